What follows belongs to an exercise in optimizing a design on an open flow for small area and a short achievable clock period; a production flow would make more cautious choices. RTL that was checked went through simulation tests only; none was proved equivalent to the original. Order is by start time. A run may have started before the one above it ended, and the first run may already hold edits. The series may have gaps, and a smaller design here may also do less where the tests do not look. No functional check of the RTL was part of runs 11, 12, 24 and 29 to 31. No driver is modelled on the clock port, so clocking that relies on it looks cheaper here than on a real chip. Power and IR drop assume default switching activity.

[flow/run.sh]
#!/bin/bash
# synth_recipe.tcl (not shown) runs the flow's synth.tcl, then flattens the netlist and writes it again
# the make line also repeats each setting of config.mk as NAME=value (left out here)
make -C /OpenROAD-flow-scripts/flow DESIGN_CONFIG=/design/flow/config.mk WORK_HOME=/design/flow/orfs CLKGATE_MAP_FILE= SYNTH_SCRIPT=/design/flow/synth_recipe.tcl finish
[flow/config.mk]
export PLATFORM = sky130hd
export DESIGN_NAME = interrupt_controller
export DESIGN_NICKNAME = interrupt_controller
export VERILOG_FILES = /design/flow/design.v
export SDC_FILE = /design/flow/constraint.sdc
export NUM_CORES = 8
export LEC_CHECK = 0
export CAP_MARGIN = 20
export CORE_MARGIN = 2
export CORE_UTILIZATION = 40
export SLEW_MARGIN = 20
[flow/constraint.sdc]
create_clock -name core_clock -period 30.0 [get_ports {pclk_i}]
set_input_delay 6.0000 -clock core_clock [delete_from_list [all_inputs] [get_ports {pclk_i}]]
set_output_delay 6.0000 -clock core_clock [all_outputs]
set_load 0.01 [all_outputs]
[flow/design.v]
module interrupt_controller(
	pclk_i,
	prst_i,
	penable_i,
	pready_o,
	pwrite_i,
	paddr_i,
	pwdata_i,
	prdata_o,
	interrupt_active_i,
	interrupt_valid_o,
	interrupt_to_be_serviced_o,
	interrupt_serviced_i);
	parameter NUM_INTR=16;
	parameter WIDTH=$clog2(NUM_INTR);
	parameter S_NO_INTERRUPT = 3'b001;
	parameter S_ACTIVE_INTERRUPT = 3'b010;
	parameter S_SERVICED_DONE = 3'b100;
	input pclk_i,prst_i,penable_i,pwrite_i;
	input [WIDTH-1:0]paddr_i,pwdata_i;
	output reg pready_o;
	output reg [WIDTH-1:0] prdata_o;
	input [NUM_INTR-1:0]interrupt_active_i;
	input interrupt_serviced_i;
	output reg interrupt_valid_o;
	output reg [WIDTH-1:0] interrupt_to_be_serviced_o;
	reg [WIDTH-1:0] priority_reg[NUM_INTR-1:0];
	reg [2:0]state;
	integer i;
	reg flag;
	reg [WIDTH-1:0] highest_priority_value;
	reg [WIDTH-1:0] highest_priority_peri;
	always@(posedge pclk_i)begin
		if(prst_i==1)begin
			pready_o<=0;
			prdata_o<=0;
			for(i=0;i<NUM_INTR;i=i+1) priority_reg[i]<=0;
				end
		else begin
			if(penable_i)begin
				pready_o<=1;
				if(pwrite_i)begin
					priority_reg[paddr_i]<=pwdata_i;
				end
				else begin
					prdata_o<=priority_reg[paddr_i];
				end
			end
			else begin
				pready_o<=0;
			end
		end
	end
	always@(posedge pclk_i)begin
		if(prst_i==1)begin
			state<=S_NO_INTERRUPT;
			interrupt_valid_o<=0;
			flag=0;
			highest_priority_value=0;
	 		highest_priority_peri=0;
			interrupt_to_be_serviced_o<=0;
		end
		else begin
			case(state)
				S_NO_INTERRUPT:begin
					if(interrupt_active_i!=0) begin
						state<=S_ACTIVE_INTERRUPT;
						flag=1;
					end
					else state<=S_NO_INTERRUPT;
				end
				S_ACTIVE_INTERRUPT:begin
						flag=1;
						highest_priority_value=0;
						highest_priority_peri=0;
						for (i=0;i<NUM_INTR;i=i+1) begin
							if (interrupt_active_i[i] ==1 ) begin
								if (flag) begin
									highest_priority_value=priority_reg[i];
									highest_priority_peri=i;
									flag=0;
								end
								else begin
									if (highest_priority_value<priority_reg[i]) begin
										highest_priority_value=priority_reg[i];
										highest_priority_peri=i;
									end
						    	end
							end
						end
						interrupt_valid_o<=1;
						interrupt_to_be_serviced_o<=highest_priority_peri;
						state<=S_SERVICED_DONE;
						end
				S_SERVICED_DONE:begin
					if (interrupt_serviced_i)begin
						interrupt_valid_o<=0;
						interrupt_to_be_serviced_o<=0;
						highest_priority_value=0;
						highest_priority_peri=0;
						if (interrupt_active_i != 0) begin
							state<=S_ACTIVE_INTERRUPT;
							flag=1;
						end
						else begin
							state<= S_NO_INTERRUPT;
						end
					end
                end
				endcase
		end
end
endmodule
==> run_results.csv, run 1 <==
group,metric,value,unit
outcome,run_status,"complete, no violations",
clock_tree,cts_tree,"done",
power,internal_power,282,uW
power,seqPwrFrac,28.6,%
timing,hold_violations,0,
detailed_routing,dr.pass1.iters,5,
placement,gp_congestion,0.947,
timing,fmax,0.0352,GHz
critical_path,end_kind,"flip-flop",
timing,finalMaxSlewViolations,0,
die,die_x,135,um
power,p_sw,170,uW
clock_tree,htreeDepth,3,
cells_and_area,layout.cells.non_filler,1023,
critical_path,cp_top_family,"compound AO/OA/AOI/OAI gates",
global_route,antenna_found_initial,1,
cells_and_area,areaGrowthSynthToFinish,16.8,%
critical_path,critical_path.max_stage_delay,0.57,ns
power,power_density,56.1,nW/um^2
clock_tree,numCtsBuffers,9,
global_route,grt_use_met2,32.5,%
critical_path,critPathMostFrequentCell,"ha_1",
timing,relSlewSlack,51.5,%
timing,fin_skew,0.00538,ns
detailed_routing,wirelength,18300,um
yosys,synthCells,750,
yosys,synth_edf_count,64,
detailed_routing,vias_per_cell,5.59,
detailed_routing,drc,0,
clock_tree,clock_sinks,77,
placement,dp_cells,995,
clock_tree,cts_root_buffer,"clkbuf_16",
critical_path,worstPathArrival,28.59,ns
run,max_cap_viol_count,0,
clock_tree,clk_pin_slew,0.06,ns
global_route,met1_usage,29.1,%
yosys,synth-seq-cells,77,
cells_and_area,nets,881,
die,ios,39,
yosys,netlist.area_leader.share,27.8,%
yosys,yosys_warnings,1,
timing,timing.final.crit_share,94.6,%
yosys,yosys.area.top_type,"edfxtp_1",
die,fp.dieH,135,um
global_route,grt_max_degree,30,
critical_path,crit_path_top_delay_cell,"clkdlybuf4s50_1",
timing,layout_setup_ws,1.61,ns
yosys,syn-cell-area,6900,um^2
cells_and_area,final_util,47.3,%
die,initial_utilization,40.5,%
global_route,grt_pass1_wl,29500,um
power,p_comb_share,48.0,%
detailed_routing,vias,5723,
critical_path,crit_fanout,10,
clock_tree,clockBufferDepth,2,
cells_and_area,layout-drive-gt1-share,16.0,%
yosys,ys_seq_area_share,31.6,%
hold_path,hold_path_class,"flip-flop to flip-flop",
critical_path,startpoint_type,"input port",
global_route,top_usage_layer,"met2",
detailed_routing,detail-route-antenna-nets,0,
detailed_routing,drtIter0Drc,463,
power,leakage,0.00329,uW
placement,pre_cts_slack,0.219,ns
critical_path,setup.worst_path.class,"input port to flip-flop",
critical_path,crit_buf_inv,9,
power,finalPower,452,uW
power,swShare,37.5,%
timing,min_period,28.39,ns
detailed_routing,wl_per_cell,17.8,um
critical_path,cp_data_required_time,30.20,ns
clock_tree,cts_hold_buf,0,
die,die-area,18300,um^2
global_route,gr-usage-met3,3.29,%
yosys,synth_ff_type,"edfxtp_1",
placement,dpl.hpwl,14200,um
timing,finalSetupViolations,0,
die,placement_rows,48,
yosys,synth_area_per_cell,9.21,um^2
global_route,grt_pass1_vias,5625,
cells_and_area,fillers,1626,
yosys,synth_cell_types,77,
cells_and_area,largest_register_ff_count,64,
clock_tree,worstSkewPairLatency,0.33,ns
global_route,grt_usage,20.5,%
global_route,gr-total-overflow,0,
power,worst_ir_drop_vdd,0.0000378,V
power,power_frac_clock,23.4,%
cells_and_area,n_antenna_cell,0,
yosys,async_flop_share,0,%
timing,worstMarginPinSlew,0.720,ns
die,fp.coreArea,17100,um^2
yosys,synth.area.top_cells,"edfxtp_1, ha_1, and2_1",
yosys,syn_nets,837,
placement,port_buffers,38,
==> area by class of cell <==
cell class	count	area, um^2	share of cell area, %
multi-input cells	568	4490	55.7
flip-flops and latches	77	2180	27.1
repair buffers	57	523	6.48
inverters	81	304	3.77
well taps	225	282	3.49
clock buffers	10	229	2.84
clock inverters	5	57.6	0.714
==> cells in the mapped netlist, drive strengths merged, types with 19 or more instances <==
cell,count
inv,81
and2,80
edfxtp,64
ha,58
nor2,57
nand2,46
o21ai,40
a21oi,32
nand3,21
mux4,20
clkbuf,19
or2,19
==> power groups by stage <==
stage	registers (uW)	clock network, uW	logic [uW]
final	129	106	217
after floorplan	128	0	149
after CTS	129	107	199
after global placement	131	0	195
after global routing	130	112	241
after detailed placement	131	0	197
==> cell usage in the layout, fill, tap and decap left out, types with 16 or more instances in the layout <==
master and n:
nand2_1 46, buf_4 19, or2_2 19, inv_1 80
edfxtp_1 64, nor2_1 57, nand3_1 21, and2_1 79
ha_1 58, mux4_2 20, o21ai_0 21, o211ai_1 16
clkdlybuf4s50_1 38, a21oi_1 26
==> stage by stage <==
step	hold WS [ns]	setup TNS, ns	cell area [um^2]
finish	0.503	0	8070
floorplan	0.514	0	6900
CTS	0.517	0	7800
detailed placement	0.491	0	7510
global placement	0.490	0	7510
global route	0.550	-0.0886	8070
==> kinds of logic (layout without fill, tap and decap cells) <==
group                      Yosys count  in the layout  share of synthesized area [%]
AOI/OAI and AO/OA                  181            181                           19.9
adders and majority gates           58             58                           10.5
buffers and inverters              105            153                           5.87
DFF                                 77             77                           31.6
muxes                               38             38                           9.35
and+or+nand+nor                    291            291                           22.8
==> worst reg2reg max path, delay by kind of cell, from the launching register on <==
| family | cells | cell delay (ns) |
|---|---|---|
| AO/OA/AOI/OAI | 66 | 12.41 |
| flip-flops | 1 | 0.45 |
| adder cells (fa/ha/maj) | 15 | 3.87 |
| multiplexers | 4 | 1.33 |
| AND/OR/NAND/NOR | 22 | 3.47 |
| buffers and inverters | 9 | 0.88 |
==> per-layer routing <==
metal | routed length, um | up-vias
met2 | 8360 | 143
li1 | - | 2815
met3 | 836 | 26
met4 | 319 | 2
met5 | 10 | -
met1 | 8730 | 2737
==> repair_timing <==
item,in CTS,in global routing
buffers inserted,0,13
hold endpoints to repair,0,0
gates resized for setup,0,31
endpoints found under the setup margin,0,4
==> path summary, 6_finish.rpt <==
kind         cells after the start                        startpoint                                         end  slack [ns]
max reg2reg                    116  priority_reg[1][3]$_SDFFCE_PN0P_  interrupt_to_be_serviced_o[1]$_SDFFE_PP0P_        7.46
min reg2reg                      2          prdata_o[2]$_SDFFE_PP0P_                    prdata_o[2]$_SDFFE_PP0P_        0.50
min                              2          prdata_o[2]$_SDFFE_PP0P_                    prdata_o[2]$_SDFFE_PP0P_        0.50
max                            117             interrupt_active_i[0]  interrupt_to_be_serviced_o[1]$_SDFFE_PP0P_        1.61
==> run 2, diff against run 1 <==
==> flow/design.v (replaced) <==
module interrupt_controller(
	pclk_i,
	prst_i,
	penable_i,
	pready_o,
	pwrite_i,
	paddr_i,
	pwdata_i,
	prdata_o,
	interrupt_active_i,
	interrupt_valid_o,
	interrupt_to_be_serviced_o,
	interrupt_serviced_i);
	input pclk_i,prst_i,penable_i,pwrite_i;
	input [3:0] paddr_i,pwdata_i;
	output reg pready_o;
	output reg [3:0] prdata_o;
	input [15:0] interrupt_active_i;
	input interrupt_serviced_i;
	output reg interrupt_valid_o;
	output reg [3:0] interrupt_to_be_serviced_o;
	reg arb;
	integer i;
	genvar g;
	reg [15:0] pb3, pb2, pb1, pb0;
	wire [3:0] wdata = pwdata_i & {4{~prst_i}};
	wire wr = penable_i & pwrite_i;
	wire [15:0] sel;
	generate
		for (g = 0; g < 16; g = g + 1) begin : regs
			assign sel[g] = paddr_i == g;
			always @(posedge pclk_i)
				if (prst_i | (wr & sel[g])) begin
					pb3[g] <= wdata[3];
					pb2[g] <= wdata[2];
					pb1[g] <= wdata[1];
					pb0[g] <= wdata[0];
				end
		end
	endgenerate
	wire [3:0] rdata = {|(sel & pb3), |(sel & pb2), |(sel & pb1), |(sel & pb0)};
	always @(posedge pclk_i) begin
		pready_o <= penable_i & ~prst_i;
		if (prst_i | (penable_i & ~pwrite_i))
			prdata_o <= rdata & {4{~prst_i}};
	end
	wire [15:0] c3 = interrupt_active_i;
	wire h3 = |(c3 & pb3);
	wire h2 = h3 ? |(c3 & pb3 & pb2) : |(c3 & pb2);
	wire [15:0] c1 = c3 & (pb3 | {16{~h3}}) & (pb2 | {16{~h2}});
	wire h1 = |(c1 & pb1);
	wire h0 = h1 ? |(c1 & pb1 & pb0) : |(c1 & pb0);
	wire [15:0] cw = c1 & (pb1 | {16{~h1}}) & (pb0 | {16{~h0}});
	wire [3:0] winner;
	wire lo8 = |cw[7:0];
	wire [7:0] e8 = lo8 ? cw[7:0] : cw[15:8];
	wire lo4 = |e8[3:0];
	wire [3:0] e4 = lo4 ? e8[3:0] : e8[7:4];
	wire lo2 = |e4[1:0];
	wire [1:0] e2 = lo2 ? e4[1:0] : e4[3:2];
	assign winner = {~lo8 & (|cw[15:8]), ~lo4, ~lo2, ~e2[0]} & {4{|cw}};
	always @(posedge pclk_i) begin
		if (prst_i) begin
			arb <= 1'b0;
			interrupt_valid_o <= 1'b0;
			interrupt_to_be_serviced_o <= 4'd0;
		end else begin
			arb <= (|interrupt_active_i) &
			       ((~arb & ~interrupt_valid_o) | (interrupt_valid_o & interrupt_serviced_i));
			interrupt_valid_o <= arb | (interrupt_valid_o & ~interrupt_serviced_i);
			if (arb) interrupt_to_be_serviced_o <= winner;
			else if (interrupt_serviced_i) interrupt_to_be_serviced_o <= 4'd0;
		end
	end
endmodule
--- a/flow/config.mk
+++ b/flow/config.mk
@@ -5,6 +5,7 @@
 export SDC_FILE = /design/flow/constraint.sdc
 export NUM_CORES = 8
 export LEC_CHECK = 0
+export ABC_AREA = 1
 export CAP_MARGIN = 20
 export CORE_MARGIN = 2
 export CORE_UTILIZATION = 40
==> run_results.csv, run 2 <==
group,metric,value,unit
cells_and_area,nets,698,
global_route,grt_max_degree,18,
power,power_frac_clock,35.6,%
timing,rsz0062_at_grt,"false",
yosys,netlist.area_leader.share,43.6,%
detailed_routing,vias_per_cell,5.39,
clock_tree,clockBufferDepth,2,
die,fp.coreArea,11400,um^2
cells_and_area,regArea,2180,um^2
cells_and_area,final_area,5500,um^2
yosys,ys_seq_area_share,46.6,%
cells_and_area,areaGrowthSynthToFinish,17.5,%
yosys,synth_cell_types,34,
detailed_routing,vias,4407,
clock_tree,worstSkewPairLatency,0.35,ns
detailed_routing,detail-route-antenna-nets,0,
hold_path,hold_path_class,"flip-flop to flip-flop",
die,placement_rows,39,
power,internal_power,215,uW
timing,relSlewSlack,42.3,%
clock_tree,cts_root_buffer,"clkbuf_16",
detailed_routing,dr.pass1.iters,4,
yosys,synthTopCellsByCount,"nand2_1, inv_1, nor2_1",
critical_path,end_kind,"flip-flop",
die,ios,39,
critical_path,critical_path.max_stage_delay,0.47,ns
timing,min_period,9.95,ns
power,worst_ir_drop_vdd,0.0000419,V
placement,pre_cts_slack,19.73,ns
critical_path,crit_path_top_delay_cell,"clkdlybuf4s50_1",
timing,fmax,0.101,GHz
timing,fin_skew,0.00713,ns
power,p_sw,92.9,uW
yosys,synthCells,625,
cells_and_area,layout-drive-gt1-share,6.82,%
clock_tree,post_cts_buffers,0,
critical_path,setup.worst_path.class,"input port to flip-flop",
detailed_routing,drtIter0Drc,332,
power,p_comb_share,21.3,%
cells_and_area,final_common_cell,"nand2_1",
run,max_cap_viol_count,0,
global_route,gr-total-overflow,0,
detailed_routing,wirelength,16000,um
die,initial_utilization,41.0,%
yosys,yosys.area.top_type,"edfxtp_1",
yosys,synth.area.top_cells,"edfxtp_1, nand2_1, inv_1",
global_route,grt_usage,26.4,%
yosys,synth-seq-cells,75,
clock_tree,clock_sinks,75,
global_route,grt_pass1_vias,4249,
critical_path,critPathMostFrequentCell,"nand2_1",
global_route,grt_pass1_wl,24400,um
placement,place_area,5200,um^2
timing,worstMarginPinSlew,0.864,ns
timing,tns,0,ns
die,die-area,12600,um^2
yosys,synth_area_per_cell,7.50,um^2
clock_tree,post_cts_resized,0,
cells_and_area,multi_input_area,2050,um^2
placement,gp_congestion,1.00,
yosys,syn-cell-area,4690,um^2
clock_tree,numCtsBuffers,9,
yosys,synth.most_common_cell,"nand2_1",
power,swShare,30.2,%
placement,dpl.hpwl,12400,um
clock_tree,clk_pin_slew,0.06,ns
critical_path,cp_data_required_time,30.21,ns
power,leakage,0.00244,uW
yosys,syn_nets,654,
die,die_x,112,um
timing,timing.final.crit_share,33.2,%
outcome,run_status,"complete, no violations",
timing,layout_setup_ws,20.05,ns
global_route,antenna_found_initial,0,
timing,hold_violations,0,
yosys,synth_ff_type,"edfxtp_1",
power,seqPwrFrac,43.1,%
yosys,synth_edf_count,68,
critical_path,crit_buf_inv,2,
critical_path,startpoint_type,"input port",
cells_and_area,n_antenna_cell,0,
detailed_routing,wl_per_cell,19.6,um
critical_path,crit_fanout,16,
die,fp.dieH,112,um
cells_and_area,layout_common_cells,"nand2_1, inv_1, nor2_1, edfxtp_1, nand3_1",
detailed_routing,drc,0,
critical_path,worstPathArrival,10.16,ns
critical_path,cp_top_family,"simple AND/OR/NAND/NOR gates",
placement,port_buffers,38,
clock_tree,htreeDepth,3,
yosys,yosys_warnings,1,
cells_and_area,fillers,1156,
yosys,async_flop_share,0,%
timing,finalMaxSlewViolations,0,
clock_tree,cts_tree,"done",
timing,finalSetupViolations,0,
clock_tree,cts_hold_buf,0,
power,power_density,55.9,nW/um^2
run 2: cells by family after synthesis:
group	Yosys count	synth area share, %
AOI/OAI and AO/OA	89	11.1
buffers and inverters	112	9.77
DFF	75	46.6
and+or+nand+nor	349	32.6
run 2: final cells by class:
cell class / instances / area share (%)
inverter: 104 / 7.14
sequential: 75 / 39.6
timing repair buffer: 41 / 7.32
clock inverter: 2 / 0.637
multi-input combinational: 438 / 37.2
tap: 143 / 3.25
clock buffer: 14 / 4.80
run 2: path summary, 6_finish.rpt:
kind	start	endpoint	slack, ns	depth (start not counted)
min	interrupt_to_be_serviced_o[1]$_SDFFE_PP0P_	interrupt_to_be_serviced_o[1]$_SDFFE_PP0P_	0.47	2
max	interrupt_active_i[0]	interrupt_to_be_serviced_o[0]$_SDFFE_PP0P_	20.05	29
max reg2reg	pb3[2]$_DFFE_PP_	interrupt_to_be_serviced_o[0]$_SDFFE_PP0P_	25.75	28
min reg2reg	interrupt_to_be_serviced_o[1]$_SDFFE_PP0P_	interrupt_to_be_serviced_o[1]$_SDFFE_PP0P_	0.47	2
run 2: worst min-delay path: cells and delay by family, from the launching register on:
kind	cells	cell delay (ns)
AND/OR/NAND/NOR	1	0.06
flip-flops	1	0.30
AO/OA/AOI/OAI	1	0.05
run 2: power groups by stage:
stage | clock (uW) | sequential (uW) | combinational [uW]
finish | 110 | 133 | 65.6
global route | 115 | 133 | 73.1
CTS | 111 | 132 | 65.1
detailed placement | 0 | 134 | 64.9
global placement | 0 | 135 | 65.0
floorplan | 0 | 132 | 43.8
run 2: per-stage QoR:
stage	total power (uW)	util (%)	hold WS, ns	cells
finish	308	48.2	0.468	817
global route	322	48.2	0.498	817
CTS	308	48.2	0.471	817
detailed placement	199	45.6	0.463	801
global placement	200	45.6	0.454	801
floorplan	176	-	0.487	625
run 2: layer usage:
| metal | routed length [um] | vias up | global-route usage, % |
|---|---|---|---|
| li1 | - | 2169 | - |
| met1 | 7180 | 2007 | 36.1 |
| met2 | 7090 | 197 | 41.1 |
| met3 | 1090 | 34 | 4.70 |
| met4 | 659 | 0 | 12.2 |
| met5 | 0 | - | 0 |
==> run 3, diff against run 2 <==
--- a/flow/design.v
+++ b/flow/design.v
@@ -51,14 +51,18 @@
 	wire h1 = |(c1 & pb1);
 	wire h0 = h1 ? |(c1 & pb1 & pb0) : |(c1 & pb0);
 	wire [15:0] cw = c1 & (pb1 | {16{~h1}}) & (pb0 | {16{~h0}});
-	wire [3:0] winner;
-	wire lo8 = |cw[7:0];
-	wire [7:0] e8 = lo8 ? cw[7:0] : cw[15:8];
-	wire lo4 = |e8[3:0];
-	wire [3:0] e4 = lo4 ? e8[3:0] : e8[7:4];
-	wire lo2 = |e4[1:0];
-	wire [1:0] e2 = lo2 ? e4[1:0] : e4[3:2];
-	assign winner = {~lo8 & (|cw[15:8]), ~lo4, ~lo2, ~e2[0]} & {4{|cw}};
+	wire [3:0] nz, lo_odd, lo_hi;
+	generate
+		for (g = 0; g < 4; g = g + 1) begin : quad
+			wire [3:0] q = cw[4*g+3:4*g];
+			assign nz[g] = |q;
+			assign lo_hi[g] = ~q[0] & ~q[1];
+			assign lo_odd[g] = ~q[0] & (q[1] | ~q[2]);
+		end
+	endgenerate
+	wire [3:0] fq = {nz[3] & ~nz[2] & ~nz[1] & ~nz[0], nz[2] & ~nz[1] & ~nz[0],
+	                 nz[1] & ~nz[0], nz[0]};
+	wire [3:0] winner = {fq[3] | fq[2], fq[3] | fq[1], |(fq & lo_hi), |(fq & lo_odd)};
 	always @(posedge pclk_i) begin
 		if (prst_i) begin
 			arb <= 1'b0;
==> flow/flow/run.sh (new file) <==
#!/bin/bash
# Own layout flow: the standard flow, with smaller port buffers and
# timing repair aimed below the clock period.
set -euo pipefail
bash standard.sh \
  "BUFFER_PORTS_ARGS=-buffer_cell sky130_fd_sc_hd__buf_2" \
  "SETUP_SLACK_MARGIN=21" \
  finish > standard_flow.log 2>&1
==> flow/standard.sh (new file) <==
#!/bin/bash
# synth_recipe.tcl (not shown) runs the flow's synth.tcl, then flattens the netlist and writes it again
# the make line also repeats each setting of config.mk as NAME=value (left out here)
make -C /OpenROAD-flow-scripts/flow DESIGN_CONFIG=/design/flow/config.mk WORK_HOME=/design/flow/orfs CLKGATE_MAP_FILE= SYNTH_SCRIPT=/design/flow/synth_recipe.tcl "${@:-finish}"
removed: flow/run.sh
==> run_results.csv, run 3 <==
group,metric,value,unit
global_route,grt_pass1_vias,4134,
yosys,ys_seq_area_share,46.4,%
yosys,syn-cell-area,4700,um^2
detailed_routing,dr.pass1.iters,5,
cells_and_area,nets,721,
critical_path,end_kind,"flip-flop",
cells_and_area,areaGrowthSynthToFinish,15.6,%
timing,relSlewSlack,32.9,%
yosys,yosys_warnings,1,
detailed_routing,detail-route-antenna-nets,0,
yosys,yosys.area.top_type,"edfxtp_1",
placement,dpl.hpwl,12300,um
detailed_routing,vias_per_cell,5.47,
yosys,synth_top_family_by_area,"simple AND/OR/NAND/NOR gates",
clock_tree,cts_root_buffer,"clkbuf_16",
global_route,grt_usage,24.9,%
yosys,synth-xor-area-share,0,%
die,ios,39,
placement,place_area,5010,um^2
yosys,synth_compound_area_share,9.93,%
detailed_routing,wirelength,15300,um
global_route,gr-total-overflow,0,
timing,timing.final.crit_share,28.7,%
yosys,synth_ff_type,"edfxtp_1",
detailed_routing,drtIter0Drc,481,
yosys,synth_cell_types,32,
clock_tree,clk_pin_slew,0.06,ns
die,placement_rows,39,
hold_path,hold_path_class,"flip-flop to flip-flop",
yosys,synth.area.mux_share,0,%
clock_tree,worstSkewPairLatency,0.35,ns
power,power_density,57.6,nW/um^2
global_route,antenna_found_initial,0,
yosys,synth-seq-cells,75,
yosys,synth_area_per_cell,7.35,um^2
global_route,grt_max_degree,18,
yosys,synth_edf_count,68,
clock_tree,clock_sinks,75,
timing,min_period,8.62,ns
yosys,netlist.area_leader.share,43.5,%
timing,rsz0062_at_grt,"false",
die,fp.dieH,112,um
detailed_routing,wl_per_cell,18.2,um
yosys,synthTopCellsByCount,"nand2_1, inv_1, nor2_1",
cells_and_area,layout_common_cells,"nand2_1, inv_1, nor2_1, edfxtp_1, nand3_1",
placement,port_buffers,38,
power,worst_ir_drop_vdd,0.0000363,V
die,die-area,12600,um^2
die,fp.coreArea,11400,um^2
clock_tree,cts_tree,"done",
global_route,grt_pass1_wl,23300,um
critical_path,cp_data_required_time,30.29,ns
timing,finalMaxSlewViolations,0,
detailed_routing,drc,0,
cells_and_area,layout-drive-gt1-share,13.1,%
cells_and_area,fillers,1192,
timing,worstMarginPinSlew,1.00,ns
critical_path,setup.worst_path.class,"input port to flip-flop",
yosys,synthCells,639,
detailed_routing,vias,4594,
clock_tree,numCtsBuffers,9,
timing,hold_violations,0,
cells_and_area,final_common_cell,"nand2_1",
critical_path,worstPathArrival,8.91,ns
critical_path,startpoint_type,"input port",
yosys,synth.most_common_cell,"nand2_1",
yosys,async_flop_share,0,%
timing,fmax,0.116,GHz
die,initial_utilization,41.2,%
clock_tree,clockBufferDepth,2,
power,finalPower,313,uW
yosys,synth_fa_ha_area_share,0,%
timing,finalSetupViolations,0,
placement,gp_congestion,0.936,
yosys,synth-simple-area-share,34.2,%
cells_and_area,n_antenna_cell,0,
timing,tns,0,ns
power,leakage,0.00247,uW
yosys,syn_nets,668,
run,max_cap_viol_count,0,
die,die_x,112,um
cells_and_area,final_area,5430,um^2
outcome,run_status,"complete, no violations",
timing,fin_skew,0.00455,ns
clock_tree,htreeDepth,3,
clock_tree,cts_hold_buf,0,
critical_path,crit_fanout,7,
yosys,synth.area.top_cells,"edfxtp_1, nand2_1, inv_1",
-- run 3: metrics by stage --
step | hold WS (ns) | util [%] | cells | setup slack [ns]
2_1_floorplan | 0.481 | - | 639 | 21.73
3_3_place_gp | 0.451 | 43.9 | 813 | 20.67
3_5_place_dp | 0.454 | 43.9 | 813 | 20.70
4_1_cts | 0.464 | 46.5 | 829 | 21.04
5_1_grt | 0.485 | 47.6 | 840 | 21.05
6_report | 0.461 | 47.6 | 840 | 21.38
-- run 3: kinds of logic (layout without fill, tap and decap cells) --
group | after synthesis | count (layout)
buf+inv | 110 | 168
simple gates | 376 | 376
flops | 75 | 75
compound gates | 78 | 78
-- run 3: final timing paths --
| path | from | cells past startpoint | to | slack, ns |
|---|---|---|---|---|
| max | interrupt_active_i[14] | 26 | interrupt_to_be_serviced_o[0]$_SDFFE_PP0P_ | 21.38 |
| min | interrupt_to_be_serviced_o[3]$_SDFFE_PP0P_ | 2 | interrupt_to_be_serviced_o[3]$_SDFFE_PP0P_ | 0.46 |
| max reg2reg | pb3[14]$_DFFE_PP_ | 25 | interrupt_to_be_serviced_o[0]$_SDFFE_PP0P_ | 26.69 |
| min reg2reg | interrupt_to_be_serviced_o[3]$_SDFFE_PP0P_ | 2 | interrupt_to_be_serviced_o[3]$_SDFFE_PP0P_ | 0.46 |
-- run 3: area by class of cell --
class / instances / area [um^2] / share of cell area, %
Sequential cell: 75 / 2180 / 40.2
Clock inverter: 7 / 68.8 / 1.27
Clock buffer: 9 / 225 / 4.15
Timing Repair Buffer: 49 / 285 / 5.25
Tap cell: 143 / 179 / 3.29
Inverter: 103 / 387 / 7.12
Multi-Input combinational cell: 454 / 2100 / 38.7
-- run 3: critical path: stages --
cell      delay (ns)
buf_2           0.12
nand2_1         0.07
nand2_1         0.06
nor2_1          0.11
nand2_1         0.13
nor2_4          0.22
buf_4           0.14
inv_1           0.04
a21oi_1         0.33
nand3_1         0.15
nand2_1         0.12
nor2_1          0.05
nand2_1         0.10
nor2_4          0.06
buf_4           0.15
inv_1           0.18
a21oi_1         0.11
nand2_1         0.10
nand2_1         0.06
clkinv_1        0.05
nand2_2         0.07
nor2_2          0.15
nand3_1         0.09
nand3_1         0.08
nand2_1         0.06
a21oi_2         0.11
-- run 3: what timing repair did --
| action | 4_1_cts | 5_1_grt |
|---|---|---|
| buffers inserted | 0 | 11 |
| gates resized for setup | 0 | 7 |
| endpoints found under the setup margin | 0 | 4 |
-- run 3: metal layers --
metal,track usage [%],vias up,wire [um]
met4,9.84,0,430
met5,0,-,0
met3,3.40,27,1210
met2,37.6,214,6750
met1,36.3,2136,6930
li1,-,2217,-
-- run 3: power by group --
group	switching [uW]	internal, uW	total, uW
Clock	46.4	64.0	110
Combinational	46.1	24.3	70.4
Sequential	7.65	125	132
==> run 4, diff against run 3 <==
==> flow/flow/run.sh (replaced) <==
#!/bin/bash
# Own layout flow: the standard flow (standard.sh) with
#  - the standard synthesis, except that ABC maps with flow/abc.script
#    (registers are mapped before ABC runs, so they are unchanged),
#  - smaller port buffers,
#  - timing repair aimed at a setup slack margin below the clock period.
# Each step's full output is in standard_flow.log and ORFS's logs/.
set -euo pipefail
source flow/params.sh
export MY_ABC_SCRIPT=$PWD/flow/abc.script
args=("BUFFER_PORTS_ARGS=-buffer_cell $PORT_BUF" "SETUP_SLACK_MARGIN=$MARGIN")
if [[ "${OWN_ABC:-1}" == 1 ]]; then args+=("SYNTH_SCRIPT=$PWD/flow/synth.tcl"); fi
bash standard.sh "${args[@]}" finish > standard_flow.log 2>&1
==> flow/flow/abc.script (new file) <==
&get -n
 &st
 &dch
 &nf -R 1000
 &put
 topo
 upsize -c
 dnsize -c
==> flow/flow/params.sh (new file) <==
PORT_BUF=sky130_fd_sc_hd__buf_1
MARGIN=21
==> flow/flow/synth.tcl (new file) <==
# synth_recipe.tcl (the standard synthesis), with ABC's script replaced by
# flow/abc.script when MY_ABC_SCRIPT names it.
proc synth {args} { yosys synth -nofsm -noshare {*}$args }
proc abc {args} {
  set i [lsearch -exact $args -script]
  if { $i >= 0 && [info exists ::env(MY_ABC_SCRIPT)] } {
    lset args [expr {$i + 1}] $::env(MY_ABC_SCRIPT)
  }
  puts "abc wrapper: $args"
  yosys abc {*}$args
}
source $::env(SCRIPTS_DIR)/synth.tcl
# left out here: clear keep_hierarchy, flatten, clean up, hide names made inside functions, write 1_2_yosys.v
--- a/flow/config.mk
+++ b/flow/config.mk
@@ -9,4 +9,5 @@
 export CAP_MARGIN = 20
 export CORE_MARGIN = 2
 export CORE_UTILIZATION = 40
+export CTS_BUF_LIST = sky130_fd_sc_hd__clkbuf_8
 export SLEW_MARGIN = 20
==> run_results.csv, run 4 <==
group,metric,value,unit
outcome,run_status,"complete, no violations",
cells_and_area,final_common_cell,"edfxtp_1",
clock_tree,cts_hold_buf,0,
critical_path,r2r_start,"pb3[3]$_DFFE_PP_",
yosys,synthCells,322,
die,placement_rows,36,
cells_and_area,areaGrowthSynthToFinish,24.3,%
critical_path,crit_fanout,8,
yosys,synth_area_per_cell,12.7,um^2
cells_and_area,layout_common_cells,"edfxtp_1, a22oi_1, buf_1, buf_4, nor2_1",
die,fp.dieH,105,um
timing,relSlewSlack,31.3,%
timing,hold_violations,0,
yosys,synth-seq-cells,75,
detailed_routing,vias,3627,
detailed_routing,drc,0,
detailed_routing,detail-route-antenna-nets,0,
critical_path,r2r_slack,25.72,ns
yosys,synth_edf_count,68,
global_route,grt_max_degree,33,
global_route,grt_pass1_wl,19500,um
run,max_cap_viol_count,0,
hold_path,hold_start,"interrupt_to_be_serviced_o[1]$_SDFFE_PP0P_",
clock_tree,worstSkewPairLatency,0.37,ns
power,leakage,0.00186,uW
yosys,synth_ff_type,"edfxtp_1",
timing,finalSetupViolations,0,
critical_path,setup.worst_path.class,"input port to flip-flop",
hold_path,whs_path_depth,2,
timing,rsz0062_at_grt,"true",
cells_and_area,n_antenna_cell,0,
placement,port_buffers,38,
critical_path,r2r_end,"interrupt_to_be_serviced_o[0]$_SDFFE_PP0P_",
cells_and_area,layout-drive-gt1-share,27.3,%
yosys,ys_seq_area_share,53.4,%
clock_tree,cts_tree,"done",
detailed_routing,vias_per_cell,6.77,
yosys,netlist.area_leader.share,49.9,%
placement,gp_congestion,0.958,
detailed_routing,wirelength,13100,um
timing,fin_skew,0.0116,ns
critical_path,end_kind,"flip-flop",
power,power_density,52.7,nW/um^2
global_route,gr-total-overflow,0,
cells_and_area,nets,427,
detailed_routing,drtIter0Drc,599,
hold_path,worstHoldEndpoint,"interrupt_to_be_serviced_o[1]$_SDFFE_PP0P_",
placement,dpl.hpwl,9330,um
yosys,yosys.area.top_type,"edfxtp_1",
clock_tree,htreeDepth,3,
global_route,antenna_found_initial,0,
yosys,synth_cell_types,51,
critical_path,worstPathArrival,9.77,ns
yosys,synthTopCellsByCount,"edfxtp_1, a22oi_1, nor2_1",
power,worst_ir_drop_vdd,0.0000239,V
critical_path,cp_data_required_time,30.31,ns
global_route,grt_usage,23.6,%
clock_tree,clock_sinks,75,
timing,min_period,9.47,ns
timing,finalMaxSlewViolations,0,
yosys,yosys_warnings,1,
die,ios,39,
yosys,synth.most_common_cell,"edfxtp_1",
detailed_routing,wl_per_cell,24.4,um
timing,fmax,0.106,GHz
global_route,grt_pass1_vias,3406,
clock_tree,cts_root_buffer,"clkbuf_8",
clock_tree,numCtsBuffers,9,
yosys,syn-cell-area,4090,um^2
timing,tns,0,ns
timing,worstMarginPinSlew,1.03,ns
yosys,async_flop_share,0,%
yosys,syn_nets,351,
clock_tree,clk_pin_slew,0.08,ns
die,die-area,11000,um^2
timing,timing.final.crit_share,31.6,%
die,fp.coreArea,9860,um^2
die,die_x,105,um
power,finalPower,268,uW
critical_path,startpoint_type,"input port",
die,initial_utilization,41.5,%
yosys,synth.area.top_cells,"edfxtp_1, a22oi_1, o221a_2",
critical_path,reg2reg_depth,21,
hold_path,hold_path_class,"flip-flop to flip-flop",
clock_tree,clockBufferDepth,2,
detailed_routing,dr.pass1.iters,5,
run 4: cell count changes after synthesis, sizes merged, moves of 11 or more:
cell,previous run,this run
nand2,195,16
inv,101,0
nor2,97,23
nand3,58,5
a22oi,0,34
o21ai,30,5
o221a,0,22
a21o,0,17
o22ai,18,1
a21oi,16,5
run 4: cell type report:
type / instances / area (um^2)
clock inverter: 7 / 35.0
sequential: 75 / 2180
multi-input combinational: 243 / 2090
inverter: 4 / 15.0
tap: 133 / 166
clock buffer: 9 / 124
timing repair buffer: 65 / 465
fill: 879 / 4780
run 4: report_power, final:
part | internal (uW) | total [uW] | switching, uW
registers | 125 | 137 | 12.1
clock network | 28.8 | 66.4 | 37.6
logic | 29.5 | 64.8 | 35.4
total | 183 | 268 | 85.1
run 4: cells by family after synthesis:
logic type	Yosys count	share of synthesized area [%]
compound gates	142	30.5
buf+inv	4	0.367
flops	75	53.4
simple gates	101	15.8
run 4: per-stage QoR:
step	hold slack [ns]	worst slack [ns]	instances	area, um^2	util, %
floorplan	0.470	20.44	322	4090	-
global placement	0.439	19.72	496	4420	44.8
detailed placement	0.446	19.65	496	4420	44.8
CTS	0.461	20.56	525	4800	48.6
global route	0.494	20.36	536	5080	51.5
finish	0.455	20.53	536	5080	51.5
run 4: routing by layer:
| layer | global-route usage [%] | up-vias | routed length (um) |
|---|---|---|---|
| met5 | 0 | - | 0 |
| met1 | 32.4 | 1748 | 5360 |
| met4 | 15.0 | 0 | 745 |
| met3 | 3.62 | 54 | 1130 |
| met2 | 34.9 | 252 | 5860 |
| li1 | - | 1573 | - |
run 4: how the worst max path moves through the flow:
stage	slack [ns]	cells after the start	endpoint	startpoint
final	20.53	22	interrupt_to_be_serviced_o[0]$_SDFFE_PP0P_	interrupt_active_i[4]
after global routing	20.36	22	interrupt_to_be_serviced_o[2]$_SDFFE_PP0P_	interrupt_active_i[10]
after CTS	20.56	21	interrupt_to_be_serviced_o[1]$_SDFFE_PP0P_	interrupt_active_i[3]
after detailed placement	19.65	19	interrupt_to_be_serviced_o[1]$_SDFFE_PP0P_	interrupt_active_i[8]
after global placement	19.72	19	interrupt_to_be_serviced_o[0]$_SDFFE_PP0P_	interrupt_active_i[8]
after floorplan	20.44	18	interrupt_to_be_serviced_o[0]$_SDFFE_PP0P_	interrupt_active_i[8]
run 4: critical path: stages:
cell and delay, ns:
buf_8 0.10, a222oi_1 0.38, nand3_2 0.23, nor2_8 0.15, a211oi_4 0.08, buf_6 0.15
o221a_4 0.23, and2_4 0.18, a2111oi_4 0.44, nand3_4 0.14, nor2_8 0.12, a211oi_4 0.08
buf_4 0.17, o221ai_1 0.21, nand2_1 0.16, nor2_4 0.17, buf_4 0.12, o21ai_2 0.06
o32a_1 0.33, o21ai_1 0.08, o21ai_1 0.07, a21oi_1 0.12
run 4: repair_timing:
action                                  in CTS  in global routing
pin swaps                                   21                 26
gates resized for setup                     30                 39
setup buffers                               13                 11
hold endpoints to repair                     0                  0
endpoints found under the setup margin       4                  4
==> run 5, diff against run 4 <==
==> flow/flow/params.sh (replaced) <==
PORT_BUF=sky130_fd_sc_hd__buf_1
MARGIN=20.5
--- a/flow/config.mk
+++ b/flow/config.mk
@@ -9,5 +9,5 @@
 export CAP_MARGIN = 20
 export CORE_MARGIN = 2
 export CORE_UTILIZATION = 40
-export CTS_BUF_LIST = sky130_fd_sc_hd__clkbuf_8
+export CTS_BUF_LIST = sky130_fd_sc_hd__clkbuf_4 sky130_fd_sc_hd__clkbuf_8
 export SLEW_MARGIN = 20
==> run_results.csv, run 5 <==
group,metric,value,unit
outcome,run_status,"complete, no violations",
power,p_sw,82.7,uW
die,fp.coreArea,9860,um^2
power,finalPower,280,uW
die,ios,39,
detailed_routing,vias_per_cell,6.79,
die,fp.dieH,105,um
timing,tns,0,ns
clock_tree,cts_root_buffer,"clkbuf_8",
power,p_comb_share,23.8,%
yosys,synth_edf_count,68,
global_route,grt_pass1_vias,3427,
power,swShare,29.5,%
global_route,antenna_found_initial,0,
global_route,grt_usage,23.2,%
timing,timing.final.crit_share,31.8,%
detailed_routing,top_layer_used,"met4",
yosys,yosys.area.top_type,"edfxtp_1",
power,leakage,0.00187,uW
cells_and_area,nets,421,
critical_path,end_kind,"flip-flop",
detailed_routing,met2_length,5700,um
critical_path,cp_data_required_time,30.28,ns
clock_tree,clock_sinks,75,
yosys,netlist.area_leader.share,49.9,%
timing,finalSetupViolations,0,
yosys,synth_cell_types,51,
clock_tree,numCtsBuffers,9,
yosys,syn-cell-area,4090,um^2
die,initial_utilization,41.5,%
cells_and_area,layout-drive-gt1-share,26.4,%
timing,fmax,0.105,GHz
power,power_density,54.9,nW/um^2
die,die-area,11000,um^2
run,max_cap_viol_count,0,
timing,relSlewSlack,31.9,%
cells_and_area,areaGrowthSynthToFinish,24.7,%
detailed_routing,drc,0,
critical_path,cp_top_family,"compound AO/OA/AOI/OAI gates",
timing,min_period,9.53,ns
hold_path,hold_path_class,"flip-flop to flip-flop",
detailed_routing,dr.pass1.iters,5,
detailed_routing,wl_met3,1190,um
critical_path,crit_path_top_delay_cell,"a222oi_1",
power,internal_power,197,uW
yosys,ys_seq_area_share,53.4,%
clock_tree,cts_tree,"done",
cells_and_area,n_antenna_cell,0,
placement,dp_cells,496,
critical_path,critical_path.max_stage_delay,0.41,ns
yosys,synth.area.top_cells,"edfxtp_1, a22oi_1, o221a_2",
placement,dpl.hpwl,9330,um
placement,gp_congestion,0.974,
yosys,synth.most_common_cell,"edfxtp_1",
critical_path,path_cells,"buf_4 -> a222oi_1 -> nand3_2 -> nor2_8 -> a211oi_4 -> buf_6 -> o221a_4 -> and2_4 -> a2111oi_4 -> nand3_4 -> nor2_8 -> a211oi_4 -> buf_12 -> o221a_4 -> or2_4 -> nor2_4 -> nand2_1 -> or2_4 -> o32ai_4 -> o21ai_1 -> a21oi_1",
power,seqPwrFrac,49.0,%
critical_path,worstPathArrival,9.81,ns
critical_path,crit_fanout,6,
global_route,grt_pass1_wl,19300,um
critical_path,setup.worst_path.class,"input port to flip-flop",
yosys,syn_nets,351,
timing,worstMarginPinSlew,1.02,ns
clock_tree,worstSkewPairLatency,0.35,ns
power,power_frac_clock,27.2,%
clock_tree,clk_pin_slew,0.07,ns
yosys,synthTopCellsByCount,"edfxtp_1, a22oi_1, nor2_1",
clock_tree,cts_hold_buf,0,
cells_and_area,final_common_cell,"edfxtp_1",
detailed_routing,vias,3600,
timing,hold_violations,0,
detailed_routing,wirelength,12700,um
placement,port_buffers,38,
clock_tree,htreeDepth,3,
detailed_routing,detail-route-antenna-nets,0,
yosys,async_flop_share,0,%
critical_path,startpoint_type,"input port",
detailed_routing,wl_met1,5150,um
yosys,synth_area_per_cell,12.7,um^2
yosys,yosys_warnings,1,
cells_and_area,layout_common_cells,"edfxtp_1, a22oi_1, buf_1, nor2_1",
yosys,synth-seq-cells,75,
timing,hold_slack,0.453,ns
power,worst_ir_drop_vdd,0.0000248,V
timing,fin_skew,0.00452,ns
die,die_x,105,um
die,placement_rows,36,
timing,rsz0062_at_grt,"true",
timing,finalMaxSlewViolations,0,
cells_and_area,layout.cells.non_filler,530,
clock_tree,clockBufferDepth,2,
detailed_routing,wl_per_cell,23.9,um
global_route,gr-total-overflow,0,
critical_path,crit_buf_inv,3,
global_route,grt_max_degree,33,
yosys,synth_ff_type,"edfxtp_1",
detailed_routing,drtIter0Drc,523,
yosys,synthCells,322,
==> run 5: cell count changes in the layout (fill, tap and decap cells not counted), moves of 2 or more <==
cell	change
buf_8	-3
and2_2	-2
clkbuf_2	+2
clkinv_2	-3
o221a_4	+4
o221a_2	-4
clkbuf_4	+4
buf_4	-7
and2_4	+2
==> run 5: cells by family (layout without fill, tap and decap cells) <==
group	count (synthesis)	in the layout	synth area share, %
and+or+nand+nor	101	101	15.8
AOI/OAI and AO/OA	142	142	30.5
DFF	75	75	53.4
buffers and inverters	4	79	0.367
==> run 5: final cells by class <==
| cell class | instances | area, um^2 |
|---|---|---|
| Clock buffer | 13 | 154 |
| Clock inverter | 3 | 38.8 |
| Fill cell | 871 | 4770 |
| Inverter | 4 | 15.0 |
| Multi-Input combinational cell | 243 | 2130 |
| Sequential cell | 75 | 2180 |
| Tap cell | 133 | 166 |
| Timing Repair Buffer | 59 | 410 |
==> run 5: worst paths after layout <==
path	start	to	slack, ns	cells past startpoint
setup / recovery	interrupt_active_i[12]	interrupt_to_be_serviced_o[1]$_SDFFE_PP0P_	20.47	21
hold / removal	interrupt_to_be_serviced_o[1]$_SDFFE_PP0P_	interrupt_to_be_serviced_o[1]$_SDFFE_PP0P_	0.45	2
setup reg to reg	pb3[4]$_DFFE_PP_	interrupt_to_be_serviced_o[1]$_SDFFE_PP0P_	25.73	20
hold reg to reg	interrupt_to_be_serviced_o[1]$_SDFFE_PP0P_	interrupt_to_be_serviced_o[1]$_SDFFE_PP0P_	0.45	2
==> run 5: layer usage <==
| metal | track usage, % | vias up |
|---|---|---|
| met5 | 0 | - |
| li1 | - | 1572 |
| met1 | 30.0 | 1730 |
| met3 | 6.86 | 47 |
| met2 | 34.3 | 251 |
| met4 | 13.4 | 0 |
==> run 5: through the flow <==
| step | util [%] | worst slack (ns) | area, um^2 |
|---|---|---|---|
| 6_report | 51.7 | 20.47 | 5100 |
| 5_1_grt | 51.7 | 20.36 | 5100 |
| 3_3_place_gp | 44.8 | 19.71 | 4420 |
| 2_1_floorplan | - | 20.44 | 4090 |
| 3_5_place_dp | 44.8 | 19.68 | 4420 |
| 4_1_cts | 50.4 | 20.48 | 4970 |
==> run 5: what timing repair did <==
item | 4_1_cts | 5_1_grt
setup buffers | 13 | 3
gates resized for setup | 42 | 26
pin swaps | 29 | 22
setup endpoints to repair | 4 | 4
gates cloned | 2 | 0
==> run 5: worst min-delay path, stage by stage, from the launching register on <==
cell and delay (ns):
dfxtp_1 0.31, nand2_1 0.05, a21oi_1 0.05
==> run 5: power by group through the flow <==
stage / Clock [uW] / Sequential (uW) / Combinational [uW]
4_1_cts: 77.9 / 136 / 62.5
6_report: 76.2 / 137 / 66.7
5_1_grt: 82.1 / 138 / 71.3
2_1_floorplan: 0 / 133 / 33.9
3_5_place_dp: 0 / 137 / 48.1
3_3_place_gp: 0 / 137 / 48.1
==> run 6, diff against run 5 <==
==> flow/flow/params.sh (replaced) <==
PORT_BUF=sky130_fd_sc_hd__buf_1
MARGIN=21
OWN_ABC=0
--- a/flow/config.mk
+++ b/flow/config.mk
@@ -9,5 +9,5 @@
 export CAP_MARGIN = 20
 export CORE_MARGIN = 2
 export CORE_UTILIZATION = 40
-export CTS_BUF_LIST = sky130_fd_sc_hd__clkbuf_4 sky130_fd_sc_hd__clkbuf_8
+export CTS_BUF_LIST = sky130_fd_sc_hd__clkbuf_8
 export SLEW_MARGIN = 20
==> run_results.csv, run 6 <==
group,metric,value,unit
critical_path,end_kind,"flip-flop",
yosys,synth-seq-cells,75,
timing,rsz0062_at_grt,"false",
die,fp.coreArea,11400,um^2
critical_path,worstPathArrival,8.97,ns
detailed_routing,drc,0,
cells_and_area,nets,720,
cells_and_area,final_area,5240,um^2
critical_path,critPathMostFrequentCell,"nand2_1",
timing,tns,0,ns
die,ios,39,
clock_tree,numCtsBuffers,9,
placement,port_buffers,38,
die,die_x,112,um
detailed_routing,dr.pass1.iters,7,
cells_and_area,layout_common_cells,"nand2_1, inv_1, nor2_1, edfxtp_1, nand3_1",
global_route,grt_pass1_vias,4214,
power,leakage,0.00231,uW
clock_tree,clock_sinks,75,
timing,hold_violations,0,
critical_path,cp_data_required_time,30.31,ns
global_route,grt_pass1_wl,23400,um
critical_path,critical_path.max_stage_delay,0.20,ns
detailed_routing,wirelength,15500,um
yosys,synth_edf_count,68,
clock_tree,cts_tree,"done",
outcome,run_status,"complete, no violations",
yosys,async_flop_share,0,%
power,swShare,33.5,%
critical_path,crit_path_top_delay_cell,"nor2_4",
die,initial_utilization,41.2,%
hold_path,hold_path_class,"flip-flop to flip-flop",
clock_tree,cts_root_buffer,"clkbuf_8",
detailed_routing,detail-route-antenna-nets,0,
clock_tree,worstSkewPairLatency,0.37,ns
power,power_density,52.6,nW/um^2
yosys,netlist.area_leader.share,43.5,%
yosys,yosys.area.top_type,"edfxtp_1",
power,power_frac_clock,27.8,%
yosys,synth_ff_type,"edfxtp_1",
clock_tree,clockBufferDepth,2,
power,p_comb_share,24.3,%
timing,finalSetupViolations,0,
detailed_routing,vias_per_cell,5.40,
timing,fmax,0.115,GHz
global_route,gr-total-overflow,0,
global_route,grt_max_degree,18,
cells_and_area,final_common_cell,"nand2_1",
placement,pre_cts_slack,20.63,ns
power,seqPwrFrac,48.0,%
power,worst_ir_drop_vdd,0.0000360,V
cells_and_area,areaGrowthSynthToFinish,11.6,%
timing,worstMarginPinSlew,0.896,ns
die,die-area,12600,um^2
cells_and_area,layout-drive-gt1-share,6.61,%
placement,gp_congestion,0.981,
yosys,syn_nets,668,
timing,finalMaxSlewViolations,0,
critical_path,setup.worst_path.class,"input port to flip-flop",
clock_tree,cts_hold_buf,0,
placement,place_area,4970,um^2
critical_path,r2r_slack,26.63,ns
yosys,ys_seq_area_share,46.4,%
yosys,syn-cell-area,4700,um^2
cells_and_area,n_antenna_cell,0,
yosys,synthCells,639,
global_route,grt_usage,25.0,%
die,placement_rows,39,
critical_path,startpoint_type,"input port",
critical_path,crit_fanout,16,
cells_and_area,fillers,1210,
clock_tree,htreeDepth,3,
yosys,synth_cell_types,32,
timing,min_period,8.66,ns
detailed_routing,drtIter0Drc,615,
run,max_cap_viol_count,0,
placement,dpl.hpwl,12400,um
detailed_routing,vias,4533,
critical_path,crit_buf_inv,3,
timing,layout_setup_ws,21.34,ns
yosys,synth.area.top_cells,"edfxtp_1, nand2_1, inv_1",
timing,timing.final.crit_share,28.9,%
timing,relSlewSlack,39.7,%
die,fp.dieH,112,um
critical_path,cp_top_family,"simple AND/OR/NAND/NOR gates",
timing,fin_skew,0.0125,ns
detailed_routing,wl_per_cell,18.5,um
yosys,synth_area_per_cell,7.35,um^2
yosys,yosys_warnings,1,
power,p_sw,92.4,uW
yosys,synth.most_common_cell,"nand2_1",
power,internal_power,183,uW
cells_and_area,final_util,45.9,%
clock_tree,clk_pin_slew,0.08,ns
global_route,antenna_found_initial,0,
yosys,synthTopCellsByCount,"nand2_1, inv_1, nor2_1",
==> run 6: changes by cell type in the layout (fill, tap and decap cells not counted), sizes merged, moves of 22 or more <==
| cell | before | now |
|---|---|---|
| o221a | 22 | 0 |
| inv | 0 | 103 |
| nand2 | 16 | 195 |
| nand3 | 5 | 58 |
| nor2 | 23 | 97 |
| a22oi | 34 | 0 |
| o21ai | 5 | 30 |
==> run 6: power groups by stage <==
stage	Combinational, uW	Clock (uW)	Sequential (uW)
finish	66.9	76.5	132
global route	74.6	81.1	133
CTS	61.2	77.8	132
detailed placement	61.1	0	134
global placement	61.0	0	134
floorplan	45.1	0	132
==> run 6: worst register-to-register path, delay by kind of cell, from the launching register on <==
kind	cells	cell delay (ns)
DFF	1	0.46
AOI/OAI and AO/OA	1	0.12
and+or+nand+nor	23	2.52
buffers and inverters	2	0.19
==> run 6: final timing paths <==
check	cells past startpoint	endpoint	start
setup / recovery	27	interrupt_to_be_serviced_o[0]$_SDFFE_PP0P_	interrupt_active_i[14]
hold / removal	2	interrupt_to_be_serviced_o[2]$_SDFFE_PP0P_	interrupt_to_be_serviced_o[2]$_SDFFE_PP0P_
setup reg to reg	26	interrupt_to_be_serviced_o[0]$_SDFFE_PP0P_	pb3[10]$_DFFE_PP_
hold reg to reg	2	interrupt_to_be_serviced_o[2]$_SDFFE_PP0P_	interrupt_to_be_serviced_o[2]$_SDFFE_PP0P_
==> run 6: cells by family after synthesis <==
group,synth area share [%]
and+or+nand+nor,34.2
AOI/OAI and AO/OA,9.93
DFF,46.4
buffers and inverters,9.42
==> run 6: cell type report <==
class | instances | area [um^2] | share of cell area, %
timing repair buffer | 48 | 218 | 4.15
inverter | 103 | 387 | 7.37
tap | 143 | 179 | 3.41
multi-input combinational | 454 | 2090 | 39.9
sequential | 75 | 2180 | 41.6
clock buffer | 9 | 124 | 2.36
clock inverter | 7 | 61.3 | 1.17
==> run 6: what timing repair did <==
| item | 4_1_cts | 5_1_grt |
|---|---|---|
| setup buffers | 0 | 9 |
| gates resized for setup | 0 | 1 |
| endpoints found under the setup margin | 0 | 4 |
| endpoints found under the hold margin | 0 | 0 |
==> run 6: metrics by stage <==
stage,total power (uW),hold WS (ns),cells
floorplan,177,0.481,639
global placement,195,0.453,814
detailed placement,195,0.460,814
CTS,271,0.472,830
global route,289,0.506,839
finish,276,0.467,839
==> run 6: routing by layer <==
| metal | vias up | routed length [um] | part of all wire, % | track usage, % |
|---|---|---|---|---|
| met5 | - | 0 | 0 | 0 |
| met4 | 0 | 411 | 2.7 | 8.13 |
| met3 | 29 | 1310 | 8.5 | 4.91 |
| met2 | 236 | 6940 | 45 | 38.9 |
| met1 | 2055 | 6820 | 44 | 35.3 |
| li1 | 2213 | - | - | - |
==> run 7, diff against run 6 <==
==> flow/flow/params.sh (replaced) <==
PORT_BUF=sky130_fd_sc_hd__buf_1
MARGIN=20
--- a/flow/config.mk
+++ b/flow/config.mk
@@ -10,4 +10,6 @@
 export CORE_MARGIN = 2
 export CORE_UTILIZATION = 40
 export CTS_BUF_LIST = sky130_fd_sc_hd__clkbuf_8
+export CTS_CLUSTER_DIAMETER = 150
+export CTS_CLUSTER_SIZE = 25
 export SLEW_MARGIN = 20
==> run_results.csv, run 7 <==
group,metric,value,unit
yosys,async_flop_share,0,%
timing,fin_skew,0.00409,ns
power,power_density,53.9,nW/um^2
critical_path,crit_path_top_delay_cell,"a2111oi_4",
cells_and_area,areaGrowthSynthToFinish,13.7,%
power,p_comb_share,21.2,%
critical_path,r2r_start,"pb3[10]$_DFFE_PP_",
clock_tree,clk_pin_slew,0.07,ns
power,p_sw,76.1,uW
clock_tree,numCtsBuffers,9,
timing,rsz0062_at_grt,"false",
yosys,netlist.area_leader.share,49.9,%
power,seqPwrFrac,53.9,%
yosys,ys_seq_area_share,53.4,%
critical_path,r2r_end,"interrupt_to_be_serviced_o[0]$_SDFFE_PP0P_",
detailed_routing,drc,0,
yosys,synth.most_common_cell,"edfxtp_1",
global_route,antenna_found_initial,0,
cells_and_area,fillers,896,
critical_path,crit_fanout,8,
global_route,gr-total-overflow,0,
critical_path,cp_data_required_time,30.28,ns
die,fp.dieH,105,um
yosys,synth_compound_area_share,30.5,%
yosys,syn_nets,351,
placement,gp_congestion,0.941,
timing,min_period,9.77,ns
timing,hold_violations,0,
clock_tree,cts_tree,"done",
detailed_routing,vias,3552,
timing,timing.final.crit_share,32.6,%
yosys,synth.area.top_cells,"edfxtp_1, a22oi_1, o221a_2",
clock_tree,worstSkewPairLatency,0.35,ns
die,placement_rows,36,
hold_path,hold_path_class,"flip-flop to flip-flop",
detailed_routing,dr.pass1.iters,5,
power,leakage,0.00162,uW
global_route,grt_pass1_vias,3352,
yosys,synth_fa_ha_area_share,0,%
yosys,synth_area_per_cell,12.7,um^2
die,die_x,105,um
placement,dp_cells,496,
yosys,syn-cell-area,4090,um^2
critical_path,reg2reg_depth,22,
critical_path,critical_path.max_stage_delay,0.36,ns
critical_path,setup.worst_path.class,"input port to flip-flop",
critical_path,startpoint,"interrupt_active_i[10]",
yosys,synth_top_family_by_area,"compound AO/OA/AOI/OAI gates",
critical_path,path_cells,"buf_1 -> a22o_1 -> a221oi_2 -> nand3_2 -> nor2_8 -> a211oi_4 -> buf_4 -> o221a_1 -> and2_4 -> a2111oi_4 -> nand3_4 -> nor2_8 -> a211oi_4 -> buf_4 -> buf_4 -> o221ai_1 -> nand2_1 -> nor2_4 -> nand2_1 -> or2_4 -> nor3_1 -> o21ai_1 -> a21oi_1",
critical_path,critPathMostFrequentCell,"buf_4",
clock_tree,clock_sinks,75,
critical_path,worstPathArrival,10.06,ns
timing,finalMaxSlewViolations,0,
cells_and_area,layout-drive-gt1-share,18.6,%
clock_tree,htreeDepth,3,
critical_path,end_kind,"flip-flop",
power,worst_ir_drop_vdd,0.0000273,V
yosys,yosys_warnings,1,
yosys,synth_ff_type,"edfxtp_1",
clock_tree,clockBufferDepth,2,
timing,tns,0,ns
yosys,yosys.area.top_type,"edfxtp_1",
power,swShare,30.3,%
die,fp.coreArea,9860,um^2
yosys,synth.area.mux_share,0,%
yosys,synth_edf_count,68,
detailed_routing,wirelength,12200,um
outcome,run_status,"complete, no violations",
timing,worstMarginPinSlew,0.983,ns
yosys,synth-xor-area-share,0,%
detailed_routing,wl_per_cell,23.6,um
yosys,synth-seq-cells,75,
cells_and_area,layout_common_cells,"edfxtp_1, buf_1, a22oi_1, nor2_1, o221a_2",
placement,port_buffers,38,
yosys,synth_cell_types,51,
detailed_routing,detail-route-antenna-nets,0,
run,max_cap_viol_count,0,
critical_path,startpoint_type,"input port",
die,ios,39,
detailed_routing,drtIter0Drc,449,
global_route,grt_max_degree,33,
global_route,grt_pass1_wl,18600,um
placement,dpl.hpwl,9220,um
cells_and_area,nets,413,
timing,fmax,0.102,GHz
cells_and_area,final_common_cell,"edfxtp_1",
critical_path,endpoint,"interrupt_to_be_serviced_o[0]$_SDFFE_PP0P_",
power,power_frac_clock,24.9,%
cells_and_area,layout.cells.non_filler,520,
cells_and_area,n_antenna_cell,0,
die,die-area,11000,um^2
power,internal_power,175,uW
timing,relSlewSlack,34.4,%
yosys,synth-simple-area-share,15.8,%
detailed_routing,vias_per_cell,6.83,
critical_path,r2r_slack,25.56,ns
die,initial_utilization,41.5,%
yosys,synthTopCellsByCount,"edfxtp_1, a22oi_1, nor2_1",
yosys,synthCells,322,
global_route,grt_usage,22.2,%
clock_tree,cts_root_buffer,"clkbuf_8",
timing,finalSetupViolations,0,
[run 7: cell count changes after synthesis, sizes merged, moves of 11 or more]
cell   before  now
a21o        0   17
a21oi      16    5
inv       101    0
a22oi       0   34
nor2       97   23
o221a       0   22
nand3      58    5
o21ai      30    5
o22ai      18    1
nand2     195   16
[run 7: how the worst min path moves through the flow]
stage / from / endpoint / slack [ns] / cells past startpoint
floorplan: interrupt_to_be_serviced_o[0]$_SDFFE_PP0P_ / interrupt_to_be_serviced_o[0]$_SDFFE_PP0P_ / 0.47 / 2
global placement: interrupt_to_be_serviced_o[0]$_SDFFE_PP0P_ / interrupt_to_be_serviced_o[0]$_SDFFE_PP0P_ / 0.45 / 2
detailed placement: interrupt_to_be_serviced_o[1]$_SDFFE_PP0P_ / interrupt_to_be_serviced_o[1]$_SDFFE_PP0P_ / 0.46 / 2
CTS: interrupt_to_be_serviced_o[1]$_SDFFE_PP0P_ / interrupt_to_be_serviced_o[1]$_SDFFE_PP0P_ / 0.46 / 2
global route: interrupt_to_be_serviced_o[1]$_SDFFE_PP0P_ / interrupt_to_be_serviced_o[1]$_SDFFE_PP0P_ / 0.50 / 2
finish: interrupt_to_be_serviced_o[1]$_SDFFE_PP0P_ / interrupt_to_be_serviced_o[1]$_SDFFE_PP0P_ / 0.46 / 2
[run 7: critical path: cells and delay by family]
| family | cells | cell delay (ns) |
|---|---|---|
| AO/OA/AOI/OAI | 9 | 1.78 |
| buffers and inverters | 4 | 0.60 |
| AND/OR/NAND/NOR | 10 | 1.68 |
[run 7: logic make-up (layout without fill, tap and decap cells)]
family	Yosys count	after routing
AOI/OAI and AO/OA	142	142
buffers and inverters	4	69
DFF	75	75
and+or+nand+nor	101	101
[run 7: routing by layer]
metal,wire length (um),up-vias,GRT usage (%)
met5,0,-,0
met4,496,0,11.0
met3,1150,42,4.55
met2,5340,239,33.1
met1,5260,1730,30.6
li1,-,1541,-
[run 7: cell type report]
| type | instances | area, um^2 | share of cell area (%) |
|---|---|---|---|
| clock buffers | 9 | 124 | 2.66 |
| clock inverters | 5 | 25.0 | 0.538 |
| multi-input cells | 243 | 1900 | 40.8 |
| inverters | 4 | 15.0 | 0.323 |
| well taps | 133 | 166 | 3.58 |
| repair buffers | 51 | 240 | 5.17 |
| flip-flops and latches | 75 | 2180 | 46.9 |
[run 7: power by group through the flow]
stage / sequential (uW) / combinational (uW) / clock [uW]
after floorplan: 133 / 33.8 / 0
after global placement: 137 / 47.8 / 0
after detailed placement: 137 / 48.3 / 0
after CTS: 134 / 48.8 / 63.7
after global routing: 136 / 57.4 / 67.0
final: 135 / 53.2 / 62.3
[run 7: timing repair]
action                                  CTS  global route
pin swaps                                 1             4
endpoints found under the setup margin    2             4
hold buffers                              0             0
gates resized for setup                   0             0
setup buffers                             2             8
[run 7: metrics by stage]
step / total power, uW / area (um^2) / setup WS [ns] / hold slack, ns / utilization [%]
after floorplan: 167 / 4090 / 20.40 / 0.470 / -
after global placement: 185 / 4420 / 19.74 / 0.450 / 44.8
after detailed placement: 185 / 4420 / 19.59 / 0.456 / 44.8
after CTS: 247 / 4580 / 20.01 / 0.464 / 46.5
after global routing: 260 / 4650 / 19.99 / 0.497 / 47.1
final: 251 / 4650 / 20.23 / 0.459 / 47.1
==> run 8, diff against run 7 <==
--- a/flow/config.mk
+++ b/flow/config.mk
@@ -9,7 +9,7 @@
 export CAP_MARGIN = 20
 export CORE_MARGIN = 2
 export CORE_UTILIZATION = 40
-export CTS_BUF_LIST = sky130_fd_sc_hd__clkbuf_8
+export CTS_BUF_LIST = sky130_fd_sc_hd__clkbuf_16
 export CTS_CLUSTER_DIAMETER = 150
-export CTS_CLUSTER_SIZE = 25
+export CTS_CLUSTER_SIZE = 40
 export SLEW_MARGIN = 20
==> run_results.csv, run 8 <==
group,metric,value,unit
clock_tree,htreeDepth,3,
timing,fmax,0.102,GHz
critical_path,r2r_end,"interrupt_to_be_serviced_o[0]$_SDFFE_PP0P_",
detailed_routing,dr.pass1.iters,5,
die,die-area,11000,um^2
critical_path,r2r_start,"pb3[4]$_DFFE_PP_",
hold_path,hold_path_class,"flip-flop to flip-flop",
timing,rsz0062_at_grt,"false",
critical_path,end_kind,"flip-flop",
timing,finalSetupViolations,0,
clock_tree,cts_hold_buf,0,
detailed_routing,wirelength,12300,um
power,worst_ir_drop_vdd,0.0000455,V
yosys,synthTopCellsByCount,"edfxtp_1, a22oi_1, nor2_1",
die,placement_rows,36,
hold_path,hold_start,"interrupt_to_be_serviced_o[1]$_SDFFE_PP0P_",
critical_path,crit_fanout,8,
yosys,synth_area_per_cell,12.7,um^2
timing,relSlewSlack,30.7,%
placement,dpl.hpwl,9220,um
global_route,gr-total-overflow,0,
yosys,synth.most_common_cell,"edfxtp_1",
cells_and_area,areaGrowthSynthToFinish,16.2,%
detailed_routing,wl_per_cell,23.7,um
run,max_cap_viol_count,0,
timing,timing.final.crit_share,32.6,%
clock_tree,clk_pin_slew,0.05,ns
clock_tree,clock_sinks,75,
detailed_routing,drc,0,
global_route,grt_usage,22.5,%
clock_tree,clockBufferDepth,2,
hold_path,whs_path_depth,2,
global_route,grt_max_degree,33,
cells_and_area,nets,413,
critical_path,cp_data_required_time,30.26,ns
yosys,netlist.area_leader.share,49.9,%
cells_and_area,layout_common_cells,"edfxtp_1, buf_1, a22oi_1, nor2_1, o221a_2",
die,ios,39,
placement,port_buffers,38,
clock_tree,cts_root_buffer,"clkbuf_16",
clock_tree,worstSkewPairLatency,0.33,ns
critical_path,setup.worst_path.class,"input port to flip-flop",
global_route,grt_pass1_vias,3378,
cells_and_area,layout.cells.non_filler,520,
detailed_routing,vias_per_cell,6.88,
yosys,syn-cell-area,4090,um^2
yosys,ys_seq_area_share,53.4,%
clock_tree,numCtsBuffers,9,
placement,gp_congestion,0.941,
yosys,synthCells,322,
placement,dp_cells,496,
die,fp.dieH,105,um
clock_tree,cts_tree,"done",
yosys,synth-seq-cells,75,
global_route,grt_pass1_wl,18700,um
timing,min_period,9.79,ns
global_route,antenna_found_initial,0,
yosys,synth_cell_types,51,
critical_path,startpoint,"interrupt_active_i[4]",
timing,layout_setup_ws,20.21,ns
yosys,synth_edf_count,68,
yosys,yosys_warnings,1,
timing,tns,0,ns
timing,finalMaxSlewViolations,0,
cells_and_area,fillers,884,
power,leakage,0.00167,uW
critical_path,startpoint_type,"input port",
yosys,synth_ff_type,"edfxtp_1",
outcome,run_status,"complete, no violations",
die,fp.coreArea,9860,um^2
timing,worstMarginPinSlew,1.03,ns
critical_path,worstPathArrival,10.06,ns
critical_path,endpoint,"interrupt_to_be_serviced_o[0]$_SDFFE_PP0P_",
timing,hold_violations,0,
detailed_routing,detail-route-antenna-nets,0,
timing,fin_skew,0.00322,ns
die,initial_utilization,41.5,%
critical_path,reg2reg_depth,20,
yosys,syn_nets,351,
cells_and_area,n_antenna_cell,0,
yosys,synth.area.top_cells,"edfxtp_1, a22oi_1, o221a_2",
placement,pre_cts_slack,19.59,ns
die,die_x,105,um
detailed_routing,vias,3576,
cells_and_area,final_common_cell,"edfxtp_1",
detailed_routing,drtIter0Drc,446,
power,power_density,59.1,nW/um^2
cells_and_area,layout-drive-gt1-share,18.6,%
yosys,yosys.area.top_type,"edfxtp_1",
critical_path,r2r_slack,25.57,ns
yosys,async_flop_share,0,%
[run 8: cell families after synthesis]
family                 count (synthesis)  share of synthesized area (%)
AND/OR/NAND/NOR                      101                           15.8
buffers and inverters                  4                          0.367
flip-flops                            75                           53.4
AO/OA/AOI/OAI                        142                           30.5
[run 8: layer usage]
layer | share of wire, % | GRT usage, % | vias to the layer above
li1 | - | - | 1541
met1 | 42 | 30.4 | 1746
met2 | 44 | 33.4 | 249
met3 | 9.6 | 5.49 | 40
met4 | 4.3 | 11.2 | 0
met5 | 0 | 0 | -
[run 8: how the worst min path moves through the flow]
stage	end	slack, ns
finish	interrupt_to_be_serviced_o[1]$_SDFFE_PP0P_	0.46
detailed placement	interrupt_to_be_serviced_o[1]$_SDFFE_PP0P_	0.46
global placement	interrupt_to_be_serviced_o[0]$_SDFFE_PP0P_	0.45
global route	interrupt_to_be_serviced_o[1]$_SDFFE_PP0P_	0.49
CTS	interrupt_to_be_serviced_o[1]$_SDFFE_PP0P_	0.46
floorplan	interrupt_to_be_serviced_o[0]$_SDFFE_PP0P_	0.47
[run 8: worst max-delay path, stage by stage]
cell,delay [ns]
buf_1,0.14
a222oi_1,0.44
nand3_2,0.20
nor2_8,0.18
a211oi_4,0.08
buf_4,0.17
o221a_1,0.31
and2_4,0.20
a2111oi_4,0.37
nand3_4,0.16
nor2_8,0.16
a211oi_4,0.08
buf_4,0.16
o221a_1,0.24
or2_4,0.27
nor2_2,0.14
nand2_1,0.07
or2_4,0.24
nor3_1,0.20
o21ai_1,0.10
a21oi_1,0.14
[run 8: timing repair]
item / 4_1_cts / 5_1_grt
setup endpoints to repair: 2 / 4
pin swaps: 2 / 4
resized for setup: 0 / 0
buffers inserted: 2 / 8
[run 8: layout make-up]
class                   instances  area (um^2)  area share (%)
inverters                       4         15.0           0.316
flip-flops and latches         75         2180            45.9
repair buffers                 51          240            5.06
well taps                     133          166            3.50
multi-input cells             243         1900            39.9
clock inverters                 5         25.0           0.527
clock buffers                   9          225            4.74
[run 8: through the flow]
stage | util (%) | hold slack, ns | instance area [um^2] | power [uW]
finish | 48.2 | 0.457 | 4750 | 281
global route | 48.2 | 0.494 | 4750 | 291
CTS | 47.5 | 0.462 | 4690 | 277
detailed placement | 44.8 | 0.456 | 4420 | 185
global placement | 44.8 | 0.450 | 4420 | 185
floorplan | - | 0.470 | 4090 | 167
[run 8: power breakdown]
part / total [uW] / internal (uW) / leakage, uW / switching, uW
logic: 53.1 / 22.0 / 0.000819 / 31.1
clock network: 92.2 / 54.0 / 0.000130 / 38.2
registers: 135 / 125 / 0.000719 / 10.7
total: 281 / 201 / 0.00167 / 80.0
==> run 9, diff against run 8 <==
--- a/flow/config.mk
+++ b/flow/config.mk
@@ -8,8 +8,7 @@
 export ABC_AREA = 1
 export CAP_MARGIN = 20
 export CORE_MARGIN = 2
-export CORE_UTILIZATION = 40
-export CTS_BUF_LIST = sky130_fd_sc_hd__clkbuf_16
-export CTS_CLUSTER_DIAMETER = 150
-export CTS_CLUSTER_SIZE = 40
+export CORE_UTILIZATION = 60
+export CTS_BUF_LIST = sky130_fd_sc_hd__clkbuf_8
+export PLACE_DENSITY = 0.75
 export SLEW_MARGIN = 20
==> run_results.csv, run 9 <==
group,metric,value,unit
outcome,run_status,"complete, no violations",
yosys,synth.most_common_cell,"edfxtp_1",
die,ios,39,
yosys,ys_seq_area_share,53.4,%
detailed_routing,vias_per_cell,7.82,
die,die_x,86.6,um
die,placement_rows,30,
cells_and_area,n_antenna_cell,0,
yosys,synth_cell_types,51,
timing,finalMaxSlewViolations,0,
power,power_density,60.4,nW/um^2
hold_path,hold_start,"interrupt_to_be_serviced_o[1]$_SDFFE_PP0P_",
placement,place_area,4350,um^2
cells_and_area,areaGrowthSynthToFinish,13.7,%
global_route,grt_pass1_vias,3206,
detailed_routing,wl_per_cell,26.2,um
timing,tns,0,ns
critical_path,r2r_slack,25.53,ns
clock_tree,cts_root_buffer,"clkbuf_8",
critical_path,crit_fanout,18,
detailed_routing,dr.pass1.iters,5,
detailed_routing,drtIter0Drc,570,
timing,fmax,0.102,GHz
cells_and_area,final_util,69.6,%
yosys,yosys.area.top_type,"edfxtp_1",
timing,timing.final.crit_share,32.7,%
timing,hold_slack,0.454,ns
timing,rsz0062_at_grt,"false",
timing,relSlewSlack,27.7,%
die,fp.coreArea,6680,um^2
detailed_routing,drc,0,
placement,dpl.hpwl,8760,um
die,initial_utilization,61.2,%
yosys,synth-seq-cells,75,
clock_tree,clk_pin_slew,0.08,ns
clock_tree,htreeDepth,3,
timing,finalSetupViolations,0,
global_route,gr-total-overflow,0,
run,max_cap_viol_count,0,
hold_path,worstHoldEndpoint,"interrupt_to_be_serviced_o[1]$_SDFFE_PP0P_",
critical_path,r2r_start,"pb3[10]$_DFFE_PP_",
timing,worstMarginPinSlew,1.08,ns
die,die-area,7490,um^2
placement,port_buffers,38,
critical_path,reg2reg_depth,19,
global_route,gr-usage-met3,9.33,%
detailed_routing,vias,3620,
hold_path,hold_path_class,"flip-flop to flip-flop",
cells_and_area,fillers,487,
global_route,top_usage_layer,"met2",
timing,hold_violations,0,
global_route,met1_usage,46.9,%
cells_and_area,layout-drive-gt1-share,18.3,%
global_route,grt_pass1_wl,18200,um
timing,min_period,9.80,ns
global_route,grt_usage,33.1,%
critical_path,setup.worst_path.class,"input port to flip-flop",
clock_tree,cts_tree,"done",
cells_and_area,nets,407,
cells_and_area,layout_common_cells,"edfxtp_1, buf_1, a22oi_1, nor2_1, o221a_2",
global_route,antenna_found_initial,0,
placement,gp_congestion,1.06,
yosys,synthCells,322,
clock_tree,numCtsBuffers,9,
cells_and_area,final_area,4650,um^2
yosys,synth_edf_count,68,
hold_path,whs_path_depth,2,
yosys,async_flop_share,0,%
clock_tree,clock_sinks,75,
power,worst_ir_drop_vdd,0.0000359,V
cells_and_area,final_common_cell,"edfxtp_1",
critical_path,end_kind,"flip-flop",
yosys,yosys_warnings,1,
timing,fin_skew,0.0108,ns
yosys,netlist.area_leader.share,49.9,%
critical_path,worstPathArrival,10.10,ns
yosys,synth.area.top_cells,"edfxtp_1, a22oi_1, o221a_2",
yosys,syn_nets,351,
global_route,grt_max_degree,33,
yosys,synth_area_per_cell,12.7,um^2
detailed_routing,wirelength,12100,um
detailed_routing,detail-route-antenna-nets,0,
critical_path,startpoint_type,"input port",
clock_tree,clockBufferDepth,2,
power,leakage,0.00163,uW
critical_path,cp_data_required_time,30.30,ns
clock_tree,worstSkewPairLatency,0.37,ns
yosys,synth_ff_type,"edfxtp_1",
critical_path,r2r_end,"interrupt_to_be_serviced_o[1]$_SDFFE_PP0P_",
yosys,syn-cell-area,4090,um^2
yosys,synthTopCellsByCount,"edfxtp_1, a22oi_1, nor2_1",
global_route,grt_use_met2,47.6,%
die,fp.dieH,86.6,um
-- run 9: report_power, final --
part | switching [uW] | internal [uW]
clock network | 38.8 | 55.2
logic | 31.7 | 19.9
registers | 10.8 | 124
-- run 9: cell type report --
cell class	count	area [um^2]	share of cell area (%)
clock inverter	7	116	2.50
sequential	75	2180	46.9
clock buffer	9	124	2.66
tap	80	100	2.15
inverter	4	15.0	0.323
multi-input combinational	245	1930	41.5
timing repair buffer	43	180	3.88
-- run 9: layer usage --
layer	vias to the layer above	share of wire (%)
met1	1716	39
met4	0	3.8
li1	1543	-
met3	53	13
met5	-	0
met2	308	44
-- run 9: logic make-up after synthesis --
family	count (synthesis)	share of synthesized area, %
buf+inv	4	0.367
compound gates	142	30.5
simple gates	101	15.8
flops	75	53.4
-- run 9: critical path, cell delays in order --
cell       delay, ns
buf_1           0.13
a22o_1          0.26
a221oi_2        0.26
nand3_2         0.19
nor2_8          0.26
a211oi_4        0.14
o221a_1         0.30
and2_4          0.19
a2111oi_4       0.37
nand3_4         0.14
nor2_8          0.26
a211oi_2        0.20
o221a_2         0.30
or2_4           0.25
nor2_2          0.12
nand2_1         0.06
or2_4           0.24
o32ai_2         0.20
o21ai_1         0.08
a21oi_1         0.14
-- run 9: timing repair --
action,4_1_cts,5_1_grt
gates resized for setup,0,1
hold buffers,0,0
setup buffers,0,3
setup endpoints to repair,0,4
-- run 9: through the flow --
| stage | std cells | power [uW] | worst slack (ns) |
|---|---|---|---|
| 2_1_floorplan | 322 | 167 | 20.40 |
| 3_3_place_gp | 442 | 184 | 19.78 |
| 3_5_place_dp | 442 | 184 | 19.76 |
| 4_1_cts | 458 | 277 | 20.12 |
| 5_1_grt | 463 | 290 | 20.02 |
| 6_report | 463 | 281 | 20.20 |
-- run 9: worst max path at each step --
stage | cells after the start | end | start | slack [ns]
3_3_place_gp | 19 | interrupt_to_be_serviced_o[0]$_SDFFE_PP0P_ | interrupt_active_i[10] | 19.78
6_report | 20 | interrupt_to_be_serviced_o[1]$_SDFFE_PP0P_ | interrupt_active_i[10] | 20.20
3_5_place_dp | 19 | interrupt_to_be_serviced_o[0]$_SDFFE_PP0P_ | interrupt_active_i[8] | 19.76
2_1_floorplan | 18 | interrupt_to_be_serviced_o[1]$_SDFFE_PP0P_ | interrupt_active_i[3] | 20.40
5_1_grt | 19 | interrupt_to_be_serviced_o[1]$_SDFFE_PP0P_ | interrupt_active_i[12] | 20.02
4_1_cts | 19 | interrupt_to_be_serviced_o[0]$_SDFFE_PP0P_ | interrupt_active_i[8] | 20.12
==> run 10, diff against run 9 <==
--- a/flow/config.mk
+++ b/flow/config.mk
@@ -8,7 +8,7 @@
 export ABC_AREA = 1
 export CAP_MARGIN = 20
 export CORE_MARGIN = 2
-export CORE_UTILIZATION = 60
+export CORE_UTILIZATION = 70
 export CTS_BUF_LIST = sky130_fd_sc_hd__clkbuf_8
-export PLACE_DENSITY = 0.75
+export PLACE_DENSITY = 0.85
 export SLEW_MARGIN = 20
==> run_results.csv, run 10 <==
group,metric,value,unit
yosys,synth_area_per_cell,12.7,um^2
yosys,synthCells,322,
detailed_routing,drc,0,
cells_and_area,nets,406,
clock_tree,clk_pin_slew,0.07,ns
cells_and_area,areaGrowthSynthToFinish,13.8,%
global_route,grt_pass1_vias,3510,
die,fp.coreArea,5570,um^2
critical_path,startpoint_type,"input port",
yosys,synth_edf_count,68,
timing,fmax,0.103,GHz
timing,min_period,9.70,ns
cells_and_area,regArea,2180,um^2
global_route,grt_max_degree,33,
die,die-area,6470,um^2
yosys,yosys.area.top_type,"edfxtp_1",
critical_path,r2r_end,"interrupt_to_be_serviced_o[0]$_SDFFE_PP0P_",
yosys,synth-seq-cells,75,
critical_path,reg2reg_depth,20,
yosys,synth_ff_type,"edfxtp_1",
power,leakage,0.00164,uW
cells_and_area,n_antenna_cell,0,
hold_path,hold_start,"interrupt_to_be_serviced_o[1]$_SDFFE_PP0P_",
clock_tree,cts_hold_buf,0,
clock_tree,post_cts_resized,0,
power,worst_ir_drop_vdd,0.0000549,V
timing,relSlewSlack,34.5,%
yosys,synth_cell_types,51,
hold_path,whs_path_depth,2,
placement,gp_congestion,0.985,
yosys,async_flop_share,0,%
cells_and_area,layout_common_cells,"edfxtp_1, buf_1, a22oi_1, nor2_1, o221a_2",
clock_tree,numCtsBuffers,9,
cells_and_area,fillers,330,
yosys,synth.most_common_cell,"edfxtp_1",
timing,finalSetupViolations,0,
global_route,gr-total-overflow,0,
timing,rsz0062_at_grt,"false",
yosys,ys_seq_area_share,53.4,%
yosys,synth.area.top_cells,"edfxtp_1, a22oi_1, o221a_2",
detailed_routing,dr.pass1.iters,7,
detailed_routing,detail-route-antenna-nets,0,
outcome,run_status,"complete, no violations",
power,power_density,62.1,nW/um^2
critical_path,crit_fanout,16,
yosys,netlist.area_leader.share,49.9,%
critical_path,setup.worst_path.class,"input port to flip-flop",
global_route,antenna_found_initial,0,
clock_tree,post_cts_buffers,0,
critical_path,end_kind,"flip-flop",
timing,hold_slack,0.452,ns
die,ios,39,
hold_path,hold_path_class,"flip-flop to flip-flop",
detailed_routing,wirelength,12400,um
hold_path,worstHoldEndpoint,"interrupt_to_be_serviced_o[1]$_SDFFE_PP0P_",
timing,timing.final.crit_share,32.3,%
clock_tree,worstSkewPairLatency,0.35,ns
detailed_routing,drtIter0Drc,711,
yosys,syn-cell-area,4090,um^2
die,initial_utilization,73.4,%
timing,hold_violations,0,
placement,port_buffers,38,
yosys,synthTopCellsByCount,"edfxtp_1, a22oi_1, nor2_1",
yosys,yosys_warnings,1,
clock_tree,clock_sinks,75,
die,die_x,80.4,um
clock_tree,cts_root_buffer,"clkbuf_8",
critical_path,worstPathArrival,9.98,ns
clock_tree,cts_tree,"done",
timing,tns,0,ns
timing,finalMaxSlewViolations,0,
yosys,syn_nets,351,
detailed_routing,wl_per_cell,27.4,um
placement,dpl.hpwl,8990,um
cells_and_area,layout-drive-gt1-share,17.3,%
cells_and_area,final_common_cell,"edfxtp_1",
detailed_routing,vias,3732,
run,max_cap_viol_count,0,
critical_path,r2r_start,"pb2[8]$_DFFE_PP_",
cells_and_area,multi_input_area,1900,um^2
critical_path,cp_data_required_time,30.28,ns
global_route,grt_pass1_wl,19000,um
die,placement_rows,27,
clock_tree,htreeDepth,3,
detailed_routing,vias_per_cell,8.22,
global_route,grt_usage,41.0,%
clock_tree,clockBufferDepth,2,
die,fp.dieH,80.4,um
timing,fin_skew,0.00468,ns
critical_path,r2r_slack,25.64,ns
timing,worstMarginPinSlew,0.983,ns
## run 10: stage by stage
step / setup slack (ns) / cell area [um^2] / utilization (%) / power [uW] / std cells
floorplan: 20.40 / 4090 / - / 167 / 322
global placement: 19.85 / 4330 / 77.7 / 183 / 433
detailed placement: 19.65 / 4330 / 77.7 / 185 / 433
CTS: 20.00 / 4590 / 82.3 / 283 / 449
global route: 20.11 / 4650 / 83.5 / 297 / 454
finish: 20.30 / 4650 / 83.5 / 289 / 454
## run 10: where the power goes
group	switching [uW]	internal [uW]
Combinational	32.4	21.5
Sequential	11.1	125
Clock	36.5	62.8
Total	80.0	209
## run 10: layer usage
metal	track usage [%]	vias to the layer above	wire length, um
met5	0	-	0
met4	23.7	0	670
met3	11.1	88	1790
met2	60.2	373	5470
met1	54.9	1736	4500
li1	-	1535	-
## run 10: critical path, cell delays in order
cell      delay (ns)
buf_1           0.17
a22o_1          0.27
a221oi_1        0.21
nand4_1         0.14
a2111o_1        0.35
a211oi_4        0.28
buf_12          0.18
o221a_2         0.28
a22oi_1         0.11
and4_1          0.21
nand4_1         0.14
a211oi_4        0.09
buf_12          0.15
o221ai_1        0.27
nand2_1         0.18
nor2_4          0.18
nand2_1         0.09
or2_4           0.25
nor3_1          0.17
o21ai_1         0.10
a21oi_1         0.15
## run 10: logic make-up (layout without fill, tap and decap cells)
kind of cell | after synthesis | count (layout) | share of synthesized area [%]
AO/OA/AOI/OAI | 142 | 142 | 30.5
buffers and inverters | 4 | 64 | 0.367
flip-flops | 75 | 75 | 53.4
AND/OR/NAND/NOR | 101 | 101 | 15.8
## run 10: worst max path at each step
stage,endpoint,slack [ns],depth (start not counted),startpoint
floorplan,interrupt_to_be_serviced_o[1]$_SDFFE_PP0P_,20.40,18,interrupt_active_i[3]
global placement,interrupt_to_be_serviced_o[0]$_SDFFE_PP0P_,19.85,19,interrupt_active_i[8]
detailed placement,interrupt_to_be_serviced_o[0]$_SDFFE_PP0P_,19.65,19,interrupt_active_i[8]
CTS,interrupt_to_be_serviced_o[0]$_SDFFE_PP0P_,20.00,19,interrupt_active_i[8]
global route,interrupt_to_be_serviced_o[2]$_SDFFE_PP0P_,20.11,20,interrupt_active_i[8]
finish,interrupt_to_be_serviced_o[0]$_SDFFE_PP0P_,20.30,21,interrupt_active_i[8]
## run 10: cell type report
type                    count  area share (%)
clock buffers               9            2.66
repair buffers             44            4.57
inverters                   4           0.323
clock inverters             7            2.82
well taps                  72            1.94
flip-flops and latches     75            46.9
multi-input cells         243            40.8
==> run 11, diff against run 10 <==
--- a/flow/design.v
+++ b/flow/design.v
@@ -44,13 +44,11 @@
 		if (prst_i | (penable_i & ~pwrite_i))
 			prdata_o <= rdata & {4{~prst_i}};
 	end
-	wire [15:0] c3 = interrupt_active_i;
-	wire h3 = |(c3 & pb3);
-	wire h2 = h3 ? |(c3 & pb3 & pb2) : |(c3 & pb2);
-	wire [15:0] c1 = c3 & (pb3 | {16{~h3}}) & (pb2 | {16{~h2}});
-	wire h1 = |(c1 & pb1);
-	wire h0 = h1 ? |(c1 & pb1 & pb0) : |(c1 & pb0);
-	wire [15:0] cw = c1 & (pb1 | {16{~h1}}) & (pb0 | {16{~h0}});
+	wire [15:0] cw;
+	ic_arb_core u_core(
+		.req(interrupt_active_i),
+		.pb3(pb3), .pb2(pb2), .pb1(pb1), .pb0(pb0),
+		.cw(cw));
 	wire [3:0] nz, lo_odd, lo_hi;
 	generate
 		for (g = 0; g < 4; g = g + 1) begin : quad
@@ -77,3 +75,14 @@
 		end
 	end
 endmodule
+module ic_arb_core(req, pb3, pb2, pb1, pb0, cw);
+	input [15:0] req;
+	input [15:0] pb3, pb2, pb1, pb0;
+	output [15:0] cw;
+	wire h3 = |(req & pb3);
+	wire h2 = h3 ? |(req & pb3 & pb2) : |(req & pb2);
+	wire [15:0] c1 = req & (pb3 | {16{~h3}}) & (pb2 | {16{~h2}});
+	wire h1 = |(c1 & pb1);
+	wire h0 = h1 ? |(c1 & pb1 & pb0) : |(c1 & pb0);
+	assign cw = c1 & (pb1 | {16{~h1}}) & (pb0 | {16{~h0}});
+endmodule
==> flow/flow/run.sh (replaced) <==
#!/bin/bash
# Own layout flow: the standard flow (standard.sh) with
#  - the standard synthesis, except that ABC maps with flow/abc.script
#    (registers are mapped before ABC runs, so they are unchanged) and,
#    when flow/arb_core.v exists, the combinational module ic_arb_core is
#    read from that gate netlist (made by gen/gen_core.py) instead of
#    being synthesised from rtl/ic.v,
#  - smaller port buffers,
#  - timing repair aimed at a setup slack margin below the clock period.
# make's full output is in standard_flow.log; ORFS's step logs are in orfs/logs/.
set -euo pipefail
source flow/params.sh
export MY_ABC_SCRIPT=$PWD/flow/abc.script
args=("BUFFER_PORTS_ARGS=-buffer_cell $PORT_BUF" "SETUP_SLACK_MARGIN=$MARGIN")
if [[ "${OWN_ABC:-1}" == 1 ]]; then args+=("SYNTH_SCRIPT=$PWD/flow/synth.tcl"); fi
if [[ -f flow/arb_core.v ]]; then
  export ARB_CORE_NETLIST=$PWD/flow/arb_core.v
  args+=("SYNTH_CANONICALIZE_TCL=$PWD/flow/subst.tcl")
fi
if [[ -n "${CTS_ARGS:-}" ]]; then args+=("CTS_ARGS=$CTS_ARGS"); fi
bash standard.sh "${args[@]}" finish > standard_flow.log 2>&1
==> flow/flow/abc.script (replaced) <==
&get -n
&st
&dch
&nf -R 1000
&put
==> flow/flow/arb_core.v (new file) <==
// generated by gen/gen_core.py: the arbiter's two elimination stages
module ic_arb_core(req, pb3, pb2, pb1, pb0, cw);
  input [15:0] req, pb3, pb2, pb1, pb0;
  output [15:0] cw;
  wire [15:0] c1;
  wire s1h_x0;
  wire s1h_x1;
  wire s1h_x2;
  wire s1h_x3;
  wire s1h_x4;
  wire s1h_x5;
  wire s1h_x6;
  wire s1h_x7;
  wire s1h_y0;
  wire s1h_y1;
  wire s1h_n;
  wire s1a_z0;
  wire s1a_z1;
  wire s1a_z2;
  wire s1a_z3;
  wire s1a_z4;
  wire s1a_z5;
  wire s1a_z6;
  wire s1a_z7;
  wire s1a_z8;
  wire s1a_z9;
  wire s1a_z10;
  wire s1a_z11;
  wire s1a_z12;
  wire s1a_z13;
  wire s1a_z14;
  wire s1a_z15;
  wire s1a_w0;
  wire s1a_w1;
  wire s1a_w2;
  wire s1a_w3;
  wire s1a_n;
  wire s1b_x0;
  wire s1b_x1;
  wire s1b_x2;
  wire s1b_x3;
  wire s1b_x4;
  wire s1b_x5;
  wire s1b_x6;
  wire s1b_x7;
  wire s1b_y0;
  wire s1b_y1;
  wire s1b_n;
  wire s1_nlo;
  wire s2h_x0;
  wire s2h_x1;
  wire s2h_x2;
  wire s2h_x3;
  wire s2h_x4;
  wire s2h_x5;
  wire s2h_x6;
  wire s2h_x7;
  wire s2h_y0;
  wire s2h_y1;
  wire s2h_n;
  wire s2a_z0;
  wire s2a_z1;
  wire s2a_z2;
  wire s2a_z3;
  wire s2a_z4;
  wire s2a_z5;
  wire s2a_z6;
  wire s2a_z7;
  wire s2a_z8;
  wire s2a_z9;
  wire s2a_z10;
  wire s2a_z11;
  wire s2a_z12;
  wire s2a_z13;
  wire s2a_z14;
  wire s2a_z15;
  wire s2a_w0;
  wire s2a_w1;
  wire s2a_w2;
  wire s2a_w3;
  wire s2a_n;
  wire s2b_x0;
  wire s2b_x1;
  wire s2b_x2;
  wire s2b_x3;
  wire s2b_x4;
  wire s2b_x5;
  wire s2b_x6;
  wire s2b_x7;
  wire s2b_y0;
  wire s2b_y1;
  wire s2b_n;
  wire s2_nlo;
  sky130_fd_sc_hd__a22oi_1 g1 (.A1(req[0]), .A2(pb3[0]), .B1(req[1]), .B2(pb3[1]), .Y(s1h_x0));
  sky130_fd_sc_hd__a22oi_1 g2 (.A1(req[2]), .A2(pb3[2]), .B1(req[3]), .B2(pb3[3]), .Y(s1h_x1));
  sky130_fd_sc_hd__a22oi_1 g3 (.A1(req[4]), .A2(pb3[4]), .B1(req[5]), .B2(pb3[5]), .Y(s1h_x2));
  sky130_fd_sc_hd__a22oi_1 g4 (.A1(req[6]), .A2(pb3[6]), .B1(req[7]), .B2(pb3[7]), .Y(s1h_x3));
  sky130_fd_sc_hd__a22oi_1 g5 (.A1(req[8]), .A2(pb3[8]), .B1(req[9]), .B2(pb3[9]), .Y(s1h_x4));
  sky130_fd_sc_hd__a22oi_1 g6 (.A1(req[10]), .A2(pb3[10]), .B1(req[11]), .B2(pb3[11]), .Y(s1h_x5));
  sky130_fd_sc_hd__a22oi_1 g7 (.A1(req[12]), .A2(pb3[12]), .B1(req[13]), .B2(pb3[13]), .Y(s1h_x6));
  sky130_fd_sc_hd__a22oi_1 g8 (.A1(req[14]), .A2(pb3[14]), .B1(req[15]), .B2(pb3[15]), .Y(s1h_x7));
  sky130_fd_sc_hd__nand4_1 g9 (.A(s1h_x0), .B(s1h_x1), .C(s1h_x2), .D(s1h_x3), .Y(s1h_y0));
  sky130_fd_sc_hd__nand4_1 g10 (.A(s1h_x4), .B(s1h_x5), .C(s1h_x6), .D(s1h_x7), .Y(s1h_y1));
  sky130_fd_sc_hd__nor2_1 g11 (.A(s1h_y0), .B(s1h_y1), .Y(s1h_n));
  sky130_fd_sc_hd__nand3_1 g12 (.A(req[0]), .B(pb3[0]), .C(pb2[0]), .Y(s1a_z0));
  sky130_fd_sc_hd__nand3_1 g13 (.A(req[1]), .B(pb3[1]), .C(pb2[1]), .Y(s1a_z1));
  sky130_fd_sc_hd__nand3_1 g14 (.A(req[2]), .B(pb3[2]), .C(pb2[2]), .Y(s1a_z2));
  sky130_fd_sc_hd__nand3_1 g15 (.A(req[3]), .B(pb3[3]), .C(pb2[3]), .Y(s1a_z3));
  sky130_fd_sc_hd__nand3_1 g16 (.A(req[4]), .B(pb3[4]), .C(pb2[4]), .Y(s1a_z4));
  sky130_fd_sc_hd__nand3_1 g17 (.A(req[5]), .B(pb3[5]), .C(pb2[5]), .Y(s1a_z5));
  sky130_fd_sc_hd__nand3_1 g18 (.A(req[6]), .B(pb3[6]), .C(pb2[6]), .Y(s1a_z6));
  sky130_fd_sc_hd__nand3_1 g19 (.A(req[7]), .B(pb3[7]), .C(pb2[7]), .Y(s1a_z7));
  sky130_fd_sc_hd__nand3_1 g20 (.A(req[8]), .B(pb3[8]), .C(pb2[8]), .Y(s1a_z8));
  sky130_fd_sc_hd__nand3_1 g21 (.A(req[9]), .B(pb3[9]), .C(pb2[9]), .Y(s1a_z9));
  sky130_fd_sc_hd__nand3_1 g22 (.A(req[10]), .B(pb3[10]), .C(pb2[10]), .Y(s1a_z10));
  sky130_fd_sc_hd__nand3_1 g23 (.A(req[11]), .B(pb3[11]), .C(pb2[11]), .Y(s1a_z11));
  sky130_fd_sc_hd__nand3_1 g24 (.A(req[12]), .B(pb3[12]), .C(pb2[12]), .Y(s1a_z12));
  sky130_fd_sc_hd__nand3_1 g25 (.A(req[13]), .B(pb3[13]), .C(pb2[13]), .Y(s1a_z13));
  sky130_fd_sc_hd__nand3_1 g26 (.A(req[14]), .B(pb3[14]), .C(pb2[14]), .Y(s1a_z14));
  sky130_fd_sc_hd__nand3_1 g27 (.A(req[15]), .B(pb3[15]), .C(pb2[15]), .Y(s1a_z15));
  sky130_fd_sc_hd__nand4_1 g28 (.A(s1a_z0), .B(s1a_z1), .C(s1a_z2), .D(s1a_z3), .Y(s1a_w0));
  sky130_fd_sc_hd__nand4_1 g29 (.A(s1a_z4), .B(s1a_z5), .C(s1a_z6), .D(s1a_z7), .Y(s1a_w1));
  sky130_fd_sc_hd__nand4_1 g30 (.A(s1a_z8), .B(s1a_z9), .C(s1a_z10), .D(s1a_z11), .Y(s1a_w2));
  sky130_fd_sc_hd__nand4_1 g31 (.A(s1a_z12), .B(s1a_z13), .C(s1a_z14), .D(s1a_z15), .Y(s1a_w3));
  sky130_fd_sc_hd__nor4_1 g32 (.A(s1a_w0), .B(s1a_w1), .C(s1a_w2), .D(s1a_w3), .Y(s1a_n));
  sky130_fd_sc_hd__a22oi_1 g33 (.A1(req[0]), .A2(pb2[0]), .B1(req[1]), .B2(pb2[1]), .Y(s1b_x0));
  sky130_fd_sc_hd__a22oi_1 g34 (.A1(req[2]), .A2(pb2[2]), .B1(req[3]), .B2(pb2[3]), .Y(s1b_x1));
  sky130_fd_sc_hd__a22oi_1 g35 (.A1(req[4]), .A2(pb2[4]), .B1(req[5]), .B2(pb2[5]), .Y(s1b_x2));
  sky130_fd_sc_hd__a22oi_1 g36 (.A1(req[6]), .A2(pb2[6]), .B1(req[7]), .B2(pb2[7]), .Y(s1b_x3));
  sky130_fd_sc_hd__a22oi_1 g37 (.A1(req[8]), .A2(pb2[8]), .B1(req[9]), .B2(pb2[9]), .Y(s1b_x4));
  sky130_fd_sc_hd__a22oi_1 g38 (.A1(req[10]), .A2(pb2[10]), .B1(req[11]), .B2(pb2[11]), .Y(s1b_x5));
  sky130_fd_sc_hd__a22oi_1 g39 (.A1(req[12]), .A2(pb2[12]), .B1(req[13]), .B2(pb2[13]), .Y(s1b_x6));
  sky130_fd_sc_hd__a22oi_1 g40 (.A1(req[14]), .A2(pb2[14]), .B1(req[15]), .B2(pb2[15]), .Y(s1b_x7));
  sky130_fd_sc_hd__nand4_1 g41 (.A(s1b_x0), .B(s1b_x1), .C(s1b_x2), .D(s1b_x3), .Y(s1b_y0));
  sky130_fd_sc_hd__nand4_1 g42 (.A(s1b_x4), .B(s1b_x5), .C(s1b_x6), .D(s1b_x7), .Y(s1b_y1));
  sky130_fd_sc_hd__nor2_1 g43 (.A(s1b_y0), .B(s1b_y1), .Y(s1b_n));
  sky130_fd_sc_hd__mux2_1 g44 (.A0(s1a_n), .A1(s1b_n), .S(s1h_n), .X(s1_nlo));
  sky130_fd_sc_hd__o221a_1 g45 (.A1(pb3[0]), .A2(s1h_n), .B1(pb2[0]), .B2(s1_nlo), .C1(req[0]), .X(c1[0]));
  sky130_fd_sc_hd__o221a_1 g46 (.A1(pb3[1]), .A2(s1h_n), .B1(pb2[1]), .B2(s1_nlo), .C1(req[1]), .X(c1[1]));
  sky130_fd_sc_hd__o221a_1 g47 (.A1(pb3[2]), .A2(s1h_n), .B1(pb2[2]), .B2(s1_nlo), .C1(req[2]), .X(c1[2]));
  sky130_fd_sc_hd__o221a_1 g48 (.A1(pb3[3]), .A2(s1h_n), .B1(pb2[3]), .B2(s1_nlo), .C1(req[3]), .X(c1[3]));
  sky130_fd_sc_hd__o221a_1 g49 (.A1(pb3[4]), .A2(s1h_n), .B1(pb2[4]), .B2(s1_nlo), .C1(req[4]), .X(c1[4]));
  sky130_fd_sc_hd__o221a_1 g50 (.A1(pb3[5]), .A2(s1h_n), .B1(pb2[5]), .B2(s1_nlo), .C1(req[5]), .X(c1[5]));
  sky130_fd_sc_hd__o221a_1 g51 (.A1(pb3[6]), .A2(s1h_n), .B1(pb2[6]), .B2(s1_nlo), .C1(req[6]), .X(c1[6]));
  sky130_fd_sc_hd__o221a_1 g52 (.A1(pb3[7]), .A2(s1h_n), .B1(pb2[7]), .B2(s1_nlo), .C1(req[7]), .X(c1[7]));
  sky130_fd_sc_hd__o221a_1 g53 (.A1(pb3[8]), .A2(s1h_n), .B1(pb2[8]), .B2(s1_nlo), .C1(req[8]), .X(c1[8]));
  sky130_fd_sc_hd__o221a_1 g54 (.A1(pb3[9]), .A2(s1h_n), .B1(pb2[9]), .B2(s1_nlo), .C1(req[9]), .X(c1[9]));
  sky130_fd_sc_hd__o221a_1 g55 (.A1(pb3[10]), .A2(s1h_n), .B1(pb2[10]), .B2(s1_nlo), .C1(req[10]), .X(c1[10]));
  sky130_fd_sc_hd__o221a_1 g56 (.A1(pb3[11]), .A2(s1h_n), .B1(pb2[11]), .B2(s1_nlo), .C1(req[11]), .X(c1[11]));
  sky130_fd_sc_hd__o221a_1 g57 (.A1(pb3[12]), .A2(s1h_n), .B1(pb2[12]), .B2(s1_nlo), .C1(req[12]), .X(c1[12]));
  sky130_fd_sc_hd__o221a_1 g58 (.A1(pb3[13]), .A2(s1h_n), .B1(pb2[13]), .B2(s1_nlo), .C1(req[13]), .X(c1[13]));
  sky130_fd_sc_hd__o221a_1 g59 (.A1(pb3[14]), .A2(s1h_n), .B1(pb2[14]), .B2(s1_nlo), .C1(req[14]), .X(c1[14]));
  sky130_fd_sc_hd__o221a_1 g60 (.A1(pb3[15]), .A2(s1h_n), .B1(pb2[15]), .B2(s1_nlo), .C1(req[15]), .X(c1[15]));
  sky130_fd_sc_hd__a22oi_1 g61 (.A1(c1[0]), .A2(pb1[0]), .B1(c1[1]), .B2(pb1[1]), .Y(s2h_x0));
  sky130_fd_sc_hd__a22oi_1 g62 (.A1(c1[2]), .A2(pb1[2]), .B1(c1[3]), .B2(pb1[3]), .Y(s2h_x1));
  sky130_fd_sc_hd__a22oi_1 g63 (.A1(c1[4]), .A2(pb1[4]), .B1(c1[5]), .B2(pb1[5]), .Y(s2h_x2));
  sky130_fd_sc_hd__a22oi_1 g64 (.A1(c1[6]), .A2(pb1[6]), .B1(c1[7]), .B2(pb1[7]), .Y(s2h_x3));
  sky130_fd_sc_hd__a22oi_1 g65 (.A1(c1[8]), .A2(pb1[8]), .B1(c1[9]), .B2(pb1[9]), .Y(s2h_x4));
  sky130_fd_sc_hd__a22oi_1 g66 (.A1(c1[10]), .A2(pb1[10]), .B1(c1[11]), .B2(pb1[11]), .Y(s2h_x5));
  sky130_fd_sc_hd__a22oi_1 g67 (.A1(c1[12]), .A2(pb1[12]), .B1(c1[13]), .B2(pb1[13]), .Y(s2h_x6));
  sky130_fd_sc_hd__a22oi_1 g68 (.A1(c1[14]), .A2(pb1[14]), .B1(c1[15]), .B2(pb1[15]), .Y(s2h_x7));
  sky130_fd_sc_hd__nand4_1 g69 (.A(s2h_x0), .B(s2h_x1), .C(s2h_x2), .D(s2h_x3), .Y(s2h_y0));
  sky130_fd_sc_hd__nand4_1 g70 (.A(s2h_x4), .B(s2h_x5), .C(s2h_x6), .D(s2h_x7), .Y(s2h_y1));
  sky130_fd_sc_hd__nor2_1 g71 (.A(s2h_y0), .B(s2h_y1), .Y(s2h_n));
  sky130_fd_sc_hd__nand3_1 g72 (.A(c1[0]), .B(pb1[0]), .C(pb0[0]), .Y(s2a_z0));
  sky130_fd_sc_hd__nand3_1 g73 (.A(c1[1]), .B(pb1[1]), .C(pb0[1]), .Y(s2a_z1));
  sky130_fd_sc_hd__nand3_1 g74 (.A(c1[2]), .B(pb1[2]), .C(pb0[2]), .Y(s2a_z2));
  sky130_fd_sc_hd__nand3_1 g75 (.A(c1[3]), .B(pb1[3]), .C(pb0[3]), .Y(s2a_z3));
  sky130_fd_sc_hd__nand3_1 g76 (.A(c1[4]), .B(pb1[4]), .C(pb0[4]), .Y(s2a_z4));
  sky130_fd_sc_hd__nand3_1 g77 (.A(c1[5]), .B(pb1[5]), .C(pb0[5]), .Y(s2a_z5));
  sky130_fd_sc_hd__nand3_1 g78 (.A(c1[6]), .B(pb1[6]), .C(pb0[6]), .Y(s2a_z6));
  sky130_fd_sc_hd__nand3_1 g79 (.A(c1[7]), .B(pb1[7]), .C(pb0[7]), .Y(s2a_z7));
  sky130_fd_sc_hd__nand3_1 g80 (.A(c1[8]), .B(pb1[8]), .C(pb0[8]), .Y(s2a_z8));
  sky130_fd_sc_hd__nand3_1 g81 (.A(c1[9]), .B(pb1[9]), .C(pb0[9]), .Y(s2a_z9));
  sky130_fd_sc_hd__nand3_1 g82 (.A(c1[10]), .B(pb1[10]), .C(pb0[10]), .Y(s2a_z10));
  sky130_fd_sc_hd__nand3_1 g83 (.A(c1[11]), .B(pb1[11]), .C(pb0[11]), .Y(s2a_z11));
  sky130_fd_sc_hd__nand3_1 g84 (.A(c1[12]), .B(pb1[12]), .C(pb0[12]), .Y(s2a_z12));
  sky130_fd_sc_hd__nand3_1 g85 (.A(c1[13]), .B(pb1[13]), .C(pb0[13]), .Y(s2a_z13));
  sky130_fd_sc_hd__nand3_1 g86 (.A(c1[14]), .B(pb1[14]), .C(pb0[14]), .Y(s2a_z14));
  sky130_fd_sc_hd__nand3_1 g87 (.A(c1[15]), .B(pb1[15]), .C(pb0[15]), .Y(s2a_z15));
  sky130_fd_sc_hd__nand4_1 g88 (.A(s2a_z0), .B(s2a_z1), .C(s2a_z2), .D(s2a_z3), .Y(s2a_w0));
  sky130_fd_sc_hd__nand4_1 g89 (.A(s2a_z4), .B(s2a_z5), .C(s2a_z6), .D(s2a_z7), .Y(s2a_w1));
  sky130_fd_sc_hd__nand4_1 g90 (.A(s2a_z8), .B(s2a_z9), .C(s2a_z10), .D(s2a_z11), .Y(s2a_w2));
  sky130_fd_sc_hd__nand4_1 g91 (.A(s2a_z12), .B(s2a_z13), .C(s2a_z14), .D(s2a_z15), .Y(s2a_w3));
  sky130_fd_sc_hd__nor4_1 g92 (.A(s2a_w0), .B(s2a_w1), .C(s2a_w2), .D(s2a_w3), .Y(s2a_n));
  sky130_fd_sc_hd__a22oi_1 g93 (.A1(c1[0]), .A2(pb0[0]), .B1(c1[1]), .B2(pb0[1]), .Y(s2b_x0));
  sky130_fd_sc_hd__a22oi_1 g94 (.A1(c1[2]), .A2(pb0[2]), .B1(c1[3]), .B2(pb0[3]), .Y(s2b_x1));
  sky130_fd_sc_hd__a22oi_1 g95 (.A1(c1[4]), .A2(pb0[4]), .B1(c1[5]), .B2(pb0[5]), .Y(s2b_x2));
  sky130_fd_sc_hd__a22oi_1 g96 (.A1(c1[6]), .A2(pb0[6]), .B1(c1[7]), .B2(pb0[7]), .Y(s2b_x3));
  sky130_fd_sc_hd__a22oi_1 g97 (.A1(c1[8]), .A2(pb0[8]), .B1(c1[9]), .B2(pb0[9]), .Y(s2b_x4));
  sky130_fd_sc_hd__a22oi_1 g98 (.A1(c1[10]), .A2(pb0[10]), .B1(c1[11]), .B2(pb0[11]), .Y(s2b_x5));
  sky130_fd_sc_hd__a22oi_1 g99 (.A1(c1[12]), .A2(pb0[12]), .B1(c1[13]), .B2(pb0[13]), .Y(s2b_x6));
  sky130_fd_sc_hd__a22oi_1 g100 (.A1(c1[14]), .A2(pb0[14]), .B1(c1[15]), .B2(pb0[15]), .Y(s2b_x7));
  sky130_fd_sc_hd__nand4_1 g101 (.A(s2b_x0), .B(s2b_x1), .C(s2b_x2), .D(s2b_x3), .Y(s2b_y0));
  sky130_fd_sc_hd__nand4_1 g102 (.A(s2b_x4), .B(s2b_x5), .C(s2b_x6), .D(s2b_x7), .Y(s2b_y1));
  sky130_fd_sc_hd__nor2_1 g103 (.A(s2b_y0), .B(s2b_y1), .Y(s2b_n));
  sky130_fd_sc_hd__mux2_1 g104 (.A0(s2a_n), .A1(s2b_n), .S(s2h_n), .X(s2_nlo));
  sky130_fd_sc_hd__o221a_1 g105 (.A1(pb1[0]), .A2(s2h_n), .B1(pb0[0]), .B2(s2_nlo), .C1(c1[0]), .X(cw[0]));
  sky130_fd_sc_hd__o221a_1 g106 (.A1(pb1[1]), .A2(s2h_n), .B1(pb0[1]), .B2(s2_nlo), .C1(c1[1]), .X(cw[1]));
  sky130_fd_sc_hd__o221a_1 g107 (.A1(pb1[2]), .A2(s2h_n), .B1(pb0[2]), .B2(s2_nlo), .C1(c1[2]), .X(cw[2]));
  sky130_fd_sc_hd__o221a_1 g108 (.A1(pb1[3]), .A2(s2h_n), .B1(pb0[3]), .B2(s2_nlo), .C1(c1[3]), .X(cw[3]));
  sky130_fd_sc_hd__o221a_1 g109 (.A1(pb1[4]), .A2(s2h_n), .B1(pb0[4]), .B2(s2_nlo), .C1(c1[4]), .X(cw[4]));
  sky130_fd_sc_hd__o221a_1 g110 (.A1(pb1[5]), .A2(s2h_n), .B1(pb0[5]), .B2(s2_nlo), .C1(c1[5]), .X(cw[5]));
  sky130_fd_sc_hd__o221a_1 g111 (.A1(pb1[6]), .A2(s2h_n), .B1(pb0[6]), .B2(s2_nlo), .C1(c1[6]), .X(cw[6]));
  sky130_fd_sc_hd__o221a_1 g112 (.A1(pb1[7]), .A2(s2h_n), .B1(pb0[7]), .B2(s2_nlo), .C1(c1[7]), .X(cw[7]));
  sky130_fd_sc_hd__o221a_1 g113 (.A1(pb1[8]), .A2(s2h_n), .B1(pb0[8]), .B2(s2_nlo), .C1(c1[8]), .X(cw[8]));
  sky130_fd_sc_hd__o221a_1 g114 (.A1(pb1[9]), .A2(s2h_n), .B1(pb0[9]), .B2(s2_nlo), .C1(c1[9]), .X(cw[9]));
  sky130_fd_sc_hd__o221a_1 g115 (.A1(pb1[10]), .A2(s2h_n), .B1(pb0[10]), .B2(s2_nlo), .C1(c1[10]), .X(cw[10]));
  sky130_fd_sc_hd__o221a_1 g116 (.A1(pb1[11]), .A2(s2h_n), .B1(pb0[11]), .B2(s2_nlo), .C1(c1[11]), .X(cw[11]));
  sky130_fd_sc_hd__o221a_1 g117 (.A1(pb1[12]), .A2(s2h_n), .B1(pb0[12]), .B2(s2_nlo), .C1(c1[12]), .X(cw[12]));
  sky130_fd_sc_hd__o221a_1 g118 (.A1(pb1[13]), .A2(s2h_n), .B1(pb0[13]), .B2(s2_nlo), .C1(c1[13]), .X(cw[13]));
  sky130_fd_sc_hd__o221a_1 g119 (.A1(pb1[14]), .A2(s2h_n), .B1(pb0[14]), .B2(s2_nlo), .C1(c1[14]), .X(cw[14]));
  sky130_fd_sc_hd__o221a_1 g120 (.A1(pb1[15]), .A2(s2h_n), .B1(pb0[15]), .B2(s2_nlo), .C1(c1[15]), .X(cw[15]));
endmodule
==> flow/flow/params.sh (replaced) <==
PORT_BUF=sky130_fd_sc_hd__buf_1
MARGIN=21.5
==> flow/flow/subst.tcl (new file) <==
# Replace the behavioural ic_arb_core by its gate netlist (gen/gen_core.py).
delete ic_arb_core
read_verilog $::env(ARB_CORE_NETLIST)
hierarchy -check -top $::env(DESIGN_NAME)
--- a/flow/config.mk
+++ b/flow/config.mk
@@ -8,7 +8,6 @@
 export ABC_AREA = 1
 export CAP_MARGIN = 20
 export CORE_MARGIN = 2
-export CORE_UTILIZATION = 70
+export CORE_UTILIZATION = 40
 export CTS_BUF_LIST = sky130_fd_sc_hd__clkbuf_8
-export PLACE_DENSITY = 0.85
 export SLEW_MARGIN = 20
==> run_results.csv, run 11 <==
group,metric,value,unit
detailed_routing,dr.pass1.iters,5,
timing,finalSetupViolations,0,
yosys,yosys_warnings,1,
critical_path,endpoint,"interrupt_to_be_serviced_o[0]$_SDFFE_PP0P_",
timing,relSlewSlack,27.0,%
timing,rsz0062_at_grt,"true",
clock_tree,clock_sinks,75,
die,placement_rows,36,
cells_and_area,nets,435,
critical_path,r2r_slack,25.79,ns
clock_tree,worstSkewPairLatency,0.35,ns
die,fp.dieH,103,um
yosys,yosys.area.top_type,"edfxtp_1",
detailed_routing,wl_per_cell,22.8,um
clock_tree,htreeDepth,3,
placement,dpl.hpwl,8380,um
cells_and_area,n_antenna_cell,0,
cells_and_area,layout-drive-gt1-share,24.3,%
timing,finalMaxSlewViolations,0,
timing,tns,0,ns
critical_path,path_cells,"buf_8 -> a22oi_2 -> nand4_1 -> nor2_4 -> mux2_4 -> o221a_4 -> a22oi_2 -> nand4_1 -> nor2_4 -> mux2_2 -> o221a_1 -> or4_4 -> a22oi_2 -> o311ai_2 -> a22oi_1 -> nor2_1",
timing,fin_skew,0.00741,ns
critical_path,critical_path.max_stage_delay,0.50,ns
power,leakage,0.00180,uW
clock_tree,cts_tree,"done",
critical_path,setup.worst_path.class,"input port to flip-flop",
power,worst_ir_drop_vdd,0.0000316,V
clock_tree,clk_pin_slew,0.08,ns
timing,worstMarginPinSlew,1.09,ns
die,ios,39,
cells_and_area,final_common_cell,"edfxtp_1",
global_route,grt_usage,23.7,%
critical_path,crit_fanout,8,
critical_path,startpoint_type,"input port",
die,die-area,10700,um^2
critical_path,critPathMostFrequentCell,"a22oi_2",
critical_path,cp_data_required_time,30.24,ns
clock_tree,numCtsBuffers,9,
detailed_routing,wirelength,12400,um
die,fp.coreArea,9680,um^2
detailed_routing,drc,0,
critical_path,worstPathArrival,9.68,ns
critical_path,end_kind,"flip-flop",
cells_and_area,fillers,852,
yosys,synth_ff_type,"edfxtp_1",
timing,hold_violations,0,
global_route,gr-total-overflow,0,
detailed_routing,detail-route-antenna-nets,0,
clock_tree,cts_root_buffer,"clkbuf_8",
yosys,synth_area_per_cell,11.7,um^2
critical_path,crit_path_top_delay_cell,"or4_4",
timing,min_period,9.44,ns
outcome,run_status,"complete, no violations",
detailed_routing,vias,3652,
global_route,grt_max_degree,33,
placement,port_buffers,38,
critical_path,reg2reg_depth,15,
yosys,syn-cell-area,3940,um^2
run,max_cap_viol_count,0,
yosys,syn_nets,366,
die,initial_utilization,40.7,%
power,finalPower,295,uW
detailed_routing,vias_per_cell,6.71,
critical_path,r2r_end,"interrupt_to_be_serviced_o[0]$_SDFFE_PP0P_",
clock_tree,cts_hold_buf,0,
yosys,synth.most_common_cell,"edfxtp_1",
critical_path,startpoint,"interrupt_active_i[12]",
global_route,grt_pass1_vias,3325,
cells_and_area,layout_common_cells,"edfxtp_1, a22oi_1, nand3_1, nor2_1, buf_1",
cells_and_area,areaGrowthSynthToFinish,28.7,%
placement,gp_congestion,0.955,
yosys,ys_seq_area_share,55.4,%
global_route,antenna_found_initial,0,
global_route,grt_pass1_wl,18500,um
yosys,synth.area.top_cells,"edfxtp_1, a22oi_1, o221a_1",
yosys,synth-seq-cells,75,
hold_path,hold_path_class,"flip-flop to flip-flop",
yosys,synth_cell_types,25,
critical_path,r2r_start,"pb3[10]$_DFFE_PP_",
power,power_density,58.1,nW/um^2
yosys,netlist.area_leader.share,51.8,%
yosys,synth_edf_count,68,
timing,timing.final.crit_share,31.5,%
yosys,synthCells,337,
yosys,async_flop_share,0,%
die,die_x,103,um
timing,fmax,0.106,GHz
yosys,synthTopCellsByCount,"edfxtp_1, a22oi_1, nand3_1, nor2_1, o221a_1",
clock_tree,clockBufferDepth,2,
detailed_routing,drtIter0Drc,386,
[run 11: worst min-delay path by stage]
stage | cells past startpoint | slack, ns | start | to
after floorplan | 2 | 0.47 | interrupt_to_be_serviced_o[2]$_SDFFE_PP0P_ | interrupt_to_be_serviced_o[2]$_SDFFE_PP0P_
after CTS | 2 | 0.46 | interrupt_to_be_serviced_o[3]$_SDFFE_PP0P_ | interrupt_to_be_serviced_o[3]$_SDFFE_PP0P_
after detailed placement | 2 | 0.45 | interrupt_to_be_serviced_o[2]$_SDFFE_PP0P_ | interrupt_to_be_serviced_o[2]$_SDFFE_PP0P_
after global placement | 2 | 0.44 | interrupt_to_be_serviced_o[2]$_SDFFE_PP0P_ | interrupt_to_be_serviced_o[2]$_SDFFE_PP0P_
after global routing | 2 | 0.47 | interrupt_to_be_serviced_o[3]$_SDFFE_PP0P_ | interrupt_to_be_serviced_o[3]$_SDFFE_PP0P_
final | 2 | 0.46 | interrupt_to_be_serviced_o[3]$_SDFFE_PP0P_ | interrupt_to_be_serviced_o[3]$_SDFFE_PP0P_
[run 11: area by class of cell]
class / instances / area, um^2 / share of cell area, %
clock buffers: 9 / 124 / 2.44
clock inverters: 7 / 116 / 2.29
inverters: 5 / 18.8 / 0.370
multi-input cells: 259 / 2130 / 42.1
flip-flops and latches: 75 / 2180 / 43.0
well taps: 133 / 166 / 3.28
repair buffers: 56 / 332 / 6.54
[run 11: cells by family (layout without fill, tap and decap cells)]
group | after synthesis | count (layout) | share of synthesized area, %
mux | 2 | 4 | 0.572
compound gates | 128 | 128 | 27.0
flops | 75 | 75 | 55.4
simple gates | 127 | 127 | 16.5
buf+inv | 5 | 77 | 0.476
[run 11: routing by layer]
layer  part of all wire (%)  vias to the layer above  GRT usage, %  routed length [um]
met2                     45                      228          35.4                5560
met3                    8.6                       48          4.77                1070
met5                      0                        -             0                   0
li1                       -                     1612             -                   -
met1                     42                     1764          32.3                5230
met4                    4.6                        0          13.3                 569
[run 11: critical path, delay by kind of cell]
kind	cells	cell delay [ns]
and+or+nand+nor	6	1.38
muxes	2	0.78
AOI/OAI and AO/OA	7	1.41
buffers and inverters	1	0.10
[run 11: where the power goes]
part / switching, uW / leakage (uW) / internal, uW / total, uW
clock network: 40.1 / 0.000125 / 55.3 / 95.3
logic: 34.7 / 0.000960 / 27.9 / 62.6
registers: 12.2 / 0.000719 / 124 / 137
[run 11: stage by stage]
step                utilization (%)  hold slack, ns  worst slack, ns  instance area, um^2  instances
global route                   52.4           0.474            20.44                 5070        544
floorplan                         -           0.470            20.35                 4000        337
finish                         52.4           0.457            20.56                 5070        544
global placement               44.7           0.440            19.59                 4330        511
detailed placement             44.7           0.451            19.53                 4330        511
CTS                            51.1           0.462            20.68                 4950        540
[run 11: repair_timing]
item | CTS | global route
pin swaps | 15 | 13
resized for setup | 51 | 17
gates cloned | 2 | 0
setup endpoints to repair | 4 | 4
buffers inserted | 11 | 4
==> run 12, diff against run 11 <==
==> flow/flow/params.sh (replaced) <==
PORT_BUF=sky130_fd_sc_hd__buf_1
MARGIN=21
==> run_results.csv, run 12 <==
group,metric,value,unit
timing,relSlewSlack,27.0,%
cells_and_area,layout_common_cells,"edfxtp_1, a22oi_1, nand3_1, nor2_1, buf_1",
cells_and_area,layout-drive-gt1-share,24.3,%
yosys,synthTopCellsByCount,"edfxtp_1, a22oi_1, nand3_1, nor2_1, o221a_1",
critical_path,cp_num_cells,16,
hold_path,hold_path_class,"flip-flop to flip-flop",
die,die-area,10700,um^2
timing,finalMaxSlewViolations,0,
die,ios,39,
critical_path,worstPathArrival,9.68,ns
detailed_routing,dr.pass1.iters,5,
critical_path,crit_buf_inv,1,
critical_path,startpoint,"interrupt_active_i[12]",
placement,dpl.hpwl,8380,um
cells_and_area,n_antenna_cell,0,
yosys,synth.area.top_cells,"edfxtp_1, a22oi_1, o221a_1",
clock_tree,numCtsBuffers,9,
critical_path,startpoint_type,"input port",
die,placement_rows,36,
cells_and_area,final_common_cell,"edfxtp_1",
yosys,ys_seq_area_share,55.4,%
yosys,synth-seq-cells,75,
timing,min_period,9.44,ns
clock_tree,cts_root_buffer,"clkbuf_8",
die,initial_utilization,40.7,%
timing,fin_skew,0.00741,ns
critical_path,critical_path.max_stage_delay,0.50,ns
detailed_routing,vias_per_cell,6.71,
global_route,antenna_found_initial,0,
critical_path,end_kind,"flip-flop",
critical_path,setup.worst_path.class,"input port to flip-flop",
cells_and_area,nets,435,
yosys,synth_area_per_cell,11.7,um^2
power,power_density,58.1,nW/um^2
timing,finalSetupViolations,0,
critical_path,r2r_slack,25.79,ns
critical_path,r2r_end,"interrupt_to_be_serviced_o[0]$_SDFFE_PP0P_",
detailed_routing,drc,0,
power,leakage,0.00180,uW
timing,timing.final.crit_share,31.5,%
detailed_routing,vias,3652,
placement,gp_congestion,0.955,
clock_tree,cts_hold_buf,0,
timing,rsz0062_at_grt,"true",
detailed_routing,drtIter0Drc,386,
global_route,grt_pass1_vias,3325,
cells_and_area,areaGrowthSynthToFinish,28.7,%
yosys,yosys_warnings,1,
global_route,grt_pass1_wl,18500,um
yosys,synth_edf_count,68,
yosys,netlist.area_leader.share,51.8,%
timing,fmax,0.106,GHz
clock_tree,clock_sinks,75,
timing,worstMarginPinSlew,1.09,ns
timing,hold_violations,0,
global_route,grt_usage,23.7,%
clock_tree,clockBufferDepth,2,
yosys,synth_cell_types,25,
global_route,gr-total-overflow,0,
yosys,syn-cell-area,3940,um^2
detailed_routing,wl_per_cell,22.8,um
yosys,synth.most_common_cell,"edfxtp_1",
critical_path,cp_data_required_time,30.24,ns
critical_path,crit_fanout,8,
detailed_routing,detail-route-antenna-nets,0,
power,worst_ir_drop_vdd,0.0000316,V
die,die_x,103,um
critical_path,r2r_start,"pb3[10]$_DFFE_PP_",
clock_tree,worstSkewPairLatency,0.35,ns
critical_path,cp_top_family,"compound AO/OA/AOI/OAI gates",
critical_path,reg2reg_depth,15,
die,fp.dieH,103,um
cells_and_area,final_util,52.4,%
yosys,yosys.area.top_type,"edfxtp_1",
outcome,run_status,"complete, no violations",
die,fp.coreArea,9680,um^2
yosys,synthCells,337,
global_route,grt_max_degree,33,
clock_tree,cts_tree,"done",
detailed_routing,wirelength,12400,um
critical_path,crit_path_top_delay_cell,"or4_4",
timing,tns,0,ns
critical_path,endpoint,"interrupt_to_be_serviced_o[0]$_SDFFE_PP0P_",
clock_tree,clk_pin_slew,0.08,ns
yosys,synth_ff_type,"edfxtp_1",
critical_path,critPathMostFrequentCell,"a22oi_2",
yosys,async_flop_share,0,%
clock_tree,htreeDepth,3,
critical_path,path_cells,"buf_8 -> a22oi_2 -> nand4_1 -> nor2_4 -> mux2_4 -> o221a_4 -> a22oi_2 -> nand4_1 -> nor2_4 -> mux2_2 -> o221a_1 -> or4_4 -> a22oi_2 -> o311ai_2 -> a22oi_1 -> nor2_1",
run,max_cap_viol_count,0,
yosys,syn_nets,366,
placement,port_buffers,38,
## run 12: cell counts in the layout (fill, tap and decap cells not counted)
No cell type changed its count.
## run 12: timing repair
| action | 4_1_cts | 5_1_grt |
|---|---|---|
| setup buffers | 11 | 4 |
| gates cloned | 2 | 0 |
| resized for setup | 51 | 17 |
| endpoints found under the setup margin | 4 | 4 |
| pin swaps | 15 | 13 |
## run 12: final cells by class
class                      instances  area, um^2
inverter                           5        18.8
clock inverter                     7         116
sequential                        75        2180
multi-input combinational        259        2130
fill                             852        4610
timing repair buffer              56         332
clock buffer                       9         124
tap                              133         166
## run 12: kinds of logic (layout without fill, tap and decap cells)
kind of cell	after synthesis	count (layout)	share of synthesized area, %
AOI/OAI and AO/OA	128	128	27.0
DFF	75	75	55.4
muxes	2	4	0.572
buffers and inverters	5	77	0.476
and+or+nand+nor	127	127	16.5
## run 12: layer usage
layer / global-route usage (%) / routed length, um
met1: 32.3 / 5230
met4: 13.3 / 569
met3: 4.77 / 1070
met5: 0 / 0
met2: 35.4 / 5560
## run 12: stage by stage
step	setup slack [ns]	cell area, um^2	std cells	hold WS [ns]	total power (uW)
floorplan	20.35	4000	337	0.470	163
global placement	19.59	4330	511	0.440	180
detailed placement	19.53	4330	511	0.451	180
CTS	20.68	4950	540	0.462	290
global route	20.44	5070	544	0.474	305
finish	20.56	5070	544	0.457	295
## run 12: worst reg2reg max path, stage by stage, from the launching register on
cell and delay, ns:
edfxtp_1 0.51, a22oi_2 0.22, nand4_1 0.18, nor2_4 0.20
mux2_4 0.39, o221a_4 0.29, a22oi_2 0.17, nand4_1 0.22
nor2_4 0.21, mux2_2 0.39, o221a_1 0.28, or4_4 0.51
a22oi_2 0.18, o311ai_2 0.13, a22oi_1 0.17, nor2_1 0.05
## run 12: report_power, final
part | leakage, uW | internal, uW | total, uW | switching, uW
clock network | 0.000125 | 55.3 | 95.3 | 40.1
logic | 0.000960 | 27.9 | 62.6 | 34.7
registers | 0.000719 | 124 | 137 | 12.2
## run 12: worst min path at each step
stage | start | endpoint | slack, ns | cells past startpoint
2_1_floorplan | interrupt_to_be_serviced_o[2]$_SDFFE_PP0P_ | interrupt_to_be_serviced_o[2]$_SDFFE_PP0P_ | 0.47 | 2
3_3_place_gp | interrupt_to_be_serviced_o[2]$_SDFFE_PP0P_ | interrupt_to_be_serviced_o[2]$_SDFFE_PP0P_ | 0.44 | 2
3_5_place_dp | interrupt_to_be_serviced_o[2]$_SDFFE_PP0P_ | interrupt_to_be_serviced_o[2]$_SDFFE_PP0P_ | 0.45 | 2
4_1_cts | interrupt_to_be_serviced_o[3]$_SDFFE_PP0P_ | interrupt_to_be_serviced_o[3]$_SDFFE_PP0P_ | 0.46 | 2
5_1_grt | interrupt_to_be_serviced_o[3]$_SDFFE_PP0P_ | interrupt_to_be_serviced_o[3]$_SDFFE_PP0P_ | 0.47 | 2
6_report | interrupt_to_be_serviced_o[3]$_SDFFE_PP0P_ | interrupt_to_be_serviced_o[3]$_SDFFE_PP0P_ | 0.46 | 2
==> run 13, diff against run 12 <==
==> flow/design.v (replaced) <==
module interrupt_controller(
	pclk_i,
	prst_i,
	penable_i,
	pready_o,
	pwrite_i,
	paddr_i,
	pwdata_i,
	prdata_o,
	interrupt_active_i,
	interrupt_valid_o,
	interrupt_to_be_serviced_o,
	interrupt_serviced_i);
	input pclk_i,prst_i,penable_i,pwrite_i;
	input [3:0] paddr_i,pwdata_i;
	output reg pready_o;
	output reg [3:0] prdata_o;
	input [15:0] interrupt_active_i;
	input interrupt_serviced_i;
	output reg interrupt_valid_o;
	output reg [3:0] interrupt_to_be_serviced_o;
	reg arb;
	integer i;
	genvar g;
	reg [15:0] pb3, pb2, npb1, npb0;
	wire [3:0] wdata = pwdata_i & {4{~prst_i}};
	wire wr = penable_i & pwrite_i;
	wire [15:0] sel;
	generate
		for (g = 0; g < 16; g = g + 1) begin : regs
			assign sel[g] = paddr_i == g;
			always @(posedge pclk_i)
				if (prst_i | (wr & sel[g])) begin
					pb3[g] <= wdata[3];
					pb2[g] <= wdata[2];
					npb1[g] <= ~wdata[1];
					npb0[g] <= ~wdata[0];
				end
		end
	endgenerate
	wire [3:0] rdata = {|(sel & pb3), |(sel & pb2), |(sel & ~npb1), |(sel & ~npb0)};
	always @(posedge pclk_i) begin
		pready_o <= penable_i & ~prst_i;
		if (prst_i | (penable_i & ~pwrite_i))
			prdata_o <= rdata & {4{~prst_i}};
	end
	wire [3:0] winner;
	ic_arb_core u_core(
		.req(interrupt_active_i),
		.pb3(pb3), .pb2(pb2), .npb1(npb1), .npb0(npb0),
		.win(winner));
	always @(posedge pclk_i) begin
		if (prst_i) begin
			arb <= 1'b0;
			interrupt_valid_o <= 1'b0;
			interrupt_to_be_serviced_o <= 4'd0;
		end else begin
			arb <= (|interrupt_active_i) &
			       ((~arb & ~interrupt_valid_o) | (interrupt_valid_o & interrupt_serviced_i));
			interrupt_valid_o <= arb | (interrupt_valid_o & ~interrupt_serviced_i);
			if (arb) interrupt_to_be_serviced_o <= winner;
			else if (interrupt_serviced_i) interrupt_to_be_serviced_o <= 4'd0;
		end
	end
endmodule
module ic_arb_core(req, pb3, pb2, npb1, npb0, win);
	input [15:0] req;
	input [15:0] pb3, pb2, npb1, npb0;
	output [3:0] win;
	genvar g;
	wire [15:0] pb1 = ~npb1;
	wire [15:0] pb0 = ~npb0;
	wire h3 = |(req & pb3);
	wire h2 = h3 ? |(req & pb3 & pb2) : |(req & pb2);
	wire [15:0] c1 = req & (pb3 | {16{~h3}}) & (pb2 | {16{~h2}});
	wire h1 = |(c1 & pb1);
	wire h0 = h1 ? |(c1 & pb1 & pb0) : |(c1 & pb0);
	wire [15:0] cw = c1 & (pb1 | {16{~h1}}) & (pb0 | {16{~h0}});
	wire [3:0] nz, lo_odd, lo_hi;
	generate
		for (g = 0; g < 4; g = g + 1) begin : quad
			wire [3:0] q = cw[4*g+3:4*g];
			assign nz[g] = |q;
			assign lo_hi[g] = ~q[0] & ~q[1];
			assign lo_odd[g] = ~q[0] & (q[1] | ~q[2]);
		end
	endgenerate
	wire [3:0] fq = {nz[3] & ~nz[2] & ~nz[1] & ~nz[0], nz[2] & ~nz[1] & ~nz[0],
	                 nz[1] & ~nz[0], nz[0]};
	assign win = {fq[3] | fq[2], fq[3] | fq[1], |(fq & lo_hi), |(fq & lo_odd)};
endmodule
==> flow/flow/arb_core.v (replaced) <==
// generated by gen/gen_core3.py: the arbiter
module ic_arb_core(req, pb3, pb2, npb1, npb0, win);
  input [15:0] req, pb3, pb2, npb1, npb0;
  output [3:0] win;
  wire [15:0] nc1, cw;
  wire s1h_x0;
  wire s1h_x1;
  wire s1h_x2;
  wire s1h_x3;
  wire s1h_x4;
  wire s1h_x5;
  wire s1h_x6;
  wire s1h_x7;
  wire s1h_y0;
  wire s1h_y1;
  wire nh3;
  wire s1a_z0;
  wire s1a_z1;
  wire s1a_z2;
  wire s1a_z3;
  wire s1a_z4;
  wire s1a_z5;
  wire s1a_z6;
  wire s1a_z7;
  wire s1a_z8;
  wire s1a_z9;
  wire s1a_z10;
  wire s1a_z11;
  wire s1a_z12;
  wire s1a_z13;
  wire s1a_z14;
  wire s1a_z15;
  wire s1a_w0;
  wire s1a_w1;
  wire s1a_w2;
  wire s1a_w3;
  wire nt2a;
  wire s1b_x0;
  wire s1b_x1;
  wire s1b_x2;
  wire s1b_x3;
  wire s1b_x4;
  wire s1b_x5;
  wire s1b_x6;
  wire s1b_x7;
  wire s1b_y0;
  wire s1b_y1;
  wire nt2b;
  wire nh2;
  wire s2h_x0;
  wire s2h_x1;
  wire s2h_x2;
  wire s2h_x3;
  wire s2h_x4;
  wire s2h_x5;
  wire s2h_x6;
  wire s2h_x7;
  wire s2h_y0;
  wire s2h_y1;
  wire h1;
  wire s2a_z0;
  wire s2a_z1;
  wire s2a_z2;
  wire s2a_z3;
  wire s2a_z4;
  wire s2a_z5;
  wire s2a_z6;
  wire s2a_z7;
  wire s2a_z8;
  wire s2a_z9;
  wire s2a_z10;
  wire s2a_z11;
  wire s2a_z12;
  wire s2a_z13;
  wire s2a_z14;
  wire s2a_z15;
  wire s2a_w0;
  wire s2a_w1;
  wire s2a_w2;
  wire s2a_w3;
  wire t0a;
  wire s2b_x0;
  wire s2b_x1;
  wire s2b_x2;
  wire s2b_x3;
  wire s2b_x4;
  wire s2b_x5;
  wire s2b_x6;
  wire s2b_x7;
  wire s2b_y0;
  wire s2b_y1;
  wire t0b;
  wire h0;
  wire pn0;
  wire pn1;
  wire pn2;
  wire pn3;
  wire pn4;
  wire pn5;
  wire pn6;
  wire pn7;
  wire nz0;
  wire nz1;
  wire nz2;
  wire nz3;
  wire z01;
  wire f1;
  wire f2;
  wire f3;
  wire e23;
  wire u0;
  wire u1;
  wire od0;
  wire od1;
  wire od2;
  wire od3;
  wire v0;
  wire v1;
  sky130_fd_sc_hd__a22oi_1 g1 (.A1(req[0]), .A2(pb3[0]), .B1(req[1]), .B2(pb3[1]), .Y(s1h_x0));
  sky130_fd_sc_hd__a22oi_1 g2 (.A1(req[2]), .A2(pb3[2]), .B1(req[3]), .B2(pb3[3]), .Y(s1h_x1));
  sky130_fd_sc_hd__a22oi_1 g3 (.A1(req[4]), .A2(pb3[4]), .B1(req[5]), .B2(pb3[5]), .Y(s1h_x2));
  sky130_fd_sc_hd__a22oi_1 g4 (.A1(req[6]), .A2(pb3[6]), .B1(req[7]), .B2(pb3[7]), .Y(s1h_x3));
  sky130_fd_sc_hd__a22oi_1 g5 (.A1(req[8]), .A2(pb3[8]), .B1(req[9]), .B2(pb3[9]), .Y(s1h_x4));
  sky130_fd_sc_hd__a22oi_1 g6 (.A1(req[10]), .A2(pb3[10]), .B1(req[11]), .B2(pb3[11]), .Y(s1h_x5));
  sky130_fd_sc_hd__a22oi_1 g7 (.A1(req[12]), .A2(pb3[12]), .B1(req[13]), .B2(pb3[13]), .Y(s1h_x6));
  sky130_fd_sc_hd__a22oi_1 g8 (.A1(req[14]), .A2(pb3[14]), .B1(req[15]), .B2(pb3[15]), .Y(s1h_x7));
  sky130_fd_sc_hd__nand4_1 g9 (.A(s1h_x0), .B(s1h_x1), .C(s1h_x2), .D(s1h_x3), .Y(s1h_y0));
  sky130_fd_sc_hd__nand4_1 g10 (.A(s1h_x4), .B(s1h_x5), .C(s1h_x6), .D(s1h_x7), .Y(s1h_y1));
  sky130_fd_sc_hd__nor2_4 g11 (.A(s1h_y0), .B(s1h_y1), .Y(nh3));
  sky130_fd_sc_hd__nand3_1 g12 (.A(req[0]), .B(pb3[0]), .C(pb2[0]), .Y(s1a_z0));
  sky130_fd_sc_hd__nand3_1 g13 (.A(req[1]), .B(pb3[1]), .C(pb2[1]), .Y(s1a_z1));
  sky130_fd_sc_hd__nand3_1 g14 (.A(req[2]), .B(pb3[2]), .C(pb2[2]), .Y(s1a_z2));
  sky130_fd_sc_hd__nand3_1 g15 (.A(req[3]), .B(pb3[3]), .C(pb2[3]), .Y(s1a_z3));
  sky130_fd_sc_hd__nand3_1 g16 (.A(req[4]), .B(pb3[4]), .C(pb2[4]), .Y(s1a_z4));
  sky130_fd_sc_hd__nand3_1 g17 (.A(req[5]), .B(pb3[5]), .C(pb2[5]), .Y(s1a_z5));
  sky130_fd_sc_hd__nand3_1 g18 (.A(req[6]), .B(pb3[6]), .C(pb2[6]), .Y(s1a_z6));
  sky130_fd_sc_hd__nand3_1 g19 (.A(req[7]), .B(pb3[7]), .C(pb2[7]), .Y(s1a_z7));
  sky130_fd_sc_hd__nand3_1 g20 (.A(req[8]), .B(pb3[8]), .C(pb2[8]), .Y(s1a_z8));
  sky130_fd_sc_hd__nand3_1 g21 (.A(req[9]), .B(pb3[9]), .C(pb2[9]), .Y(s1a_z9));
  sky130_fd_sc_hd__nand3_1 g22 (.A(req[10]), .B(pb3[10]), .C(pb2[10]), .Y(s1a_z10));
  sky130_fd_sc_hd__nand3_1 g23 (.A(req[11]), .B(pb3[11]), .C(pb2[11]), .Y(s1a_z11));
  sky130_fd_sc_hd__nand3_1 g24 (.A(req[12]), .B(pb3[12]), .C(pb2[12]), .Y(s1a_z12));
  sky130_fd_sc_hd__nand3_1 g25 (.A(req[13]), .B(pb3[13]), .C(pb2[13]), .Y(s1a_z13));
  sky130_fd_sc_hd__nand3_1 g26 (.A(req[14]), .B(pb3[14]), .C(pb2[14]), .Y(s1a_z14));
  sky130_fd_sc_hd__nand3_1 g27 (.A(req[15]), .B(pb3[15]), .C(pb2[15]), .Y(s1a_z15));
  sky130_fd_sc_hd__nand4_1 g28 (.A(s1a_z0), .B(s1a_z1), .C(s1a_z2), .D(s1a_z3), .Y(s1a_w0));
  sky130_fd_sc_hd__nand4_1 g29 (.A(s1a_z4), .B(s1a_z5), .C(s1a_z6), .D(s1a_z7), .Y(s1a_w1));
  sky130_fd_sc_hd__nand4_1 g30 (.A(s1a_z8), .B(s1a_z9), .C(s1a_z10), .D(s1a_z11), .Y(s1a_w2));
  sky130_fd_sc_hd__nand4_1 g31 (.A(s1a_z12), .B(s1a_z13), .C(s1a_z14), .D(s1a_z15), .Y(s1a_w3));
  sky130_fd_sc_hd__nor4_1 g32 (.A(s1a_w0), .B(s1a_w1), .C(s1a_w2), .D(s1a_w3), .Y(nt2a));
  sky130_fd_sc_hd__a22oi_1 g33 (.A1(req[0]), .A2(pb2[0]), .B1(req[1]), .B2(pb2[1]), .Y(s1b_x0));
  sky130_fd_sc_hd__a22oi_1 g34 (.A1(req[2]), .A2(pb2[2]), .B1(req[3]), .B2(pb2[3]), .Y(s1b_x1));
  sky130_fd_sc_hd__a22oi_1 g35 (.A1(req[4]), .A2(pb2[4]), .B1(req[5]), .B2(pb2[5]), .Y(s1b_x2));
  sky130_fd_sc_hd__a22oi_1 g36 (.A1(req[6]), .A2(pb2[6]), .B1(req[7]), .B2(pb2[7]), .Y(s1b_x3));
  sky130_fd_sc_hd__a22oi_1 g37 (.A1(req[8]), .A2(pb2[8]), .B1(req[9]), .B2(pb2[9]), .Y(s1b_x4));
  sky130_fd_sc_hd__a22oi_1 g38 (.A1(req[10]), .A2(pb2[10]), .B1(req[11]), .B2(pb2[11]), .Y(s1b_x5));
  sky130_fd_sc_hd__a22oi_1 g39 (.A1(req[12]), .A2(pb2[12]), .B1(req[13]), .B2(pb2[13]), .Y(s1b_x6));
  sky130_fd_sc_hd__a22oi_1 g40 (.A1(req[14]), .A2(pb2[14]), .B1(req[15]), .B2(pb2[15]), .Y(s1b_x7));
  sky130_fd_sc_hd__nand4_1 g41 (.A(s1b_x0), .B(s1b_x1), .C(s1b_x2), .D(s1b_x3), .Y(s1b_y0));
  sky130_fd_sc_hd__nand4_1 g42 (.A(s1b_x4), .B(s1b_x5), .C(s1b_x6), .D(s1b_x7), .Y(s1b_y1));
  sky130_fd_sc_hd__nor2_1 g43 (.A(s1b_y0), .B(s1b_y1), .Y(nt2b));
  sky130_fd_sc_hd__mux2_4 g44 (.A0(nt2a), .A1(nt2b), .S(nh3), .X(nh2));
  sky130_fd_sc_hd__o221ai_1 g45 (.A1(pb3[0]), .A2(nh3), .B1(pb2[0]), .B2(nh2), .C1(req[0]), .Y(nc1[0]));
  sky130_fd_sc_hd__o221ai_1 g46 (.A1(pb3[1]), .A2(nh3), .B1(pb2[1]), .B2(nh2), .C1(req[1]), .Y(nc1[1]));
  sky130_fd_sc_hd__o221ai_1 g47 (.A1(pb3[2]), .A2(nh3), .B1(pb2[2]), .B2(nh2), .C1(req[2]), .Y(nc1[2]));
  sky130_fd_sc_hd__o221ai_1 g48 (.A1(pb3[3]), .A2(nh3), .B1(pb2[3]), .B2(nh2), .C1(req[3]), .Y(nc1[3]));
  sky130_fd_sc_hd__o221ai_1 g49 (.A1(pb3[4]), .A2(nh3), .B1(pb2[4]), .B2(nh2), .C1(req[4]), .Y(nc1[4]));
  sky130_fd_sc_hd__o221ai_1 g50 (.A1(pb3[5]), .A2(nh3), .B1(pb2[5]), .B2(nh2), .C1(req[5]), .Y(nc1[5]));
  sky130_fd_sc_hd__o221ai_1 g51 (.A1(pb3[6]), .A2(nh3), .B1(pb2[6]), .B2(nh2), .C1(req[6]), .Y(nc1[6]));
  sky130_fd_sc_hd__o221ai_1 g52 (.A1(pb3[7]), .A2(nh3), .B1(pb2[7]), .B2(nh2), .C1(req[7]), .Y(nc1[7]));
  sky130_fd_sc_hd__o221ai_1 g53 (.A1(pb3[8]), .A2(nh3), .B1(pb2[8]), .B2(nh2), .C1(req[8]), .Y(nc1[8]));
  sky130_fd_sc_hd__o221ai_1 g54 (.A1(pb3[9]), .A2(nh3), .B1(pb2[9]), .B2(nh2), .C1(req[9]), .Y(nc1[9]));
  sky130_fd_sc_hd__o221ai_1 g55 (.A1(pb3[10]), .A2(nh3), .B1(pb2[10]), .B2(nh2), .C1(req[10]), .Y(nc1[10]));
  sky130_fd_sc_hd__o221ai_1 g56 (.A1(pb3[11]), .A2(nh3), .B1(pb2[11]), .B2(nh2), .C1(req[11]), .Y(nc1[11]));
  sky130_fd_sc_hd__o221ai_1 g57 (.A1(pb3[12]), .A2(nh3), .B1(pb2[12]), .B2(nh2), .C1(req[12]), .Y(nc1[12]));
  sky130_fd_sc_hd__o221ai_1 g58 (.A1(pb3[13]), .A2(nh3), .B1(pb2[13]), .B2(nh2), .C1(req[13]), .Y(nc1[13]));
  sky130_fd_sc_hd__o221ai_1 g59 (.A1(pb3[14]), .A2(nh3), .B1(pb2[14]), .B2(nh2), .C1(req[14]), .Y(nc1[14]));
  sky130_fd_sc_hd__o221ai_1 g60 (.A1(pb3[15]), .A2(nh3), .B1(pb2[15]), .B2(nh2), .C1(req[15]), .Y(nc1[15]));
  sky130_fd_sc_hd__o22ai_1 g61 (.A1(nc1[0]), .A2(npb1[0]), .B1(nc1[1]), .B2(npb1[1]), .Y(s2h_x0));
  sky130_fd_sc_hd__o22ai_1 g62 (.A1(nc1[2]), .A2(npb1[2]), .B1(nc1[3]), .B2(npb1[3]), .Y(s2h_x1));
  sky130_fd_sc_hd__o22ai_1 g63 (.A1(nc1[4]), .A2(npb1[4]), .B1(nc1[5]), .B2(npb1[5]), .Y(s2h_x2));
  sky130_fd_sc_hd__o22ai_1 g64 (.A1(nc1[6]), .A2(npb1[6]), .B1(nc1[7]), .B2(npb1[7]), .Y(s2h_x3));
  sky130_fd_sc_hd__o22ai_1 g65 (.A1(nc1[8]), .A2(npb1[8]), .B1(nc1[9]), .B2(npb1[9]), .Y(s2h_x4));
  sky130_fd_sc_hd__o22ai_1 g66 (.A1(nc1[10]), .A2(npb1[10]), .B1(nc1[11]), .B2(npb1[11]), .Y(s2h_x5));
  sky130_fd_sc_hd__o22ai_1 g67 (.A1(nc1[12]), .A2(npb1[12]), .B1(nc1[13]), .B2(npb1[13]), .Y(s2h_x6));
  sky130_fd_sc_hd__o22ai_1 g68 (.A1(nc1[14]), .A2(npb1[14]), .B1(nc1[15]), .B2(npb1[15]), .Y(s2h_x7));
  sky130_fd_sc_hd__nor4_1 g69 (.A(s2h_x0), .B(s2h_x1), .C(s2h_x2), .D(s2h_x3), .Y(s2h_y0));
  sky130_fd_sc_hd__nor4_1 g70 (.A(s2h_x4), .B(s2h_x5), .C(s2h_x6), .D(s2h_x7), .Y(s2h_y1));
  sky130_fd_sc_hd__nand2_4 g71 (.A(s2h_y0), .B(s2h_y1), .Y(h1));
  sky130_fd_sc_hd__nor3_1 g72 (.A(nc1[0]), .B(npb1[0]), .C(npb0[0]), .Y(s2a_z0));
  sky130_fd_sc_hd__nor3_1 g73 (.A(nc1[1]), .B(npb1[1]), .C(npb0[1]), .Y(s2a_z1));
  sky130_fd_sc_hd__nor3_1 g74 (.A(nc1[2]), .B(npb1[2]), .C(npb0[2]), .Y(s2a_z2));
  sky130_fd_sc_hd__nor3_1 g75 (.A(nc1[3]), .B(npb1[3]), .C(npb0[3]), .Y(s2a_z3));
  sky130_fd_sc_hd__nor3_1 g76 (.A(nc1[4]), .B(npb1[4]), .C(npb0[4]), .Y(s2a_z4));
  sky130_fd_sc_hd__nor3_1 g77 (.A(nc1[5]), .B(npb1[5]), .C(npb0[5]), .Y(s2a_z5));
  sky130_fd_sc_hd__nor3_1 g78 (.A(nc1[6]), .B(npb1[6]), .C(npb0[6]), .Y(s2a_z6));
  sky130_fd_sc_hd__nor3_1 g79 (.A(nc1[7]), .B(npb1[7]), .C(npb0[7]), .Y(s2a_z7));
  sky130_fd_sc_hd__nor3_1 g80 (.A(nc1[8]), .B(npb1[8]), .C(npb0[8]), .Y(s2a_z8));
  sky130_fd_sc_hd__nor3_1 g81 (.A(nc1[9]), .B(npb1[9]), .C(npb0[9]), .Y(s2a_z9));
  sky130_fd_sc_hd__nor3_1 g82 (.A(nc1[10]), .B(npb1[10]), .C(npb0[10]), .Y(s2a_z10));
  sky130_fd_sc_hd__nor3_1 g83 (.A(nc1[11]), .B(npb1[11]), .C(npb0[11]), .Y(s2a_z11));
  sky130_fd_sc_hd__nor3_1 g84 (.A(nc1[12]), .B(npb1[12]), .C(npb0[12]), .Y(s2a_z12));
  sky130_fd_sc_hd__nor3_1 g85 (.A(nc1[13]), .B(npb1[13]), .C(npb0[13]), .Y(s2a_z13));
  sky130_fd_sc_hd__nor3_1 g86 (.A(nc1[14]), .B(npb1[14]), .C(npb0[14]), .Y(s2a_z14));
  sky130_fd_sc_hd__nor3_1 g87 (.A(nc1[15]), .B(npb1[15]), .C(npb0[15]), .Y(s2a_z15));
  sky130_fd_sc_hd__nor4_1 g88 (.A(s2a_z0), .B(s2a_z1), .C(s2a_z2), .D(s2a_z3), .Y(s2a_w0));
  sky130_fd_sc_hd__nor4_1 g89 (.A(s2a_z4), .B(s2a_z5), .C(s2a_z6), .D(s2a_z7), .Y(s2a_w1));
  sky130_fd_sc_hd__nor4_1 g90 (.A(s2a_z8), .B(s2a_z9), .C(s2a_z10), .D(s2a_z11), .Y(s2a_w2));
  sky130_fd_sc_hd__nor4_1 g91 (.A(s2a_z12), .B(s2a_z13), .C(s2a_z14), .D(s2a_z15), .Y(s2a_w3));
  sky130_fd_sc_hd__nand4_1 g92 (.A(s2a_w0), .B(s2a_w1), .C(s2a_w2), .D(s2a_w3), .Y(t0a));
  sky130_fd_sc_hd__o22ai_1 g93 (.A1(nc1[0]), .A2(npb0[0]), .B1(nc1[1]), .B2(npb0[1]), .Y(s2b_x0));
  sky130_fd_sc_hd__o22ai_1 g94 (.A1(nc1[2]), .A2(npb0[2]), .B1(nc1[3]), .B2(npb0[3]), .Y(s2b_x1));
  sky130_fd_sc_hd__o22ai_1 g95 (.A1(nc1[4]), .A2(npb0[4]), .B1(nc1[5]), .B2(npb0[5]), .Y(s2b_x2));
  sky130_fd_sc_hd__o22ai_1 g96 (.A1(nc1[6]), .A2(npb0[6]), .B1(nc1[7]), .B2(npb0[7]), .Y(s2b_x3));
  sky130_fd_sc_hd__o22ai_1 g97 (.A1(nc1[8]), .A2(npb0[8]), .B1(nc1[9]), .B2(npb0[9]), .Y(s2b_x4));
  sky130_fd_sc_hd__o22ai_1 g98 (.A1(nc1[10]), .A2(npb0[10]), .B1(nc1[11]), .B2(npb0[11]), .Y(s2b_x5));
  sky130_fd_sc_hd__o22ai_1 g99 (.A1(nc1[12]), .A2(npb0[12]), .B1(nc1[13]), .B2(npb0[13]), .Y(s2b_x6));
  sky130_fd_sc_hd__o22ai_1 g100 (.A1(nc1[14]), .A2(npb0[14]), .B1(nc1[15]), .B2(npb0[15]), .Y(s2b_x7));
  sky130_fd_sc_hd__nor4_1 g101 (.A(s2b_x0), .B(s2b_x1), .C(s2b_x2), .D(s2b_x3), .Y(s2b_y0));
  sky130_fd_sc_hd__nor4_1 g102 (.A(s2b_x4), .B(s2b_x5), .C(s2b_x6), .D(s2b_x7), .Y(s2b_y1));
  sky130_fd_sc_hd__nand2_1 g103 (.A(s2b_y0), .B(s2b_y1), .Y(t0b));
  sky130_fd_sc_hd__mux2_4 g104 (.A0(t0b), .A1(t0a), .S(h1), .X(h0));
  sky130_fd_sc_hd__a221oi_1 g105 (.A1(npb1[0]), .A2(h1), .B1(npb0[0]), .B2(h0), .C1(nc1[0]), .Y(cw[0]));
  sky130_fd_sc_hd__a221oi_1 g106 (.A1(npb1[1]), .A2(h1), .B1(npb0[1]), .B2(h0), .C1(nc1[1]), .Y(cw[1]));
  sky130_fd_sc_hd__a221oi_1 g107 (.A1(npb1[2]), .A2(h1), .B1(npb0[2]), .B2(h0), .C1(nc1[2]), .Y(cw[2]));
  sky130_fd_sc_hd__a221oi_1 g108 (.A1(npb1[3]), .A2(h1), .B1(npb0[3]), .B2(h0), .C1(nc1[3]), .Y(cw[3]));
  sky130_fd_sc_hd__a221oi_1 g109 (.A1(npb1[4]), .A2(h1), .B1(npb0[4]), .B2(h0), .C1(nc1[4]), .Y(cw[4]));
  sky130_fd_sc_hd__a221oi_1 g110 (.A1(npb1[5]), .A2(h1), .B1(npb0[5]), .B2(h0), .C1(nc1[5]), .Y(cw[5]));
  sky130_fd_sc_hd__a221oi_1 g111 (.A1(npb1[6]), .A2(h1), .B1(npb0[6]), .B2(h0), .C1(nc1[6]), .Y(cw[6]));
  sky130_fd_sc_hd__a221oi_1 g112 (.A1(npb1[7]), .A2(h1), .B1(npb0[7]), .B2(h0), .C1(nc1[7]), .Y(cw[7]));
  sky130_fd_sc_hd__a221oi_1 g113 (.A1(npb1[8]), .A2(h1), .B1(npb0[8]), .B2(h0), .C1(nc1[8]), .Y(cw[8]));
  sky130_fd_sc_hd__a221oi_1 g114 (.A1(npb1[9]), .A2(h1), .B1(npb0[9]), .B2(h0), .C1(nc1[9]), .Y(cw[9]));
  sky130_fd_sc_hd__a221oi_1 g115 (.A1(npb1[10]), .A2(h1), .B1(npb0[10]), .B2(h0), .C1(nc1[10]), .Y(cw[10]));
  sky130_fd_sc_hd__a221oi_1 g116 (.A1(npb1[11]), .A2(h1), .B1(npb0[11]), .B2(h0), .C1(nc1[11]), .Y(cw[11]));
  sky130_fd_sc_hd__a221oi_1 g117 (.A1(npb1[12]), .A2(h1), .B1(npb0[12]), .B2(h0), .C1(nc1[12]), .Y(cw[12]));
  sky130_fd_sc_hd__a221oi_1 g118 (.A1(npb1[13]), .A2(h1), .B1(npb0[13]), .B2(h0), .C1(nc1[13]), .Y(cw[13]));
  sky130_fd_sc_hd__a221oi_1 g119 (.A1(npb1[14]), .A2(h1), .B1(npb0[14]), .B2(h0), .C1(nc1[14]), .Y(cw[14]));
  sky130_fd_sc_hd__a221oi_1 g120 (.A1(npb1[15]), .A2(h1), .B1(npb0[15]), .B2(h0), .C1(nc1[15]), .Y(cw[15]));
  sky130_fd_sc_hd__nor2_1 g121 (.A(cw[0]), .B(cw[1]), .Y(pn0));
  sky130_fd_sc_hd__nor2_1 g122 (.A(cw[2]), .B(cw[3]), .Y(pn1));
  sky130_fd_sc_hd__nor2_1 g123 (.A(cw[4]), .B(cw[5]), .Y(pn2));
  sky130_fd_sc_hd__nor2_1 g124 (.A(cw[6]), .B(cw[7]), .Y(pn3));
  sky130_fd_sc_hd__nor2_1 g125 (.A(cw[8]), .B(cw[9]), .Y(pn4));
  sky130_fd_sc_hd__nor2_1 g126 (.A(cw[10]), .B(cw[11]), .Y(pn5));
  sky130_fd_sc_hd__nor2_1 g127 (.A(cw[12]), .B(cw[13]), .Y(pn6));
  sky130_fd_sc_hd__nor2_1 g128 (.A(cw[14]), .B(cw[15]), .Y(pn7));
  sky130_fd_sc_hd__nand2_1 g129 (.A(pn0), .B(pn1), .Y(nz0));
  sky130_fd_sc_hd__nand2_1 g130 (.A(pn2), .B(pn3), .Y(nz1));
  sky130_fd_sc_hd__nand2_1 g131 (.A(pn4), .B(pn5), .Y(nz2));
  sky130_fd_sc_hd__nand2_1 g132 (.A(pn6), .B(pn7), .Y(nz3));
  sky130_fd_sc_hd__nor2_1 g133 (.A(nz0), .B(nz1), .Y(z01));
  sky130_fd_sc_hd__nor2b_1 g134 (.A(nz0), .B_N(nz1), .Y(f1));
  sky130_fd_sc_hd__and2_1 g135 (.A(z01), .B(nz2), .X(f2));
  sky130_fd_sc_hd__and3b_1 g136 (.A_N(nz2), .B(z01), .C(nz3), .X(f3));
  sky130_fd_sc_hd__o21a_1 g137 (.A1(nz2), .A2(nz3), .B1(z01), .X(win[3]));
  sky130_fd_sc_hd__and2b_1 g138 (.A_N(nz2), .B(nz3), .X(e23));
  sky130_fd_sc_hd__o21ba_1 g139 (.A1(nz1), .A2(e23), .B1_N(nz0), .X(win[2]));
  sky130_fd_sc_hd__a22oi_1 g140 (.A1(nz0), .A2(pn0), .B1(f1), .B2(pn2), .Y(u0));
  sky130_fd_sc_hd__a22oi_1 g141 (.A1(f2), .A2(pn4), .B1(f3), .B2(pn6), .Y(u1));
  sky130_fd_sc_hd__nand2_1 g142 (.A(u0), .B(u1), .Y(win[1]));
  sky130_fd_sc_hd__mux2i_1 g143 (.A0(cw[0]), .A1(cw[2]), .S(pn0), .Y(od0));
  sky130_fd_sc_hd__mux2i_1 g144 (.A0(cw[4]), .A1(cw[6]), .S(pn2), .Y(od1));
  sky130_fd_sc_hd__mux2i_1 g145 (.A0(cw[8]), .A1(cw[10]), .S(pn4), .Y(od2));
  sky130_fd_sc_hd__mux2i_1 g146 (.A0(cw[12]), .A1(cw[14]), .S(pn6), .Y(od3));
  sky130_fd_sc_hd__a22oi_1 g147 (.A1(nz0), .A2(od0), .B1(f1), .B2(od1), .Y(v0));
  sky130_fd_sc_hd__a22oi_1 g148 (.A1(f2), .A2(od2), .B1(f3), .B2(od3), .Y(v1));
  sky130_fd_sc_hd__nand2_1 g149 (.A(v0), .B(v1), .Y(win[0]));
endmodule
==> flow/flow/params.sh (replaced) <==
PORT_BUF=sky130_fd_sc_hd__buf_1
MARGIN=0
==> run_results.csv, run 13 <==
group,metric,value,unit
placement,dpl.hpwl,8490,um
critical_path,crit_buf_inv,1,
die,placement_rows,36,
clock_tree,worstSkewPairLatency,0.36,ns
critical_path,setup.worst_path.class,"input port to flip-flop",
critical_path,startpoint_type,"input port",
timing,finalMaxSlewViolations,0,
power,worst_ir_drop_vdd,0.0000276,V
clock_tree,cts_hold_buf,0,
global_route,antenna_found_initial,0,
detailed_routing,detail-route-antenna-nets,0,
clock_tree,cts_root_buffer,"clkbuf_8",
detailed_routing,drtIter0Drc,496,
clock_tree,post_cts_buffers,0,
yosys,ys_seq_area_share,55.1,%
clock_tree,htreeDepth,3,
timing,timing.final.crit_share,35.4,%
detailed_routing,wl_per_cell,21.5,um
yosys,synth_area_per_cell,11.2,um^2
power,p_comb_share,17.6,%
critical_path,cp_data_required_time,30.24,ns
power,power_density,58.7,nW/um^2
critical_path,crit_path_top_delay_cell,"nor4_1",
critical_path,end_kind,"flip-flop",
yosys,synth_ff_type,"edfxtp_1",
yosys,synth_cell_types,31,
power,power_frac_clock,31.4,%
yosys,synth.area.top_cells,"edfxtp_1, a22oi_1, o22ai_1",
timing,tns,0,ns
outcome,run_status,"complete, no violations",
yosys,syn-cell-area,3960,um^2
global_route,grt_usage,21.8,%
clock_tree,post_cts_resized,0,
power,p_sw,76.9,uW
yosys,yosys.area.top_type,"edfxtp_1",
die,initial_utilization,40.9,%
global_route,grt_max_degree,33,
power,leakage,0.00146,uW
power,seqPwrFrac,51.0,%
global_route,grt_pass1_vias,3286,
cells_and_area,multi_input_area,1780,um^2
yosys,syn_nets,382,
timing,worstMarginPinSlew,1.09,ns
die,die-area,10700,um^2
detailed_routing,dr.pass1.iters,6,
run,max_cap_viol_count,0,
global_route,gr-total-overflow,0,
clock_tree,cts_tree,"done",
cells_and_area,layout_common_cells,"edfxtp_1, buf_1, a22oi_1, o22ai_1, nor2_1",
placement,gp_congestion,0.939,
die,ios,39,
timing,relSlewSlack,27.0,%
die,fp.coreArea,9680,um^2
yosys,synth-seq-cells,75,
timing,hold_violations,0,
detailed_routing,drc,0,
cells_and_area,fillers,894,
detailed_routing,vias_per_cell,6.76,
detailed_routing,vias,3656,
timing,rsz0062_at_grt,"false",
yosys,synth_edf_count,68,
yosys,synthTopCellsByCount,"edfxtp_1, a22oi_1, o22ai_1",
placement,port_buffers,38,
critical_path,path_cells,"buf_1 -> a22oi_1 -> nand4_1 -> nor2_4 -> mux2_4 -> o221ai_1 -> o22ai_1 -> nor4_1 -> nand2_4 -> mux2_4 -> a221oi_1 -> nor2_1 -> nand2_1 -> nor2_1 -> and2_1 -> a22oi_1 -> nand2_1 -> a22oi_1 -> nor2_1",
clock_tree,clockBufferDepth,2,
yosys,async_flop_share,0,%
yosys,yosys_warnings,1,
global_route,grt_pass1_wl,18200,um
critical_path,worstPathArrival,10.88,ns
cells_and_area,nets,432,
power,swShare,29.2,%
die,die_x,104,um
clock_tree,clock_sinks,75,
die,fp.dieH,104,um
critical_path,cp_top_family,"simple AND/OR/NAND/NOR gates",
critical_path,critical_path.max_stage_delay,0.66,ns
yosys,synthCells,353,
timing,fin_skew,0.0112,ns
timing,finalSetupViolations,0,
cells_and_area,n_antenna_cell,0,
cells_and_area,final_common_cell,"edfxtp_1",
clock_tree,numCtsBuffers,9,
yosys,netlist.area_leader.share,51.5,%
hold_path,hold_path_class,"flip-flop to flip-flop",
cells_and_area,final_util,46.4,%
yosys,synth.most_common_cell,"edfxtp_1",
timing,min_period,10.63,ns
critical_path,crit_fanout,17,
power,finalPower,264,uW
cells_and_area,layout-drive-gt1-share,4.66,%
cells_and_area,areaGrowthSynthToFinish,13.3,%
timing,fmax,0.0941,GHz
cells_and_area,regArea,2180,um^2
power,internal_power,187,uW
clock_tree,clk_pin_slew,0.08,ns
detailed_routing,wirelength,11700,um
run 13: cell count changes after synthesis, moves of 13 or more:
cell | before | now
a221oi_1 | 0 | 20
a22oi_1 | 67 | 32
nor3_1 | 9 | 22
o221ai_1 | 0 | 16
o22ai_1 | 0 | 32
o221a_1 | 32 | 0
nand4_1 | 24 | 10
run 13: path summary, 6_finish.rpt:
| kind | from | endpoint | slack, ns | depth (start not counted) |
|---|---|---|---|---|
| max reg2reg | pb3[0]$_DFFE_PP_ | interrupt_to_be_serviced_o[0]$_SDFFE_PP0P_ | 24.65 | 18 |
| min | interrupt_valid_o$_SDFF_PP0_ | arb$_SDFF_PP0_ | 0.50 | 2 |
| min reg2reg | interrupt_valid_o$_SDFF_PP0_ | arb$_SDFF_PP0_ | 0.50 | 2 |
| max | interrupt_active_i[0] | interrupt_to_be_serviced_o[0]$_SDFFE_PP0P_ | 19.37 | 19 |
run 13: area by class of cell:
class	instances	area share, %
flip-flops and latches	75	48.6
multi-input cells	276	39.6
well taps	133	3.70
repair buffers	39	3.34
clock buffers	9	2.76
clock inverters	7	1.84
inverters	2	0.167
run 13: worst register-to-register path, delay by kind of cell, from the launching register on:
kind	cells	cell delay, ns
DFF	1	0.46
and+or+nand+nor	10	2.33
muxes	2	0.89
AOI/OAI and AO/OA	6	1.55
run 13: routing by layer:
metal / track usage, % / wire length, um
met1: 31.1 / 5040
met2: 32.6 / 5170
met3: 4.66 / 1150
met4: 8.59 / 292
met5: 0 / 0
run 13: power groups by stage:
stage	clock network (uW)	logic (uW)	registers [uW]
6_report	82.7	46.4	134
5_1_grt	88.9	50.3	136
4_1_cts	84.5	45.2	134
3_5_place_dp	0	45.1	136
3_3_place_gp	0	44.6	137
2_1_floorplan	0	30.2	134
run 13: through the flow:
| step | hold WS [ns] | area [um^2] | std cells | worst slack, ns |
|---|---|---|---|---|
| global route | 0.536 | 4490 | 541 | 19.18 |
| detailed placement | 0.487 | 4280 | 525 | 19.22 |
| CTS | 0.501 | 4490 | 541 | 19.60 |
| floorplan | 0.498 | 3960 | 353 | 20.25 |
| global placement | 0.470 | 4280 | 525 | 19.22 |
| finish | 0.496 | 4490 | 541 | 19.37 |
run 13: logic make-up (layout without fill, tap and decap cells):
group / after synthesis / after routing / synth area share (%)
and+or+nand+nor: 142 / 142 / 18.6
muxes: 6 / 6 / 1.77
buffers and inverters: 2 / 57 / 0.189
DFF: 75 / 75 / 55.1
AOI/OAI and AO/OA: 128 / 128 / 24.4
==> run 14, diff against run 13 <==
==> flow/flow/params.sh (replaced) <==
PORT_BUF=sky130_fd_sc_hd__buf_1
MARGIN=20.3
==> run_results.csv, run 14 <==
group,metric,value,unit
placement,place_area,4300,um^2
cells_and_area,areaGrowthSynthToFinish,30.8,%
timing,worstMarginPinSlew,0.948,ns
global_route,grt_max_degree,33,
global_route,grt_usage,23.9,%
clock_tree,cts_root_buffer,"clkbuf_8",
power,power_density,57.0,nW/um^2
detailed_routing,drtIter0Drc,449,
timing,tns,0,ns
timing,timing.final.crit_share,32.1,%
critical_path,worstPathArrival,9.86,ns
clock_tree,clockBufferDepth,2,
yosys,async_flop_share,0,%
outcome,run_status,"complete, no violations",
detailed_routing,drc,0,
global_route,grt_pass1_vias,3506,
yosys,yosys.area.top_type,"edfxtp_1",
cells_and_area,layout-drive-gt1-share,21.7,%
yosys,synthTopCellsByCount,"edfxtp_1, a22oi_1, o22ai_1",
hold_path,worstHoldEndpoint,"arb$_SDFF_PP0_",
yosys,syn-cell-area,3960,um^2
cells_and_area,final_area,5180,um^2
yosys,synth_fa_ha_area_share,0,%
die,die-area,10700,um^2
global_route,antenna_found_initial,0,
detailed_routing,dr.pass1.iters,5,
timing,min_period,9.62,ns
cells_and_area,n_antenna_cell,0,
critical_path,r2r_end,"interrupt_to_be_serviced_o[0]$_SDFFE_PP0P_",
critical_path,reg2reg_depth,18,
timing,relSlewSlack,36.8,%
cells_and_area,nets,447,
placement,port_buffers,38,
clock_tree,cts_tree,"done",
hold_path,hold_path_class,"flip-flop to flip-flop",
placement,dp_cells,525,
yosys,synth-xor-area-share,0,%
critical_path,startpoint_type,"input port",
timing,hold_slack,0.500,ns
power,worst_ir_drop_vdd,0.0000278,V
cells_and_area,layout.cells.non_filler,556,
detailed_routing,vias,3802,
timing,finalSetupViolations,0,
hold_path,hold_start,"interrupt_valid_o$_SDFF_PP0_",
die,placement_rows,36,
critical_path,cp_data_required_time,30.23,ns
yosys,synth_area_per_cell,11.2,um^2
critical_path,crit_fanout,8,
detailed_routing,vias_per_cell,6.84,
timing,finalMaxSlewViolations,0,
yosys,synth.area.mux_share,1.77,%
timing,hold_violations,0,
clock_tree,htreeDepth,3,
power,leakage,0.00169,uW
die,die_x,104,um
cells_and_area,layout_common_cells,"edfxtp_1, buf_1, a22oi_1, o22ai_1, nor2_1",
yosys,ys_seq_area_share,55.1,%
yosys,synth_edf_count,68,
timing,fmax,0.104,GHz
placement,dpl.hpwl,9150,um
detailed_routing,detail-route-antenna-nets,0,
timing,fin_skew,0.00675,ns
yosys,synth.most_common_cell,"edfxtp_1",
die,initial_utilization,40.9,%
yosys,yosys_warnings,1,
cells_and_area,final_common_cell,"edfxtp_1",
yosys,synth_cell_types,31,
run,max_cap_viol_count,0,
detailed_routing,wl_per_cell,23.7,um
yosys,synth-seq-cells,75,
global_route,gr-total-overflow,0,
clock_tree,worstSkewPairLatency,0.36,ns
die,fp.dieH,104,um
yosys,syn_nets,382,
yosys,synth_compound_area_share,24.4,%
yosys,synth-simple-area-share,18.6,%
clock_tree,numCtsBuffers,9,
critical_path,setup.worst_path.class,"input port to flip-flop",
critical_path,r2r_slack,25.66,ns
detailed_routing,wirelength,13200,um
die,ios,39,
yosys,synth.area.top_cells,"edfxtp_1, a22oi_1, o22ai_1",
die,fp.coreArea,9680,um^2
yosys,synthCells,353,
critical_path,r2r_start,"pb3[0]$_DFFE_PP_",
yosys,synth_ff_type,"edfxtp_1",
global_route,grt_pass1_wl,19600,um
hold_path,whs_path_depth,2,
placement,gp_congestion,0.926,
yosys,netlist.area_leader.share,51.5,%
clock_tree,clock_sinks,75,
clock_tree,clk_pin_slew,0.07,ns
critical_path,end_kind,"flip-flop",
timing,rsz0062_at_grt,"true",
yosys,synth_top_family_by_area,"compound AO/OA/AOI/OAI gates",
## run 14: changes by cell type in the layout (fill, tap and decap cells not counted), moves of 5 or more
| cell | before | now |
|---|---|---|
| buf_4 | 1 | 14 |
| o221ai_1 | 16 | 0 |
| nor4_1 | 18 | 12 |
| clkbuf_2 | 0 | 6 |
| buf_1 | 38 | 32 |
| a221oi_1 | 20 | 8 |
| nor4_2 | 0 | 5 |
| o221ai_4 | 0 | 13 |
| a221oi_4 | 0 | 8 |
## run 14: cell type report
cell class	count	area (um^2)
Fill cell	849	4500
Tap cell	133	166
Clock buffer	9	124
Multi-Input combinational cell	278	2330
Timing Repair Buffer	52	255
Sequential cell	75	2180
Clock inverter	7	116
Inverter	2	7.51
## run 14: metrics by stage
stage	total power, uW	worst slack, ns	utilization, %
after floorplan	164	20.34	-
after global placement	182	19.41	44.3
after detailed placement	183	19.30	44.4
after CTS	278	20.33	48.6
after global routing	308	20.25	53.5
final	296	20.38	53.5
## run 14: critical path, stage by stage
cell      delay [ns]
clkbuf_2        0.16
a22oi_2         0.22
nand4_1         0.24
nor2_4          0.23
mux2_4          0.42
buf_4           0.17
o221ai_4        0.26
o22ai_2         0.15
nor4_4          0.26
nand2_4         0.11
mux2_4          0.41
buf_4           0.18
a221oi_1        0.32
nor2_2          0.10
mux2i_1         0.14
a22oi_1         0.17
nand2_1         0.09
a22oi_2         0.19
nor2_1          0.06
## run 14: how the worst max path moves through the flow
| stage | start | to | slack [ns] |
|---|---|---|---|
| 6_report | interrupt_active_i[4] | interrupt_to_be_serviced_o[0]$_SDFFE_PP0P_ | 20.38 |
| 5_1_grt | interrupt_active_i[4] | interrupt_to_be_serviced_o[0]$_SDFFE_PP0P_ | 20.25 |
| 4_1_cts | interrupt_active_i[4] | interrupt_to_be_serviced_o[0]$_SDFFE_PP0P_ | 20.33 |
| 3_5_place_dp | interrupt_active_i[4] | interrupt_to_be_serviced_o[0]$_SDFFE_PP0P_ | 19.30 |
| 3_3_place_gp | interrupt_active_i[4] | interrupt_to_be_serviced_o[0]$_SDFFE_PP0P_ | 19.41 |
| 2_1_floorplan | interrupt_active_i[6] | interrupt_to_be_serviced_o[0]$_SDFFE_PP0P_ | 20.34 |
## run 14: logic make-up (layout without fill, tap and decap cells)
family | count (synthesis) | after routing
AND/OR/NAND/NOR | 142 | 142
AO/OA/AOI/OAI | 128 | 128
flip-flops | 75 | 75
multiplexers | 6 | 8
buffers and inverters | 2 | 70
## run 14: report_power, final
part | total [uW] | internal (uW) | leakage [uW] | switching [uW]
Combinational | 65.1 | 24.9 | 0.000838 | 40.2
Sequential | 139 | 125 | 0.000727 | 14.1
Clock | 91.9 | 55.0 | 0.000121 | 36.9
## run 14: what timing repair did
action / 4_1_cts / 5_1_grt
gates resized for setup: 22 / 55
gates cloned: 1 / 1
pin swaps: 4 / 21
hold buffers: 0 / 0
buffers inserted: 2 / 11
setup endpoints to repair: 4 / 3
## run 14: layer usage
layer | part of all wire (%) | wire (um) | track usage [%] | up-vias
met1 | 42 | 5570 | 33.2 | 1853
li1 | - | - | - | 1666
met5 | 0 | 0 | 0 | -
met4 | 4.6 | 600 | 9.85 | 0
met3 | 8.3 | 1090 | 5.16 | 45
met2 | 45 | 5910 | 36.4 | 238
==> run 15, diff against run 14 <==
==> flow/design.v (replaced) <==
module interrupt_controller(
	pclk_i,
	prst_i,
	penable_i,
	pready_o,
	pwrite_i,
	paddr_i,
	pwdata_i,
	prdata_o,
	interrupt_active_i,
	interrupt_valid_o,
	interrupt_to_be_serviced_o,
	interrupt_serviced_i);
	input pclk_i,prst_i,penable_i,pwrite_i;
	input [3:0] paddr_i,pwdata_i;
	output reg pready_o;
	output reg [3:0] prdata_o;
	input [15:0] interrupt_active_i;
	input interrupt_serviced_i;
	output reg interrupt_valid_o;
	output reg [3:0] interrupt_to_be_serviced_o;
	reg arb;
	integer i;
	genvar g;
	reg [15:0] pb3, pb2, pb1, pb0;
	wire [3:0] wdata = pwdata_i & {4{~prst_i}};
	wire wr = penable_i & pwrite_i;
	wire [15:0] sel;
	generate
		for (g = 0; g < 16; g = g + 1) begin : regs
			assign sel[g] = paddr_i == g;
			always @(posedge pclk_i)
				if (prst_i | (wr & sel[g])) begin
					pb3[g] <= wdata[3];
					pb2[g] <= wdata[2];
					pb1[g] <= wdata[1];
					pb0[g] <= wdata[0];
				end
		end
	endgenerate
	wire [3:0] rdata = {|(sel & pb3), |(sel & pb2), |(sel & pb1), |(sel & pb0)};
	always @(posedge pclk_i) begin
		pready_o <= penable_i & ~prst_i;
		if (prst_i | (penable_i & ~pwrite_i))
			prdata_o <= rdata & {4{~prst_i}};
	end
	wire [15:0] c3 = interrupt_active_i;
	wire h3 = |(c3 & pb3);
	wire h2 = h3 ? |(c3 & pb3 & pb2) : |(c3 & pb2);
	wire [15:0] c1 = c3 & (pb3 | {16{~h3}}) & (pb2 | {16{~h2}});
	wire h1 = |(c1 & pb1);
	wire h0 = h1 ? |(c1 & pb1 & pb0) : |(c1 & pb0);
	wire [15:0] cw = c1 & (pb1 | {16{~h1}}) & (pb0 | {16{~h0}});
	wire [3:0] nz, lo_odd, lo_hi;
	generate
		for (g = 0; g < 4; g = g + 1) begin : quad
			wire [3:0] q = cw[4*g+3:4*g];
			assign nz[g] = |q;
			assign lo_hi[g] = ~q[0] & ~q[1];
			assign lo_odd[g] = ~q[0] & (q[1] | ~q[2]);
		end
	endgenerate
	wire [3:0] fq = {nz[3] & ~nz[2] & ~nz[1] & ~nz[0], nz[2] & ~nz[1] & ~nz[0],
	                 nz[1] & ~nz[0], nz[0]};
	wire [3:0] winner = {fq[3] | fq[2], fq[3] | fq[1], |(fq & lo_hi), |(fq & lo_odd)};
	always @(posedge pclk_i) begin
		if (prst_i) begin
			arb <= 1'b0;
			interrupt_valid_o <= 1'b0;
			interrupt_to_be_serviced_o <= 4'd0;
		end else begin
			arb <= (|interrupt_active_i) &
			       ((~arb & ~interrupt_valid_o) | (interrupt_valid_o & interrupt_serviced_i));
			interrupt_valid_o <= arb | (interrupt_valid_o & ~interrupt_serviced_i);
			if (arb) interrupt_to_be_serviced_o <= winner;
			else if (interrupt_serviced_i) interrupt_to_be_serviced_o <= 4'd0;
		end
	end
endmodule
==> flow/flow/run.sh (replaced) <==
#!/bin/bash
# Own layout flow: the standard flow (standard.sh) with
#  - the standard synthesis, except that ABC maps with flow/abc.script
#    (registers are mapped before ABC runs, so they are unchanged),
#  - smaller port buffers,
#  - timing repair aimed at a setup slack margin below the clock period.
# Each step's full output is in standard_flow.log and ORFS's logs/.
set -euo pipefail
source flow/params.sh
export MY_ABC_SCRIPT=$PWD/flow/abc.script
args=("BUFFER_PORTS_ARGS=-buffer_cell $PORT_BUF" "SETUP_SLACK_MARGIN=$MARGIN")
if [[ "${OWN_ABC:-1}" == 1 ]]; then args+=("SYNTH_SCRIPT=$PWD/flow/synth.tcl"); fi
bash standard.sh "${args[@]}" finish > standard_flow.log 2>&1
==> flow/flow/abc.script (replaced) <==
&get -n
 &st
 &dch
 &nf -R 1000
 &put
 topo
 upsize -c
 dnsize -c
==> flow/flow/params.sh (replaced) <==
PORT_BUF=sky130_fd_sc_hd__buf_1
MARGIN=20
removed: flow/flow/arb_core.v
removed: flow/flow/subst.tcl
==> run_results.csv, run 15 <==
group,metric,value,unit
outcome,run_status,"complete, no violations",
hold_path,hold_start,"interrupt_to_be_serviced_o[1]$_SDFFE_PP0P_",
yosys,yosys_warnings,1,
power,leakage,0.00162,uW
detailed_routing,vias,3552,
timing,rsz0062_at_grt,"false",
cells_and_area,layout-drive-gt1-share,18.6,%
detailed_routing,met2_length,5340,um
critical_path,worstPathArrival,10.06,ns
die,initial_utilization,41.5,%
detailed_routing,vias_per_cell,6.83,
power,seqPwrFrac,53.9,%
placement,place_area,4420,um^2
timing,fmax,0.102,GHz
yosys,synth_cell_types,51,
timing,hold_slack,0.459,ns
yosys,synth_area_per_cell,12.7,um^2
timing,tns,0,ns
die,fp.coreArea,9860,um^2
yosys,synthTopCellsByCount,"edfxtp_1, a22oi_1, nor2_1",
die,die-area,11000,um^2
timing,relSlewSlack,34.4,%
cells_and_area,regArea,2180,um^2
yosys,yosys.area.top_type,"edfxtp_1",
clock_tree,clk_pin_slew,0.07,ns
yosys,synth_top_family_by_area,"compound AO/OA/AOI/OAI gates",
hold_path,hold_path_class,"flip-flop to flip-flop",
yosys,syn_nets,351,
yosys,synth_compound_area_share,30.5,%
power,worst_ir_drop_vdd,0.0000273,V
yosys,synth.most_common_cell,"edfxtp_1",
die,die_x,105,um
yosys,async_flop_share,0,%
cells_and_area,final_common_cell,"edfxtp_1",
yosys,synth_fa_ha_area_share,0,%
critical_path,end_kind,"flip-flop",
placement,gp_congestion,0.941,
timing,fin_skew,0.00409,ns
cells_and_area,nets,413,
clock_tree,cts_root_buffer,"clkbuf_8",
detailed_routing,wl_per_cell,23.6,um
cells_and_area,fillers,896,
timing,min_period,9.77,ns
power,swShare,30.3,%
placement,dpl.hpwl,9220,um
cells_and_area,layout.cells.non_filler,520,
yosys,synth-xor-area-share,0,%
global_route,gr-total-overflow,0,
clock_tree,post_cts_resized,0,
critical_path,crit_fanout,8,
timing,hold_violations,0,
die,ios,39,
power,p_sw,76.1,uW
detailed_routing,drtIter0Drc,449,
timing,finalMaxSlewViolations,0,
cells_and_area,layout_common_cells,"edfxtp_1, buf_1, a22oi_1, nor2_1, o221a_2",
detailed_routing,wirelength,12200,um
critical_path,setup.worst_path.class,"input port to flip-flop",
global_route,grt_pass1_wl,18600,um
power,p_comb_share,21.2,%
global_route,antenna_found_initial,0,
global_route,grt_max_degree,33,
critical_path,cp_data_required_time,30.28,ns
placement,dp_cells,496,
detailed_routing,top_layer_used,"met4",
die,fp.dieH,105,um
yosys,synthCells,322,
critical_path,r2r_start,"pb3[10]$_DFFE_PP_",
power,power_frac_clock,24.9,%
timing,timing.final.crit_share,32.6,%
global_route,grt_usage,22.2,%
yosys,synth.area.mux_share,0,%
detailed_routing,dr.pass1.iters,5,
detailed_routing,drc,0,
cells_and_area,final_area,4650,um^2
clock_tree,htreeDepth,3,
timing,worstMarginPinSlew,0.983,ns
yosys,syn-cell-area,4090,um^2
yosys,synth_ff_type,"edfxtp_1",
critical_path,startpoint_type,"input port",
run,max_cap_viol_count,0,
power,power_density,53.9,nW/um^2
clock_tree,clockBufferDepth,2,
detailed_routing,wl_met1,5260,um
yosys,synth.area.top_cells,"edfxtp_1, a22oi_1, o221a_2",
clock_tree,worstSkewPairLatency,0.35,ns
cells_and_area,areaGrowthSynthToFinish,13.7,%
power,internal_power,175,uW
yosys,synth_edf_count,68,
detailed_routing,wl_met3,1150,um
timing,finalSetupViolations,0,
clock_tree,cts_hold_buf,0,
global_route,grt_pass1_vias,3352,
critical_path,startpoint,"interrupt_active_i[10]",
die,placement_rows,36,
power,finalPower,251,uW
detailed_routing,detail-route-antenna-nets,0,
yosys,synth-seq-cells,75,
yosys,ys_seq_area_share,53.4,%
cells_and_area,multi_input_area,1900,um^2
clock_tree,numCtsBuffers,9,
placement,port_buffers,38,
yosys,netlist.area_leader.share,49.9,%
clock_tree,clock_sinks,75,
cells_and_area,n_antenna_cell,0,
yosys,synth-simple-area-share,15.8,%
clock_tree,cts_tree,"done",
## run 15: path summary, 6_finish.rpt
| path | cells after the start | to | slack (ns) |
|---|---|---|---|
| setup / recovery | 23 | interrupt_to_be_serviced_o[0]$_SDFFE_PP0P_ | 20.23 |
| setup reg to reg | 22 | interrupt_to_be_serviced_o[0]$_SDFFE_PP0P_ | 25.56 |
| hold reg to reg | 2 | interrupt_to_be_serviced_o[1]$_SDFFE_PP0P_ | 0.46 |
| hold / removal | 2 | interrupt_to_be_serviced_o[1]$_SDFFE_PP0P_ | 0.46 |
## run 15: area by class of cell
class / count / share of cell area [%]
Clock buffer: 9 / 2.66
Multi-Input combinational cell: 243 / 40.8
Sequential cell: 75 / 46.9
Clock inverter: 5 / 0.538
Tap cell: 133 / 3.58
Inverter: 4 / 0.323
Timing Repair Buffer: 51 / 5.17
## run 15: worst max-delay path, stage by stage
cell and delay [ns]:
buf_1 0.13, a22o_1 0.26, a221oi_2 0.24, nand3_2 0.17, nor2_8 0.18, a211oi_4 0.08
buf_4 0.17, o221a_1 0.30, and2_4 0.20, a2111oi_4 0.36, nand3_4 0.16, nor2_8 0.16
a211oi_4 0.08, buf_4 0.16, buf_4 0.14, o221ai_1 0.22, nand2_1 0.15, nor2_4 0.15
nand2_1 0.07, or2_4 0.24, nor3_1 0.20, o21ai_1 0.10, a21oi_1 0.14
## run 15: cells by family (layout without fill, tap and decap cells)
| logic type | Yosys count | count (layout) |
|---|---|---|
| flops | 75 | 75 |
| simple gates | 101 | 101 |
| buf+inv | 4 | 69 |
| compound gates | 142 | 142 |
## run 15: metal layers
layer	vias to the layer above	track usage, %
met5	-	0
met4	0	11.0
met3	42	4.55
met2	239	33.1
met1	1730	30.6
li1	1541	-
## run 15: timing repair
| action | in CTS | in global routing |
|---|---|---|
| hold endpoints to repair | 0 | 0 |
| endpoints found under the setup margin | 2 | 4 |
| pin swaps | 1 | 4 |
| buffers inserted | 2 | 8 |
| cloned | 0 | 0 |
## run 15: power groups by stage
stage                     Sequential, uW  Clock (uW)  Combinational [uW]
final                                135        62.3                53.2
after global routing                 136        67.0                57.4
after CTS                            134        63.7                48.8
after detailed placement             137           0                48.3
after global placement               137           0                47.8
after floorplan                      133           0                33.8
## run 15: per-stage QoR
| stage | setup WS [ns] | util, % |
|---|---|---|
| global placement | 19.74 | 44.8 |
| floorplan | 20.40 | - |
| global route | 19.99 | 47.1 |
| finish | 20.23 | 47.1 |
| detailed placement | 19.59 | 44.8 |
| CTS | 20.01 | 46.5 |
==> run 16, diff against run 15 <==
==> flow/design.v: back to that of run 13 <==
==> flow/flow/run.sh (replaced) <==
#!/bin/bash
# Own layout flow: the standard flow (standard.sh) with
#  - the standard synthesis, except that ABC maps with flow/abc.script
#    (registers are mapped before ABC runs, so they are unchanged) and,
#    when flow/arb_core.v exists, the combinational module ic_arb_core is
#    read from that gate netlist (made by gen/gen_core.py) instead of
#    being synthesised from rtl/ic.v,
#  - smaller port buffers,
#  - timing repair aimed at a setup slack margin below the clock period.
# make's full output is in standard_flow.log; ORFS's step logs are in orfs/logs/.
set -euo pipefail
source flow/params.sh
export MY_ABC_SCRIPT=$PWD/flow/abc.script
args=("BUFFER_PORTS_ARGS=-buffer_cell $PORT_BUF" "SETUP_SLACK_MARGIN=$MARGIN")
if [[ "${OWN_ABC:-1}" == 1 ]]; then args+=("SYNTH_SCRIPT=$PWD/flow/synth.tcl"); fi
if [[ -f flow/arb_core.v ]]; then
  export ARB_CORE_NETLIST=$PWD/flow/arb_core.v
  args+=("SYNTH_CANONICALIZE_TCL=$PWD/flow/subst.tcl")
fi
if [[ -n "${CTS_ARGS:-}" ]]; then args+=("CTS_ARGS=$CTS_ARGS"); fi
bash standard.sh "${args[@]}" finish > standard_flow.log 2>&1
==> flow/flow/abc.script (replaced) <==
&get -n
&st
&dch
&nf -R 1000
&put
==> flow/flow/arb_core.v (new file) <==
// generated by gen/gen_core4.py g10=2 g11=8 g117=4 g134=2 g136=2 g138=2 g140=2 g142=2 g144=2 g45=4 g74=4 g9=2
module ic_arb_core(req, pb3, pb2, npb1, npb0, win);
  input [15:0] req, pb3, pb2, npb1, npb0;
  output [3:0] win;
  wire [15:0] nc1, cw;
  wire x3_0;
  wire x3_1;
  wire x3_2;
  wire x3_3;
  wire x3_4;
  wire x3_5;
  wire x3_6;
  wire x3_7;
  wire y3_0;
  wire y3_1;
  wire nh3;
  wire x2b_0;
  wire x2b_1;
  wire x2b_2;
  wire x2b_3;
  wire x2b_4;
  wire x2b_5;
  wire x2b_6;
  wire x2b_7;
  wire y2b_0;
  wire y2b_1;
  wire z2a_0;
  wire z2a_1;
  wire z2a_2;
  wire z2a_3;
  wire z2a_4;
  wire z2a_5;
  wire z2a_6;
  wire z2a_7;
  wire z2a_8;
  wire z2a_9;
  wire z2a_10;
  wire z2a_11;
  wire z2a_12;
  wire z2a_13;
  wire z2a_14;
  wire z2a_15;
  wire q2a_0;
  wire q2a_1;
  wire q2a_2;
  wire q2a_3;
  wire s2a_0;
  wire s2a_1;
  wire t2a;
  wire nh2;
  wire t1_x0;
  wire t1_x1;
  wire t1_x2;
  wire t1_x3;
  wire t1_x4;
  wire t1_x5;
  wire t1_x6;
  wire t1_x7;
  wire t1_r0;
  wire t1_r1;
  wire t1_r2;
  wire t1_r3;
  wire h1;
  wire t0b_x0;
  wire t0b_x1;
  wire t0b_x2;
  wire t0b_x3;
  wire t0b_x4;
  wire t0b_x5;
  wire t0b_x6;
  wire t0b_x7;
  wire t0b_r0;
  wire t0b_r1;
  wire t0b_r2;
  wire t0b_r3;
  wire y0b_0;
  wire y0b_1;
  wire nt0b;
  wire z0a_0;
  wire z0a_1;
  wire z0a_2;
  wire z0a_3;
  wire z0a_4;
  wire z0a_5;
  wire z0a_6;
  wire z0a_7;
  wire z0a_8;
  wire z0a_9;
  wire z0a_10;
  wire z0a_11;
  wire z0a_12;
  wire z0a_13;
  wire z0a_14;
  wire z0a_15;
  wire r0a_0;
  wire r0a_1;
  wire r0a_2;
  wire r0a_3;
  wire r0a_4;
  wire r0a_5;
  wire r0a_6;
  wire r0a_7;
  wire y0a_0;
  wire y0a_1;
  wire nt0a;
  wire h0;
  wire pn0;
  wire pn1;
  wire pn2;
  wire pn3;
  wire pn4;
  wire pn5;
  wire pn6;
  wire pn7;
  wire nz0;
  wire nz1;
  wire nz2;
  wire nz3;
  wire z01;
  wire f1;
  wire f2;
  wire f3;
  wire e23;
  wire u0;
  wire u1;
  wire od0;
  wire od1;
  wire od2;
  wire od3;
  wire v0;
  wire v1;
  sky130_fd_sc_hd__a22oi_1 g1 (.A1(req[0]), .A2(pb3[0]), .B1(req[1]), .B2(pb3[1]), .Y(x3_0));
  sky130_fd_sc_hd__a22oi_1 g2 (.A1(req[2]), .A2(pb3[2]), .B1(req[3]), .B2(pb3[3]), .Y(x3_1));
  sky130_fd_sc_hd__a22oi_1 g3 (.A1(req[4]), .A2(pb3[4]), .B1(req[5]), .B2(pb3[5]), .Y(x3_2));
  sky130_fd_sc_hd__a22oi_1 g4 (.A1(req[6]), .A2(pb3[6]), .B1(req[7]), .B2(pb3[7]), .Y(x3_3));
  sky130_fd_sc_hd__a22oi_1 g5 (.A1(req[8]), .A2(pb3[8]), .B1(req[9]), .B2(pb3[9]), .Y(x3_4));
  sky130_fd_sc_hd__a22oi_1 g6 (.A1(req[10]), .A2(pb3[10]), .B1(req[11]), .B2(pb3[11]), .Y(x3_5));
  sky130_fd_sc_hd__a22oi_1 g7 (.A1(req[12]), .A2(pb3[12]), .B1(req[13]), .B2(pb3[13]), .Y(x3_6));
  sky130_fd_sc_hd__a22oi_1 g8 (.A1(req[14]), .A2(pb3[14]), .B1(req[15]), .B2(pb3[15]), .Y(x3_7));
  sky130_fd_sc_hd__nand4_2 g9 (.A(x3_0), .B(x3_1), .C(x3_2), .D(x3_3), .Y(y3_0));
  sky130_fd_sc_hd__nand4_2 g10 (.A(x3_4), .B(x3_5), .C(x3_6), .D(x3_7), .Y(y3_1));
  sky130_fd_sc_hd__nor2_8 g11 (.A(y3_0), .B(y3_1), .Y(nh3));
  sky130_fd_sc_hd__a22oi_1 g12 (.A1(req[0]), .A2(pb2[0]), .B1(req[1]), .B2(pb2[1]), .Y(x2b_0));
  sky130_fd_sc_hd__a22oi_1 g13 (.A1(req[2]), .A2(pb2[2]), .B1(req[3]), .B2(pb2[3]), .Y(x2b_1));
  sky130_fd_sc_hd__a22oi_1 g14 (.A1(req[4]), .A2(pb2[4]), .B1(req[5]), .B2(pb2[5]), .Y(x2b_2));
  sky130_fd_sc_hd__a22oi_1 g15 (.A1(req[6]), .A2(pb2[6]), .B1(req[7]), .B2(pb2[7]), .Y(x2b_3));
  sky130_fd_sc_hd__a22oi_1 g16 (.A1(req[8]), .A2(pb2[8]), .B1(req[9]), .B2(pb2[9]), .Y(x2b_4));
  sky130_fd_sc_hd__a22oi_1 g17 (.A1(req[10]), .A2(pb2[10]), .B1(req[11]), .B2(pb2[11]), .Y(x2b_5));
  sky130_fd_sc_hd__a22oi_1 g18 (.A1(req[12]), .A2(pb2[12]), .B1(req[13]), .B2(pb2[13]), .Y(x2b_6));
  sky130_fd_sc_hd__a22oi_1 g19 (.A1(req[14]), .A2(pb2[14]), .B1(req[15]), .B2(pb2[15]), .Y(x2b_7));
  sky130_fd_sc_hd__nand4_1 g20 (.A(x2b_0), .B(x2b_1), .C(x2b_2), .D(x2b_3), .Y(y2b_0));
  sky130_fd_sc_hd__nand4_1 g21 (.A(x2b_4), .B(x2b_5), .C(x2b_6), .D(x2b_7), .Y(y2b_1));
  sky130_fd_sc_hd__nand3_1 g22 (.A(req[0]), .B(pb3[0]), .C(pb2[0]), .Y(z2a_0));
  sky130_fd_sc_hd__nand3_1 g23 (.A(req[1]), .B(pb3[1]), .C(pb2[1]), .Y(z2a_1));
  sky130_fd_sc_hd__nand3_1 g24 (.A(req[2]), .B(pb3[2]), .C(pb2[2]), .Y(z2a_2));
  sky130_fd_sc_hd__nand3_1 g25 (.A(req[3]), .B(pb3[3]), .C(pb2[3]), .Y(z2a_3));
  sky130_fd_sc_hd__nand3_1 g26 (.A(req[4]), .B(pb3[4]), .C(pb2[4]), .Y(z2a_4));
  sky130_fd_sc_hd__nand3_1 g27 (.A(req[5]), .B(pb3[5]), .C(pb2[5]), .Y(z2a_5));
  sky130_fd_sc_hd__nand3_1 g28 (.A(req[6]), .B(pb3[6]), .C(pb2[6]), .Y(z2a_6));
  sky130_fd_sc_hd__nand3_1 g29 (.A(req[7]), .B(pb3[7]), .C(pb2[7]), .Y(z2a_7));
  sky130_fd_sc_hd__nand3_1 g30 (.A(req[8]), .B(pb3[8]), .C(pb2[8]), .Y(z2a_8));
  sky130_fd_sc_hd__nand3_1 g31 (.A(req[9]), .B(pb3[9]), .C(pb2[9]), .Y(z2a_9));
  sky130_fd_sc_hd__nand3_1 g32 (.A(req[10]), .B(pb3[10]), .C(pb2[10]), .Y(z2a_10));
  sky130_fd_sc_hd__nand3_1 g33 (.A(req[11]), .B(pb3[11]), .C(pb2[11]), .Y(z2a_11));
  sky130_fd_sc_hd__nand3_1 g34 (.A(req[12]), .B(pb3[12]), .C(pb2[12]), .Y(z2a_12));
  sky130_fd_sc_hd__nand3_1 g35 (.A(req[13]), .B(pb3[13]), .C(pb2[13]), .Y(z2a_13));
  sky130_fd_sc_hd__nand3_1 g36 (.A(req[14]), .B(pb3[14]), .C(pb2[14]), .Y(z2a_14));
  sky130_fd_sc_hd__nand3_1 g37 (.A(req[15]), .B(pb3[15]), .C(pb2[15]), .Y(z2a_15));
  sky130_fd_sc_hd__nand4_1 g38 (.A(z2a_0), .B(z2a_1), .C(z2a_2), .D(z2a_3), .Y(q2a_0));
  sky130_fd_sc_hd__nand4_1 g39 (.A(z2a_4), .B(z2a_5), .C(z2a_6), .D(z2a_7), .Y(q2a_1));
  sky130_fd_sc_hd__nand4_1 g40 (.A(z2a_8), .B(z2a_9), .C(z2a_10), .D(z2a_11), .Y(q2a_2));
  sky130_fd_sc_hd__nand4_1 g41 (.A(z2a_12), .B(z2a_13), .C(z2a_14), .D(z2a_15), .Y(q2a_3));
  sky130_fd_sc_hd__nor2_1 g42 (.A(q2a_0), .B(q2a_1), .Y(s2a_0));
  sky130_fd_sc_hd__nor2_1 g43 (.A(q2a_2), .B(q2a_3), .Y(s2a_1));
  sky130_fd_sc_hd__nand2_1 g44 (.A(s2a_0), .B(s2a_1), .Y(t2a));
  sky130_fd_sc_hd__a221oi_4 g45 (.A1(nh3), .A2(y2b_0), .B1(nh3), .B2(y2b_1), .C1(t2a), .Y(nh2));
  sky130_fd_sc_hd__o221ai_1 g46 (.A1(pb3[0]), .A2(nh3), .B1(pb2[0]), .B2(nh2), .C1(req[0]), .Y(nc1[0]));
  sky130_fd_sc_hd__o221ai_1 g47 (.A1(pb3[1]), .A2(nh3), .B1(pb2[1]), .B2(nh2), .C1(req[1]), .Y(nc1[1]));
  sky130_fd_sc_hd__o221ai_1 g48 (.A1(pb3[2]), .A2(nh3), .B1(pb2[2]), .B2(nh2), .C1(req[2]), .Y(nc1[2]));
  sky130_fd_sc_hd__o221ai_1 g49 (.A1(pb3[3]), .A2(nh3), .B1(pb2[3]), .B2(nh2), .C1(req[3]), .Y(nc1[3]));
  sky130_fd_sc_hd__o221ai_1 g50 (.A1(pb3[4]), .A2(nh3), .B1(pb2[4]), .B2(nh2), .C1(req[4]), .Y(nc1[4]));
  sky130_fd_sc_hd__o221ai_1 g51 (.A1(pb3[5]), .A2(nh3), .B1(pb2[5]), .B2(nh2), .C1(req[5]), .Y(nc1[5]));
  sky130_fd_sc_hd__o221ai_1 g52 (.A1(pb3[6]), .A2(nh3), .B1(pb2[6]), .B2(nh2), .C1(req[6]), .Y(nc1[6]));
  sky130_fd_sc_hd__o221ai_1 g53 (.A1(pb3[7]), .A2(nh3), .B1(pb2[7]), .B2(nh2), .C1(req[7]), .Y(nc1[7]));
  sky130_fd_sc_hd__o221ai_1 g54 (.A1(pb3[8]), .A2(nh3), .B1(pb2[8]), .B2(nh2), .C1(req[8]), .Y(nc1[8]));
  sky130_fd_sc_hd__o221ai_1 g55 (.A1(pb3[9]), .A2(nh3), .B1(pb2[9]), .B2(nh2), .C1(req[9]), .Y(nc1[9]));
  sky130_fd_sc_hd__o221ai_1 g56 (.A1(pb3[10]), .A2(nh3), .B1(pb2[10]), .B2(nh2), .C1(req[10]), .Y(nc1[10]));
  sky130_fd_sc_hd__o221ai_1 g57 (.A1(pb3[11]), .A2(nh3), .B1(pb2[11]), .B2(nh2), .C1(req[11]), .Y(nc1[11]));
  sky130_fd_sc_hd__o221ai_1 g58 (.A1(pb3[12]), .A2(nh3), .B1(pb2[12]), .B2(nh2), .C1(req[12]), .Y(nc1[12]));
  sky130_fd_sc_hd__o221ai_1 g59 (.A1(pb3[13]), .A2(nh3), .B1(pb2[13]), .B2(nh2), .C1(req[13]), .Y(nc1[13]));
  sky130_fd_sc_hd__o221ai_1 g60 (.A1(pb3[14]), .A2(nh3), .B1(pb2[14]), .B2(nh2), .C1(req[14]), .Y(nc1[14]));
  sky130_fd_sc_hd__o221ai_1 g61 (.A1(pb3[15]), .A2(nh3), .B1(pb2[15]), .B2(nh2), .C1(req[15]), .Y(nc1[15]));
  sky130_fd_sc_hd__o22ai_1 g62 (.A1(nc1[0]), .A2(npb1[0]), .B1(nc1[1]), .B2(npb1[1]), .Y(t1_x0));
  sky130_fd_sc_hd__o22ai_1 g63 (.A1(nc1[2]), .A2(npb1[2]), .B1(nc1[3]), .B2(npb1[3]), .Y(t1_x1));
  sky130_fd_sc_hd__o22ai_1 g64 (.A1(nc1[4]), .A2(npb1[4]), .B1(nc1[5]), .B2(npb1[5]), .Y(t1_x2));
  sky130_fd_sc_hd__o22ai_1 g65 (.A1(nc1[6]), .A2(npb1[6]), .B1(nc1[7]), .B2(npb1[7]), .Y(t1_x3));
  sky130_fd_sc_hd__o22ai_1 g66 (.A1(nc1[8]), .A2(npb1[8]), .B1(nc1[9]), .B2(npb1[9]), .Y(t1_x4));
  sky130_fd_sc_hd__o22ai_1 g67 (.A1(nc1[10]), .A2(npb1[10]), .B1(nc1[11]), .B2(npb1[11]), .Y(t1_x5));
  sky130_fd_sc_hd__o22ai_1 g68 (.A1(nc1[12]), .A2(npb1[12]), .B1(nc1[13]), .B2(npb1[13]), .Y(t1_x6));
  sky130_fd_sc_hd__o22ai_1 g69 (.A1(nc1[14]), .A2(npb1[14]), .B1(nc1[15]), .B2(npb1[15]), .Y(t1_x7));
  sky130_fd_sc_hd__nor2_1 g70 (.A(t1_x0), .B(t1_x1), .Y(t1_r0));
  sky130_fd_sc_hd__nor2_1 g71 (.A(t1_x2), .B(t1_x3), .Y(t1_r1));
  sky130_fd_sc_hd__nor2_1 g72 (.A(t1_x4), .B(t1_x5), .Y(t1_r2));
  sky130_fd_sc_hd__nor2_1 g73 (.A(t1_x6), .B(t1_x7), .Y(t1_r3));
  sky130_fd_sc_hd__nand4_4 g74 (.A(t1_r0), .B(t1_r1), .C(t1_r2), .D(t1_r3), .Y(h1));
  sky130_fd_sc_hd__o22ai_1 g75 (.A1(nc1[0]), .A2(npb0[0]), .B1(nc1[1]), .B2(npb0[1]), .Y(t0b_x0));
  sky130_fd_sc_hd__o22ai_1 g76 (.A1(nc1[2]), .A2(npb0[2]), .B1(nc1[3]), .B2(npb0[3]), .Y(t0b_x1));
  sky130_fd_sc_hd__o22ai_1 g77 (.A1(nc1[4]), .A2(npb0[4]), .B1(nc1[5]), .B2(npb0[5]), .Y(t0b_x2));
  sky130_fd_sc_hd__o22ai_1 g78 (.A1(nc1[6]), .A2(npb0[6]), .B1(nc1[7]), .B2(npb0[7]), .Y(t0b_x3));
  sky130_fd_sc_hd__o22ai_1 g79 (.A1(nc1[8]), .A2(npb0[8]), .B1(nc1[9]), .B2(npb0[9]), .Y(t0b_x4));
  sky130_fd_sc_hd__o22ai_1 g80 (.A1(nc1[10]), .A2(npb0[10]), .B1(nc1[11]), .B2(npb0[11]), .Y(t0b_x5));
  sky130_fd_sc_hd__o22ai_1 g81 (.A1(nc1[12]), .A2(npb0[12]), .B1(nc1[13]), .B2(npb0[13]), .Y(t0b_x6));
  sky130_fd_sc_hd__o22ai_1 g82 (.A1(nc1[14]), .A2(npb0[14]), .B1(nc1[15]), .B2(npb0[15]), .Y(t0b_x7));
  sky130_fd_sc_hd__nor2_1 g83 (.A(t0b_x0), .B(t0b_x1), .Y(t0b_r0));
  sky130_fd_sc_hd__nor2_1 g84 (.A(t0b_x2), .B(t0b_x3), .Y(t0b_r1));
  sky130_fd_sc_hd__nor2_1 g85 (.A(t0b_x4), .B(t0b_x5), .Y(t0b_r2));
  sky130_fd_sc_hd__nor2_1 g86 (.A(t0b_x6), .B(t0b_x7), .Y(t0b_r3));
  sky130_fd_sc_hd__nand2_1 g87 (.A(t0b_r0), .B(t0b_r1), .Y(y0b_0));
  sky130_fd_sc_hd__nand2_1 g88 (.A(t0b_r2), .B(t0b_r3), .Y(y0b_1));
  sky130_fd_sc_hd__nor2_1 g89 (.A(y0b_0), .B(y0b_1), .Y(nt0b));
  sky130_fd_sc_hd__nor3_1 g90 (.A(nc1[0]), .B(npb1[0]), .C(npb0[0]), .Y(z0a_0));
  sky130_fd_sc_hd__nor3_1 g91 (.A(nc1[1]), .B(npb1[1]), .C(npb0[1]), .Y(z0a_1));
  sky130_fd_sc_hd__nor3_1 g92 (.A(nc1[2]), .B(npb1[2]), .C(npb0[2]), .Y(z0a_2));
  sky130_fd_sc_hd__nor3_1 g93 (.A(nc1[3]), .B(npb1[3]), .C(npb0[3]), .Y(z0a_3));
  sky130_fd_sc_hd__nor3_1 g94 (.A(nc1[4]), .B(npb1[4]), .C(npb0[4]), .Y(z0a_4));
  sky130_fd_sc_hd__nor3_1 g95 (.A(nc1[5]), .B(npb1[5]), .C(npb0[5]), .Y(z0a_5));
  sky130_fd_sc_hd__nor3_1 g96 (.A(nc1[6]), .B(npb1[6]), .C(npb0[6]), .Y(z0a_6));
  sky130_fd_sc_hd__nor3_1 g97 (.A(nc1[7]), .B(npb1[7]), .C(npb0[7]), .Y(z0a_7));
  sky130_fd_sc_hd__nor3_1 g98 (.A(nc1[8]), .B(npb1[8]), .C(npb0[8]), .Y(z0a_8));
  sky130_fd_sc_hd__nor3_1 g99 (.A(nc1[9]), .B(npb1[9]), .C(npb0[9]), .Y(z0a_9));
  sky130_fd_sc_hd__nor3_1 g100 (.A(nc1[10]), .B(npb1[10]), .C(npb0[10]), .Y(z0a_10));
  sky130_fd_sc_hd__nor3_1 g101 (.A(nc1[11]), .B(npb1[11]), .C(npb0[11]), .Y(z0a_11));
  sky130_fd_sc_hd__nor3_1 g102 (.A(nc1[12]), .B(npb1[12]), .C(npb0[12]), .Y(z0a_12));
  sky130_fd_sc_hd__nor3_1 g103 (.A(nc1[13]), .B(npb1[13]), .C(npb0[13]), .Y(z0a_13));
  sky130_fd_sc_hd__nor3_1 g104 (.A(nc1[14]), .B(npb1[14]), .C(npb0[14]), .Y(z0a_14));
  sky130_fd_sc_hd__nor3_1 g105 (.A(nc1[15]), .B(npb1[15]), .C(npb0[15]), .Y(z0a_15));
  sky130_fd_sc_hd__nor2_1 g106 (.A(z0a_0), .B(z0a_1), .Y(r0a_0));
  sky130_fd_sc_hd__nor2_1 g107 (.A(z0a_2), .B(z0a_3), .Y(r0a_1));
  sky130_fd_sc_hd__nor2_1 g108 (.A(z0a_4), .B(z0a_5), .Y(r0a_2));
  sky130_fd_sc_hd__nor2_1 g109 (.A(z0a_6), .B(z0a_7), .Y(r0a_3));
  sky130_fd_sc_hd__nor2_1 g110 (.A(z0a_8), .B(z0a_9), .Y(r0a_4));
  sky130_fd_sc_hd__nor2_1 g111 (.A(z0a_10), .B(z0a_11), .Y(r0a_5));
  sky130_fd_sc_hd__nor2_1 g112 (.A(z0a_12), .B(z0a_13), .Y(r0a_6));
  sky130_fd_sc_hd__nor2_1 g113 (.A(z0a_14), .B(z0a_15), .Y(r0a_7));
  sky130_fd_sc_hd__nand4_1 g114 (.A(r0a_0), .B(r0a_1), .C(r0a_2), .D(r0a_3), .Y(y0a_0));
  sky130_fd_sc_hd__nand4_1 g115 (.A(r0a_4), .B(r0a_5), .C(r0a_6), .D(r0a_7), .Y(y0a_1));
  sky130_fd_sc_hd__nor2_1 g116 (.A(y0a_0), .B(y0a_1), .Y(nt0a));
  sky130_fd_sc_hd__a21oi_4 g117 (.A1(nt0a), .A2(h1), .B1(nt0b), .Y(h0));
  sky130_fd_sc_hd__a221oi_1 g118 (.A1(npb1[0]), .A2(h1), .B1(npb0[0]), .B2(h0), .C1(nc1[0]), .Y(cw[0]));
  sky130_fd_sc_hd__a221oi_1 g119 (.A1(npb1[1]), .A2(h1), .B1(npb0[1]), .B2(h0), .C1(nc1[1]), .Y(cw[1]));
  sky130_fd_sc_hd__a221oi_1 g120 (.A1(npb1[2]), .A2(h1), .B1(npb0[2]), .B2(h0), .C1(nc1[2]), .Y(cw[2]));
  sky130_fd_sc_hd__a221oi_1 g121 (.A1(npb1[3]), .A2(h1), .B1(npb0[3]), .B2(h0), .C1(nc1[3]), .Y(cw[3]));
  sky130_fd_sc_hd__a221oi_1 g122 (.A1(npb1[4]), .A2(h1), .B1(npb0[4]), .B2(h0), .C1(nc1[4]), .Y(cw[4]));
  sky130_fd_sc_hd__a221oi_1 g123 (.A1(npb1[5]), .A2(h1), .B1(npb0[5]), .B2(h0), .C1(nc1[5]), .Y(cw[5]));
  sky130_fd_sc_hd__a221oi_1 g124 (.A1(npb1[6]), .A2(h1), .B1(npb0[6]), .B2(h0), .C1(nc1[6]), .Y(cw[6]));
  sky130_fd_sc_hd__a221oi_1 g125 (.A1(npb1[7]), .A2(h1), .B1(npb0[7]), .B2(h0), .C1(nc1[7]), .Y(cw[7]));
  sky130_fd_sc_hd__a221oi_1 g126 (.A1(npb1[8]), .A2(h1), .B1(npb0[8]), .B2(h0), .C1(nc1[8]), .Y(cw[8]));
  sky130_fd_sc_hd__a221oi_1 g127 (.A1(npb1[9]), .A2(h1), .B1(npb0[9]), .B2(h0), .C1(nc1[9]), .Y(cw[9]));
  sky130_fd_sc_hd__a221oi_1 g128 (.A1(npb1[10]), .A2(h1), .B1(npb0[10]), .B2(h0), .C1(nc1[10]), .Y(cw[10]));
  sky130_fd_sc_hd__a221oi_1 g129 (.A1(npb1[11]), .A2(h1), .B1(npb0[11]), .B2(h0), .C1(nc1[11]), .Y(cw[11]));
  sky130_fd_sc_hd__a221oi_1 g130 (.A1(npb1[12]), .A2(h1), .B1(npb0[12]), .B2(h0), .C1(nc1[12]), .Y(cw[12]));
  sky130_fd_sc_hd__a221oi_1 g131 (.A1(npb1[13]), .A2(h1), .B1(npb0[13]), .B2(h0), .C1(nc1[13]), .Y(cw[13]));
  sky130_fd_sc_hd__a221oi_1 g132 (.A1(npb1[14]), .A2(h1), .B1(npb0[14]), .B2(h0), .C1(nc1[14]), .Y(cw[14]));
  sky130_fd_sc_hd__a221oi_1 g133 (.A1(npb1[15]), .A2(h1), .B1(npb0[15]), .B2(h0), .C1(nc1[15]), .Y(cw[15]));
  sky130_fd_sc_hd__nor2_2 g134 (.A(cw[0]), .B(cw[1]), .Y(pn0));
  sky130_fd_sc_hd__nor2_1 g135 (.A(cw[2]), .B(cw[3]), .Y(pn1));
  sky130_fd_sc_hd__nor2_2 g136 (.A(cw[4]), .B(cw[5]), .Y(pn2));
  sky130_fd_sc_hd__nor2_1 g137 (.A(cw[6]), .B(cw[7]), .Y(pn3));
  sky130_fd_sc_hd__nor2_2 g138 (.A(cw[8]), .B(cw[9]), .Y(pn4));
  sky130_fd_sc_hd__nor2_1 g139 (.A(cw[10]), .B(cw[11]), .Y(pn5));
  sky130_fd_sc_hd__nor2_2 g140 (.A(cw[12]), .B(cw[13]), .Y(pn6));
  sky130_fd_sc_hd__nor2_1 g141 (.A(cw[14]), .B(cw[15]), .Y(pn7));
  sky130_fd_sc_hd__nand2_2 g142 (.A(pn0), .B(pn1), .Y(nz0));
  sky130_fd_sc_hd__nand2_1 g143 (.A(pn2), .B(pn3), .Y(nz1));
  sky130_fd_sc_hd__nand2_2 g144 (.A(pn4), .B(pn5), .Y(nz2));
  sky130_fd_sc_hd__nand2_1 g145 (.A(pn6), .B(pn7), .Y(nz3));
  sky130_fd_sc_hd__nor2_1 g146 (.A(nz0), .B(nz1), .Y(z01));
  sky130_fd_sc_hd__nor2b_1 g147 (.A(nz0), .B_N(nz1), .Y(f1));
  sky130_fd_sc_hd__and2_1 g148 (.A(z01), .B(nz2), .X(f2));
  sky130_fd_sc_hd__and3b_1 g149 (.A_N(nz2), .B(z01), .C(nz3), .X(f3));
  sky130_fd_sc_hd__o21a_1 g150 (.A1(nz2), .A2(nz3), .B1(z01), .X(win[3]));
  sky130_fd_sc_hd__and2b_1 g151 (.A_N(nz2), .B(nz3), .X(e23));
  sky130_fd_sc_hd__o21ba_1 g152 (.A1(nz1), .A2(e23), .B1_N(nz0), .X(win[2]));
  sky130_fd_sc_hd__a22oi_1 g153 (.A1(nz0), .A2(pn0), .B1(f1), .B2(pn2), .Y(u0));
  sky130_fd_sc_hd__a22oi_1 g154 (.A1(f2), .A2(pn4), .B1(f3), .B2(pn6), .Y(u1));
  sky130_fd_sc_hd__nand2_1 g155 (.A(u0), .B(u1), .Y(win[1]));
  sky130_fd_sc_hd__mux2i_1 g156 (.A0(cw[0]), .A1(cw[2]), .S(pn0), .Y(od0));
  sky130_fd_sc_hd__mux2i_1 g157 (.A0(cw[4]), .A1(cw[6]), .S(pn2), .Y(od1));
  sky130_fd_sc_hd__mux2i_1 g158 (.A0(cw[8]), .A1(cw[10]), .S(pn4), .Y(od2));
  sky130_fd_sc_hd__mux2i_1 g159 (.A0(cw[12]), .A1(cw[14]), .S(pn6), .Y(od3));
  sky130_fd_sc_hd__a22oi_1 g160 (.A1(nz0), .A2(od0), .B1(f1), .B2(od1), .Y(v0));
  sky130_fd_sc_hd__a22oi_1 g161 (.A1(f2), .A2(od2), .B1(f3), .B2(od3), .Y(v1));
  sky130_fd_sc_hd__nand2_1 g162 (.A(v0), .B(v1), .Y(win[0]));
endmodule
==> flow/flow/subst.tcl (new file) <==
# Replace the behavioural ic_arb_core by its gate netlist (gen/gen_core.py).
delete ic_arb_core
read_verilog $::env(ARB_CORE_NETLIST)
hierarchy -check -top $::env(DESIGN_NAME)
==> run_results.csv, run 16 <==
group,metric,value,unit
outcome,run_status,"complete, no violations",
yosys,syn-cell-area,4050,um^2
critical_path,cp_top_family,"compound AO/OA/AOI/OAI gates",
critical_path,path_cells,"buf_1 -> a22oi_1 -> nand4_2 -> nor2_8 -> a221oi_4 -> o221ai_1 -> nor3_1 -> nor2_1 -> nand4_1 -> nor2_1 -> a21oi_2 -> a221oi_1 -> nor2_1 -> nand2_1 -> nor2_1 -> and3b_1 -> a22oi_1 -> nand2_1 -> a22oi_1 -> nor2_1",
die,die-area,10900,um^2
yosys,yosys_warnings,1,
detailed_routing,detail-route-antenna-nets,0,
critical_path,cp_data_required_time,30.23,ns
clock_tree,clock_sinks,75,
critical_path,end_kind,"flip-flop",
timing,fin_skew,0.00854,ns
yosys,netlist.area_leader.share,50.4,%
placement,gp_congestion,0.914,
yosys,synth_cell_types,35,
power,leakage,0.00152,uW
power,power_density,57.0,nW/um^2
run,max_cap_viol_count,0,
power,finalPower,261,uW
yosys,synthTopCellsByCount,"edfxtp_1, nor2_1, a22oi_1, o22ai_1",
die,die_x,105,um
detailed_routing,dr.pass1.iters,8,
cells_and_area,layout-drive-gt1-share,7.58,%
yosys,syn_nets,395,
clock_tree,clockBufferDepth,2,
critical_path,critPathMostFrequentCell,"nor2_1",
cells_and_area,n_antenna_cell,0,
clock_tree,numCtsBuffers,9,
clock_tree,cts_tree,"done",
timing,fmax,0.103,GHz
placement,dpl.hpwl,8840,um
clock_tree,clk_pin_slew,0.08,ns
detailed_routing,drc,0,
cells_and_area,fillers,956,
timing,rsz0062_at_grt,"false",
global_route,antenna_found_initial,0,
die,fp.dieH,105,um
cells_and_area,areaGrowthSynthToFinish,13.1,%
power,worst_ir_drop_vdd,0.0000242,V
detailed_routing,wl_per_cell,21.8,um
die,fp.coreArea,9820,um^2
yosys,synth_edf_count,68,
yosys,synth.area.top_cells,"edfxtp_1, a22oi_1, o22ai_1",
timing,timing.final.crit_share,32.4,%
global_route,grt_pass1_wl,18600,um
die,placement_rows,36,
critical_path,worstPathArrival,9.96,ns
yosys,synthCells,366,
detailed_routing,vias_per_cell,6.70,
clock_tree,post_cts_buffers,0,
timing,worstMarginPinSlew,0.955,ns
timing,min_period,9.72,ns
timing,hold_violations,0,
critical_path,crit_path_top_delay_cell,"o221ai_1",
yosys,ys_seq_area_share,53.9,%
clock_tree,cts_root_buffer,"clkbuf_8",
yosys,synth-seq-cells,75,
clock_tree,htreeDepth,3,
yosys,synth_area_per_cell,11.1,um^2
die,initial_utilization,41.3,%
die,ios,39,
critical_path,critical_path.max_stage_delay,0.45,ns
global_route,grt_pass1_vias,3291,
cells_and_area,nets,446,
timing,finalSetupViolations,0,
timing,relSlewSlack,36.3,%
global_route,gr-total-overflow,0,
global_route,grt_usage,22.1,%
critical_path,startpoint_type,"input port",
global_route,grt_max_degree,33,
cells_and_area,final_common_cell,"edfxtp_1",
hold_path,hold_path_class,"flip-flop to flip-flop",
critical_path,crit_fanout,18,
timing,tns,0,ns
cells_and_area,layout_common_cells,"edfxtp_1, nor2_1, buf_1, a22oi_1, o22ai_1",
critical_path,setup.worst_path.class,"input port to flip-flop",
yosys,synth_ff_type,"edfxtp_1",
detailed_routing,vias,3719,
placement,port_buffers,38,
clock_tree,worstSkewPairLatency,0.35,ns
yosys,synth.most_common_cell,"edfxtp_1",
detailed_routing,wirelength,12100,um
detailed_routing,drtIter0Drc,616,
timing,finalMaxSlewViolations,0,
critical_path,crit_buf_inv,1,
yosys,async_flop_share,0,%
yosys,yosys.area.top_type,"edfxtp_1",
[run 16: cell types whose count changed after synthesis, sizes merged, moves of 5 or more]
cell,previous run,this run
o221ai,10,16
nor2,23,49
o21ai,5,0
and2,8,2
a31oi,11,2
o221a,22,0
o22ai,1,32
nor3,8,22
nand3,5,22
a22o,10,4
and3,9,0
a221oi,10,21
[run 16: timing repair]
item	CTS	global route
hold buffers	0	0
gates resized for setup	0	1
setup endpoints to repair	0	1
endpoints found under the hold margin	0	0
[run 16: final timing paths]
kind	startpoint	endpoint	slack (ns)	cells after the start
worst max-delay path	interrupt_active_i[2]	interrupt_to_be_serviced_o[1]$_SDFFE_PP0P_	20.28	20
worst min-delay path	interrupt_to_be_serviced_o[1]$_SDFFE_PP0P_	interrupt_to_be_serviced_o[1]$_SDFFE_PP0P_	0.50	2
worst max register to register	pb3[0]$_DFFE_PP_	interrupt_to_be_serviced_o[1]$_SDFFE_PP0P_	25.58	19
worst min register to register	interrupt_to_be_serviced_o[1]$_SDFFE_PP0P_	interrupt_to_be_serviced_o[1]$_SDFFE_PP0P_	0.50	2
[run 16: kinds of logic after synthesis]
kind of cell	after synthesis	share of synthesized area [%]
mux	4	0.988
simple gates	155	20.0
flops	75	53.9
compound gates	130	24.9
buf+inv	2	0.185
[run 16: through the flow]
stage	setup WS [ns]	hold WS (ns)	area (um^2)	instances	utilization (%)
floorplan	20.88	0.498	4050	366	-
global placement	20.05	0.484	4370	538	44.5
detailed placement	19.99	0.487	4370	538	44.5
CTS	20.35	0.509	4560	554	46.5
global route	20.02	0.547	4580	555	46.6
finish	20.28	0.503	4580	555	46.6
[run 16: area by class of cell]
| cell class | count | area [um^2] | area share [%] |
|---|---|---|---|
| clock buffers | 9 | 124 | 2.70 |
| well taps | 133 | 166 | 3.63 |
| repair buffers | 39 | 150 | 3.28 |
| inverters | 2 | 7.51 | 0.164 |
| clock inverters | 7 | 68.8 | 1.50 |
| multi-input cells | 290 | 1880 | 41.1 |
| flip-flops and latches | 75 | 2180 | 47.6 |
[run 16: tightest hold or removal path, delay by kind of cell (launching register included)]
family / cells / cell delay, ns
AOI/OAI and AO/OA: 1 / 0.06
and+or+nand+nor: 1 / 0.08
DFF: 1 / 0.33
[run 16: routing by layer]
layer,up-vias,GRT usage [%],part of all wire [%]
met3,31,4.24,9.8
li1,1660,-,-
met5,-,0,0
met1,1764,32.2,44
met4,0,7.33,2.1
met2,264,33.2,44
[run 16: report_power, final]
| group | leakage (uW) | switching (uW) | internal [uW] | total [uW] |
|---|---|---|---|---|
| Combinational | 0.000690 | 32.0 | 17.2 | 49.2 |
| Sequential | 0.000727 | 10.7 | 124 | 135 |
| Clock | 0.000101 | 38.5 | 38.2 | 76.7 |
==> run 17, diff against run 16 <==
==> flow/flow/params.sh (replaced) <==
PORT_BUF=sky130_fd_sc_hd__buf_1
MARGIN=0
==> run_results.csv, run 17 <==
group,metric,value,unit
global_route,grt_pass1_vias,3291,
hold_path,hold_path_class,"flip-flop to flip-flop",
yosys,synth_ff_type,"edfxtp_1",
timing,tns,0,ns
yosys,syn-cell-area,4050,um^2
cells_and_area,layout-drive-gt1-share,7.13,%
clock_tree,numCtsBuffers,9,
critical_path,worstPathArrival,10.07,ns
yosys,syn_nets,395,
cells_and_area,areaGrowthSynthToFinish,12.7,%
global_route,gr-total-overflow,0,
yosys,synth_cell_types,35,
power,worst_ir_drop_vdd,0.0000239,V
critical_path,r2r_start,"pb3[0]$_DFFE_PP_",
cells_and_area,multi_input_area,1870,um^2
global_route,grt_pass1_wl,18600,um
timing,finalMaxSlewViolations,0,
clock_tree,post_cts_resized,0,
clock_tree,clockBufferDepth,2,
critical_path,r2r_end,"interrupt_to_be_serviced_o[1]$_SDFFE_PP0P_",
yosys,synth.area.top_cells,"edfxtp_1, a22oi_1, o22ai_1",
cells_and_area,regArea,2180,um^2
clock_tree,worstSkewPairLatency,0.35,ns
timing,hold_violations,0,
yosys,yosys.area.top_type,"edfxtp_1",
yosys,synthCells,366,
placement,place_area,4370,um^2
detailed_routing,drtIter0Drc,582,
timing,relSlewSlack,35.1,%
run,max_cap_viol_count,0,
die,initial_utilization,41.3,%
yosys,synth-seq-cells,75,
yosys,synth.most_common_cell,"edfxtp_1",
timing,timing.final.crit_share,32.6,%
critical_path,setup.worst_path.class,"input port to flip-flop",
detailed_routing,top_layer_used,"met4",
clock_tree,post_cts_buffers,0,
clock_tree,cts_tree,"done",
yosys,synthTopCellsByCount,"edfxtp_1, nor2_1, a22oi_1, o22ai_1",
placement,port_buffers,38,
detailed_routing,drc,0,
critical_path,reg2reg_depth,18,
placement,gp_congestion,0.914,
detailed_routing,vias,3679,
clock_tree,htreeDepth,3,
timing,min_period,9.78,ns
global_route,grt_max_degree,33,
critical_path,end_kind,"flip-flop",
yosys,synth_area_per_cell,11.1,um^2
yosys,synth_edf_count,68,
die,die_x,105,um
detailed_routing,wl_per_cell,21.8,um
critical_path,startpoint_type,"input port",
timing,rsz0062_at_grt,"false",
detailed_routing,dr.pass1.iters,5,
die,ios,39,
die,placement_rows,36,
critical_path,crit_fanout,18,
power,power_density,56.9,nW/um^2
yosys,ys_seq_area_share,53.9,%
die,fp.coreArea,9820,um^2
global_route,antenna_found_initial,0,
die,die-area,10900,um^2
timing,fin_skew,0.0101,ns
cells_and_area,final_area,4570,um^2
placement,dpl.hpwl,8840,um
cells_and_area,layout_common_cells,"edfxtp_1, nor2_1, buf_1, a22oi_1, o22ai_1",
critical_path,r2r_slack,25.53,ns
global_route,grt_usage,22.1,%
clock_tree,cts_hold_buf,0,
timing,fmax,0.102,GHz
yosys,async_flop_share,0,%
critical_path,endpoint,"interrupt_to_be_serviced_o[1]$_SDFFE_PP0P_",
detailed_routing,detail-route-antenna-nets,0,
cells_and_area,n_antenna_cell,0,
critical_path,cp_data_required_time,30.29,ns
detailed_routing,vias_per_cell,6.64,
detailed_routing,wirelength,12100,um
cells_and_area,nets,445,
critical_path,startpoint,"interrupt_active_i[2]",
timing,worstMarginPinSlew,0.972,ns
detailed_routing,wl_met3,1200,um
cells_and_area,fillers,955,
clock_tree,clk_pin_slew,0.08,ns
outcome,run_status,"complete, no violations",
power,leakage,0.00152,uW
timing,finalSetupViolations,0,
yosys,yosys_warnings,1,
die,fp.dieH,105,um
clock_tree,cts_root_buffer,"clkbuf_8",
cells_and_area,final_common_cell,"edfxtp_1",
detailed_routing,met2_length,5270,um
clock_tree,clock_sinks,75,
detailed_routing,wl_met1,5360,um
yosys,netlist.area_leader.share,50.4,%
## run 17: cell count changes in the layout (fill, tap and decap cells not counted)
cell      change
o221ai_1      +1
a21oi_2       -1
o221ai_2      -1
## run 17: critical path, cell delays in order
cell and delay [ns]:
buf_1 0.13, a22oi_1 0.25, nand4_2 0.23, nor2_8 0.34, a221oi_4 0.22, o221ai_1 0.46
o22ai_1 0.17, nor2_1 0.20, nand4_4 0.28, a21oi_4 0.46, a221oi_1 0.20, nor2_2 0.23
nand2_2 0.11, nor2_1 0.21, and3b_1 0.22, a22oi_1 0.08, nand2_1 0.09, a22oi_1 0.08
nor2_1 0.09
## run 17: cell families (layout without fill, tap and decap cells)
| kind of cell | Yosys count | after routing | share of synthesized area (%) |
|---|---|---|---|
| compound gates | 130 | 130 | 24.9 |
| buf+inv | 2 | 57 | 0.185 |
| flops | 75 | 75 | 53.9 |
| mux | 4 | 4 | 0.988 |
| simple gates | 155 | 155 | 20.0 |
## run 17: where the power goes
part	leakage (uW)	switching [uW]	internal (uW)
logic	0.000688	31.3	16.9
clock network	0.000101	38.3	38.2
registers	0.000727	10.6	124
## run 17: area by class of cell
cell class	instances	area share, %
tap	133	3.64
multi-input combinational	289	40.9
timing repair buffer	39	3.29
clock buffer	9	2.71
clock inverter	7	1.51
sequential	75	47.8
inverter	2	0.164
## run 17: per-stage QoR
stage                     cells  util, %  total power, uW  hold WS [ns]  worst slack (ns)
after detailed placement    538     44.5              184         0.487             19.99
after global placement      538     44.5              184         0.484             20.05
final                       554     46.5              260         0.502             20.22
after global routing        554     46.5              270         0.547             19.96
after CTS                   554     46.5              260         0.509             20.35
after floorplan             366        -              166         0.498             20.88
## run 17: routing by layer
layer,global-route usage [%],up-vias
li1,-,1651
met1,32.2,1747
met2,33.2,254
met3,4.24,27
met4,7.33,0
met5,0,-
## run 17: worst min path at each step
stage | start | end | slack [ns] | cells past startpoint
after floorplan | interrupt_valid_o$_SDFF_PP0_ | arb$_SDFF_PP0_ | 0.50 | 2
after global placement | interrupt_to_be_serviced_o[3]$_SDFFE_PP0P_ | interrupt_to_be_serviced_o[3]$_SDFFE_PP0P_ | 0.48 | 2
after detailed placement | interrupt_to_be_serviced_o[1]$_SDFFE_PP0P_ | interrupt_to_be_serviced_o[1]$_SDFFE_PP0P_ | 0.49 | 2
after CTS | interrupt_to_be_serviced_o[1]$_SDFFE_PP0P_ | interrupt_to_be_serviced_o[1]$_SDFFE_PP0P_ | 0.51 | 2
after global routing | interrupt_to_be_serviced_o[0]$_SDFFE_PP0P_ | interrupt_to_be_serviced_o[0]$_SDFFE_PP0P_ | 0.55 | 2
final | interrupt_to_be_serviced_o[1]$_SDFFE_PP0P_ | interrupt_to_be_serviced_o[1]$_SDFFE_PP0P_ | 0.50 | 2
==> run 18, diff against run 17 <==
--- a/flow/flow/arb_core.v
+++ b/flow/flow/arb_core.v
@@ -1,4 +1,4 @@
-// generated by gen/gen_core4.py g10=2 g11=8 g117=4 g134=2 g136=2 g138=2 g140=2 g142=2 g144=2 g45=4 g74=4 g9=2
+// generated by gen/gen_core4.py g11=8 g117=4 g138=2 g140=2 g144=2 g146=2 g45=4 g74=4 g9=2
 module ic_arb_core(req, pb3, pb2, npb1, npb0, win);
   input [15:0] req, pb3, pb2, npb1, npb0;
   output [3:0] win;
@@ -138,7 +138,7 @@
   sky130_fd_sc_hd__a22oi_1 g7 (.A1(req[12]), .A2(pb3[12]), .B1(req[13]), .B2(pb3[13]), .Y(x3_6));
   sky130_fd_sc_hd__a22oi_1 g8 (.A1(req[14]), .A2(pb3[14]), .B1(req[15]), .B2(pb3[15]), .Y(x3_7));
   sky130_fd_sc_hd__nand4_2 g9 (.A(x3_0), .B(x3_1), .C(x3_2), .D(x3_3), .Y(y3_0));
-  sky130_fd_sc_hd__nand4_2 g10 (.A(x3_4), .B(x3_5), .C(x3_6), .D(x3_7), .Y(y3_1));
+  sky130_fd_sc_hd__nand4_1 g10 (.A(x3_4), .B(x3_5), .C(x3_6), .D(x3_7), .Y(y3_1));
   sky130_fd_sc_hd__nor2_8 g11 (.A(y3_0), .B(y3_1), .Y(nh3));
   sky130_fd_sc_hd__a22oi_1 g12 (.A1(req[0]), .A2(pb2[0]), .B1(req[1]), .B2(pb2[1]), .Y(x2b_0));
   sky130_fd_sc_hd__a22oi_1 g13 (.A1(req[2]), .A2(pb2[2]), .B1(req[3]), .B2(pb2[3]), .Y(x2b_1));
@@ -262,19 +262,19 @@
   sky130_fd_sc_hd__a221oi_1 g131 (.A1(npb1[13]), .A2(h1), .B1(npb0[13]), .B2(h0), .C1(nc1[13]), .Y(cw[13]));
   sky130_fd_sc_hd__a221oi_1 g132 (.A1(npb1[14]), .A2(h1), .B1(npb0[14]), .B2(h0), .C1(nc1[14]), .Y(cw[14]));
   sky130_fd_sc_hd__a221oi_1 g133 (.A1(npb1[15]), .A2(h1), .B1(npb0[15]), .B2(h0), .C1(nc1[15]), .Y(cw[15]));
-  sky130_fd_sc_hd__nor2_2 g134 (.A(cw[0]), .B(cw[1]), .Y(pn0));
+  sky130_fd_sc_hd__nor2_1 g134 (.A(cw[0]), .B(cw[1]), .Y(pn0));
   sky130_fd_sc_hd__nor2_1 g135 (.A(cw[2]), .B(cw[3]), .Y(pn1));
-  sky130_fd_sc_hd__nor2_2 g136 (.A(cw[4]), .B(cw[5]), .Y(pn2));
+  sky130_fd_sc_hd__nor2_1 g136 (.A(cw[4]), .B(cw[5]), .Y(pn2));
   sky130_fd_sc_hd__nor2_1 g137 (.A(cw[6]), .B(cw[7]), .Y(pn3));
   sky130_fd_sc_hd__nor2_2 g138 (.A(cw[8]), .B(cw[9]), .Y(pn4));
   sky130_fd_sc_hd__nor2_1 g139 (.A(cw[10]), .B(cw[11]), .Y(pn5));
   sky130_fd_sc_hd__nor2_2 g140 (.A(cw[12]), .B(cw[13]), .Y(pn6));
   sky130_fd_sc_hd__nor2_1 g141 (.A(cw[14]), .B(cw[15]), .Y(pn7));
-  sky130_fd_sc_hd__nand2_2 g142 (.A(pn0), .B(pn1), .Y(nz0));
+  sky130_fd_sc_hd__nand2_1 g142 (.A(pn0), .B(pn1), .Y(nz0));
   sky130_fd_sc_hd__nand2_1 g143 (.A(pn2), .B(pn3), .Y(nz1));
   sky130_fd_sc_hd__nand2_2 g144 (.A(pn4), .B(pn5), .Y(nz2));
   sky130_fd_sc_hd__nand2_1 g145 (.A(pn6), .B(pn7), .Y(nz3));
-  sky130_fd_sc_hd__nor2_1 g146 (.A(nz0), .B(nz1), .Y(z01));
+  sky130_fd_sc_hd__nor2_2 g146 (.A(nz0), .B(nz1), .Y(z01));
   sky130_fd_sc_hd__nor2b_1 g147 (.A(nz0), .B_N(nz1), .Y(f1));
   sky130_fd_sc_hd__and2_1 g148 (.A(z01), .B(nz2), .X(f2));
   sky130_fd_sc_hd__and3b_1 g149 (.A_N(nz2), .B(z01), .C(nz3), .X(f3));
==> flow/flow/params.sh (replaced) <==
PORT_BUF=sky130_fd_sc_hd__buf_1
MARGIN=20.5
CTS_ARGS="-sink_clustering_enable -repair_clock_nets -buf_list sky130_fd_sc_hd__clkbuf_8 -dont_use_dummy_load"
==> run_results.csv, run 18 <==
group,metric,value,unit
detailed_routing,dr.pass1.iters,5,
yosys,synth_cell_types,35,
timing,fmax,0.107,GHz
die,ios,39,
yosys,netlist.area_leader.share,50.5,%
global_route,gr-total-overflow,0,
die,die_x,105,um
yosys,synth-seq-cells,75,
global_route,grt_max_degree,33,
clock_tree,numCtsBuffers,9,
critical_path,r2r_end,"interrupt_to_be_serviced_o[0]$_SDFFE_PP0P_",
clock_tree,cts_tree,"done",
yosys,yosys_warnings,1,
detailed_routing,wirelength,12700,um
yosys,synth_area_per_cell,11.0,um^2
die,placement_rows,36,
die,initial_utilization,41.3,%
clock_tree,cts_hold_buf,0,
die,fp.dieH,105,um
placement,gp_congestion,0.948,
yosys,synthCells,366,
power,finalPower,257,uW
critical_path,reg2reg_depth,19,
timing,finalMaxSlewViolations,0,
yosys,synth_ff_type,"edfxtp_1",
cells_and_area,nets,458,
critical_path,worstPathArrival,9.60,ns
timing,finalSetupViolations,0,
yosys,synth.most_common_cell,"edfxtp_1",
power,power_density,53.7,nW/um^2
cells_and_area,areaGrowthSynthToFinish,18.3,%
yosys,yosys.area.top_type,"edfxtp_1",
hold_path,hold_path_class,"flip-flop to flip-flop",
timing,min_period,9.37,ns
placement,port_buffers,38,
detailed_routing,vias,3767,
cells_and_area,layout_common_cells,"edfxtp_1, nor2_1, buf_1, o22ai_1, a22oi_1",
hold_path,hold_start,"interrupt_to_be_serviced_o[0]$_SDFFE_PP0P_",
cells_and_area,final_common_cell,"edfxtp_1",
detailed_routing,drc,0,
critical_path,cp_data_required_time,30.22,ns
hold_path,worstHoldEndpoint,"interrupt_to_be_serviced_o[0]$_SDFFE_PP0P_",
timing,tns,0,ns
cells_and_area,multi_input_area,2060,um^2
global_route,grt_pass1_vias,3423,
die,die-area,10900,um^2
yosys,synth.area.top_cells,"edfxtp_1, a22oi_1, o22ai_1",
global_route,grt_usage,22.6,%
detailed_routing,drtIter0Drc,450,
clock_tree,clk_pin_slew,0.06,ns
cells_and_area,fillers,889,
run,max_cap_viol_count,0,
yosys,ys_seq_area_share,54.0,%
critical_path,setup.worst_path.class,"input port to flip-flop",
placement,dpl.hpwl,8760,um
yosys,synth_edf_count,68,
critical_path,r2r_start,"pb3[10]$_DFFE_PP_",
global_route,grt_pass1_wl,18900,um
power,leakage,0.00157,uW
clock_tree,htreeDepth,3,
critical_path,startpoint_type,"input port",
cells_and_area,regArea,2180,um^2
cells_and_area,n_antenna_cell,0,
timing,rsz0062_at_grt,"false",
clock_tree,cts_root_buffer,"clkbuf_8",
timing,hold_violations,0,
yosys,syn-cell-area,4040,um^2
clock_tree,worstSkewPairLatency,0.36,ns
cells_and_area,layout-drive-gt1-share,14.5,%
clock_tree,clockBufferDepth,2,
hold_path,whs_path_depth,2,
detailed_routing,detail-route-antenna-nets,0,
clock_tree,clock_sinks,75,
detailed_routing,vias_per_cell,6.73,
timing,fin_skew,0.0177,ns
power,worst_ir_drop_vdd,0.0000236,V
critical_path,r2r_slack,25.91,ns
timing,worstMarginPinSlew,0.994,ns
yosys,async_flop_share,0,%
critical_path,crit_fanout,8,
yosys,synthTopCellsByCount,"edfxtp_1, nor2_1, a22oi_1, o22ai_1",
detailed_routing,wl_per_cell,22.6,um
timing,timing.final.crit_share,31.2,%
critical_path,end_kind,"flip-flop",
yosys,syn_nets,395,
outcome,run_status,"complete, no violations",
timing,relSlewSlack,33.7,%
global_route,antenna_found_initial,0,
die,fp.coreArea,9770,um^2
-- run 18: cell count changes after synthesis --
cell and change:
nand2_2 -1, nand4_1 +1, nor2_1 +1, nand2_1 +1
nand4_2 -1, nor2_2 -1
-- run 18: where the power goes --
part / internal [uW] / switching [uW] / total, uW
combinational: 23.0 / 37.0 / 60.0
clock: 26.8 / 33.6 / 60.4
sequential: 125 / 11.5 / 136
-- run 18: stage by stage --
step	instances	hold WS [ns]	utilization [%]	setup slack (ns)	area [um^2]
2_1_floorplan	366	0.498	-	20.88	4040
3_3_place_gp	538	0.491	44.6	19.90	4360
3_5_place_dp	538	0.488	44.6	19.91	4360
4_1_cts	555	0.506	46.7	20.52	4560
5_1_grt	560	0.546	48.9	20.47	4780
6_report	560	0.504	48.9	20.63	4780
-- run 18: worst max path at each step --
stage	start	end	slack [ns]	cells after the start
floorplan	interrupt_active_i[14]	interrupt_to_be_serviced_o[1]$_SDFFE_PP0P_	20.88	18
global placement	interrupt_active_i[12]	interrupt_to_be_serviced_o[1]$_SDFFE_PP0P_	19.90	18
detailed placement	interrupt_active_i[12]	interrupt_to_be_serviced_o[1]$_SDFFE_PP0P_	19.91	18
CTS	interrupt_active_i[12]	interrupt_to_be_serviced_o[1]$_SDFFE_PP0P_	20.52	20
global route	interrupt_active_i[12]	interrupt_to_be_serviced_o[1]$_SDFFE_PP0P_	20.47	20
finish	interrupt_active_i[10]	interrupt_to_be_serviced_o[0]$_SDFFE_PP0P_	20.63	20
-- run 18: area by class of cell --
type	count	share of cell area (%)
inverters	2	0.157
multi-input cells	290	43.1
well taps	133	3.48
flip-flops and latches	75	45.7
clock buffers	9	2.59
repair buffers	51	5.03
-- run 18: logic make-up after synthesis --
group	share of synthesized area [%]
mux	0.991
compound gates	25.0
flops	54.0
simple gates	19.8
buf+inv	0.186
-- run 18: timing repair --
| item | in CTS | in global routing |
|---|---|---|
| pin swaps | 3 | 8 |
| resized for setup | 3 | 29 |
| setup buffers | 7 | 5 |
| gates cloned | 1 | 0 |
| setup endpoints to repair | 4 | 4 |
-- run 18: critical path: stages --
cell      delay (ns)
buf_1           0.16
a22oi_1         0.22
nand4_1         0.27
nor2_8          0.21
a221oi_4        0.08
buf_4           0.19
buf_4           0.15
o221ai_4        0.20
o22ai_1         0.15
nor2_2          0.20
nand4_4         0.19
a21oi_4         0.34
a221oi_1        0.14
nor2_1          0.25
nand2_1         0.15
nor2b_1         0.17
a22oi_1         0.19
nand2_1         0.10
a22oi_1         0.19
nor2_1          0.05
-- run 18: per-layer routing --
layer	global-route usage [%]	routed length (um)	up-vias
met5	0	0	-
met4	8.40	395	0
met3	5.20	1290	41
met2	33.8	5610	281
met1	31.9	5370	1762
li1	-	-	1683
==> run 19, diff against run 18 <==
==> flow/flow/params.sh (replaced) <==
PORT_BUF=sky130_fd_sc_hd__buf_1
MARGIN=0
CTS_ARGS="-sink_clustering_enable -repair_clock_nets -buf_list sky130_fd_sc_hd__clkbuf_8 -dont_use_dummy_load"
==> run_results.csv, run 19 <==
group,metric,value,unit
global_route,antenna_found_initial,0,
yosys,synth.most_common_cell,"edfxtp_1",
placement,dpl.hpwl,8760,um
die,die_x,105,um
cells_and_area,nets,445,
outcome,run_status,"complete, no violations",
timing,min_period,9.88,ns
detailed_routing,drtIter0Drc,379,
hold_path,whs_path_depth,2,
timing,hold_slack,0.504,ns
timing,finalMaxSlewViolations,0,
yosys,syn-cell-area,4040,um^2
yosys,netlist.area_leader.share,50.5,%
global_route,grt_max_degree,33,
clock_tree,numCtsBuffers,9,
power,leakage,0.00148,uW
critical_path,r2r_end,"interrupt_to_be_serviced_o[0]$_SDFFE_PP0P_",
die,placement_rows,36,
clock_tree,cts_hold_buf,0,
global_route,gr-total-overflow,0,
placement,port_buffers,38,
run,max_cap_viol_count,0,
die,ios,39,
hold_path,worstHoldEndpoint,"interrupt_to_be_serviced_o[0]$_SDFFE_PP0P_",
critical_path,worstPathArrival,10.10,ns
yosys,synth_area_per_cell,11.0,um^2
power,power_density,54.2,nW/um^2
yosys,synth_cell_types,35,
timing,fmax,0.101,GHz
yosys,syn_nets,395,
die,initial_utilization,41.3,%
power,finalPower,243,uW
yosys,yosys_warnings,1,
critical_path,r2r_slack,25.45,ns
timing,rsz0062_at_grt,"false",
yosys,ys_seq_area_share,54.0,%
yosys,async_flop_share,0,%
timing,timing.final.crit_share,32.9,%
critical_path,reg2reg_depth,17,
clock_tree,htreeDepth,3,
global_route,grt_pass1_wl,18600,um
die,fp.dieH,105,um
timing,worstMarginPinSlew,0.988,ns
detailed_routing,detail-route-antenna-nets,0,
die,die-area,10900,um^2
cells_and_area,layout-drive-gt1-share,5.07,%
cells_and_area,final_common_cell,"edfxtp_1",
detailed_routing,wirelength,12000,um
clock_tree,cts_root_buffer,"clkbuf_8",
critical_path,startpoint_type,"input port",
clock_tree,clock_sinks,75,
clock_tree,post_cts_resized,0,
global_route,grt_usage,22.3,%
clock_tree,clk_pin_slew,0.06,ns
yosys,synth-seq-cells,75,
placement,gp_congestion,0.948,
timing,hold_violations,0,
timing,tns,0,ns
detailed_routing,vias,3631,
clock_tree,worstSkewPairLatency,0.36,ns
hold_path,hold_path_class,"flip-flop to flip-flop",
critical_path,cp_data_required_time,30.22,ns
global_route,grt_pass1_vias,3340,
yosys,synthTopCellsByCount,"edfxtp_1, nor2_1, a22oi_1, o22ai_1",
timing,finalSetupViolations,0,
clock_tree,clockBufferDepth,2,
detailed_routing,wl_per_cell,22.0,um
timing,relSlewSlack,34.1,%
critical_path,crit_fanout,18,
cells_and_area,fillers,920,
cells_and_area,areaGrowthSynthToFinish,11.0,%
power,worst_ir_drop_vdd,0.0000235,V
detailed_routing,vias_per_cell,6.64,
detailed_routing,drc,0,
detailed_routing,dr.pass1.iters,7,
clock_tree,cts_tree,"done",
cells_and_area,n_antenna_cell,0,
cells_and_area,layout_common_cells,"edfxtp_1, nor2_1, buf_1, a22oi_1, o22ai_1",
hold_path,hold_start,"interrupt_to_be_serviced_o[0]$_SDFFE_PP0P_",
clock_tree,post_cts_buffers,0,
yosys,synth.area.top_cells,"edfxtp_1, a22oi_1, o22ai_1",
yosys,synthCells,366,
critical_path,setup.worst_path.class,"input port to flip-flop",
die,fp.coreArea,9770,um^2
yosys,yosys.area.top_type,"edfxtp_1",
placement,pre_cts_slack,19.91,ns
timing,layout_setup_ws,20.12,ns
timing,fin_skew,0.0216,ns
cells_and_area,regArea,2180,um^2
yosys,synth_ff_type,"edfxtp_1",
cells_and_area,multi_input_area,1860,um^2
critical_path,end_kind,"flip-flop",
yosys,synth_edf_count,68,
critical_path,r2r_start,"pb3[10]$_DFFE_PP_",
run 19: cell counts after synthesis:
Identical to the previous run, type by type.
run 19: how the worst max path moves through the flow:
stage	from	slack (ns)	to
floorplan	interrupt_active_i[14]	20.88	interrupt_to_be_serviced_o[1]$_SDFFE_PP0P_
global placement	interrupt_active_i[12]	19.90	interrupt_to_be_serviced_o[1]$_SDFFE_PP0P_
detailed placement	interrupt_active_i[12]	19.91	interrupt_to_be_serviced_o[1]$_SDFFE_PP0P_
CTS	interrupt_active_i[12]	20.25	interrupt_to_be_serviced_o[1]$_SDFFE_PP0P_
global route	interrupt_active_i[12]	19.79	interrupt_to_be_serviced_o[1]$_SDFFE_PP0P_
finish	interrupt_active_i[12]	20.12	interrupt_to_be_serviced_o[0]$_SDFFE_PP0P_
run 19: where the power goes:
part	internal, uW	switching, uW	leakage (uW)	total, uW
clock network	26.8	33.2	0.0000647	60.0
registers	125	10.0	0.000727	135
logic	16.8	31.6	0.000683	48.4
run 19: kinds of logic (layout without fill, tap and decap cells):
kind of cell	after synthesis	in the layout	share of synthesized area (%)
and+or+nand+nor	155	155	19.8
AOI/OAI and AO/OA	130	130	25.0
DFF	75	75	54.0
muxes	4	4	0.991
buffers and inverters	2	50	0.186
run 19: area by class of cell:
class | instances | share of cell area (%)
Inverter | 2 | 0.167
Multi-Input combinational cell | 289 | 41.4
Sequential cell | 75 | 48.6
Tap cell | 133 | 3.71
Clock buffer | 9 | 2.76
Timing Repair Buffer | 39 | 3.35
run 19: stage by stage:
stage,util (%),cells,instance area [um^2]
2_1_floorplan,-,366,4040
3_3_place_gp,44.6,538,4360
3_5_place_dp,44.6,538,4360
4_1_cts,45.8,547,4480
5_1_grt,45.9,547,4490
6_report,45.9,547,4490
run 19: worst max-delay path, stage by stage:
cell and delay, ns:
buf_1 0.14, a22oi_1 0.22, nand4_1 0.27, nor2_8 0.34
a221oi_4 0.22, o221ai_1 0.43, o22ai_1 0.16, nor2_1 0.27
nand4_4 0.29, a21oi_4 0.47, a221oi_1 0.17, nor2_1 0.25
nand2_1 0.15, nor2b_1 0.17, a22oi_1 0.20, nand2_1 0.09
a22oi_1 0.19, nor2_1 0.05
run 19: routing by layer:
metal / wire length (um) / up-vias / track usage (%)
met4: 309 / 0 / 7.43
li1: - / 1646 / -
met2: 5250 / 252 / 33.4
met5: 0 / - / 0
met3: 1260 / 29 / 5.33
met1: 5200 / 1704 / 31.6
==> run 20, diff against run 19 <==
--- a/flow/config.mk
+++ b/flow/config.mk
@@ -8,6 +8,7 @@
 export ABC_AREA = 1
 export CAP_MARGIN = 20
 export CORE_MARGIN = 2
-export CORE_UTILIZATION = 40
+export CORE_UTILIZATION = 65
 export CTS_BUF_LIST = sky130_fd_sc_hd__clkbuf_8
+export PLACE_DENSITY = 0.8
 export SLEW_MARGIN = 20
==> run_results.csv, run 20 <==
group,metric,value,unit
clock_tree,cts_tree,"done",
die,die-area,6860,um^2
cells_and_area,final_util,74.1,%
yosys,async_flop_share,0,%
detailed_routing,wirelength,11500,um
critical_path,critical_path.max_stage_delay,0.50,ns
critical_path,crit_path_top_delay_cell,"a21oi_4",
cells_and_area,regArea,2180,um^2
clock_tree,numCtsBuffers,9,
die,fp.dieH,82.8,um
yosys,synth_edf_count,68,
power,leakage,0.00148,uW
clock_tree,clk_pin_slew,0.06,ns
clock_tree,worstSkewPairLatency,0.34,ns
critical_path,end_kind,"flip-flop",
yosys,synth_ff_type,"edfxtp_1",
detailed_routing,drtIter0Drc,762,
timing,finalMaxSlewViolations,0,
die,ios,39,
power,worst_ir_drop_vdd,0.0000384,V
yosys,yosys_warnings,1,
timing,rsz0062_at_grt,"false",
outcome,run_status,"complete, no violations",
clock_tree,post_cts_buffers,0,
global_route,grt_pass1_wl,18100,um
global_route,antenna_found_initial,0,
yosys,synthCells,366,
power,power_density,54.7,nW/um^2
clock_tree,htreeDepth,3,
timing,hold_violations,0,
yosys,netlist.area_leader.share,50.5,%
timing,relSlewSlack,34.9,%
yosys,yosys.area.top_type,"edfxtp_1",
cells_and_area,multi_input_area,1860,um^2
placement,port_buffers,38,
global_route,grt_usage,34.0,%
die,placement_rows,28,
critical_path,reg2reg_depth,17,
global_route,gr-total-overflow,0,
timing,min_period,10.12,ns
clock_tree,cts_root_buffer,"clkbuf_8",
global_route,grt_max_degree,33,
power,finalPower,242,uW
cells_and_area,areaGrowthSynthToFinish,9.23,%
critical_path,crit_fanout,18,
yosys,synth-seq-cells,75,
timing,tns,0,ns
detailed_routing,dr.pass1.iters,10,
clock_tree,post_cts_resized,0,
clock_tree,clockBufferDepth,2,
placement,place_area,4280,um^2
yosys,synth_cell_types,35,
cells_and_area,layout_common_cells,"edfxtp_1, nor2_1, buf_1, a22oi_1, o22ai_1",
cells_and_area,fillers,440,
detailed_routing,wl_per_cell,23.6,um
timing,timing.final.crit_share,33.7,%
run,max_cap_viol_count,0,
detailed_routing,vias_per_cell,7.71,
yosys,syn-cell-area,4040,um^2
critical_path,setup.worst_path.class,"input port to flip-flop",
global_route,grt_pass1_vias,3422,
clock_tree,cts_hold_buf,0,
die,initial_utilization,67.8,%
die,fp.coreArea,5960,um^2
detailed_routing,drc,0,
placement,gp_congestion,0.934,
detailed_routing,detail-route-antenna-nets,0,
placement,dpl.hpwl,8160,um
critical_path,worstPathArrival,10.33,ns
die,die_x,82.8,um
cells_and_area,final_area,4410,um^2
yosys,syn_nets,395,
cells_and_area,n_antenna_cell,0,
timing,worstMarginPinSlew,0.977,ns
critical_path,startpoint_type,"input port",
yosys,ys_seq_area_share,54.0,%
detailed_routing,vias,3772,
yosys,synth_area_per_cell,11.0,um^2
yosys,synthTopCellsByCount,"edfxtp_1, nor2_1, a22oi_1, o22ai_1",
timing,fin_skew,0.0163,ns
critical_path,path_cells,"buf_1 -> a22oi_1 -> nand4_1 -> nor2_8 -> a221oi_4 -> o221ai_1 -> o22ai_1 -> nor2_1 -> nand4_4 -> a21oi_4 -> a221oi_1 -> nor2_1 -> nand2_1 -> nor2b_1 -> a22oi_1 -> nand2_1 -> a22oi_1 -> nor2_1",
cells_and_area,nets,445,
yosys,synth.most_common_cell,"edfxtp_1",
critical_path,cp_data_required_time,30.21,ns
cells_and_area,final_common_cell,"edfxtp_1",
hold_path,hold_path_class,"flip-flop to flip-flop",
timing,fmax,0.0988,GHz
clock_tree,clock_sinks,75,
cells_and_area,layout-drive-gt1-share,5.07,%
timing,finalSetupViolations,0,
yosys,synth.area.top_cells,"edfxtp_1, a22oi_1, o22ai_1",
hold_path,whs_path_depth,2,
run 20: cell counts in the layout (fill, tap and decap cells not counted):
Identical to the previous run, type by type.
run 20: path summary, 6_finish.rpt:
kind                                                    from                                          to  slack [ns]
worst min register to register  interrupt_valid_o$_SDFF_PP0_                              arb$_SDFF_PP0_        0.47
worst max register to register              pb3[8]$_DFFE_PP_  interrupt_to_be_serviced_o[1]$_SDFFE_PP0P_       25.19
worst min-delay path            interrupt_valid_o$_SDFF_PP0_                              arb$_SDFF_PP0_        0.47
worst max-delay path                   interrupt_active_i[8]  interrupt_to_be_serviced_o[1]$_SDFFE_PP0P_       19.88
run 20: layer usage:
layer	share of wire (%)	routed length [um]	up-vias	track usage, %
met5	0	0	-	0
met4	4.7	537	0	16.4
met3	13	1520	64	7.55
met2	44	5100	363	50.1
met1	38	4370	1695	48.2
li1	-	-	1650	-
run 20: cell type report:
type                            instances  share of cell area (%)
Sequential cell                        75                    49.4
Multi-Input combinational cell        289                    42.0
Timing Repair Buffer                   39                    3.40
Clock buffer                            9                    2.81
Tap cell                               75                    2.13
Inverter                                2                   0.170
run 20: power breakdown:
group	total (uW)	internal, uW	switching, uW
combinational	48.8	16.8	32.1
sequential	134	125	9.92
clock	58.3	26.8	31.5
run 20: logic make-up after synthesis:
group	Yosys count	share of synthesized area [%]
and+or+nand+nor	155	19.8
AOI/OAI and AO/OA	130	25.0
DFF	75	54.0
muxes	4	0.991
buffers and inverters	2	0.186
run 20: through the flow:
stage	setup slack, ns	hold slack, ns	instances
6_report	19.88	0.474	489
5_1_grt	19.65	0.490	489
4_1_cts	20.10	0.476	489
3_5_place_dp	19.83	0.478	480
3_3_place_gp	19.89	0.474	480
2_1_floorplan	20.88	0.498	366
run 20: worst max-delay path, delay by kind of cell:
| family | cells | cell delay (ns) |
|---|---|---|
| compound gates | 8 | 2.18 |
| simple gates | 9 | 2.03 |
| buf+inv | 1 | 0.13 |
==> run 21, diff against run 20 <==
==> flow/flow/params.sh (replaced) <==
PORT_BUF=sky130_fd_sc_hd__buf_1
MARGIN=0
CTS_ARGS="-sink_clustering_enable -repair_clock_nets -buf_list sky130_fd_sc_hd__clkbuf_4 -dont_use_dummy_load"
--- a/flow/config.mk
+++ b/flow/config.mk
@@ -9,6 +9,6 @@
 export CAP_MARGIN = 20
 export CORE_MARGIN = 2
 export CORE_UTILIZATION = 65
-export CTS_BUF_LIST = sky130_fd_sc_hd__clkbuf_8
+export CTS_BUF_LIST = sky130_fd_sc_hd__clkbuf_4
 export PLACE_DENSITY = 0.8
 export SLEW_MARGIN = 20
==> run_results.csv, run 21 <==
group,metric,value,unit
die,ios,39,
critical_path,cp_data_required_time,30.28,ns
detailed_routing,vias,3698,
die,placement_rows,28,
hold_path,hold_path_class,"flip-flop to flip-flop",
placement,gp_congestion,0.934,
timing,fin_skew,0.0260,ns
clock_tree,post_cts_resized,0,
yosys,syn_nets,395,
yosys,yosys_warnings,1,
die,die-area,6860,um^2
die,die_x,82.8,um
timing,min_period,9.98,ns
power,leakage,0.00145,uW
placement,dpl.hpwl,8160,um
detailed_routing,drc,0,
timing,finalSetupViolations,0,
power,worst_ir_drop_vdd,0.0000349,V
critical_path,setup.worst_path.class,"input port to flip-flop",
yosys,synth_edf_count,68,
detailed_routing,detail-route-antenna-nets,0,
run,max_cap_viol_count,0,
global_route,antenna_found_initial,1,
timing,fmax,0.100,GHz
critical_path,worstPathArrival,10.27,ns
clock_tree,clockBufferDepth,2,
detailed_routing,wl_per_cell,23.2,um
detailed_routing,wirelength,11300,um
timing,finalMaxSlewViolations,0,
global_route,grt_max_degree,33,
global_route,grt_pass1_vias,3322,
yosys,synth_ff_type,"edfxtp_1",
clock_tree,cts_tree,"done",
timing,hold_violations,0,
die,initial_utilization,67.8,%
clock_tree,numCtsBuffers,9,
clock_tree,clk_pin_slew,0.09,ns
global_route,grt_usage,33.4,%
die,fp.coreArea,5960,um^2
detailed_routing,vias_per_cell,7.56,
timing,rsz0062_at_grt,"false",
timing,tns,0,ns
clock_tree,cts_hold_buf,0,
timing,timing.final.crit_share,33.3,%
yosys,ys_seq_area_share,54.0,%
cells_and_area,layout-drive-gt1-share,5.07,%
global_route,gr-total-overflow,0,
clock_tree,post_cts_buffers,0,
clock_tree,cts_root_buffer,"clkbuf_4",
yosys,syn-cell-area,4040,um^2
yosys,synth_area_per_cell,11.0,um^2
detailed_routing,dr.pass1.iters,8,
cells_and_area,nets,445,
detailed_routing,drtIter0Drc,633,
cells_and_area,layout_common_cells,"edfxtp_1, nor2_1, buf_1, a22oi_1, o22ai_1",
yosys,synth_cell_types,35,
critical_path,critical_path.max_stage_delay,0.48,ns
cells_and_area,areaGrowthSynthToFinish,7.84,%
timing,worstMarginPinSlew,0.967,ns
critical_path,end_kind,"flip-flop",
clock_tree,htreeDepth,3,
timing,relSlewSlack,35.5,%
die,fp.dieH,82.8,um
power,power_density,52.1,nW/um^2
yosys,synth.most_common_cell,"edfxtp_1",
clock_tree,clock_sinks,75,
critical_path,crit_fanout,18,
outcome,run_status,"complete, no violations",
yosys,synthTopCellsByCount,"edfxtp_1, nor2_1, a22oi_1, o22ai_1",
global_route,grt_pass1_wl,17800,um
critical_path,cp_top_family,"compound AO/OA/AOI/OAI gates",
critical_path,crit_path_top_delay_cell,"o221ai_1",
yosys,synth.area.top_cells,"edfxtp_1, a22oi_1, o22ai_1",
cells_and_area,final_common_cell,"edfxtp_1",
timing,hold_slack,0.478,ns
yosys,yosys.area.top_type,"edfxtp_1",
placement,port_buffers,38,
yosys,async_flop_share,0,%
clock_tree,worstSkewPairLatency,0.42,ns
yosys,synth-seq-cells,75,
yosys,synthCells,366,
critical_path,crit_buf_inv,1,
critical_path,path_cells,"buf_1 -> a22oi_1 -> nand4_1 -> nor2_8 -> a221oi_4 -> o221ai_1 -> o22ai_1 -> nor2_1 -> nand4_4 -> a21oi_4 -> a221oi_1 -> nor2_1 -> nand2_1 -> nor2b_1 -> a22oi_1 -> nand2_1 -> a22oi_1 -> nor2_1",
yosys,netlist.area_leader.share,50.5,%
critical_path,startpoint_type,"input port",
cells_and_area,n_antenna_cell,0,
run 21: cell counts after synthesis:
No cell type changed its count.
run 21: final cells by class:
type	count	area, um^2
timing repair buffer	39	150
multi-input combinational	289	1860
inverter	2	7.51
fill	447	1600
sequential	75	2180
clock buffer	9	67.6
tap	75	93.8
run 21: report_power, final:
part           total [uW]  internal [uW]  switching [uW]
combinational        48.5           16.8            31.7
sequential            134            124            9.82
clock                44.2           13.9            30.3
total                 227            155            71.8
run 21: cells by family (layout without fill, tap and decap cells):
group	after synthesis	in the layout	share of synthesized area (%)
DFF	75	75	54.0
muxes	4	4	0.991
buffers and inverters	2	50	0.186
AOI/OAI and AO/OA	130	130	25.0
and+or+nand+nor	155	155	19.8
run 21: per-stage QoR:
stage / setup slack [ns] / std cells / area (um^2) / util (%) / total power (uW)
final: 20.02 / 489 / 4360 / 73.2 / 227
after global routing: 19.77 / 489 / 4360 / 73.2 / 236
after CTS: 20.24 / 489 / 4350 / 73.1 / 225
after detailed placement: 19.83 / 480 / 4280 / 71.9 / 183
after global placement: 19.89 / 480 / 4280 / 71.9 / 182
after floorplan: 20.88 / 366 / 4040 / - / 166
run 21: worst register-to-register path: stages (launching register included):
cell and delay (ns):
edfxtp_1 0.47, a22oi_1 0.27, nand4_1 0.28, nor2_8 0.35, a221oi_4 0.23, o221ai_1 0.48, o22ai_1 0.18, nor2_1 0.29
nand4_4 0.30, a21oi_4 0.48, a221oi_1 0.16, nor2_1 0.25, nand2_1 0.17, nor2b_1 0.18, a22oi_1 0.23, nand2_1 0.08
a22oi_1 0.18, nor2_1 0.05
run 21: final timing paths:
path / startpoint / endpoint / depth (start not counted) / slack (ns)
worst max-delay path: interrupt_active_i[8] / interrupt_to_be_serviced_o[0]$_SDFFE_PP0P_ / 18 / 20.02
worst min-delay path: interrupt_valid_o$_SDFF_PP0_ / arb$_SDFF_PP0_ / 2 / 0.48
worst max register to register: pb3[8]$_DFFE_PP_ / interrupt_to_be_serviced_o[0]$_SDFFE_PP0P_ / 17 / 25.24
worst min register to register: interrupt_valid_o$_SDFF_PP0_ / arb$_SDFF_PP0_ / 2 / 0.48
run 21: routing by layer:
layer  wire length [um]  part of all wire [%]  track usage [%]  up-vias
met5                 12                  0.11                0        -
met4                368                   3.2             12.4        2
met3               1450                    13             9.24       44
met2               5000                    44             48.5      308
met1               4500                    40             48.4     1688
li1                   -                     -                -     1656
==> run 22, diff against run 21 <==
--- a/flow/flow/run.sh
+++ b/flow/flow/run.sh
@@ -18,4 +18,5 @@
   args+=("SYNTH_CANONICALIZE_TCL=$PWD/flow/subst.tcl")
 fi
 if [[ -n "${CTS_ARGS:-}" ]]; then args+=("CTS_ARGS=$CTS_ARGS"); fi
-bash standard.sh "${args[@]}" finish > standard_flow.log 2>&1
+if [[ -n "${EXTRA:-}" ]]; then for kv in $EXTRA; do args+=("$kv"); done; fi
+bash standard.sh "${args[@]}" "${FLOW_TARGET:-finish}" > standard_flow.log 2>&1
==> flow/flow/params.sh (replaced) <==
PORT_BUF=sky130_fd_sc_hd__buf_1
MARGIN=20.5
CTS_ARGS="-sink_clustering_enable -repair_clock_nets -buf_list sky130_fd_sc_hd__clkbuf_4 -dont_use_dummy_load"
==> run_results.csv, run 22 <==
group,metric,value,unit
outcome,run_status,"complete, no violations",
yosys,synthCells,366,
clock_tree,cts_root_buffer,"clkbuf_4",
detailed_routing,drc,0,
power,leakage,0.00156,uW
hold_path,hold_start,"interrupt_valid_o$_SDFF_PP0_",
die,placement_rows,28,
placement,dpl.hpwl,8160,um
detailed_routing,drtIter0Drc,727,
clock_tree,clockBufferDepth,2,
yosys,syn_nets,395,
cells_and_area,layout-drive-gt1-share,14.0,%
detailed_routing,wl_per_cell,24.0,um
yosys,async_flop_share,0,%
global_route,antenna_found_initial,0,
die,fp.coreArea,5960,um^2
global_route,grt_usage,33.6,%
cells_and_area,layout_common_cells,"edfxtp_1, nor2_1, buf_1, a22oi_1, o22ai_1",
critical_path,end_kind,"flip-flop",
detailed_routing,vias_per_cell,7.70,
die,initial_utilization,67.8,%
die,die_x,82.8,um
yosys,synth.area.top_cells,"edfxtp_1, a22oi_1, o22ai_1",
critical_path,startpoint_type,"input port",
die,die-area,6860,um^2
critical_path,path_cells,"buf_1 -> a22oi_1 -> nand4_1 -> nor2_8 -> a221oi_4 -> buf_4 -> o221ai_2 -> nor3_1 -> nor2_1 -> nand4_1 -> nor2_2 -> a21oi_4 -> buf_4 -> buf_4 -> a221oi_1 -> nor2_1 -> nand2_2 -> nor2_2 -> and3b_1 -> a22oi_1 -> nand2_1 -> a22oi_1 -> nor2_1",
global_route,grt_pass1_vias,3381,
critical_path,r2r_start,"pb3[8]$_DFFE_PP_",
yosys,synth-seq-cells,75,
timing,finalMaxSlewViolations,0,
placement,port_buffers,38,
timing,relSlewSlack,34.5,%
detailed_routing,detail-route-antenna-nets,0,
critical_path,cp_data_required_time,30.29,ns
yosys,synth_area_per_cell,11.0,um^2
detailed_routing,dr.pass1.iters,6,
yosys,synthTopCellsByCount,"edfxtp_1, nor2_1, a22oi_1, o22ai_1",
critical_path,r2r_end,"interrupt_to_be_serviced_o[1]$_SDFFE_PP0P_",
timing,hold_violations,0,
timing,finalSetupViolations,0,
global_route,grt_pass1_wl,17900,um
timing,fin_skew,0.0269,ns
critical_path,worstPathArrival,9.72,ns
critical_path,endpoint,"interrupt_to_be_serviced_o[1]$_SDFFE_PP0P_",
cells_and_area,nets,459,
clock_tree,cts_tree,"done",
timing,timing.final.crit_share,31.4,%
clock_tree,htreeDepth,3,
power,swShare,32.7,%
yosys,yosys.area.top_type,"edfxtp_1",
yosys,synth_edf_count,68,
global_route,gr-total-overflow,0,
run,max_cap_viol_count,0,
power,power_density,51.3,nW/um^2
timing,fmax,0.106,GHz
critical_path,crit_fanout,8,
timing,min_period,9.42,ns
clock_tree,clk_pin_slew,0.09,ns
critical_path,critical_path.max_stage_delay,0.30,ns
detailed_routing,wirelength,12100,um
yosys,yosys_warnings,1,
hold_path,hold_path_class,"flip-flop to flip-flop",
placement,gp_congestion,0.934,
yosys,synth_ff_type,"edfxtp_1",
critical_path,startpoint,"interrupt_active_i[8]",
power,internal_power,162,uW
die,fp.dieH,82.8,um
yosys,synth_cell_types,35,
clock_tree,clock_sinks,75,
power,seqPwrFrac,56.4,%
cells_and_area,n_antenna_cell,0,
cells_and_area,areaGrowthSynthToFinish,16.4,%
power,worst_ir_drop_vdd,0.0000400,V
timing,tns,0,ns
clock_tree,worstSkewPairLatency,0.44,ns
yosys,netlist.area_leader.share,50.5,%
yosys,syn-cell-area,4040,um^2
yosys,synth.most_common_cell,"edfxtp_1",
timing,rsz0062_at_grt,"false",
critical_path,crit_path_top_delay_cell,"nand4_1",
critical_path,setup.worst_path.class,"input port to flip-flop",
power,power_frac_clock,18.7,%
power,p_sw,78.9,uW
die,ios,39,
timing,worstMarginPinSlew,0.981,ns
detailed_routing,vias,3875,
yosys,ys_seq_area_share,54.0,%
clock_tree,cts_hold_buf,0,
power,p_comb_share,24.9,%
cells_and_area,final_common_cell,"edfxtp_1",
timing,hold_slack,0.478,ns
clock_tree,numCtsBuffers,9,
critical_path,r2r_slack,25.78,ns
global_route,grt_max_degree,33,
critical_path,reg2reg_depth,22,
## run 22: how the worst min path moves through the flow
stage / endpoint / slack (ns) / cells after the start
2_1_floorplan: arb$_SDFF_PP0_ / 0.50 / 2
4_1_cts: arb$_SDFF_PP0_ / 0.48 / 2
6_report: arb$_SDFF_PP0_ / 0.48 / 2
3_3_place_gp: arb$_SDFF_PP0_ / 0.47 / 2
3_5_place_dp: arb$_SDFF_PP0_ / 0.48 / 2
5_1_grt: arb$_SDFF_PP0_ / 0.49 / 2
## run 22: power by group through the flow
stage / clock, uW / combinational [uW] / sequential, uW
4_1_cts: 44.4 / 50.3 / 134
6_report: 45.0 / 60.0 / 136
3_3_place_gp: 0 / 45.9 / 136
3_5_place_dp: 0 / 46.7 / 136
5_1_grt: 48.2 / 64.2 / 137
2_1_floorplan: 0 / 32.1 / 134
## run 22: critical path: cells and delay by family
family	cells	cell delay, ns
buffers and inverters	4	0.64
and+or+nand+nor	12	1.71
AOI/OAI and AO/OA	7	1.35
## run 22: what timing repair did
item,CTS,global route
setup endpoints to repair,3,4
gates resized for setup,0,34
pin swaps,3,3
buffers inserted,8,6
## run 22: per-layer routing
metal	part of all wire [%]	GRT usage [%]	up-vias
li1	-	-	1680
met1	38	48.2	1777
met2	45	47.9	350
met3	13	9.84	68
met4	4.9	14.6	0
met5	0	0	-
## run 22: cells by family after synthesis
kind of cell	synth area share, %
simple gates	19.8
mux	0.991
compound gates	25.0
flops	54.0
buf+inv	0.186
## run 22: final cells by class
type | count | area [um^2]
Tap cell | 75 | 93.8
Multi-Input combinational cell | 289 | 2090
Fill cell | 396 | 1250
Timing Repair Buffer | 53 | 255
Clock buffer | 9 | 67.6
Inverter | 2 | 7.51
Sequential cell | 75 | 2180
## run 22: metrics by stage
stage / setup WS (ns) / utilization [%] / instances / instance area (um^2) / total power [uW]
2_1_floorplan: 20.88 / - / 366 / 4040 / 166
3_3_place_gp: 19.89 / 71.9 / 480 / 4280 / 182
3_5_place_dp: 19.83 / 71.9 / 480 / 4280 / 183
4_1_cts: 20.54 / 74.1 / 497 / 4410 / 228
5_1_grt: 20.39 / 78.9 / 503 / 4700 / 249
6_report: 20.58 / 78.9 / 503 / 4700 / 241
==> run 23, diff against run 22 <==
==> flow/flow/params.sh (replaced) <==
PORT_BUF=sky130_fd_sc_hd__buf_1
MARGIN=20.5
CTS_ARGS="-sink_clustering_enable -repair_clock_nets -buf_list sky130_fd_sc_hd__clkbuf_4 -dont_use_dummy_load"
EXTRA="SKIP_INCREMENTAL_REPAIR=1"
==> run_results.csv, run 23 <==
group,metric,value,unit
critical_path,crit_path_top_delay_cell,"o221ai_1",
cells_and_area,n_antenna_cell,0,
critical_path,crit_buf_inv,4,
placement,dpl.hpwl,8160,um
clock_tree,cts_root_buffer,"clkbuf_4",
yosys,synthCells,366,
timing,hold_violations,0,
critical_path,worstPathArrival,9.95,ns
die,die_x,82.8,um
timing,finalSetupViolations,0,
die,die-area,6860,um^2
clock_tree,clock_sinks,75,
power,internal_power,158,uW
cells_and_area,layout_common_cells,"edfxtp_1, nor2_1, buf_1, a22oi_1, o22ai_1",
power,seqPwrFrac,58.2,%
critical_path,setup.worst_path.class,"input port to flip-flop",
yosys,synth.area.top_cells,"edfxtp_1, a22oi_1, o22ai_1",
detailed_routing,drtIter0Drc,681,
critical_path,startpoint_type,"input port",
cells_and_area,nets,453,
clock_tree,cts_hold_buf,0,
clock_tree,clockBufferDepth,2,
clock_tree,cts_tree,"done",
power,swShare,31.5,%
global_route,grt_pass1_vias,3381,
yosys,syn-cell-area,4040,um^2
critical_path,cp_top_family,"simple AND/OR/NAND/NOR gates",
power,leakage,0.00149,uW
outcome,run_status,"complete, no violations",
yosys,syn_nets,395,
detailed_routing,detail-route-antenna-nets,0,
yosys,async_flop_share,0,%
critical_path,cp_data_required_time,30.29,ns
die,fp.dieH,82.8,um
timing,relSlewSlack,22.4,%
clock_tree,numCtsBuffers,9,
detailed_routing,vias,3793,
clock_tree,worstSkewPairLatency,0.43,ns
detailed_routing,drc,0,
die,placement_rows,28,
timing,timing.final.crit_share,32.2,%
global_route,grt_usage,33.6,%
yosys,yosys_warnings,1,
placement,gp_congestion,0.934,
power,p_sw,72.7,uW
die,fp.coreArea,5960,um^2
placement,place_area,4280,um^2
critical_path,cp_num_cells,23,
global_route,grt_max_degree,33,
timing,fmax,0.104,GHz
yosys,synth-seq-cells,75,
global_route,antenna_found_initial,0,
cells_and_area,layout.cells.non_filler,497,
critical_path,path_cells,"buf_1 -> a22oi_1 -> nand4_1 -> nor2_8 -> a221oi_4 -> buf_4 -> o221ai_1 -> nor3_1 -> nor2_1 -> nand4_1 -> nor2_1 -> a21oi_4 -> buf_4 -> buf_4 -> a221oi_1 -> nor2_1 -> nand2_1 -> nor2_2 -> and3b_1 -> a22oi_1 -> nand2_1 -> a22oi_1 -> nor2_1",
power,power_frac_clock,19.2,%
yosys,synth_cell_types,35,
die,initial_utilization,67.8,%
yosys,synth_ff_type,"edfxtp_1",
critical_path,critPathMostFrequentCell,"nor2_1",
clock_tree,post_cts_resized,0,
yosys,netlist.area_leader.share,50.5,%
yosys,synth_edf_count,68,
cells_and_area,areaGrowthSynthToFinish,9.20,%
placement,dp_cells,480,
cells_and_area,final_util,74.1,%
power,worst_ir_drop_vdd,0.0000375,V
hold_path,whs_path_depth,2,
yosys,ys_seq_area_share,54.0,%
detailed_routing,wirelength,11400,um
hold_path,hold_path_class,"flip-flop to flip-flop",
timing,fin_skew,0.0269,ns
timing,worstMarginPinSlew,1.16,ns
clock_tree,htreeDepth,3,
yosys,yosys.area.top_type,"edfxtp_1",
detailed_routing,dr.pass1.iters,7,
global_route,gr-total-overflow,0,
timing,min_period,9.66,ns
cells_and_area,fillers,446,
critical_path,reg2reg_depth,22,
clock_tree,post_cts_buffers,8,
placement,port_buffers,38,
critical_path,critical_path.max_stage_delay,0.45,ns
hold_path,hold_start,"interrupt_valid_o$_SDFF_PP0_",
clock_tree,clk_pin_slew,0.09,ns
detailed_routing,wl_per_cell,23.0,um
critical_path,r2r_start,"pb3[8]$_DFFE_PP_",
critical_path,crit_fanout,8,
timing,hold_slack,0.473,ns
detailed_routing,vias_per_cell,7.63,
power,power_density,52.3,nW/um^2
cells_and_area,final_area,4410,um^2
critical_path,end_kind,"flip-flop",
yosys,synthTopCellsByCount,"edfxtp_1, nor2_1, a22oi_1, o22ai_1",
timing,tns,0,ns
yosys,synth_area_per_cell,11.0,um^2
cells_and_area,layout-drive-gt1-share,6.40,%
run,max_cap_viol_count,0,
power,p_comb_share,22.7,%
global_route,grt_pass1_wl,17900,um
die,ios,39,
yosys,synth.most_common_cell,"edfxtp_1",
cells_and_area,final_common_cell,"edfxtp_1",
timing,finalMaxSlewViolations,0,
critical_path,startpoint,"interrupt_active_i[8]",
## run 23: layer usage
layer  routed length [um]  global-route usage, %  up-vias
met5                    0                      0        -
met4                  506                   14.6        0
met3                 1580                   9.84       62
met2                 4920                   47.9      346
met1                 4440                   48.2     1718
li1                     -                      -     1667
## run 23: final timing paths
| check | slack, ns | to |
|---|---|---|
| worst max-delay path | 20.34 | interrupt_to_be_serviced_o[1]$_SDFFE_PP0P_ |
| worst min-delay path | 0.47 | arb$_SDFF_PP0_ |
| worst max register to register | 25.56 | interrupt_to_be_serviced_o[1]$_SDFFE_PP0P_ |
| worst min register to register | 0.47 | arb$_SDFF_PP0_ |
## run 23: area by class of cell
class | instances | area (um^2) | share of cell area (%)
sequential | 75 | 2180 | 49.5
clock buffer | 9 | 67.6 | 1.53
tap | 75 | 93.8 | 2.13
timing repair buffer | 47 | 210 | 4.76
inverter | 2 | 7.51 | 0.170
multi-input combinational | 289 | 1850 | 41.9
## run 23: power groups by stage
stage,Clock [uW],Sequential (uW),Combinational [uW]
6_report,44.3,134,52.3
3_3_place_gp,0,136,45.9
4_1_cts,44.4,134,50.3
2_1_floorplan,0,134,32.1
3_5_place_dp,0,136,46.7
5_1_grt,48.1,135,56.3
## run 23: per-stage QoR
stage	worst slack [ns]	power, uW
6_report	20.34	231
5_1_grt	20.11	240
4_1_cts	20.54	228
3_5_place_dp	19.83	183
3_3_place_gp	19.89	182
2_1_floorplan	20.88	166
## run 23: logic make-up after synthesis
group | count (synthesis) | share of synthesized area (%)
simple gates | 155 | 19.8
compound gates | 130 | 25.0
flops | 75 | 54.0
mux | 4 | 0.991
buf+inv | 2 | 0.186
## run 23: worst reg2reg max path, delay by kind of cell (launching register included)
kind                   cells  cell delay [ns]
DFF                        1             0.47
buffers and inverters      3             0.47
AOI/OAI and AO/OA          7             1.56
and+or+nand+nor           12             1.84
==> run 24, diff against run 23 <==
--- a/flow/design.v
+++ b/flow/design.v
@@ -44,11 +44,11 @@
 		if (prst_i | (penable_i & ~pwrite_i))
 			prdata_o <= rdata & {4{~prst_i}};
 	end
-	wire [3:0] winner;
+	wire [3:0] nwinner;
 	ic_arb_core u_core(
 		.req(interrupt_active_i),
 		.pb3(pb3), .pb2(pb2), .npb1(npb1), .npb0(npb0),
-		.win(winner));
+		.nwin(nwinner));
 	always @(posedge pclk_i) begin
 		if (prst_i) begin
 			arb <= 1'b0;
@@ -58,15 +58,15 @@
 			arb <= (|interrupt_active_i) &
 			       ((~arb & ~interrupt_valid_o) | (interrupt_valid_o & interrupt_serviced_i));
 			interrupt_valid_o <= arb | (interrupt_valid_o & ~interrupt_serviced_i);
-			if (arb) interrupt_to_be_serviced_o <= winner;
+			if (arb) interrupt_to_be_serviced_o <= ~nwinner;
 			else if (interrupt_serviced_i) interrupt_to_be_serviced_o <= 4'd0;
 		end
 	end
 endmodule
-module ic_arb_core(req, pb3, pb2, npb1, npb0, win);
+module ic_arb_core(req, pb3, pb2, npb1, npb0, nwin);
 	input [15:0] req;
 	input [15:0] pb3, pb2, npb1, npb0;
-	output [3:0] win;
+	output [3:0] nwin;
 	genvar g;
 	wire [15:0] pb1 = ~npb1;
 	wire [15:0] pb0 = ~npb0;
@@ -87,5 +87,5 @@
 	endgenerate
 	wire [3:0] fq = {nz[3] & ~nz[2] & ~nz[1] & ~nz[0], nz[2] & ~nz[1] & ~nz[0],
 	                 nz[1] & ~nz[0], nz[0]};
-	assign win = {fq[3] | fq[2], fq[3] | fq[1], |(fq & lo_hi), |(fq & lo_odd)};
+	assign nwin = ~{fq[3] | fq[2], fq[3] | fq[1], |(fq & lo_hi), |(fq & lo_odd)};
 endmodule
--- a/flow/flow/run.sh
+++ b/flow/flow/run.sh
@@ -6,11 +6,14 @@
 #    read from that gate netlist (made by gen/gen_core.py) instead of
 #    being synthesised from rtl/ic.v,
 #  - smaller port buffers,
-#  - timing repair aimed at a setup slack margin below the clock period.
+#  - timing repair aimed at a setup slack margin below the clock period,
+#  - clock buffers upsized after CTS where the register clock pins would
+#    see too slow a slew (flow/clkfix.tcl).
 # make's full output is in standard_flow.log; ORFS's step logs are in orfs/logs/.
 set -euo pipefail
 source flow/params.sh
 export MY_ABC_SCRIPT=$PWD/flow/abc.script
+export CLK_SLEW_LIMIT=${CLK_SLEW_LIMIT:-0.1}
 args=("BUFFER_PORTS_ARGS=-buffer_cell $PORT_BUF" "SETUP_SLACK_MARGIN=$MARGIN")
 if [[ "${OWN_ABC:-1}" == 1 ]]; then args+=("SYNTH_SCRIPT=$PWD/flow/synth.tcl"); fi
 if [[ -f flow/arb_core.v ]]; then
@@ -18,5 +21,6 @@
   args+=("SYNTH_CANONICALIZE_TCL=$PWD/flow/subst.tcl")
 fi
 if [[ -n "${CTS_ARGS:-}" ]]; then args+=("CTS_ARGS=$CTS_ARGS"); fi
+if [[ -f flow/clkfix.tcl ]]; then args+=("POST_CTS_TCL=$PWD/flow/clkfix.tcl"); fi
 if [[ -n "${EXTRA:-}" ]]; then for kv in $EXTRA; do args+=("$kv"); done; fi
 bash standard.sh "${args[@]}" "${FLOW_TARGET:-finish}" > standard_flow.log 2>&1
--- a/flow/flow/arb_core.v
+++ b/flow/flow/arb_core.v
@@ -1,7 +1,7 @@
-// generated by gen/gen_core4.py g11=8 g117=4 g138=2 g140=2 g144=2 g146=2 g45=4 g74=4 g9=2
-module ic_arb_core(req, pb3, pb2, npb1, npb0, win);
+// generated by gen/gen_core8.py y3_0=2 nh3=8 nh2=4 h1=4 h0=4
+module ic_arb_core(req, pb3, pb2, npb1, npb0, nwin);
   input [15:0] req, pb3, pb2, npb1, npb0;
-  output [3:0] win;
+  output [3:0] nwin;
   wire [15:0] nc1, cw;
   wire x3_0;
   wire x3_1;
@@ -116,19 +116,22 @@
   wire nz1;
   wire nz2;
   wire nz3;
-  wire z01;
-  wire f1;
-  wire f2;
-  wire f3;
-  wire e23;
-  wire u0;
-  wire u1;
-  wire od0;
-  wire od1;
-  wire od2;
-  wire od3;
-  wire v0;
-  wire v1;
+  wire nnz0;
+  wire nnz1;
+  wire nnz2;
+  wire nnz3;
+  wire lo8;
+  wire nlo8;
+  wire hi8;
+  wire e3only;
+  wire la;
+  wire ha;
+  wire O0;
+  wire O1;
+  wire O2;
+  wire O3;
+  wire lq;
+  wire hq;
   sky130_fd_sc_hd__a22oi_1 g1 (.A1(req[0]), .A2(pb3[0]), .B1(req[1]), .B2(pb3[1]), .Y(x3_0));
   sky130_fd_sc_hd__a22oi_1 g2 (.A1(req[2]), .A2(pb3[2]), .B1(req[3]), .B2(pb3[3]), .Y(x3_1));
   sky130_fd_sc_hd__a22oi_1 g3 (.A1(req[4]), .A2(pb3[4]), .B1(req[5]), .B2(pb3[5]), .Y(x3_2));
@@ -266,29 +269,30 @@
   sky130_fd_sc_hd__nor2_1 g135 (.A(cw[2]), .B(cw[3]), .Y(pn1));
   sky130_fd_sc_hd__nor2_1 g136 (.A(cw[4]), .B(cw[5]), .Y(pn2));
   sky130_fd_sc_hd__nor2_1 g137 (.A(cw[6]), .B(cw[7]), .Y(pn3));
-  sky130_fd_sc_hd__nor2_2 g138 (.A(cw[8]), .B(cw[9]), .Y(pn4));
+  sky130_fd_sc_hd__nor2_1 g138 (.A(cw[8]), .B(cw[9]), .Y(pn4));
   sky130_fd_sc_hd__nor2_1 g139 (.A(cw[10]), .B(cw[11]), .Y(pn5));
-  sky130_fd_sc_hd__nor2_2 g140 (.A(cw[12]), .B(cw[13]), .Y(pn6));
+  sky130_fd_sc_hd__nor2_1 g140 (.A(cw[12]), .B(cw[13]), .Y(pn6));
   sky130_fd_sc_hd__nor2_1 g141 (.A(cw[14]), .B(cw[15]), .Y(pn7));
   sky130_fd_sc_hd__nand2_1 g142 (.A(pn0), .B(pn1), .Y(nz0));
   sky130_fd_sc_hd__nand2_1 g143 (.A(pn2), .B(pn3), .Y(nz1));
-  sky130_fd_sc_hd__nand2_2 g144 (.A(pn4), .B(pn5), .Y(nz2));
+  sky130_fd_sc_hd__nand2_1 g144 (.A(pn4), .B(pn5), .Y(nz2));
   sky130_fd_sc_hd__nand2_1 g145 (.A(pn6), .B(pn7), .Y(nz3));
-  sky130_fd_sc_hd__nor2_2 g146 (.A(nz0), .B(nz1), .Y(z01));
-  sky130_fd_sc_hd__nor2b_1 g147 (.A(nz0), .B_N(nz1), .Y(f1));
-  sky130_fd_sc_hd__and2_1 g148 (.A(z01), .B(nz2), .X(f2));
-  sky130_fd_sc_hd__and3b_1 g149 (.A_N(nz2), .B(z01), .C(nz3), .X(f3));
-  sky130_fd_sc_hd__o21a_1 g150 (.A1(nz2), .A2(nz3), .B1(z01), .X(win[3]));
-  sky130_fd_sc_hd__and2b_1 g151 (.A_N(nz2), .B(nz3), .X(e23));
-  sky130_fd_sc_hd__o21ba_1 g152 (.A1(nz1), .A2(e23), .B1_N(nz0), .X(win[2]));
-  sky130_fd_sc_hd__a22oi_1 g153 (.A1(nz0), .A2(pn0), .B1(f1), .B2(pn2), .Y(u0));
-  sky130_fd_sc_hd__a22oi_1 g154 (.A1(f2), .A2(pn4), .B1(f3), .B2(pn6), .Y(u1));
-  sky130_fd_sc_hd__nand2_1 g155 (.A(u0), .B(u1), .Y(win[1]));
-  sky130_fd_sc_hd__mux2i_1 g156 (.A0(cw[0]), .A1(cw[2]), .S(pn0), .Y(od0));
-  sky130_fd_sc_hd__mux2i_1 g157 (.A0(cw[4]), .A1(cw[6]), .S(pn2), .Y(od1));
-  sky130_fd_sc_hd__mux2i_1 g158 (.A0(cw[8]), .A1(cw[10]), .S(pn4), .Y(od2));
-  sky130_fd_sc_hd__mux2i_1 g159 (.A0(cw[12]), .A1(cw[14]), .S(pn6), .Y(od3));
-  sky130_fd_sc_hd__a22oi_1 g160 (.A1(nz0), .A2(od0), .B1(f1), .B2(od1), .Y(v0));
-  sky130_fd_sc_hd__a22oi_1 g161 (.A1(f2), .A2(od2), .B1(f3), .B2(od3), .Y(v1));
-  sky130_fd_sc_hd__nand2_1 g162 (.A(v0), .B(v1), .Y(win[0]));
+  sky130_fd_sc_hd__and2_1 g146 (.A(pn0), .B(pn1), .X(nnz0));
+  sky130_fd_sc_hd__and2_1 g147 (.A(pn4), .B(pn5), .X(nnz2));
+  sky130_fd_sc_hd__nand4_1 g148 (.A(pn0), .B(pn1), .C(pn2), .D(pn3), .Y(lo8));
+  sky130_fd_sc_hd__and4_1 g149 (.A(pn0), .B(pn1), .C(pn2), .D(pn3), .X(nlo8));
+  sky130_fd_sc_hd__nand4_1 g150 (.A(pn4), .B(pn5), .C(pn6), .D(pn7), .Y(hi8));
+  sky130_fd_sc_hd__nand2b_1 g151 (.A_N(lo8), .B(hi8), .Y(nwin[3]));
+  sky130_fd_sc_hd__and3_1 g152 (.A(pn4), .B(pn5), .C(nz3), .X(e3only));
+  sky130_fd_sc_hd__o21ai_1 g153 (.A1(lo8), .A2(e3only), .B1(nnz0), .Y(nwin[2]));
+  sky130_fd_sc_hd__a32o_1 g154 (.A1(nnz0), .A2(nz1), .A3(pn2), .B1(nz0), .B2(pn0), .X(la));
+  sky130_fd_sc_hd__a32o_1 g155 (.A1(nnz2), .A2(nz3), .A3(pn6), .B1(nz2), .B2(pn4), .X(ha));
+  sky130_fd_sc_hd__a21oi_1 g156 (.A1(nlo8), .A2(ha), .B1(la), .Y(nwin[1]));
+  sky130_fd_sc_hd__a21oi_1 g157 (.A1(pn0), .A2(cw[2]), .B1(cw[0]), .Y(O0));
+  sky130_fd_sc_hd__a21oi_1 g158 (.A1(pn2), .A2(cw[6]), .B1(cw[4]), .Y(O1));
+  sky130_fd_sc_hd__a21oi_1 g159 (.A1(pn4), .A2(cw[10]), .B1(cw[8]), .Y(O2));
+  sky130_fd_sc_hd__a21oi_1 g160 (.A1(pn6), .A2(cw[14]), .B1(cw[12]), .Y(O3));
+  sky130_fd_sc_hd__a32o_1 g161 (.A1(O1), .A2(nz1), .A3(nnz0), .B1(O0), .B2(nz0), .X(lq));
+  sky130_fd_sc_hd__a32o_1 g162 (.A1(O3), .A2(nz3), .A3(nnz2), .B1(O2), .B2(nz2), .X(hq));
+  sky130_fd_sc_hd__a21oi_1 g163 (.A1(nlo8), .A2(hq), .B1(lq), .Y(nwin[0]));
 endmodule
==> flow/flow/clkfix.tcl (new file) <==
set_propagated_clock [all_clocks]
estimate_parasitics -placement
set limit [expr {[info exists ::env(CLK_SLEW_LIMIT)] ? $::env(CLK_SLEW_LIMIT) : 0.1}]
set changed 1
while {$changed} {
  set changed 0
  foreach inst [get_cells *] {
    set r [get_property $inst ref_name]
    if {![regexp {^sky130_fd_sc_hd__clkbuf_([0-9]+)$} $r -> sz]} continue
    set worst 0.0
    foreach pin [get_pins -of_objects $inst -filter "direction==output"] {
      foreach load [get_pins -of_objects [get_nets -of_objects $pin] -filter "direction==input"] {
        if {[get_name $load] ne "CLK" && ![string match "*/CLK" [get_full_name $load]]} continue
        set s [get_property $load slew_max]
        if {$s > $worst} { set worst $s }
      }
    }
    if {$worst > $limit && $sz < 16} {
      set nsz [expr {$sz * 2}]
      puts "clkfix: [get_name $inst] $r -> clkbuf_$nsz (sink slew $worst)"
      replace_cell $inst [get_lib_cells */sky130_fd_sc_hd__clkbuf_$nsz]
      estimate_parasitics -placement
      set changed 1
    }
  }
}
detailed_placement
check_placement -verbose
==> flow/flow/params.sh (replaced) <==
PORT_BUF=sky130_fd_sc_hd__buf_1
MARGIN=20.5
CTS_ARGS="-sink_clustering_enable -repair_clock_nets -buf_list sky130_fd_sc_hd__clkbuf_4 -dont_use_dummy_load"
EXTRA="SKIP_INCREMENTAL_REPAIR=1"
CLK_SLEW_LIMIT=0.1
==> run_results.csv, run 24 <==
group,metric,value,unit
global_route,gr-total-overflow,0,
clock_tree,clock_sinks,75,
critical_path,cp_top_family,"compound AO/OA/AOI/OAI gates",
die,die_x,82.8,um
yosys,synth.area.top_cells,"edfxtp_1, o22ai_1, a22oi_1",
detailed_routing,vias,3839,
timing,relSlewSlack,30.2,%
yosys,yosys_warnings,1,
critical_path,end_kind,"flip-flop",
timing,min_period,9.61,ns
placement,dp_cells,485,
clock_tree,cts_tree,"done",
outcome,run_status,"complete, no violations",
timing,tns,0,ns
cells_and_area,n_antenna_cell,0,
clock_tree,clk_pin_slew,0.07,ns
yosys,synth_area_per_cell,10.9,um^2
die,placement_rows,28,
placement,place_area,4280,um^2
timing,timing.final.crit_share,32.0,%
global_route,grt_max_degree,33,
yosys,synth.most_common_cell,"edfxtp_1",
global_route,antenna_found_initial,0,
detailed_routing,drtIter0Drc,603,
yosys,synth_compound_area_share,25.4,%
global_route,grt_usage,33.2,%
yosys,synth_cell_types,31,
detailed_routing,detail-route-antenna-nets,0,
cells_and_area,layout_common_cells,"edfxtp_1, nor2_1, buf_1, o22ai_1, a22oi_1",
timing,hold_violations,0,
power,power_density,53.3,nW/um^2
detailed_routing,wl_per_cell,22.7,um
placement,gp_congestion,0.965,
detailed_routing,dr.pass1.iters,8,
critical_path,cp_data_required_time,30.27,ns
cells_and_area,areaGrowthSynthToFinish,9.29,%
yosys,synth_ff_type,"edfxtp_1",
timing,finalMaxSlewViolations,0,
die,die-area,6860,um^2
cells_and_area,final_area,4410,um^2
critical_path,startpoint_type,"input port",
critical_path,worstPathArrival,9.88,ns
global_route,grt_pass1_wl,17800,um
yosys,syn-cell-area,4040,um^2
yosys,synth_edf_count,68,
critical_path,crit_fanout,17,
critical_path,setup.worst_path.class,"input port to flip-flop",
global_route,grt_pass1_vias,3563,
yosys,yosys.area.top_type,"edfxtp_1",
die,fp.coreArea,5960,um^2
yosys,synthTopCellsByCount,"edfxtp_1, nor2_1, o22ai_1",
critical_path,critPathMostFrequentCell,"nor2_1",
placement,port_buffers,38,
detailed_routing,vias_per_cell,7.68,
cells_and_area,final_common_cell,"edfxtp_1",
yosys,synthCells,371,
yosys,syn_nets,400,
yosys,ys_seq_area_share,54.0,%
die,fp.dieH,82.8,um
yosys,netlist.area_leader.share,50.6,%
clock_tree,worstSkewPairLatency,0.41,ns
detailed_routing,wirelength,11400,um
critical_path,path_cells,"buf_1 -> a22oi_1 -> nand4_1 -> nor2_8 -> a221oi_4 -> buf_4 -> o221ai_1 -> o22ai_1 -> nor2_1 -> nand4_4 -> a21oi_4 -> buf_4 -> a221oi_1 -> nor2_1 -> nand2_1 -> a32o_1 -> a21oi_1 -> nor2b_1 -> a21oi_1 -> nor2_1",
power,leakage,0.00145,uW
run,max_cap_viol_count,0,
hold_path,hold_path_class,"flip-flop to flip-flop",
cells_and_area,layout-drive-gt1-share,4.94,%
timing,fin_skew,0.0267,ns
critical_path,crit_path_top_delay_cell,"o221ai_1",
timing,finalSetupViolations,0,
placement,dpl.hpwl,8210,um
cells_and_area,nets,456,
critical_path,crit_buf_inv,3,
yosys,synth_top_family_by_area,"compound AO/OA/AOI/OAI gates",
yosys,synth.area.mux_share,0,%
yosys,synth-seq-cells,75,
critical_path,critical_path.max_stage_delay,0.39,ns
yosys,synth-simple-area-share,20.4,%
timing,hold_slack,0.490,ns
power,finalPower,235,uW
power,worst_ir_drop_vdd,0.0000348,V
timing,fmax,0.104,GHz
yosys,synth_fa_ha_area_share,0,%
die,ios,39,
timing,worstMarginPinSlew,1.04,ns
cells_and_area,layout.cells.non_filler,500,
detailed_routing,drc,0,
yosys,async_flop_share,0,%
yosys,synth-xor-area-share,0,%
die,initial_utilization,67.8,%
-- run 24: changes by cell type after synthesis, moves of 2 or more --
cell	change
a21oi_1	+10
nor2b_1	+3
mux2i_1	-4
nor2_2	-3
a32o_1	+4
a22oi_1	-8
nor2_1	+2
nand4_1	+2
-- run 24: worst min-delay path, stage by stage (launching register included) --
cell	delay (ns)
dfxtp_1	0.33
a21oi_1	0.06
nor2_1	0.07
-- run 24: cell families after synthesis --
logic type             count (synthesis)
buffers and inverters                  2
DFF                                   75
AOI/OAI and AO/OA                    135
and+or+nand+nor                      159
-- run 24: stage by stage --
| stage | worst slack, ns | util [%] |
|---|---|---|
| after global routing | 20.12 | 74.1 |
| after detailed placement | 19.90 | 71.9 |
| final | 20.39 | 74.1 |
| after global placement | 19.95 | 71.9 |
| after floorplan | 20.89 | - |
-- run 24: layout make-up --
class                           count  area, um^2
Clock buffer                        9        86.3
Fill cell                         436        1540
Timing Repair Buffer               45         195
Inverter                            2        7.51
Sequential cell                    75        2180
Tap cell                           75        93.8
Multi-Input combinational cell    294        1850
-- run 24: layer usage --
layer	GRT usage [%]	routed length, um	share of wire [%]
met1	47.1	4360	38
met2	50.9	5170	46
met3	6.06	1430	13
met4	13.6	397	3.5
met5	0	0	0
-- run 24: final timing paths --
check | startpoint | to | slack (ns) | depth (start not counted)
setup / recovery | interrupt_active_i[8] | interrupt_to_be_serviced_o[1]$_SDFFE_PP0P_ | 20.39 | 20
hold / removal | interrupt_to_be_serviced_o[3]$_SDFFE_PP0P_ | interrupt_to_be_serviced_o[3]$_SDFFE_PP0P_ | 0.49 | 2
setup reg to reg | pb3[8]$_DFFE_PP_ | interrupt_to_be_serviced_o[1]$_SDFFE_PP0P_ | 25.66 | 19
hold reg to reg | interrupt_to_be_serviced_o[3]$_SDFFE_PP0P_ | interrupt_to_be_serviced_o[3]$_SDFFE_PP0P_ | 0.49 | 2
-- run 24: report_power, final --
group / internal (uW) / switching (uW)
combinational: 18.9 / 33.1
clock: 18.2 / 31.0
sequential: 124 / 9.55
total: 162 / 73.7
==> run 25, diff against run 24 <==
--- a/flow/design.v
+++ b/flow/design.v
@@ -20,7 +20,6 @@
 	output reg interrupt_valid_o;
 	output reg [3:0] interrupt_to_be_serviced_o;
 	reg arb;
-	integer i;
 	genvar g;
 	reg [15:0] pb3, pb2, npb1, npb0;
 	wire [3:0] wdata = pwdata_i & {4{~prst_i}};
--- a/flow/flow/run.sh
+++ b/flow/flow/run.sh
@@ -3,10 +3,12 @@
 #  - the standard synthesis, except that ABC maps with flow/abc.script
 #    (registers are mapped before ABC runs, so they are unchanged) and,
 #    when flow/arb_core.v exists, the combinational module ic_arb_core is
-#    read from that gate netlist (made by gen/gen_core.py) instead of
+#    read from that gate netlist (made by gen/gen_core8.py) instead of
 #    being synthesised from rtl/ic.v,
-#  - smaller port buffers,
-#  - timing repair aimed at a setup slack margin below the clock period,
+#  - smaller port buffers (PORT_BUF),
+#  - timing repair aimed at a setup slack margin below the clock period
+#    (MARGIN), and the other settings in flow/params.sh (CTS arguments,
+#    EXTRA make variables),
 #  - clock buffers upsized after CTS where the register clock pins would
 #    see too slow a slew (flow/clkfix.tcl).
 # make's full output is in standard_flow.log; ORFS's step logs are in orfs/logs/.
==> flow/flow/subst.tcl (replaced) <==
# Replace the behavioural ic_arb_core by its gate netlist (gen/gen_core8.py).
delete ic_arb_core
read_verilog $::env(ARB_CORE_NETLIST)
hierarchy -check -top $::env(DESIGN_NAME)
==> run_results.csv, run 25 <==
group,metric,value,unit
yosys,synth-seq-cells,75,
run,max_cap_viol_count,0,
detailed_routing,wl_per_cell,22.7,um
hold_path,whs_path_depth,2,
critical_path,reg2reg_depth,19,
timing,min_period,9.61,ns
timing,fmax,0.104,GHz
placement,dpl.hpwl,8210,um
detailed_routing,detail-route-antenna-nets,0,
detailed_routing,wirelength,11400,um
cells_and_area,areaGrowthSynthToFinish,9.29,%
cells_and_area,layout_common_cells,"edfxtp_1, nor2_1, buf_1, o22ai_1, a22oi_1",
cells_and_area,fillers,436,
critical_path,worstPathArrival,9.88,ns
timing,timing.final.crit_share,32.0,%
detailed_routing,met2_length,5170,um
global_route,grt_max_degree,33,
critical_path,setup.worst_path.class,"input port to flip-flop",
power,power_density,53.3,nW/um^2
power,worst_ir_drop_vdd,0.0000348,V
critical_path,cp_data_required_time,30.27,ns
yosys,synthTopCellsByCount,"edfxtp_1, nor2_1, o22ai_1",
critical_path,crit_fanout,17,
timing,tns,0,ns
detailed_routing,drc,0,
yosys,synth_cell_types,31,
clock_tree,worstSkewPairLatency,0.41,ns
timing,fin_skew,0.0267,ns
cells_and_area,layout-drive-gt1-share,4.94,%
die,die-area,6860,um^2
timing,worstMarginPinSlew,1.04,ns
detailed_routing,wl_met3,1430,um
yosys,synth_ff_type,"edfxtp_1",
global_route,gr-total-overflow,0,
cells_and_area,final_area,4410,um^2
global_route,grt_pass1_vias,3563,
yosys,synth_area_per_cell,10.9,um^2
detailed_routing,dr.pass1.iters,8,
outcome,run_status,"complete, no violations",
detailed_routing,wl_met1,4360,um
yosys,syn-cell-area,4040,um^2
hold_path,hold_path_class,"flip-flop to flip-flop",
detailed_routing,vias_per_cell,7.68,
yosys,netlist.area_leader.share,50.6,%
yosys,ys_seq_area_share,54.0,%
yosys,synth.area.top_cells,"edfxtp_1, o22ai_1, a22oi_1",
critical_path,startpoint_type,"input port",
die,placement_rows,28,
critical_path,end_kind,"flip-flop",
yosys,yosys.area.top_type,"edfxtp_1",
global_route,grt_usage,33.2,%
die,initial_utilization,67.8,%
power,leakage,0.00145,uW
global_route,antenna_found_initial,0,
clock_tree,clk_pin_slew,0.07,ns
yosys,syn_nets,400,
die,fp.coreArea,5960,um^2
yosys,synth.most_common_cell,"edfxtp_1",
yosys,yosys_warnings,1,
timing,relSlewSlack,30.2,%
cells_and_area,final_common_cell,"edfxtp_1",
cells_and_area,n_antenna_cell,0,
placement,gp_congestion,0.965,
yosys,synthCells,371,
timing,finalMaxSlewViolations,0,
yosys,synth_edf_count,68,
clock_tree,cts_tree,"done",
die,die_x,82.8,um
placement,port_buffers,38,
detailed_routing,top_layer_used,"met4",
detailed_routing,vias,3839,
timing,hold_violations,0,
timing,finalSetupViolations,0,
detailed_routing,drtIter0Drc,603,
global_route,grt_pass1_wl,17800,um
cells_and_area,nets,456,
die,ios,39,
yosys,async_flop_share,0,%
clock_tree,clock_sinks,75,
die,fp.dieH,82.8,um
placement,place_area,4280,um^2
-- run 25: cell counts after synthesis --
Identical to the previous run, type by type.
-- run 25: worst max-delay path, stage by stage --
cell	delay, ns
buf_1	0.14
a22oi_1	0.20
nand4_1	0.28
nor2_8	0.24
a221oi_4	0.09
buf_4	0.18
o221ai_1	0.39
o22ai_1	0.19
nor2_1	0.29
nand4_4	0.31
a21oi_4	0.22
buf_4	0.17
a221oi_1	0.12
nor2_1	0.31
nand2_1	0.13
a32o_1	0.27
a21oi_1	0.13
nor2b_1	0.06
a21oi_1	0.12
nor2_1	0.05
-- run 25: final timing paths --
kind	from	to	slack, ns
max	interrupt_active_i[8]	interrupt_to_be_serviced_o[1]$_SDFFE_PP0P_	20.39
min	interrupt_to_be_serviced_o[3]$_SDFFE_PP0P_	interrupt_to_be_serviced_o[3]$_SDFFE_PP0P_	0.49
max reg2reg	pb3[8]$_DFFE_PP_	interrupt_to_be_serviced_o[1]$_SDFFE_PP0P_	25.66
min reg2reg	interrupt_to_be_serviced_o[3]$_SDFFE_PP0P_	interrupt_to_be_serviced_o[3]$_SDFFE_PP0P_	0.49
-- run 25: metal layers --
| layer | vias to the layer above | GRT usage [%] |
|---|---|---|
| li1 | 1681 | - |
| met1 | 1777 | 47.1 |
| met2 | 336 | 50.9 |
| met3 | 45 | 6.06 |
| met4 | 0 | 13.6 |
| met5 | - | 0 |
-- run 25: cell families (layout without fill, tap and decap cells) --
| family | Yosys count | in the layout | synth area share (%) |
|---|---|---|---|
| and+or+nand+nor | 159 | 159 | 20.4 |
| buffers and inverters | 2 | 56 | 0.186 |
| AOI/OAI and AO/OA | 135 | 135 | 25.4 |
| DFF | 75 | 75 | 54.0 |
-- run 25: area by class of cell --
cell class / instances / area [um^2] / area share (%)
Sequential cell: 75 / 2180 / 49.4
Tap cell: 75 / 93.8 / 2.13
Multi-Input combinational cell: 294 / 1850 / 41.9
Inverter: 2 / 7.51 / 0.170
Timing Repair Buffer: 45 / 195 / 4.42
Clock buffer: 9 / 86.3 / 1.96
-- run 25: per-stage QoR --
step           std cells  worst slack [ns]  utilization [%]  hold WS [ns]  total power (uW)
6_report             500             20.39             74.1         0.490               235
5_1_grt              500             20.12             74.1         0.521               245
3_5_place_dp         485             19.90             71.9         0.478               184
3_3_place_gp         485             19.95             71.9         0.467               182
2_1_floorplan        371             20.89                -         0.498               166
-- run 25: power by group --
group          total [uW]  internal (uW)  leakage (uW)  switching (uW)
registers             134            124      0.000727            9.55
logic                52.0           18.9      0.000678            33.1
clock network        49.2           18.2     0.0000492            31.0
==> run 26, diff against run 25 <==
--- a/flow/design.v
+++ b/flow/design.v
@@ -22,26 +22,29 @@
 	reg arb;
 	genvar g;
 	reg [15:0] pb3, pb2, npb1, npb0;
-	wire [3:0] wdata = pwdata_i & {4{~prst_i}};
-	wire wr = penable_i & pwrite_i;
-	wire [15:0] sel;
+	wire [15:0] we;
+	wire [3:0] wd, rd_d;
+	wire rd_en, rdy_d;
+	ic_port u_port(
+		.rst(prst_i), .pen(penable_i), .pw(pwrite_i),
+		.pa(paddr_i), .pd(pwdata_i),
+		.pb3(pb3), .pb2(pb2), .npb1(npb1), .npb0(npb0),
+		.we(we), .wd(wd), .rd_en(rd_en), .rd_d(rd_d), .rdy_d(rdy_d));
 	generate
 		for (g = 0; g < 16; g = g + 1) begin : regs
-			assign sel[g] = paddr_i == g;
 			always @(posedge pclk_i)
-				if (prst_i | (wr & sel[g])) begin
-					pb3[g] <= wdata[3];
-					pb2[g] <= wdata[2];
-					npb1[g] <= ~wdata[1];
-					npb0[g] <= ~wdata[0];
+				if (we[g]) begin
+					pb3[g] <= wd[3];
+					pb2[g] <= wd[2];
+					npb1[g] <= wd[1];
+					npb0[g] <= wd[0];
 				end
 		end
 	endgenerate
-	wire [3:0] rdata = {|(sel & pb3), |(sel & pb2), |(sel & ~npb1), |(sel & ~npb0)};
 	always @(posedge pclk_i) begin
-		pready_o <= penable_i & ~prst_i;
-		if (prst_i | (penable_i & ~pwrite_i))
-			prdata_o <= rdata & {4{~prst_i}};
+		pready_o <= rdy_d;
+		if (rd_en)
+			prdata_o <= rd_d;
 	end
 	wire [3:0] nwinner;
 	ic_arb_core u_core(
@@ -88,3 +91,26 @@
 	                 nz[1] & ~nz[0], nz[0]};
 	assign nwin = ~{fq[3] | fq[2], fq[3] | fq[1], |(fq & lo_hi), |(fq & lo_odd)};
 endmodule
+module ic_port(rst, pen, pw, pa, pd, pb3, pb2, npb1, npb0, we, wd, rd_en, rd_d, rdy_d);
+	input rst, pen, pw;
+	input [3:0] pa, pd;
+	input [15:0] pb3, pb2, npb1, npb0;
+	output [15:0] we;
+	output [3:0] wd;
+	output rd_en;
+	output [3:0] rd_d;
+	output rdy_d;
+	genvar g;
+	wire [15:0] sel;
+	generate
+		for (g = 0; g < 16; g = g + 1) begin : dec
+			assign sel[g] = pa == g;
+		end
+	endgenerate
+	wire [3:0] wdata = pd & {4{~rst}};
+	assign we = {16{rst}} | ({16{pen & pw}} & sel);
+	assign wd = {wdata[3], wdata[2], ~wdata[1], ~wdata[0]};
+	assign rd_en = rst | (pen & ~pw);
+	assign rd_d = {|(sel & pb3), |(sel & pb2), |(sel & ~npb1), |(sel & ~npb0)} & {4{~rst}};
+	assign rdy_d = pen & ~rst;
+endmodule
--- a/flow/flow/run.sh
+++ b/flow/flow/run.sh
@@ -1,10 +1,10 @@
 #!/bin/bash
 # Own layout flow: the standard flow (standard.sh) with
 #  - the standard synthesis, except that ABC maps with flow/abc.script
-#    (registers are mapped before ABC runs, so they are unchanged) and,
-#    when flow/arb_core.v exists, the combinational module ic_arb_core is
-#    read from that gate netlist (made by gen/gen_core8.py) instead of
-#    being synthesised from rtl/ic.v,
+#    (registers are mapped before ABC runs, so they are unchanged); also
+#    the combinational modules ic_arb_core and ic_port are read from the
+#    gate netlists flow/arb_core.v and flow/port.v (made by gen/gen_core8.py
+#    and gen/gen_port.py) instead of being synthesised from rtl/ic.v,
 #  - smaller port buffers (PORT_BUF),
 #  - timing repair aimed at a setup slack margin below the clock period
 #    (MARGIN), and the other settings in flow/params.sh (CTS arguments,
@@ -18,8 +18,11 @@
 export CLK_SLEW_LIMIT=${CLK_SLEW_LIMIT:-0.1}
 args=("BUFFER_PORTS_ARGS=-buffer_cell $PORT_BUF" "SETUP_SLACK_MARGIN=$MARGIN")
 if [[ "${OWN_ABC:-1}" == 1 ]]; then args+=("SYNTH_SCRIPT=$PWD/flow/synth.tcl"); fi
-if [[ -f flow/arb_core.v ]]; then
-  export ARB_CORE_NETLIST=$PWD/flow/arb_core.v
+subst=""
+if [[ -f flow/arb_core.v ]]; then subst="$subst ic_arb_core=$PWD/flow/arb_core.v"; fi
+if [[ -f flow/port.v ]]; then subst="$subst ic_port=$PWD/flow/port.v"; fi
+if [[ -n "$subst" ]]; then
+  export SUBST_NETLISTS="$subst"
   args+=("SYNTH_CANONICALIZE_TCL=$PWD/flow/subst.tcl")
 fi
 if [[ -n "${CTS_ARGS:-}" ]]; then args+=("CTS_ARGS=$CTS_ARGS"); fi
==> flow/flow/port.v (new file) <==
// generated by gen/gen_port.py 
module ic_port(rst, pen, pw, pa, pd, pb3, pb2, npb1, npb0, we, wd, rd_en, rd_d, rdy_d);
  input rst, pen, pw;
  input [3:0] pa, pd;
  input [15:0] pb3, pb2, npb1, npb0;
  output [15:0] we;
  output [3:0] wd, rd_d;
  output rd_en, rdy_d;
  wire na0;
  wire na1;
  wire na2;
  wire na3;
  wire nrst;
  wire npw;
  wire lo0;
  wire lo1;
  wire lo2;
  wire lo3;
  wire nlo0;
  wire nlo1;
  wire nlo2;
  wire nlo3;
  wire hi0;
  wire hi1;
  wire hi2;
  wire hi3;
  wire nhi0;
  wire nhi1;
  wire nhi2;
  wire nhi3;
  wire wa0;
  wire wa1;
  wire wa2;
  wire wa3;
  wire wb0;
  wire wb1;
  wire wb2;
  wire wb3;
  wire r3_x0_0;
  wire r3_x0_1;
  wire r3_g0;
  wire r3_x1_0;
  wire r3_x1_1;
  wire r3_g1;
  wire r3_x2_0;
  wire r3_x2_1;
  wire r3_g2;
  wire r3_x3_0;
  wire r3_x3_1;
  wire r3_g3;
  wire r3_y0;
  wire r3_y1;
  wire r2_x0_0;
  wire r2_x0_1;
  wire r2_g0;
  wire r2_x1_0;
  wire r2_x1_1;
  wire r2_g1;
  wire r2_x2_0;
  wire r2_x2_1;
  wire r2_g2;
  wire r2_x3_0;
  wire r2_x3_1;
  wire r2_g3;
  wire r2_y0;
  wire r2_y1;
  wire r1_x0_0;
  wire r1_x0_1;
  wire r1_ng0;
  wire r1_x1_0;
  wire r1_x1_1;
  wire r1_ng1;
  wire r1_x2_0;
  wire r1_x2_1;
  wire r1_ng2;
  wire r1_x3_0;
  wire r1_x3_1;
  wire r1_ng3;
  wire r1_z0;
  wire r1_z1;
  wire r0_x0_0;
  wire r0_x0_1;
  wire r0_ng0;
  wire r0_x1_0;
  wire r0_x1_1;
  wire r0_ng1;
  wire r0_x2_0;
  wire r0_x2_1;
  wire r0_ng2;
  wire r0_x3_0;
  wire r0_x3_1;
  wire r0_ng3;
  wire r0_z0;
  wire r0_z1;
  sky130_fd_sc_hd__inv_1 p1 (.A(pa[0]), .Y(na0));
  sky130_fd_sc_hd__inv_1 p2 (.A(pa[1]), .Y(na1));
  sky130_fd_sc_hd__inv_1 p3 (.A(pa[2]), .Y(na2));
  sky130_fd_sc_hd__inv_1 p4 (.A(pa[3]), .Y(na3));
  sky130_fd_sc_hd__inv_1 p5 (.A(rst), .Y(nrst));
  sky130_fd_sc_hd__inv_1 p6 (.A(pw), .Y(npw));
  sky130_fd_sc_hd__nor2_1 p7 (.A(pa[0]), .B(pa[1]), .Y(lo0));
  sky130_fd_sc_hd__nor2_1 p8 (.A(na0), .B(pa[1]), .Y(lo1));
  sky130_fd_sc_hd__nor2_1 p9 (.A(pa[0]), .B(na1), .Y(lo2));
  sky130_fd_sc_hd__nor2_1 p10 (.A(na0), .B(na1), .Y(lo3));
  sky130_fd_sc_hd__nand2_1 p11 (.A(na0), .B(na1), .Y(nlo0));
  sky130_fd_sc_hd__nand2_1 p12 (.A(pa[0]), .B(na1), .Y(nlo1));
  sky130_fd_sc_hd__nand2_1 p13 (.A(na0), .B(pa[1]), .Y(nlo2));
  sky130_fd_sc_hd__nand2_1 p14 (.A(pa[0]), .B(pa[1]), .Y(nlo3));
  sky130_fd_sc_hd__nor2_1 p15 (.A(pa[2]), .B(pa[3]), .Y(hi0));
  sky130_fd_sc_hd__nor2_1 p16 (.A(na2), .B(pa[3]), .Y(hi1));
  sky130_fd_sc_hd__nor2_1 p17 (.A(pa[2]), .B(na3), .Y(hi2));
  sky130_fd_sc_hd__nor2_1 p18 (.A(na2), .B(na3), .Y(hi3));
  sky130_fd_sc_hd__nand2_1 p19 (.A(na2), .B(na3), .Y(nhi0));
  sky130_fd_sc_hd__nand2_1 p20 (.A(pa[2]), .B(na3), .Y(nhi1));
  sky130_fd_sc_hd__nand2_1 p21 (.A(na2), .B(pa[3]), .Y(nhi2));
  sky130_fd_sc_hd__nand2_1 p22 (.A(pa[2]), .B(pa[3]), .Y(nhi3));
  sky130_fd_sc_hd__nor2_1 p23 (.A(rst), .B(lo0), .Y(wa0));
  sky130_fd_sc_hd__nor2_1 p24 (.A(rst), .B(lo1), .Y(wa1));
  sky130_fd_sc_hd__nor2_1 p25 (.A(rst), .B(lo2), .Y(wa2));
  sky130_fd_sc_hd__nor2_1 p26 (.A(rst), .B(lo3), .Y(wa3));
  sky130_fd_sc_hd__a31oi_1 p27 (.A1(pen), .A2(pw), .A3(hi0), .B1(rst), .Y(wb0));
  sky130_fd_sc_hd__a31oi_1 p28 (.A1(pen), .A2(pw), .A3(hi1), .B1(rst), .Y(wb1));
  sky130_fd_sc_hd__a31oi_1 p29 (.A1(pen), .A2(pw), .A3(hi2), .B1(rst), .Y(wb2));
  sky130_fd_sc_hd__a31oi_1 p30 (.A1(pen), .A2(pw), .A3(hi3), .B1(rst), .Y(wb3));
  sky130_fd_sc_hd__nor2_1 p31 (.A(wa0), .B(wb0), .Y(we[0]));
  sky130_fd_sc_hd__nor2_1 p32 (.A(wa1), .B(wb0), .Y(we[1]));
  sky130_fd_sc_hd__nor2_1 p33 (.A(wa2), .B(wb0), .Y(we[2]));
  sky130_fd_sc_hd__nor2_1 p34 (.A(wa3), .B(wb0), .Y(we[3]));
  sky130_fd_sc_hd__nor2_1 p35 (.A(wa0), .B(wb1), .Y(we[4]));
  sky130_fd_sc_hd__nor2_1 p36 (.A(wa1), .B(wb1), .Y(we[5]));
  sky130_fd_sc_hd__nor2_1 p37 (.A(wa2), .B(wb1), .Y(we[6]));
  sky130_fd_sc_hd__nor2_1 p38 (.A(wa3), .B(wb1), .Y(we[7]));
  sky130_fd_sc_hd__nor2_1 p39 (.A(wa0), .B(wb2), .Y(we[8]));
  sky130_fd_sc_hd__nor2_1 p40 (.A(wa1), .B(wb2), .Y(we[9]));
  sky130_fd_sc_hd__nor2_1 p41 (.A(wa2), .B(wb2), .Y(we[10]));
  sky130_fd_sc_hd__nor2_1 p42 (.A(wa3), .B(wb2), .Y(we[11]));
  sky130_fd_sc_hd__nor2_1 p43 (.A(wa0), .B(wb3), .Y(we[12]));
  sky130_fd_sc_hd__nor2_1 p44 (.A(wa1), .B(wb3), .Y(we[13]));
  sky130_fd_sc_hd__nor2_1 p45 (.A(wa2), .B(wb3), .Y(we[14]));
  sky130_fd_sc_hd__nor2_1 p46 (.A(wa3), .B(wb3), .Y(we[15]));
  sky130_fd_sc_hd__nor2b_1 p47 (.A(rst), .B_N(pd[3]), .Y(wd[3]));
  sky130_fd_sc_hd__nor2b_1 p48 (.A(rst), .B_N(pd[2]), .Y(wd[2]));
  sky130_fd_sc_hd__nand2b_1 p49 (.A_N(rst), .B(pd[1]), .Y(wd[1]));
  sky130_fd_sc_hd__nand2b_1 p50 (.A_N(rst), .B(pd[0]), .Y(wd[0]));
  sky130_fd_sc_hd__a21o_1 p51 (.A1(pen), .A2(npw), .B1(rst), .X(rd_en));
  sky130_fd_sc_hd__nor2b_1 p52 (.A(rst), .B_N(pen), .Y(rdy_d));
  sky130_fd_sc_hd__a22oi_1 p53 (.A1(lo0), .A2(pb3[0]), .B1(lo1), .B2(pb3[1]), .Y(r3_x0_0));
  sky130_fd_sc_hd__a22oi_1 p54 (.A1(lo2), .A2(pb3[2]), .B1(lo3), .B2(pb3[3]), .Y(r3_x0_1));
  sky130_fd_sc_hd__nand2_1 p55 (.A(r3_x0_0), .B(r3_x0_1), .Y(r3_g0));
  sky130_fd_sc_hd__a22oi_1 p56 (.A1(lo0), .A2(pb3[4]), .B1(lo1), .B2(pb3[5]), .Y(r3_x1_0));
  sky130_fd_sc_hd__a22oi_1 p57 (.A1(lo2), .A2(pb3[6]), .B1(lo3), .B2(pb3[7]), .Y(r3_x1_1));
  sky130_fd_sc_hd__nand2_1 p58 (.A(r3_x1_0), .B(r3_x1_1), .Y(r3_g1));
  sky130_fd_sc_hd__a22oi_1 p59 (.A1(lo0), .A2(pb3[8]), .B1(lo1), .B2(pb3[9]), .Y(r3_x2_0));
  sky130_fd_sc_hd__a22oi_1 p60 (.A1(lo2), .A2(pb3[10]), .B1(lo3), .B2(pb3[11]), .Y(r3_x2_1));
  sky130_fd_sc_hd__nand2_1 p61 (.A(r3_x2_0), .B(r3_x2_1), .Y(r3_g2));
  sky130_fd_sc_hd__a22oi_1 p62 (.A1(lo0), .A2(pb3[12]), .B1(lo1), .B2(pb3[13]), .Y(r3_x3_0));
  sky130_fd_sc_hd__a22oi_1 p63 (.A1(lo2), .A2(pb3[14]), .B1(lo3), .B2(pb3[15]), .Y(r3_x3_1));
  sky130_fd_sc_hd__nand2_1 p64 (.A(r3_x3_0), .B(r3_x3_1), .Y(r3_g3));
  sky130_fd_sc_hd__a22oi_1 p65 (.A1(hi0), .A2(r3_g0), .B1(hi1), .B2(r3_g1), .Y(r3_y0));
  sky130_fd_sc_hd__a22oi_1 p66 (.A1(hi2), .A2(r3_g2), .B1(hi3), .B2(r3_g3), .Y(r3_y1));
  sky130_fd_sc_hd__a21oi_1 p67 (.A1(r3_y0), .A2(r3_y1), .B1(rst), .Y(rd_d[3]));
  sky130_fd_sc_hd__a22oi_1 p68 (.A1(lo0), .A2(pb2[0]), .B1(lo1), .B2(pb2[1]), .Y(r2_x0_0));
  sky130_fd_sc_hd__a22oi_1 p69 (.A1(lo2), .A2(pb2[2]), .B1(lo3), .B2(pb2[3]), .Y(r2_x0_1));
  sky130_fd_sc_hd__nand2_1 p70 (.A(r2_x0_0), .B(r2_x0_1), .Y(r2_g0));
  sky130_fd_sc_hd__a22oi_1 p71 (.A1(lo0), .A2(pb2[4]), .B1(lo1), .B2(pb2[5]), .Y(r2_x1_0));
  sky130_fd_sc_hd__a22oi_1 p72 (.A1(lo2), .A2(pb2[6]), .B1(lo3), .B2(pb2[7]), .Y(r2_x1_1));
  sky130_fd_sc_hd__nand2_1 p73 (.A(r2_x1_0), .B(r2_x1_1), .Y(r2_g1));
  sky130_fd_sc_hd__a22oi_1 p74 (.A1(lo0), .A2(pb2[8]), .B1(lo1), .B2(pb2[9]), .Y(r2_x2_0));
  sky130_fd_sc_hd__a22oi_1 p75 (.A1(lo2), .A2(pb2[10]), .B1(lo3), .B2(pb2[11]), .Y(r2_x2_1));
  sky130_fd_sc_hd__nand2_1 p76 (.A(r2_x2_0), .B(r2_x2_1), .Y(r2_g2));
  sky130_fd_sc_hd__a22oi_1 p77 (.A1(lo0), .A2(pb2[12]), .B1(lo1), .B2(pb2[13]), .Y(r2_x3_0));
  sky130_fd_sc_hd__a22oi_1 p78 (.A1(lo2), .A2(pb2[14]), .B1(lo3), .B2(pb2[15]), .Y(r2_x3_1));
  sky130_fd_sc_hd__nand2_1 p79 (.A(r2_x3_0), .B(r2_x3_1), .Y(r2_g3));
  sky130_fd_sc_hd__a22oi_1 p80 (.A1(hi0), .A2(r2_g0), .B1(hi1), .B2(r2_g1), .Y(r2_y0));
  sky130_fd_sc_hd__a22oi_1 p81 (.A1(hi2), .A2(r2_g2), .B1(hi3), .B2(r2_g3), .Y(r2_y1));
  sky130_fd_sc_hd__a21oi_1 p82 (.A1(r2_y0), .A2(r2_y1), .B1(rst), .Y(rd_d[2]));
  sky130_fd_sc_hd__o22ai_1 p83 (.A1(nlo0), .A2(npb1[0]), .B1(nlo1), .B2(npb1[1]), .Y(r1_x0_0));
  sky130_fd_sc_hd__o22ai_1 p84 (.A1(nlo2), .A2(npb1[2]), .B1(nlo3), .B2(npb1[3]), .Y(r1_x0_1));
  sky130_fd_sc_hd__nor2_1 p85 (.A(r1_x0_0), .B(r1_x0_1), .Y(r1_ng0));
  sky130_fd_sc_hd__o22ai_1 p86 (.A1(nlo0), .A2(npb1[4]), .B1(nlo1), .B2(npb1[5]), .Y(r1_x1_0));
  sky130_fd_sc_hd__o22ai_1 p87 (.A1(nlo2), .A2(npb1[6]), .B1(nlo3), .B2(npb1[7]), .Y(r1_x1_1));
  sky130_fd_sc_hd__nor2_1 p88 (.A(r1_x1_0), .B(r1_x1_1), .Y(r1_ng1));
  sky130_fd_sc_hd__o22ai_1 p89 (.A1(nlo0), .A2(npb1[8]), .B1(nlo1), .B2(npb1[9]), .Y(r1_x2_0));
  sky130_fd_sc_hd__o22ai_1 p90 (.A1(nlo2), .A2(npb1[10]), .B1(nlo3), .B2(npb1[11]), .Y(r1_x2_1));
  sky130_fd_sc_hd__nor2_1 p91 (.A(r1_x2_0), .B(r1_x2_1), .Y(r1_ng2));
  sky130_fd_sc_hd__o22ai_1 p92 (.A1(nlo0), .A2(npb1[12]), .B1(nlo1), .B2(npb1[13]), .Y(r1_x3_0));
  sky130_fd_sc_hd__o22ai_1 p93 (.A1(nlo2), .A2(npb1[14]), .B1(nlo3), .B2(npb1[15]), .Y(r1_x3_1));
  sky130_fd_sc_hd__nor2_1 p94 (.A(r1_x3_0), .B(r1_x3_1), .Y(r1_ng3));
  sky130_fd_sc_hd__o22ai_1 p95 (.A1(nhi0), .A2(r1_ng0), .B1(nhi1), .B2(r1_ng1), .Y(r1_z0));
  sky130_fd_sc_hd__o22ai_1 p96 (.A1(nhi2), .A2(r1_ng2), .B1(nhi3), .B2(r1_ng3), .Y(r1_z1));
  sky130_fd_sc_hd__o21a_1 p97 (.A1(r1_z0), .A2(r1_z1), .B1(nrst), .X(rd_d[1]));
  sky130_fd_sc_hd__o22ai_1 p98 (.A1(nlo0), .A2(npb0[0]), .B1(nlo1), .B2(npb0[1]), .Y(r0_x0_0));
  sky130_fd_sc_hd__o22ai_1 p99 (.A1(nlo2), .A2(npb0[2]), .B1(nlo3), .B2(npb0[3]), .Y(r0_x0_1));
  sky130_fd_sc_hd__nor2_1 p100 (.A(r0_x0_0), .B(r0_x0_1), .Y(r0_ng0));
  sky130_fd_sc_hd__o22ai_1 p101 (.A1(nlo0), .A2(npb0[4]), .B1(nlo1), .B2(npb0[5]), .Y(r0_x1_0));
  sky130_fd_sc_hd__o22ai_1 p102 (.A1(nlo2), .A2(npb0[6]), .B1(nlo3), .B2(npb0[7]), .Y(r0_x1_1));
  sky130_fd_sc_hd__nor2_1 p103 (.A(r0_x1_0), .B(r0_x1_1), .Y(r0_ng1));
  sky130_fd_sc_hd__o22ai_1 p104 (.A1(nlo0), .A2(npb0[8]), .B1(nlo1), .B2(npb0[9]), .Y(r0_x2_0));
  sky130_fd_sc_hd__o22ai_1 p105 (.A1(nlo2), .A2(npb0[10]), .B1(nlo3), .B2(npb0[11]), .Y(r0_x2_1));
  sky130_fd_sc_hd__nor2_1 p106 (.A(r0_x2_0), .B(r0_x2_1), .Y(r0_ng2));
  sky130_fd_sc_hd__o22ai_1 p107 (.A1(nlo0), .A2(npb0[12]), .B1(nlo1), .B2(npb0[13]), .Y(r0_x3_0));
  sky130_fd_sc_hd__o22ai_1 p108 (.A1(nlo2), .A2(npb0[14]), .B1(nlo3), .B2(npb0[15]), .Y(r0_x3_1));
  sky130_fd_sc_hd__nor2_1 p109 (.A(r0_x3_0), .B(r0_x3_1), .Y(r0_ng3));
  sky130_fd_sc_hd__o22ai_1 p110 (.A1(nhi0), .A2(r0_ng0), .B1(nhi1), .B2(r0_ng1), .Y(r0_z0));
  sky130_fd_sc_hd__o22ai_1 p111 (.A1(nhi2), .A2(r0_ng2), .B1(nhi3), .B2(r0_ng3), .Y(r0_z1));
  sky130_fd_sc_hd__o21a_1 p112 (.A1(r0_z0), .A2(r0_z1), .B1(nrst), .X(rd_d[0]));
endmodule
==> flow/flow/subst.tcl (replaced) <==
# Replace behavioural modules of rtl/ic.v by gate netlists of the same
# function (made by the scripts in gen/): SUBST_NETLISTS lists
# module=netlist pairs.
foreach pair $::env(SUBST_NETLISTS) {
  lassign [split $pair =] module netlist
  delete $module
  read_verilog $netlist
}
hierarchy -check -top $::env(DESIGN_NAME)
==> run_results.csv, run 26 <==
group,metric,value,unit
outcome,run_status,"complete, no violations",
global_route,antenna_found_initial,0,
critical_path,endpoint,"interrupt_to_be_serviced_o[0]$_SDFFE_PP0P_",
yosys,yosys_warnings,1,
cells_and_area,layout.cells.non_filler,501,
critical_path,r2r_end,"interrupt_to_be_serviced_o[0]$_SDFFE_PP0P_",
power,power_frac_clock,21.2,%
yosys,synth.area.mux_share,0,%
yosys,synth-xor-area-share,0,%
cells_and_area,regArea,2180,um^2
die,placement_rows,28,
timing,worstMarginPinSlew,1.18,ns
cells_and_area,layout-drive-gt1-share,4.69,%
critical_path,reg2reg_depth,19,
yosys,synth-seq-cells,75,
clock_tree,clk_pin_slew,0.08,ns
critical_path,crit_fanout,17,
power,worst_ir_drop_vdd,0.0000443,V
timing,min_period,9.54,ns
yosys,synth_top_family_by_area,"compound AO/OA/AOI/OAI gates",
die,ios,39,
global_route,grt_pass1_wl,18300,um
detailed_routing,drtIter0Drc,757,
clock_tree,clock_sinks,75,
power,p_comb_share,23.0,%
placement,dpl.hpwl,8560,um
yosys,synth.most_common_cell,"nor2_1",
clock_tree,worstSkewPairLatency,0.45,ns
critical_path,r2r_start,"pb3[12]$_DFFE_PP_",
timing,finalSetupViolations,0,
timing,fmax,0.105,GHz
timing,hold_violations,0,
detailed_routing,wirelength,11800,um
run,max_cap_viol_count,0,
global_route,grt_usage,37.7,%
yosys,synth_ff_type,"edfxtp_1",
global_route,top_usage_layer,"met2",
placement,dp_cells,486,
power,leakage,0.00145,uW
detailed_routing,vias_per_cell,7.57,
timing,fin_skew,0.0343,ns
power,seqPwrFrac,55.8,%
die,fp.coreArea,5890,um^2
detailed_routing,vias,3795,
critical_path,startpoint,"interrupt_active_i[12]",
cells_and_area,nets,457,
yosys,synth_area_per_cell,10.6,um^2
critical_path,path_cells,"buf_1 -> a22oi_1 -> nand4_1 -> nor2_8 -> a221oi_4 -> buf_4 -> o221ai_1 -> o22ai_1 -> nor2_1 -> nand4_4 -> a21oi_4 -> buf_4 -> a221oi_1 -> nor2_1 -> nand2_1 -> a32o_1 -> a21oi_1 -> nor2b_1 -> a21oi_1 -> nor2_1",
global_route,grt_pass1_vias,3542,
placement,port_buffers,38,
cells_and_area,final_common_cell,"nor2_1",
clock_tree,cts_tree,"done",
cells_and_area,fillers,434,
critical_path,critPathMostFrequentCell,"nor2_1",
timing,finalMaxSlewViolations,0,
yosys,async_flop_share,0,%
yosys,ys_seq_area_share,55.2,%
detailed_routing,dr.pass1.iters,8,
global_route,gr-total-overflow,0,
yosys,synth_cell_types,31,
global_route,met1_usage,51.2,%
yosys,netlist.area_leader.share,51.7,%
power,power_density,56.4,nW/um^2
power,swShare,31.8,%
detailed_routing,wl_per_cell,23.6,um
critical_path,critical_path.max_stage_delay,0.38,ns
cells_and_area,multi_input_area,1740,um^2
critical_path,crit_path_top_delay_cell,"o221ai_1",
global_route,gr-usage-met3,9.45,%
die,die_x,82.0,um
die,die-area,6720,um^2
power,internal_power,167,uW
yosys,synth_compound_area_share,24.8,%
cells_and_area,areaGrowthSynthToFinish,9.63,%
critical_path,setup.worst_path.class,"input port to flip-flop",
yosys,synth_edf_count,68,
hold_path,hold_path_class,"flip-flop to flip-flop",
timing,hold_slack,0.503,ns
detailed_routing,drc,0,
cells_and_area,layout_common_cells,"nor2_1, edfxtp_1, buf_1, a22oi_1, o22ai_1",
yosys,yosys.area.top_type,"edfxtp_1",
critical_path,worstPathArrival,9.83,ns
yosys,synth-simple-area-share,19.3,%
timing,tns,0,ns
cells_and_area,final_util,73.6,%
placement,gp_congestion,0.992,
die,initial_utilization,67.1,%
global_route,grt_use_met2,56.8,%
detailed_routing,detail-route-antenna-nets,0,
critical_path,cp_data_required_time,30.29,ns
yosys,synth_fa_ha_area_share,0,%
critical_path,r2r_slack,25.69,ns
yosys,synthTopCellsByCount,"nor2_1, edfxtp_1, a22oi_1, o22ai_1, nand2_1",
cells_and_area,n_antenna_cell,0,
yosys,synthCells,373,
die,fp.dieH,82.0,um
critical_path,startpoint_type,"input port",
global_route,grt_max_degree,24,
power,p_sw,77.8,uW
yosys,syn_nets,402,
timing,timing.final.crit_share,31.8,%
timing,relSlewSlack,21.0,%
yosys,synth.area.top_cells,"edfxtp_1, a22oi_1, nor2_1",
yosys,syn-cell-area,3950,um^2
critical_path,end_kind,"flip-flop",
==> run 26: worst max-delay path, delay by kind of cell <==
kind | cells | cell delay, ns
AOI/OAI and AO/OA | 9 | 1.68
and+or+nand+nor | 8 | 1.67
buffers and inverters | 3 | 0.49
==> run 26: per-layer routing <==
| metal | wire, um | share of wire, % |
|---|---|---|
| met1 | 4600 | 39 |
| met4 | 473 | 4.0 |
| met2 | 5260 | 44 |
| met5 | 0 | 0 |
| met3 | 1490 | 13 |
==> run 26: logic make-up after synthesis <==
group / count (synthesis)
buffers and inverters: 7
DFF: 75
AOI/OAI and AO/OA: 131
and+or+nand+nor: 160
==> run 26: final cells by class <==
cell class	count	area share (%)
inverter	7	0.607
timing repair buffer	44	4.33
multi-input combinational	291	40.2
clock buffer	9	2.28
tap	75	2.17
sequential	75	50.4
==> run 26: per-stage QoR <==
| step | setup slack [ns] | instance area [um^2] | total power (uW) |
|---|---|---|---|
| 2_1_floorplan | 20.89 | 3950 | 171 |
| 3_3_place_gp | 19.96 | 4190 | 188 |
| 3_5_place_dp | 19.83 | 4190 | 190 |
| 5_1_grt | 20.22 | 4330 | 255 |
| 6_report | 20.46 | 4330 | 244 |
==> run 26: how the worst min path moves through the flow <==
stage,from,endpoint,slack (ns),cells after the start
final,interrupt_to_be_serviced_o[0]$_SDFFE_PP0P_,interrupt_to_be_serviced_o[0]$_SDFFE_PP0P_,0.50,2
after floorplan,interrupt_valid_o$_SDFF_PP0_,arb$_SDFF_PP0_,0.50,2
after global placement,interrupt_to_be_serviced_o[1]$_SDFFE_PP0P_,interrupt_to_be_serviced_o[1]$_SDFFE_PP0P_,0.47,2
after global routing,interrupt_to_be_serviced_o[0]$_SDFFE_PP0P_,interrupt_to_be_serviced_o[0]$_SDFFE_PP0P_,0.54,2
after detailed placement,interrupt_to_be_serviced_o[0]$_SDFFE_PP0P_,interrupt_to_be_serviced_o[0]$_SDFFE_PP0P_,0.48,2
==> run 26: power by group through the flow <==
stage               combinational, uW  clock (uW)  sequential, uW
global route                     60.6        56.9             138
detailed placement               52.1           0             138
floorplan                        36.1           0             135
finish                           56.1        51.8             136
global placement                 50.2           0             138
==> run 27, diff against run 26 <==
--- a/flow/flow/run.sh
+++ b/flow/flow/run.sh
@@ -26,6 +26,8 @@
   args+=("SYNTH_CANONICALIZE_TCL=$PWD/flow/subst.tcl")
 fi
 if [[ -n "${CTS_ARGS:-}" ]]; then args+=("CTS_ARGS=$CTS_ARGS"); fi
-if [[ -f flow/clkfix.tcl ]]; then args+=("POST_CTS_TCL=$PWD/flow/clkfix.tcl"); fi
+if [[ -f flow/post_cts.tcl ]]; then args+=("POST_CTS_TCL=$PWD/flow/post_cts.tcl");
+elif [[ -f flow/clkfix.tcl ]]; then args+=("POST_CTS_TCL=$PWD/flow/clkfix.tcl"); fi
+if [[ -f flow/post_grt.tcl ]]; then args+=("POST_GLOBAL_ROUTE_TCL=$PWD/flow/post_grt.tcl"); fi
 if [[ -n "${EXTRA:-}" ]]; then for kv in $EXTRA; do args+=("$kv"); done; fi
 bash standard.sh "${args[@]}" "${FLOW_TARGET:-finish}" > standard_flow.log 2>&1
==> flow/flow/post_cts.tcl (new file) <==
# After CTS (POST_CTS_TCL): clock buffer slews, then gate sizing.
source [file join [file dirname [info script]] clkfix.tcl]
if {[file exists [file join [file dirname [info script]] size.tcl]]} {
  source [file join [file dirname [info script]] size.tcl]
}
==> flow/flow/post_grt.tcl (new file) <==
# After global routing (POST_GLOBAL_ROUTE_TCL): gate sizing again, with the
# parasitics of the global routes; the nets it touches are routed again.
global_route -start_incremental
set sz_par -global_routing
source [file join [file dirname [info script]] size.tcl]
global_route -end_incremental
estimate_parasitics -global_routing
==> flow/flow/size.tcl (new file) <==
if {![info exists sz_par]} { set sz_par -placement }
proc sz_area_of {c} { return [get_property [get_lib_cells */[get_property $c ref_name]] area] }
proc sz_period {} { return [expr {$::env(FLOW_PERIOD_NS) - [sta::worst_slack_cmd max] * 1e9}] }
set_propagated_clock [all_clocks]
estimate_parasitics $sz_par
set sz_cells {}
set sz_area 0.0
foreach c [get_cells *] {
  set r [get_property $c ref_name]
  set lc [get_lib_cells */$r]
  if {[string match "*tap*" $r] || [string match "*fill*" $r] || [string match "*decap*" $r]} continue
  set sz_area [expr {$sz_area + [get_property $lc area]}]
  if {[regexp {__(e?s?df|s?dl)} $r]} continue
  if {[string match "*clkbuf*" $r] || [string match "*clkinv*" $r] || [string match "*conb*" $r]} continue
  if {[string match "clkbuf_*" [get_name $c]]} continue
  lappend sz_cells $c
}
set sz_best [expr {$sz_area * [sz_period]}]
puts "size.tcl: start area $sz_area period [sz_period] cells [llength $sz_cells]"
for {set pass 0} {$pass < 6} {incr pass} {
  set changed 0
  foreach c $sz_cells {
    set cur [get_property $c ref_name]
    if {![regexp {^(.*)_([0-9]+)$} $cur -> base sz]} continue
    set cura [sz_area_of $c]
    set bestcell $cur
    foreach lc [get_lib_cells */${base}_*] {
      set n [get_name $lc]
      if {![regexp "^${base}_\[0-9\]+\$" $n] || $n eq $cur} continue
      if {[string match "*lpflow*" $n] || [string match "*probe*" $n]} continue
      replace_cell $c $lc
      estimate_parasitics $sz_par
      set a [expr {$sz_area - $cura + [get_property $lc area]}]
      set o [expr {$a * [sz_period]}]
      if {$o < $sz_best - 1e-6} { set sz_best $o; set bestcell $n }
      replace_cell $c [get_lib_cells */$cur]
    }
    estimate_parasitics $sz_par
    if {$bestcell ne $cur} {
      replace_cell $c [get_lib_cells */$bestcell]
      set sz_area [expr {$sz_area - $cura + [sz_area_of $c]}]
      incr changed
    }
  }
  puts "size.tcl: pass $pass changed $changed area $sz_area period [sz_period]"
  if {$changed == 0} break
}
detailed_placement
check_placement -verbose
estimate_parasitics $sz_par
puts "size.tcl: end area $sz_area period [sz_period]"
==> run_results.csv, run 27 <==
group,metric,value,unit
yosys,synth_cell_types,31,
timing,fin_skew,0.0308,ns
critical_path,startpoint,"interrupt_active_i[6]",
clock_tree,clk_pin_slew,0.08,ns
timing,relSlewSlack,21.7,%
critical_path,cp_num_cells,19,
placement,port_buffers,38,
critical_path,r2r_slack,25.80,ns
power,leakage,0.00143,uW
timing,hold_violations,0,
timing,fmax,0.106,GHz
detailed_routing,detail-route-antenna-nets,0,
timing,timing.final.crit_share,31.3,%
yosys,synth_edf_count,68,
yosys,syn_nets,402,
critical_path,critical_path.max_stage_delay,0.40,ns
die,die-area,6720,um^2
critical_path,path_cells,"buf_1 -> a22oi_1 -> nand4_1 -> a221oi_2 -> buf_2 -> o221ai_1 -> o22ai_1 -> nor2_1 -> nand4_4 -> a21oi_4 -> buf_2 -> a221oi_1 -> nor2_1 -> and2_1 -> a32o_1 -> a21oi_2 -> nor2b_1 -> a21oi_1 -> nor2_1",
placement,pre_cts_slack,19.83,ns
detailed_routing,wl_met1,4490,um
critical_path,setup.worst_path.class,"input port to flip-flop",
timing,tns,0,ns
critical_path,cp_data_required_time,30.31,ns
yosys,yosys.area.top_type,"edfxtp_1",
critical_path,r2r_start,"pb3[9]$_DFFE_PP_",
yosys,synth.area.top_cells,"edfxtp_1, a22oi_1, nor2_1",
yosys,ys_seq_area_share,55.2,%
placement,dpl.hpwl,8560,um
detailed_routing,wirelength,11900,um
power,worst_ir_drop_vdd,0.0000450,V
detailed_routing,wl_met3,1590,um
global_route,grt_max_degree,24,
timing,hold_slack,0.502,ns
cells_and_area,nets,457,
hold_path,hold_path_class,"flip-flop to flip-flop",
yosys,syn-cell-area,3950,um^2
detailed_routing,dr.pass1.iters,6,
die,die_x,82.0,um
critical_path,startpoint_type,"input port",
yosys,synth_area_per_cell,10.6,um^2
timing,layout_setup_ws,20.60,ns
cells_and_area,layout-drive-gt1-share,7.04,%
placement,place_area,4190,um^2
yosys,netlist.area_leader.share,51.7,%
critical_path,reg2reg_depth,20,
critical_path,crit_path_top_delay_cell,"a221oi_1",
critical_path,cp_top_family,"compound AO/OA/AOI/OAI gates",
detailed_routing,drtIter0Drc,776,
yosys,synthTopCellsByCount,"nor2_1, edfxtp_1, a22oi_1, o22ai_1, nand2_1",
die,placement_rows,28,
critical_path,crit_buf_inv,3,
detailed_routing,top_layer_used,"met4",
cells_and_area,final_util,73.8,%
placement,gp_congestion,0.992,
critical_path,endpoint,"interrupt_to_be_serviced_o[0]$_SDFFE_PP0P_",
yosys,yosys_warnings,1,
detailed_routing,vias_per_cell,7.70,
yosys,synth-seq-cells,75,
detailed_routing,met2_length,5250,um
power,power_density,56.4,nW/um^2
detailed_routing,wl_per_cell,23.8,um
global_route,grt_usage,38.2,%
clock_tree,worstSkewPairLatency,0.43,ns
cells_and_area,final_area,4340,um^2
cells_and_area,n_antenna_cell,0,
clock_tree,clock_sinks,75,
cells_and_area,fillers,447,
cells_and_area,layout_common_cells,"nor2_1, edfxtp_1, o22ai_1, buf_1, a22oi_1",
cells_and_area,areaGrowthSynthToFinish,9.91,%
global_route,grt_pass1_vias,3591,
yosys,synthCells,373,
run,max_cap_viol_count,0,
detailed_routing,drc,0,
die,fp.coreArea,5890,um^2
die,ios,39,
global_route,antenna_found_initial,0,
detailed_routing,vias,3857,
yosys,async_flop_share,0,%
timing,finalMaxSlewViolations,0,
global_route,gr-total-overflow,0,
timing,min_period,9.40,ns
critical_path,r2r_end,"interrupt_to_be_serviced_o[0]$_SDFFE_PP0P_",
clock_tree,cts_tree,"done",
critical_path,crit_fanout,17,
die,fp.dieH,82.0,um
outcome,run_status,"complete, no violations",
yosys,synth.most_common_cell,"nor2_1",
die,initial_utilization,67.1,%
cells_and_area,final_common_cell,"nor2_1",
critical_path,worstPathArrival,9.71,ns
timing,finalSetupViolations,0,
critical_path,end_kind,"flip-flop",
timing,worstMarginPinSlew,1.17,ns
yosys,synth_ff_type,"edfxtp_1",
global_route,grt_pass1_wl,18500,um
critical_path,critPathMostFrequentCell,"nor2_1",
## run 27: cell counts after synthesis
No cell type changed its count.
## run 27: worst min path at each step
stage | start | endpoint | slack [ns] | depth (start not counted)
floorplan | interrupt_valid_o$_SDFF_PP0_ | arb$_SDFF_PP0_ | 0.50 | 2
global placement | interrupt_to_be_serviced_o[1]$_SDFFE_PP0P_ | interrupt_to_be_serviced_o[1]$_SDFFE_PP0P_ | 0.47 | 2
detailed placement | interrupt_to_be_serviced_o[0]$_SDFFE_PP0P_ | interrupt_to_be_serviced_o[0]$_SDFFE_PP0P_ | 0.48 | 2
finish | interrupt_to_be_serviced_o[0]$_SDFFE_PP0P_ | interrupt_to_be_serviced_o[0]$_SDFFE_PP0P_ | 0.50 | 2
## run 27: worst register-to-register path, stage by stage (launching register included)
cell and delay [ns]:
edfxtp_1 0.47, nand3_1 0.13, nand4_1 0.12, nor2_1 0.20, nand2_1 0.10, a221oi_2 0.25, buf_2 0.26, o221ai_1 0.24
o22ai_1 0.28, nor2_1 0.10, nand4_4 0.24, a21oi_4 0.10, buf_2 0.17, a221oi_1 0.41, nor2_1 0.17, and2_1 0.21
a32o_1 0.29, a21oi_2 0.13, nor2b_1 0.05, a21oi_1 0.10, nor2_1 0.05
## run 27: kinds of logic after synthesis
group | count (synthesis) | synth area share (%)
AO/OA/AOI/OAI | 131 | 24.8
buffers and inverters | 7 | 0.665
flip-flops | 75 | 55.2
AND/OR/NAND/NOR | 160 | 19.3
## run 27: power by group
group / internal, uW / total, uW / switching, uW
sequential: 126 / 137 / 11.1
clock: 20.9 / 51.5 / 30.6
combinational: 20.3 / 56.7 / 36.4
## run 27: final cells by class
cell class	count	area, um^2	share of cell area, %
well taps	75	93.8	2.16
inverters	7	26.3	0.605
multi-input cells	291	1750	40.4
flip-flops and latches	75	2180	50.2
clock buffers	9	98.8	2.28
repair buffers	44	188	4.32
## run 27: stage by stage
step	std cells	power, uW
after floorplan	373	171
after global placement	486	188
after detailed placement	486	190
final	501	245
## run 27: routing by layer
metal	vias up	track usage (%)
met5	-	0
met4	0	18.8
met3	71	10.4
met2	376	58.3
met1	1759	50.4
li1	1651	-
==> run 28, diff against run 27 <==
--- a/flow/flow/run.sh
+++ b/flow/flow/run.sh
@@ -28,6 +28,5 @@
 if [[ -n "${CTS_ARGS:-}" ]]; then args+=("CTS_ARGS=$CTS_ARGS"); fi
 if [[ -f flow/post_cts.tcl ]]; then args+=("POST_CTS_TCL=$PWD/flow/post_cts.tcl");
 elif [[ -f flow/clkfix.tcl ]]; then args+=("POST_CTS_TCL=$PWD/flow/clkfix.tcl"); fi
-if [[ -f flow/post_grt.tcl ]]; then args+=("POST_GLOBAL_ROUTE_TCL=$PWD/flow/post_grt.tcl"); fi
 if [[ -n "${EXTRA:-}" ]]; then for kv in $EXTRA; do args+=("$kv"); done; fi
 bash standard.sh "${args[@]}" "${FLOW_TARGET:-finish}" > standard_flow.log 2>&1
--- a/flow/flow/size.tcl
+++ b/flow/flow/size.tcl
@@ -1,8 +1,7 @@
-if {![info exists sz_par]} { set sz_par -placement }
 proc sz_area_of {c} { return [get_property [get_lib_cells */[get_property $c ref_name]] area] }
 proc sz_period {} { return [expr {$::env(FLOW_PERIOD_NS) - [sta::worst_slack_cmd max] * 1e9}] }
 set_propagated_clock [all_clocks]
-estimate_parasitics $sz_par
+estimate_parasitics -placement
 set sz_cells {}
 set sz_area 0.0
 foreach c [get_cells *] {
@@ -29,13 +28,13 @@
       if {![regexp "^${base}_\[0-9\]+\$" $n] || $n eq $cur} continue
       if {[string match "*lpflow*" $n] || [string match "*probe*" $n]} continue
       replace_cell $c $lc
-      estimate_parasitics $sz_par
+      estimate_parasitics -placement
       set a [expr {$sz_area - $cura + [get_property $lc area]}]
       set o [expr {$a * [sz_period]}]
       if {$o < $sz_best - 1e-6} { set sz_best $o; set bestcell $n }
       replace_cell $c [get_lib_cells */$cur]
     }
-    estimate_parasitics $sz_par
+    estimate_parasitics -placement
     if {$bestcell ne $cur} {
       replace_cell $c [get_lib_cells */$bestcell]
       set sz_area [expr {$sz_area - $cura + [sz_area_of $c]}]
@@ -47,5 +46,5 @@
 }
 detailed_placement
 check_placement -verbose
-estimate_parasitics $sz_par
+estimate_parasitics -placement
 puts "size.tcl: end area $sz_area period [sz_period]"
removed: flow/flow/post_grt.tcl
==> run_results.csv, run 28 <==
group,metric,value,unit
outcome,run_status,"complete, no violations",
global_route,grt_usage,38.2,%
yosys,async_flop_share,0,%
timing,hold_slack,0.504,ns
critical_path,reg2reg_depth,19,
yosys,syn_nets,402,
critical_path,setup.worst_path.class,"input port to flip-flop",
placement,dp_cells,486,
detailed_routing,wirelength,12000,um
critical_path,r2r_end,"interrupt_to_be_serviced_o[0]$_SDFFE_PP0P_",
yosys,synth_edf_count,68,
clock_tree,cts_tree,"done",
yosys,yosys_warnings,1,
critical_path,cp_data_required_time,30.32,ns
yosys,synthCells,373,
placement,place_area,4190,um^2
timing,min_period,9.37,ns
yosys,netlist.area_leader.share,51.7,%
yosys,syn-cell-area,3950,um^2
placement,gp_congestion,0.992,
placement,dpl.hpwl,8560,um
detailed_routing,vias_per_cell,7.72,
cells_and_area,nets,457,
timing,fin_skew,0.0309,ns
placement,port_buffers,38,
yosys,synth_cell_types,31,
critical_path,r2r_slack,25.85,ns
yosys,synth-seq-cells,75,
critical_path,crit_fanout,17,
placement,pre_cts_slack,19.83,ns
timing,tns,0,ns
power,worst_ir_drop_vdd,0.0000445,V
cells_and_area,final_common_cell,"nor2_1",
cells_and_area,n_antenna_cell,0,
detailed_routing,drc,0,
timing,relSlewSlack,20.8,%
die,die-area,6720,um^2
global_route,grt_pass1_wl,18500,um
global_route,gr-total-overflow,0,
cells_and_area,areaGrowthSynthToFinish,9.59,%
cells_and_area,layout_common_cells,"nor2_1, edfxtp_1, o22ai_1, buf_1, a22oi_1",
die,initial_utilization,67.1,%
die,placement_rows,28,
clock_tree,clock_sinks,75,
detailed_routing,drtIter0Drc,747,
yosys,yosys.area.top_type,"edfxtp_1",
yosys,synth.most_common_cell,"nor2_1",
critical_path,startpoint_type,"input port",
clock_tree,worstSkewPairLatency,0.44,ns
global_route,grt_pass1_vias,3591,
timing,hold_violations,0,
yosys,synthTopCellsByCount,"nor2_1, edfxtp_1, a22oi_1, o22ai_1, nand2_1",
critical_path,startpoint,"interrupt_active_i[10]",
yosys,synth_area_per_cell,10.6,um^2
yosys,synth_ff_type,"edfxtp_1",
global_route,grt_max_degree,24,
cells_and_area,layout-drive-gt1-share,6.57,%
power,power_density,56.6,nW/um^2
timing,layout_setup_ws,20.63,ns
yosys,synth.area.top_cells,"edfxtp_1, a22oi_1, nor2_1",
power,leakage,0.00143,uW
timing,finalSetupViolations,0,
yosys,ys_seq_area_share,55.2,%
die,die_x,82.0,um
timing,finalMaxSlewViolations,0,
die,ios,39,
critical_path,worstPathArrival,9.69,ns
critical_path,endpoint,"interrupt_to_be_serviced_o[0]$_SDFFE_PP0P_",
detailed_routing,wl_per_cell,23.9,um
cells_and_area,final_area,4330,um^2
die,fp.dieH,82.0,um
critical_path,end_kind,"flip-flop",
timing,worstMarginPinSlew,1.19,ns
critical_path,r2r_start,"pb3[10]$_DFFE_PP_",
die,fp.coreArea,5890,um^2
timing,fmax,0.107,GHz
cells_and_area,layout.cells.non_filler,501,
detailed_routing,vias,3867,
hold_path,hold_path_class,"flip-flop to flip-flop",
global_route,antenna_found_initial,0,
clock_tree,clk_pin_slew,0.08,ns
detailed_routing,detail-route-antenna-nets,0,
detailed_routing,dr.pass1.iters,7,
timing,timing.final.crit_share,31.2,%
run,max_cap_viol_count,0,
## run 28: cell counts after synthesis
Identical to the previous run, type by type.
## run 28: cell type report
type | count | area [um^2]
inverters | 7 | 26.3
fillers | 445 | 1560
multi-input cells | 291 | 1740
clock buffers | 9 | 98.8
repair buffers | 44 | 188
flip-flops and latches | 75 | 2180
well taps | 75 | 93.8
## run 28: kinds of logic after synthesis
family | share of synthesized area, %
compound gates | 24.8
buf+inv | 0.665
flops | 55.2
simple gates | 19.3
## run 28: worst max-delay path, stage by stage
cell and delay [ns]:
buf_2 0.13, a22oi_1 0.21, nand4_2 0.19, nor2_4 0.19
a221oi_2 0.10, buf_6 0.15, o221ai_1 0.40, o22ai_1 0.18
nor2_1 0.30, nand4_4 0.30, a21oi_4 0.24, buf_2 0.20
a221oi_1 0.11, nor2_1 0.25, nand2_1 0.12, a32o_1 0.26
a21oi_2 0.13, nor2b_1 0.05, a21oi_1 0.11, nor2_1 0.05
## run 28: how the worst min path moves through the flow
stage / slack, ns / depth (start not counted) / end / from
after floorplan: 0.50 / 2 / arb$_SDFF_PP0_ / interrupt_valid_o$_SDFF_PP0_
after global placement: 0.47 / 2 / interrupt_to_be_serviced_o[1]$_SDFFE_PP0P_ / interrupt_to_be_serviced_o[1]$_SDFFE_PP0P_
after detailed placement: 0.48 / 2 / interrupt_to_be_serviced_o[0]$_SDFFE_PP0P_ / interrupt_to_be_serviced_o[0]$_SDFFE_PP0P_
after global routing: 0.54 / 2 / interrupt_to_be_serviced_o[0]$_SDFFE_PP0P_ / interrupt_to_be_serviced_o[0]$_SDFFE_PP0P_
final: 0.50 / 2 / interrupt_to_be_serviced_o[0]$_SDFFE_PP0P_ / interrupt_to_be_serviced_o[0]$_SDFFE_PP0P_
## run 28: per-layer routing
layer  vias to the layer above  part of all wire, %  routed length [um]  GRT usage (%)
met5                         -                    0                   0              0
met4                         0                  4.8                 571           18.8
met3                        72                   14                1670           10.4
met2                       376                   44                5270           58.3
met1                      1768                   37                4480           50.4
li1                       1651                    -                   -              -
## run 28: through the flow
stage	utilization, %	total power (uW)
floorplan	-	171
global placement	71.2	188
detailed placement	71.2	190
global route	73.6	255
finish	73.6	245
## run 28: where the power goes
group / switching (uW) / total, uW / internal [uW]
Clock: 31.0 / 51.9 / 20.9
Sequential: 11.0 / 137 / 126
Combinational: 36.4 / 56.6 / 20.2
==> run 29, diff against run 28 <==
--- a/flow/design.v
+++ b/flow/design.v
@@ -46,29 +46,33 @@
 		if (rd_en)
 			prdata_o <= rd_d;
 	end
-	wire [3:0] nwinner;
+	wire tbs_load = ~prst_i & arb;
+	wire tbs_keep = ~prst_i & ~arb & ~interrupt_serviced_i;
+	wire [3:0] tbs_next;
 	ic_arb_core u_core(
 		.req(interrupt_active_i),
 		.pb3(pb3), .pb2(pb2), .npb1(npb1), .npb0(npb0),
-		.nwin(nwinner));
+		.load(tbs_load), .keep(tbs_keep), .tbs(interrupt_to_be_serviced_o),
+		.tbs_next(tbs_next));
 	always @(posedge pclk_i) begin
 		if (prst_i) begin
 			arb <= 1'b0;
 			interrupt_valid_o <= 1'b0;
-			interrupt_to_be_serviced_o <= 4'd0;
 		end else begin
 			arb <= (|interrupt_active_i) &
 			       ((~arb & ~interrupt_valid_o) | (interrupt_valid_o & interrupt_serviced_i));
 			interrupt_valid_o <= arb | (interrupt_valid_o & ~interrupt_serviced_i);
-			if (arb) interrupt_to_be_serviced_o <= ~nwinner;
-			else if (interrupt_serviced_i) interrupt_to_be_serviced_o <= 4'd0;
 		end
 	end
+	always @(posedge pclk_i)
+		interrupt_to_be_serviced_o <= tbs_next;
 endmodule
-module ic_arb_core(req, pb3, pb2, npb1, npb0, nwin);
+module ic_arb_core(req, pb3, pb2, npb1, npb0, load, keep, tbs, tbs_next);
 	input [15:0] req;
 	input [15:0] pb3, pb2, npb1, npb0;
-	output [3:0] nwin;
+	input load, keep;
+	input [3:0] tbs;
+	output [3:0] tbs_next;
 	genvar g;
 	wire [15:0] pb1 = ~npb1;
 	wire [15:0] pb0 = ~npb0;
@@ -89,7 +93,8 @@
 	endgenerate
 	wire [3:0] fq = {nz[3] & ~nz[2] & ~nz[1] & ~nz[0], nz[2] & ~nz[1] & ~nz[0],
 	                 nz[1] & ~nz[0], nz[0]};
-	assign nwin = ~{fq[3] | fq[2], fq[3] | fq[1], |(fq & lo_hi), |(fq & lo_odd)};
+	wire [3:0] win = {fq[3] | fq[2], fq[3] | fq[1], |(fq & lo_hi), |(fq & lo_odd)};
+	assign tbs_next = ({4{load}} & win) | ({4{keep}} & tbs);
 endmodule
 module ic_port(rst, pen, pw, pa, pd, pb3, pb2, npb1, npb0, we, wd, rd_en, rd_d, rdy_d);
 	input rst, pen, pw;
--- a/flow/flow/arb_core.v
+++ b/flow/flow/arb_core.v
@@ -1,8 +1,11 @@
-// generated by gen/gen_core8.py y3_0=2 nh3=8 nh2=4 h1=4 h0=4
-module ic_arb_core(req, pb3, pb2, npb1, npb0, nwin);
+// generated by gen/gen_core9.py y3_0=2 nh3=8 nh2=4 h1=4 h0=4
+module ic_arb_core(req, pb3, pb2, npb1, npb0, load, keep, tbs, tbs_next);
   input [15:0] req, pb3, pb2, npb1, npb0;
-  output [3:0] nwin;
+  input load, keep;
+  input [3:0] tbs;
+  output [3:0] tbs_next;
   wire [15:0] nc1, cw;
+  wire [3:0] nwin;
   wire x3_0;
   wire x3_1;
   wire x3_2;
@@ -132,6 +135,12 @@
   wire O3;
   wire lq;
   wire hq;
+  wire nload;
+  wire nkeep;
+  wire ntbs0;
+  wire ntbs1;
+  wire ntbs2;
+  wire ntbs3;
   sky130_fd_sc_hd__a22oi_1 g1 (.A1(req[0]), .A2(pb3[0]), .B1(req[1]), .B2(pb3[1]), .Y(x3_0));
   sky130_fd_sc_hd__a22oi_1 g2 (.A1(req[2]), .A2(pb3[2]), .B1(req[3]), .B2(pb3[3]), .Y(x3_1));
   sky130_fd_sc_hd__a22oi_1 g3 (.A1(req[4]), .A2(pb3[4]), .B1(req[5]), .B2(pb3[5]), .Y(x3_2));
@@ -295,4 +304,14 @@
   sky130_fd_sc_hd__a32o_1 g161 (.A1(O1), .A2(nz1), .A3(nnz0), .B1(O0), .B2(nz0), .X(lq));
   sky130_fd_sc_hd__a32o_1 g162 (.A1(O3), .A2(nz3), .A3(nnz2), .B1(O2), .B2(nz2), .X(hq));
   sky130_fd_sc_hd__a21oi_1 g163 (.A1(nlo8), .A2(hq), .B1(lq), .Y(nwin[0]));
+  sky130_fd_sc_hd__inv_1 g164 (.A(load), .Y(nload));
+  sky130_fd_sc_hd__inv_1 g165 (.A(keep), .Y(nkeep));
+  sky130_fd_sc_hd__inv_1 g166 (.A(tbs[0]), .Y(ntbs0));
+  sky130_fd_sc_hd__o22ai_1 g167 (.A1(nload), .A2(nwin[0]), .B1(nkeep), .B2(ntbs0), .Y(tbs_next[0]));
+  sky130_fd_sc_hd__inv_1 g168 (.A(tbs[1]), .Y(ntbs1));
+  sky130_fd_sc_hd__o22ai_1 g169 (.A1(nload), .A2(nwin[1]), .B1(nkeep), .B2(ntbs1), .Y(tbs_next[1]));
+  sky130_fd_sc_hd__inv_1 g170 (.A(tbs[2]), .Y(ntbs2));
+  sky130_fd_sc_hd__o22ai_1 g171 (.A1(nload), .A2(nwin[2]), .B1(nkeep), .B2(ntbs2), .Y(tbs_next[2]));
+  sky130_fd_sc_hd__inv_1 g172 (.A(tbs[3]), .Y(ntbs3));
+  sky130_fd_sc_hd__o22ai_1 g173 (.A1(nload), .A2(nwin[3]), .B1(nkeep), .B2(ntbs3), .Y(tbs_next[3]));
 endmodule
==> run_results.csv, run 29 <==
group,metric,value,unit
placement,gp_congestion,0.976,
clock_tree,clock_sinks,75,
die,ios,39,
timing,fmax,0.105,GHz
cells_and_area,fillers,425,
global_route,top_usage_layer,"met2",
critical_path,path_cells,"buf_1 -> a22oi_1 -> nand4_2 -> nor2_8 -> a221oi_4 -> o221ai_1 -> o22ai_1 -> nor2_2 -> nand4_4 -> a21oi_4 -> a221oi_1 -> nor2_1 -> and2_1 -> a32o_1 -> a21oi_1 -> o22ai_1",
critical_path,cp_data_required_time,30.30,ns
critical_path,endpoint,"interrupt_to_be_serviced_o[1]$_DFF_P_",
power,worst_ir_drop_vdd,0.0000376,V
detailed_routing,wirelength,11300,um
run,max_cap_viol_count,0,
critical_path,critical_path.max_stage_delay,0.68,ns
critical_path,crit_fanout,18,
global_route,grt_pass1_wl,17700,um
power,power_density,55.5,nW/um^2
global_route,grt_use_met2,54.5,%
timing,min_period,9.57,ns
hold_path,hold_path_class,"flip-flop to flip-flop",
timing,timing.final.crit_share,31.9,%
yosys,synth_edf_count,68,
die,die_x,81.9,um
yosys,syn-cell-area,3950,um^2
cells_and_area,final_common_cell,"edfxtp_1",
timing,fin_skew,0.0313,ns
yosys,async_flop_share,0,%
critical_path,cp_num_cells,16,
outcome,run_status,"complete, no violations",
detailed_routing,vias_per_cell,7.72,
power,finalPower,238,uW
die,fp.coreArea,5890,um^2
yosys,synth.most_common_cell,"edfxtp_1",
yosys,yosys_warnings,1,
yosys,synth-seq-cells,75,
detailed_routing,detail-route-antenna-nets,0,
yosys,synth_fa_ha_area_share,0,%
global_route,gr-usage-met3,8.35,%
critical_path,end_kind,"flip-flop",
cells_and_area,final_util,72.9,%
die,die-area,6710,um^2
timing,hold_violations,0,
critical_path,reg2reg_depth,15,
detailed_routing,drtIter0Drc,582,
die,initial_utilization,67.0,%
detailed_routing,vias,3822,
timing,finalSetupViolations,0,
detailed_routing,wl_per_cell,22.9,um
critical_path,r2r_start,"pb3[4]$_DFFE_PP_",
critical_path,crit_path_top_delay_cell,"a221oi_4",
critical_path,startpoint,"interrupt_active_i[13]",
critical_path,setup.worst_path.class,"input port to flip-flop",
global_route,grt_pass1_vias,3451,
yosys,ys_seq_area_share,55.3,%
critical_path,r2r_end,"interrupt_to_be_serviced_o[1]$_DFF_P_",
clock_tree,worstSkewPairLatency,0.41,ns
critical_path,crit_buf_inv,1,
yosys,synth.area.top_cells,"edfxtp_1, a22oi_1, nor2_1",
yosys,synthTopCellsByCount,"edfxtp_1, nor2_1, o22ai_1",
timing,tns,0,ns
placement,dp_cells,485,
cells_and_area,layout-drive-gt1-share,5.24,%
die,fp.dieH,81.9,um
global_route,antenna_found_initial,0,
cells_and_area,multi_input_area,1740,um^2
yosys,synth_compound_area_share,25.0,%
cells_and_area,layout_common_cells,"edfxtp_1, nor2_1, o22ai_1, buf_1, a22oi_1",
detailed_routing,drc,0,
yosys,synth-xor-area-share,0,%
die,placement_rows,28,
global_route,grt_usage,36.4,%
yosys,synthCells,372,
detailed_routing,dr.pass1.iters,8,
global_route,grt_max_degree,22,
yosys,synth.area.mux_share,0,%
yosys,synth_top_family_by_area,"compound AO/OA/AOI/OAI gates",
cells_and_area,layout.cells.non_filler,495,
critical_path,r2r_slack,25.71,ns
placement,dpl.hpwl,8370,um
timing,finalMaxSlewViolations,0,
yosys,synth_cell_types,31,
clock_tree,cts_tree,"done",
timing,worstMarginPinSlew,1.09,ns
timing,relSlewSlack,27.2,%
cells_and_area,nets,451,
yosys,synth-simple-area-share,18.5,%
critical_path,worstPathArrival,9.87,ns
critical_path,startpoint_type,"input port",
cells_and_area,areaGrowthSynthToFinish,8.66,%
cells_and_area,regArea,2180,um^2
placement,port_buffers,38,
yosys,netlist.area_leader.share,51.7,%
power,leakage,0.00141,uW
critical_path,critPathMostFrequentCell,"o22ai_1",
global_route,met1_usage,50.5,%
global_route,gr-total-overflow,0,
yosys,synth_area_per_cell,10.6,um^2
cells_and_area,n_antenna_cell,0,
yosys,yosys.area.top_type,"edfxtp_1",
yosys,synth_ff_type,"edfxtp_1",
clock_tree,clk_pin_slew,0.09,ns
critical_path,cp_top_family,"compound AO/OA/AOI/OAI gates",
yosys,syn_nets,401,
run 29: cell types whose count changed after synthesis:
cell | previous run | this run
o22ai_1 | 36 | 40
nor2b_1 | 7 | 4
nor2_1 | 72 | 67
inv_1 | 6 | 12
nor3_1 | 16 | 17
a21oi_1 | 12 | 8
run 29: how the worst min path moves through the flow:
stage / start / end / slack, ns / depth (start not counted)
after floorplan: arb$_SDFF_PP0_ / arb$_SDFF_PP0_ / 0.46 / 1
after global placement: interrupt_to_be_serviced_o[1]$_DFF_P_ / interrupt_to_be_serviced_o[1]$_DFF_P_ / 0.44 / 2
final: interrupt_to_be_serviced_o[0]$_DFF_P_ / interrupt_to_be_serviced_o[0]$_DFF_P_ / 0.45 / 2
after detailed placement: interrupt_to_be_serviced_o[0]$_DFF_P_ / interrupt_to_be_serviced_o[0]$_DFF_P_ / 0.44 / 2
after global routing: interrupt_to_be_serviced_o[0]$_DFF_P_ / interrupt_to_be_serviced_o[0]$_DFF_P_ / 0.49 / 2
run 29: final cells by class:
cell class                 instances  share of cell area, %
tap                               75                   2.19
sequential                        75                   50.9
inverter                          13                   1.14
timing repair buffer              38                   3.36
multi-input combinational        285                   40.6
clock buffer                       9                   1.87
run 29: tightest hold or removal path, stage by stage, from the launching register on:
cell and delay [ns]:
dfxtp_1 0.32, inv_1 0.04, o22ai_1 0.05
run 29: kinds of logic (layout without fill, tap and decap cells):
logic type / count (synthesis) / in the layout
buffers and inverters: 13 / 60
DFF: 75 / 75
AOI/OAI and AO/OA: 131 / 132
and+or+nand+nor: 153 / 153
run 29: layer usage:
metal | share of wire (%) | routed length (um)
met1 | 38 | 4320
met2 | 45 | 5050
met3 | 13 | 1440
met4 | 4.7 | 530
met5 | 0 | 0
run 29: per-stage QoR:
step	hold slack, ns	worst slack (ns)	instance area (um^2)
after floorplan	0.465	21.00	3950
after global placement	0.437	20.16	4180
after detailed placement	0.441	20.02	4180
after global routing	0.485	20.25	4290
final	0.452	20.43	4290
run 29: power by group:
part | switching (uW) | leakage (uW) | internal [uW]
logic | 36.5 | 0.000655 | 18.9
registers | 10.6 | 0.000711 | 126
clock network | 29.8 | 0.0000466 | 16.8
total | 76.9 | 0.00141 | 161
==> run 30, diff against run 29 <==
==> flow/flow/params.sh (replaced) <==
PORT_BUF=sky130_fd_sc_hd__buf_1
MARGIN=20.3
CTS_ARGS="-sink_clustering_enable -repair_clock_nets -buf_list sky130_fd_sc_hd__clkbuf_4 -dont_use_dummy_load"
EXTRA="SKIP_INCREMENTAL_REPAIR=1"
CLK_SLEW_LIMIT=0.1
==> run_results.csv, run 30 <==
group,metric,value,unit
outcome,run_status,"complete, no violations",
power,power_frac_clock,19.6,%
die,fp.coreArea,5890,um^2
cells_and_area,n_antenna_cell,0,
power,p_sw,76.2,uW
critical_path,cp_data_required_time,30.30,ns
yosys,synth.most_common_cell,"edfxtp_1",
clock_tree,clk_pin_slew,0.09,ns
yosys,yosys_warnings,1,
critical_path,endpoint,"interrupt_to_be_serviced_o[1]$_DFF_P_",
critical_path,critical_path.max_stage_delay,0.49,ns
critical_path,end_kind,"flip-flop",
detailed_routing,vias_per_cell,7.74,
yosys,synth_area_per_cell,10.6,um^2
timing,fin_skew,0.0322,ns
cells_and_area,areaGrowthSynthToFinish,8.47,%
placement,gp_congestion,0.976,
power,leakage,0.00141,uW
timing,worstMarginPinSlew,1.12,ns
global_route,antenna_found_initial,0,
detailed_routing,drc,0,
timing,finalMaxSlewViolations,0,
detailed_routing,dr.pass1.iters,6,
critical_path,cp_top_family,"compound AO/OA/AOI/OAI gates",
critical_path,startpoint,"interrupt_active_i[4]",
detailed_routing,wl_per_cell,22.9,um
yosys,netlist.area_leader.share,51.7,%
yosys,synthCells,372,
power,internal_power,161,uW
timing,layout_setup_ws,20.36,ns
timing,tns,0,ns
cells_and_area,final_area,4280,um^2
global_route,grt_pass1_wl,17600,um
clock_tree,worstSkewPairLatency,0.41,ns
cells_and_area,multi_input_area,1730,um^2
global_route,grt_max_degree,22,
placement,dpl.hpwl,8370,um
cells_and_area,regArea,2180,um^2
critical_path,setup.worst_path.class,"input port to flip-flop",
yosys,synth_cell_types,31,
power,seqPwrFrac,57.5,%
hold_path,hold_start,"interrupt_to_be_serviced_o[0]$_DFF_P_",
hold_path,hold_path_class,"flip-flop to flip-flop",
timing,hold_violations,0,
die,ios,39,
detailed_routing,detail-route-antenna-nets,0,
die,die_x,81.9,um
global_route,gr-total-overflow,0,
die,placement_rows,28,
die,initial_utilization,67.0,%
power,worst_ir_drop_vdd,0.0000378,V
critical_path,crit_buf_inv,1,
clock_tree,clock_sinks,75,
timing,fmax,0.104,GHz
yosys,synthTopCellsByCount,"edfxtp_1, nor2_1, o22ai_1",
cells_and_area,nets,450,
yosys,syn_nets,401,
cells_and_area,layout-drive-gt1-share,5.25,%
die,fp.dieH,81.9,um
critical_path,r2r_slack,25.62,ns
detailed_routing,wirelength,11300,um
die,die-area,6710,um^2
timing,finalSetupViolations,0,
yosys,ys_seq_area_share,55.3,%
global_route,grt_pass1_vias,3441,
critical_path,reg2reg_depth,15,
yosys,synth.area.top_cells,"edfxtp_1, a22oi_1, nor2_1",
clock_tree,cts_tree,"done",
run,max_cap_viol_count,0,
timing,relSlewSlack,24.9,%
yosys,synth_ff_type,"edfxtp_1",
global_route,grt_usage,36.1,%
placement,place_area,4180,um^2
critical_path,worstPathArrival,9.94,ns
critical_path,startpoint_type,"input port",
yosys,yosys.area.top_type,"edfxtp_1",
cells_and_area,fillers,427,
critical_path,crit_fanout,18,
detailed_routing,vias,3823,
detailed_routing,drtIter0Drc,633,
yosys,synth_edf_count,68,
power,p_comb_share,22.9,%
yosys,async_flop_share,0,%
timing,min_period,9.64,ns
cells_and_area,final_common_cell,"edfxtp_1",
power,swShare,32.2,%
yosys,synth-seq-cells,75,
critical_path,crit_path_top_delay_cell,"a21oi_4",
power,power_density,55.4,nW/um^2
critical_path,r2r_start,"pb3[4]$_DFFE_PP_",
timing,timing.final.crit_share,32.1,%
critical_path,r2r_end,"interrupt_to_be_serviced_o[1]$_DFF_P_",
placement,port_buffers,38,
cells_and_area,layout_common_cells,"edfxtp_1, nor2_1, o22ai_1, buf_1, a22oi_1",
critical_path,path_cells,"buf_1 -> a22oi_1 -> nand4_2 -> nor2_8 -> a221oi_4 -> o221ai_1 -> o22ai_1 -> nor2_2 -> nand4_4 -> a21oi_4 -> a221oi_1 -> nor2_2 -> nand2_1 -> a32o_1 -> a21oi_1 -> o22ai_1",
placement,pre_cts_slack,20.02,ns
critical_path,cp_num_cells,16,
yosys,syn-cell-area,3950,um^2
[run 30: final cells by class]
type,instances,share of cell area (%)
tap,75,2.19
clock buffer,9,1.87
timing repair buffer,38,3.36
inverter,13,1.14
sequential,75,51.0
multi-input combinational,284,40.5
[run 30: how the worst min path moves through the flow]
| stage | endpoint | depth (start not counted) | slack (ns) |
|---|---|---|---|
| floorplan | arb$_SDFF_PP0_ | 1 | 0.46 |
| global placement | interrupt_to_be_serviced_o[1]$_DFF_P_ | 2 | 0.44 |
| detailed placement | interrupt_to_be_serviced_o[0]$_DFF_P_ | 2 | 0.44 |
| global route | interrupt_to_be_serviced_o[0]$_DFF_P_ | 2 | 0.49 |
| finish | interrupt_to_be_serviced_o[0]$_DFF_P_ | 2 | 0.45 |
[run 30: metal layers]
layer  track usage (%)  up-vias  part of all wire, %
li1                  -     1637                    -
met2              54.0      384                   43
met4              17.0        0                  5.5
met3              8.13       75                   14
met1              50.2     1727                   38
met5                 0        -                    0
[run 30: kinds of logic (layout without fill, tap and decap cells)]
kind of cell           count (synthesis)  in the layout  share of synthesized area (%)
flip-flops                            75             75                           55.3
AO/OA/AOI/OAI                        131            131                           25.0
AND/OR/NAND/NOR                      153            153                           18.5
buffers and inverters                 13             60                           1.24
[run 30: power groups by stage]
stage               combinational [uW]  sequential (uW)  clock (uW)
global placement                  49.2              138           0
detailed placement                51.2              138           0
floorplan                         35.6              135           0
finish                            54.3              136        46.6
global route                      58.2              137        51.6
[run 30: worst register-to-register path, delay by kind of cell, from the launching register on]
family          cells  cell delay [ns]
compound gates      9             2.44
simple gates        6             1.39
flops               1             0.46
[run 30: per-stage QoR]
stage	power, uW	hold slack (ns)	instances	utilization (%)
global route	247	0.485	494	72.7
global placement	187	0.437	485	71.1
detailed placement	189	0.441	485	71.1
finish	237	0.451	494	72.7
floorplan	171	0.465	372	-
==> run 31, diff against run 30 <==
==> flow/flow/params.sh (replaced) <==
PORT_BUF=sky130_fd_sc_hd__buf_1
MARGIN=20.7
CTS_ARGS="-sink_clustering_enable -repair_clock_nets -buf_list sky130_fd_sc_hd__clkbuf_4 -dont_use_dummy_load"
EXTRA="SKIP_INCREMENTAL_REPAIR=1"
CLK_SLEW_LIMIT=0.1
==> run_results.csv, run 31 <==
group,metric,value,unit
detailed_routing,wirelength,11700,um
critical_path,crit_fanout,18,
cells_and_area,areaGrowthSynthToFinish,10.0,%
die,ios,39,
yosys,synth_area_per_cell,10.6,um^2
yosys,synth.area.top_cells,"edfxtp_1, a22oi_1, nor2_1",
cells_and_area,final_area,4340,um^2
power,power_density,55.2,nW/um^2
placement,gp_congestion,0.976,
global_route,antenna_found_initial,0,
cells_and_area,nets,458,
clock_tree,worstSkewPairLatency,0.41,ns
yosys,synth-seq-cells,75,
timing,fin_skew,0.0301,ns
critical_path,cp_data_required_time,30.31,ns
timing,tns,0,ns
timing,relSlewSlack,26.4,%
power,leakage,0.00140,uW
power,finalPower,240,uW
yosys,yosys.area.top_type,"edfxtp_1",
detailed_routing,dr.pass1.iters,6,
timing,finalMaxSlewViolations,0,
critical_path,worstPathArrival,9.72,ns
detailed_routing,vias_per_cell,7.69,
yosys,synthTopCellsByCount,"edfxtp_1, nor2_1, o22ai_1",
yosys,async_flop_share,0,%
placement,place_area,4180,um^2
global_route,grt_max_degree,22,
yosys,synth_edf_count,68,
cells_and_area,final_common_cell,"edfxtp_1",
detailed_routing,drc,0,
yosys,synth.area.mux_share,0,%
die,initial_utilization,67.0,%
yosys,synth-simple-area-share,18.5,%
hold_path,hold_path_class,"flip-flop to flip-flop",
placement,dpl.hpwl,8370,um
clock_tree,clk_pin_slew,0.10,ns
die,die_x,81.9,um
detailed_routing,wl_per_cell,23.3,um
detailed_routing,vias,3862,
yosys,synthCells,372,
timing,timing.final.crit_share,31.4,%
timing,fmax,0.106,GHz
yosys,netlist.area_leader.share,51.7,%
run,max_cap_viol_count,0,
global_route,gr-total-overflow,0,
critical_path,r2r_slack,25.84,ns
cells_and_area,layout-drive-gt1-share,7.26,%
yosys,ys_seq_area_share,55.3,%
clock_tree,clock_sinks,75,
clock_tree,cts_tree,"done",
critical_path,startpoint_type,"input port",
global_route,grt_usage,37.1,%
yosys,synth-xor-area-share,0,%
die,placement_rows,28,
die,die-area,6710,um^2
yosys,yosys_warnings,1,
die,fp.coreArea,5890,um^2
yosys,synth_cell_types,31,
detailed_routing,detail-route-antenna-nets,0,
global_route,grt_pass1_vias,3505,
timing,finalSetupViolations,0,
die,fp.dieH,81.9,um
yosys,synth_fa_ha_area_share,0,%
timing,hold_violations,0,
placement,port_buffers,38,
cells_and_area,n_antenna_cell,0,
critical_path,setup.worst_path.class,"input port to flip-flop",
detailed_routing,drtIter0Drc,638,
yosys,synth_top_family_by_area,"compound AO/OA/AOI/OAI gates",
cells_and_area,layout_common_cells,"edfxtp_1, nor2_1, buf_1, o22ai_1, a22oi_1",
yosys,synth.most_common_cell,"edfxtp_1",
outcome,run_status,"complete, no violations",
power,worst_ir_drop_vdd,0.0000376,V
timing,min_period,9.42,ns
critical_path,end_kind,"flip-flop",
cells_and_area,fillers,426,
yosys,syn_nets,401,
timing,worstMarginPinSlew,1.10,ns
yosys,synth_ff_type,"edfxtp_1",
yosys,syn-cell-area,3950,um^2
global_route,grt_pass1_wl,18100,um
yosys,synth_compound_area_share,25.0,%
==> run 31: cell counts after synthesis <==
Identical to the previous run, type by type.
==> run 31: metrics by stage <==
step | setup slack, ns | std cells | util [%] | hold WS, ns
after floorplan | 21.00 | 372 | - | 0.465
after global placement | 20.16 | 485 | 71.1 | 0.437
after detailed placement | 20.02 | 485 | 71.1 | 0.441
after global routing | 20.38 | 502 | 73.8 | 0.485
final | 20.58 | 502 | 73.8 | 0.452
==> run 31: layer usage <==
layer / GRT usage [%] / up-vias / share of wire, %
li1: - / 1661 / -
met1: 50.8 / 1737 / 38
met2: 55.8 / 385 / 43
met3: 8.46 / 79 / 13
met4: 18.0 / 0 / 5.5
met5: 0 / - / 0
==> run 31: path summary, 6_finish.rpt <==
check	startpoint	end	cells after the start
hold / removal	interrupt_to_be_serviced_o[0]$_DFF_P_	interrupt_to_be_serviced_o[0]$_DFF_P_	2
setup reg to reg	pb3[8]$_DFFE_PP_	interrupt_to_be_serviced_o[1]$_DFF_P_	17
setup / recovery	interrupt_active_i[6]	interrupt_to_be_serviced_o[1]$_DFF_P_	15
hold reg to reg	interrupt_to_be_serviced_o[0]$_DFF_P_	interrupt_to_be_serviced_o[0]$_DFF_P_	2
==> run 31: power breakdown <==
group          leakage, uW  internal (uW)  total, uW  switching (uW)
logic             0.000642           19.4       56.6            37.1
registers         0.000711            126        137            11.0
clock network    0.0000466           16.8       46.5            29.8
total              0.00140            162        240            77.9
==> run 31: cell families (layout without fill, tap and decap cells) <==
logic type / Yosys count / in the layout
simple gates: 153 / 154
flops: 75 / 75
compound gates: 131 / 133
buf+inv: 13 / 65
==> run 31: area by class of cell <==
| cell class | count | area (um^2) | share of cell area (%) |
|---|---|---|---|
| tap | 75 | 93.8 | 2.16 |
| timing repair buffer | 43 | 166 | 3.83 |
| sequential | 75 | 2180 | 50.3 |
| clock buffer | 9 | 80.1 | 1.84 |
| multi-input combinational | 287 | 1770 | 40.8 |
| inverter | 13 | 48.8 | 1.12 |
==> run 31: worst max-delay path, stage by stage <==
cell      delay, ns
buf_1          0.14
a22oi_1        0.25
nand4_1        0.24
a221oi_2       0.66
o221ai_1       0.34
o22ai_1        0.30
nor2_2         0.08
nand4_4        0.25
a21oi_4        0.15
a221oi_1       0.47
nor2_2         0.12
and2_1         0.20
a32o_1         0.25
a21oi_1        0.17
o22ai_1        0.09
==> run 32, diff against run 31 <==
--- a/flow/design.v
+++ b/flow/design.v
@@ -46,33 +46,29 @@
 		if (rd_en)
 			prdata_o <= rd_d;
 	end
-	wire tbs_load = ~prst_i & arb;
-	wire tbs_keep = ~prst_i & ~arb & ~interrupt_serviced_i;
-	wire [3:0] tbs_next;
+	wire [3:0] nwinner;
 	ic_arb_core u_core(
 		.req(interrupt_active_i),
 		.pb3(pb3), .pb2(pb2), .npb1(npb1), .npb0(npb0),
-		.load(tbs_load), .keep(tbs_keep), .tbs(interrupt_to_be_serviced_o),
-		.tbs_next(tbs_next));
+		.nwin(nwinner));
 	always @(posedge pclk_i) begin
 		if (prst_i) begin
 			arb <= 1'b0;
 			interrupt_valid_o <= 1'b0;
+			interrupt_to_be_serviced_o <= 4'd0;
 		end else begin
 			arb <= (|interrupt_active_i) &
 			       ((~arb & ~interrupt_valid_o) | (interrupt_valid_o & interrupt_serviced_i));
 			interrupt_valid_o <= arb | (interrupt_valid_o & ~interrupt_serviced_i);
+			if (arb) interrupt_to_be_serviced_o <= ~nwinner;
+			else if (interrupt_serviced_i) interrupt_to_be_serviced_o <= 4'd0;
 		end
 	end
-	always @(posedge pclk_i)
-		interrupt_to_be_serviced_o <= tbs_next;
 endmodule
-module ic_arb_core(req, pb3, pb2, npb1, npb0, load, keep, tbs, tbs_next);
+module ic_arb_core(req, pb3, pb2, npb1, npb0, nwin);
 	input [15:0] req;
 	input [15:0] pb3, pb2, npb1, npb0;
-	input load, keep;
-	input [3:0] tbs;
-	output [3:0] tbs_next;
+	output [3:0] nwin;
 	genvar g;
 	wire [15:0] pb1 = ~npb1;
 	wire [15:0] pb0 = ~npb0;
@@ -93,8 +89,7 @@
 	endgenerate
 	wire [3:0] fq = {nz[3] & ~nz[2] & ~nz[1] & ~nz[0], nz[2] & ~nz[1] & ~nz[0],
 	                 nz[1] & ~nz[0], nz[0]};
-	wire [3:0] win = {fq[3] | fq[2], fq[3] | fq[1], |(fq & lo_hi), |(fq & lo_odd)};
-	assign tbs_next = ({4{load}} & win) | ({4{keep}} & tbs);
+	assign nwin = ~{fq[3] | fq[2], fq[3] | fq[1], |(fq & lo_hi), |(fq & lo_odd)};
 endmodule
 module ic_port(rst, pen, pw, pa, pd, pb3, pb2, npb1, npb0, we, wd, rd_en, rd_d, rdy_d);
 	input rst, pen, pw;
--- a/flow/flow/arb_core.v
+++ b/flow/flow/arb_core.v
@@ -1,11 +1,8 @@
-// generated by gen/gen_core9.py y3_0=2 nh3=8 nh2=4 h1=4 h0=4
-module ic_arb_core(req, pb3, pb2, npb1, npb0, load, keep, tbs, tbs_next);
+// generated by gen/gen_core8.py y3_0=2 nh3=8 nh2=4 h1=4 h0=4
+module ic_arb_core(req, pb3, pb2, npb1, npb0, nwin);
   input [15:0] req, pb3, pb2, npb1, npb0;
-  input load, keep;
-  input [3:0] tbs;
-  output [3:0] tbs_next;
+  output [3:0] nwin;
   wire [15:0] nc1, cw;
-  wire [3:0] nwin;
   wire x3_0;
   wire x3_1;
   wire x3_2;
@@ -135,12 +132,6 @@
   wire O3;
   wire lq;
   wire hq;
-  wire nload;
-  wire nkeep;
-  wire ntbs0;
-  wire ntbs1;
-  wire ntbs2;
-  wire ntbs3;
   sky130_fd_sc_hd__a22oi_1 g1 (.A1(req[0]), .A2(pb3[0]), .B1(req[1]), .B2(pb3[1]), .Y(x3_0));
   sky130_fd_sc_hd__a22oi_1 g2 (.A1(req[2]), .A2(pb3[2]), .B1(req[3]), .B2(pb3[3]), .Y(x3_1));
   sky130_fd_sc_hd__a22oi_1 g3 (.A1(req[4]), .A2(pb3[4]), .B1(req[5]), .B2(pb3[5]), .Y(x3_2));
@@ -304,14 +295,4 @@
   sky130_fd_sc_hd__a32o_1 g161 (.A1(O1), .A2(nz1), .A3(nnz0), .B1(O0), .B2(nz0), .X(lq));
   sky130_fd_sc_hd__a32o_1 g162 (.A1(O3), .A2(nz3), .A3(nnz2), .B1(O2), .B2(nz2), .X(hq));
   sky130_fd_sc_hd__a21oi_1 g163 (.A1(nlo8), .A2(hq), .B1(lq), .Y(nwin[0]));
-  sky130_fd_sc_hd__inv_1 g164 (.A(load), .Y(nload));
-  sky130_fd_sc_hd__inv_1 g165 (.A(keep), .Y(nkeep));
-  sky130_fd_sc_hd__inv_1 g166 (.A(tbs[0]), .Y(ntbs0));
-  sky130_fd_sc_hd__o22ai_1 g167 (.A1(nload), .A2(nwin[0]), .B1(nkeep), .B2(ntbs0), .Y(tbs_next[0]));
-  sky130_fd_sc_hd__inv_1 g168 (.A(tbs[1]), .Y(ntbs1));
-  sky130_fd_sc_hd__o22ai_1 g169 (.A1(nload), .A2(nwin[1]), .B1(nkeep), .B2(ntbs1), .Y(tbs_next[1]));
-  sky130_fd_sc_hd__inv_1 g170 (.A(tbs[2]), .Y(ntbs2));
-  sky130_fd_sc_hd__o22ai_1 g171 (.A1(nload), .A2(nwin[2]), .B1(nkeep), .B2(ntbs2), .Y(tbs_next[2]));
-  sky130_fd_sc_hd__inv_1 g172 (.A(tbs[3]), .Y(ntbs3));
-  sky130_fd_sc_hd__o22ai_1 g173 (.A1(nload), .A2(nwin[3]), .B1(nkeep), .B2(ntbs3), .Y(tbs_next[3]));
 endmodule
==> flow/flow/params.sh (replaced) <==
PORT_BUF=sky130_fd_sc_hd__buf_1
MARGIN=20.5
CTS_ARGS="-sink_clustering_enable -repair_clock_nets -buf_list sky130_fd_sc_hd__clkbuf_4 -dont_use_dummy_load"
EXTRA="SKIP_INCREMENTAL_REPAIR=1"
CLK_SLEW_LIMIT=0.1
--- a/flow/config.mk
+++ b/flow/config.mk
@@ -8,7 +8,7 @@
 export ABC_AREA = 1
 export CAP_MARGIN = 20
 export CORE_MARGIN = 2
-export CORE_UTILIZATION = 65
+export CORE_UTILIZATION = 50
 export CTS_BUF_LIST = sky130_fd_sc_hd__clkbuf_4
-export PLACE_DENSITY = 0.8
+export PLACE_DENSITY = 0.7
 export SLEW_MARGIN = 20
==> run_results.csv, run 32 <==
group,metric,value,unit
yosys,async_flop_share,0,%
hold_path,whs_path_depth,2,
timing,min_period,9.33,ns
cells_and_area,areaGrowthSynthToFinish,9.69,%
detailed_routing,wl_per_cell,22.2,um
die,ios,39,
die,die_x,92.9,um
timing,hold_violations,0,
placement,dpl.hpwl,8520,um
timing,relSlewSlack,24.4,%
yosys,ys_seq_area_share,55.2,%
cells_and_area,n_antenna_cell,0,
timing,finalSetupViolations,0,
clock_tree,worstSkewPairLatency,0.44,ns
clock_tree,cts_tree,"done",
power,internal_power,165,uW
critical_path,r2r_start,"pb3[12]$_DFFE_PP_",
power,p_comb_share,22.2,%
die,die-area,8630,um^2
power,swShare,32.0,%
placement,place_area,4220,um^2
hold_path,hold_path_class,"flip-flop to flip-flop",
critical_path,r2r_slack,25.89,ns
power,leakage,0.00142,uW
cells_and_area,final_area,4330,um^2
clock_tree,clk_pin_slew,0.07,ns
die,placement_rows,32,
yosys,synth.area.top_cells,"edfxtp_1, a22oi_1, nor2_1",
hold_path,hold_start,"interrupt_to_be_serviced_o[0]$_SDFFE_PP0P_",
power,power_density,56.0,nW/um^2
critical_path,crit_fanout,17,
placement,gp_congestion,0.950,
cells_and_area,layout-drive-gt1-share,5.16,%
critical_path,worstPathArrival,9.62,ns
die,fp.dieH,92.9,um
cells_and_area,nets,457,
yosys,synth-seq-cells,75,
global_route,grt_pass1_wl,18200,um
critical_path,cp_data_required_time,30.30,ns
power,p_sw,77.6,uW
timing,timing.final.crit_share,31.1,%
cells_and_area,layout_common_cells,"nor2_1, edfxtp_1, buf_1, o22ai_1, a22oi_1",
die,fp.coreArea,7690,um^2
yosys,synth_ff_type,"edfxtp_1",
yosys,synth.most_common_cell,"nor2_1",
critical_path,startpoint_type,"input port",
power,power_frac_clock,21.4,%
cells_and_area,fillers,703,
timing,fin_skew,0.0314,ns
cells_and_area,regArea,2180,um^2
die,initial_utilization,51.4,%
detailed_routing,drtIter0Drc,662,
detailed_routing,wirelength,11700,um
critical_path,setup.worst_path.class,"input port to flip-flop",
timing,fmax,0.107,GHz
run,max_cap_viol_count,0,
yosys,netlist.area_leader.share,51.7,%
cells_and_area,multi_input_area,1720,um^2
yosys,synth_cell_types,31,
detailed_routing,vias_per_cell,7.02,
yosys,syn_nets,402,
detailed_routing,detail-route-antenna-nets,0,
yosys,synthTopCellsByCount,"nor2_1, edfxtp_1, a22oi_1, o22ai_1, nand2_1",
yosys,synth_edf_count,68,
global_route,grt_pass1_vias,3314,
cells_and_area,final_common_cell,"nor2_1",
yosys,synth_area_per_cell,10.6,um^2
power,finalPower,243,uW
placement,port_buffers,38,
clock_tree,clock_sinks,75,
hold_path,worstHoldEndpoint,"interrupt_to_be_serviced_o[0]$_SDFFE_PP0P_",
yosys,synthCells,373,
detailed_routing,dr.pass1.iters,5,
outcome,run_status,"complete, no violations",
power,worst_ir_drop_vdd,0.0000283,V
critical_path,reg2reg_depth,19,
yosys,yosys.area.top_type,"edfxtp_1",
global_route,antenna_found_initial,0,
power,seqPwrFrac,56.4,%
timing,tns,0,ns
global_route,gr-total-overflow,0,
critical_path,r2r_end,"interrupt_to_be_serviced_o[0]$_SDFFE_PP0P_",
global_route,grt_max_degree,24,
timing,finalMaxSlewViolations,0,
detailed_routing,vias,3707,
critical_path,end_kind,"flip-flop",
detailed_routing,drc,0,
global_route,grt_usage,28.2,%
yosys,syn-cell-area,3950,um^2
yosys,yosys_warnings,1,
timing,worstMarginPinSlew,1.13,ns
-- run 32: critical path: stages --
cell	delay [ns]
buf_1	0.14
a22oi_1	0.23
nand4_2	0.18
nor2_4	0.18
a221oi_2	0.09
buf_4	0.17
o221ai_1	0.42
o22ai_1	0.19
nor2_2	0.22
nand4_4	0.27
a21oi_2	0.23
buf_4	0.17
a221oi_1	0.09
nor2_1	0.30
nand2_1	0.12
a32o_1	0.25
a21oi_1	0.15
nor2b_1	0.06
a21oi_1	0.11
nor2_1	0.04
-- run 32: metal layers --
metal  global-route usage (%)  up-vias  part of all wire, %
li1                         -     1657                    -
met3                     6.83       41                   11
met2                     41.1      276                   44
met4                     12.0        0                  3.9
met5                        0        -                    0
met1                     40.4     1733                   42
-- run 32: layout make-up --
type / count / area share (%)
flip-flops and latches: 75 / 50.3
repair buffers: 44 / 4.21
multi-input cells: 291 / 39.8
clock buffers: 9 / 2.14
well taps: 102 / 2.94
inverters: 7 / 0.606
-- run 32: how the worst max path moves through the flow --
stage	start	endpoint	slack, ns	cells past startpoint
after global placement	interrupt_active_i[14]	interrupt_to_be_serviced_o[0]$_SDFFE_PP0P_	19.93	18
after floorplan	interrupt_active_i[14]	interrupt_to_be_serviced_o[0]$_SDFFE_PP0P_	20.89	17
final	interrupt_active_i[10]	interrupt_to_be_serviced_o[0]$_SDFFE_PP0P_	20.67	20
after global routing	interrupt_active_i[13]	interrupt_to_be_serviced_o[0]$_SDFFE_PP0P_	20.32	20
after detailed placement	interrupt_active_i[14]	interrupt_to_be_serviced_o[1]$_SDFFE_PP0P_	19.87	18
-- run 32: metrics by stage --
stage / hold WS [ns] / std cells / worst slack, ns / util, %
2_1_floorplan: 0.495 / 373 / 20.89 / -
3_3_place_gp: 0.466 / 513 / 19.93 / 54.9
3_5_place_dp: 0.473 / 513 / 19.87 / 54.9
5_1_grt: 0.520 / 528 / 20.32 / 56.4
6_report: 0.484 / 528 / 20.67 / 56.4
-- run 32: power by group through the flow --
stage                     combinational (uW)  sequential (uW)  clock, uW
after floorplan                         36.1              135          0
after global placement                  50.7              138          0
after detailed placement                51.2              138          0
after global routing                    59.2              138       57.3
final                                   53.9              137       51.9
-- run 32: kinds of logic after synthesis --
kind of cell	synth area share, %
simple gates	19.3
compound gates	24.8
flops	55.2
buf+inv	0.665
==> run 33, diff against run 32 <==
--- a/flow/config.mk
+++ b/flow/config.mk
@@ -8,7 +8,7 @@
 export ABC_AREA = 1
 export CAP_MARGIN = 20
 export CORE_MARGIN = 2
-export CORE_UTILIZATION = 50
+export CORE_UTILIZATION = 80
 export CTS_BUF_LIST = sky130_fd_sc_hd__clkbuf_4
-export PLACE_DENSITY = 0.7
+export PLACE_DENSITY = 0.9
 export SLEW_MARGIN = 20
==> run_results.csv, run 33 <==
group,metric,value,unit
outcome,run_status,"stopped before the end",
outcome,lastStage,"global routing (5_1_grt)",
outcome,firstError,"[ERROR GRT-0116] Global routing finished with congestion. Check the congestion regions in the DRC Viewer.",
yosys,ys_seq_area_share,55.2,%
yosys,synth_ff_type,"edfxtp_1",
die,ios,39,
yosys,synth_edf_count,68,
die,fp.dieH,74.3,um
yosys,synth.area.top_cells,"edfxtp_1, a22oi_1, nor2_1",
placement,dpl.hpwl,8570,um
die,placement_rows,25,
yosys,synth_cell_types,31,
global_route,grt_max_degree,24,
die,initial_utilization,83.1,%
placement,place_area,4180,um^2
yosys,synth_area_per_cell,10.6,um^2
yosys,synth.most_common_cell,"nor2_1",
global_route,grt_pass1_vias,5100,
placement,gp_congestion,1.01,
clock_tree,clock_sinks,75,
yosys,yosys_warnings,1,
yosys,netlist.area_leader.share,51.7,%
yosys,synth-seq-cells,75,
global_route,grt_usage,74.8,%
yosys,syn_nets,402,
die,die_x,74.3,um
yosys,async_flop_share,0,%
yosys,synthCells,373,
yosys,synthTopCellsByCount,"nor2_1, edfxtp_1, a22oi_1, o22ai_1, nand2_1",
placement,port_buffers,38,
yosys,yosys.area.top_type,"edfxtp_1",
placement,dp_cells,478,
global_route,grt_pass1_wl,29700,um
yosys,syn-cell-area,3950,um^2
global_route,gr-total-overflow,3,
run 33: cell counts after synthesis:
Identical to the previous run, type by type.
run 33: per-stage QoR:
stage	hold WS, ns	worst slack [ns]
2_1_floorplan	0.495	20.89
3_3_place_gp	0.467	20.07
3_5_place_dp	0.472	19.81
run 33: how the worst min path moves through the flow:
stage                                                          start                                    endpoint  slack, ns
after detailed placement  interrupt_to_be_serviced_o[1]$_SDFFE_PP0P_  interrupt_to_be_serviced_o[1]$_SDFFE_PP0P_       0.47
after floorplan                         interrupt_valid_o$_SDFF_PP0_                              arb$_SDFF_PP0_       0.50
after global placement                  interrupt_valid_o$_SDFF_PP0_                              arb$_SDFF_PP0_       0.47
run 33: power by group through the flow:
stage               clock (uW)  sequential, uW  combinational [uW]
detailed placement           0             138                52.4
global placement             0             137                48.9
floorplan                    0             135                36.1
run 33: cells by family after synthesis:
| group | Yosys count | synth area share [%] |
|---|---|---|
| simple gates | 160 | 19.3 |
| buf+inv | 7 | 0.665 |
| flops | 75 | 55.2 |
| compound gates | 131 | 24.8 |
run 33: layer usage:
layer | overflow | global-route usage (%)
met5 | 0 | 19.4
met4 | 2 | 66.5
met3 | 0 | 64.0
met2 | 1 | 88.2
met1 | 0 | 79.1
==> run 34, diff against run 33 <==
--- a/flow/flow/run.sh
+++ b/flow/flow/run.sh
@@ -9,9 +9,6 @@
 #  - timing repair aimed at a setup slack margin below the clock period
 #    (MARGIN), and the other settings in flow/params.sh (CTS arguments,
 #    EXTRA make variables),
-#  - clock buffers upsized after CTS where the register clock pins would
-#    see too slow a slew (flow/clkfix.tcl).
-# make's full output is in standard_flow.log; ORFS's step logs are in orfs/logs/.
 set -euo pipefail
 source flow/params.sh
 export MY_ABC_SCRIPT=$PWD/flow/abc.script
--- a/flow/config.mk
+++ b/flow/config.mk
@@ -8,7 +8,7 @@
 export ABC_AREA = 1
 export CAP_MARGIN = 20
 export CORE_MARGIN = 2
-export CORE_UTILIZATION = 80
+export CORE_UTILIZATION = 50
 export CTS_BUF_LIST = sky130_fd_sc_hd__clkbuf_4
-export PLACE_DENSITY = 0.9
+export PLACE_DENSITY = 0.7
 export SLEW_MARGIN = 20
==> run_results.csv, run 34 <==
group,metric,value,unit
yosys,synth.most_common_cell,"nor2_1",
critical_path,path_cells,"buf_1 -> a22oi_1 -> nand4_2 -> nor2_4 -> a221oi_2 -> buf_4 -> o221ai_1 -> o22ai_1 -> nor2_2 -> nand4_4 -> a21oi_2 -> buf_4 -> a221oi_1 -> nor2_1 -> nand2_1 -> a32o_1 -> a21oi_1 -> nor2b_1 -> a21oi_1 -> nor2_1",
yosys,synthTopCellsByCount,"nor2_1, edfxtp_1, a22oi_1, o22ai_1, nand2_1",
detailed_routing,wl_per_cell,22.2,um
cells_and_area,final_util,56.4,%
hold_path,whs_path_depth,2,
hold_path,hold_start,"interrupt_to_be_serviced_o[0]$_SDFFE_PP0P_",
critical_path,r2r_end,"interrupt_to_be_serviced_o[0]$_SDFFE_PP0P_",
detailed_routing,dr.pass1.iters,5,
global_route,grt_usage,28.2,%
hold_path,worstHoldEndpoint,"interrupt_to_be_serviced_o[0]$_SDFFE_PP0P_",
cells_and_area,layout_common_cells,"nor2_1, edfxtp_1, buf_1, o22ai_1, a22oi_1",
critical_path,startpoint_type,"input port",
yosys,synth_cell_types,31,
cells_and_area,layout.cells.non_filler,528,
run,max_cap_viol_count,0,
timing,hold_violations,0,
die,fp.dieH,92.9,um
power,seqPwrFrac,56.4,%
critical_path,critical_path.max_stage_delay,0.42,ns
detailed_routing,drc,0,
timing,layout_setup_ws,20.67,ns
critical_path,reg2reg_depth,19,
critical_path,end_kind,"flip-flop",
cells_and_area,final_common_cell,"nor2_1",
global_route,gr-total-overflow,0,
timing,min_period,9.33,ns
detailed_routing,drtIter0Drc,662,
yosys,synthCells,373,
timing,worstMarginPinSlew,1.13,ns
cells_and_area,n_antenna_cell,0,
detailed_routing,top_layer_used,"met4",
yosys,async_flop_share,0,%
timing,finalMaxSlewViolations,0,
detailed_routing,vias_per_cell,7.02,
yosys,synth.area.top_cells,"edfxtp_1, a22oi_1, nor2_1",
yosys,syn-cell-area,3950,um^2
critical_path,r2r_slack,25.89,ns
outcome,run_status,"complete, no violations",
critical_path,worstPathArrival,9.62,ns
cells_and_area,areaGrowthSynthToFinish,9.69,%
power,internal_power,165,uW
detailed_routing,vias,3707,
critical_path,crit_fanout,17,
placement,pre_cts_slack,19.87,ns
timing,fmax,0.107,GHz
yosys,synth_ff_type,"edfxtp_1",
detailed_routing,met2_length,5110,um
die,die-area,8630,um^2
yosys,yosys_warnings,1,
detailed_routing,wl_met1,4890,um
clock_tree,clk_pin_slew,0.07,ns
power,worst_ir_drop_vdd,0.0000283,V
detailed_routing,wl_met3,1250,um
yosys,ys_seq_area_share,55.2,%
detailed_routing,detail-route-antenna-nets,0,
detailed_routing,wirelength,11700,um
die,ios,39,
die,die_x,92.9,um
clock_tree,cts_tree,"done",
yosys,synth_edf_count,68,
placement,gp_congestion,0.950,
power,swShare,32.0,%
yosys,syn_nets,402,
timing,finalSetupViolations,0,
placement,dpl.hpwl,8520,um
clock_tree,worstSkewPairLatency,0.44,ns
yosys,synth_area_per_cell,10.6,um^2
global_route,antenna_found_initial,0,
power,power_frac_clock,21.4,%
placement,port_buffers,38,
power,power_density,56.0,nW/um^2
hold_path,hold_path_class,"flip-flop to flip-flop",
timing,relSlewSlack,24.4,%
yosys,synth-seq-cells,75,
timing,timing.final.crit_share,31.1,%
yosys,netlist.area_leader.share,51.7,%
clock_tree,clock_sinks,75,
yosys,yosys.area.top_type,"edfxtp_1",
critical_path,cp_data_required_time,30.30,ns
cells_and_area,layout-drive-gt1-share,5.16,%
global_route,grt_max_degree,24,
power,leakage,0.00142,uW
global_route,grt_pass1_vias,3314,
cells_and_area,nets,457,
power,p_sw,77.6,uW
placement,dp_cells,513,
die,fp.coreArea,7690,um^2
critical_path,crit_path_top_delay_cell,"o221ai_1",
critical_path,setup.worst_path.class,"input port to flip-flop",
timing,fin_skew,0.0314,ns
power,p_comb_share,22.2,%
die,placement_rows,32,
global_route,grt_pass1_wl,18200,um
die,initial_utilization,51.4,%
timing,tns,0,ns
critical_path,r2r_start,"pb3[12]$_DFFE_PP_",
[run 34: critical path: cells and delay by family]
family,cells,cell delay [ns]
AO/OA/AOI/OAI,9,1.76
buffers and inverters,3,0.48
AND/OR/NAND/NOR,8,1.37
[run 34: power groups by stage]
stage	logic [uW]	clock network (uW)	registers (uW)
5_1_grt	59.2	57.3	138
6_report	53.9	51.9	137
3_5_place_dp	51.2	0	138
3_3_place_gp	50.7	0	138
2_1_floorplan	36.1	0	135
[run 34: worst max path at each step]
stage                           startpoint                                          to  cells after the start  slack [ns]
floorplan           interrupt_active_i[14]  interrupt_to_be_serviced_o[0]$_SDFFE_PP0P_                     17       20.89
global placement    interrupt_active_i[14]  interrupt_to_be_serviced_o[0]$_SDFFE_PP0P_                     18       19.93
detailed placement  interrupt_active_i[14]  interrupt_to_be_serviced_o[1]$_SDFFE_PP0P_                     18       19.87
global route        interrupt_active_i[13]  interrupt_to_be_serviced_o[0]$_SDFFE_PP0P_                     20       20.32
finish              interrupt_active_i[10]  interrupt_to_be_serviced_o[0]$_SDFFE_PP0P_                     20       20.67
[run 34: cells by family after synthesis]
family | synth area share [%]
flip-flops | 55.2
buffers and inverters | 0.665
AO/OA/AOI/OAI | 24.8
AND/OR/NAND/NOR | 19.3
[run 34: cell type report]
type / count / area, um^2
Tap cell: 102 / 128
Fill cell: 703 / 3350
Multi-Input combinational cell: 291 / 1720
Clock buffer: 9 / 92.6
Sequential cell: 75 / 2180
Inverter: 7 / 26.3
Timing Repair Buffer: 44 / 183
[run 34: layer usage]
metal | track usage (%) | up-vias
met5 | 0 | -
met4 | 12.0 | 0
met3 | 6.83 | 41
met2 | 41.1 | 276
met1 | 40.4 | 1733
li1 | - | 1657
[run 34: through the flow]
step	total power (uW)	instance area, um^2	hold WS [ns]
2_1_floorplan	171	3950	0.495
3_3_place_gp	189	4220	0.466
3_5_place_dp	190	4220	0.473
5_1_grt	254	4330	0.520
6_report	243	4330	0.484
==> run 35, diff against run 34 <==
--- a/flow/flow/size.tcl
+++ b/flow/flow/size.tcl
@@ -1,7 +1,8 @@
+if {![info exists sz_par]} { set sz_par -placement }
 proc sz_area_of {c} { return [get_property [get_lib_cells */[get_property $c ref_name]] area] }
 proc sz_period {} { return [expr {$::env(FLOW_PERIOD_NS) - [sta::worst_slack_cmd max] * 1e9}] }
 set_propagated_clock [all_clocks]
-estimate_parasitics -placement
+estimate_parasitics $sz_par
 set sz_cells {}
 set sz_area 0.0
 foreach c [get_cells *] {
@@ -28,13 +29,13 @@
       if {![regexp "^${base}_\[0-9\]+\$" $n] || $n eq $cur} continue
       if {[string match "*lpflow*" $n] || [string match "*probe*" $n]} continue
       replace_cell $c $lc
-      estimate_parasitics -placement
+      estimate_parasitics $sz_par
       set a [expr {$sz_area - $cura + [get_property $lc area]}]
       set o [expr {$a * [sz_period]}]
       if {$o < $sz_best - 1e-6} { set sz_best $o; set bestcell $n }
       replace_cell $c [get_lib_cells */$cur]
     }
-    estimate_parasitics -placement
+    estimate_parasitics $sz_par
     if {$bestcell ne $cur} {
       replace_cell $c [get_lib_cells */$bestcell]
       set sz_area [expr {$sz_area - $cura + [sz_area_of $c]}]
@@ -44,7 +45,55 @@
   puts "size.tcl: pass $pass changed $changed area $sz_area period [sz_period]"
   if {$changed == 0} break
 }
+# group moves: every u_core cell of a kind and drive strength one step up
+# or down at once (the per-source gates are on equal paths)
+proc sz_step {base sz dir} {
+  set sizes {}
+  foreach lc [get_lib_cells */${base}_*] {
+    if {[regexp "^${base}_(\[0-9\]+)\$" [get_name $lc] -> n]} { lappend sizes $n }
+  }
+  set sizes [lsort -integer $sizes]
+  set i [lsearch -exact $sizes $sz]
+  set j [expr {$i + $dir}]
+  if {$i < 0 || $j < 0 || $j >= [llength $sizes]} { return "" }
+  return ${base}_[lindex $sizes $j]
+}
+set sz_groups [dict create]
+foreach c $sz_cells {
+  if {![string match "u_core.*" [get_name $c]]} continue
+  dict lappend sz_groups [get_property $c ref_name] $c
+}
+set improved 1
+while {$improved} {
+  set improved 0
+  dict for {ref members} $sz_groups {
+    if {[llength $members] < 4} continue
+    regexp {^(.*)_([0-9]+)$} $ref -> base sz
+    foreach dir {1 -1} {
+      set to [sz_step $base $sz $dir]
+      if {$to eq ""} continue
+      set d [expr {[get_property [get_lib_cells */$to] area] - [get_property [get_lib_cells */$ref] area]}]
+      foreach c $members { replace_cell $c [get_lib_cells */$to] }
+      estimate_parasitics $sz_par
+      set a [expr {$sz_area + $d * [llength $members]}]
+      set o [expr {$a * [sz_period]}]
+      if {$o < $sz_best - 1e-6} {
+        puts "size.tcl: group $ref ([llength $members]) -> $to"
+        set sz_best $o
+        set sz_area $a
+        set sz_groups [dict remove $sz_groups $ref]
+        dict set sz_groups $to $members
+        set improved 1
+        break
+      }
+      foreach c $members { replace_cell $c [get_lib_cells */$ref] }
+      estimate_parasitics $sz_par
+    }
+    if {$improved} break
+  }
+}
+puts "size.tcl: after groups area $sz_area period [sz_period]"
 detailed_placement
 check_placement -verbose
-estimate_parasitics -placement
+estimate_parasitics $sz_par
 puts "size.tcl: end area $sz_area period [sz_period]"
==> run_results.csv, run 35 <==
group,metric,value,unit
timing,fmax,0.107,GHz
yosys,netlist.area_leader.share,51.7,%
detailed_routing,vias_per_cell,7.02,
placement,gp_congestion,0.950,
power,swShare,32.0,%
run,max_cap_viol_count,0,
detailed_routing,wl_met1,4890,um
cells_and_area,n_antenna_cell,0,
placement,dp_cells,513,
detailed_routing,met2_length,5110,um
critical_path,crit_path_top_delay_cell,"o221ai_1",
yosys,yosys.area.top_type,"edfxtp_1",
power,power_density,56.0,nW/um^2
timing,tns,0,ns
critical_path,cp_num_cells,20,
yosys,synthCells,373,
yosys,async_flop_share,0,%
placement,dpl.hpwl,8520,um
global_route,gr-total-overflow,0,
timing,finalMaxSlewViolations,0,
die,die_x,92.9,um
die,initial_utilization,51.4,%
detailed_routing,wl_met3,1250,um
die,fp.dieH,92.9,um
timing,timing.final.crit_share,31.1,%
critical_path,end_kind,"flip-flop",
yosys,synthTopCellsByCount,"nor2_1, edfxtp_1, a22oi_1, o22ai_1, nand2_1",
critical_path,crit_buf_inv,3,
global_route,antenna_found_initial,0,
power,worst_ir_drop_vdd,0.0000283,V
global_route,grt_pass1_vias,3314,
yosys,synth.area.top_cells,"edfxtp_1, a22oi_1, nor2_1",
critical_path,worstPathArrival,9.62,ns
yosys,synth_ff_type,"edfxtp_1",
cells_and_area,areaGrowthSynthToFinish,9.69,%
cells_and_area,layout.cells.non_filler,528,
yosys,ys_seq_area_share,55.2,%
yosys,synth_edf_count,68,
timing,min_period,9.33,ns
die,fp.coreArea,7690,um^2
cells_and_area,final_common_cell,"nor2_1",
outcome,run_status,"complete, no violations",
critical_path,critical_path.max_stage_delay,0.42,ns
clock_tree,cts_tree,"done",
timing,worstMarginPinSlew,1.13,ns
yosys,yosys_warnings,1,
yosys,synth_cell_types,31,
power,p_comb_share,22.2,%
critical_path,reg2reg_depth,19,
detailed_routing,drtIter0Drc,662,
global_route,grt_pass1_wl,18200,um
yosys,synth_area_per_cell,10.6,um^2
critical_path,cp_data_required_time,30.30,ns
power,internal_power,165,uW
critical_path,cp_top_family,"compound AO/OA/AOI/OAI gates",
global_route,grt_max_degree,24,
cells_and_area,layout_common_cells,"nor2_1, edfxtp_1, buf_1, o22ai_1, a22oi_1",
yosys,synth.most_common_cell,"nor2_1",
timing,hold_violations,0,
power,seqPwrFrac,56.4,%
detailed_routing,dr.pass1.iters,5,
cells_and_area,layout-drive-gt1-share,5.16,%
critical_path,path_cells,"buf_1 -> a22oi_1 -> nand4_2 -> nor2_4 -> a221oi_2 -> buf_4 -> o221ai_1 -> o22ai_1 -> nor2_2 -> nand4_4 -> a21oi_2 -> buf_4 -> a221oi_1 -> nor2_1 -> nand2_1 -> a32o_1 -> a21oi_1 -> nor2b_1 -> a21oi_1 -> nor2_1",
die,ios,39,
detailed_routing,detail-route-antenna-nets,0,
power,power_frac_clock,21.4,%
yosys,syn-cell-area,3950,um^2
hold_path,hold_path_class,"flip-flop to flip-flop",
critical_path,startpoint_type,"input port",
detailed_routing,top_layer_used,"met4",
clock_tree,worstSkewPairLatency,0.44,ns
critical_path,setup.worst_path.class,"input port to flip-flop",
die,die-area,8630,um^2
detailed_routing,vias,3707,
cells_and_area,nets,457,
power,p_sw,77.6,uW
timing,relSlewSlack,24.4,%
critical_path,crit_fanout,17,
yosys,syn_nets,402,
detailed_routing,wirelength,11700,um
detailed_routing,drc,0,
detailed_routing,wl_per_cell,22.2,um
cells_and_area,final_util,56.4,%
clock_tree,clk_pin_slew,0.07,ns
die,placement_rows,32,
yosys,synth-seq-cells,75,
timing,finalSetupViolations,0,
global_route,grt_usage,28.2,%
cells_and_area,fillers,703,
clock_tree,clock_sinks,75,
timing,fin_skew,0.0314,ns
placement,port_buffers,38,
hold_path,whs_path_depth,2,
power,leakage,0.00142,uW
-- run 35: cell counts after synthesis --
No cell type changed its count.
-- run 35: final timing paths --
check                                             startpoint                                          to  slack [ns]
setup / recovery                      interrupt_active_i[10]  interrupt_to_be_serviced_o[0]$_SDFFE_PP0P_       20.67
hold / removal    interrupt_to_be_serviced_o[0]$_SDFFE_PP0P_  interrupt_to_be_serviced_o[0]$_SDFFE_PP0P_        0.48
setup reg to reg                           pb3[12]$_DFFE_PP_  interrupt_to_be_serviced_o[0]$_SDFFE_PP0P_       25.89
hold reg to reg   interrupt_to_be_serviced_o[0]$_SDFFE_PP0P_  interrupt_to_be_serviced_o[0]$_SDFFE_PP0P_        0.48
-- run 35: worst register-to-register path: cells and delay by family (launching register included) --
family,cells,cell delay (ns)
and+or+nand+nor,8,1.37
buffers and inverters,2,0.34
DFF,1,0.45
AOI/OAI and AO/OA,9,1.79
-- run 35: cells by family (layout without fill, tap and decap cells) --
kind of cell,count (synthesis),count (layout),synth area share [%]
flip-flops,75,75,55.2
AO/OA/AOI/OAI,131,131,24.8
buffers and inverters,7,60,0.665
AND/OR/NAND/NOR,160,160,19.3
-- run 35: metrics by stage --
stage	total power (uW)	hold WS [ns]	worst slack, ns	area [um^2]
after detailed placement	190	0.473	19.87	4220
final	243	0.484	20.67	4330
after global placement	189	0.466	19.93	4220
after global routing	254	0.520	20.32	4330
after floorplan	171	0.495	20.89	3950
-- run 35: cell type report --
type	instances	area (um^2)	area share (%)
clock buffer	9	92.6	2.14
inverter	7	26.3	0.606
multi-input combinational	291	1720	39.8
sequential	75	2180	50.3
tap	102	128	2.94
timing repair buffer	44	183	4.21
-- run 35: power groups by stage --
stage	Clock [uW]	Sequential, uW	Combinational, uW
global route	57.3	138	59.2
floorplan	0	135	36.1
global placement	0	138	50.7
detailed placement	0	138	51.2
finish	51.9	137	53.9
-- run 35: per-layer routing --
layer / track usage (%) / up-vias
met5: 0 / -
met4: 12.0 / 0
met3: 6.83 / 41
met2: 41.1 / 276
met1: 40.4 / 1733
li1: - / 1657
==> run 36, diff against run 35 <==
==> flow/flow/size.tcl (replaced) <==
proc sz_area_of {c} { return [get_property [get_lib_cells */[get_property $c ref_name]] area] }
proc sz_period {} { return [expr {$::env(FLOW_PERIOD_NS) - [sta::worst_slack_cmd max] * 1e9}] }
set_propagated_clock [all_clocks]
estimate_parasitics -placement
set sz_cells {}
set sz_area 0.0
foreach c [get_cells *] {
  set r [get_property $c ref_name]
  set lc [get_lib_cells */$r]
  if {[string match "*tap*" $r] || [string match "*fill*" $r] || [string match "*decap*" $r]} continue
  set sz_area [expr {$sz_area + [get_property $lc area]}]
  if {[regexp {__(e?s?df|s?dl)} $r]} continue
  if {[string match "*clkbuf*" $r] || [string match "*clkinv*" $r] || [string match "*conb*" $r]} continue
  if {[string match "clkbuf_*" [get_name $c]]} continue
  lappend sz_cells $c
}
set sz_best [expr {$sz_area * [sz_period]}]
puts "size.tcl: start area $sz_area period [sz_period] cells [llength $sz_cells]"
for {set pass 0} {$pass < 6} {incr pass} {
  set changed 0
  foreach c $sz_cells {
    set cur [get_property $c ref_name]
    if {![regexp {^(.*)_([0-9]+)$} $cur -> base sz]} continue
    set cura [sz_area_of $c]
    set bestcell $cur
    foreach lc [get_lib_cells */${base}_*] {
      set n [get_name $lc]
      if {![regexp "^${base}_\[0-9\]+\$" $n] || $n eq $cur} continue
      if {[string match "*lpflow*" $n] || [string match "*probe*" $n]} continue
      replace_cell $c $lc
      estimate_parasitics -placement
      set a [expr {$sz_area - $cura + [get_property $lc area]}]
      set o [expr {$a * [sz_period]}]
      if {$o < $sz_best - 1e-6} { set sz_best $o; set bestcell $n }
      replace_cell $c [get_lib_cells */$cur]
    }
    estimate_parasitics -placement
    if {$bestcell ne $cur} {
      replace_cell $c [get_lib_cells */$bestcell]
      set sz_area [expr {$sz_area - $cura + [sz_area_of $c]}]
      incr changed
    }
  }
  puts "size.tcl: pass $pass changed $changed area $sz_area period [sz_period]"
  if {$changed == 0} break
}
detailed_placement
check_placement -verbose
estimate_parasitics -placement
puts "size.tcl: end area $sz_area period [sz_period]"
--- a/flow/config.mk
+++ b/flow/config.mk
@@ -8,7 +8,7 @@
 export ABC_AREA = 1
 export CAP_MARGIN = 20
 export CORE_MARGIN = 2
-export CORE_UTILIZATION = 50
+export CORE_UTILIZATION = 45
 export CTS_BUF_LIST = sky130_fd_sc_hd__clkbuf_4
 export PLACE_DENSITY = 0.7
 export SLEW_MARGIN = 20
==> run_results.csv, run 36 <==
group,metric,value,unit
power,finalPower,237,uW
critical_path,cp_data_required_time,30.31,ns
yosys,synthCells,373,
global_route,grt_usage,23.9,%
hold_path,hold_path_class,"flip-flop to flip-flop",
detailed_routing,drc,0,
power,leakage,0.00142,uW
cells_and_area,nets,452,
critical_path,critical_path.max_stage_delay,0.43,ns
die,ios,39,
global_route,antenna_found_initial,0,
global_route,grt_pass1_vias,3294,
critical_path,critPathMostFrequentCell,"nor2_1",
die,fp.coreArea,8640,um^2
timing,relSlewSlack,25.6,%
yosys,synth_ff_type,"edfxtp_1",
yosys,synthTopCellsByCount,"nor2_1, edfxtp_1, a22oi_1, o22ai_1, nand2_1",
yosys,yosys.area.top_type,"edfxtp_1",
timing,timing.final.crit_share,31.6,%
placement,port_buffers,38,
yosys,synth-seq-cells,75,
power,internal_power,161,uW
hold_path,hold_start,"interrupt_valid_o$_SDFF_PP0_",
clock_tree,worstSkewPairLatency,0.42,ns
die,placement_rows,34,
detailed_routing,detail-route-antenna-nets,0,
power,p_comb_share,22.4,%
timing,tns,0,ns
global_route,grt_pass1_wl,17700,um
timing,finalMaxSlewViolations,0,
outcome,run_status,"complete, no violations",
timing,min_period,9.49,ns
timing,fin_skew,0.0154,ns
critical_path,setup.worst_path.class,"input port to flip-flop",
critical_path,end_kind,"flip-flop",
global_route,gr-total-overflow,0,
die,initial_utilization,45.8,%
yosys,yosys_warnings,1,
critical_path,worstPathArrival,9.80,ns
yosys,async_flop_share,0,%
yosys,synth.area.top_cells,"edfxtp_1, a22oi_1, nor2_1",
clock_tree,cts_tree,"done",
cells_and_area,areaGrowthSynthToFinish,9.78,%
yosys,synth_area_per_cell,10.6,um^2
power,p_sw,75.9,uW
die,fp.dieH,97.7,um
critical_path,r2r_slack,25.74,ns
die,die_x,97.7,um
timing,worstMarginPinSlew,1.11,ns
yosys,synth.most_common_cell,"nor2_1",
critical_path,r2r_end,"interrupt_to_be_serviced_o[0]$_SDFFE_PP0P_",
clock_tree,clk_pin_slew,0.09,ns
hold_path,whs_path_depth,2,
global_route,grt_max_degree,24,
critical_path,startpoint,"interrupt_active_i[14]",
yosys,synth_cell_types,31,
power,worst_ir_drop_vdd,0.0000257,V
yosys,netlist.area_leader.share,51.7,%
detailed_routing,wl_per_cell,21.5,um
power,power_density,54.7,nW/um^2
cells_and_area,layout-drive-gt1-share,4.99,%
detailed_routing,vias,3699,
yosys,syn-cell-area,3950,um^2
critical_path,crit_path_top_delay_cell,"o221ai_1",
detailed_routing,vias_per_cell,6.99,
timing,fmax,0.105,GHz
placement,gp_congestion,0.976,
timing,hold_violations,0,
detailed_routing,wirelength,11400,um
run,max_cap_viol_count,0,
critical_path,reg2reg_depth,17,
critical_path,path_cells,"buf_1 -> a22oi_1 -> nand4_2 -> nor2_8 -> a221oi_4 -> o221ai_1 -> o22ai_1 -> nor2_1 -> nand4_4 -> a21oi_2 -> a221oi_1 -> nor2_1 -> nand2_1 -> a32o_1 -> a21oi_1 -> nor2b_1 -> a21oi_1 -> nor2_1",
hold_path,worstHoldEndpoint,"arb$_SDFF_PP0_",
placement,dpl.hpwl,8500,um
critical_path,r2r_start,"pb3[14]$_DFFE_PP_",
power,seqPwrFrac,57.6,%
clock_tree,clock_sinks,75,
detailed_routing,dr.pass1.iters,5,
timing,finalSetupViolations,0,
detailed_routing,drtIter0Drc,647,
cells_and_area,n_antenna_cell,0,
yosys,ys_seq_area_share,55.2,%
yosys,synth_edf_count,68,
power,power_frac_clock,20.0,%
critical_path,crit_fanout,18,
yosys,syn_nets,402,
die,die-area,9550,um^2
critical_path,startpoint_type,"input port",
power,swShare,32.0,%
cells_and_area,layout_common_cells,"nor2_1, edfxtp_1, buf_1, a22oi_1, o22ai_1",
run 36: cell type report:
class / instances / area, um^2
Clock buffer: 9 / 80.1
Fill cell: 808 / 4300
Inverter: 7 / 26.3
Multi-Input combinational cell: 292 / 1770
Sequential cell: 75 / 2180
Tap cell: 108 / 135
Timing Repair Buffer: 38 / 146
run 36: worst max-delay path by stage:
stage	end	slack [ns]
after global placement	interrupt_to_be_serviced_o[0]$_SDFFE_PP0P_	20.04
after detailed placement	interrupt_to_be_serviced_o[0]$_SDFFE_PP0P_	19.99
final	interrupt_to_be_serviced_o[0]$_SDFFE_PP0P_	20.51
after floorplan	interrupt_to_be_serviced_o[0]$_SDFFE_PP0P_	20.89
after global routing	interrupt_to_be_serviced_o[2]$_SDFFE_PP0P_	20.20
run 36: per-layer routing:
layer,share of wire [%],GRT usage [%],wire length (um)
met5,0,0,0
met4,3.8,10.0,431
met3,9.6,4.75,1090
met2,45,36.9,5060
met1,42,33.2,4790
run 36: power by group through the flow:
| stage | Combinational (uW) | Sequential (uW) | Clock (uW) |
|---|---|---|---|
| after floorplan | 36.1 | 135 | 0 |
| after global placement | 50.0 | 138 | 0 |
| after detailed placement | 50.6 | 138 | 0 |
| after global routing | 58.7 | 138 | 51.4 |
| final | 53.2 | 137 | 47.4 |
run 36: worst max-delay path, delay by kind of cell:
kind | cells | cell delay, ns
compound gates | 9 | 2.18
simple gates | 8 | 1.50
buf+inv | 1 | 0.12
run 36: cells by family after synthesis:
group	Yosys count	synth area share [%]
simple gates	160	19.3
compound gates	131	24.8
flops	75	55.2
buf+inv	7	0.665
run 36: through the flow:
step | instance area [um^2] | setup WS (ns) | cells | hold WS, ns | utilization (%)
2_1_floorplan | 3950 | 20.89 | 373 | 0.495 | -
3_3_place_gp | 4230 | 20.04 | 519 | 0.467 | 49.0
3_5_place_dp | 4230 | 19.99 | 519 | 0.483 | 49.0
5_1_grt | 4340 | 20.20 | 529 | 0.540 | 50.2
6_report | 4340 | 20.51 | 529 | 0.499 | 50.2

## afterwards: timing with drivers on the ports
In the flow no input, the clock included, has a driving cell. The finished layouts below were timed again as built, in two steps. Step 1 assumes that a clkbuf_16 drives the clock port and a buf_2 every other input. Step 2 also shifts input and output timing later by t, the mid clock arrival at the registers, as if the neighbouring blocks saw the same clock. Slacks: ideal / step 1 / step 2; pairs: ideal / step 1.
run | t, ns | slack for setup (ns) | latest minus earliest clock arrival (ns) | worst data-port slew with drivers (ns) | cell pins on the clock port's net
run 1 | 0.367 | 1.606 / 1.623 / 1.256 | 0.006 / 0.006 | 0.03 | 1
run 2 | 0.386 | 20.054 / 20.072 / 19.687 | 0.011 / 0.011 | 0.03 | 1
run 3 | 0.388 | 21.377 / 21.397 / 21.010 | 0.005 / 0.005 | 0.04 | 1
run 4 | 0.399 | 20.534 / 20.525 / 20.126 | 0.012 / 0.011 | 0.06 | 1
run 5 | 0.379 | 20.474 / 20.470 / 20.091 | 0.007 / 0.008 | 0.05 | 1
run 6 | 0.403 | 21.338 / 21.350 / 20.946 | 0.014 / 0.013 | 0.03 | 1
run 7 | 0.380 | 20.227 / 20.238 / 19.858 | 0.006 / 0.006 | 0.04 | 1
run 8 | 0.367 | 20.207 / 20.222 / 19.855 | 0.004 / 0.004 | 0.04 | 1
run 9 | 0.394 | 20.195 / 20.204 / 19.810 | 0.011 / 0.011 | 0.04 | 1
run 10 | 0.377 | 20.303 / 20.310 / 19.934 | 0.006 / 0.007 | 0.04 | 1
run 11 | 0.386 | 20.560 / 20.556 / 20.170 | 0.011 / 0.010 | 0.05 | 1
run 12 | 0.386 | 20.560 / 20.556 / 20.170 | 0.011 / 0.010 | 0.05 | 1
run 13 | 0.392 | 19.368 / 19.368 / 18.977 | 0.012 / 0.011 | 0.04 | 1
run 14 | 0.387 | 20.377 / 20.389 / 20.003 | 0.007 / 0.007 | 0.04 | 1
run 15 | 0.380 | 20.227 / 20.238 / 19.858 | 0.006 / 0.006 | 0.04 | 1
run 16 | 0.384 | 20.275 / 20.288 / 19.904 | 0.009 / 0.009 | 0.04 | 1
run 17 | 0.382 | 20.220 / 20.234 / 19.852 | 0.010 / 0.010 | 0.03 | 1
run 18 | 0.383 | 20.628 / 20.643 / 20.260 | 0.019 / 0.019 | 0.03 | 1
run 19 | 0.381 | 20.122 / 20.136 / 19.755 | 0.022 / 0.022 | 0.03 | 1
run 20 | 0.368 | 19.879 / 19.890 / 19.522 | 0.017 / 0.017 | 0.03 | 1
run 21 | 0.441 | 20.017 / 20.026 / 19.585 | 0.027 / 0.026 | 0.03 | 1
run 22 | 0.453 | 20.577 / 20.586 / 20.134 | 0.027 / 0.027 | 0.03 | 1
run 23 | 0.448 | 20.344 / 20.353 / 19.906 | 0.027 / 0.027 | 0.03 | 1
run 24 | 0.420 | 20.391 / 20.392 / 19.971 | 0.027 / 0.027 | 0.03 | 1
run 25 | 0.420 | 20.391 / 20.392 / 19.971 | 0.027 / 0.027 | 0.03 | 1
run 26 | 0.457 | 20.458 / 20.462 / 20.005 | 0.035 / 0.034 | 0.04 | 1
run 27 | 0.446 | 20.603 / 20.609 / 20.163 | 0.030 / 0.031 | 0.04 | 1
run 28 | 0.450 | 20.628 / 20.638 / 20.188 | 0.031 / 0.031 | 0.04 | 1
run 29 | 0.425 | 20.432 / 20.439 / 20.014 | 0.031 / 0.031 | 0.04 | 1
run 30 | 0.422 | 20.359 / 20.365 / 19.943 | 0.032 / 0.032 | 0.04 | 1
run 31 | 0.425 | 20.582 / 20.590 / 20.165 | 0.030 / 0.031 | 0.04 | 1
run 32 | 0.450 | 20.674 / 20.685 / 20.235 | 0.031 / 0.032 | 0.04 | 1
run 34 | 0.450 | 20.674 / 20.685 / 20.235 | 0.031 / 0.032 | 0.04 | 1
run 35 | 0.450 | 20.674 / 20.685 / 20.235 | 0.031 / 0.032 | 0.04 | 1
run 36 | 0.443 | 20.506 / 20.507 / 20.064 | 0.022 / 0.022 | 0.05 | 1
After both steps every run listed still meets setup and hold. For run 26, which loses most, drivers alone change the setup slack by +0.004 ns; drivers and shift together by -0.453 ns.
